What follows belongs to an exercise in optimizing a design on an open flow for small area, a short achievable clock period and few clock cycles; a production flow would make more cautious choices.
Where RTL was checked, it was by simulation tests only, not by an equivalence proof against the original.
Runs are listed by start time; runs that overlapped did not see each other's results, and the first one shown may already differ from the original design.
The series may have gaps, and a smaller design here may also do less where the tests do not look.
Function not checked in runs 2, 4 to 7, 9, 13 to 17, 21 to 24 and 27: the RTL went through the layout flow alone.

==> flow/design.v <==
module Mips_Processor (
    input             clk,
    input             rst,
    output     [15:0] mem_addr,
    output            mem_wr,
    output     [15:0] mem_wdata,
    input      [15:0] mem_rdata,
    output reg        wb_we,
    output reg [3:0]  wb_rd,
    output reg [15:0] wb_data
);
    localparam OP_ADD  = 4'd0,  OP_ADDM = 4'd1,  OP_SUB = 4'd2,  OP_ADDI = 4'd3;
    localparam OP_MUL  = 4'd4,  OP_AND  = 4'd5,  OP_SHL = 4'd6,  OP_LW   = 4'd7;
    localparam OP_LWI  = 4'd8,  OP_SW   = 4'd9,  OP_SWI = 4'd10, OP_CLR  = 4'd11;
    localparam OP_LI   = 4'd12, OP_CMP  = 4'd13, OP_BNE = 4'd14, OP_J    = 4'd15;
    reg  [15:0] pc;
    reg         ifid_valid;
    reg  [15:0] ifid_instr, ifid_pcp2;
    reg         idex_valid;
    reg  [3:0]  idex_op, idex_r1, idex_r2;
    reg  [15:0] idex_v1, idex_v2, idex_imm;
    reg         exmem_valid;
    reg  [3:0]  exmem_op, exmem_rd;
    reg  [15:0] exmem_res, exmem_s;
    reg         exmem_phase;
    reg  [15:0] sr, hi, lo;
    reg  [15:0] rf [0:15];
    function writes_reg(input [3:0] op);
        writes_reg = (op == OP_ADD) || (op == OP_ADDM) || (op == OP_SUB) || (op == OP_ADDI) ||
                     (op == OP_AND) || (op == OP_SHL) || (op == OP_LW) || (op == OP_LWI) ||
                     (op == OP_CLR) || (op == OP_LI);
    endfunction
    function uses_ba(input [3:0] op);
        uses_ba = (op == OP_ADDM) || (op == OP_LW) || (op == OP_LWI) || (op == OP_SW) || (op == OP_SWI);
    endfunction
    function uses_mem(input [3:0] op);
        uses_mem = uses_ba(op);
    endfunction
    function is_load(input [3:0] op);
        is_load = (op == OP_ADDM) || (op == OP_LW) || (op == OP_LWI);
    endfunction
    function b_is_reg(input [3:0] op);
        b_is_reg = (op == OP_ADD) || (op == OP_SUB) || (op == OP_MUL) || (op == OP_AND) || (op == OP_CMP);
    endfunction
    function b_shifted(input [3:0] op);
        b_shifted = (op == OP_ADDM) || (op == OP_LW) || (op == OP_LI);
    endfunction
    function real_rd(input [3:0] r);
        real_rd = (r != 4'd0) && (r != 4'd9) && (r != 4'd12) && (r != 4'd13);
    endfunction
    wire mem_port   = exmem_valid && uses_mem(exmem_op);
    wire two_phase  = (exmem_op == OP_LWI) || (exmem_op == OP_SWI);
    wire stall_mem  = exmem_valid && two_phase && !exmem_phase;
    wire [15:0] data_addr = exmem_res;
    assign mem_addr  = mem_port ? data_addr : pc;
    assign mem_wr    = exmem_valid && ((exmem_op == OP_SW) || (exmem_op == OP_SWI && exmem_phase));
    assign mem_wdata = exmem_s;
    reg [15:0] mem_result;
    always @* begin
        case (exmem_op)
            OP_ADDM:       mem_result = exmem_s + mem_rdata;
            OP_LW, OP_LWI: mem_result = mem_rdata;
            default:       mem_result = exmem_res;
        endcase
    end
    wire mem_we       = exmem_valid && writes_reg(exmem_op) && !stall_mem;
    wire mem_fwd_ok   = exmem_valid && writes_reg(exmem_op) && !is_load(exmem_op) && real_rd(exmem_rd);
    wire wb_real      = wb_we && real_rd(wb_rd);
    function [15:0] fwd(input [3:0] r, input [15:0] v);
        if (mem_fwd_ok && exmem_rd == r)
            fwd = exmem_res;
        else if (wb_real && wb_rd == r)
            fwd = wb_data;
        else
            fwd = v;
    endfunction
    wire [15:0] f1 = fwd(idex_r1, idex_v1);
    wire [15:0] f2 = fwd(idex_r2, idex_v2);
    wire [15:0] ex_a = uses_ba(idex_op) ? f2 : f1;
    wire [15:0] ex_b = b_is_reg(idex_op) ? f2 : idex_imm;
    wire [16:0] ex_diff = {1'b0, ex_a} + {1'b0, ~ex_b} + 17'd1;
    wire        ex_eq   = (ex_a == ex_b);
    wire [31:0] ex_prod = ex_a * ex_b;
    wire [15:0] ex_shl  = (ex_b[15:4] != 12'd0) ? 16'd0 : (ex_a << ex_b[3:0]);
    reg [15:0] ex_res;
    always @* begin
        case (idex_op)
            OP_SUB:  ex_res = ex_diff[15:0];
            OP_AND:  ex_res = ex_a & ex_b;
            OP_SHL:  ex_res = ex_shl;
            OP_CLR:  ex_res = 16'd0;
            OP_LI:   ex_res = ex_b;
            default: ex_res = ex_a + ex_b;
        endcase
    end
    wire [15:0] ex_sr = {ex_eq, ex_diff[15], ex_diff[16],
                         (ex_a[15] != ex_b[15]) && (ex_diff[15] != ex_a[15]), 12'd0};
    wire [3:0]  id_op = ifid_instr[15:12];
    wire [3:0]  id_r1 = ifid_instr[11:8];
    wire [3:0]  id_r2 = uses_ba(id_op) ? 4'd10 : ifid_instr[7:4];
    wire [15:0] id_sx = {{8{ifid_instr[7]}}, ifid_instr[7:0]};
    wire [15:0] id_imm = b_shifted(id_op) ? {id_sx[14:0], 1'b0} : id_sx;
    function [15:0] rd_reg(input [3:0] r);
        if (r == 4'd0)
            rd_reg = 16'd0;
        else if (r == 4'd9)
            rd_reg = sr;
        else if (r == 4'd12)
            rd_reg = hi;
        else if (r == 4'd13)
            rd_reg = lo;
        else if (wb_real && wb_rd == r)
            rd_reg = wb_data;
        else
            rd_reg = rf[r];
    endfunction
    wire id_reads1 = ifid_valid && (id_op != OP_LI) && (id_op != OP_CLR) && (id_op != OP_BNE) &&
                     (id_op != OP_J) && (!uses_ba(id_op) || id_op == OP_ADDM || id_op == OP_SW || id_op == OP_SWI);
    wire id_reads2 = ifid_valid && (b_is_reg(id_op) || uses_ba(id_op));
    wire ex_load   = idex_valid && writes_reg(idex_op) && is_load(idex_op);
    wire load_use  = ex_load && ((id_reads1 && id_r1 == idex_r1) || (id_reads2 && id_r2 == idex_r1));
    function spec_hit(input [3:0] r);
        spec_hit = idex_valid && (((idex_op == OP_CMP) && r == 4'd9) ||
                                  ((idex_op == OP_MUL) && (r == 4'd12 || r == 4'd13)));
    endfunction
    wire spec_use  = (id_reads1 && spec_hit(id_r1)) || (id_reads2 && spec_hit(id_r2));
    wire stall_id  = load_use || spec_use;
    wire id_go     = ifid_valid && !stall_mem && !stall_id;
    wire ex_cmp    = idex_valid && (idex_op == OP_CMP);
    wire br_taken  = ifid_valid && (id_op == OP_BNE) && (ex_cmp ? !ex_eq : !sr[15]);
    wire redirect  = id_go && (br_taken || id_op == OP_J);
    wire [15:0] br_target = ifid_pcp2 + {id_sx[14:0], 1'b0};
    wire [15:0] j_target  = {ifid_pcp2[15:13], ifid_instr[11:0], 1'b0};
    wire fetch    = !mem_port;                  
    wire if_hold  = stall_mem || (ifid_valid && stall_id);
    wire [15:0] pcp2 = pc + 16'd2;
    integer i;
    always @(posedge clk) begin
        if (rst) begin
            pc <= 16'd0;
            ifid_valid <= 1'b0;
            idex_valid <= 1'b0;
            exmem_valid <= 1'b0;
            exmem_phase <= 1'b0;
            wb_we <= 1'b0;
            sr <= 16'd0;
            hi <= 16'd0;
            lo <= 16'd0;
            for (i = 0; i < 16; i = i + 1)
                rf[i] <= 16'd0;
        end else begin
            if (wb_real)
                rf[wb_rd] <= wb_data;
            wb_we   <= mem_we;
            wb_rd   <= exmem_rd;
            wb_data <= mem_result;
            if (stall_mem) begin
                exmem_phase <= 1'b1;
                exmem_res   <= mem_rdata;
                idex_v1     <= f1;
                idex_v2     <= f2;
            end else begin
                exmem_valid <= idex_valid && (idex_op != OP_BNE) && (idex_op != OP_J);
                exmem_op    <= idex_op;
                exmem_rd    <= idex_r1;
                exmem_res   <= ex_res;
                exmem_s     <= f1;
                exmem_phase <= 1'b0;
                if (idex_valid && idex_op == OP_CMP)
                    sr <= ex_sr;
                if (idex_valid && idex_op == OP_MUL) begin
                    hi <= ex_prod[31:16];
                    lo <= ex_prod[15:0];
                end
                idex_valid <= id_go;
                idex_op    <= id_op;
                idex_r1    <= id_r1;
                idex_r2    <= id_r2;
                idex_v1    <= rd_reg(id_r1);
                idex_v2    <= rd_reg(id_r2);
                idex_imm   <= id_imm;
            end
            if (redirect) begin
                pc <= (id_op == OP_J) ? j_target : br_target;
                ifid_valid <= 1'b0;
            end else if (!if_hold) begin
                if (fetch) begin
                    pc <= pcp2;
                    ifid_valid <= 1'b1;
                    ifid_instr <= mem_rdata;
                    ifid_pcp2  <= pcp2;
                end else begin
                    ifid_valid <= 1'b0;
                end
            end
        end
    end
endmodule
==> flow/run.sh <==
#!/bin/bash
# synth_recipe.tcl (not shown) runs the flow's synth.tcl, then flattens the netlist and writes it again
# the make line also repeats each setting of config.mk as NAME=value (left out here)
make -C /OpenROAD-flow-scripts/flow DESIGN_CONFIG=/design/flow/config.mk WORK_HOME=/design/flow/orfs CLKGATE_MAP_FILE= SYNTH_SCRIPT=/design/flow/synth_recipe.tcl finish
==> flow/config.mk <==
export PLATFORM = sky130hd
export DESIGN_NAME = Mips_Processor
export DESIGN_NICKNAME = Mips_Processor
export VERILOG_FILES = /design/flow/design.v
export SDC_FILE = /design/flow/constraint.sdc
export NUM_CORES = 4
export LEC_CHECK = 0
export CAP_MARGIN = 20
export CORE_MARGIN = 2
export CORE_UTILIZATION = 40
export PLACE_DENSITY = 0.6
export SLEW_MARGIN = 20
==> flow/constraint.sdc <==
create_clock -name core_clock -period 11.0 [get_ports {clk}]
set_input_delay 2.2000 -clock core_clock [delete_from_list [all_inputs] [get_ports {clk}]]
set_output_delay 2.2000 -clock core_clock [all_outputs]
set_load 0.01 [all_outputs]
==> results.rst, run 1 <==
.. list-table::
   :header-rows: 1

   * - Metric
     - Value
   * - Run status
     - complete, no violations
   * - Most used cell, CP
     - sky130_fd_sc_hd__fa_1
   * - Crit path capture type
     - register
   * - Time the worst path needs with I/O delays and setup
     - 10.22 ns
   * - Fill count
     - 8425
   * - Cell accounting for the most synthesized area
     - sky130_fd_sc_hd__edfxtp_1
   * - Final TNS setup
     - 0 ns
   * - Critical path launch point type
     - register
   * - Die Span X
     - 306 um
   * - Largest net degree at the start of global routing
     - 67
   * - Start of the worst register-to-register path
     - exmem_op[0]
   * - Clock latency on the worst-skew pair
     - 0.63 ns
   * - Final routed wirelength across all metal layers
     - 131000 um
   * - Remaining Overflow, GRT
     - 0
   * - Library cells used by synthesis
     - 88
   * - Post-DR wirelength/cell
     - 26.5 um
   * - Overall track demand over capacity in global routing
     - 27.7%
   * - Via count
     - 29.7k
   * - Clock Sinks
     - 462
   * - Detailed-route vias per instance
     - 6.03
   * - Largest stage delay, worst path
     - 0.59 ns
   * - Post-synthesis average cell area
     - 9.95 um2
   * - Maximum fanout along the worst path
     - 36
   * - Total of buffers placed on input and output ports
     - 71
   * - Fraction of the cycle the final worst path needs
     - 92.9%
   * - Y dimension of the die
     - 306 um
   * - Fraction of synthesized cell area taken by the top area cell type
     - 33.0%
   * - Clock tree skew after final layout
     - 0.0253 ns
   * - Number of max-slew violations in the final report
     - 0
   * - Via count of the first global-routing pass
     - 28.8k
   * - Critical Path RT
     - 11.45 ns
   * - # nets final
     - 4089
   * - Master of the slowest instance on the critical path
     - sky130_fd_sc_hd__o221ai_2
   * - Highest achievable clock rate
     - 97.8 MHz
   * - Clock root buffer
     - sky130_fd_sc_hd__clkbuf_16
   * - Area of the core region
     - 0.0901 mm2
   * - Number of levels the H-tree was split into
     - 2
   * - Instance count of the mapped netlist
     - 3664
   * - Number of design-rule violations left by the first detailed-router iteration
     - 3374
   * - Flop2flop setup slack
     - 0.78 ns
   * - Total setup violations reported at the end of the flow
     - 0
   * - Cell row count
     - 110
   * - TritonCTS clock tree
     - done
   * - Final-report hold violation count
     - 0
   * - Die outline area
     - 0.0936 mm2
   * - Most frequently used flop master after synthesis
     - sky130_fd_sc_hd__edfxtp_1
   * - Boundary Pins
     - 72
   * - Max-Slew Margin vs Limit
     - 23.8%
   * - Sum of net half-perimeters after detailed placement
     - 92300 um
   * - Starting density of the core
     - 40.4%
   * - Hold-fix buffers at CTS
     - 0
   * - Antenna Violating Nets Remaining
     - 0
   * - Type of the worst setup path
     - register to register
   * - Worst Hold Launch
     - lo[10]
   * - Total setup buffers inserted after CTS
     - 0
   * - Maxcap violations
     - 0
   * - Worst hold slack
     - 0.490 ns
   * - Yosys reg bits
     - 462
   * - Worst slew pin tran
     - 1.11 ns
   * - Part of the Yosys area used for sequential elements
     - 36.4%
   * - Top-count cell post-synth
     - sky130_fd_sc_hd__nand2_1
   * - Synth top cells by count
     - sky130_fd_sc_hd__nand2_1 (404), sky130_fd_sc_hd__edfxtp_1 (401), sky130_fd_sc_hd__nor2_1 (284)
   * - Layout area overhead
     - 10.8%
   * - Worst Setup SP
     - exmem_op[0]
   * - Arrival time reported for the critical path endpoint
     - 10.67 ns
   * - Setup repair after global routing missed its margin
     - false
   * - Antenna violations before repair
     - 4
   * - FFs w/ async S/R, synth
     - 0%
   * - Post-route DRC
     - 0
   * - Post-cts gate resize count
     - 0
   * - Placer Congestion
     - 0.959
   * - Clock slew seen by the registers of the worst setup and hold paths
     - 0.06 ns
   * - Count of synthesis-stage warnings from yosys
     - 1
   * - Detailed-routing iteration count for the pre-antenna-repair pass
     - 6
   * - Fraction of layout cells with a size suffix above 1
     - 9.96%
   * - Post-Syn Area
     - 0.0365 mm2
   * - Num CTS Buffers
     - 48
   * - Hold crit path type
     - register to register
   * - Top area cells in the synthesized netlist
     - sky130_fd_sc_hd__edfxtp_1 (33%), sky130_fd_sc_hd__fa_1 (11%), sky130_fd_sc_hd__ha_1 (5.7%)
   * - Maximum clock path buffer count
     - 3
   * - EDFF count, synth
     - 401
   * - First-pass GRT wire length
     - 193000 um
routing by layer:
layer | part of all wire [%] | wire length [um] | global-route usage (%)
met4 | 4.5 | 5850 | 10.4
met2 | 45 | 58300 | 43.4
met5 | 0.043 | 56 | 0
met1 | 41 | 54200 | 38.5
met3 | 9.4 | 12200 | 4.73
worst paths after layout:
check | endpoint | cells after the start
setup reg to reg | hi[15] | 30
setup / recovery | hi[15] | 30
hold reg to reg | lo[10] | 2
hold / removal | lo[10] | 2
sequential cells by signal (all words and copies together) (netlist names), 9 cells and up, named ones only:
signal,count
hi,16
rf,256
pc,16
ifid_pcp2,16
exmem_s,16
ifid_instr,16
idex_imm,9
exmem_res,16
wb_data,16
idex_v2,16
lo,16
idex_v1,16
critical path: cells and delay by family (launching register included):
kind | cells | cell delay (ns)
flops | 1 | 0.49
buf+inv | 7 | 1.42
mux | 1 | 0.42
compound gates | 9 | 3.01
simple gates | 5 | 1.12
fa+ha+maj | 8 | 3.57
area by class of cell:
cell class                 count  area, um2  share of cell area (%)
multi-input combinational   2722      21500                    53.3
sequential                   462      13300                    32.8
tap                         1176       1470                    3.64
timing repair buffer         170       1460                    3.60
clock buffer                  70       1370                    3.39
inverter                     302       1130                    2.81
clock inverter                18        174                   0.431
antenna                        2       5.00                  0.0124
through the flow:
stage / instances / util [%] / setup WS [ns] / cell area, um2
floorplan: 3727 / - / 2.24 / 36700
global placement: 4832 / 43.1 / 1.12 / 38800
detailed placement: 4832 / 43.1 / 0.924 / 38800
CTS: 4920 / 44.8 / 0.913 / 40400
global route: 4920 / 44.8 / 0.252 / 40400
finish: 4922 / 44.8 / 0.779 / 40400
cells by family after synthesis:
group	Yosys count	share of synthesized area, %
AND/OR/NAND/NOR	1244	16.4
AO/OA/AOI/OAI	729	13.6
buffers and inverters	543	5.66
flip-flops	462	36.4
adder cells (fa/ha/maj)	365	16.6
multiplexers	204	8.51
XOR/XNOR	116	2.82
other	1	0.0103
placed cells by master (no fill, tap or decap), drive strengths merged, types with 27 or more instances in the layout:
cell type / count
and2: 203
mux2i: 82
xor2: 30
clkbuf: 70
buf: 100
o21ai: 134
mux2: 42
nor2: 284
clkdlybuf4s50: 70
inv: 292
edfxtp: 401
xnor2: 85
ha: 167
mux4: 80
nand4: 32
dfxtp: 61
a21oi: 171
fa: 198
a21o: 27
conb: 64
a311oi: 27
nor2b: 53
nor3: 53
a31oi: 43
a211oi: 87
nand3: 92
nand2: 404
Testbench counts, summed over its fixed seeds: cycles 23,836.
Power of run 1 is not shown: the default activity estimate is doubtful for this run.
==> inputs of run 2 (changes only) <==
==> flow/design.v (replaced) <==
module Mips_Processor (
    input             clk,
    input             rst,
    output     [15:0] mem_addr,
    output            mem_wr,
    output     [15:0] mem_wdata,
    input      [15:0] mem_rdata,
    output reg        wb_we,
    output reg [3:0]  wb_rd,
    output reg [15:0] wb_data
);
    localparam OP_ADD  = 4'd0,  OP_ADDM = 4'd1,  OP_SUB = 4'd2,  OP_ADDI = 4'd3;
    localparam OP_MUL  = 4'd4,  OP_AND  = 4'd5,  OP_SHL = 4'd6,  OP_LW   = 4'd7;
    localparam OP_LWI  = 4'd8,  OP_SW   = 4'd9,  OP_SWI = 4'd10, OP_CLR  = 4'd11;
    localparam OP_LI   = 4'd12, OP_CMP  = 4'd13, OP_BNE = 4'd14, OP_J    = 4'd15;
    function writes_reg(input [3:0] op);
        writes_reg = (op == OP_ADD) || (op == OP_ADDM) || (op == OP_SUB) || (op == OP_ADDI) ||
                     (op == OP_AND) || (op == OP_SHL) || (op == OP_LW) || (op == OP_LWI) ||
                     (op == OP_CLR) || (op == OP_LI);
    endfunction
    function uses_ba(input [3:0] op);
        uses_ba = (op == OP_ADDM) || (op == OP_LW) || (op == OP_LWI) || (op == OP_SW) || (op == OP_SWI);
    endfunction
    function is_load(input [3:0] op);
        is_load = (op == OP_ADDM) || (op == OP_LW) || (op == OP_LWI);
    endfunction
    function b_is_reg(input [3:0] op);
        b_is_reg = (op == OP_ADD) || (op == OP_SUB) || (op == OP_MUL) || (op == OP_AND) || (op == OP_CMP);
    endfunction
    function real_rd(input [3:0] r);
        real_rd = (r != 4'd0) && (r != 4'd9) && (r != 4'd12) && (r != 4'd13);
    endfunction
    function is_hilo(input [3:0] r);
        is_hilo = (r == 4'd12) || (r == 4'd13);
    endfunction
    reg  [15:0] pc;
    reg         d_valid;
    reg  [15:0] d_ir;
    reg         e_valid;
    reg  [3:0]  e_op, e_rd;
    reg  [15:0] e_v1, e_v2, e_imm;
    reg         e_fm1, e_fw1, e_fm2, e_fw2;
    reg         e_fwd;           
    reg         m_valid, m_port, m_wr, m_phase, m_fwd;
    reg  [3:0]  m_op, m_rd;
    reg  [15:0] m_res, m_s;
    reg  [3:0]  sr;              
    reg  [15:0] hi, lo, mcand;
    reg  [2:0]  mcnt;
    reg  [15:0] rf [0:15];
    wire m_two  = (m_op == OP_LWI) || (m_op == OP_SWI);
    wire freeze = m_valid && m_two && !m_phase;    
    assign mem_addr  = m_port ? m_res : pc;
    assign mem_wr    = m_wr;
    assign mem_wdata = m_s;
    reg [15:0] m_result;
    always @* begin
        case (m_op)
            OP_ADDM:       m_result = m_s + mem_rdata;
            OP_LW, OP_LWI: m_result = mem_rdata;
            default:       m_result = m_res;
        endcase
    end
    wire [15:0] f1 = e_fm1 ? m_res : (e_fw1 ? wb_data : e_v1);
    wire [15:0] f2 = e_fm2 ? m_res : (e_fw2 ? wb_data : e_v2);
    wire        e_sub = (e_op == OP_SUB) || (e_op == OP_CMP);
    wire [15:0] e_b   = b_is_reg(e_op) ? f2 : e_imm;
    wire [16:0] e_sum = {1'b0, f1} + {1'b0, e_sub ? ~e_b : e_b} + {16'd0, e_sub};
    wire        e_eq  = (f1 == f2);
    wire [15:0] e_shl = (e_imm[7:4] != 4'd0) ? 16'd0 : (f1 << e_imm[3:0]);
    wire [3:0]  e_sr  = {e_eq, e_sum[15], e_sum[16], (f1[15] != f2[15]) && (e_sum[15] != f1[15])};
    reg [15:0] e_res;
    always @* begin
        case (e_op)
            OP_AND:         e_res = f1 & f2;
            OP_SHL:         e_res = e_shl;
            OP_CLR, OP_LI:  e_res = e_imm;
            OP_CMP:         e_res = {e_sr, 12'd0};
            default:        e_res = e_sum[15:0];
        endcase
    end
    wire e_cmp = e_valid && (e_op == OP_CMP);
    wire e_mul = e_valid && (e_op == OP_MUL);
    wire [3:0]  d_op  = d_ir[15:12];
    wire        d_ba  = uses_ba(d_op);
    wire [3:0]  d_r1  = d_ba ? 4'd10 : d_ir[11:8];
    wire [3:0]  d_r2  = d_ba ? d_ir[11:8] : d_ir[7:4];
    wire        d_rd1 = (d_op != OP_LI) && (d_op != OP_CLR) && (d_op != OP_BNE) && (d_op != OP_J);
    wire        d_rd2 = b_is_reg(d_op) || (d_op == OP_ADDM) || (d_op == OP_SW) || (d_op == OP_SWI);
    wire [15:0] d_sx  = {{8{d_ir[7]}}, d_ir[7:0]};
    wire [15:0] d_sx2 = {d_sx[14:0], 1'b0};
    reg  [15:0] d_imm;
    always @* begin
        case (d_op)
            OP_ADDM, OP_LW, OP_LI: d_imm = d_sx2;
            OP_CLR:                d_imm = 16'd0;
            default:               d_imm = d_sx;
        endcase
    end
    wire [3:0]  d_dest = (d_op == OP_CMP) ? 4'd9 : d_ir[11:8];
    wire        d_fwd  = (writes_reg(d_op) && !is_load(d_op) && real_rd(d_ir[11:8])) || (d_op == OP_CMP);
    function [15:0] rd_reg(input [3:0] r);
        if (r == 4'd0)
            rd_reg = 16'd0;
        else if (r == 4'd9)
            rd_reg = {sr, 12'd0};
        else if (r == 4'd12)
            rd_reg = hi;
        else if (r == 4'd13)
            rd_reg = lo;
        else if (wb_we && wb_rd == r)
            rd_reg = wb_data;
        else
            rd_reg = rf[r];
    endfunction
    wire e_load  = e_valid && is_load(e_op) && real_rd(e_rd);
    wire m_wreal = m_valid && writes_reg(m_op) && real_rd(m_rd);
    wire load_use = e_load && ((d_rd1 && d_r1 == e_rd) || (d_rd2 && d_r2 == e_rd));
    wire mul_busy = e_mul || (mcnt != 3'd0);
    wire hilo_use = mul_busy && ((d_rd1 && is_hilo(d_r1)) || (d_rd2 && is_hilo(d_r2)));
    wire stall_d  = load_use || hilo_use;
    wire d_adv    = d_valid && !freeze && !stall_d;
    wire br_taken = !(e_cmp ? e_eq : sr[3]);
    wire mispred  = d_valid && (d_op == OP_BNE) && !freeze && !br_taken;
    wire [15:0] pcp2   = pc + 16'd2;
    wire [3:0]  f_op   = mem_rdata[15:12];
    wire [15:0] f_sx2  = {{7{mem_rdata[7]}}, mem_rdata[7:0], 1'b0};
    wire        take   = !m_port && (!d_valid || d_adv) && !mispred;
    integer i;
    always @(posedge clk) begin
        if (rst) begin
            pc <= 16'd0;
            d_valid <= 1'b0;
            e_valid <= 1'b0;
            m_valid <= 1'b0;
            m_port <= 1'b0;
            m_wr <= 1'b0;
            m_phase <= 1'b0;
            wb_we <= 1'b0;
            sr <= 4'd0;
            hi <= 16'd0;
            lo <= 16'd0;
            mcnt <= 3'd0;
            for (i = 0; i < 16; i = i + 1)
                rf[i] <= 16'd0;
        end else begin
            if (wb_we && real_rd(wb_rd))
                rf[wb_rd] <= wb_data;
            wb_we   <= m_valid && writes_reg(m_op) && !freeze;
            wb_rd   <= m_rd;
            wb_data <= m_result;
            if (e_mul && !freeze) begin
                hi    <= 16'd0;
                lo    <= f2;
                mcand <= f1;
                mcnt  <= 3'd4;
            end else if (mcnt != 3'd0) begin
                {hi, lo} <= {({4'd0, hi} + mcand * lo[3:0]), lo[15:4]};
                mcnt <= mcnt - 3'd1;
            end
            if (freeze) begin
                m_phase <= 1'b1;
                m_res   <= mem_rdata;
                m_wr    <= (m_op == OP_SWI);
                e_v1    <= f1;
                e_v2    <= f2;
                e_fw1   <= 1'b0;
                e_fw2   <= 1'b0;
            end else begin
                m_valid <= e_valid;
                m_op    <= e_op;
                m_rd    <= e_rd;
                m_res   <= e_res;
                m_s     <= f2;
                m_fwd   <= e_valid && e_fwd;
                m_port  <= e_valid && uses_ba(e_op);
                m_wr    <= e_valid && (e_op == OP_SW);
                m_phase <= 1'b0;
                if (e_cmp)
                    sr <= e_sr;
                e_valid <= d_adv && (d_op != OP_BNE);
                e_op    <= d_op;
                e_rd    <= d_dest;
                e_fwd   <= d_fwd;
                e_v1    <= rd_reg(d_r1);
                e_v2    <= rd_reg(d_r2);
                e_imm   <= d_imm;
                e_fm1   <= e_valid && e_fwd && (e_rd == d_r1);
                e_fm2   <= e_valid && e_fwd && (e_rd == d_r2);
                e_fw1   <= m_wreal && (m_rd == d_r1);
                e_fw2   <= m_wreal && (m_rd == d_r2);
            end
            if (mispred) begin
                pc <= pc - d_sx2;
                d_valid <= 1'b0;
            end else if (take) begin
                if (f_op == OP_J) begin
                    pc <= {pcp2[15:13], mem_rdata[11:0], 1'b0};
                    d_valid <= 1'b0;
                end else begin
                    pc <= (f_op == OP_BNE) ? pcp2 + f_sx2 : pcp2;
                    d_valid <= 1'b1;
                    d_ir <= mem_rdata;
                end
            end else if (d_adv) begin
                d_valid <= 1'b0;
            end
        end
    end
endmodule
==> run 2 against run 1 <==
Against the previous run: highest routed layer is now met4; non-clock buffer count shrank 6; first-iteration DRC count grew 15%; via count fell by 7.0%; utilization is 0.41 points higher.
==> results.rst, run 2 <==
.. list-table::
   :header-rows: 1

   * - Metric
     - Value
   * - Run status
     - complete, no violations
   * - Max-Slew Margin vs Limit
     - 26.2% (+2.4 points)
   * - Highest achievable clock rate
     - 200 MHz (+100%)
   * - Setup repair after global routing missed its margin
     - false
   * - Critical-path cell list
     - mux2i_1 > o21ai_0 > buf_2 > ha_1 > nor4_1 > nand4_1 > nor2_1 > a21oi_1 > or3_1 > nand2_1 > a211oi_2 > buf_4
   * - Depth of the worst register-to-register path
     - 12 (-60%)
   * - Post-synthesis average cell area
     - 9.35 um2 (-6.1%)
   * - Number of design-rule violations left by the first detailed-router iteration
     - 3882 (+15%)
   * - Dominant delay contributor by cell family on the critical path
     - simple AND/OR/NAND/NOR gates
   * - Most frequently used flop master after synthesis
     - sky130_fd_sc_hd__edfxtp_1
   * - Ant diodes
     - 0 (-2)
   * - Flop2flop setup slack
     - 5.99 ns (+5.21 ns)
   * - Number of levels the H-tree was split into
     - 2 (unchanged)
   * - Clock tree skew after final layout
     - 0.0303 ns (+0.00496 ns)
   * - Num CTS Buffers
     - 55 (+15%)
   * - Sum of net half-perimeters after detailed placement
     - 80200 um (-13%)
   * - Starting density of the core
     - 40.4% (about the same)
   * - Total met2 wirelength after detailed routing
     - 50800 um (-13%)
   * - Worst slew pin tran
     - 1.11 ns (-0.00770 ns)
   * - Instance count of the mapped netlist
     - 3423 (-6.6%)
   * - Master of the slowest instance on the critical path
     - sky130_fd_sc_hd__edfxtp_1
   * - Via count
     - 27.6k (-7.0%)
   * - Worst Setup SP
     - wb_data[13]
   * - Critical path launch point type
     - register
   * - Yosys reg bits
     - 463 (+0.22%)
   * - Cell row count
     - 103 (-6.4%)
   * - Boundary Pins
     - 72 (unchanged)
   * - Most frequent cells in the layout
     - sky130_fd_sc_hd__nand2_1 (554), sky130_fd_sc_hd__edfxtp_1 (402), sky130_fd_sc_hd__nor2_1 (205)
   * - Area of combinational cells with multiple inputs
     - 0.0175 mm2 (-19%)
   * - Clock Sinks
     - 463 (+0.22%)
   * - Layout area overhead
     - 11.8%
   * - Number of instances on the worst hold path
     - 2 (unchanged)
   * - Final TNS setup
     - 0 ns (unchanged)
   * - Top area cells in the synthesized netlist
     - sky130_fd_sc_hd__edfxtp_1 (38%), sky130_fd_sc_hd__nand2_1 (6.5%), sky130_fd_sc_hd__ha_1 (4.1%)
   * - Fill count
     - 7675 (-8.9%)
   * - Capturing element of the worst setup path
     - d_ir[14]
   * - Sequential Area
     - 0.0133 mm2 (+0.19%)
   * - FFs w/ async S/R, synth
     - 0% (unchanged)
   * - Synth top cells by count
     - sky130_fd_sc_hd__nand2_1 (556), sky130_fd_sc_hd__edfxtp_1 (402), sky130_fd_sc_hd__nor2_1 (208)
   * - Total setup buffers inserted after CTS
     - 0 (unchanged)
   * - Detailed-routing iteration count for the pre-antenna-repair pass
     - 6 (unchanged)
   * - Time the worst path needs with I/O delays and setup
     - 5.01 ns (-5.21 ns)
   * - Antenna violations before repair
     - 5 (+1)
   * - Die outline area
     - 0.0823 mm2 (-12%)
   * - Fraction of layout cells with a size suffix above 1
     - 8.08% (-1.9 points)
   * - Part of the Yosys area used for sequential elements
     - 41.5% (+5.2 points)
   * - Routed metal-1 wire length
     - 49300 um (-9.1%)
   * - Clock root buffer
     - sky130_fd_sc_hd__clkbuf_16
   * - Sum of buffers and inverters on the critical path
     - 2 (-5)
   * - Placer Congestion
     - 0.971 (+1.3%)
   * - Maxcap violations
     - 0 (unchanged)
   * - Post-cts gate resize count
     - 0 (unchanged)
   * - Largest Register
     - rf
   * - Via count of the first global-routing pass
     - 26.0k (-9.8%)
   * - Clock latency on the worst-skew pair
     - 0.65 ns (+0.02 ns)
   * - Post-route DRC
     - 0 (unchanged)
   * - Flip-flop count of the largest register after layout
     - 256 (unchanged)
   * - Area of the core region
     - 0.0791 mm2 (-12%)
   * - Maximum fanout along the worst path
     - 17 (-53%)
   * - Post-Syn Area
     - 0.0320 mm2 (-12%)
   * - Start of the worst register-to-register path
     - wb_data[13]
   * - End of the worst register-to-register path
     - d_ir[14]
   * - Largest net degree at the start of global routing
     - 69 (+3.0%)
   * - Maximum clock path buffer count
     - 3 (unchanged)
   * - Arrival time reported for the critical path endpoint
     - 5.38 ns (-5.29 ns)
   * - Uppermost signal routing layer after detailed routing
     - met4
   * - Overall track demand over capacity in global routing
     - 27.8% (+0.098 points)
   * - Antenna Violating Nets Remaining
     - 0 (unchanged)
   * - Total of buffers placed on input and output ports
     - 71 (unchanged)
   * - TritonCTS clock tree
     - done
   * - Final-report hold violation count
     - 0 (unchanged)
   * - Remaining Overflow, GRT
     - 0 (unchanged)
   * - Detailed-route vias per instance
     - 6.08 (+0.78%)
   * - EDFF count, synth
     - 402 (+0.25%)
   * - Post-DR wirelength/cell
     - 25.7 um (-3.2%)
   * - Count of synthesis-stage warnings from yosys
     - 1 (unchanged)
   * - Critical Path RT
     - 11.37 ns (-0.08 ns)
   * - Clock slew seen by the registers of the worst setup and hold paths
     - 0.06 ns (about the same)
   * - DR WL met3
     - 11200 um (-8.8%)
   * - Total setup violations reported at the end of the flow
     - 0 (unchanged)
   * - Top-count cell post-synth
     - sky130_fd_sc_hd__nand2_1
   * - Fraction of the cycle the final worst path needs
     - 45.5% (-47 points)
   * - Fraction of synthesized cell area taken by the top area cell type
     - 37.7% (+4.7 points)
   * - Largest stage delay, worst path
     - 1.08 ns (+0.49 ns)
   * - Leading cell type in the layout, fill and taps excluded
     - sky130_fd_sc_hd__nand2_1
   * - Total number of cells along the worst setup path
     - 12 (-60%)
   * - Type of the worst setup path
     - register to register
   * - Hold-fix buffers at CTS
     - 0 (unchanged)
   * - First-pass GRT wire length
     - 171000 um (-11%)
   * - Crit path capture type
     - register
   * - Hold crit path type
     - register to register
   * - Die Span X
     - 287 um (-6.2%)
   * - Library cells used by synthesis
     - 101 (+15%)
   * - # nets final
     - 3620 (-11%)
   * - Number of max-slew violations in the final report
     - 0 (unchanged)
   * - Y dimension of the die
     - 287 um (-6.2%)
   * - Cell accounting for the most synthesized area
     - sky130_fd_sc_hd__edfxtp_1
   * - Final routed wirelength across all metal layers
     - 117000 um (-11%)
-- run 2: cell types whose count changed after synthesis, sizes merged, moves of 29 or more --
cell,before,now
clkbuf,195,160
mux2i,82,120
mux4,80,19
nand2,404,556
nor2,284,213
fa,198,47
and3,25,54
nor3,53,88
ha,167,106
inv,291,99
buf,46,98
-- run 2: logic make-up (layout without fill, tap and decap cells) --
| group | after synthesis | count (layout) | synth area share (%) |
|---|---|---|---|
| multiplexers | 169 | 169 | 6.15 |
| other | 1 | 64 | 0.0117 |
| adder cells (fa/ha/maj) | 154 | 154 | 7.12 |
| AO/OA/AOI/OAI | 791 | 791 | 16.6 |
| XOR/XNOR | 113 | 113 | 3.15 |
| buffers and inverters | 357 | 362 | 4.76 |
| AND/OR/NAND/NOR | 1375 | 1375 | 20.6 |
| flip-flops | 463 | 463 | 41.5 |
-- run 2: worst min-delay path by stage --
stage	start	to	slack, ns
after global placement	hi[3]	hi[3]	0.47
final	mcnt[1]	mcnt[1]	0.49
after detailed placement	mcnt[1]	mcnt[1]	0.49
after floorplan	d_ir[13]	e_op[1]	0.43
after CTS	mcnt[1]	mcnt[1]	0.50
after global routing	hi[3]	hi[3]	0.52
-- run 2: worst min-delay path: stages, from the launching register on --
cell and delay [ns]:
sky130_fd_sc_hd__dfxtp_1 0.32, sky130_fd_sc_hd__a21oi_1 0.06, sky130_fd_sc_hd__nor2_1 0.07
-- run 2: area by class of cell --
type / instances / area share (%)
clock buffers: 68 / 4.04
clock inverters: 31 / 1.22
inverters: 99 / 1.05
multi-input cells: 2666 / 48.9
flip-flops and latches: 463 / 37.2
well taps: 1050 / 3.67
repair buffers: 164 / 3.93
-- run 2: metal layers --
| layer | GRT usage, % | vias to the layer above |
|---|---|---|
| met5 | 0 | - |
| met4 | 11.8 | 0 |
| met3 | 4.62 | 250 |
| met2 | 42.1 | 1447 |
| met1 | 39.3 | 13364 |
| li1 | - | 12532 |
-- run 2: per-stage QoR --
stage	hold WS, ns	cell area, um2	cells	worst slack, ns	util (%)
after floorplan	0.428	32200	3486	4.52	-
after global placement	0.467	33900	4439	5.34	42.8
after detailed placement	0.491	33900	4441	5.40	42.8
after CTS	0.505	35800	4540	6.04	45.2
after global routing	0.518	35800	4541	5.68	45.2
final	0.493	35800	4541	5.99	45.2
Power of run 2 is not shown: the default activity estimate is doubtful for this run.
==> inputs of run 3 (changes only) <==
--- a/flow/design.v
+++ b/flow/design.v
@@ -120,12 +120,13 @@
     wire hilo_use = mul_busy && ((d_rd1 && is_hilo(d_r1)) || (d_rd2 && is_hilo(d_r2)));
     wire stall_d  = load_use || hilo_use;
     wire d_adv    = d_valid && !freeze && !stall_d;
-    wire br_taken = !(e_cmp ? e_eq : sr[3]);
-    wire mispred  = d_valid && (d_op == OP_BNE) && !freeze && !br_taken;
+    wire d_bne    = d_valid && (d_op == OP_BNE);
+    wire mis_e    = e_valid && (e_op == OP_BNE) && sr[3] && !freeze;
+    wire mis_d    = d_bne && !e_cmp && sr[3] && !freeze && !mis_e;
     wire [15:0] pcp2   = pc + 16'd2;
     wire [3:0]  f_op   = mem_rdata[15:12];
     wire [15:0] f_sx2  = {{7{mem_rdata[7]}}, mem_rdata[7:0], 1'b0};
-    wire        take   = !m_port && (!d_valid || d_adv) && !mispred;
+    wire        take   = !m_port && (!d_valid || d_adv) && !mis_d && !mis_e;
     integer i;
     always @(posedge clk) begin
         if (rst) begin
@@ -178,11 +179,11 @@
                 m_phase <= 1'b0;
                 if (e_cmp)
                     sr <= e_sr;
-                e_valid <= d_adv && (d_op != OP_BNE);
+                e_valid <= d_adv && !mis_e && (!d_bne || e_cmp);
                 e_op    <= d_op;
                 e_rd    <= d_dest;
                 e_fwd   <= d_fwd;
-                e_v1    <= rd_reg(d_r1);
+                e_v1    <= d_bne ? pc - d_sx2 : rd_reg(d_r1);    
                 e_v2    <= rd_reg(d_r2);
                 e_imm   <= d_imm;
                 e_fm1   <= e_valid && e_fwd && (e_rd == d_r1);
@@ -190,7 +191,10 @@
                 e_fw1   <= m_wreal && (m_rd == d_r1);
                 e_fw2   <= m_wreal && (m_rd == d_r2);
             end
-            if (mispred) begin
+            if (mis_e) begin
+                pc <= e_v1;
+                d_valid <= 1'b0;
+            end else if (mis_d) begin
                 pc <= pc - d_sx2;
                 d_valid <= 1'b0;
             end else if (take) begin
==> flow/flow/run.sh (new file) <==
#!/bin/bash
# Standard layout, with timing repair aimed at 8 ns of setup slack.
set -euo pipefail
bash standard.sh SETUP_SLACK_MARGIN=8 finish > flow_make.log 2>&1
==> flow/standard.sh (new file) <==
#!/bin/bash
# synth_recipe.tcl (not shown) runs the flow's synth.tcl, then flattens the netlist and writes it again
# the make line also repeats each setting of config.mk as NAME=value (left out here)
make -C /OpenROAD-flow-scripts/flow DESIGN_CONFIG=/design/flow/config.mk WORK_HOME=/design/flow/orfs CLKGATE_MAP_FILE= SYNTH_SCRIPT=/design/flow/synth_recipe.tcl "${@:-finish}"
removed: flow/run.sh
==> run 3 against run 2 <==
Against the previous run: critical path depth is 5 higher; clock-buffer cell count is 1 lower; highest routed layer is now met5; synthesized cell count is 3.2% lower; first-iteration DRC count is 32% higher; die area is 1.5% lower; utilization is 13 points higher; clock skew is 0.084 ns higher.
==> results.rst, run 3 <==
.. list-table::
   :header-rows: 1

   * - Metric
     - Value
   * - Starting density of the core
     - 40.5% (+0.094 points)
   * - Clock root buffer
     - sky130_fd_sc_hd__clkbuf_16
   * - Final routed wirelength across all metal layers
     - 151000 um (+29%)
   * - Top-count cell post-synth
     - sky130_fd_sc_hd__nand2_1
   * - Fraction of synthesized cell area taken by the top area cell type
     - 38.3% (+0.59 points)
   * - Post-Route Utilization
     - 58.3% (+13 points)
   * - Fraction of layout cells with a size suffix above 1
     - 33.1% (+25 points)
   * - Critical path launch point type
     - register
   * - Detailed-routing iteration count for the pre-antenna-repair pass
     - 7 (+1)
   * - Instance count of the mapped netlist
     - 3313 (-3.2%)
   * - Run status
     - complete, no violations
   * - Num CTS Buffers
     - 54 (-1.8%)
   * - Sum of net half-perimeters after detailed placement
     - 82800 um (+3.2%)
   * - Final-report hold violation count
     - 0 (unchanged)
   * - Arrival time reported for the critical path endpoint
     - 4.74 ns (-0.64 ns)
   * - First-pass GRT wire length
     - 207000 um (+21%)
   * - Maximum fanout along the worst path
     - 5 (-12)
   * - EDFF count, synth
     - 402 (unchanged)
   * - Boundary Pins
     - 72 (unchanged)
   * - Antenna Violating Nets Remaining
     - 0 (unchanged)
   * - Most frequent cells in the layout
     - sky130_fd_sc_hd__nand2_1 (465), sky130_fd_sc_hd__edfxtp_1 (402), sky130_fd_sc_hd__buf_4 (310)
   * - Placer Congestion
     - 1.00 (+3.0%)
   * - Overall track demand over capacity in global routing
     - 35.0% (+7.2 points)
   * - Post-synthesis average cell area
     - 9.51 um2 (+1.7%)
   * - Y dimension of the die
     - 285 um (-0.77%)
   * - Maxcap violations
     - 0 (unchanged)
   * - Synth top cells by count
     - sky130_fd_sc_hd__nand2_1 (504), sky130_fd_sc_hd__edfxtp_1 (402), sky130_fd_sc_hd__and2_1 (293)
   * - Part of the Yosys area used for sequential elements
     - 42.3% (+0.72 points)
   * - Post-DR wirelength/cell
     - 30.7 um (+20%)
   * - Clock latency on the worst-skew pair
     - 0.70 ns (+0.05 ns)
   * - Library cells used by synthesis
     - 98 (-3.0%)
   * - Number of max-slew violations in the final report
     - 0 (unchanged)
   * - Time the worst path needs with I/O delays and setup
     - 4.27 ns (-0.736 ns)
   * - DP Area
     - 0.0343 mm2 (+1.4%)
   * - Area of the core region
     - 0.0777 mm2 (-1.8%)
   * - Top area cells in the synthesized netlist
     - sky130_fd_sc_hd__edfxtp_1 (38%), sky130_fd_sc_hd__nand2_1 (6.0%), sky130_fd_sc_hd__and2_1 (5.8%)
   * - Type of the worst setup path
     - register to register
   * - Total setup violations reported at the end of the flow
     - 0 (unchanged)
   * - Cell accounting for the most synthesized area
     - sky130_fd_sc_hd__edfxtp_1
   * - Largest net degree at the start of global routing
     - 86 (+25%)
   * - Hold crit path type
     - register to register
   * - Number of design-rule violations left by the first detailed-router iteration
     - 5112 (+32%)
   * - Cell row count
     - 102 (-0.97%)
   * - Die outline area
     - 0.0810 mm2 (-1.5%)
   * - Post-route DRC
     - 0 (unchanged)
   * - Most frequently used flop master after synthesis
     - sky130_fd_sc_hd__edfxtp_1
   * - Area of all placed cells without fillers
     - 0.0453 mm2 (+27%)
   * - FFs w/ async S/R, synth
     - 0% (unchanged)
   * - Layout area overhead
     - 43.8%
   * - Remaining Overflow, GRT
     - 0 (unchanged)
   * - Via count
     - 31.7k (+15%)
   * - Clock tree skew after final layout
     - 0.114 ns (+0.0839 ns)
   * - Detailed-route vias per instance
     - 6.46 (+6.3%)
   * - # nets final
     - 3996 (+10%)
   * - Fraction of the cycle the final worst path needs
     - 38.8% (-6.7 points)
   * - Clock slew seen by the registers of the worst setup and hold paths
     - 0.06 ns (about the same)
   * - Die Span X
     - 285 um (-0.77%)
   * - Yosys reg bits
     - 464 (+0.22%)
   * - Max-Slew Margin vs Limit
     - 19.4% (-6.8 points)
   * - Number of levels the H-tree was split into
     - 2 (unchanged)
   * - Antenna violations before repair
     - 12 (+7)
   * - Area of combinational cells with multiple inputs
     - 0.0208 mm2 (+19%)
   * - Worst slew pin tran
     - 1.19 ns (+0.0855 ns)
   * - Crit path capture type
     - register
   * - Critical Path RT
     - 11.46 ns (+0.09 ns)
   * - Maximum clock path buffer count
     - 3 (unchanged)
   * - Count of synthesis-stage warnings from yosys
     - 1 (unchanged)
   * - Via count of the first global-routing pass
     - 28.9k (+11%)
   * - Sequential Area
     - 0.0133 mm2 (+0.32%)
   * - Setup repair after global routing missed its margin
     - true
   * - Leading cell type in the layout, fill and taps excluded
     - sky130_fd_sc_hd__nand2_1
   * - Post-Syn Area
     - 0.0315 mm2 (-1.5%)
   * - Highest achievable clock rate
     - 234 MHz (+17%)
   * - Flip-flop count of the largest register after layout
     - 256 (unchanged)
   * - Fill count
     - 6191 (-19%)
   * - Final TNS setup
     - 0 ns (unchanged)
   * - Largest Register
     - rf
   * - Clock Sinks
     - 464 (+0.22%)
   * - Total of buffers placed on input and output ports
     - 71 (unchanged)
   * - TritonCTS clock tree
     - done
## run 3: changes by cell type after synthesis, moves of 15 or more
cell                       delta
sky130_fd_sc_hd__and2_1     +118
sky130_fd_sc_hd__nand3_1     -75
sky130_fd_sc_hd__nor3_1      -53
sky130_fd_sc_hd__nand2_1     -52
sky130_fd_sc_hd__and3_1      -33
sky130_fd_sc_hd__a31oi_1     +30
sky130_fd_sc_hd__buf_2       -23
sky130_fd_sc_hd__a211oi_1    +21
sky130_fd_sc_hd__nor2_1      -21
sky130_fd_sc_hd__a221oi_1    +20
sky130_fd_sc_hd__o21ai_1     -18
sky130_fd_sc_hd__clkbuf_1    +17
sky130_fd_sc_hd__xnor2_1     +15
## run 3: area by class of cell
class                   instances  share of cell area (%)
multi-input cells            2584                    46.0
flip-flops and latches        464                    29.4
repair buffers                627                    16.6
clock buffers                  67                    3.16
well taps                    1040                    2.87
clock inverters                35                   0.986
inverters                      92                   0.828
repair inverters                2                  0.0718
diodes                          1                 0.00552
## run 3: per-stage QoR
stage	instances	hold WS, ns	worst slack (ns)
floorplan	3376	0.443	6.54
finish	4912	0.500	6.73
CTS	4811	0.505	6.65
detailed placement	4329	0.493	5.42
global placement	4328	0.472	5.47
global route	4911	0.546	6.57
## run 3: per-layer routing
metal	GRT usage, %	vias up	part of all wire (%)
met2	50.3	2640	41
met4	19.3	18	7.1
met5	0	-	0.19
li1	-	13111	-
met1	46.6	15253	37
met3	11.0	698	15
## run 3: final timing paths
kind	slack, ns	from	cells past startpoint	to
worst min register to register	0.50	mcnt[1]	2	mcnt[1]
worst max-delay path	6.73	lo[1]	17	hi[15]
worst min-delay path	0.50	mcnt[1]	2	mcnt[1]
worst max register to register	6.73	lo[1]	17	hi[15]
## run 3: cells by family (layout without fill, tap and decap cells)
family                   after synthesis  in the layout  share of synthesized area (%)
adder cells (fa/ha/maj)              153            153                           7.20
XOR/XNOR                             121            121                           3.36
other                                  1             65                         0.0119
flip-flops                           464            464                           42.3
AND/OR/NAND/NOR                     1232           1234                           19.1
buffers and inverters                334            823                           4.23
multiplexers                         134            134                           4.72
AO/OA/AOI/OAI                        874            878                           19.1
## run 3: critical path, stage by stage, from the launching register on
cell	delay, ns
sky130_fd_sc_hd__dfxtp_4	0.40
sky130_fd_sc_hd__buf_12	0.14
sky130_fd_sc_hd__nand2_4	0.04
sky130_fd_sc_hd__fa_1	0.51
sky130_fd_sc_hd__fa_1	0.45
sky130_fd_sc_hd__fa_1	0.54
sky130_fd_sc_hd__inv_2	0.05
sky130_fd_sc_hd__ha_4	0.21
sky130_fd_sc_hd__a21o_1	0.17
sky130_fd_sc_hd__a21o_1	0.18
sky130_fd_sc_hd__nand2_2	0.09
sky130_fd_sc_hd__a211oi_2	0.07
sky130_fd_sc_hd__o31a_1	0.30
sky130_fd_sc_hd__o41ai_4	0.37
sky130_fd_sc_hd__o21bai_2	0.13
sky130_fd_sc_hd__a41oi_2	0.15
sky130_fd_sc_hd__mux2i_1	0.19
sky130_fd_sc_hd__o211ai_1	0.09
## run 3: what timing repair did
| item | CTS | global route |
|---|---|---|
| gates cloned | 44 | 5 |
| hold buffers | 0 | 0 |
| pin swaps | 265 | 219 |
| buffers inserted | 336 | 95 |
| setup endpoints to repair | 578 | 290 |
| resized for setup | 916 | 247 |
Testbench counts for the RTL of run 3, summed over its fixed seeds: cycles 23,254.
Power of run 3 is not shown: the default activity estimate is doubtful for this run.
==> inputs of run 4 (changes only) <==
--- a/flow/design.v
+++ b/flow/design.v
@@ -37,50 +37,40 @@
     reg         d_valid;
     reg  [15:0] d_ir;
     reg         e_valid;
-    reg  [3:0]  e_op, e_rd;
+    reg  [3:0]  e_rd;
     reg  [15:0] e_v1, e_v2, e_imm;
     reg         e_fm1, e_fw1, e_fm2, e_fw2;
     reg         e_fwd;           
-    reg         m_valid, m_port, m_wr, m_phase, m_fwd;
-    reg  [3:0]  m_op, m_rd;
+    reg         e_ldr;           
+    reg         e_sub, e_breg, e_s_and, e_s_shl, e_s_imm, e_cmp, e_mul, e_bne;
+    reg         e_mem, e_sw, e_two, e_ld, e_addm, e_wr;
+    reg         m_valid, m_port, m_wr, m_phase, m_swi;
+    reg         m_two, m_ld, m_addm, m_wrr;
+    reg  [3:0]  m_rd;
     reg  [15:0] m_res, m_s;
     reg  [3:0]  sr;              
     reg  [15:0] hi, lo, mcand;
     reg  [2:0]  mcnt;
     reg  [15:0] rf [0:15];
-    wire m_two  = (m_op == OP_LWI) || (m_op == OP_SWI);
+    reg  [15:0] rv;              
     wire freeze = m_valid && m_two && !m_phase;    
     assign mem_addr  = m_port ? m_res : pc;
     assign mem_wr    = m_wr;
     assign mem_wdata = m_s;
-    reg [15:0] m_result;
-    always @* begin
-        case (m_op)
-            OP_ADDM:       m_result = m_s + mem_rdata;
-            OP_LW, OP_LWI: m_result = mem_rdata;
-            default:       m_result = m_res;
-        endcase
-    end
+    wire [15:0] m_result = m_ld ? mem_rdata : (m_addm ? m_s + mem_rdata : m_res);
     wire [15:0] f1 = e_fm1 ? m_res : (e_fw1 ? wb_data : e_v1);
     wire [15:0] f2 = e_fm2 ? m_res : (e_fw2 ? wb_data : e_v2);
-    wire        e_sub = (e_op == OP_SUB) || (e_op == OP_CMP);
-    wire [15:0] e_b   = b_is_reg(e_op) ? f2 : e_imm;
+    wire [15:0] e_b   = e_breg ? f2 : e_imm;
     wire [16:0] e_sum = {1'b0, f1} + {1'b0, e_sub ? ~e_b : e_b} + {16'd0, e_sub};
     wire        e_eq  = (f1 == f2);
     wire [15:0] e_shl = (e_imm[7:4] != 4'd0) ? 16'd0 : (f1 << e_imm[3:0]);
     wire [3:0]  e_sr  = {e_eq, e_sum[15], e_sum[16], (f1[15] != f2[15]) && (e_sum[15] != f1[15])};
-    reg [15:0] e_res;
-    always @* begin
-        case (e_op)
-            OP_AND:         e_res = f1 & f2;
-            OP_SHL:         e_res = e_shl;
-            OP_CLR, OP_LI:  e_res = e_imm;
-            OP_CMP:         e_res = {e_sr, 12'd0};
-            default:        e_res = e_sum[15:0];
-        endcase
-    end
-    wire e_cmp = e_valid && (e_op == OP_CMP);
-    wire e_mul = e_valid && (e_op == OP_MUL);
+    wire [15:0] e_res = e_s_and ? (f1 & f2) :
+                        e_s_shl ? e_shl :
+                        e_s_imm ? e_imm :
+                        e_cmp   ? {e_sr, 12'd0} : e_sum[15:0];
+    wire e_cmpv = e_valid && e_cmp;
+    wire e_mulv = e_valid && e_mul;
     wire [3:0]  d_op  = d_ir[15:12];
     wire        d_ba  = uses_ba(d_op);
     wire [3:0]  d_r1  = d_ba ? 4'd10 : d_ir[11:8];
@@ -111,24 +101,32 @@
         else if (wb_we && wb_rd == r)
             rd_reg = wb_data;
         else
-            rd_reg = rf[r];
-    endfunction
-    wire e_load  = e_valid && is_load(e_op) && real_rd(e_rd);
-    wire m_wreal = m_valid && writes_reg(m_op) && real_rd(m_rd);
-    wire load_use = e_load && ((d_rd1 && d_r1 == e_rd) || (d_rd2 && d_r2 == e_rd));
-    wire mul_busy = e_mul || (mcnt != 3'd0);
+            rd_reg = rv[r] ? rf[r] : 16'd0;
+    endfunction
+    wire [15:0] d_ra = rd_reg(d_ir[11:8]);
+    wire [15:0] d_rb = rd_reg(d_ir[7:4]);
+    wire [15:0] d_ba_v = rd_reg(4'd10);
+    wire m_wreal  = m_valid && m_wrr && real_rd(m_rd);
+    wire load_use = e_valid && e_ldr && ((d_rd1 && d_r1 == e_rd) || (d_rd2 && d_r2 == e_rd));
+    wire mul_busy = e_mulv || (mcnt != 3'd0);
     wire hilo_use = mul_busy && ((d_rd1 && is_hilo(d_r1)) || (d_rd2 && is_hilo(d_r2)));
     wire stall_d  = load_use || hilo_use;
     wire d_adv    = d_valid && !freeze && !stall_d;
     wire d_bne    = d_valid && (d_op == OP_BNE);
-    wire mis_e    = e_valid && (e_op == OP_BNE) && sr[3] && !freeze;
-    wire mis_d    = d_bne && !e_cmp && sr[3] && !freeze && !mis_e;
+    wire mis_e    = e_valid && e_bne && sr[3] && !freeze;
+    wire mis_d    = d_bne && !e_cmpv && sr[3] && !freeze && !mis_e;
     wire [15:0] pcp2   = pc + 16'd2;
     wire [3:0]  f_op   = mem_rdata[15:12];
-    wire [15:0] f_sx2  = {{7{mem_rdata[7]}}, mem_rdata[7:0], 1'b0};
+    wire [9:0]  f_lo   = {1'b0, pcp2[8:0]} + {1'b0, mem_rdata[7:0], 1'b0};
+    wire [6:0]  f_hi0  = pcp2[15:9];
+    wire [6:0]  f_hip  = pcp2[15:9] + 7'd1;
+    wire [6:0]  f_him  = pcp2[15:9] - 7'd1;
+    wire [6:0]  f_hi   = (f_lo[9] == mem_rdata[7]) ? f_hi0 : (f_lo[9] ? f_hip : f_him);
+    wire [15:0] f_btgt = {f_hi, f_lo[8:0]};
     wire        take   = !m_port && (!d_valid || d_adv) && !mis_d && !mis_e;
-    integer i;
     always @(posedge clk) begin
+        if (wb_we && real_rd(wb_rd))
+            rf[wb_rd] <= wb_data;
         if (rst) begin
             pc <= 16'd0;
             d_valid <= 1'b0;
@@ -142,15 +140,14 @@
             hi <= 16'd0;
             lo <= 16'd0;
             mcnt <= 3'd0;
-            for (i = 0; i < 16; i = i + 1)
-                rf[i] <= 16'd0;
+            rv <= 16'd0;
         end else begin
             if (wb_we && real_rd(wb_rd))
-                rf[wb_rd] <= wb_data;
-            wb_we   <= m_valid && writes_reg(m_op) && !freeze;
+                rv[wb_rd] <= 1'b1;
+            wb_we   <= m_valid && m_wrr && !freeze;
             wb_rd   <= m_rd;
             wb_data <= m_result;
-            if (e_mul && !freeze) begin
+            if (e_mulv && !freeze) begin
                 hi    <= 16'd0;
                 lo    <= f2;
                 mcand <= f1;
@@ -162,34 +159,51 @@
             if (freeze) begin
                 m_phase <= 1'b1;
                 m_res   <= mem_rdata;
-                m_wr    <= (m_op == OP_SWI);
+                m_wr    <= m_swi;
                 e_v1    <= f1;
                 e_v2    <= f2;
                 e_fw1   <= 1'b0;
                 e_fw2   <= 1'b0;
             end else begin
                 m_valid <= e_valid;
-                m_op    <= e_op;
                 m_rd    <= e_rd;
                 m_res   <= e_res;
                 m_s     <= f2;
-                m_fwd   <= e_valid && e_fwd;
-                m_port  <= e_valid && uses_ba(e_op);
-                m_wr    <= e_valid && (e_op == OP_SW);
+                m_port  <= e_valid && e_mem;
+                m_wr    <= e_valid && e_sw;
                 m_phase <= 1'b0;
-                if (e_cmp)
+                m_two   <= e_two;
+                m_swi   <= e_two && !e_wr;
+                m_ld    <= e_ld;
+                m_addm  <= e_addm;
+                m_wrr   <= e_wr;
+                if (e_cmpv)
                     sr <= e_sr;
-                e_valid <= d_adv && !mis_e && (!d_bne || e_cmp);
-                e_op    <= d_op;
+                e_valid <= d_adv && !mis_e && (!d_bne || e_cmpv);
                 e_rd    <= d_dest;
                 e_fwd   <= d_fwd;
-                e_v1    <= d_bne ? pc - d_sx2 : rd_reg(d_r1);    
-                e_v2    <= rd_reg(d_r2);
+                e_ldr   <= is_load(d_op) && real_rd(d_ir[11:8]);
+                e_v1    <= d_bne ? pc - d_sx2 : (d_ba ? d_ba_v : d_ra);    
+                e_v2    <= d_ba ? d_ra : d_rb;
                 e_imm   <= d_imm;
                 e_fm1   <= e_valid && e_fwd && (e_rd == d_r1);
                 e_fm2   <= e_valid && e_fwd && (e_rd == d_r2);
                 e_fw1   <= m_wreal && (m_rd == d_r1);
                 e_fw2   <= m_wreal && (m_rd == d_r2);
+                e_sub   <= (d_op == OP_SUB) || (d_op == OP_CMP);
+                e_breg  <= b_is_reg(d_op);
+                e_s_and <= (d_op == OP_AND);
+                e_s_shl <= (d_op == OP_SHL);
+                e_s_imm <= (d_op == OP_CLR) || (d_op == OP_LI);
+                e_cmp   <= (d_op == OP_CMP);
+                e_mul   <= (d_op == OP_MUL);
+                e_bne   <= (d_op == OP_BNE);
+                e_mem   <= d_ba;
+                e_sw    <= (d_op == OP_SW);
+                e_two   <= (d_op == OP_LWI) || (d_op == OP_SWI);
+                e_ld    <= (d_op == OP_LW) || (d_op == OP_LWI);
+                e_addm  <= (d_op == OP_ADDM);
+                e_wr    <= writes_reg(d_op);
             end
             if (mis_e) begin
                 pc <= e_v1;
@@ -202,7 +216,7 @@
                     pc <= {pcp2[15:13], mem_rdata[11:0], 1'b0};
                     d_valid <= 1'b0;
                 end else begin
-                    pc <= (f_op == OP_BNE) ? pcp2 + f_sx2 : pcp2;
+                    pc <= (f_op == OP_BNE) ? f_btgt : pcp2;
                     d_valid <= 1'b1;
                     d_ir <= mem_rdata;
                 end
==> flow/flow/run.sh (replaced) <==
#!/bin/bash
# Standard layout, with timing repair aimed at 7 ns of setup slack.
set -euo pipefail
bash standard.sh SETUP_SLACK_MARGIN=7 finish > flow_make.log 2>&1
==> run 4 against run 3 <==
Against the previous run: still clean; first-iteration DRC count fell by 34%; clock skew fell by 0.070 ns; cell area fell by 16%.
==> results.rst, run 4 <==
.. list-table::
   :header-rows: 1

   * - Metric
     - Value
   * - Run status
     - complete, no violations
   * - # nets final
     - 3163 (-21%)
   * - Area of the core region
     - 0.0793 mm2 (+2.0%)
   * - Largest net degree at the start of global routing
     - 62 (-28%)
   * - First-pass GRT wire length
     - 171000 um (-18%)
   * - Fraction of layout cells with a size suffix above 1
     - 22.3% (-11 points)
   * - DP Area
     - 0.0344 mm2 (+0.16%)
   * - Clock root buffer
     - sky130_fd_sc_hd__clkbuf_16
   * - Final routed wirelength across all metal layers
     - 118000 um (-22%)
   * - Number of levels the H-tree was split into
     - 2 (unchanged)
   * - Antenna Violating Nets Remaining
     - 0 (unchanged)
   * - Hold-fix buffers at CTS
     - 0 (unchanged)
   * - Y dimension of the die
     - 288 um (+1.0%)
   * - Die outline area
     - 0.0827 mm2 (+2.1%)
   * - Post-DR wirelength/cell
     - 28.9 um (-5.9%)
   * - Starting density of the core
     - 40.6% (+0.049 points)
   * - Boundary Pins
     - 72 (unchanged)
   * - Layout area overhead
     - 18.7%
   * - Final std cells w/o fill
     - 4090 (-17%)
   * - Yosys reg bits
     - 500 (+7.8%)
   * - Cell accounting for the most synthesized area
     - sky130_fd_sc_hd__edfxtp_1
   * - Number of design-rule violations left by the first detailed-router iteration
     - 3371 (-34%)
   * - Clock latency on the worst-skew pair
     - 0.67 ns (-0.03 ns)
   * - Crit path capture type
     - register
   * - Uppermost signal routing layer after detailed routing
     - met5
   * - Total setup violations reported at the end of the flow
     - 0 (unchanged)
   * - Number of cells in the design after placement
     - 3865 (-11%)
   * - Post-synthesis average cell area
     - 11.5 um2 (+21%)
   * - Placer Congestion
     - 0.975 (-2.5%)
   * - Detailed-routing iteration count for the pre-antenna-repair pass
     - 8 (+1)
   * - Cell row count
     - 103 (+0.98%)
   * - Time the worst path needs with I/O delays and setup
     - 4.42 ns (+0.153 ns)
   * - Routed metal-1 wire length
     - 46200 um (-17%)
   * - Type of the worst setup path
     - primary input to register
   * - Area of all placed cells without fillers
     - 0.0382 mm2 (-16%)
   * - Highest achievable clock rate
     - 226 MHz (-3.4%)
   * - Fraction of the cycle the final worst path needs
     - 40.2% (+1.4 points)
   * - Overall track demand over capacity in global routing
     - 28.2% (-6.8 points)
   * - Instance count of the mapped netlist
     - 2793 (-16%)
   * - Post-Syn Area
     - 0.0322 mm2 (+2.1%)
   * - Top-count cell post-synth
     - sky130_fd_sc_hd__edfxtp_1
   * - Remaining Overflow, GRT
     - 0 (unchanged)
   * - Most frequent cells in the layout
     - sky130_fd_sc_hd__edfxtp_1 (414), sky130_fd_sc_hd__nand2_1 (197), sky130_fd_sc_hd__nor2_1 (177)
   * - FFs w/ async S/R, synth
     - 0% (unchanged)
   * - Antenna violations before repair
     - 5 (-7)
   * - Worst slew pin tran
     - 1.11 ns (-0.0807 ns)
   * - Fraction of synthesized cell area taken by the top area cell type
     - 38.7% (+0.33 points)
   * - Sum of net half-perimeters after detailed placement
     - 79800 um (-3.6%)
   * - Synth top cells by count
     - sky130_fd_sc_hd__edfxtp_1 (414), sky130_fd_sc_hd__nand2_1 (200), sky130_fd_sc_hd__nor2_1 (182)
   * - Largest Register
     - rf
   * - Via count of the first global-routing pass
     - 24.9k (-14%)
   * - Arrival time reported for the critical path endpoint
     - 4.98 ns (+0.24 ns)
   * - Detailed-route vias per instance
     - 6.27 (-2.9%)
   * - Final-report hold violation count
     - 0 (unchanged)
   * - Critical Path RT
     - 11.55 ns (+0.09 ns)
   * - Clock Sinks
     - 500 (+7.8%)
   * - Most frequently used flop master after synthesis
     - sky130_fd_sc_hd__edfxtp_1
   * - Total met2 wirelength after detailed routing
     - 53800 um (-14%)
   * - Maxcap violations
     - 0 (unchanged)
   * - Final TNS setup
     - 0 ns (unchanged)
   * - Leading cell type in the layout, fill and taps excluded
     - sky130_fd_sc_hd__edfxtp_1
   * - DR WL met3
     - 10600 um (-51%)
   * - Num CTS Buffers
     - 58 (+7.4%)
   * - Top area cells in the synthesized netlist
     - sky130_fd_sc_hd__edfxtp_1 (39%), sky130_fd_sc_hd__mux4_2 (12%), sky130_fd_sc_hd__dfxtp_1 (5.4%)
   * - Clock slew seen by the registers of the worst setup and hold paths
     - 0.07 ns (about the same)
   * - Part of the Yosys area used for sequential elements
     - 44.0% (+1.7 points)
   * - Number of max-slew violations in the final report
     - 0 (unchanged)
   * - Maximum fanout along the worst path
     - 4 (-1)
   * - Die Span X
     - 288 um (+1.0%)
   * - Count of synthesis-stage warnings from yosys
     - 1 (unchanged)
   * - Library cells used by synthesis
     - 94 (-4.1%)
   * - Clock tree skew after final layout
     - 0.0443 ns (-0.0699 ns)
   * - Max-Slew Margin vs Limit
     - 25.1% (+5.7 points)
   * - Critical path launch point type
     - primary input
   * - Total of buffers placed on input and output ports
     - 71 (unchanged)
   * - Maximum clock path buffer count
     - 3 (unchanged)
   * - Flip-flop count of the largest register after layout
     - 256 (unchanged)
   * - Hold crit path type
     - register to register
   * - Post-route DRC
     - 0 (unchanged)
   * - TritonCTS clock tree
     - done
   * - Via count
     - 25.6k (-19%)
   * - Post-Route Utilization
     - 48.2% (-10 points)
   * - EDFF count, synth
     - 414 (+3.0%)
   * - Setup repair after global routing missed its margin
     - true
==> run 4: metal layers <==
metal,global-route usage [%],up-vias
li1,-,11021
met1,37.0,12878
met2,44.2,1363
met3,5.45,370
met4,14.9,8
met5,0,-
==> run 4: area by class of cell <==
| type | count | area, um2 |
|---|---|---|
| fillers | 7101 | 41100 |
| multi-input cells | 2050 | 17800 |
| flip-flops and latches | 500 | 14200 |
| repair buffers | 260 | 2450 |
| clock buffers | 70 | 1530 |
| well taps | 1050 | 1310 |
| clock inverters | 40 | 453 |
| inverters | 118 | 453 |
| diodes | 2 | 5.00 |
==> run 4: worst paths after layout <==
path	start	end	slack (ns)	cells after the start
hold / removal	e_addm	m_addm	0.42	0
setup / recovery	mem_rdata[0]	pc[14]	6.58	17
hold reg to reg	e_addm	m_addm	0.42	0
setup reg to reg	pc[5]	pc[14]	6.73	18
==> run 4: kinds of logic after synthesis <==
family                     count (synthesis)  synth area share [%]
AOI/OAI and AO/OA                        649                  12.8
xor gates and xnor gates                 111                  3.07
adders and majority gates                158                  7.26
buffers and inverters                    307                  3.82
DFF                                      500                  44.0
muxes                                    358                  18.1
other                                      1                0.0117
and+or+nand+nor                          709                  10.9
==> run 4: per-stage QoR <==
stage,hold WS [ns],worst slack (ns)
after global routing,0.434,6.35
after floorplan,0.400,6.27
after global placement,0.409,5.22
after detailed placement,0.407,5.18
final,0.423,6.58
after CTS,0.423,6.69
==> run 4: repair_timing <==
action,CTS,global route
setup buffers,91,20
resized for setup,222,100
cloned,1,0
pin swaps,46,45
endpoints found under the setup margin,116,92
==> run 4: critical path, cell delays in order <==
cell	delay, ns
sky130_fd_sc_hd__buf_12	0.08
sky130_fd_sc_hd__ha_4	0.13
sky130_fd_sc_hd__inv_2	0.03
sky130_fd_sc_hd__fa_2	0.33
sky130_fd_sc_hd__nand2b_4	0.16
sky130_fd_sc_hd__a21oi_4	0.17
sky130_fd_sc_hd__o21a_4	0.19
sky130_fd_sc_hd__inv_4	0.06
sky130_fd_sc_hd__ha_4	0.26
sky130_fd_sc_hd__nand3b_1	0.11
sky130_fd_sc_hd__o311ai_4	0.34
sky130_fd_sc_hd__a31oi_1	0.14
sky130_fd_sc_hd__nor2b_1	0.18
sky130_fd_sc_hd__a21oi_2	0.05
sky130_fd_sc_hd__xnor2_1	0.16
sky130_fd_sc_hd__a31oi_1	0.10
sky130_fd_sc_hd__a311oi_1	0.27
Power of run 4 is not shown: the default activity estimate is doubtful for this run.
==> inputs of run 5 (changes only) <==
==> flow/flow/run.sh (replaced) <==
#!/bin/bash
# Standard layout, with timing repair aimed at 7.5 ns of setup slack.
set -euo pipefail
bash standard.sh SETUP_SLACK_MARGIN=7.5 finish > flow_make.log 2>&1
==> run 5 against run 4 <==
Against the previous run: routed wire length is 7.3% higher; register-to-register slack better by 0.11 ns; clock-buffer cell count up 3; synthesized area is the same; fmax shrank 0.80%; synthesized cell count is the same; non-clock buffer count increased by 147; cell area grew 6.1%; still clean; sequential share of layout area down 2.1 points; first-iteration DRC count up 1.3%.
==> results.rst, run 5 <==
.. list-table::
   :header-rows: 1

   * - Metric
     - Value
   * - Layout area overhead
     - 26.0%
   * - Flip-flop count of the largest register after layout
     - 256 (unchanged)
   * - Num CTS Buffers
     - 59 (+1.7%)
   * - Maximum clock path buffer count
     - 3 (unchanged)
   * - Clock slew seen by the registers of the worst setup and hold paths
     - 0.06 ns (about the same)
   * - Number of design-rule violations left by the first detailed-router iteration
     - 3416 (+1.3%)
   * - Run status
     - complete, no violations
   * - Post-Syn Area
     - 0.0322 mm2 (unchanged)
   * - Antenna Violating Nets Remaining
     - 0 (unchanged)
   * - Instance count of the mapped netlist
     - 2793 (unchanged)
   * - Antenna violations before repair
     - 14 (+9)
   * - Final setup margin
     - 6.54 ns (-0.0356 ns)
   * - Synth top cells by count
     - sky130_fd_sc_hd__edfxtp_1 (414), sky130_fd_sc_hd__nand2_1 (200), sky130_fd_sc_hd__nor2_1 (182)
   * - Area of the core region
     - 0.0793 mm2 (unchanged)
   * - Top-count cell post-synth
     - sky130_fd_sc_hd__edfxtp_1
   * - Die Span X
     - 288 um (unchanged)
   * - First-pass GRT wire length
     - 180000 um (+5.4%)
   * - Setup repair after global routing missed its margin
     - true
   * - Overall track demand over capacity in global routing
     - 30.0% (+1.9 points)
   * - Worst Hold Launch
     - e_addm
   * - Fraction of layout cells with a size suffix above 1
     - 30.4% (+8.2 points)
   * - Cell accounting for the most synthesized area
     - sky130_fd_sc_hd__edfxtp_1
   * - Depth of the worst register-to-register path
     - 16 (-2)
   * - Arrival time reported for the critical path endpoint
     - 4.87 ns (-0.11 ns)
   * - FFs w/ async S/R, synth
     - 0% (unchanged)
   * - Flop2flop setup slack
     - 6.84 ns (+0.11 ns)
   * - Detailed-route vias per instance
     - 6.29 (+0.41%)
   * - Post-synthesis average cell area
     - 11.5 um2 (unchanged)
   * - Most frequent cells in the layout
     - sky130_fd_sc_hd__edfxtp_1 (414), sky130_fd_sc_hd__buf_4 (245), sky130_fd_sc_hd__nand2_1 (191)
   * - Sum of net half-perimeters after detailed placement
     - 79300 um (-0.55%)
   * - Routing usage on met1
     - 39.4% (+2.4 points)
   * - Largest Register
     - rf
   * - Via count of the first global-routing pass
     - 25.6k (+2.7%)
   * - Final routed wirelength across all metal layers
     - 127000 um (+7.3%)
   * - Largest net degree at the start of global routing
     - 81 (+31%)
   * - Yosys reg bits
     - 500 (unchanged)
   * - Fraction of synthesized cell area taken by the top area cell type
     - 38.7% (unchanged)
   * - Via count
     - 26.7k (+4.0%)
   * - Clock latency on the worst-skew pair
     - 0.68 ns (about the same)
   * - Top area cells in the synthesized netlist
     - sky130_fd_sc_hd__edfxtp_1 (39%), sky130_fd_sc_hd__mux4_2 (12%), sky130_fd_sc_hd__dfxtp_1 (5.4%)
   * - Y dimension of the die
     - 288 um (unchanged)
   * - Worst hold slack
     - 0.428 ns (+0.00463 ns)
   * - Critical Path RT
     - 11.41 ns (-0.14 ns)
   * - Total of buffers placed on input and output ports
     - 71 (unchanged)
   * - Time the worst path needs with I/O delays and setup
     - 4.46 ns (+0.0356 ns)
   * - Library cells used by synthesis
     - 94 (unchanged)
   * - Number of max-slew violations in the final report
     - 0 (unchanged)
   * - Boundary Pins
     - 72 (unchanged)
   * - Highest achievable clock rate
     - 224 MHz (-0.80%)
   * - TritonCTS clock tree
     - done
   * - EDFF count, synth
     - 414 (unchanged)
   * - Placer Congestion
     - 0.973 (-0.26%)
   * - # nets final
     - 3312 (+4.7%)
   * - Maxcap violations
     - 0 (unchanged)
   * - Start of the worst register-to-register path
     - pc[5]
   * - Max-Slew Margin vs Limit
     - 29.1% (+4.0 points)
   * - Remaining Overflow, GRT
     - 0 (unchanged)
   * - Most frequently used flop master after synthesis
     - sky130_fd_sc_hd__edfxtp_1
   * - Number of cells in the design after placement
     - 3871 (+0.16%)
   * - Critical path launch point type
     - primary input
   * - Fraction of the cycle the final worst path needs
     - 40.5% (+0.32 points)
   * - Final TNS setup
     - 0 ns (unchanged)
   * - Detailed-routing iteration count for the pre-antenna-repair pass
     - 6 (-2)
   * - Worst slew pin tran
     - 1.06 ns (-0.0486 ns)
   * - Leading cell type in the layout, fill and taps excluded
     - sky130_fd_sc_hd__edfxtp_1
   * - Global route hottest layer
     - met2
   * - Type of the worst setup path
     - primary input to register
   * - Part of the Yosys area used for sequential elements
     - 44.0% (unchanged)
   * - Final-report hold violation count
     - 0 (unchanged)
   * - Hold Crit Endpoint
     - m_addm
   * - Clock tree skew after final layout
     - 0.0666 ns (+0.0223 ns)
   * - Total setup violations reported at the end of the flow
     - 0 (unchanged)
   * - Die outline area
     - 0.0827 mm2 (unchanged)
   * - Clock root buffer
     - sky130_fd_sc_hd__clkbuf_16
   * - Count of synthesis-stage warnings from yosys
     - 1 (unchanged)
   * - Crit path capture type
     - register
   * - Clock Sinks
     - 500 (unchanged)
   * - Starting density of the core
     - 40.6% (unchanged)
   * - Cell row count
     - 103 (unchanged)
   * - Global Route met2 Usage
     - 45.4% (+1.1 points)
   * - End of the worst register-to-register path
     - pc[11]
   * - Met3 track demand over resource in global routing
     - 7.53% (+2.1 points)
   * - Final std cells w/o fill
     - 4237 (+3.6%)
   * - Number of levels the H-tree was split into
     - 2 (unchanged)
   * - Post-route DRC
     - 0 (unchanged)
   * - Number of instances on the worst hold path
     - 0 (unchanged)
   * - Post-DR wirelength/cell
     - 30.0 um (+3.6%)
   * - Hold crit path type
     - register to register
   * - Maximum fanout along the worst path
     - 3 (-1)
   * - Pre-CTS worst setup slack
     - 5.13 ns (-0.0551 ns)
run 5: cell count changes in the layout (fill, tap and decap cells not counted), moves of 15 or more:
cell	delta
sky130_fd_sc_hd__buf_4	+100
sky130_fd_sc_hd__buf_6	+51
sky130_fd_sc_hd__a21oi_2	+15
sky130_fd_sc_hd__o21ai_2	+16
sky130_fd_sc_hd__clkdlybuf4s50_1	-28
sky130_fd_sc_hd__a21oi_1	-17
sky130_fd_sc_hd__o21ai_0	-25
run 5: what timing repair did:
action	in CTS	in global routing
hold buffers	0	0
setup buffers	178	58
setup endpoints to repair	204	168
pin swaps	114	79
resized for setup	579	115
cloned	17	2
endpoints found under the hold margin	0	0
run 5: logic make-up after synthesis:
| family | Yosys count | synth area share [%] |
|---|---|---|
| AO/OA/AOI/OAI | 649 | 12.8 |
| XOR/XNOR | 111 | 3.07 |
| flip-flops | 500 | 44.0 |
| other | 1 | 0.0117 |
| multiplexers | 358 | 18.1 |
| AND/OR/NAND/NOR | 709 | 10.9 |
| adder cells (fa/ha/maj) | 158 | 7.26 |
| buffers and inverters | 307 | 3.82 |
run 5: stage by stage:
stage,util (%),instance area [um2]
global placement,43.6,34600
finish,51.1,40500
global route,51.1,40500
floorplan,-,32700
detailed placement,43.6,34600
CTS,49.9,39600
run 5: worst max-delay path, stage by stage:
cell	delay, ns
sky130_fd_sc_hd__buf_12	0.10
sky130_fd_sc_hd__buf_4	0.13
sky130_fd_sc_hd__buf_8	0.12
sky130_fd_sc_hd__ha_4	0.15
sky130_fd_sc_hd__inv_2	0.05
sky130_fd_sc_hd__fa_2	0.21
sky130_fd_sc_hd__nor2b_2	0.05
sky130_fd_sc_hd__o21ai_2	0.22
sky130_fd_sc_hd__a21boi_2	0.11
sky130_fd_sc_hd__o41a_1	0.35
sky130_fd_sc_hd__a41o_1	0.23
sky130_fd_sc_hd__o41ai_2	0.32
sky130_fd_sc_hd__o21ai_1	0.14
sky130_fd_sc_hd__xor2_1	0.17
sky130_fd_sc_hd__a221o_1	0.31
run 5: how the worst max path moves through the flow:
stage	from	end	slack, ns
after global routing	mem_rdata[0]	wb_data[14]	6.43
after floorplan	mem_rdata[0]	pc[14]	6.27
after CTS	mem_rdata[0]	pc[14]	6.70
after detailed placement	mem_rdata[1]	pc[14]	5.13
final	mem_rdata[0]	wb_data[14]	6.54
after global placement	mem_rdata[1]	pc[14]	5.19
run 5: final cells by class:
class	count	area (um2)
Fill cell	6883	38700
Multi-Input combinational cell	2051	18400
Sequential cell	500	14200
Timing Repair Buffer	407	4150
Clock buffer	73	1580
Tap cell	1050	1310
Inverter	118	487
Clock inverter	36	432
Antenna cell	2	5.00
run 5: per-layer routing:
metal | vias to the layer above | routed length, um
met1 | 13361 | 48600
met3 | 402 | 13800
met2 | 1569 | 55900
met5 | - | 111
met4 | 16 | 8600
li1 | 11323 | -
Power of run 5 is not shown: the default activity estimate is doubtful for this run.
==> inputs of run 6 (changes only) <==
--- a/flow/design.v
+++ b/flow/design.v
@@ -51,8 +51,8 @@
     reg  [3:0]  sr;              
     reg  [15:0] hi, lo, mcand;
     reg  [2:0]  mcnt;
-    reg  [15:0] rf [0:15];
-    reg  [15:0] rv;              
+    reg  [15:0] x1, x2, x3, x4, x5, x6, x7, x8, x10, x11, x14, x15;
+    reg         rst_q;           
     wire freeze = m_valid && m_two && !m_phase;    
     assign mem_addr  = m_port ? m_res : pc;
     assign mem_wr    = m_wr;
@@ -89,23 +89,30 @@
     end
     wire [3:0]  d_dest = (d_op == OP_CMP) ? 4'd9 : d_ir[11:8];
     wire        d_fwd  = (writes_reg(d_op) && !is_load(d_op) && real_rd(d_ir[11:8])) || (d_op == OP_CMP);
-    function [15:0] rd_reg(input [3:0] r);
-        if (r == 4'd0)
-            rd_reg = 16'd0;
-        else if (r == 4'd9)
-            rd_reg = {sr, 12'd0};
-        else if (r == 4'd12)
-            rd_reg = hi;
-        else if (r == 4'd13)
-            rd_reg = lo;
-        else if (wb_we && wb_rd == r)
-            rd_reg = wb_data;
-        else
-            rd_reg = rv[r] ? rf[r] : 16'd0;
-    endfunction
-    wire [15:0] d_ra = rd_reg(d_ir[11:8]);
-    wire [15:0] d_rb = rd_reg(d_ir[7:4]);
-    wire [15:0] d_ba_v = rd_reg(4'd10);
+    function [15:0] rf_rd(input [3:0] r);
+        case (r)
+            4'd1:    rf_rd = x1;
+            4'd2:    rf_rd = x2;
+            4'd3:    rf_rd = x3;
+            4'd4:    rf_rd = x4;
+            4'd5:    rf_rd = x5;
+            4'd6:    rf_rd = x6;
+            4'd7:    rf_rd = x7;
+            4'd8:    rf_rd = x8;
+            4'd9:    rf_rd = {sr, 12'd0};
+            4'd10:   rf_rd = x10;
+            4'd11:   rf_rd = x11;
+            4'd12:   rf_rd = hi;
+            4'd13:   rf_rd = lo;
+            4'd14:   rf_rd = x14;
+            4'd15:   rf_rd = x15;
+            default: rf_rd = 16'd0;
+        endcase
+    endfunction
+    wire        wb_real = wb_we && real_rd(wb_rd);
+    wire [15:0] d_ra    = (wb_real && wb_rd == d_ir[11:8]) ? wb_data : rf_rd(d_ir[11:8]);
+    wire [15:0] d_rb    = (wb_real && wb_rd == d_ir[7:4]) ? wb_data : rf_rd(d_ir[7:4]);
+    wire [15:0] d_ba_v  = (wb_we && wb_rd == 4'd10) ? wb_data : x10;
     wire m_wreal  = m_valid && m_wrr && real_rd(m_rd);
     wire load_use = e_valid && e_ldr && ((d_rd1 && d_r1 == e_rd) || (d_rd2 && d_r2 == e_rd));
     wire mul_busy = e_mulv || (mcnt != 3'd0);
@@ -121,12 +128,26 @@
     wire [6:0]  f_hi0  = pcp2[15:9];
     wire [6:0]  f_hip  = pcp2[15:9] + 7'd1;
     wire [6:0]  f_him  = pcp2[15:9] - 7'd1;
-    wire [6:0]  f_hi   = (f_lo[9] == mem_rdata[7]) ? f_hi0 : (f_lo[9] ? f_hip : f_him);
+    wire        f_s0   = (f_lo[9] == mem_rdata[7]);
+    wire        f_sp   = f_lo[9] && !mem_rdata[7];
+    wire        f_sm   = !f_lo[9] && mem_rdata[7];
+    wire [6:0]  f_hi   = ({7{f_s0}} & f_hi0) | ({7{f_sp}} & f_hip) | ({7{f_sm}} & f_him);
     wire [15:0] f_btgt = {f_hi, f_lo[8:0]};
     wire        take   = !m_port && (!d_valid || d_adv) && !mis_d && !mis_e;
     always @(posedge clk) begin
-        if (wb_we && real_rd(wb_rd))
-            rf[wb_rd] <= wb_data;
+        rst_q <= rst;
+        if (rst_q || (wb_we && wb_rd == 4'd1))  x1  <= rst_q ? 16'd0 : wb_data;
+        if (rst_q || (wb_we && wb_rd == 4'd2))  x2  <= rst_q ? 16'd0 : wb_data;
+        if (rst_q || (wb_we && wb_rd == 4'd3))  x3  <= rst_q ? 16'd0 : wb_data;
+        if (rst_q || (wb_we && wb_rd == 4'd4))  x4  <= rst_q ? 16'd0 : wb_data;
+        if (rst_q || (wb_we && wb_rd == 4'd5))  x5  <= rst_q ? 16'd0 : wb_data;
+        if (rst_q || (wb_we && wb_rd == 4'd6))  x6  <= rst_q ? 16'd0 : wb_data;
+        if (rst_q || (wb_we && wb_rd == 4'd7))  x7  <= rst_q ? 16'd0 : wb_data;
+        if (rst_q || (wb_we && wb_rd == 4'd8))  x8  <= rst_q ? 16'd0 : wb_data;
+        if (rst_q || (wb_we && wb_rd == 4'd10)) x10 <= rst_q ? 16'd0 : wb_data;
+        if (rst_q || (wb_we && wb_rd == 4'd11)) x11 <= rst_q ? 16'd0 : wb_data;
+        if (rst_q || (wb_we && wb_rd == 4'd14)) x14 <= rst_q ? 16'd0 : wb_data;
+        if (rst_q || (wb_we && wb_rd == 4'd15)) x15 <= rst_q ? 16'd0 : wb_data;
         if (rst) begin
             pc <= 16'd0;
             d_valid <= 1'b0;
@@ -140,10 +161,7 @@
             hi <= 16'd0;
             lo <= 16'd0;
             mcnt <= 3'd0;
-            rv <= 16'd0;
         end else begin
-            if (wb_we && real_rd(wb_rd))
-                rv[wb_rd] <= 1'b1;
             wb_we   <= m_valid && m_wrr && !freeze;
             wb_rd   <= m_rd;
             wb_data <= m_result;
==> flow/flow/run.sh (replaced) <==
#!/bin/bash
# Standard layout, with timing repair aimed at 7 ns of setup slack.
set -euo pipefail
bash standard.sh SETUP_SLACK_MARGIN=7 finish > flow_make.log 2>&1
==> run 6 against run 5 <==
Against the previous run: fmax down 7.7%; register-to-register slack better by 0.08 ns; die area down 14%; critical path type unchanged; global-route usage up 3.1 points.
==> results.rst, run 6 <==
.. list-table::
   :header-rows: 1

   * - Metric
     - Value
   * - Run status
     - complete, no violations
   * - Remaining Overflow, GRT
     - 0 (unchanged)
   * - Top-count cell post-synth
     - sky130_fd_sc_hd__edfxtp_1
   * - Total setup violations reported at the end of the flow
     - 0 (unchanged)
   * - Worst Setup SP
     - mem_rdata[0]
   * - Via count of the first global-routing pass
     - 24.2k (-5.3%)
   * - Clock tree skew after final layout
     - 0.0275 ns (-0.0391 ns)
   * - Post-Syn Area
     - 0.0275 mm2 (-14%)
   * - Y dimension of the die
     - 266 um (-7.4%)
   * - Maxcap violations
     - 0 (unchanged)
   * - Final routed wirelength across all metal layers
     - 121000 um (-4.8%)
   * - Start of the worst register-to-register path
     - mcand[4]
   * - Hold crit path type
     - register to register
   * - FFs w/ async S/R, synth
     - 0% (unchanged)
   * - Final setup margin
     - 6.17 ns (-0.374 ns)
   * - Count of synthesis-stage warnings from yosys
     - 1 (unchanged)
   * - Clock root buffer
     - sky130_fd_sc_hd__clkbuf_16
   * - Part of the Yosys area used for sequential elements
     - 42.7% (-1.3 points)
   * - Fraction of layout cells with a size suffix above 1
     - 18.0% (-12 points)
   * - Most used cell, CP
     - sky130_fd_sc_hd__a21o_1
   * - TritonCTS clock tree
     - done
   * - Antenna Violating Nets Remaining
     - 0 (unchanged)
   * - Top area cells in the synthesized netlist
     - sky130_fd_sc_hd__edfxtp_1 (38%), sky130_fd_sc_hd__ha_1 (4.8%), sky130_fd_sc_hd__dfxtp_1 (4.6%)
   * - Area of the core region
     - 0.0683 mm2 (-14%)
   * - Clock Sinks
     - 413 (-17%)
   * - Final TNS setup
     - 0 ns (unchanged)
   * - Cell row count
     - 96 (-6.8%)
   * - Leading cell type in the layout, fill and taps excluded
     - sky130_fd_sc_hd__edfxtp_1
   * - Setup repair after global routing missed its margin
     - true
   * - Pre-CTS worst setup slack
     - 4.79 ns (-0.337 ns)
   * - Antenna violations before repair
     - 4 (-10)
   * - Detailed-route vias per instance
     - 6.68 (+6.1%)
   * - Hold-fix buffers at CTS
     - 0 (unchanged)
   * - Max-Slew Margin vs Limit
     - 18.1% (-11 points)
   * - Maximum clock path buffer count
     - 3 (unchanged)
   * - Starting density of the core
     - 40.3% (-0.28 points)
   * - Layout area overhead
     - 20.6%
   * - Instance count of the mapped netlist
     - 2778 (-0.54%)
   * - First-pass GRT wire length
     - 171000 um (-5.1%)
   * - Die outline area
     - 0.0710 mm2 (-14%)
   * - Largest stage delay, worst path
     - 0.38 ns (+0.03 ns)
   * - Most frequently used flop master after synthesis
     - sky130_fd_sc_hd__edfxtp_1
   * - Boundary Pins
     - 72 (unchanged)
   * - End of the worst register-to-register path
     - hi[15]
   * - Number of levels the H-tree was split into
     - 2 (unchanged)
   * - Maximum fanout along the worst path
     - 3 (unchanged)
   * - Final-report hold violation count
     - 0 (unchanged)
   * - Synth top cells by count
     - sky130_fd_sc_hd__edfxtp_1 (350), sky130_fd_sc_hd__nand2_1 (265), sky130_fd_sc_hd__nor2_1 (172)
   * - Overall track demand over capacity in global routing
     - 33.1% (+3.1 points)
   * - Worst hold slack
     - 0.417 ns (-0.0105 ns)
   * - Fill count
     - 6182 (-10%)
   * - Die Span X
     - 266 um (-7.4%)
   * - Capturing element of the worst setup path
     - pc[12]
   * - Cell accounting for the most synthesized area
     - sky130_fd_sc_hd__edfxtp_1
   * - Number of design-rule violations left by the first detailed-router iteration
     - 4092 (+20%)
   * - Yosys reg bits
     - 413 (-17%)
   * - Highest achievable clock rate
     - 207 MHz (-7.7%)
   * - Arrival time reported for the critical path endpoint
     - 5.33 ns (+0.46 ns)
   * - Post-DR wirelength/cell
     - 31.4 um (+4.7%)
   * - Detailed-routing iteration count for the pre-antenna-repair pass
     - 9 (+3)
   * - Post-Route Utilization
     - 48.6% (-2.5 points)
   * - Number of max-slew violations in the final report
     - 0 (unchanged)
   * - Fraction of the cycle the final worst path needs
     - 43.9% (+3.4 points)
   * - Worst slew pin tran
     - 1.22 ns (+0.161 ns)
   * - Most frequent cells in the layout
     - sky130_fd_sc_hd__edfxtp_1 (350), sky130_fd_sc_hd__nand2_1 (264), sky130_fd_sc_hd__buf_4 (166)
   * - Post-synthesis average cell area
     - 9.92 um2 (-14%)
   * - Clock latency on the worst-skew pair
     - 0.63 ns (-0.05 ns)
   * - # nets final
     - 3098 (-6.5%)
   * - Post-route DRC
     - 0 (unchanged)
   * - Type of the worst setup path
     - primary input to register
   * - Sum of net half-perimeters after detailed placement
     - 82600 um (+4.2%)
   * - Via count
     - 25.7k (-3.5%)
   * - Master of the slowest instance on the critical path
     - sky130_fd_sc_hd__or3_4
   * - Placer Congestion
     - 0.981 (+0.83%)
   * - Num CTS Buffers
     - 48 (-19%)
   * - Crit path capture type
     - register
   * - Critical-path cell list
     - buf_12 > ha_4 > fa_2 > a21o_1 > a21oi_2 > o21ai_2 > a21o_1 > a21o_1 > a21o_1 > ha_4 > or3_4 > or3_1 > a221o_1 > o211ai_1 > a211oi_1 > a21oi_1 > a21oi_1
   * - Flop2flop setup slack
     - 6.92 ns (+0.08 ns)
   * - Largest net degree at the start of global routing
     - 70 (-14%)
   * - Clock slew seen by the registers of the worst setup and hold paths
     - 0.06 ns (about the same)
   * - Total of buffers placed on input and output ports
     - 71 (unchanged)
   * - Critical path launch point type
     - primary input
   * - Time the worst path needs with I/O delays and setup
     - 4.83 ns (+0.374 ns)
   * - Library cells used by synthesis
     - 92 (-2.1%)
   * - Depth of the worst register-to-register path
     - 16 (unchanged)
   * - Fraction of synthesized cell area taken by the top area cell type
     - 38.2% (-0.50 points)
   * - EDFF count, synth
     - 350 (-15%)
   * - Worst Hold Launch
     - e_ld
   * - Critical Path RT
     - 11.49 ns (+0.08 ns)
## run 6: metal layers
metal | wire (um) | global-route usage [%] | vias to the layer above
li1 | - | - | 10807
met1 | 46300 | 44.2 | 12510
met2 | 50400 | 48.1 | 1947
met3 | 16000 | 9.36 | 466
met4 | 8240 | 18.9 | 8
met5 | 54 | 0 | -
## run 6: worst max-delay path: cells and delay by family
kind,cells,cell delay [ns]
AOI/OAI and AO/OA,11,1.58
adders and majority gates,3,0.71
buffers and inverters,1,0.10
and+or+nand+nor,2,0.70
## run 6: final cells by class
| class | count | area (um2) | area share [%] |
|---|---|---|---|
| Multi-Input combinational cell | 2053 | 15700 | 47.2 |
| Sequential cell | 413 | 11800 | 35.5 |
| Timing Repair Buffer | 277 | 2410 | 7.26 |
| Clock buffer | 56 | 1260 | 3.80 |
| Tap cell | 882 | 1100 | 3.32 |
| Inverter | 135 | 510 | 1.54 |
| Clock inverter | 33 | 467 | 1.40 |
| Antenna cell | 3 | 7.51 | 0.0226 |
## run 6: timing repair
action / 4_1_cts / 5_1_grt
gates resized for setup: 163 / 109
setup buffers: 90 / 23
pin swaps: 41 / 52
endpoints found under the setup margin: 100 / 68
## run 6: worst min-delay path by stage
| stage | end | depth (start not counted) |
|---|---|---|
| after floorplan | m_addm | 0 |
| after global placement | m_ld | 0 |
| after detailed placement | m_ld | 0 |
| after CTS | m_ld | 0 |
| after global routing | m_ld | 0 |
| final | m_ld | 0 |
## run 6: per-stage QoR
step,cells,cell area (um2)
finish,3852,33200
global route,3849,33200
CTS,3825,32600
detailed placement,3646,29700
global placement,3643,29700
floorplan,2778,27800
## run 6: cell families after synthesis
| kind of cell | share of synthesized area, % |
|---|---|
| multiplexers | 5.47 |
| adder cells (fa/ha/maj) | 8.19 |
| AO/OA/AOI/OAI | 21.2 |
| XOR/XNOR | 3.55 |
| AND/OR/NAND/NOR | 14.4 |
| buffers and inverters | 4.43 |
| flip-flops | 42.7 |
Power of run 6 is not shown: the default activity estimate is doubtful for this run.
==> inputs of run 7 (changes only) <==
==> flow/flow/run.sh (replaced) <==
#!/bin/bash
# Standard layout, with timing repair aimed at 7.2 ns of setup slack.
set -euo pipefail
bash standard.sh SETUP_SLACK_MARGIN=7.2 finish > flow_make.log 2>&1
==> run 7 against run 6 <==
Against the previous run: fmax fell by 0.38%; via count grew 0.21%; routed wire length grew 1.7%; die area is the same; first-iteration DRC count fell by 6.8%; highest routed layer unchanged; non-clock buffer count grew 31; largest cell class unchanged; synthesized cell count stayed put.
==> results.rst, run 7 <==
.. list-table::
   :header-rows: 1

   * - Metric
     - Value
   * - Dominant combinational cell family by area after synthesis
     - compound AO/OA/AOI/OAI gates
   * - Clock latency on the worst-skew pair
     - 0.64 ns (about the same)
   * - Crit path capture type
     - register
   * - Clock Sinks
     - 413 (unchanged)
   * - Post-synthesis average cell area
     - 9.92 um2 (unchanged)
   * - Fraction of the cycle the final worst path needs
     - 44.1% (+0.17 points)
   * - Die outline area
     - 0.0710 mm2 (unchanged)
   * - Sum of buffers and inverters on the critical path
     - 1 (unchanged)
   * - Total of buffers placed on input and output ports
     - 71 (unchanged)
   * - Most frequently used flop master after synthesis
     - sky130_fd_sc_hd__edfxtp_1
   * - Maxcap violations
     - 0 (unchanged)
   * - Clock slew seen by the registers of the worst setup and hold paths
     - 0.07 ns (about the same)
   * - FFs w/ async S/R, synth
     - 0% (unchanged)
   * - Post-DR wirelength/cell
     - 31.7 um (+0.88%)
   * - Post-synthesis compound-gate area fraction
     - 21.2% (unchanged)
   * - Arrival time reported for the critical path endpoint
     - 5.37 ns (+0.04 ns)
   * - Clock tree skew after final layout
     - 0.0514 ns (+0.0239 ns)
   * - Maximum fanout along the worst path
     - 3 (unchanged)
   * - Area of the core region
     - 0.0683 mm2 (unchanged)
   * - Library cells used by synthesis
     - 92 (unchanged)
   * - Synthesized-area fraction occupied by xor and xnor cells
     - 3.55% (unchanged)
   * - Leading cell type in the layout, fill and taps excluded
     - sky130_fd_sc_hd__edfxtp_1
   * - Fraction of synthesized cell area taken by the top area cell type
     - 38.2% (unchanged)
   * - Master of the slowest instance on the critical path
     - sky130_fd_sc_hd__or3_4
   * - Most frequent cells in the layout
     - sky130_fd_sc_hd__edfxtp_1 (350), sky130_fd_sc_hd__nand2_1 (259), sky130_fd_sc_hd__buf_4 (197)
   * - Largest stage delay, worst path
     - 0.39 ns (about the same)
   * - Sum of net half-perimeters after detailed placement
     - 82900 um (+0.37%)
   * - Antenna violations before repair
     - 6 (+2)
   * - Clock root buffer
     - sky130_fd_sc_hd__clkbuf_16
   * - Starting density of the core
     - 40.3% (unchanged)
   * - Largest net degree at the start of global routing
     - 74 (+5.7%)
   * - Final routed wirelength across all metal layers
     - 123000 um (+1.7%)
   * - Number of max-slew violations in the final report
     - 0 (unchanged)
   * - Dominant delay contributor by cell family on the critical path
     - compound AO/OA/AOI/OAI gates
   * - Max-Slew Margin vs Limit
     - 13.7% (-4.4 points)
   * - Type of the worst setup path
     - primary input to register
   * - Critical Path RT
     - 11.52 ns (+0.03 ns)
   * - Detailed-routing iteration count for the pre-antenna-repair pass
     - 9 (unchanged)
   * - Top-count cell post-synth
     - sky130_fd_sc_hd__edfxtp_1
   * - Time the worst path needs with I/O delays and setup
     - 4.85 ns (+0.0182 ns)
   * - Critical-path cell list
     - buf_12 > ha_4 > fa_2 > a21o_1 > a21oi_2 > o21ai_2 > a21o_1 > a21o_1 > a21o_1 > ha_4 > or3_4 > or3_1 > a221o_1 > o211ai_1 > a211oi_2 > a21oi_1 > a21oi_1
   * - Cell row count
     - 96 (unchanged)
   * - Top area cells in the synthesized netlist
     - sky130_fd_sc_hd__edfxtp_1 (38%), sky130_fd_sc_hd__ha_1 (4.8%), sky130_fd_sc_hd__dfxtp_1 (4.6%)
   * - Simple-gate portion of the synthesized area
     - 14.4% (unchanged)
   * - First-pass GRT wire length
     - 174000 um (+2.1%)
   * - Via count of the first global-routing pass
     - 24.8k (+2.4%)
   * - # nets final
     - 3128 (+0.97%)
   * - Hold-fix buffers at CTS
     - 0 (unchanged)
   * - Post-route DRC
     - 0 (unchanged)
   * - Cell accounting for the most synthesized area
     - sky130_fd_sc_hd__edfxtp_1
   * - Via count
     - 25.8k (+0.21%)
   * - Boundary Pins
     - 72 (unchanged)
   * - Antenna Violating Nets Remaining
     - 0 (unchanged)
   * - EDFF count, synth
     - 350 (unchanged)
   * - Run status
     - complete, no violations
   * - Number of design-rule violations left by the first detailed-router iteration
     - 3814 (-6.8%)
   * - Synth top cells by count
     - sky130_fd_sc_hd__edfxtp_1 (350), sky130_fd_sc_hd__nand2_1 (265), sky130_fd_sc_hd__nor2_1 (172)
   * - Instance count of the mapped netlist
     - 2778 (unchanged)
   * - Y dimension of the die
     - 266 um (unchanged)
   * - Yosys reg bits
     - 413 (unchanged)
   * - Part of the Yosys area used for sequential elements
     - 42.7% (unchanged)
   * - Adder and majority cell fraction of the synthesized area
     - 8.19% (unchanged)
   * - Most used cell, CP
     - sky130_fd_sc_hd__a21o_1
   * - Setup repair after global routing missed its margin
     - true
   * - Num CTS Buffers
     - 47 (-2.1%)
   * - Total setup violations reported at the end of the flow
     - 0 (unchanged)
   * - Detailed-route vias per instance
     - 6.64 (-0.56%)
   * - Multiplexer area fraction after synthesis
     - 5.47% (unchanged)
   * - Final TNS setup
     - 0 ns (unchanged)
   * - Fill count
     - 6124 (-0.94%)
   * - Die Span X
     - 266 um (unchanged)
   * - Worst slew pin tran
     - 1.29 ns (+0.0695 ns)
   * - Number of levels the H-tree was split into
     - 2 (unchanged)
   * - Highest achievable clock rate
     - 206 MHz (-0.38%)
   * - Overall track demand over capacity in global routing
     - 33.8% (+0.68 points)
   * - Layout area overhead
     - 21.2%
   * - Critical path launch point type
     - primary input
   * - Placer Congestion
     - 0.998 (+1.8%)
   * - TritonCTS clock tree
     - done
   * - Hold crit path type
     - register to register
   * - Count of synthesis-stage warnings from yosys
     - 1 (unchanged)
   * - Final-report hold violation count
     - 0 (unchanged)
   * - Remaining Overflow, GRT
     - 0 (unchanged)
   * - Post-Syn Area
     - 0.0275 mm2 (unchanged)
   * - Maximum clock path buffer count
     - 3 (unchanged)
   * - Fraction of layout cells with a size suffix above 1
     - 19.4% (+1.4 points)
==> run 7: what timing repair did <==
action / 4_1_cts / 5_1_grt
pin swaps: 36 / 62
setup endpoints to repair: 135 / 85
gates resized for setup: 252 / 123
buffers inserted: 104 / 36
==> run 7: cells by family (layout without fill, tap and decap cells) <==
group / count (synthesis) / in the layout
compound gates: 840 / 840
simple gates: 806 / 806
flops: 413 / 413
buf+inv: 312 / 531
fa+ha+maj: 152 / 152
mux: 145 / 145
xor+xnor: 110 / 110
other cells: 0 / 3
==> run 7: cell type report <==
class,count,area (um2),share of cell area (%)
Tap cell,882,1100,3.30
Antenna cell,3,7.51,0.0225
Multi-Input combinational cell,2053,15700,46.9
Sequential cell,413,11800,35.3
Timing Repair Buffer,308,2730,8.16
Inverter,135,510,1.53
Clock inverter,24,258,0.772
Clock buffer,64,1320,3.95
==> run 7: worst paths after layout <==
kind / endpoint / from / cells past startpoint / slack (ns)
max: pc[12] / mem_rdata[0] / 17 / 6.15
min: m_ld / e_ld / 0 / 0.43
max reg2reg: hi[15] / mcand[9] / 16 / 6.87
min reg2reg: m_ld / e_ld / 0 / 0.43
==> run 7: metal layers <==
metal | wire [um] | up-vias | GRT usage, %
met3 | 16700 | 497 | 11.0
met4 | 8460 | 4 | 19.5
met2 | 51200 | 1923 | 49.5
met1 | 46600 | 12490 | 43.8
met5 | 18 | - | 0
li1 | - | 10878 | -
==> run 7: metrics by stage <==
step / instances / utilization (%) / cell area, um2 / hold WS (ns) / setup slack (ns)
floorplan: 2778 / - / 27900 / 0.400 / 5.71
global placement: 3648 / 43.6 / 29800 / 0.421 / 4.79
detailed placement: 3649 / 43.7 / 29800 / 0.422 / 4.79
CTS: 3841 / 47.8 / 32600 / 0.436 / 6.20
global route: 3881 / 48.9 / 33400 / 0.452 / 6.07
finish: 3882 / 48.9 / 33400 / 0.431 / 6.15
Power of run 7 is not shown: the default activity estimate is doubtful for this run.
==> inputs of run 8 (changes only) <==
==> flow/design.v: back to that of run 3 <==
==> flow/flow/run.sh (replaced) <==
#!/bin/bash
# Standard layout, with timing repair aimed at 7 ns of setup slack.
set -euo pipefail
bash standard.sh SETUP_SLACK_MARGIN=7 finish > flow_make.log 2>&1
==> run 8 against run 7 <==
Against the previous run: critical path depth unchanged; still clean; synthesized area grew 14%; cell area up 13%; cell count is 18% higher; routed wire length down 1.8%.
==> results.rst, run 8 <==
.. list-table::
   :header-rows: 1

   * - Metric
     - Value
   * - Number of max-slew violations in the final report
     - 0 (unchanged)
   * - Antenna violations before repair
     - 4 (-2)
   * - Fraction of synthesized cell area taken by the top area cell type
     - 38.3% (+0.17 points)
   * - Starting density of the core
     - 40.5% (+0.23 points)
   * - Post-DR wirelength/cell
     - 26.4 um (-17%)
   * - Hold crit path type
     - register to register
   * - TritonCTS clock tree
     - done
   * - Post-route DRC
     - 0 (unchanged)
   * - Remaining Overflow, GRT
     - 0 (unchanged)
   * - Flop2flop setup slack
     - 6.88 ns (about the same)
   * - Part of the Yosys area used for sequential elements
     - 42.3% (-0.47 points)
   * - Largest stage delay, worst path
     - 0.55 ns (+0.16 ns)
   * - Clock root buffer
     - sky130_fd_sc_hd__clkbuf_16
   * - Maximum fanout along the worst path
     - 6 (+3)
   * - Type of the worst setup path
     - register to register
   * - Cell accounting for the most synthesized area
     - sky130_fd_sc_hd__edfxtp_1
   * - Most frequent cells in the layout
     - sky130_fd_sc_hd__nand2_1 (497), sky130_fd_sc_hd__edfxtp_1 (402), sky130_fd_sc_hd__and2_1 (290)
   * - Highest achievable clock rate
     - 243 MHz (+18%)
   * - Final TNS setup
     - 0 ns (unchanged)
   * - Flip-flop count of the largest register after layout
     - 256
   * - Antenna Violating Nets Remaining
     - 0 (unchanged)
   * - Clock latency on the worst-skew pair
     - 0.66 ns (+0.02 ns)
   * - Y dimension of the die
     - 285 um (+6.8%)
   * - Layout area overhead
     - 19.4%
   * - Maxcap violations
     - 0 (unchanged)
   * - Clock tree skew after final layout
     - 0.0667 ns (+0.0153 ns)
   * - Dominant delay contributor by cell family on the critical path
     - adder cells
   * - EDFF count, synth
     - 402 (+15%)
   * - Critical-path cell list
     - buf_12 > nand2_4 > fa_1 > inv_1 > fa_1 > fa_1 > ha_4 > o21ai_2 > nand2b_1 > a21oi_2 > a211oi_2 > o31a_1 > o41ai_4 > o21bai_2 > a41oi_2 > mux2i_1 > o211ai_1
   * - Area of the core region
     - 0.0777 mm2 (+14%)
   * - Maximum clock path buffer count
     - 3 (unchanged)
   * - Total setup violations reported at the end of the flow
     - 0 (unchanged)
   * - Setup repair after global routing missed its margin
     - true
   * - Via count of the first global-routing pass
     - 26.0k (+4.8%)
   * - Capturing element of the worst setup path
     - hi[15]
   * - Number of design-rule violations left by the first detailed-router iteration
     - 3471 (-9.0%)
   * - Largest net degree at the start of global routing
     - 75 (+1.4%)
   * - Start of the worst register-to-register path
     - lo[1]
   * - Routing usage on met1
     - 41.3% (-2.5 points)
   * - Synth top cells by count
     - sky130_fd_sc_hd__nand2_1 (504), sky130_fd_sc_hd__edfxtp_1 (402), sky130_fd_sc_hd__and2_1 (293)
   * - Critical Path RT
     - 11.52 ns (about the same)
   * - Num CTS Buffers
     - 56 (+19%)
   * - Depth of the worst register-to-register path
     - 17 (+1)
   * - Global route hottest layer
     - met2
   * - Overall track demand over capacity in global routing
     - 28.8% (-5.0 points)
   * - Sum of buffers and inverters on the critical path
     - 2 (+1)
   * - Most frequently used flop master after synthesis
     - sky130_fd_sc_hd__edfxtp_1
   * - Most used cell, CP
     - sky130_fd_sc_hd__fa_1
   * - Cell row count
     - 102 (+6.3%)
   * - Max-Slew Margin vs Limit
     - 21.8% (+8.1 points)
   * - Number of levels the H-tree was split into
     - 2 (unchanged)
   * - # nets final
     - 3656 (+17%)
   * - Run status
     - complete, no violations
   * - End of the worst register-to-register path
     - hi[15]
   * - Leading cell type in the layout, fill and taps excluded
     - sky130_fd_sc_hd__nand2_1
   * - Largest Register
     - rf
   * - Met3 track demand over resource in global routing
     - 5.46% (-5.6 points)
   * - Die Span X
     - 285 um (+6.8%)
   * - Master of the slowest instance on the critical path
     - sky130_fd_sc_hd__fa_1
   * - Sum of net half-perimeters after detailed placement
     - 79500 um (-4.2%)
   * - FFs w/ async S/R, synth
     - 0% (unchanged)
   * - Instance count of the mapped netlist
     - 3313 (+19%)
   * - Die outline area
     - 0.0810 mm2 (+14%)
   * - Post-Syn Area
     - 0.0315 mm2 (+14%)
   * - Global Route met2 Usage
     - 42.9% (-6.5 points)
   * - Placer Congestion
     - 1.01 (+1.6%)
   * - Boundary Pins
     - 72 (unchanged)
   * - Clock slew seen by the registers of the worst setup and hold paths
     - 0.07 ns (about the same)
   * - Detailed-routing iteration count for the pre-antenna-repair pass
     - 6 (-3)
   * - Top-count cell post-synth
     - sky130_fd_sc_hd__nand2_1
   * - Final-report hold violation count
     - 0 (unchanged)
   * - Arrival time reported for the critical path endpoint
     - 4.64 ns (-0.73 ns)
   * - Fraction of the cycle the final worst path needs
     - 37.5% (-6.7 points)
   * - Worst Setup SP
     - lo[1]
   * - Clock Sinks
     - 464 (+12%)
   * - First-pass GRT wire length
     - 175000 um (+0.63%)
   * - Top area cells in the synthesized netlist
     - sky130_fd_sc_hd__edfxtp_1 (38%), sky130_fd_sc_hd__nand2_1 (6.0%), sky130_fd_sc_hd__and2_1 (5.8%)
   * - Critical path launch point type
     - register
   * - Post-synthesis average cell area
     - 9.51 um2 (-4.1%)
   * - Time the worst path needs with I/O delays and setup
     - 4.12 ns (-0.732 ns)
   * - Library cells used by synthesis
     - 98 (+6.5%)
   * - Total of buffers placed on input and output ports
     - 71 (unchanged)
   * - Crit path capture type
     - register
   * - Fraction of layout cells with a size suffix above 1
     - 15.6% (-3.8 points)
   * - Worst slew pin tran
     - 1.17 ns (-0.122 ns)
   * - Detailed-route vias per instance
     - 6.13 (-7.8%)
   * - Total number of cells along the worst setup path
     - 17 (unchanged)
   * - Count of synthesis-stage warnings from yosys
     - 1 (unchanged)
   * - Yosys reg bits
     - 464 (+12%)
   * - Via count
     - 28.0k (+8.6%)
   * - Final routed wirelength across all metal layers
     - 121000 um (-1.8%)
-- run 8: metal layers --
layer / vias up / wire length (um)
li1: 12423 / -
met3: 316 / 13400
met2: 1522 / 52200
met5: - / 0
met4: 0 / 5570
met1: 13754 / 49600
-- run 8: stage by stage --
step                cells  worst slack, ns  util (%)  hold WS, ns  cell area [um2]
global placement     4336             5.53      43.5        0.470            33800
floorplan            3376             6.53         -        0.443            32000
CTS                  4507             6.85      47.1        0.489            36600
detailed placement   4336             5.54      43.5        0.479            33800
finish               4571             6.88      48.4        0.492            37600
global route         4568             6.66      48.4        0.523            37600
-- run 8: worst min path at each step --
stage,start,to,slack (ns),cells past startpoint
5_1_grt,sr[2],sr[2],0.52,2
4_1_cts,sr[1],sr[1],0.49,2
3_3_place_gp,sr[1],sr[1],0.47,2
2_1_floorplan,d_ir[13],e_op[1],0.44,0
3_5_place_dp,sr[1],sr[1],0.48,2
6_report,sr[1],sr[1],0.49,2
-- run 8: cell type report --
| class | instances | area [um2] |
|---|---|---|
| fillers | 7168 | 40100 |
| diodes | 3 | 7.51 |
| flip-flops and latches | 464 | 13300 |
| clock inverters | 37 | 343 |
| multi-input cells | 2580 | 18200 |
| repair buffers | 291 | 2650 |
| clock buffers | 64 | 1430 |
| well taps | 1040 | 1300 |
| inverters | 92 | 350 |
-- run 8: cells by family after synthesis --
family | synth area share [%]
and+or+nand+nor | 19.1
AOI/OAI and AO/OA | 19.1
DFF | 42.3
buffers and inverters | 4.23
adders and majority gates | 7.20
muxes | 4.72
xor gates and xnor gates | 3.36
other | 0.0119
-- run 8: timing repair --
action / CTS / global route
hold endpoints to repair: 0 / 0
setup endpoints to repair: 206 / 84
resized for setup: 174 / 123
setup buffers: 68 / 61
pin swaps: 27 / 69
cloned: 2 / 0
hold buffers: 0 / 0
-- run 8: tightest hold or removal path, stage by stage (launching register included) --
cell and delay (ns):
sky130_fd_sc_hd__dfxtp_1 0.33, sky130_fd_sc_hd__nand2_1 0.06, sky130_fd_sc_hd__a21oi_1 0.06
Testbench counts for the RTL of run 8, summed over its fixed seeds: cycles 23,254.
Power of run 8 is not shown: the default activity estimate is doubtful for this run.
==> inputs of run 9 (changes only) <==
==> flow/design.v (replaced) <==
module Mips_Processor (
    input             clk,
    input             rst,
    output     [15:0] mem_addr,
    output            mem_wr,
    output     [15:0] mem_wdata,
    input      [15:0] mem_rdata,
    output reg        wb_we,
    output reg [3:0]  wb_rd,
    output reg [15:0] wb_data
);
    localparam OP_ADD  = 4'd0,  OP_ADDM = 4'd1,  OP_SUB = 4'd2,  OP_ADDI = 4'd3;
    localparam OP_MUL  = 4'd4,  OP_AND  = 4'd5,  OP_SHL = 4'd6,  OP_LW   = 4'd7;
    localparam OP_LWI  = 4'd8,  OP_SW   = 4'd9,  OP_SWI = 4'd10, OP_CLR  = 4'd11;
    localparam OP_LI   = 4'd12, OP_CMP  = 4'd13, OP_BNE = 4'd14, OP_J    = 4'd15;
    function writes_reg(input [3:0] op);
        writes_reg = (op == OP_ADD) || (op == OP_ADDM) || (op == OP_SUB) || (op == OP_ADDI) ||
                     (op == OP_AND) || (op == OP_SHL) || (op == OP_LW) || (op == OP_LWI) ||
                     (op == OP_CLR) || (op == OP_LI);
    endfunction
    function uses_ba(input [3:0] op);
        uses_ba = (op == OP_ADDM) || (op == OP_LW) || (op == OP_LWI) || (op == OP_SW) || (op == OP_SWI);
    endfunction
    function is_load(input [3:0] op);
        is_load = (op == OP_ADDM) || (op == OP_LW) || (op == OP_LWI);
    endfunction
    function b_is_reg(input [3:0] op);
        b_is_reg = (op == OP_ADD) || (op == OP_SUB) || (op == OP_MUL) || (op == OP_AND) || (op == OP_CMP);
    endfunction
    function real_rd(input [3:0] r);
        real_rd = (r != 4'd0) && (r != 4'd9) && (r != 4'd12) && (r != 4'd13);
    endfunction
    function is_hilo(input [3:0] r);
        is_hilo = (r == 4'd12) || (r == 4'd13);
    endfunction
    reg  [15:0] pc;
    reg         d_valid;
    reg  [15:0] d_ir;
    reg         d_ba, d_rd1, d_rd2, d_isbne, d_hl;
    reg         e_valid;
    reg  [3:0]  e_rd;
    reg  [15:0] e_v1, e_v2, e_imm;
    reg         e_fm1, e_fw1, e_fm2, e_fw2;
    reg         e_fwd;           
    reg         e_ldr;           
    reg         e_sub, e_breg, e_s_and, e_s_shl, e_s_imm, e_cmp, e_mul, e_bne;
    reg         e_mem, e_sw, e_two, e_ld, e_addm, e_wr;
    reg         m_valid, m_port, m_wr, m_ph1, m_swi;
    reg         m_two, m_ld, m_addm, m_wrr;
    reg  [3:0]  m_rd;
    reg  [15:0] m_res, m_s;
    reg  [3:0]  sr;              
    reg  [15:0] hi, lo, mcand;
    reg  [17:0] mcand3;          
    reg  [2:0]  mcnt;
    reg  [15:0] x1, x2, x3, x4, x5, x6, x7, x8, x10, x11, x14, x15;
    reg         rst_q;           
    wire freeze = m_ph1;        
    assign mem_addr  = m_port ? m_res : pc;
    assign mem_wr    = m_wr;
    assign mem_wdata = m_s;
    wire [15:0] m_sum    = m_s + mem_rdata;
    wire [15:0] m_result = m_ld ? mem_rdata : (m_addm ? m_sum : m_res);
    wire [15:0] f1 = e_fm1 ? m_res : (e_fw1 ? wb_data : e_v1);
    wire [15:0] f2 = e_fm2 ? m_res : (e_fw2 ? wb_data : e_v2);
    wire [15:0] e_b   = e_breg ? f2 : e_imm;
    wire [16:0] e_sum = {1'b0, f1} + {1'b0, e_sub ? ~e_b : e_b} + {16'd0, e_sub};
    wire        e_eq  = (f1 == f2);
    wire [15:0] e_shl = (e_imm[7:4] != 4'd0) ? 16'd0 : (f1 << e_imm[3:0]);
    wire [3:0]  e_sr  = {e_eq, e_sum[15], e_sum[16], (f1[15] != f2[15]) && (e_sum[15] != f1[15])};
    wire [15:0] e_res = e_s_and ? (f1 & f2) :
                        e_s_shl ? e_shl :
                        e_s_imm ? e_imm :
                        e_cmp   ? {e_sr, 12'd0} : e_sum[15:0];
    wire e_cmpv = e_valid && e_cmp;
    wire [17:0] mcand3_n = {2'b00, f1} + {1'b0, f1, 1'b0};
    wire e_mulv = e_valid && e_mul;
    wire [3:0]  d_op  = d_ir[15:12];
    wire [3:0]  d_r1  = d_ba ? 4'd10 : d_ir[11:8];
    wire [3:0]  d_r2  = d_ba ? d_ir[11:8] : d_ir[7:4];
    wire [15:0] d_sx  = {{8{d_ir[7]}}, d_ir[7:0]};
    wire [15:0] d_sx2 = {d_sx[14:0], 1'b0};
    reg  [15:0] d_imm;
    always @* begin
        case (d_op)
            OP_ADDM, OP_LW, OP_LI: d_imm = d_sx2;
            OP_CLR:                d_imm = 16'd0;
            default:               d_imm = d_sx;
        endcase
    end
    wire [3:0]  d_dest = (d_op == OP_CMP) ? 4'd9 : d_ir[11:8];
    wire        d_fwd  = (writes_reg(d_op) && !is_load(d_op) && real_rd(d_ir[11:8])) || (d_op == OP_CMP);
    function [15:0] rf_rd(input [3:0] r);
        case (r)
            4'd1:    rf_rd = x1;
            4'd2:    rf_rd = x2;
            4'd3:    rf_rd = x3;
            4'd4:    rf_rd = x4;
            4'd5:    rf_rd = x5;
            4'd6:    rf_rd = x6;
            4'd7:    rf_rd = x7;
            4'd8:    rf_rd = x8;
            4'd9:    rf_rd = {sr, 12'd0};
            4'd10:   rf_rd = x10;
            4'd11:   rf_rd = x11;
            4'd12:   rf_rd = hi;
            4'd13:   rf_rd = lo;
            4'd14:   rf_rd = x14;
            4'd15:   rf_rd = x15;
            default: rf_rd = 16'd0;
        endcase
    endfunction
    wire        wb_real = wb_we && real_rd(wb_rd);
    wire [15:0] d_ra    = (wb_real && wb_rd == d_ir[11:8]) ? wb_data : rf_rd(d_ir[11:8]);
    wire [15:0] d_rb    = (wb_real && wb_rd == d_ir[7:4]) ? wb_data : rf_rd(d_ir[7:4]);
    wire [15:0] d_ba_v  = (wb_we && wb_rd == 4'd10) ? wb_data : x10;
    wire m_wreal  = m_valid && m_wrr && real_rd(m_rd);
    wire load_use = e_valid && e_ldr && ((d_rd1 && d_r1 == e_rd) || (d_rd2 && d_r2 == e_rd));
    wire mul_busy = e_mulv || (mcnt != 3'd0);
    wire hilo_use = mul_busy && d_hl;
    wire stall_d  = load_use || hilo_use;
    wire d_adv    = d_valid && !freeze && !stall_d;
    wire d_bne    = d_valid && d_isbne;
    wire mis_e    = e_valid && e_bne && sr[3] && !freeze;
    wire mis_d    = d_bne && !e_cmpv && sr[3] && !freeze && !mis_e;
    wire [15:0] pcp2   = pc + 16'd2;
    wire [3:0]  f_op   = mem_rdata[15:12];
    wire [15:0] f_btgt = pcp2 + {{7{mem_rdata[7]}}, mem_rdata[7:0], 1'b0};
    wire        take   = !m_port && (!d_valid || d_adv) && !mis_d && !mis_e;
    wire        f_ba   = uses_ba(f_op);
    wire        f_rd1  = (f_op != OP_LI) && (f_op != OP_CLR) && (f_op != OP_BNE) && (f_op != OP_J);
    wire        f_rd2  = b_is_reg(f_op) || (f_op == OP_ADDM) || (f_op == OP_SW) || (f_op == OP_SWI);
    wire        f_hl   = (f_rd1 && !f_ba && is_hilo(mem_rdata[11:8])) ||
                         (f_rd2 && is_hilo(f_ba ? mem_rdata[11:8] : mem_rdata[7:4]));
    function [17:0] mpick(input [1:0] dgt);
        mpick = ({18{dgt == 2'd1}} & {2'b00, mcand}) |
                ({18{dgt == 2'd2}} & {1'b0, mcand, 1'b0}) |
                ({18{dgt == 2'd3}} & mcand3);
    endfunction
    wire [19:0] mul_p = {4'd0, hi} + {2'd0, mpick(lo[1:0])} + {mpick(lo[3:2]), 2'd0};
    always @(posedge clk) begin
        rst_q <= rst;
        if (rst_q || (wb_we && wb_rd == 4'd1))  x1  <= rst_q ? 16'd0 : wb_data;
        if (rst_q || (wb_we && wb_rd == 4'd2))  x2  <= rst_q ? 16'd0 : wb_data;
        if (rst_q || (wb_we && wb_rd == 4'd3))  x3  <= rst_q ? 16'd0 : wb_data;
        if (rst_q || (wb_we && wb_rd == 4'd4))  x4  <= rst_q ? 16'd0 : wb_data;
        if (rst_q || (wb_we && wb_rd == 4'd5))  x5  <= rst_q ? 16'd0 : wb_data;
        if (rst_q || (wb_we && wb_rd == 4'd6))  x6  <= rst_q ? 16'd0 : wb_data;
        if (rst_q || (wb_we && wb_rd == 4'd7))  x7  <= rst_q ? 16'd0 : wb_data;
        if (rst_q || (wb_we && wb_rd == 4'd8))  x8  <= rst_q ? 16'd0 : wb_data;
        if (rst_q || (wb_we && wb_rd == 4'd10)) x10 <= rst_q ? 16'd0 : wb_data;
        if (rst_q || (wb_we && wb_rd == 4'd11)) x11 <= rst_q ? 16'd0 : wb_data;
        if (rst_q || (wb_we && wb_rd == 4'd14)) x14 <= rst_q ? 16'd0 : wb_data;
        if (rst_q || (wb_we && wb_rd == 4'd15)) x15 <= rst_q ? 16'd0 : wb_data;
        if (rst) begin
            pc <= 16'd0;
            d_valid <= 1'b0;
            e_valid <= 1'b0;
            m_valid <= 1'b0;
            m_port <= 1'b0;
            m_wr <= 1'b0;
            m_ph1 <= 1'b0;
            wb_we <= 1'b0;
            sr <= 4'd0;
            hi <= 16'd0;
            lo <= 16'd0;
            mcnt <= 3'd0;
        end else begin
            wb_we   <= m_valid && m_wrr && !freeze;
            wb_rd   <= m_rd;
            wb_data <= m_result;
            if (e_mulv && !freeze) begin
                hi    <= 16'd0;
                lo    <= f2;
                mcand <= f1;
                mcand3 <= mcand3_n[17:0];
                mcnt  <= 3'd4;
            end else if (mcnt != 3'd0) begin
                {hi, lo} <= {mul_p, lo[15:4]};
                mcnt <= mcnt - 3'd1;
            end
            if (freeze) begin
                m_ph1   <= 1'b0;
                m_res   <= mem_rdata;
                m_wr    <= m_swi;
                e_v1    <= f1;
                e_v2    <= f2;
                e_fw1   <= 1'b0;
                e_fw2   <= 1'b0;
            end else begin
                m_valid <= e_valid;
                m_rd    <= e_rd;
                m_res   <= e_res;
                m_s     <= f2;
                m_port  <= e_valid && e_mem;
                m_wr    <= e_valid && e_sw;
                m_ph1   <= e_valid && e_two;
                m_two   <= e_two;
                m_swi   <= e_two && !e_wr;
                m_ld    <= e_ld;
                m_addm  <= e_addm;
                m_wrr   <= e_wr;
                if (e_cmpv)
                    sr <= e_sr;
                e_valid <= d_adv && !mis_e && (!d_bne || e_cmpv);
                e_rd    <= d_dest;
                e_fwd   <= d_fwd;
                e_ldr   <= is_load(d_op) && real_rd(d_ir[11:8]);
                e_v1    <= d_bne ? pc - d_sx2 : (d_ba ? d_ba_v : d_ra);    
                e_v2    <= d_ba ? d_ra : d_rb;
                e_imm   <= d_imm;
                e_fm1   <= e_valid && e_fwd && (e_rd == d_r1);
                e_fm2   <= e_valid && e_fwd && (e_rd == d_r2);
                e_fw1   <= m_wreal && (m_rd == d_r1);
                e_fw2   <= m_wreal && (m_rd == d_r2);
                e_sub   <= (d_op == OP_SUB) || (d_op == OP_CMP);
                e_breg  <= b_is_reg(d_op);
                e_s_and <= (d_op == OP_AND);
                e_s_shl <= (d_op == OP_SHL);
                e_s_imm <= (d_op == OP_CLR) || (d_op == OP_LI);
                e_cmp   <= (d_op == OP_CMP);
                e_mul   <= (d_op == OP_MUL);
                e_bne   <= (d_op == OP_BNE);
                e_mem   <= d_ba;
                e_sw    <= (d_op == OP_SW);
                e_two   <= (d_op == OP_LWI) || (d_op == OP_SWI);
                e_ld    <= (d_op == OP_LW) || (d_op == OP_LWI);
                e_addm  <= (d_op == OP_ADDM);
                e_wr    <= writes_reg(d_op);
            end
            if (mis_e) begin
                pc <= e_v1;
                d_valid <= 1'b0;
            end else if (mis_d) begin
                pc <= pc - d_sx2;
                d_valid <= 1'b0;
            end else if (take) begin
                if (f_op == OP_J) begin
                    pc <= {pcp2[15:13], mem_rdata[11:0], 1'b0};
                    d_valid <= 1'b0;
                end else begin
                    pc <= (f_op == OP_BNE) ? f_btgt : pcp2;
                    d_valid <= 1'b1;
                    d_ir <= mem_rdata;
                    d_ba <= f_ba;
                    d_rd1 <= f_rd1;
                    d_rd2 <= f_rd2;
                    d_isbne <= (f_op == OP_BNE);
                    d_hl <= f_hl;
                end
            end else if (d_adv) begin
                d_valid <= 1'b0;
            end
        end
    end
endmodule
==> flow/flow/run.sh (replaced) <==
#!/bin/bash
# Standard layout with extra make settings: a tighter timing-repair target,
# and the settings listed on the make line below.
set -euo pipefail
bash standard.sh 'SETUP_SLACK_MARGIN=7' 'SYNTH_WRAPPED_OPERATORS=1' 'BUFFER_PORTS_ARGS=-buffer_cell sky130_fd_sc_hd__buf_4' finish > flow_make.log 2>&1
==> run 9 against run 8 <==
Against the previous run: the run now fails in netlist read-in after synthesis (1_synth).
==> results.rst, run 9 <==
.. list-table::
   :header-rows: 1

   * - Metric
     - Value
   * - Run status
     - did not finish
   * - Failing step
     - netlist read-in after synthesis (1_synth)
   * - Error that stopped the run
     - Error: synth_odb.tcl, 4 SYNTH_WRAPPED_OPERATORS or SWAP_ARITH_OPERATORS require OPENROAD_HIERARCHICAL to be set.
   * - Count of synthesis-stage warnings from yosys
     - 21 (+20)
==> inputs of run 10 (changes only) <==
--- a/flow/design.v
+++ b/flow/design.v
@@ -33,6 +33,23 @@
     function is_hilo(input [3:0] r);
         is_hilo = (r == 4'd12) || (r == 4'd13);
     endfunction
+    function [20:0] ks20(input [19:0] a, input [19:0] b, input cin);
+        reg [19:0] g, p, gg, pp;
+        integer i, d;
+        begin
+            g = a & b;
+            p = a ^ b;
+            gg = g;
+            pp = p;
+            gg[0] = g[0] | (p[0] & cin);
+            for (d = 1; d < 20; d = d * 2)
+                for (i = 19; i >= d; i = i - 1) begin
+                    gg[i] = gg[i] | (pp[i] & gg[i - d]);
+                    pp[i] = pp[i] & pp[i - d];
+                end
+            ks20 = {gg[19], p ^ {gg[18:0], cin}};
+        end
+    endfunction
     reg  [15:0] pc;
     reg         d_valid;
     reg  [15:0] d_ir;
@@ -45,7 +62,7 @@
     reg         e_ldr;           
     reg         e_sub, e_breg, e_s_and, e_s_shl, e_s_imm, e_cmp, e_mul, e_bne;
     reg         e_mem, e_sw, e_two, e_ld, e_addm, e_wr;
-    reg         m_valid, m_port, m_wr, m_ph1, m_swi;
+    reg         m_valid, m_port, m_wr, m_phase, m_swi;
     reg         m_two, m_ld, m_addm, m_wrr;
     reg  [3:0]  m_rd;
     reg  [15:0] m_res, m_s;
@@ -55,16 +72,17 @@
     reg  [2:0]  mcnt;
     reg  [15:0] x1, x2, x3, x4, x5, x6, x7, x8, x10, x11, x14, x15;
     reg         rst_q;           
-    wire freeze = m_ph1;        
+    wire freeze = m_valid && m_two && !m_phase;    
     assign mem_addr  = m_port ? m_res : pc;
     assign mem_wr    = m_wr;
     assign mem_wdata = m_s;
-    wire [15:0] m_sum    = m_s + mem_rdata;
-    wire [15:0] m_result = m_ld ? mem_rdata : (m_addm ? m_sum : m_res);
+    wire [20:0] m_sum    = ks20({4'd0, m_s}, {4'd0, mem_rdata}, 1'b0);
+    wire [15:0] m_result = m_ld ? mem_rdata : (m_addm ? m_sum[15:0] : m_res);
     wire [15:0] f1 = e_fm1 ? m_res : (e_fw1 ? wb_data : e_v1);
     wire [15:0] f2 = e_fm2 ? m_res : (e_fw2 ? wb_data : e_v2);
     wire [15:0] e_b   = e_breg ? f2 : e_imm;
-    wire [16:0] e_sum = {1'b0, f1} + {1'b0, e_sub ? ~e_b : e_b} + {16'd0, e_sub};
+    wire [20:0] e_ks  = ks20({4'd0, f1}, {4'd0, e_sub ? ~e_b : e_b}, e_sub);
+    wire [16:0] e_sum = {e_ks[16], e_ks[15:0]};
     wire        e_eq  = (f1 == f2);
     wire [15:0] e_shl = (e_imm[7:4] != 4'd0) ? 16'd0 : (f1 << e_imm[3:0]);
     wire [3:0]  e_sr  = {e_eq, e_sum[15], e_sum[16], (f1[15] != f2[15]) && (e_sum[15] != f1[15])};
@@ -73,7 +91,7 @@
                         e_s_imm ? e_imm :
                         e_cmp   ? {e_sr, 12'd0} : e_sum[15:0];
     wire e_cmpv = e_valid && e_cmp;
-    wire [17:0] mcand3_n = {2'b00, f1} + {1'b0, f1, 1'b0};
+    wire [20:0] mcand3_n = ks20({4'd0, f1}, {3'd0, f1, 1'b0}, 1'b0);
     wire e_mulv = e_valid && e_mul;
     wire [3:0]  d_op  = d_ir[15:12];
     wire [3:0]  d_r1  = d_ba ? 4'd10 : d_ir[11:8];
@@ -125,7 +143,16 @@
     wire mis_d    = d_bne && !e_cmpv && sr[3] && !freeze && !mis_e;
     wire [15:0] pcp2   = pc + 16'd2;
     wire [3:0]  f_op   = mem_rdata[15:12];
-    wire [15:0] f_btgt = pcp2 + {{7{mem_rdata[7]}}, mem_rdata[7:0], 1'b0};
+    wire [20:0] f_ks   = ks20({12'd0, pcp2[8:1]}, {12'd0, mem_rdata[7:0]}, 1'b0);
+    wire [9:0]  f_lo   = {f_ks[8:0], pcp2[0]};
+    wire [6:0]  f_hi0  = pcp2[15:9];
+    wire [6:0]  f_hip  = pcp2[15:9] + 7'd1;
+    wire [6:0]  f_him  = pcp2[15:9] - 7'd1;
+    wire        f_s0   = (f_lo[9] == mem_rdata[7]);
+    wire        f_sp   = f_lo[9] && !mem_rdata[7];
+    wire        f_sm   = !f_lo[9] && mem_rdata[7];
+    wire [6:0]  f_hi   = ({7{f_s0}} & f_hi0) | ({7{f_sp}} & f_hip) | ({7{f_sm}} & f_him);
+    wire [15:0] f_btgt = {f_hi, f_lo[8:0]};
     wire        take   = !m_port && (!d_valid || d_adv) && !mis_d && !mis_e;
     wire        f_ba   = uses_ba(f_op);
     wire        f_rd1  = (f_op != OP_LI) && (f_op != OP_CLR) && (f_op != OP_BNE) && (f_op != OP_J);
@@ -137,7 +164,13 @@
                 ({18{dgt == 2'd2}} & {1'b0, mcand, 1'b0}) |
                 ({18{dgt == 2'd3}} & mcand3);
     endfunction
-    wire [19:0] mul_p = {4'd0, hi} + {2'd0, mpick(lo[1:0])} + {mpick(lo[3:2]), 2'd0};
+    wire [19:0] mul_x = {4'd0, hi};
+    wire [19:0] mul_y = {2'd0, mpick(lo[1:0])};
+    wire [19:0] mul_z = {mpick(lo[3:2]), 2'd0};
+    wire [19:0] mul_s = mul_x ^ mul_y ^ mul_z;
+    wire [19:0] mul_c = (mul_x & mul_y) | (mul_x & mul_z) | (mul_y & mul_z);
+    wire [20:0] mul_k = ks20(mul_s, {mul_c[18:0], 1'b0}, 1'b0);
+    wire [19:0] mul_p = mul_k[19:0];
     always @(posedge clk) begin
         rst_q <= rst;
         if (rst_q || (wb_we && wb_rd == 4'd1))  x1  <= rst_q ? 16'd0 : wb_data;
@@ -159,7 +192,7 @@
             m_valid <= 1'b0;
             m_port <= 1'b0;
             m_wr <= 1'b0;
-            m_ph1 <= 1'b0;
+            m_phase <= 1'b0;
             wb_we <= 1'b0;
             sr <= 4'd0;
             hi <= 16'd0;
@@ -180,7 +213,7 @@
                 mcnt <= mcnt - 3'd1;
             end
             if (freeze) begin
-                m_ph1   <= 1'b0;
+                m_phase <= 1'b1;
                 m_res   <= mem_rdata;
                 m_wr    <= m_swi;
                 e_v1    <= f1;
@@ -194,7 +227,7 @@
                 m_s     <= f2;
                 m_port  <= e_valid && e_mem;
                 m_wr    <= e_valid && e_sw;
-                m_ph1   <= e_valid && e_two;
+                m_phase <= 1'b0;
                 m_two   <= e_two;
                 m_swi   <= e_two && !e_wr;
                 m_ld    <= e_ld;
==> flow/flow/run.sh (replaced) <==
#!/bin/bash
# Standard layout with extra make settings: a tighter timing-repair target,
# and the settings listed on the make line below.
set -euo pipefail
bash standard.sh 'SETUP_SLACK_MARGIN=7' 'BUFFER_PORTS_ARGS=-buffer_cell sky130_fd_sc_hd__buf_4' finish > flow_make.log 2>&1
==> run 10 against run 9 <==
Against the previous run: the run now finishes clean.
==> results.rst, run 10 <==
.. list-table::
   :header-rows: 1

   * - Metric
     - Value
   * - Run status
     - complete, no violations
   * - FFs w/ async S/R, synth
     - 0%
   * - Largest Register
     - mcand3
   * - Count of synthesis-stage warnings from yosys
     - 1 (-95%)
   * - # nets final
     - 3062
   * - Part of the Yosys area used for sequential elements
     - 44.0%
   * - Simple-gate portion of the synthesized area
     - 13.4%
   * - Clock latency on the worst-skew pair
     - 0.63 ns
   * - Most used cell, CP
     - sky130_fd_sc_hd__a21o_1
   * - Pre-CTS worst setup slack
     - 5.46 ns
   * - Clock slew seen by the registers of the worst setup and hold paths
     - 0.06 ns
   * - Worst slew pin tran
     - 1.23 ns
   * - Post-synthesis average cell area
     - 10.0 um2
   * - Final routed wirelength across all metal layers
     - 118000 um
   * - Dominant delay contributor by cell family on the critical path
     - compound AO/OA/AOI/OAI gates
   * - Yosys reg bits
     - 435
   * - Maximum clock path buffer count
     - 3
   * - Final TNS setup
     - 0 ns
   * - Crit path capture type
     - register
   * - Synthesized-area fraction occupied by xor and xnor cells
     - 3.74%
   * - Number of max-slew violations in the final report
     - 0
   * - Synth top cells by count
     - sky130_fd_sc_hd__edfxtp_1 (372), sky130_fd_sc_hd__nand2_1 (262), sky130_fd_sc_hd__nor2_1 (198)
   * - Multiplexer area fraction after synthesis
     - 6.87%
   * - Worst Setup SP
     - mem_rdata[0]
   * - Antenna violations before repair
     - 6
   * - Largest stage delay, worst path
     - 0.37 ns
   * - Number of levels the H-tree was split into
     - 2
   * - EDFF count, synth
     - 372
   * - Depth of the worst register-to-register path
     - 8
   * - Top area cells in the synthesized netlist
     - sky130_fd_sc_hd__edfxtp_1 (40%), sky130_fd_sc_hd__ha_1 (5.1%), sky130_fd_sc_hd__dfxtp_1 (4.5%)
   * - Capturing element of the worst setup path
     - pc[9]
   * - Hold crit path type
     - register to register
   * - Number of design-rule violations left by the first detailed-router iteration
     - 3702
   * - Num CTS Buffers
     - 50
   * - Setup repair after global routing missed its margin
     - true
   * - Instance count of the mapped netlist
     - 2822
   * - Time the worst path needs with I/O delays and setup
     - 4.50 ns
   * - Overall track demand over capacity in global routing
     - 31.3%
   * - Worst hold slack
     - 0.425 ns
   * - Library cells used by synthesis
     - 99
   * - Most frequently used flop master after synthesis
     - sky130_fd_sc_hd__edfxtp_1
   * - Fraction of synthesized cell area taken by the top area cell type
     - 39.6%
   * - Via count of the first global-routing pass
     - 24.3k
   * - Post-Route Utilization
     - 46.8%
   * - Total number of cells along the worst setup path
     - 19
   * - Hold-fix buffers at CTS
     - 0
   * - Post-route DRC
     - 0
   * - Final setup margin
     - 6.50 ns
   * - Area of the core region
     - 0.0699 mm2
   * - Flop2flop setup slack
     - 7.04 ns
   * - Clock Sinks
     - 435
   * - Cell row count
     - 97
   * - First-pass GRT wire length
     - 168000 um
   * - Placer Congestion
     - 0.998
   * - Largest net degree at the start of global routing
     - 60
   * - Y dimension of the die
     - 270 um
   * - Arrival time reported for the critical path endpoint
     - 4.98 ns
   * - Starting density of the core
     - 40.4%
   * - Post-Syn Area
     - 0.0282 mm2
   * - Most frequent cells in the layout
     - sky130_fd_sc_hd__edfxtp_1 (372), sky130_fd_sc_hd__nand2_1 (259), sky130_fd_sc_hd__buf_4 (197)
   * - Detailed-routing iteration count for the pre-antenna-repair pass
     - 6
   * - Boundary Pins
     - 72
   * - Type of the worst setup path
     - primary input to register
   * - Post-synthesis compound-gate area fraction
     - 21.2%
   * - Via count
     - 25.6k
   * - Remaining Overflow, GRT
     - 0
   * - Maxcap violations
     - 0
   * - Max-Slew Margin vs Limit
     - 18.1%
   * - Post-DR wirelength/cell
     - 30.4 um
   * - Total setup violations reported at the end of the flow
     - 0
   * - Critical-path cell list
     - buf_12 > ha_4 > inv_2 > fa_2 > inv_2 > a21oi_2 > o21ai_2 > a21o_1 > a21o_1 > a21o_1 > nand2_2 > nand2b_4 > ha_4 > or3_4 > buf_4 > a211oi_2 > nor3_1 > a2111oi_1 > nor3_1
   * - Dominant combinational cell family by area after synthesis
     - compound AO/OA/AOI/OAI gates
   * - Total of buffers placed on input and output ports
     - 71
   * - Die Span X
     - 270 um
   * - Die outline area
     - 0.0727 mm2
   * - Layout area overhead
     - 15.9%
   * - Leading cell type in the layout, fill and taps excluded
     - sky130_fd_sc_hd__edfxtp_1
   * - Cell accounting for the most synthesized area
     - sky130_fd_sc_hd__edfxtp_1
   * - Top-count cell post-synth
     - sky130_fd_sc_hd__edfxtp_1
   * - Antenna Violating Nets Remaining
     - 0
   * - Detailed-route vias per instance
     - 6.59
   * - Final-report hold violation count
     - 0
   * - TritonCTS clock tree
     - done
   * - Master of the slowest instance on the critical path
     - sky130_fd_sc_hd__or3_4
   * - Number of instances on the worst hold path
     - 0
   * - Fraction of layout cells with a size suffix above 1
     - 17.0%
   * - Start of the worst register-to-register path
     - d_ir[7]
   * - Critical path launch point type
     - primary input
   * - Flip-flop count of the largest register after layout
     - 18
   * - Highest achievable clock rate
     - 222 MHz
   * - Sum of buffers and inverters on the critical path
     - 4
   * - Fraction of the cycle the final worst path needs
     - 40.9%
   * - Critical Path RT
     - 11.48 ns
   * - Maximum fanout along the worst path
     - 3
   * - Clock tree skew after final layout
     - 0.0387 ns
   * - End of the worst register-to-register path
     - e_v2[11]
   * - Adder and majority cell fraction of the synthesized area
     - 6.59%
   * - Sum of net half-perimeters after detailed placement
     - 82700 um
   * - Clock root buffer
     - sky130_fd_sc_hd__clkbuf_16
## run 10: worst min path at each step
stage / start / end / slack (ns)
floorplan: e_addm / m_addm / 0.40
global placement: e_addm / m_addm / 0.40
detailed placement: e_addm / m_addm / 0.41
CTS: e_addm / m_addm / 0.42
global route: e_addm / m_addm / 0.42
finish: e_addm / m_addm / 0.43
## run 10: metal layers
metal  GRT usage [%]  vias up  wire (um)
li1                -    10958          -
met1            42.3    12490      46600
met2            46.3     1779      50400
met3            8.64      385      15000
met4            15.1        0       6440
met5               0        -          0
## run 10: metrics by stage
stage,cells,area (um2)
after global placement,3737,30100
after global routing,3888,32700
after detailed placement,3739,30100
final,3889,32700
after CTS,3856,32200
after floorplan,2822,28400
## run 10: cell type report
class                      instances  area [um2]
antenna                            1        2.50
clock buffer                      67        1370
clock inverter                    25         289
fill                            6461       37200
inverter                         108         413
multi-input combinational       2104       15400
sequential                       435       12400
tap                              940        1180
timing repair buffer             209        1660
## run 10: cell families (layout without fill, tap and decap cells)
| kind of cell | count (synthesis) | count (layout) |
|---|---|---|
| simple gates | 796 | 796 |
| buf+inv | 283 | 409 |
| flops | 435 | 435 |
| xor+xnor | 119 | 119 |
| mux | 179 | 179 |
| fa+ha+maj | 137 | 137 |
| compound gates | 873 | 873 |
| other cells | 0 | 1 |
## run 10: timing repair
action | CTS | global route
setup endpoints to repair | 52 | 46
setup buffers | 25 | 32
gates resized for setup | 61 | 55
pin swaps | 28 | 28
Testbench counts for the RTL of run 10, summed over its fixed seeds: cycles 23,254.
Power of run 10 is not shown: the default activity estimate is doubtful for this run.
==> inputs of run 11 (changes only) <==
--- a/flow/design.v
+++ b/flow/design.v
@@ -50,7 +50,8 @@
             ks20 = {gg[19], p ^ {gg[18:0], cin}};
         end
     endfunction
-    reg  [15:0] pc;
+    reg  [15:0] pc, tgt;
+    reg         tsel;
     reg         d_valid;
     reg  [15:0] d_ir;
     reg         d_ba, d_rd1, d_rd2, d_isbne, d_hl;
@@ -62,7 +63,8 @@
     reg         e_ldr;           
     reg         e_sub, e_breg, e_s_and, e_s_shl, e_s_imm, e_cmp, e_mul, e_bne;
     reg         e_mem, e_sw, e_two, e_ld, e_addm, e_wr;
-    reg         m_valid, m_port, m_wr, m_phase, m_swi;
+    reg         m_valid, m_port, m_wr, m_ph1, m_swi;
+    reg         m_asel;          
     reg         m_two, m_ld, m_addm, m_wrr;
     reg  [3:0]  m_rd;
     reg  [15:0] m_res, m_s;
@@ -72,12 +74,13 @@
     reg  [2:0]  mcnt;
     reg  [15:0] x1, x2, x3, x4, x5, x6, x7, x8, x10, x11, x14, x15;
     reg         rst_q;           
-    wire freeze = m_valid && m_two && !m_phase;    
-    assign mem_addr  = m_port ? m_res : pc;
+    wire freeze = m_ph1;        
+    wire [15:0] fa   = tsel ? tgt : pc;
+    assign mem_addr  = m_asel ? m_res : fa;
     assign mem_wr    = m_wr;
     assign mem_wdata = m_s;
-    wire [20:0] m_sum    = ks20({4'd0, m_s}, {4'd0, mem_rdata}, 1'b0);
-    wire [15:0] m_result = m_ld ? mem_rdata : (m_addm ? m_sum[15:0] : m_res);
+    wire [20:0] m_sum    = ks20({4'd0, m_addm ? m_s : 16'd0}, {4'd0, mem_rdata}, 1'b0);
+    wire [15:0] m_result = (m_ld || m_addm) ? m_sum[15:0] : m_res;
     wire [15:0] f1 = e_fm1 ? m_res : (e_fw1 ? wb_data : e_v1);
     wire [15:0] f2 = e_fm2 ? m_res : (e_fw2 ? wb_data : e_v2);
     wire [15:0] e_b   = e_breg ? f2 : e_imm;
@@ -141,7 +144,7 @@
     wire d_bne    = d_valid && d_isbne;
     wire mis_e    = e_valid && e_bne && sr[3] && !freeze;
     wire mis_d    = d_bne && !e_cmpv && sr[3] && !freeze && !mis_e;
-    wire [15:0] pcp2   = pc + 16'd2;
+    wire [15:0] pcp2   = fa + 16'd2;
     wire [3:0]  f_op   = mem_rdata[15:12];
     wire [20:0] f_ks   = ks20({12'd0, pcp2[8:1]}, {12'd0, mem_rdata[7:0]}, 1'b0);
     wire [9:0]  f_lo   = {f_ks[8:0], pcp2[0]};
@@ -187,12 +190,14 @@
         if (rst_q || (wb_we && wb_rd == 4'd15)) x15 <= rst_q ? 16'd0 : wb_data;
         if (rst) begin
             pc <= 16'd0;
+            tsel <= 1'b0;
             d_valid <= 1'b0;
             e_valid <= 1'b0;
             m_valid <= 1'b0;
             m_port <= 1'b0;
+            m_asel <= 1'b0;
             m_wr <= 1'b0;
-            m_phase <= 1'b0;
+            m_ph1 <= 1'b0;
             wb_we <= 1'b0;
             sr <= 4'd0;
             hi <= 16'd0;
@@ -213,9 +218,10 @@
                 mcnt <= mcnt - 3'd1;
             end
             if (freeze) begin
-                m_phase <= 1'b1;
+                m_ph1   <= 1'b0;
                 m_res   <= mem_rdata;
                 m_wr    <= m_swi;
+                m_asel  <= 1'b1;
                 e_v1    <= f1;
                 e_v2    <= f2;
                 e_fw1   <= 1'b0;
@@ -226,8 +232,9 @@
                 m_res   <= e_res;
                 m_s     <= f2;
                 m_port  <= e_valid && e_mem;
+                m_asel  <= e_valid && e_mem;
                 m_wr    <= e_valid && e_sw;
-                m_phase <= 1'b0;
+                m_ph1   <= e_valid && e_two;
                 m_two   <= e_two;
                 m_swi   <= e_two && !e_wr;
                 m_ld    <= e_ld;
@@ -239,7 +246,7 @@
                 e_rd    <= d_dest;
                 e_fwd   <= d_fwd;
                 e_ldr   <= is_load(d_op) && real_rd(d_ir[11:8]);
-                e_v1    <= d_bne ? pc - d_sx2 : (d_ba ? d_ba_v : d_ra);    
+                e_v1    <= d_bne ? pc : (d_ba ? d_ba_v : d_ra);    
                 e_v2    <= d_ba ? d_ra : d_rb;
                 e_imm   <= d_imm;
                 e_fm1   <= e_valid && e_fwd && (e_rd == d_r1);
@@ -263,16 +270,21 @@
             end
             if (mis_e) begin
                 pc <= e_v1;
+                tsel <= 1'b0;
                 d_valid <= 1'b0;
             end else if (mis_d) begin
-                pc <= pc - d_sx2;
+                tsel <= 1'b0;
                 d_valid <= 1'b0;
             end else if (take) begin
                 if (f_op == OP_J) begin
                     pc <= {pcp2[15:13], mem_rdata[11:0], 1'b0};
+                    tsel <= 1'b0;
                     d_valid <= 1'b0;
                 end else begin
-                    pc <= (f_op == OP_BNE) ? f_btgt : pcp2;
+                    pc <= pcp2;
+                    tsel <= (f_op == OP_BNE);
+                    if (f_op == OP_BNE)
+                        tgt <= f_btgt;
                     d_valid <= 1'b1;
                     d_ir <= mem_rdata;
                     d_ba <= f_ba;
==> flow/flow/run.sh (replaced) <==
#!/bin/bash
# Standard layout with extra make settings: a tighter timing-repair target,
# and the settings listed on the make line below.
set -euo pipefail
bash standard.sh 'SETUP_SLACK_MARGIN=7.5' 'BUFFER_PORTS_ARGS=-buffer_cell sky130_fd_sc_hd__buf_4' finish > flow_make.log 2>&1
==> run 11 against run 10 <==
Against the previous run: flip-flop and latch count increased by 17; sequential share of layout area is 2.2 points lower; cell area rose by 10%; clock-buffer cell count decreased by 2; fmax rose by 8.6%; global-route usage up 0.40 points; routed wire length increased by 3.9%; critical path depth shrank 14; highest routed layer is now met5.
==> results.rst, run 11 <==
.. list-table::
   :header-rows: 1

   * - Metric
     - Value
   * - Run status
     - complete, no violations
   * - Via count of the first global-routing pass
     - 24.4k (+0.47%)
   * - Maximum fanout along the worst path
     - 6 (+3)
   * - TritonCTS clock tree
     - done
   * - Top area cells in the synthesized netlist
     - sky130_fd_sc_hd__edfxtp_1 (40%), sky130_fd_sc_hd__dfxtp_1 (4.5%), sky130_fd_sc_hd__ha_1 (4.4%)
   * - Post-Syn Area
     - 0.0287 mm2 (+1.8%)
   * - Fraction of the cycle the final worst path needs
     - 37.7% (-3.3 points)
   * - Detailed-route vias per instance
     - 6.45 (-2.1%)
   * - Clock slew seen by the registers of the worst setup and hold paths
     - 0.06 ns (about the same)
   * - Final-report hold violation count
     - 0 (unchanged)
   * - First-pass GRT wire length
     - 172000 um (+2.3%)
   * - Flop2flop setup slack
     - 7.22 ns (+0.18 ns)
   * - Detailed-routing iteration count for the pre-antenna-repair pass
     - 10 (+4)
   * - Maximum clock path buffer count
     - 3 (unchanged)
   * - Depth of the worst register-to-register path
     - 22 (+14)
   * - Highest achievable clock rate
     - 241 MHz (+8.6%)
   * - Most frequent cells in the layout
     - sky130_fd_sc_hd__edfxtp_1 (387), sky130_fd_sc_hd__buf_4 (281), sky130_fd_sc_hd__nand2_1 (257)
   * - Cell accounting for the most synthesized area
     - sky130_fd_sc_hd__edfxtp_1
   * - Number of instances on the worst hold path
     - 0 (unchanged)
   * - Total number of cells along the worst setup path
     - 5 (-14)
   * - Antenna violations before repair
     - 6 (unchanged)
   * - DR WL met3
     - 13200 um (-12%)
   * - Top-count cell post-synth
     - sky130_fd_sc_hd__edfxtp_1
   * - Instance count of the mapped netlist
     - 2797 (-0.89%)
   * - Maxcap violations
     - 0 (unchanged)
   * - Total of buffers placed on input and output ports
     - 71 (unchanged)
   * - FFs w/ async S/R, synth
     - 0% (unchanged)
   * - Post-route DRC
     - 0 (unchanged)
   * - Part of the Yosys area used for sequential elements
     - 45.0% (+0.94 points)
   * - Count of synthesis-stage warnings from yosys
     - 1 (unchanged)
   * - Number of cells in the design after placement
     - 3718 (-0.56%)
   * - Via count
     - 26.1k (+1.8%)
   * - Leading cell type in the layout, fill and taps excluded
     - sky130_fd_sc_hd__edfxtp_1
   * - Antenna Violating Nets Remaining
     - 0 (unchanged)
   * - Arrival time reported for the critical path endpoint
     - 1.94 ns (-3.04 ns)
   * - Number of max-slew violations in the final report
     - 0 (unchanged)
   * - Fraction of synthesized cell area taken by the top area cell type
     - 40.4% (+0.88 points)
   * - EDFF count, synth
     - 387 (+4.0%)
   * - Cell row count
     - 98 (+1.0%)
   * - Largest Register
     - mcand3
   * - Sum of net half-perimeters after detailed placement
     - 80500 um (-2.7%)
   * - Area of the core region
     - 0.0714 mm2 (+2.1%)
   * - Largest net degree at the start of global routing
     - 77 (+28%)
   * - Ant diodes
     - 0 (-1)
   * - Remaining Overflow, GRT
     - 0 (unchanged)
   * - Overall track demand over capacity in global routing
     - 31.7% (+0.40 points)
   * - Critical-path cell list
     - buf_12 > buf_12 > mux2_4 > mux2_4 > buf_6
   * - Dominant delay contributor by cell family on the critical path
     - multiplexers
   * - Worst slew pin tran
     - 1.14 ns (-0.0849 ns)
   * - Critical path launch point type
     - register
   * - Uppermost signal routing layer after detailed routing
     - met5
   * - Hold crit path type
     - register to register
   * - # nets final
     - 3190 (+4.2%)
   * - Max-Slew Margin vs Limit
     - 23.7% (+5.6 points)
   * - Setup repair after global routing missed its margin
     - true
   * - Routed metal-1 wire length
     - 48500 um (+4.0%)
   * - Die outline area
     - 0.0740 mm2 (+1.8%)
   * - Post-synthesis average cell area
     - 10.3 um2 (+2.7%)
   * - Yosys reg bits
     - 452 (+3.9%)
   * - Final std cells w/o fill
     - 4045 (+4.0%)
   * - Critical Path RT
     - 8.80 ns (-2.68 ns)
   * - Final routed wirelength across all metal layers
     - 123000 um (+3.9%)
   * - Starting density of the core
     - 40.3% (-0.12 points)
   * - Layout area overhead
     - 25.7%
   * - Sum of buffers and inverters on the critical path
     - 3 (-1)
   * - Largest stage delay, worst path
     - 0.36 ns (about the same)
   * - Post-DR wirelength/cell
     - 30.4 um (-0.14%)
   * - Boundary Pins
     - 72 (unchanged)
   * - Clock Sinks
     - 452 (+3.9%)
   * - Num CTS Buffers
     - 52 (+4.0%)
   * - Fraction of layout cells with a size suffix above 1
     - 26.8% (+9.8 points)
   * - Master of the slowest instance on the critical path
     - sky130_fd_sc_hd__dfxtp_4
   * - Die Span X
     - 272 um (+0.87%)
   * - Synth top cells by count
     - sky130_fd_sc_hd__edfxtp_1 (387), sky130_fd_sc_hd__nand2_1 (263), sky130_fd_sc_hd__nor2_1 (176)
   * - Number of design-rule violations left by the first detailed-router iteration
     - 3661 (-1.1%)
   * - Time the worst path needs with I/O delays and setup
     - 4.14 ns (-0.358 ns)
   * - Library cells used by synthesis
     - 105 (+6.1%)
   * - Clock root buffer
     - sky130_fd_sc_hd__clkbuf_16
   * - Y dimension of the die
     - 272 um (+0.87%)
   * - Most frequently used flop master after synthesis
     - sky130_fd_sc_hd__edfxtp_1
   * - Total met2 wirelength after detailed routing
     - 53300 um (+5.8%)
   * - Number of levels the H-tree was split into
     - 2 (unchanged)
   * - Clock tree skew after final layout
     - 0.0330 ns (-0.00570 ns)
   * - Flip-flop count of the largest register after layout
     - 18 (unchanged)
   * - Crit path capture type
     - output pin
   * - Type of the worst setup path
     - register to output pin
   * - Final TNS setup
     - 0 ns (unchanged)
   * - Total setup violations reported at the end of the flow
     - 0 (unchanged)
   * - Placer Congestion
     - 0.984 (-1.4%)
   * - Clock latency on the worst-skew pair
     - 0.64 ns (about the same)
## run 11: stage by stage
step,instance area (um2),hold WS (ns),utilization [%],setup slack [ns]
floorplan,29100,0.400,-,6.61
global placement,30700,0.405,43.0,6.24
detailed placement,30700,0.415,43.0,6.23
CTS,34600,0.423,48.5,6.84
global route,36100,0.430,50.6,6.83
finish,36100,0.426,50.6,6.86
## run 11: worst paths after layout
kind | startpoint | endpoint
setup / recovery | tsel | mem_addr[0]
hold / removal | e_addm | m_addm
setup reg to reg | tsel | tgt[7]
hold reg to reg | e_addm | m_addm
## run 11: cells by family after synthesis
family | after synthesis | synth area share, %
buffers and inverters | 284 | 4.03
and+or+nand+nor | 822 | 14.3
adders and majority gates | 122 | 5.80
xor gates and xnor gates | 106 | 3.39
muxes | 190 | 7.32
AOI/OAI and AO/OA | 821 | 20.2
DFF | 452 | 45.0
## run 11: per-layer routing
metal | GRT usage [%] | vias up
met3 | 7.09 | 405
met4 | 16.9 | 6
met2 | 48.0 | 1664
li1 | - | 11202
met5 | 0 | -
met1 | 42.3 | 12801
## run 11: worst register-to-register path: cells and delay by family, from the launching register on
kind            cells  cell delay (ns)
mux                 1             0.30
buf+inv            14             1.56
flops               1             0.36
fa+ha+maj           2             0.64
xor+xnor            2             0.29
compound gates      3             0.37
## run 11: layout make-up
cell class / count / area, um2
fill: 6317 / 35200
multi-input combinational: 2062 / 16400
sequential: 452 / 12900
timing repair buffer: 377 / 3410
clock buffer: 65 / 1430
tap: 950 / 1190
inverter: 106 / 458
clock inverter: 33 / 353
## run 11: timing repair
action / in CTS / in global routing
setup buffers: 153 / 72
endpoints found under the setup margin: 155 / 130
hold buffers: 0 / 0
gates cloned: 2 / 2
pin swaps: 75 / 100
gates resized for setup: 191 / 193
Testbench counts for the RTL of run 11, summed over its fixed seeds: cycles 23,254.
Power of run 11 is not shown: the default activity estimate is doubtful for this run.
==> inputs of run 12 (changes only) <==
==> flow/flow/run.sh (replaced) <==
#!/bin/bash
# Standard layout with extra make settings: a tighter timing-repair target,
# and the settings listed on the make line below.
set -euo pipefail
bash standard.sh 'SETUP_SLACK_MARGIN=7' 'BUFFER_PORTS_ARGS=-buffer_cell sky130_fd_sc_hd__buf_4' finish > flow_make.log 2>&1
==> run 12 against run 11 <==
Against the previous run: cell count down 3.7%; first-iteration DRC count down 1.5%; cell area down 7.3%; critical path depth down 1; fmax up 0.84%; worst setup slack better by 0.035 ns; flip-flop and latch count unchanged.
==> results.rst, run 12 <==
.. list-table::
   :header-rows: 1

   * - Metric
     - Value
   * - Run status
     - complete, no violations
   * - Final routed wirelength across all metal layers
     - 117000 um (-4.7%)
   * - Top area cells in the synthesized netlist
     - sky130_fd_sc_hd__edfxtp_1 (40%), sky130_fd_sc_hd__dfxtp_1 (4.5%), sky130_fd_sc_hd__ha_1 (4.4%)
   * - Crit path capture type
     - output pin
   * - Max-Slew Margin vs Limit
     - 14.8% (-8.9 points)
   * - FFs w/ async S/R, synth
     - 0% (unchanged)
   * - Clock latency on the worst-skew pair
     - 0.64 ns (about the same)
   * - Met3 track demand over resource in global routing
     - 6.10% (-0.99 points)
   * - Multiplexer area fraction after synthesis
     - 7.32% (unchanged)
   * - Part of the Yosys area used for sequential elements
     - 45.0% (unchanged)
   * - Synthesized-area fraction occupied by xor and xnor cells
     - 3.39% (unchanged)
   * - Critical Path RT
     - 8.80 ns (about the same)
   * - Final TNS setup
     - 0 ns (unchanged)
   * - Routing usage on met1
     - 41.5% (-0.88 points)
   * - Detailed-route vias per instance
     - 6.48 (+0.58%)
   * - Fraction of the cycle the final worst path needs
     - 37.4% (-0.32 points)
   * - Global Route met2 Usage
     - 46.7% (-1.3 points)
   * - Global route hottest layer
     - met2
   * - Leading cell type in the layout, fill and taps excluded
     - sky130_fd_sc_hd__edfxtp_1
   * - Maxcap violations
     - 0 (unchanged)
   * - Critical path launch point type
     - register
   * - Die outline area
     - 0.0740 mm2 (unchanged)
   * - Final-report hold violation count
     - 0 (unchanged)
   * - Layout area overhead
     - 16.6%
   * - Maximum fanout along the worst path
     - 7 (+1)
   * - Remaining Overflow, GRT
     - 0 (unchanged)
   * - Number of design-rule violations left by the first detailed-router iteration
     - 3607 (-1.5%)
   * - Via count
     - 25.3k (-3.1%)
   * - Sum of net half-perimeters after detailed placement
     - 81100 um (+0.84%)
   * - Clock root buffer
     - sky130_fd_sc_hd__clkbuf_16
   * - Library cells used by synthesis
     - 105 (unchanged)
   * - # nets final
     - 3041 (-4.7%)
   * - Total setup violations reported at the end of the flow
     - 0 (unchanged)
   * - Placer Congestion
     - 0.997 (+1.3%)
   * - Most used cell, CP
     - sky130_fd_sc_hd__mux2_4
   * - Antenna violations before repair
     - 2 (-4)
   * - Fraction of layout cells with a size suffix above 1
     - 18.0% (-8.9 points)
   * - Count of synthesis-stage warnings from yosys
     - 1 (unchanged)
   * - Highest achievable clock rate
     - 243 MHz (+0.84%)
   * - Num CTS Buffers
     - 51 (-1.9%)
   * - Master of the slowest instance on the critical path
     - sky130_fd_sc_hd__dfxtp_4
   * - EDFF count, synth
     - 387 (unchanged)
   * - Arrival time reported for the critical path endpoint
     - 1.91 ns (-0.03 ns)
   * - Y dimension of the die
     - 272 um (unchanged)
   * - Die Span X
     - 272 um (unchanged)
   * - Fraction of synthesized cell area taken by the top area cell type
     - 40.4% (unchanged)
   * - Critical-path cell list
     - buf_12 > mux2_4 > mux2_4 > buf_6
   * - Via count of the first global-routing pass
     - 24.1k (-1.5%)
   * - Maximum clock path buffer count
     - 3 (unchanged)
   * - Total of buffers placed on input and output ports
     - 71 (unchanged)
   * - Setup repair after global routing missed its margin
     - true
   * - Time the worst path needs with I/O delays and setup
     - 4.11 ns (-0.0347 ns)
   * - Post-synthesis average cell area
     - 10.3 um2 (unchanged)
   * - Post-DR wirelength/cell
     - 30.1 um (-1.1%)
   * - Largest Register
     - mcand3
   * - Hold crit path type
     - register to register
   * - Post-route DRC
     - 0 (unchanged)
   * - Cell row count
     - 98 (unchanged)
   * - Dominant combinational cell family by area after synthesis
     - compound AO/OA/AOI/OAI gates
   * - Synth top cells by count
     - sky130_fd_sc_hd__edfxtp_1 (387), sky130_fd_sc_hd__nand2_1 (263), sky130_fd_sc_hd__nor2_1 (176)
   * - Overall track demand over capacity in global routing
     - 30.7% (-1.0 points)
   * - Top-count cell post-synth
     - sky130_fd_sc_hd__edfxtp_1
   * - Largest stage delay, worst path
     - 0.40 ns (+0.04 ns)
   * - Antenna Violating Nets Remaining
     - 0 (unchanged)
   * - Most frequent cells in the layout
     - sky130_fd_sc_hd__edfxtp_1 (387), sky130_fd_sc_hd__nand2_1 (259), sky130_fd_sc_hd__buf_4 (208)
   * - Starting density of the core
     - 40.3% (unchanged)
   * - Clock slew seen by the registers of the worst setup and hold paths
     - 0.07 ns (about the same)
   * - Boundary Pins
     - 72 (unchanged)
   * - Area of the core region
     - 0.0714 mm2 (unchanged)
   * - Detailed-routing iteration count for the pre-antenna-repair pass
     - 7 (-3)
   * - Most frequently used flop master after synthesis
     - sky130_fd_sc_hd__edfxtp_1
   * - Number of levels the H-tree was split into
     - 2 (unchanged)
   * - First-pass GRT wire length
     - 167000 um (-2.7%)
   * - Flip-flop count of the largest register after layout
     - 18 (unchanged)
   * - Cell accounting for the most synthesized area
     - sky130_fd_sc_hd__edfxtp_1
   * - Clock tree skew after final layout
     - 0.0358 ns (+0.00283 ns)
   * - Type of the worst setup path
     - register to output pin
   * - Post-Syn Area
     - 0.0287 mm2 (unchanged)
   * - Adder and majority cell fraction of the synthesized area
     - 5.80% (unchanged)
   * - Simple-gate portion of the synthesized area
     - 14.3% (unchanged)
   * - Post-synthesis compound-gate area fraction
     - 20.2% (unchanged)
   * - Largest net degree at the start of global routing
     - 77 (unchanged)
   * - Yosys reg bits
     - 452 (unchanged)
   * - Instance count of the mapped netlist
     - 2797 (unchanged)
   * - Worst slew pin tran
     - 1.28 ns (+0.138 ns)
   * - Number of max-slew violations in the final report
     - 0 (unchanged)
   * - TritonCTS clock tree
     - done
   * - Clock Sinks
     - 452 (unchanged)
   * - Hold-fix buffers at CTS
     - 0 (unchanged)
run 12: cell counts after synthesis:
No cell type changed its count.
run 12: cell type report:
cell class / count / area, um2
Fill cell: 6601 / 37900
Sequential cell: 452 / 12900
Inverter: 106 / 433
Clock buffer: 60 / 1380
Multi-Input combinational cell: 2062 / 15300
Tap cell: 950 / 1190
Antenna cell: 2 / 5.00
Clock inverter: 36 / 348
Timing Repair Buffer: 229 / 1880
run 12: cell families after synthesis:
kind of cell,after synthesis
simple gates,822
compound gates,821
flops,452
buf+inv,284
mux,190
fa+ha+maj,122
xor+xnor,106
run 12: final timing paths:
path	startpoint	endpoint	slack [ns]	cells after the start
worst max-delay path	tsel	mem_addr[13]	6.89	4
worst max register to register	e_fw2	m_res[14]	7.14	15
worst min register to register	e_addm	m_addm	0.42	0
worst min-delay path	e_addm	m_addm	0.42	0
run 12: what timing repair did:
action,in CTS,in global routing
pin swaps,11,10
resized for setup,59,48
buffers inserted,35,39
setup endpoints to repair,65,60
gates cloned,2,1
run 12: through the flow:
| stage | util, % | setup WS, ns | instance area, um2 | hold slack [ns] | std cells |
|---|---|---|---|---|---|
| 3_5_place_dp | 43.0 | 6.23 | 30700 | 0.408 | 3722 |
| 3_3_place_gp | 42.9 | 6.22 | 30600 | 0.407 | 3721 |
| 2_1_floorplan | - | 6.61 | 29000 | 0.400 | 2797 |
| 5_1_grt | 46.9 | 6.84 | 33500 | 0.428 | 3895 |
| 4_1_cts | 46.2 | 6.88 | 33000 | 0.419 | 3855 |
| 6_report | 46.9 | 6.89 | 33500 | 0.416 | 3897 |
run 12: metal layers:
| metal | wire (um) | vias up |
|---|---|---|
| li1 | - | 10916 |
| met1 | 47300 | 12412 |
| met2 | 50700 | 1576 |
| met3 | 12100 | 366 |
| met4 | 7110 | 0 |
| met5 | 0 | - |
run 12: critical path: cells and delay by family (launching register included):
family | cells | cell delay [ns]
buffers and inverters | 2 | 0.27
DFF | 1 | 0.40
muxes | 2 | 0.60
Power of run 12 is not shown: the default activity estimate is doubtful for this run.
==> inputs of run 13 (changes only) <==
--- a/flow/design.v
+++ b/flow/design.v
@@ -64,7 +64,7 @@
     reg         e_sub, e_breg, e_s_and, e_s_shl, e_s_imm, e_cmp, e_mul, e_bne;
     reg         e_mem, e_sw, e_two, e_ld, e_addm, e_wr;
     reg         m_valid, m_port, m_wr, m_ph1, m_swi;
-    reg         m_asel;          
+    reg         m_asel, a_t, a_p;
     reg         m_two, m_ld, m_addm, m_wrr;
     reg  [3:0]  m_rd;
     reg  [15:0] m_res, m_s;
@@ -76,7 +76,7 @@
     reg         rst_q;           
     wire freeze = m_ph1;        
     wire [15:0] fa   = tsel ? tgt : pc;
-    assign mem_addr  = m_asel ? m_res : fa;
+    assign mem_addr  = ({16{m_asel}} & m_res) | ({16{a_t}} & tgt) | ({16{a_p}} & pc);
     assign mem_wr    = m_wr;
     assign mem_wdata = m_s;
     wire [20:0] m_sum    = ks20({4'd0, m_addm ? m_s : 16'd0}, {4'd0, mem_rdata}, 1'b0);
@@ -151,12 +151,13 @@
     wire [6:0]  f_hi0  = pcp2[15:9];
     wire [6:0]  f_hip  = pcp2[15:9] + 7'd1;
     wire [6:0]  f_him  = pcp2[15:9] - 7'd1;
-    wire        f_s0   = (f_lo[9] == mem_rdata[7]);
-    wire        f_sp   = f_lo[9] && !mem_rdata[7];
-    wire        f_sm   = !f_lo[9] && mem_rdata[7];
-    wire [6:0]  f_hi   = ({7{f_s0}} & f_hi0) | ({7{f_sp}} & f_hip) | ({7{f_sm}} & f_him);
+    wire [6:0]  f_hic  = mem_rdata[7] ? f_hi0 : f_hip;     
+    wire [6:0]  f_hin  = mem_rdata[7] ? f_him : f_hi0;     
+    wire [6:0]  f_hi   = ({7{f_lo[9]}} & f_hic) | ({7{!f_lo[9]}} & f_hin);
     wire [15:0] f_btgt = {f_hi, f_lo[8:0]};
     wire        take   = !m_port && (!d_valid || d_adv) && !mis_d && !mis_e;
+    wire        tsel_n = !mis_e && !mis_d && (take ? (f_op == OP_BNE) : tsel);
+    wire        masel_n = freeze || (e_valid && e_mem);
     wire        f_ba   = uses_ba(f_op);
     wire        f_rd1  = (f_op != OP_LI) && (f_op != OP_CLR) && (f_op != OP_BNE) && (f_op != OP_J);
     wire        f_rd2  = b_is_reg(f_op) || (f_op == OP_ADDM) || (f_op == OP_SW) || (f_op == OP_SWI);
@@ -196,6 +197,8 @@
             m_valid <= 1'b0;
             m_port <= 1'b0;
             m_asel <= 1'b0;
+            a_t <= 1'b0;
+            a_p <= 1'b1;
             m_wr <= 1'b0;
             m_ph1 <= 1'b0;
             wb_we <= 1'b0;
@@ -221,7 +224,6 @@
                 m_ph1   <= 1'b0;
                 m_res   <= mem_rdata;
                 m_wr    <= m_swi;
-                m_asel  <= 1'b1;
                 e_v1    <= f1;
                 e_v2    <= f2;
                 e_fw1   <= 1'b0;
@@ -232,7 +234,6 @@
                 m_res   <= e_res;
                 m_s     <= f2;
                 m_port  <= e_valid && e_mem;
-                m_asel  <= e_valid && e_mem;
                 m_wr    <= e_valid && e_sw;
                 m_ph1   <= e_valid && e_two;
                 m_two   <= e_two;
@@ -268,6 +269,9 @@
                 e_addm  <= (d_op == OP_ADDM);
                 e_wr    <= writes_reg(d_op);
             end
+            m_asel <= masel_n;
+            a_t    <= !masel_n && tsel_n;
+            a_p    <= !masel_n && !tsel_n;
             if (mis_e) begin
                 pc <= e_v1;
                 tsel <= 1'b0;
==> run 13 against run 12 <==
Against the previous run: cell area decreased by 2.1%; cell count decreased by 1.5%; register-to-register slack got worse by 0.12 ns; clock skew increased by 0.031 ns; first-iteration DRC count increased by 13%; routed wire length decreased by 1.8%; clock-buffer cell count increased by 8; flip-flop and latch count increased by 2; utilization increased by 0.71 points.
==> results.rst, run 13 <==
.. list-table::
   :header-rows: 1

   * - Metric
     - Value
   * - Antenna Violating Nets Remaining
     - 0 (unchanged)
   * - Top area cells in the synthesized netlist
     - sky130_fd_sc_hd__edfxtp_1 (42%), sky130_fd_sc_hd__dfxtp_1 (4.8%), sky130_fd_sc_hd__ha_1 (4.4%)
   * - Clock latency on the worst-skew pair
     - 0.66 ns (+0.02 ns)
   * - Starting density of the core
     - 40.6% (+0.32 points)
   * - Number of max-slew violations in the final report
     - 0 (unchanged)
   * - Critical path launch point type
     - primary input
   * - Maximum clock path buffer count
     - 3 (unchanged)
   * - Worst slew pin tran
     - 1.26 ns (-0.0206 ns)
   * - Maxcap violations
     - 0 (unchanged)
   * - Final-report hold violation count
     - 0 (unchanged)
   * - EDFF count, synth
     - 387 (unchanged)
   * - Instance count of the mapped netlist
     - 2734 (-2.3%)
   * - Fraction of layout cells with a size suffix above 1
     - 18.1% (+0.14 points)
   * - Cell accounting for the most synthesized area
     - sky130_fd_sc_hd__edfxtp_1
   * - Fraction of synthesized cell area taken by the top area cell type
     - 41.6% (+1.2 points)
   * - Antenna violations before repair
     - 4 (+2)
   * - Number of cells in the design after placement
     - 3644 (-2.1%)
   * - Total of buffers placed on input and output ports
     - 71 (unchanged)
   * - Fraction of the cycle the final worst path needs
     - 36.6% (-0.78 points)
   * - Detailed-routing iteration count for the pre-antenna-repair pass
     - 7 (unchanged)
   * - Maximum fanout along the worst path
     - 5 (-2)
   * - TritonCTS clock tree
     - done
   * - Via count
     - 25.3k (+0.091%)
   * - Worst Hold Launch
     - e_addm
   * - Clock Sinks
     - 454 (+0.44%)
   * - Clock root buffer
     - sky130_fd_sc_hd__clkbuf_16
   * - Area of the core region
     - 0.0688 mm2 (-3.6%)
   * - Post-Syn Area
     - 0.0279 mm2 (-2.8%)
   * - Hold Crit Endpoint
     - m_addm
   * - Number of instances on the worst hold path
     - 0 (unchanged)
   * - Via count of the first global-routing pass
     - 23.9k (-0.76%)
   * - Layout area overhead
     - 17.4%
   * - Yosys reg bits
     - 454 (+0.44%)
   * - Number of levels the H-tree was split into
     - 2 (unchanged)
   * - Total setup violations reported at the end of the flow
     - 0 (unchanged)
   * - Flop2flop setup slack
     - 7.02 ns (-0.12 ns)
   * - # nets final
     - 2998 (-1.4%)
   * - Final routed wirelength across all metal layers
     - 115000 um (-1.8%)
   * - Post-DR wirelength/cell
     - 30.0 um (-0.32%)
   * - Number of design-rule violations left by the first detailed-router iteration
     - 4080 (+13%)
   * - Time the worst path needs with I/O delays and setup
     - 4.02 ns (-0.0854 ns)
   * - Max-Slew Margin vs Limit
     - 15.9% (+1.1 points)
   * - Flip-flop count of the largest register after layout
     - 18 (unchanged)
   * - Crit path capture type
     - register
   * - Critical Path RT
     - 11.36 ns (+2.56 ns)
   * - Overall track demand over capacity in global routing
     - 31.3% (+0.61 points)
   * - Synth top cells by count
     - sky130_fd_sc_hd__edfxtp_1 (387), sky130_fd_sc_hd__nand2_1 (268), sky130_fd_sc_hd__nor2_1 (204)
   * - Placer Congestion
     - 0.991 (-0.63%)
   * - Leading cell type in the layout, fill and taps excluded
     - sky130_fd_sc_hd__edfxtp_1
   * - Largest net degree at the start of global routing
     - 73 (-5.2%)
   * - FFs w/ async S/R, synth
     - 0% (unchanged)
   * - Setup repair after global routing missed its margin
     - true
   * - Die Span X
     - 268 um (-1.4%)
   * - Highest achievable clock rate
     - 249 MHz (+2.1%)
   * - Hold crit path type
     - register to register
   * - Largest Register
     - mcand3
   * - Clock tree skew after final layout
     - 0.0673 ns (+0.0314 ns)
   * - Clock slew seen by the registers of the worst setup and hold paths
     - 0.06 ns (about the same)
   * - Worst hold slack
     - 0.423 ns (+0.00773 ns)
   * - Count of synthesis-stage warnings from yosys
     - 1 (unchanged)
   * - Post-synthesis average cell area
     - 10.2 um2 (-0.56%)
   * - Run status
     - complete, no violations
   * - Type of the worst setup path
     - primary input to register
   * - Start of the worst register-to-register path
     - wb_data[14]
   * - Post-route DRC
     - 0 (unchanged)
   * - Boundary Pins
     - 72 (unchanged)
   * - Most frequently used flop master after synthesis
     - sky130_fd_sc_hd__edfxtp_1
   * - Remaining Overflow, GRT
     - 0 (unchanged)
   * - Detailed-route vias per instance
     - 6.59 (+1.6%)
   * - Most frequent cells in the layout
     - sky130_fd_sc_hd__edfxtp_1 (387), sky130_fd_sc_hd__nand2_1 (264), sky130_fd_sc_hd__buf_4 (222)
   * - Final TNS setup
     - 0 ns (unchanged)
   * - Arrival time reported for the critical path endpoint
     - 4.38 ns (+2.47 ns)
   * - Final setup margin
     - 6.98 ns (+0.0854 ns)
   * - Depth of the worst register-to-register path
     - 13 (-2)
   * - Part of the Yosys area used for sequential elements
     - 46.4% (+1.4 points)
   * - End of the worst register-to-register path
     - m_res[12]
   * - Cell row count
     - 96 (-2.0%)
   * - Library cells used by synthesis
     - 97 (-7.6%)
   * - Die outline area
     - 0.0720 mm2 (-2.8%)
   * - Final std cells w/o fill
     - 3839 (-1.5%)
   * - Sum of net half-perimeters after detailed placement
     - 79900 um (-1.6%)
   * - First-pass GRT wire length
     - 164000 um (-2.0%)
   * - Num CTS Buffers
     - 52 (+2.0%)
   * - Top-count cell post-synth
     - sky130_fd_sc_hd__edfxtp_1
   * - Pre-CTS worst setup slack
     - 6.14 ns (-0.0862 ns)
   * - Y dimension of the die
     - 268 um (-1.4%)
[run 13: cell count changes in the layout (fill, tap and decap cells not counted), sizes merged, moves of 11 or more]
cell     change
o21ai       +13
mux2i       -11
o2bb2ai     +15
mux2        -11
a211oi      -24
a22o        -17
and3        -11
nor2b       -12
a222oi      +20
a21oi       +26
nor2        +29
[run 13: repair_timing]
action                     4_1_cts  5_1_grt
hold endpoints to repair         0        0
cloned                           0        2
setup buffers                   62       30
pin swaps                       15       31
resized for setup               34       68
hold buffers                     0        0
setup endpoints to repair       85       58
[run 13: stage by stage]
| step | area [um2] | utilization, % |
|---|---|---|
| floorplan | 28100 | - |
| global placement | 29700 | 43.2 |
| detailed placement | 29800 | 43.2 |
| CTS | 32200 | 46.8 |
| global route | 32800 | 47.6 |
| finish | 32800 | 47.7 |
[run 13: worst max-delay path, cell delays in order]
cell and delay, ns:
sky130_fd_sc_hd__buf_12 0.11, sky130_fd_sc_hd__ha_4 0.16, sky130_fd_sc_hd__fa_2 0.35, sky130_fd_sc_hd__a21o_1 0.19, sky130_fd_sc_hd__a21oi_2 0.16, sky130_fd_sc_hd__o21bai_1 0.10
sky130_fd_sc_hd__a2111o_1 0.45, sky130_fd_sc_hd__nand2_4 0.12, sky130_fd_sc_hd__nand2_1 0.11, sky130_fd_sc_hd__mux2i_1 0.19, sky130_fd_sc_hd__nand2_1 0.09, sky130_fd_sc_hd__xnor2_1 0.13
[run 13: layer usage]
layer / routed length (um) / share of wire (%) / global-route usage, %
met5: 23 / 0.020 / 0
met4: 6710 / 5.8 / 15.5
met3: 14600 / 13 / 7.85
met2: 49500 / 43 / 46.4
met1: 44300 / 38 / 42.5
[run 13: how the worst max path moves through the flow]
stage                             from         to  slack [ns]  depth (start not counted)
after floorplan           mem_rdata[0]    tgt[14]        6.56                         11
after global placement           e_fw2  m_res[12]        5.83                         14
after detailed placement  mem_rdata[0]    tgt[14]        6.14                         12
after CTS                        lo[3]     hi[14]        6.95                         14
after global routing      mem_rdata[0]    tgt[15]        6.86                         12
final                     mem_rdata[0]    tgt[14]        6.98                         12
[run 13: layout make-up]
class / count / area, um2
clock buffers: 68 / 1420
repair buffers: 237 / 1910
inverters: 103 / 408
well taps: 931 / 1160
diodes: 2 / 5.00
fillers: 6366 / 36000
clock inverters: 30 / 428
flip-flops and latches: 454 / 13000
multi-input cells: 2014 / 14500
[run 13: cell families after synthesis]
kind of cell / after synthesis / synth area share, %
AOI/OAI and AO/OA: 826 / 20.6
and+or+nand+nor: 799 / 13.4
DFF: 454 / 46.4
buffers and inverters: 266 / 3.94
muxes: 167 / 6.61
adders and majority gates: 119 / 5.83
xor gates and xnor gates: 103 / 3.23
Power of run 13 is not shown: the default activity estimate is doubtful for this run.
==> inputs of run 14 (changes only) <==
--- a/flow/config.mk
+++ b/flow/config.mk
@@ -7,6 +7,6 @@
 export LEC_CHECK = 0
 export CAP_MARGIN = 20
 export CORE_MARGIN = 2
-export CORE_UTILIZATION = 40
-export PLACE_DENSITY = 0.6
+export CORE_UTILIZATION = 55
+export PLACE_DENSITY = 0.7
 export SLEW_MARGIN = 20
==> run 14 against run 13 <==
Against the previous run: utilization rose by 17 points; critical path depth did not move; via count rose by 0.15%; flip-flop and latch count did not move; fmax fell by 1.7%; sequential share of layout area rose by 0.72 points; non-clock buffer count fell by 5; die area fell by 27%; clock skew fell by 0.050 ns; clock-buffer cell count did not move; critical endpoint unchanged.
==> results.rst, run 14 <==
.. list-table::
   :header-rows: 1

   * - Metric
     - Value
   * - DP Area
     - 0.0294 mm2 (-1.2%)
   * - Most frequently used flop master after synthesis
     - sky130_fd_sc_hd__edfxtp_1
   * - Dominant delay contributor by cell family on the critical path
     - compound AO/OA/AOI/OAI gates
   * - Number of design-rule violations left by the first detailed-router iteration
     - 4251 (+4.2%)
   * - Run status
     - complete, no violations
   * - Boundary Pins
     - 72 (unchanged)
   * - Worst slew pin tran
     - 1.31 ns (+0.0575 ns)
   * - Critical Path RT
     - 11.35 ns (about the same)
   * - Clock root buffer
     - sky130_fd_sc_hd__clkbuf_16
   * - Final routed wirelength across all metal layers
     - 112000 um (-3.0%)
   * - Count of synthesis-stage warnings from yosys
     - 1 (unchanged)
   * - Clock Sinks
     - 454 (unchanged)
   * - # nets final
     - 2992 (-0.20%)
   * - Post-Syn Area
     - 0.0279 mm2 (unchanged)
   * - Fraction of the cycle the final worst path needs
     - 37.2% (+0.62 points)
   * - First-pass GRT wire length
     - 159000 um (-2.9%)
   * - Die Span X
     - 229 um (-15%)
   * - Max-Slew Margin vs Limit
     - 12.1% (-3.8 points)
   * - Total setup violations reported at the end of the flow
     - 0 (unchanged)
   * - Starting density of the core
     - 55.7% (+15 points)
   * - Master of the slowest instance on the critical path
     - sky130_fd_sc_hd__a2111o_1
   * - Maximum fanout along the worst path
     - 4 (-1)
   * - Cell accounting for the most synthesized area
     - sky130_fd_sc_hd__edfxtp_1
   * - Via count of the first global-routing pass
     - 23.7k (-0.61%)
   * - Largest net degree at the start of global routing
     - 73 (unchanged)
   * - Synth top cells by count
     - sky130_fd_sc_hd__edfxtp_1 (387), sky130_fd_sc_hd__nand2_1 (268), sky130_fd_sc_hd__nor2_1 (204)
   * - EDFF count, synth
     - 387 (unchanged)
   * - Sum of buffers and inverters on the critical path
     - 1 (unchanged)
   * - Uppermost signal routing layer after detailed routing
     - met5
   * - Crit path capture type
     - register
   * - Sum of net half-perimeters after detailed placement
     - 78300 um (-2.0%)
   * - Clock latency on the worst-skew pair
     - 0.61 ns (-0.05 ns)
   * - Num CTS Buffers
     - 51 (-1.9%)
   * - Maximum clock path buffer count
     - 3 (unchanged)
   * - Maxcap violations
     - 0 (unchanged)
   * - Largest stage delay, worst path
     - 0.45 ns (about the same)
   * - Detailed-route vias per instance
     - 7.10 (+7.7%)
   * - Placer Congestion
     - 1.02 (+3.3%)
   * - Clock tree skew after final layout
     - 0.0178 ns (-0.0495 ns)
   * - Antenna Violating Nets Remaining
     - 0 (unchanged)
   * - Number of max-slew violations in the final report
     - 0 (unchanged)
   * - Post-Route Utilization
     - 64.2% (+17 points)
   * - Post-synthesis average cell area
     - 10.2 um2 (unchanged)
   * - Part of the Yosys area used for sequential elements
     - 46.4% (unchanged)
   * - Detailed-routing iteration count for the pre-antenna-repair pass
     - 9 (+2)
   * - Antenna violations before repair
     - 4 (unchanged)
   * - Time the worst path needs with I/O delays and setup
     - 4.09 ns (+0.0679 ns)
   * - Y dimension of the die
     - 229 um (-15%)
   * - Fraction of synthesized cell area taken by the top area cell type
     - 41.6% (unchanged)
   * - Total of buffers placed on input and output ports
     - 71 (unchanged)
   * - Flip-flop count of the largest register after layout
     - 18 (unchanged)
   * - Area of the core region
     - 0.0502 mm2 (-27%)
   * - Most frequent cells in the layout
     - sky130_fd_sc_hd__edfxtp_1 (387), sky130_fd_sc_hd__nand2_1 (266), sky130_fd_sc_hd__buf_4 (216)
   * - FFs w/ async S/R, synth
     - 0% (unchanged)
   * - Final-report hold violation count
     - 0 (unchanged)
   * - Overall track demand over capacity in global routing
     - 41.3% (+10 points)
   * - Largest Register
     - mcand3
   * - Flop2flop setup slack
     - 7.00 ns (-0.02 ns)
   * - Leading cell type in the layout, fill and taps excluded
     - sky130_fd_sc_hd__edfxtp_1
   * - Yosys reg bits
     - 454 (unchanged)
   * - Final std cells w/o fill
     - 3569 (-7.0%)
   * - Number of levels the H-tree was split into
     - 2 (unchanged)
   * - Setup repair after global routing missed its margin
     - true
   * - Critical path launch point type
     - primary input
   * - Instance count of the mapped netlist
     - 2734 (unchanged)
   * - Post-route DRC
     - 0 (unchanged)
   * - Top area cells in the synthesized netlist
     - sky130_fd_sc_hd__edfxtp_1 (42%), sky130_fd_sc_hd__dfxtp_1 (4.8%), sky130_fd_sc_hd__ha_1 (4.4%)
   * - TritonCTS clock tree
     - done
   * - Hold-fix buffers at CTS
     - 0 (unchanged)
   * - Top-count cell post-synth
     - sky130_fd_sc_hd__edfxtp_1
   * - Total met2 wirelength after detailed routing
     - 47800 um (-3.4%)
   * - Arrival time reported for the critical path endpoint
     - 4.44 ns (+0.06 ns)
   * - Final TNS setup
     - 0 ns (unchanged)
   * - Routed metal-1 wire length
     - 41300 um (-6.8%)
   * - Die outline area
     - 0.0526 mm2 (-27%)
   * - Highest achievable clock rate
     - 244 MHz (-1.7%)
   * - Via count
     - 25.3k (+0.15%)
   * - Type of the worst setup path
     - primary input to register
   * - Library cells used by synthesis
     - 97 (unchanged)
   * - Post-DR wirelength/cell
     - 31.3 um (+4.3%)
   * - Critical-path cell list
     - buf_12 > ha_4 > fa_2 > a21o_1 > a21oi_2 > o21bai_1 > a2111o_1 > nand2_4 > nand3_2 > o22ai_4 > nand2_1 > xnor2_1
   * - DR WL met3
     - 16200 um (+11%)
   * - Fraction of layout cells with a size suffix above 1
     - 17.3% (-0.80 points)
   * - Cell row count
     - 82 (-15%)
   * - Number of cells in the design after placement
     - 3385 (-7.1%)
   * - Hold crit path type
     - register to register
   * - Layout area overhead
     - 15.3%
   * - Clock slew seen by the registers of the worst setup and hold paths
     - 0.06 ns (about the same)
   * - Remaining Overflow, GRT
     - 0 (unchanged)
   * - Area of all placed cells without fillers
     - 0.0322 mm2 (-1.8%)
[run 14: cell count changes in the layout (fill, tap and decap cells not counted), sizes merged]
| cell | previous run | this run |
|---|---|---|
| clkinvlp | 10 | 4 |
| clkinv | 18 | 16 |
| buf | 235 | 232 |
| inv | 97 | 100 |
| diode | 2 | 1 |
| clkbuf | 70 | 68 |
[run 14: area by class of cell]
class	count	area (um2)
multi-input combinational	2014	14500
antenna	1	2.50
fill	4021	18000
timing repair buffer	232	1840
inverter	103	398
sequential	454	13000
tap	672	841
clock buffer	68	1370
clock inverter	25	328
[run 14: final timing paths]
kind,startpoint,end,cells after the start
setup / recovery,mem_rdata[0],tgt[14],12
hold / removal,e_addm,m_addm,0
setup reg to reg,d_ir[9],e_v1[13],10
hold reg to reg,e_addm,m_addm,0
[run 14: metrics by stage]
| stage | hold WS (ns) | setup WS (ns) |
|---|---|---|
| floorplan | 0.400 | 6.56 |
| global placement | 0.403 | 6.16 |
| detailed placement | 0.407 | 6.16 |
| CTS | 0.420 | 6.89 |
| global route | 0.423 | 6.86 |
| finish | 0.423 | 6.91 |
[run 14: repair_timing]
item / 4_1_cts / 5_1_grt
pin swaps: 13 / 31
gates resized for setup: 32 / 70
endpoints found under the setup margin: 45 / 49
gates cloned: 0 / 1
setup buffers: 43 / 44
[run 14: cell families after synthesis]
logic type / count (synthesis) / synth area share (%)
xor gates and xnor gates: 103 / 3.23
adders and majority gates: 119 / 5.83
DFF: 454 / 46.4
AOI/OAI and AO/OA: 826 / 20.6
and+or+nand+nor: 799 / 13.4
muxes: 167 / 6.61
buffers and inverters: 266 / 3.94
[run 14: routing by layer]
layer	track usage, %	up-vias
met5	0	-
met2	61.3	1936
met3	14.2	430
li1	-	10713
met1	54.4	12249
met4	19.5	2
Power of run 14 is not shown: the default activity estimate is doubtful for this run.
==> inputs of run 15 (changes only) <==
--- a/flow/config.mk
+++ b/flow/config.mk
@@ -7,6 +7,7 @@
 export LEC_CHECK = 0
 export CAP_MARGIN = 20
 export CORE_MARGIN = 2
-export CORE_UTILIZATION = 55
-export PLACE_DENSITY = 0.7
+export CORE_UTILIZATION = 40
+export CTS_BUF_LIST = sky130_fd_sc_hd__clkbuf_4
+export PLACE_DENSITY = 0.6
 export SLEW_MARGIN = 20
==> run 15 against run 14 <==
Against the previous run: critical path depth down 9; cell area up 1.3%; synthesized cell count stayed put; first-iteration DRC count decreased by 4.8%; utilization is 17 points lower; global-route usage shrank 9.8 points; critical path type is now register to output pin; highest routed layer unchanged.
==> results.rst, run 15 <==
.. list-table::
   :header-rows: 1

   * - Metric
     - Value
   * - EDFF count, synth
     - 387 (unchanged)
   * - Largest Register
     - mcand3
   * - Fraction of the cycle the final worst path needs
     - 39.3% (+2.1 points)
   * - Top-count cell post-synth
     - sky130_fd_sc_hd__edfxtp_1
   * - Starting density of the core
     - 40.6% (-15 points)
   * - Post-Syn Area
     - 0.0279 mm2 (unchanged)
   * - Area of the core region
     - 0.0688 mm2 (+37%)
   * - Dominant combinational cell family by area after synthesis
     - compound AO/OA/AOI/OAI gates
   * - Synthesized-area fraction occupied by xor and xnor cells
     - 3.23% (unchanged)
   * - Y dimension of the die
     - 268 um (+17%)
   * - Hold crit path type
     - register to register
   * - Detailed-routing iteration count for the pre-antenna-repair pass
     - 10 (+1)
   * - Clock root buffer
     - sky130_fd_sc_hd__clkbuf_4
   * - Clock slew seen by the registers of the worst setup and hold paths
     - 0.07 ns (about the same)
   * - Layout area overhead
     - 16.7%
   * - Maximum clock path buffer count
     - 3 (unchanged)
   * - Final-report hold violation count
     - 0 (unchanged)
   * - Total of buffers placed on input and output ports
     - 71 (unchanged)
   * - Final routed wirelength across all metal layers
     - 116000 um (+3.5%)
   * - Via count of the first global-routing pass
     - 24.6k (+3.9%)
   * - Adder and majority cell fraction of the synthesized area
     - 5.83% (unchanged)
   * - Crit path capture type
     - output pin
   * - Post-DR wirelength/cell
     - 29.0 um (-7.2%)
   * - Sum of net half-perimeters after detailed placement
     - 79900 um (+2.0%)
   * - Number of design-rule violations left by the first detailed-router iteration
     - 4045 (-4.8%)
   * - Antenna Violating Nets Remaining
     - 0 (unchanged)
   * - Top area cells in the synthesized netlist
     - sky130_fd_sc_hd__edfxtp_1 (42%), sky130_fd_sc_hd__dfxtp_1 (4.8%), sky130_fd_sc_hd__ha_1 (4.4%)
   * - Part of the Yosys area used for sequential elements
     - 46.4% (unchanged)
   * - Critical path launch point type
     - register
   * - Time the worst path needs with I/O delays and setup
     - 4.33 ns (+0.235 ns)
   * - Flop2flop setup slack
     - 7.05 ns (+0.05 ns)
   * - Most frequently used flop master after synthesis
     - sky130_fd_sc_hd__edfxtp_1
   * - Type of the worst setup path
     - register to output pin
   * - Final TNS setup
     - 0 ns (unchanged)
   * - Arrival time reported for the critical path endpoint
     - 2.13 ns (-2.31 ns)
   * - Number of instances on the worst hold path
     - 0 (unchanged)
   * - First-pass GRT wire length
     - 165000 um (+3.8%)
   * - Post-route DRC
     - 0 (unchanged)
   * - Highest achievable clock rate
     - 231 MHz (-5.4%)
   * - Run status
     - complete, no violations
   * - # nets final
     - 3076 (+2.8%)
   * - Overall track demand over capacity in global routing
     - 31.5% (-9.8 points)
   * - Count of synthesis-stage warnings from yosys
     - 1 (unchanged)
   * - Hold-fix buffers at CTS
     - 0 (unchanged)
   * - Fill count
     - 6420 (+60%)
   * - Cell row count
     - 96 (+17%)
   * - Worst Hold Launch
     - e_ld
   * - FFs w/ async S/R, synth
     - 0% (unchanged)
   * - Hold Crit Endpoint
     - m_ld
   * - Placer Congestion
     - 0.991 (-3.2%)
   * - Master of the slowest instance on the critical path
     - sky130_fd_sc_hd__a222oi_1
   * - Setup repair after global routing missed its margin
     - true
   * - Via count
     - 25.8k (+2.0%)
   * - Flip-flop count of the largest register after layout
     - 18 (unchanged)
   * - Maxcap violations
     - 0 (unchanged)
   * - Critical-path cell list
     - a222oi_1 > inv_1 > buf_6
   * - Maximum fanout along the worst path
     - 2 (-2)
   * - Remaining Overflow, GRT
     - 0 (unchanged)
   * - Die outline area
     - 0.0720 mm2 (+37%)
   * - Fraction of synthesized cell area taken by the top area cell type
     - 41.6% (unchanged)
   * - Instance count of the mapped netlist
     - 2734 (unchanged)
   * - Fraction of layout cells with a size suffix above 1
     - 20.9% (+3.6 points)
   * - Clock Sinks
     - 454 (unchanged)
   * - Max-Slew Margin vs Limit
     - 13.3% (+1.3 points)
   * - Most frequent cells in the layout
     - sky130_fd_sc_hd__edfxtp_1 (387), sky130_fd_sc_hd__nand2_1 (264), sky130_fd_sc_hd__buf_4 (234)
   * - Clock latency on the worst-skew pair
     - 0.94 ns (+0.33 ns)
   * - Synth top cells by count
     - sky130_fd_sc_hd__edfxtp_1 (387), sky130_fd_sc_hd__nand2_1 (268), sky130_fd_sc_hd__nor2_1 (204)
   * - Cell accounting for the most synthesized area
     - sky130_fd_sc_hd__edfxtp_1
   * - Post-synthesis average cell area
     - 10.2 um2 (unchanged)
   * - Yosys reg bits
     - 454 (unchanged)
   * - TritonCTS clock tree
     - done
   * - Largest stage delay, worst path
     - 0.49 ns (+0.04 ns)
   * - End of the worst register-to-register path
     - m_res[13]
   * - Depth of the worst register-to-register path
     - 16 (+6)
   * - Leading cell type in the layout, fill and taps excluded
     - sky130_fd_sc_hd__edfxtp_1
   * - Clock tree skew after final layout
     - 0.0855 ns (+0.0678 ns)
   * - Post-synthesis compound-gate area fraction
     - 20.6% (unchanged)
   * - Start of the worst register-to-register path
     - e_fw2
   * - Die Span X
     - 268 um (+17%)
   * - Simple-gate portion of the synthesized area
     - 13.4% (unchanged)
   * - Library cells used by synthesis
     - 97 (unchanged)
   * - Boundary Pins
     - 72 (unchanged)
   * - Critical Path RT
     - 8.80 ns (-2.55 ns)
   * - Num CTS Buffers
     - 120 (+140%)
   * - Largest net degree at the start of global routing
     - 73 (unchanged)
   * - Sum of buffers and inverters on the critical path
     - 2 (+1)
   * - Worst slew pin tran
     - 1.30 ns (-0.0193 ns)
   * - Number of levels the H-tree was split into
     - 3 (+1)
   * - Detailed-route vias per instance
     - 6.49 (-8.5%)
   * - Dominant delay contributor by cell family on the critical path
     - compound AO/OA/AOI/OAI gates
   * - Total setup violations reported at the end of the flow
     - 0 (unchanged)
   * - Number of max-slew violations in the final report
     - 0 (unchanged)
   * - Multiplexer area fraction after synthesis
     - 6.61% (unchanged)
   * - Antenna violations before repair
     - 6 (+2)
[run 15: cell counts after synthesis]
No cell type changed its count.
[run 15: worst max-delay path by stage]
stage            startpoint      endpoint  slack, ns  cells past startpoint
3_3_place_gp          e_fw2     m_res[12]       5.83                     14
5_1_grt           m_res[13]  mem_addr[13]       6.61                      3
4_1_cts           m_res[12]  mem_addr[12]       6.64                      3
2_1_floorplan  mem_rdata[0]       tgt[14]       6.56                     11
6_report          m_res[13]  mem_addr[13]       6.67                      3
3_5_place_dp   mem_rdata[0]       tgt[14]       6.14                     12
[run 15: worst register-to-register path, delay by kind of cell (launching register included)]
| family | cells | cell delay [ns] |
|---|---|---|
| flops | 1 | 0.41 |
| simple gates | 2 | 0.55 |
| buf+inv | 2 | 0.30 |
| compound gates | 8 | 1.64 |
| mux | 2 | 0.31 |
| fa+ha+maj | 1 | 0.42 |
| xor+xnor | 1 | 0.18 |
[run 15: repair_timing]
action | 4_1_cts | 5_1_grt
resized for setup | 28 | 71
endpoints found under the setup margin | 98 | 74
gates cloned | 0 | 1
buffers inserted | 65 | 37
pin swaps | 9 | 30
[run 15: metrics by stage]
step	util (%)	instance area (um2)	setup slack, ns	cells	hold WS, ns
global placement	43.2	29700	5.83	3641	0.409
global route	47.4	32600	6.61	3974	0.434
detailed placement	43.2	29800	6.14	3644	0.415
floorplan	-	28100	6.56	2734	0.400
finish	47.4	32600	6.67	3979	0.426
CTS	46.4	32000	6.64	3933	0.430
[run 15: cells by family (layout without fill, tap and decap cells)]
group           count (synthesis)  in the layout
fa+ha+maj                     119            119
flops                         454            454
buf+inv                       266            574
compound gates                826            826
other cells                     0              6
simple gates                  799            799
mux                           167            167
xor+xnor                      103            103
[run 15: per-layer routing]
metal	wire [um]	share of wire, %	track usage [%]
met3	14900	13	8.75
met5	48	0.042	0
met4	6990	6.1	18.2
met1	44600	39	42.0
met2	49100	42	45.9
[run 15: final cells by class]
class | instances | area, um2 | share of cell area (%)
inverters | 103 | 405 | 1.24
well taps | 931 | 1160 | 3.57
clock inverters | 52 | 314 | 0.963
repair buffers | 247 | 1960 | 6.00
multi-input cells | 2014 | 14500 | 44.4
clock buffers | 172 | 1290 | 3.96
flip-flops and latches | 454 | 13000 | 39.8
diodes | 6 | 15.0 | 0.0460
Power of run 15 is not shown: the default activity estimate is doubtful for this run.
==> inputs of run 16 (changes only) <==
--- a/flow/design.v
+++ b/flow/design.v
@@ -59,6 +59,7 @@
     reg  [3:0]  e_rd;
     reg  [15:0] e_v1, e_v2, e_imm;
     reg         e_fm1, e_fw1, e_fm2, e_fw2;
+    reg         e_fv1, e_fv2;    
     reg         e_fwd;           
     reg         e_ldr;           
     reg         e_sub, e_breg, e_s_and, e_s_shl, e_s_imm, e_cmp, e_mul, e_bne;
@@ -81,8 +82,8 @@
     assign mem_wdata = m_s;
     wire [20:0] m_sum    = ks20({4'd0, m_addm ? m_s : 16'd0}, {4'd0, mem_rdata}, 1'b0);
     wire [15:0] m_result = (m_ld || m_addm) ? m_sum[15:0] : m_res;
-    wire [15:0] f1 = e_fm1 ? m_res : (e_fw1 ? wb_data : e_v1);
-    wire [15:0] f2 = e_fm2 ? m_res : (e_fw2 ? wb_data : e_v2);
+    wire [15:0] f1 = ({16{e_fm1}} & m_res) | ({16{e_fw1}} & wb_data) | ({16{e_fv1}} & e_v1);
+    wire [15:0] f2 = ({16{e_fm2}} & m_res) | ({16{e_fw2}} & wb_data) | ({16{e_fv2}} & e_v2);
     wire [15:0] e_b   = e_breg ? f2 : e_imm;
     wire [20:0] e_ks  = ks20({4'd0, f1}, {4'd0, e_sub ? ~e_b : e_b}, e_sub);
     wire [16:0] e_sum = {e_ks[16], e_ks[15:0]};
@@ -140,6 +141,10 @@
     wire mul_busy = e_mulv || (mcnt != 3'd0);
     wire hilo_use = mul_busy && d_hl;
     wire stall_d  = load_use || hilo_use;
+    wire fm1_n = e_valid && e_fwd && (e_rd == d_r1);
+    wire fm2_n = e_valid && e_fwd && (e_rd == d_r2);
+    wire fw1_n = m_wreal && (m_rd == d_r1);
+    wire fw2_n = m_wreal && (m_rd == d_r2);
     wire d_adv    = d_valid && !freeze && !stall_d;
     wire d_bne    = d_valid && d_isbne;
     wire mis_e    = e_valid && e_bne && sr[3] && !freeze;
@@ -226,8 +231,12 @@
                 m_wr    <= m_swi;
                 e_v1    <= f1;
                 e_v2    <= f2;
+                e_fm1   <= 1'b0;
+                e_fm2   <= 1'b0;
                 e_fw1   <= 1'b0;
                 e_fw2   <= 1'b0;
+                e_fv1   <= 1'b1;
+                e_fv2   <= 1'b1;
             end else begin
                 m_valid <= e_valid;
                 m_rd    <= e_rd;
@@ -250,10 +259,12 @@
                 e_v1    <= d_bne ? pc : (d_ba ? d_ba_v : d_ra);    
                 e_v2    <= d_ba ? d_ra : d_rb;
                 e_imm   <= d_imm;
-                e_fm1   <= e_valid && e_fwd && (e_rd == d_r1);
-                e_fm2   <= e_valid && e_fwd && (e_rd == d_r2);
-                e_fw1   <= m_wreal && (m_rd == d_r1);
-                e_fw2   <= m_wreal && (m_rd == d_r2);
+                e_fm1   <= fm1_n;
+                e_fm2   <= fm2_n;
+                e_fw1   <= !fm1_n && fw1_n;
+                e_fw2   <= !fm2_n && fw2_n;
+                e_fv1   <= !fm1_n && !fw1_n;
+                e_fv2   <= !fm2_n && !fw2_n;
                 e_sub   <= (d_op == OP_SUB) || (d_op == OP_CMP);
                 e_breg  <= b_is_reg(d_op);
                 e_s_and <= (d_op == OP_AND);
--- a/flow/config.mk
+++ b/flow/config.mk
@@ -8,6 +8,5 @@
 export CAP_MARGIN = 20
 export CORE_MARGIN = 2
 export CORE_UTILIZATION = 40
-export CTS_BUF_LIST = sky130_fd_sc_hd__clkbuf_4
 export PLACE_DENSITY = 0.6
 export SLEW_MARGIN = 20
==> run 16 against run 15 <==
Against the previous run: sequential share of layout area shrank 0.28 points; via count shrank 2.5%; hold slack lost 0.0029 ns; clock skew shrank 0.042 ns; die area grew 1.1%; critical endpoint is now mem_addr[1].
==> results.rst, run 16 <==
.. list-table::
   :header-rows: 1

   * - Metric
     - Value
   * - Run status
     - complete, no violations
   * - TritonCTS clock tree
     - done
   * - Final TNS setup
     - 0 ns (unchanged)
   * - Top area cells in the synthesized netlist
     - sky130_fd_sc_hd__edfxtp_1 (41%), sky130_fd_sc_hd__dfxtp_1 (4.7%), sky130_fd_sc_hd__ha_1 (4.4%)
   * - FFs w/ async S/R, synth
     - 0% (unchanged)
   * - Hold-fix buffers at CTS
     - 0 (unchanged)
   * - Master of the slowest instance on the critical path
     - sky130_fd_sc_hd__a222oi_1
   * - Starting density of the core
     - 40.3% (-0.24 points)
   * - Placer Congestion
     - 0.990 (-0.10%)
   * - Fraction of synthesized cell area taken by the top area cell type
     - 41.3% (-0.26 points)
   * - Layout area overhead
     - 16.8% (about the same)
   * - Final routed wirelength across all metal layers
     - 117000 um (+1.5%)
   * - Largest net degree at the start of global routing
     - 55 (-25%)
   * - Setup repair after global routing missed its margin
     - true
   * - Clock latency on the worst-skew pair
     - 0.64 ns (-0.30 ns)
   * - Clock slew seen by the registers of the worst setup and hold paths
     - 0.06 ns (about the same)
   * - Top-count cell post-synth
     - sky130_fd_sc_hd__edfxtp_1
   * - Count of synthesis-stage warnings from yosys
     - 1 (unchanged)
   * - Critical-path cell list
     - a222oi_1 > inv_1 > buf_4
   * - Crit path capture type
     - output pin
   * - Detailed-routing iteration count for the pre-antenna-repair pass
     - 7 (-3)
   * - Via count
     - 25.2k (-2.5%)
   * - Arrival time reported for the critical path endpoint
     - 1.91 ns (-0.22 ns)
   * - Maxcap violations
     - 0 (unchanged)
   * - # nets final
     - 3015 (-2.0%)
   * - Worst slew pin tran
     - 1.29 ns (-0.00209 ns)
   * - Critical Path RT
     - 8.80 ns (about the same)
   * - Final setup margin
     - 6.89 ns (+0.215 ns)
   * - Total setup violations reported at the end of the flow
     - 0 (unchanged)
   * - Fraction of layout cells with a size suffix above 1
     - 17.3% (-3.6 points)
   * - Library cells used by synthesis
     - 95 (-2.1%)
   * - Most frequently used flop master after synthesis
     - sky130_fd_sc_hd__edfxtp_1
   * - Highest achievable clock rate
     - 243 MHz (+5.2%)
   * - Detailed-route vias per instance
     - 6.52 (+0.37%)
   * - Cell accounting for the most synthesized area
     - sky130_fd_sc_hd__edfxtp_1
   * - First-pass GRT wire length
     - 167000 um (+1.1%)
   * - Number of design-rule violations left by the first detailed-router iteration
     - 3882 (-4.0%)
   * - Clock Sinks
     - 456 (+0.44%)
   * - Antenna Violating Nets Remaining
     - 0 (unchanged)
   * - Post-DR wirelength/cell
     - 30.3 um (+4.5%)
   * - Critical path launch point type
     - register
   * - Final std cells w/o fill
     - 3865 (-2.9%)
   * - Type of the worst setup path
     - register to output pin
   * - Die outline area
     - 0.0728 mm2 (+1.1%)
   * - Synth top cells by count
     - sky130_fd_sc_hd__edfxtp_1 (389), sky130_fd_sc_hd__nand2_1 (269), sky130_fd_sc_hd__o21ai_0 (148)
   * - Final-report hold violation count
     - 0 (unchanged)
   * - Overall track demand over capacity in global routing
     - 31.0% (-0.54 points)
   * - Antenna violations before repair
     - 2 (-4)
   * - Number of cells in the design after placement
     - 3662 (+0.49%)
   * - Clock tree skew after final layout
     - 0.0438 ns (-0.0417 ns)
   * - Cell row count
     - 97 (+1.0%)
   * - Via count of the first global-routing pass
     - 24.0k (-2.7%)
   * - Max-Slew Margin vs Limit
     - 13.4% (+0.094 points)
   * - Post-Syn Area
     - 0.0283 mm2 (+1.1%)
   * - Largest Register
     - mcand3
   * - Part of the Yosys area used for sequential elements
     - 46.1% (-0.31 points)
   * - Post-synthesis average cell area
     - 10.2 um2 (+0.29%)
   * - Leading cell type in the layout, fill and taps excluded
     - sky130_fd_sc_hd__edfxtp_1
   * - Post-route DRC
     - 0 (unchanged)
   * - Die Span X
     - 270 um (+0.56%)
   * - Fraction of the cycle the final worst path needs
     - 37.4% (-2.0 points)
   * - Hold crit path type
     - register to register
   * - Sum of net half-perimeters after detailed placement
     - 81600 um (+2.1%)
   * - Number of levels the H-tree was split into
     - 2 (-1)
   * - Area of the core region
     - 0.0700 mm2 (+1.7%)
   * - Flip-flop count of the largest register after layout
     - 18 (unchanged)
   * - Clock root buffer
     - sky130_fd_sc_hd__clkbuf_16
   * - Instance count of the mapped netlist
     - 2757 (+0.84%)
   * - Pre-CTS worst setup slack
     - 5.85 ns (-0.296 ns)
   * - Num CTS Buffers
     - 54 (-55%)
   * - Largest stage delay, worst path
     - 0.57 ns (+0.08 ns)
   * - Remaining Overflow, GRT
     - 0 (unchanged)
   * - Maximum fanout along the worst path
     - 2 (unchanged)
   * - Y dimension of the die
     - 270 um (+0.56%)
   * - Total of buffers placed on input and output ports
     - 71 (unchanged)
   * - Most frequent cells in the layout
     - sky130_fd_sc_hd__edfxtp_1 (389), sky130_fd_sc_hd__nand2_1 (267), sky130_fd_sc_hd__buf_4 (237)
   * - EDFF count, synth
     - 389 (+0.52%)
   * - Time the worst path needs with I/O delays and setup
     - 4.11 ns (-0.215 ns)
   * - Yosys reg bits
     - 456 (+0.44%)
   * - Number of max-slew violations in the final report
     - 0 (unchanged)
   * - Boundary Pins
     - 72 (unchanged)
   * - Maximum clock path buffer count
     - 3 (unchanged)
## run 16: repair_timing
item | in CTS | in global routing
resized for setup | 27 | 47
pin swaps | 38 | 23
setup buffers | 84 | 15
gates cloned | 1 | 1
endpoints found under the setup margin | 132 | 139
## run 16: cell type report
cell class | instances | area, um2
fillers | 6424 | 37000
multi-input cells | 1999 | 14500
flip-flops and latches | 456 | 13000
repair buffers | 251 | 1980
clock buffers | 72 | 1540
well taps | 940 | 1180
inverters | 115 | 440
clock inverters | 29 | 314
repair inverters | 2 | 12.5
diodes | 1 | 2.50
## run 16: worst paths after layout
check                end  slack [ns]  startpoint  cells after the start
max          mem_addr[1]        6.89    m_res[1]                      3
max reg2reg    m_res[15]        6.99       e_fv2                     15
min reg2reg       m_addm        0.42      e_addm                      0
min               m_addm        0.42      e_addm                      0
## run 16: cell families after synthesis
kind of cell / after synthesis / share of synthesized area [%]
compound gates: 843 / 21.2
xor+xnor: 102 / 3.19
flops: 456 / 46.1
fa+ha+maj: 119 / 5.77
buf+inv: 302 / 4.33
mux: 130 / 4.97
simple gates: 805 / 14.4
## run 16: critical path, delay by kind of cell (launching register included)
kind	cells	cell delay (ns)
buffers and inverters	2	0.25
flip-flops	1	0.46
AO/OA/AOI/OAI	1	0.57
## run 16: routing by layer
metal | wire length [um] | vias up | global-route usage (%) | share of wire (%)
met2 | 53500 | 1588 | 49.8 | 46
met4 | 6220 | 0 | 14.9 | 5.3
li1 | - | 10894 | - | -
met1 | 44900 | 12377 | 39.9 | 38
met5 | 0 | - | 0 | 0
met3 | 12600 | 330 | 6.45 | 11
## run 16: through the flow
step / hold WS [ns] / util (%) / cell area [um2]
after floorplan: 0.400 / - / 28400
after global placement: 0.412 / 42.9 / 30000
after detailed placement: 0.414 / 42.9 / 30000
after CTS: 0.426 / 46.7 / 32700
after global routing: 0.442 / 47.1 / 33000
final: 0.423 / 47.1 / 33000
Power of run 16 is not shown: the default activity estimate is doubtful for this run.
==> inputs of run 17 (changes only) <==
--- a/flow/design.v
+++ b/flow/design.v
@@ -133,9 +133,8 @@
         endcase
     endfunction
     wire        wb_real = wb_we && real_rd(wb_rd);
-    wire [15:0] d_ra    = (wb_real && wb_rd == d_ir[11:8]) ? wb_data : rf_rd(d_ir[11:8]);
-    wire [15:0] d_rb    = (wb_real && wb_rd == d_ir[7:4]) ? wb_data : rf_rd(d_ir[7:4]);
-    wire [15:0] d_ba_v  = (wb_we && wb_rd == 4'd10) ? wb_data : x10;
+    wire [15:0] d_ra    = (wb_real && wb_rd == d_r1) ? wb_data : rf_rd(d_r1);
+    wire [15:0] d_rb    = (wb_real && wb_rd == d_r2) ? wb_data : rf_rd(d_r2);
     wire m_wreal  = m_valid && m_wrr && real_rd(m_rd);
     wire load_use = e_valid && e_ldr && ((d_rd1 && d_r1 == e_rd) || (d_rd2 && d_r2 == e_rd));
     wire mul_busy = e_mulv || (mcnt != 3'd0);
@@ -194,6 +193,29 @@
         if (rst_q || (wb_we && wb_rd == 4'd11)) x11 <= rst_q ? 16'd0 : wb_data;
         if (rst_q || (wb_we && wb_rd == 4'd14)) x14 <= rst_q ? 16'd0 : wb_data;
         if (rst_q || (wb_we && wb_rd == 4'd15)) x15 <= rst_q ? 16'd0 : wb_data;
+        if (rst)
+            mcnt <= 3'd0;
+        else if (e_mulv && !freeze)
+            mcnt <= 3'd4;
+        else if (mcnt != 3'd0)
+            mcnt <= mcnt - 3'd1;
+        if (rst_q) begin
+            hi <= 16'd0;
+            lo <= 16'd0;
+        end else if (e_mulv && !freeze) begin
+            hi <= 16'd0;
+            lo <= f2;
+        end else if (mcnt != 3'd0) begin
+            {hi, lo} <= {mul_p, lo[15:4]};
+        end
+        if (e_mulv && !freeze) begin
+            mcand  <= f1;
+            mcand3 <= mcand3_n[17:0];
+        end
+        if (rst_q)
+            sr <= 4'd0;
+        else if (e_cmpv && !freeze)
+            sr <= e_sr;
         if (rst) begin
             pc <= 16'd0;
             tsel <= 1'b0;
@@ -207,24 +229,10 @@
             m_wr <= 1'b0;
             m_ph1 <= 1'b0;
             wb_we <= 1'b0;
-            sr <= 4'd0;
-            hi <= 16'd0;
-            lo <= 16'd0;
-            mcnt <= 3'd0;
         end else begin
             wb_we   <= m_valid && m_wrr && !freeze;
             wb_rd   <= m_rd;
             wb_data <= m_result;
-            if (e_mulv && !freeze) begin
-                hi    <= 16'd0;
-                lo    <= f2;
-                mcand <= f1;
-                mcand3 <= mcand3_n[17:0];
-                mcnt  <= 3'd4;
-            end else if (mcnt != 3'd0) begin
-                {hi, lo} <= {mul_p, lo[15:4]};
-                mcnt <= mcnt - 3'd1;
-            end
             if (freeze) begin
                 m_ph1   <= 1'b0;
                 m_res   <= mem_rdata;
@@ -250,14 +258,12 @@
                 m_ld    <= e_ld;
                 m_addm  <= e_addm;
                 m_wrr   <= e_wr;
-                if (e_cmpv)
-                    sr <= e_sr;
                 e_valid <= d_adv && !mis_e && (!d_bne || e_cmpv);
                 e_rd    <= d_dest;
                 e_fwd   <= d_fwd;
                 e_ldr   <= is_load(d_op) && real_rd(d_ir[11:8]);
-                e_v1    <= d_bne ? pc : (d_ba ? d_ba_v : d_ra);    
-                e_v2    <= d_ba ? d_ra : d_rb;
+                e_v1    <= d_bne ? pc : d_ra;    
+                e_v2    <= d_rb;
                 e_imm   <= d_imm;
                 e_fm1   <= fm1_n;
                 e_fm2   <= fm2_n;
--- a/flow/config.mk
+++ b/flow/config.mk
@@ -5,6 +5,7 @@
 export SDC_FILE = /design/flow/constraint.sdc
 export NUM_CORES = 4
 export LEC_CHECK = 0
+export ABC_AREA = 1
 export CAP_MARGIN = 20
 export CORE_MARGIN = 2
 export CORE_UTILIZATION = 40
==> run 17 against run 16 <==
Against the previous run: routed wire length fell by 13%; first-iteration DRC count shrank 9.2%; still clean; critical path type is now register to register; utilization is 1.4 points lower.
==> results.rst, run 17 <==
.. list-table::
   :header-rows: 1

   * - Metric
     - Value
   * - Sum of net half-perimeters after detailed placement
     - 74900 um (-8.2%)
   * - Antenna violations before repair
     - 3 (+1)
   * - Yosys reg bits
     - 456 (unchanged)
   * - Fill count
     - 6555 (+2.0%)
   * - Die Span X
     - 264 um (-2.1%)
   * - Fraction of the cycle the final worst path needs
     - 36.5% (-0.83 points)
   * - Arrival time reported for the critical path endpoint
     - 4.41 ns (+2.50 ns)
   * - # nets final
     - 3316 (+10%)
   * - Boundary Pins
     - 72 (unchanged)
   * - Critical path launch point type
     - register
   * - First-pass GRT wire length
     - 148000 um (-12%)
   * - Time the worst path needs with I/O delays and setup
     - 4.02 ns (-0.0915 ns)
   * - Library cells used by synthesis
     - 61 (-36%)
   * - Clock latency on the worst-skew pair
     - 0.66 ns (+0.02 ns)
   * - Post-route DRC
     - 0 (unchanged)
   * - Top-count cell post-synth
     - sky130_fd_sc_hd__nand2_1
   * - Final TNS setup
     - 0 ns (unchanged)
   * - Clock root buffer
     - sky130_fd_sc_hd__clkbuf_16
   * - Die outline area
     - 0.0697 mm2 (-4.2%)
   * - Clock slew seen by the registers of the worst setup and hold paths
     - 0.06 ns (about the same)
   * - Total of buffers placed on input and output ports
     - 71 (unchanged)
   * - Post-Syn Area
     - 0.0270 mm2 (-4.3%)
   * - Post-DR wirelength/cell
     - 25.0 um (-18%)
   * - Maximum clock path buffer count
     - 3 (unchanged)
   * - Antenna Violating Nets Remaining
     - 0 (unchanged)
   * - Cell row count
     - 95 (-2.1%)
   * - Part of the Yosys area used for sequential elements
     - 48.2% (+2.1 points)
   * - Number of cells in the design after placement
     - 3974 (+8.5%)
   * - Post-Route Utilization
     - 45.8% (-1.4 points)
   * - Y dimension of the die
     - 264 um (-2.1%)
   * - Crit path capture type
     - register
   * - Number of design-rule violations left by the first detailed-router iteration
     - 3526 (-9.2%)
   * - Maximum fanout along the worst path
     - 16 (+14)
   * - Number of levels the H-tree was split into
     - 2 (unchanged)
   * - Leading cell type in the layout, fill and taps excluded
     - sky130_fd_sc_hd__nand2_1
   * - Critical Path RT
     - 11.39 ns (+2.59 ns)
   * - EDFF count, synth
     - 389 (unchanged)
   * - Final-report hold violation count
     - 0 (unchanged)
   * - Synth top cells by count
     - sky130_fd_sc_hd__nand2_1 (617), sky130_fd_sc_hd__inv_1 (448), sky130_fd_sc_hd__edfxtp_1 (389)
   * - TritonCTS clock tree
     - done
   * - Fraction of layout cells with a size suffix above 1
     - 10.3% (-7.0 points)
   * - Worst slew pin tran
     - 1.08 ns (-0.216 ns)
   * - Highest achievable clock rate
     - 249 MHz (+2.3%)
   * - Placer Congestion
     - 0.980 (-0.95%)
   * - Maxcap violations
     - 0 (unchanged)
   * - Remaining Overflow, GRT
     - 0 (unchanged)
   * - Fraction of synthesized cell area taken by the top area cell type
     - 43.2% (+1.9 points)
   * - Via count
     - 24.3k (-3.7%)
   * - Setup repair after global routing missed its margin
     - true
   * - Number of max-slew violations in the final report
     - 0 (unchanged)
   * - Instance count of the mapped netlist
     - 3107 (+13%)
   * - Final std cells w/o fill
     - 4099 (+6.1%)
   * - Starting density of the core
     - 40.3% (about the same)
   * - Max-Slew Margin vs Limit
     - 27.9% (+14 points)
   * - Post-synthesis average cell area
     - 8.70 um2 (-15%)
   * - Total setup violations reported at the end of the flow
     - 0 (unchanged)
   * - Most frequent cells in the layout
     - sky130_fd_sc_hd__nand2_1 (612), sky130_fd_sc_hd__inv_1 (442), sky130_fd_sc_hd__edfxtp_1 (389)
   * - Area of the core region
     - 0.0670 mm2 (-4.3%)
   * - Largest Register
     - mcand3
   * - Via count of the first global-routing pass
     - 22.3k (-7.0%)
   * - Hold crit path type
     - register to register
   * - Clock Sinks
     - 456 (unchanged)
   * - Type of the worst setup path
     - register to register
   * - Count of synthesis-stage warnings from yosys
     - 1 (unchanged)
   * - Most frequently used flop master after synthesis
     - sky130_fd_sc_hd__edfxtp_1
   * - Top area cells in the synthesized netlist
     - sky130_fd_sc_hd__edfxtp_1 (43%), sky130_fd_sc_hd__nand2_1 (8.6%), sky130_fd_sc_hd__inv_1 (6.2%)
   * - Clock tree skew after final layout
     - 0.0735 ns (+0.0297 ns)
   * - Detailed-route vias per instance
     - 5.92 (-9.2%)
   * - Layout area overhead
     - 13.4%
   * - Overall track demand over capacity in global routing
     - 28.7% (-2.3 points)
   * - Run status
     - complete, no violations
   * - Hold-fix buffers at CTS
     - 0 (unchanged)
   * - Flip-flop count of the largest register after layout
     - 18 (unchanged)
   * - Cell accounting for the most synthesized area
     - sky130_fd_sc_hd__edfxtp_1
   * - Final routed wirelength across all metal layers
     - 103000 um (-13%)
   * - Largest net degree at the start of global routing
     - 71 (+29%)
   * - Detailed-routing iteration count for the pre-antenna-repair pass
     - 8 (+1)
   * - Num CTS Buffers
     - 52 (-3.7%)
   * - FFs w/ async S/R, synth
     - 0% (unchanged)
-- run 17: changes by cell type after synthesis, sizes merged, moves of 50 or more --
cell,change
nand2,+362
o22ai,+120
xnor2,-54
a22o,-51
mux2i,-69
a222oi,-63
o21ai,+110
a22oi,-138
nor2b,-52
inv,+340
nor2,+100
mux2,-50
-- run 17: kinds of logic (layout without fill, tap and decap cells) --
group | after synthesis | after routing | share of synthesized area, %
multiplexers | 8 | 8 | 0.305
other | 0 | 4 | 0
adder cells (fa/ha/maj) | 118 | 118 | 5.99
AO/OA/AOI/OAI | 771 | 771 | 17.4
buffers and inverters | 569 | 684 | 8.16
flip-flops | 456 | 456 | 48.2
XOR/XNOR | 96 | 96 | 3.21
AND/OR/NAND/NOR | 1089 | 1089 | 16.8
-- run 17: critical path: stages (launching register included) --
cell and delay, ns:
sky130_fd_sc_hd__edfxtp_1 0.73, sky130_fd_sc_hd__o21ai_1 0.35, sky130_fd_sc_hd__inv_1 0.21, sky130_fd_sc_hd__nor2_1 0.17, sky130_fd_sc_hd__nand2_1 0.71, sky130_fd_sc_hd__o22ai_1 0.18, sky130_fd_sc_hd__nor4_1 0.80, sky130_fd_sc_hd__nand3_1 0.37
sky130_fd_sc_hd__nand2_1 0.15, sky130_fd_sc_hd__a21oi_1 0.07
-- run 17: path summary, 6_finish.rpt --
path	from	endpoint	slack, ns	depth (start not counted)
max	d_ba	e_v2[5]	6.98	9
min	e_addm	m_addm	0.43	0
max reg2reg	d_ba	e_v2[5]	6.98	9
min reg2reg	e_addm	m_addm	0.43	0
-- run 17: repair_timing --
item,in CTS,in global routing
buffers inserted,2,22
pin swaps,0,10
gates resized for setup,12,51
endpoints found under the hold margin,0,0
endpoints found under the setup margin,22,37
cloned,0,1
-- run 17: metal layers --
metal | vias up | routed length, um | GRT usage [%] | part of all wire, %
met1 | 11570 | 42500 | 40.5 | 41
met4 | 6 | 5030 | 13.1 | 4.9
met5 | - | 91 | 0.693 | 0.089
li1 | 10975 | - | - | -
met3 | 261 | 12300 | 7.07 | 12
met2 | 1455 | 42600 | 41.2 | 42
-- run 17: area by class of cell --
cell class / instances / area (um2) / share of cell area, %
clock buffers: 72 / 1420 / 4.62
repair buffers: 127 / 953 / 3.11
clock inverters: 24 / 260 / 0.848
well taps: 873 / 1090 / 3.56
inverters: 460 / 1750 / 5.71
repair inverters: 1 / 5.00 / 0.0163
multi-input cells: 2082 / 12200 / 39.6
flip-flops and latches: 456 / 13000 / 42.5
diodes: 4 / 10.0 / 0.0326
-- run 17: per-stage QoR --
step	hold slack, ns	area (um2)	setup slack [ns]
2_1_floorplan	0.400	27100	6.82
3_3_place_gp	0.405	28500	6.40
3_5_place_dp	0.413	28500	6.38
4_1_cts	0.431	30200	7.01
5_1_grt	0.434	30700	6.76
6_report	0.428	30700	6.98
Power of run 17 is not shown: the default activity estimate is doubtful for this run.
==> inputs of run 18 (changes only) <==
--- a/flow/design.v
+++ b/flow/design.v
@@ -193,29 +193,6 @@
         if (rst_q || (wb_we && wb_rd == 4'd11)) x11 <= rst_q ? 16'd0 : wb_data;
         if (rst_q || (wb_we && wb_rd == 4'd14)) x14 <= rst_q ? 16'd0 : wb_data;
         if (rst_q || (wb_we && wb_rd == 4'd15)) x15 <= rst_q ? 16'd0 : wb_data;
-        if (rst)
-            mcnt <= 3'd0;
-        else if (e_mulv && !freeze)
-            mcnt <= 3'd4;
-        else if (mcnt != 3'd0)
-            mcnt <= mcnt - 3'd1;
-        if (rst_q) begin
-            hi <= 16'd0;
-            lo <= 16'd0;
-        end else if (e_mulv && !freeze) begin
-            hi <= 16'd0;
-            lo <= f2;
-        end else if (mcnt != 3'd0) begin
-            {hi, lo} <= {mul_p, lo[15:4]};
-        end
-        if (e_mulv && !freeze) begin
-            mcand  <= f1;
-            mcand3 <= mcand3_n[17:0];
-        end
-        if (rst_q)
-            sr <= 4'd0;
-        else if (e_cmpv && !freeze)
-            sr <= e_sr;
         if (rst) begin
             pc <= 16'd0;
             tsel <= 1'b0;
@@ -229,10 +206,24 @@
             m_wr <= 1'b0;
             m_ph1 <= 1'b0;
             wb_we <= 1'b0;
+            sr <= 4'd0;
+            hi <= 16'd0;
+            lo <= 16'd0;
+            mcnt <= 3'd0;
         end else begin
             wb_we   <= m_valid && m_wrr && !freeze;
             wb_rd   <= m_rd;
             wb_data <= m_result;
+            if (e_mulv && !freeze) begin
+                hi    <= 16'd0;
+                lo    <= f2;
+                mcand <= f1;
+                mcand3 <= mcand3_n[17:0];
+                mcnt  <= 3'd4;
+            end else if (mcnt != 3'd0) begin
+                {hi, lo} <= {mul_p, lo[15:4]};
+                mcnt <= mcnt - 3'd1;
+            end
             if (freeze) begin
                 m_ph1   <= 1'b0;
                 m_res   <= mem_rdata;
@@ -258,6 +249,8 @@
                 m_ld    <= e_ld;
                 m_addm  <= e_addm;
                 m_wrr   <= e_wr;
+                if (e_cmpv)
+                    sr <= e_sr;
                 e_valid <= d_adv && !mis_e && (!d_bne || e_cmpv);
                 e_rd    <= d_dest;
                 e_fwd   <= d_fwd;
==> run 18 against run 17 <==
Against the previous run: critical path type unchanged; sequential share of layout area barely moved; synthesized cell count rose by 0.74%; critical path depth did not move; die area barely moved; fmax rose by 0.73%; still clean; non-clock buffer count rose by 2; hold slack improved by 0.0016 ns; largest cell class unchanged; global-route usage rose by 0.061 points.
==> results.rst, run 18 <==
.. list-table::
   :header-rows: 1

   * - Metric
     - Value
   * - Antenna Violating Nets Remaining
     - 0 (unchanged)
   * - Worst slew pin tran
     - 1.10 ns (+0.0243 ns)
   * - Post-synthesis average cell area
     - 8.64 um2 (-0.70%)
   * - Largest Register
     - mcand3
   * - Fraction of the cycle the final worst path needs
     - 36.3% (-0.26 points)
   * - Maximum clock path buffer count
     - 3 (unchanged)
   * - Synth top cells by count
     - sky130_fd_sc_hd__nand2_1 (648), sky130_fd_sc_hd__inv_1 (422), sky130_fd_sc_hd__edfxtp_1 (389)
   * - Post-route DRC
     - 0 (unchanged)
   * - Clock tree skew after final layout
     - 0.0420 ns (-0.0315 ns)
   * - Pre-CTS worst setup slack
     - 6.41 ns (+0.0290 ns)
   * - Clock latency on the worst-skew pair
     - 0.64 ns (-0.02 ns)
   * - Die outline area
     - 0.0697 mm2 (about the same)
   * - Y dimension of the die
     - 264 um (about the same)
   * - Clock slew seen by the registers of the worst setup and hold paths
     - 0.06 ns (about the same)
   * - Fraction of layout cells with a size suffix above 1
     - 9.86% (-0.44 points)
   * - Fill count
     - 6586 (+0.47%)
   * - Post-Syn Area
     - 0.0270 mm2 (about the same)
   * - First-pass GRT wire length
     - 148000 um (+0.54%)
   * - Clock Sinks
     - 456 (unchanged)
   * - Crit path capture type
     - register
   * - Via count of the first global-routing pass
     - 22.4k (+0.50%)
   * - Final TNS setup
     - 0 ns (unchanged)
   * - Arrival time reported for the critical path endpoint
     - 4.35 ns (-0.06 ns)
   * - TritonCTS clock tree
     - done
   * - Number of design-rule violations left by the first detailed-router iteration
     - 3478 (-1.4%)
   * - Number of max-slew violations in the final report
     - 0 (unchanged)
   * - Top area cells in the synthesized netlist
     - sky130_fd_sc_hd__edfxtp_1 (43%), sky130_fd_sc_hd__nand2_1 (9.0%), sky130_fd_sc_hd__inv_1 (5.9%)
   * - Critical Path RT
     - 11.36 ns (-0.03 ns)
   * - Clock root buffer
     - sky130_fd_sc_hd__clkbuf_16
   * - Cell row count
     - 95 (unchanged)
   * - Highest achievable clock rate
     - 251 MHz (+0.73%)
   * - Post-Route Utilization
     - 45.8% (about the same)
   * - Maxcap violations
     - 0 (unchanged)
   * - Final-report hold violation count
     - 0 (unchanged)
   * - Start of the worst register-to-register path
     - d_ba
   * - Depth of the worst register-to-register path
     - 9 (unchanged)
   * - FFs w/ async S/R, synth
     - 0% (unchanged)
   * - Boundary Pins
     - 72 (unchanged)
   * - Flip-flop count of the largest register after layout
     - 18 (unchanged)
   * - Count of synthesis-stage warnings from yosys
     - 1 (unchanged)
   * - Part of the Yosys area used for sequential elements
     - 48.2% (about the same)
   * - Layout area overhead
     - 13.4% (about the same)
   * - Placer Congestion
     - 0.996 (+1.6%)
   * - Sum of net half-perimeters after detailed placement
     - 74900 um (about the same)
   * - Hold crit path type
     - register to register
   * - Die Span X
     - 264 um (about the same)
   * - DP Area
     - 0.0285 mm2 (about the same)
   * - Library cells used by synthesis
     - 65 (+6.6%)
   * - Number of instances on the worst hold path
     - 0 (unchanged)
   * - EDFF count, synth
     - 389 (unchanged)
   * - Detailed-routing iteration count for the pre-antenna-repair pass
     - 7 (-1)
   * - Num CTS Buffers
     - 52 (unchanged)
   * - Detailed-route vias per instance
     - 5.92 (about the same)
   * - # nets final
     - 3336 (+0.60%)
   * - Starting density of the core
     - 40.3% (about the same)
   * - Top-count cell post-synth
     - sky130_fd_sc_hd__nand2_1
   * - Worst Setup SP
     - d_ba
   * - Leading cell type in the layout, fill and taps excluded
     - sky130_fd_sc_hd__nand2_1
   * - Run status
     - complete, no violations
   * - Area of all placed cells without fillers
     - 0.0307 mm2 (about the same)
   * - Worst Hold Launch
     - e_ld
   * - Total of buffers placed on input and output ports
     - 71 (unchanged)
   * - Ant diodes
     - 0 (-4)
   * - Post-DR wirelength/cell
     - 25.0 um (-0.24%)
   * - Yosys reg bits
     - 456 (unchanged)
   * - Largest net degree at the start of global routing
     - 74 (+4.2%)
   * - Fraction of synthesized cell area taken by the top area cell type
     - 43.2% (about the same)
   * - Cell accounting for the most synthesized area
     - sky130_fd_sc_hd__edfxtp_1
   * - Area of the core region
     - 0.0670 mm2 (unchanged)
   * - Final setup margin
     - 7.01 ns (+0.0291 ns)
   * - Maximum fanout along the worst path
     - 16 (unchanged)
   * - Setup repair after global routing missed its margin
     - true
   * - Remaining Overflow, GRT
     - 0 (unchanged)
   * - Max-Slew Margin vs Limit
     - 24.6% (-3.3 points)
   * - Hold-fix buffers at CTS
     - 0 (unchanged)
   * - Overall track demand over capacity in global routing
     - 28.7% (+0.061 points)
   * - Total setup violations reported at the end of the flow
     - 0 (unchanged)
   * - Number of levels the H-tree was split into
     - 2 (unchanged)
   * - Final routed wirelength across all metal layers
     - 103000 um (+0.20%)
   * - Via count
     - 24.4k (+0.49%)
   * - Time the worst path needs with I/O delays and setup
     - 3.99 ns (-0.0291 ns)
   * - Most frequent cells in the layout
     - sky130_fd_sc_hd__nand2_1 (640), sky130_fd_sc_hd__inv_1 (415), sky130_fd_sc_hd__edfxtp_1 (389)
   * - Critical path launch point type
     - register
   * - Type of the worst setup path
     - register to register
   * - Instance count of the mapped netlist
     - 3130 (+0.74%)
   * - Antenna violations before repair
     - 1 (-2)
   * - Most frequently used flop master after synthesis
     - sky130_fd_sc_hd__edfxtp_1
-- run 18: worst paths after layout --
kind | slack (ns) | endpoint
worst min-delay path | 0.43 | m_ld
worst max register to register | 7.01 | e_v1[6]
worst min register to register | 0.43 | m_ld
worst max-delay path | 7.01 | e_v1[6]
-- run 18: through the flow --
stage / hold slack, ns / cells
after global routing: 0.441 / 4117
after detailed placement: 0.416 / 3991
after global placement: 0.404 / 3991
after CTS: 0.431 / 4093
after floorplan: 0.400 / 3130
final: 0.429 / 4117
-- run 18: cell families (layout without fill, tap and decap cells) --
group                      count (synthesis)  count (layout)  share of synthesized area, %
and+or+nand+nor                         1138            1139                          17.5
AOI/OAI and AO/OA                        764             764                          17.1
buffers and inverters                    553             666                          7.86
DFF                                      456             456                          48.2
adders and majority gates                118             118                          5.99
xor gates and xnor gates                  94              94                          3.17
muxes                                      7               7                         0.296
-- run 18: layout make-up --
| type | instances | area, um2 | share of cell area [%] |
|---|---|---|---|
| Inverter | 438 | 1660 | 5.40 |
| Timing Repair inverter | 1 | 5.00 | 0.0163 |
| Clock buffer | 74 | 1420 | 4.64 |
| Timing Repair Buffer | 129 | 978 | 3.19 |
| Clock inverter | 24 | 285 | 0.930 |
| Tap cell | 873 | 1090 | 3.56 |
| Multi-Input combinational cell | 2122 | 12200 | 39.8 |
| Sequential cell | 456 | 13000 | 42.5 |
-- run 18: layer usage --
layer  global-route usage [%]  wire length, um  vias up
li1                         -                -    11028
met1                     42.0            43300    11640
met2                     41.5            42500     1493
met3                     5.98            12500      225
met4                     11.1             4460        0
met5                        0                0        -
-- run 18: timing repair --
action | 4_1_cts | 5_1_grt
pin swaps | 0 | 4
setup endpoints to repair | 26 | 59
cloned | 0 | 2
resized for setup | 12 | 39
setup buffers | 4 | 22
-- run 18: critical path: stages, from the launching register on --
cell and delay [ns]:
sky130_fd_sc_hd__edfxtp_1 0.70, sky130_fd_sc_hd__inv_2 0.10, sky130_fd_sc_hd__nand2_2 0.19, sky130_fd_sc_hd__nor2_1 0.17, sky130_fd_sc_hd__nand3_1 0.66, sky130_fd_sc_hd__o22ai_1 0.20, sky130_fd_sc_hd__nor4_1 0.84, sky130_fd_sc_hd__nand3_1 0.31
sky130_fd_sc_hd__a21oi_1 0.40, sky130_fd_sc_hd__o22ai_1 0.11
Testbench counts for the RTL of run 18, summed over its fixed seeds: cycles 23,254.
Power of run 18 is not shown: the default activity estimate is doubtful for this run.
==> inputs of run 19 (changes only) <==
--- a/flow/design.v
+++ b/flow/design.v
@@ -55,6 +55,7 @@
     reg         d_valid;
     reg  [15:0] d_ir;
     reg         d_ba, d_rd1, d_rd2, d_isbne, d_hl;
+    reg  [3:0]  d_r1, d_r2;
     reg         e_valid;
     reg  [3:0]  e_rd;
     reg  [15:0] e_v1, e_v2, e_imm;
@@ -98,8 +99,6 @@
     wire [20:0] mcand3_n = ks20({4'd0, f1}, {3'd0, f1, 1'b0}, 1'b0);
     wire e_mulv = e_valid && e_mul;
     wire [3:0]  d_op  = d_ir[15:12];
-    wire [3:0]  d_r1  = d_ba ? 4'd10 : d_ir[11:8];
-    wire [3:0]  d_r2  = d_ba ? d_ir[11:8] : d_ir[7:4];
     wire [15:0] d_sx  = {{8{d_ir[7]}}, d_ir[7:0]};
     wire [15:0] d_sx2 = {d_sx[14:0], 1'b0};
     reg  [15:0] d_imm;
@@ -193,6 +192,29 @@
         if (rst_q || (wb_we && wb_rd == 4'd11)) x11 <= rst_q ? 16'd0 : wb_data;
         if (rst_q || (wb_we && wb_rd == 4'd14)) x14 <= rst_q ? 16'd0 : wb_data;
         if (rst_q || (wb_we && wb_rd == 4'd15)) x15 <= rst_q ? 16'd0 : wb_data;
+        if (rst)
+            mcnt <= 3'd0;
+        else if (e_mulv && !freeze)
+            mcnt <= 3'd4;
+        else if (mcnt != 3'd0)
+            mcnt <= mcnt - 3'd1;
+        if (rst_q) begin
+            hi <= 16'd0;
+            lo <= 16'd0;
+        end else if (e_mulv && !freeze) begin
+            hi <= 16'd0;
+            lo <= f2;
+        end else if (mcnt != 3'd0) begin
+            {hi, lo} <= {mul_p, lo[15:4]};
+        end
+        if (e_mulv && !freeze) begin
+            mcand  <= f1;
+            mcand3 <= mcand3_n[17:0];
+        end
+        if (rst_q)
+            sr <= 4'd0;
+        else if (e_cmpv && !freeze)
+            sr <= e_sr;
         if (rst) begin
             pc <= 16'd0;
             tsel <= 1'b0;
@@ -206,24 +228,10 @@
             m_wr <= 1'b0;
             m_ph1 <= 1'b0;
             wb_we <= 1'b0;
-            sr <= 4'd0;
-            hi <= 16'd0;
-            lo <= 16'd0;
-            mcnt <= 3'd0;
         end else begin
             wb_we   <= m_valid && m_wrr && !freeze;
             wb_rd   <= m_rd;
             wb_data <= m_result;
-            if (e_mulv && !freeze) begin
-                hi    <= 16'd0;
-                lo    <= f2;
-                mcand <= f1;
-                mcand3 <= mcand3_n[17:0];
-                mcnt  <= 3'd4;
-            end else if (mcnt != 3'd0) begin
-                {hi, lo} <= {mul_p, lo[15:4]};
-                mcnt <= mcnt - 3'd1;
-            end
             if (freeze) begin
                 m_ph1   <= 1'b0;
                 m_res   <= mem_rdata;
@@ -249,8 +257,6 @@
                 m_ld    <= e_ld;
                 m_addm  <= e_addm;
                 m_wrr   <= e_wr;
-                if (e_cmpv)
-                    sr <= e_sr;
                 e_valid <= d_adv && !mis_e && (!d_bne || e_cmpv);
                 e_rd    <= d_dest;
                 e_fwd   <= d_fwd;
@@ -302,6 +308,8 @@
                     d_valid <= 1'b1;
                     d_ir <= mem_rdata;
                     d_ba <= f_ba;
+                    d_r1 <= f_ba ? 4'd10 : mem_rdata[11:8];
+                    d_r2 <= f_ba ? mem_rdata[11:8] : mem_rdata[7:4];
                     d_rd1 <= f_rd1;
                     d_rd2 <= f_rd2;
                     d_isbne <= (f_op == OP_BNE);
==> run 19 against run 18 <==
Against the previous run: register-to-register slack better by 0.17 ns; worst setup slack better by 0.15 ns; clock skew up 0.0029 ns; global-route usage down 1.5 points; cell count down 0.29%; critical path type is now register to output pin; critical endpoint is now mem_addr[15].
==> results.rst, run 19 <==
.. list-table::
   :header-rows: 1

   * - Metric
     - Value
   * - Arrival time reported for the critical path endpoint
     - 1.64 ns (-2.71 ns)
   * - Y dimension of the die
     - 265 um (+0.56%)
   * - Post-Syn Area
     - 0.0274 mm2 (+1.1%)
   * - Cell accounting for the most synthesized area
     - sky130_fd_sc_hd__edfxtp_1
   * - Top area cells in the synthesized netlist
     - sky130_fd_sc_hd__edfxtp_1 (44%), sky130_fd_sc_hd__nand2_1 (9.0%), sky130_fd_sc_hd__inv_1 (5.9%)
   * - Depth of the worst register-to-register path
     - 19 (+10)
   * - Master of the slowest instance on the critical path
     - sky130_fd_sc_hd__edfxtp_1
   * - Maxcap violations
     - 0 (unchanged)
   * - First-pass GRT wire length
     - 143000 um (-3.6%)
   * - Most frequent cells in the layout
     - sky130_fd_sc_hd__nand2_1 (653), sky130_fd_sc_hd__inv_1 (422), sky130_fd_sc_hd__edfxtp_1 (397)
   * - Fill count
     - 6541 (-0.68%)
   * - Flop2flop setup slack
     - 7.18 ns (+0.17 ns)
   * - Global route hottest layer
     - met2
   * - Maximum fanout along the worst path
     - 4 (-12)
   * - FFs w/ async S/R, synth
     - 0% (unchanged)
   * - Yosys reg bits
     - 464 (+1.8%)
   * - Cell row count
     - 95 (unchanged)
   * - Setup repair after global routing missed its margin
     - true
   * - Global Route met2 Usage
     - 41.7% (+0.22 points)
   * - Final TNS setup
     - 0 ns (unchanged)
   * - Final-report hold violation count
     - 0 (unchanged)
   * - Overall track demand over capacity in global routing
     - 27.2% (-1.5 points)
   * - Number of design-rule violations left by the first detailed-router iteration
     - 3019 (-13%)
   * - Starting density of the core
     - 40.6% (+0.24 points)
   * - Worst Hold Launch
     - e_addm
   * - Clock tree skew after final layout
     - 0.0450 ns (+0.00294 ns)
   * - Hold-fix buffers at CTS
     - 0 (unchanged)
   * - Leading cell type in the layout, fill and taps excluded
     - sky130_fd_sc_hd__nand2_1
   * - Fraction of the cycle the final worst path needs
     - 34.9% (-1.4 points)
   * - Final routed wirelength across all metal layers
     - 97900 um (-4.6%)
   * - Time the worst path needs with I/O delays and setup
     - 3.84 ns (-0.149 ns)
   * - Number of levels the H-tree was split into
     - 2 (unchanged)
   * - Detailed-routing iteration count for the pre-antenna-repair pass
     - 6 (-1)
   * - Post-route DRC
     - 0 (unchanged)
   * - Met3 track demand over resource in global routing
     - 5.17% (-0.82 points)
   * - Synth top cells by count
     - sky130_fd_sc_hd__nand2_1 (656), sky130_fd_sc_hd__inv_1 (427), sky130_fd_sc_hd__edfxtp_1 (397)
   * - Clock Sinks
     - 464 (+1.8%)
   * - Via count of the first global-routing pass
     - 22.2k (-0.84%)
   * - Routing usage on met1
     - 38.3% (-3.7 points)
   * - EDFF count, synth
     - 397 (+2.1%)
   * - Number of instances on the worst hold path
     - 0 (unchanged)
   * - Hold Crit Endpoint
     - m_addm
   * - Post-synthesis average cell area
     - 8.77 um2 (+1.5%)
   * - Clock slew seen by the registers of the worst setup and hold paths
     - 0.06 ns (about the same)
   * - Ant diodes
     - 0 (unchanged)
   * - Run status
     - complete, no violations
   * - Highest achievable clock rate
     - 260 MHz (+3.9%)
   * - Count of synthesis-stage warnings from yosys
     - 1 (unchanged)
   * - Die outline area
     - 0.0705 mm2 (+1.1%)
   * - Largest stage delay, worst path
     - 0.57 ns (-0.27 ns)
   * - Critical-path cell list
     - nand2_1 > nand3_1 > buf_4
   * - Number of max-slew violations in the final report
     - 0 (unchanged)
   * - Critical Path RT
     - 8.80 ns (-2.56 ns)
   * - Largest net degree at the start of global routing
     - 83 (+12%)
   * - Part of the Yosys area used for sequential elements
     - 48.5% (+0.34 points)
   * - Instance count of the mapped netlist
     - 3120 (-0.32%)
   * - Clock latency on the worst-skew pair
     - 0.64 ns (about the same)
   * - Remaining Overflow, GRT
     - 0 (unchanged)
   * - Hold crit path type
     - register to register
   * - End of the worst register-to-register path
     - m_res[10]
   * - Boundary Pins
     - 72 (unchanged)
   * - Layout area overhead
     - 13.2%
   * - Start of the worst register-to-register path
     - wb_data[1]
   * - Antenna violations before repair
     - 2 (+1)
   * - Library cells used by synthesis
     - 68 (+4.6%)
   * - Type of the worst setup path
     - register to output pin
   * - Die Span X
     - 265 um (+0.56%)
   * - Antenna Violating Nets Remaining
     - 0 (unchanged)
   * - Fraction of layout cells with a size suffix above 1
     - 10.2% (+0.35 points)
   * - Worst slew pin tran
     - 1.07 ns (-0.0365 ns)
   * - Flip-flop count of the largest register after layout
     - 18 (unchanged)
   * - Total of buffers placed on input and output ports
     - 71 (unchanged)
   * - Maximum clock path buffer count
     - 3 (unchanged)
   * - Sum of net half-perimeters after detailed placement
     - 72000 um (-3.8%)
   * - Area of the core region
     - 0.0674 mm2 (+0.53%)
   * - Detailed-route vias per instance
     - 5.84 (-1.5%)
   * - Clock root buffer
     - sky130_fd_sc_hd__clkbuf_16
   * - Largest Register
     - mcand3
   * - Total setup violations reported at the end of the flow
     - 0 (unchanged)
   * - # nets final
     - 3326 (-0.30%)
   * - Num CTS Buffers
     - 52 (unchanged)
   * - Most frequently used flop master after synthesis
     - sky130_fd_sc_hd__edfxtp_1
   * - Max-Slew Margin vs Limit
     - 28.7% (+4.0 points)
   * - Post-DR wirelength/cell
     - 23.9 um (-4.4%)
   * - Fraction of synthesized cell area taken by the top area cell type
     - 43.6% (+0.39 points)
   * - Top-count cell post-synth
     - sky130_fd_sc_hd__nand2_1
   * - TritonCTS clock tree
     - done
   * - Placer Congestion
     - 0.976 (-2.0%)
   * - Via count
     - 24.0k (-1.8%)
   * - Crit path capture type
     - output pin
   * - Critical path launch point type
     - register
## run 19: changes by cell type in the layout (fill, tap and decap cells not counted), moves of 11 or more
cell,change
sky130_fd_sc_hd__a21oi_1,-52
sky130_fd_sc_hd__o211ai_1,+11
sky130_fd_sc_hd__nand3_1,+52
sky130_fd_sc_hd__a31oi_1,+21
sky130_fd_sc_hd__o21ai_0,-40
sky130_fd_sc_hd__nor2_1,-25
sky130_fd_sc_hd__a2111oi_0,+11
sky130_fd_sc_hd__nand2_1,+13
## run 19: layout make-up
type | count | area (um2) | area share (%)
inverters | 444 | 1690 | 5.44
clock buffers | 65 | 1380 | 4.46
repair inverters | 1 | 5.00 | 0.0162
flip-flops and latches | 464 | 13300 | 42.8
clock inverters | 31 | 397 | 1.28
repair buffers | 135 | 1020 | 3.30
well taps | 873 | 1090 | 3.53
multi-input cells | 2092 | 12100 | 39.2
## run 19: layer usage
layer	routed length, um	up-vias
li1	-	11005
met1	40600	11406
met2	42800	1323
met3	10800	215
met4	3690	4
met5	101	-
## run 19: cells by family (layout without fill, tap and decap cells)
| kind of cell | Yosys count | count (layout) | synth area share (%) |
|---|---|---|---|
| AOI/OAI and AO/OA | 710 | 710 | 16.2 |
| muxes | 7 | 7 | 0.325 |
| xor gates and xnor gates | 95 | 95 | 3.17 |
| buffers and inverters | 564 | 676 | 7.96 |
| and+or+nand+nor | 1162 | 1162 | 17.9 |
| DFF | 464 | 464 | 48.5 |
| adders and majority gates | 118 | 118 | 5.92 |
## run 19: critical path: cells and delay by family (launching register included)
kind | cells | cell delay (ns)
simple gates | 2 | 0.26
buf+inv | 1 | 0.17
flops | 1 | 0.57
## run 19: what timing repair did
action                                  4_1_cts  5_1_grt
hold endpoints to repair                      0        0
cloned                                        0        1
setup buffers                                 1       26
pin swaps                                     0       10
endpoints found under the setup margin        5       49
resized for setup                             9       26
## run 19: worst max-delay path by stage
stage	end	slack, ns	from
6_report	mem_addr[15]	7.16	m_res[15]
3_5_place_dp	tgt[15]	6.41	mem_rdata[0]
4_1_cts	mem_addr[12]	7.00	m_asel
2_1_floorplan	tgt[15]	6.81	mem_rdata[0]
5_1_grt	hi[12]	6.97	lo[2]
3_3_place_gp	tgt[15]	6.42	mem_rdata[0]
## run 19: metrics by stage
step	setup WS, ns	cells	instance area, um2	hold slack, ns	util [%]
finish	7.16	4105	31000	0.421	46.0
global placement	6.42	3981	28900	0.401	42.8
detailed placement	6.41	3981	28900	0.406	42.8
CTS	7.00	4078	30700	0.422	45.5
floorplan	6.81	3120	27400	0.400	-
global route	6.97	4105	31000	0.425	46.0
Testbench counts for the RTL of run 19, summed over its fixed seeds: cycles 23,254.
Power of run 19 is not shown: the default activity estimate is doubtful for this run.
==> inputs of run 20 (changes only) <==
--- a/flow/config.mk
+++ b/flow/config.mk
@@ -9,5 +9,6 @@
 export CAP_MARGIN = 20
 export CORE_MARGIN = 2
 export CORE_UTILIZATION = 40
+export CTS_BUF_LIST = sky130_fd_sc_hd__clkbuf_8
 export PLACE_DENSITY = 0.6
 export SLEW_MARGIN = 20
==> run 20 against run 19 <==
Against the previous run: still clean on timing, DRC and antenna; cell area hardly changed; cell count grew 1.5%; clock skew increased by 0.018 ns; register-to-register slack worse by 0.04 ns; clock-buffer cell count grew 26; synthesized area unchanged; fmax fell by 1.9%; highest routed layer unchanged.
==> results.rst, run 20 <==
.. list-table::
   :header-rows: 1

   * - Metric
     - Value
   * - Run status
     - complete, no violations
   * - Clock root buffer
     - sky130_fd_sc_hd__clkbuf_8
   * - TritonCTS clock tree
     - done
   * - Sum of net half-perimeters after detailed placement
     - 72000 um (unchanged)
   * - Post-Syn Area
     - 0.0274 mm2 (unchanged)
   * - Worst slew pin tran
     - 1.09 ns (+0.0284 ns)
   * - Total setup violations reported at the end of the flow
     - 0 (unchanged)
   * - Synth top cells by count
     - sky130_fd_sc_hd__nand2_1 (656), sky130_fd_sc_hd__inv_1 (427), sky130_fd_sc_hd__edfxtp_1 (397)
   * - Post-synthesis average cell area
     - 8.77 um2 (unchanged)
   * - Post-DR wirelength/cell
     - 23.7 um (-0.78%)
   * - Die outline area
     - 0.0705 mm2 (unchanged)
   * - Detailed-route vias per instance
     - 5.83 (about the same)
   * - Cell accounting for the most synthesized area
     - sky130_fd_sc_hd__edfxtp_1
   * - Synthesized-area fraction occupied by xor and xnor cells
     - 3.17% (unchanged)
   * - # nets final
     - 3361 (+1.1%)
   * - Adder and majority cell fraction of the synthesized area
     - 5.92% (unchanged)
   * - Routed metal-1 wire length
     - 40500 um (about the same)
   * - DR WL met3
     - 11300 um (+4.3%)
   * - Master of the slowest instance on the critical path
     - sky130_fd_sc_hd__edfxtp_1
   * - Type of the worst setup path
     - register to output pin
   * - EDFF count, synth
     - 397 (unchanged)
   * - Remaining Overflow, GRT
     - 0 (unchanged)
   * - Clock tree skew after final layout
     - 0.0629 ns (+0.0180 ns)
   * - Flip-flop count of the largest register after layout
     - 18 (unchanged)
   * - Yosys reg bits
     - 464 (unchanged)
   * - Max-Slew Margin vs Limit
     - 27.1% (-1.6 points)
   * - Most frequently used flop master after synthesis
     - sky130_fd_sc_hd__edfxtp_1
   * - Dominant combinational cell family by area after synthesis
     - simple AND/OR/NAND/NOR gates
   * - Crit path capture type
     - output pin
   * - Overall track demand over capacity in global routing
     - 27.6% (+0.32 points)
   * - Boundary Pins
     - 72 (unchanged)
   * - Setup repair after global routing missed its margin
     - true
   * - Clock Sinks
     - 464 (unchanged)
   * - Placer Congestion
     - 0.976 (unchanged)
   * - Final routed wirelength across all metal layers
     - 98600 um (+0.69%)
   * - Largest net degree at the start of global routing
     - 83 (unchanged)
   * - Cell row count
     - 95 (unchanged)
   * - Hold crit path type
     - register to register
   * - Starting density of the core
     - 40.6% (unchanged)
   * - Largest Register
     - mcand3
   * - Total met2 wirelength after detailed routing
     - 42800 um (about the same)
   * - Part of the Yosys area used for sequential elements
     - 48.5% (unchanged)
   * - Simple-gate portion of the synthesized area
     - 17.9% (unchanged)
   * - Library cells used by synthesis
     - 68 (unchanged)
   * - Antenna Violating Nets Remaining
     - 0 (unchanged)
   * - Fraction of the cycle the final worst path needs
     - 35.6% (+0.67 points)
   * - Fraction of synthesized cell area taken by the top area cell type
     - 43.6% (unchanged)
   * - Post-synthesis compound-gate area fraction
     - 16.2% (unchanged)
   * - Layout area overhead
     - 13.2% (about the same)
   * - Total of buffers placed on input and output ports
     - 71 (unchanged)
   * - Maximum clock path buffer count
     - 3 (unchanged)
   * - Top area cells in the synthesized netlist
     - sky130_fd_sc_hd__edfxtp_1 (44%), sky130_fd_sc_hd__nand2_1 (9.0%), sky130_fd_sc_hd__inv_1 (5.9%)
   * - First-pass GRT wire length
     - 144000 um (+0.88%)
   * - Multiplexer area fraction after synthesis
     - 0.325% (unchanged)
   * - Leading cell type in the layout, fill and taps excluded
     - sky130_fd_sc_hd__nand2_1
   * - Critical-path cell list
     - nand2_1 > nand3_1 > buf_4
   * - Highest achievable clock rate
     - 255 MHz (-1.9%)
   * - Critical Path RT
     - 8.80 ns (about the same)
   * - Number of design-rule violations left by the first detailed-router iteration
     - 2998 (-0.70%)
   * - Number of max-slew violations in the final report
     - 0 (unchanged)
   * - Top-count cell post-synth
     - sky130_fd_sc_hd__nand2_1
   * - Clock slew seen by the registers of the worst setup and hold paths
     - 0.07 ns (about the same)
   * - Via count of the first global-routing pass
     - 22.5k (+1.3%)
   * - Arrival time reported for the critical path endpoint
     - 1.71 ns (+0.07 ns)
   * - Fraction of layout cells with a size suffix above 1
     - 11.0% (+0.79 points)
   * - Area of the core region
     - 0.0674 mm2 (unchanged)
   * - Number of levels the H-tree was split into
     - 3 (+1)
   * - Uppermost signal routing layer after detailed routing
     - met5
   * - Die Span X
     - 265 um (unchanged)
   * - Maxcap violations
     - 0 (unchanged)
   * - Most frequent cells in the layout
     - sky130_fd_sc_hd__nand2_1 (653), sky130_fd_sc_hd__inv_1 (447), sky130_fd_sc_hd__edfxtp_1 (397)
   * - Time the worst path needs with I/O delays and setup
     - 3.91 ns (+0.0733 ns)
   * - Count of synthesis-stage warnings from yosys
     - 1 (unchanged)
   * - Final TNS setup
     - 0 ns (unchanged)
   * - Post-route DRC
     - 0 (unchanged)
   * - FFs w/ async S/R, synth
     - 0% (unchanged)
   * - Y dimension of the die
     - 265 um (unchanged)
   * - Antenna violations before repair
     - 3 (+1)
   * - Via count
     - 24.3k (+1.4%)
   * - Detailed-routing iteration count for the pre-antenna-repair pass
     - 6 (unchanged)
   * - Instance count of the mapped netlist
     - 3120 (unchanged)
   * - Largest stage delay, worst path
     - 0.58 ns (about the same)
   * - Critical path launch point type
     - register
   * - Clock latency on the worst-skew pair
     - 0.71 ns (+0.07 ns)
   * - Num CTS Buffers
     - 82 (+58%)
   * - Final-report hold violation count
     - 0 (unchanged)
   * - Maximum fanout along the worst path
     - 4 (unchanged)
-- run 20: cell counts after synthesis --
No cell type changed its count.
-- run 20: what timing repair did --
action                                  4_1_cts  5_1_grt
hold buffers                                  0        0
resized for setup                            12       20
buffers inserted                              0       32
pin swaps                                     0        5
cloned                                        0        1
endpoints found under the setup margin       20       15
hold endpoints to repair                      0        0
-- run 20: metrics by stage --
stage / hold slack (ns) / cells / worst slack (ns) / util (%) / instance area (um2)
after floorplan: 0.400 / 3120 / 6.81 / - / 27400
after global placement: 0.401 / 3981 / 6.42 / 42.8 / 28900
after detailed placement: 0.406 / 3981 / 6.41 / 42.8 / 28900
final: 0.417 / 4166 / 7.09 / 45.9 / 31000
after CTS: 0.420 / 4132 / 7.01 / 45.4 / 30600
after global routing: 0.425 / 4166 / 6.97 / 45.9 / 31000
-- run 20: cells by family after synthesis --
group                      count (synthesis)
and+or+nand+nor                         1162
AOI/OAI and AO/OA                        710
buffers and inverters                    564
DFF                                      464
adders and majority gates                118
xor gates and xnor gates                  95
muxes                                      7
-- run 20: critical path: cells and delay by family, from the launching register on --
family | cells | cell delay, ns
buffers and inverters | 1 | 0.17
DFF | 1 | 0.58
and+or+nand+nor | 2 | 0.25
-- run 20: path summary, 6_finish.rpt --
check                           cells after the start       from           end  slack (ns)
worst max-delay path                                3  m_res[15]  mem_addr[15]        7.09
worst min-delay path                                0     e_addm        m_addm        0.42
worst max register to register                     19      e_fv2     m_res[12]        7.14
worst min register to register                      0     e_addm        m_addm        0.42
-- run 20: area by class of cell --
cell class / count / area [um2]
Clock inverter: 60 / 470
Timing Repair inverter: 1 / 5.00
Clock buffer: 91 / 1250
Inverter: 444 / 1690
Sequential cell: 464 / 13300
Multi-Input combinational cell: 2092 / 12100
Timing Repair Buffer: 140 / 1060
Tap cell: 873 / 1090
Fill cell: 6567 / 36400
Antenna cell: 1 / 2.50
-- run 20: metal layers --
metal | global-route usage, % | vias up
li1 | - | 11100
met1 | 38.4 | 11571
met2 | 41.8 | 1358
met3 | 6.42 | 259
met4 | 10.0 | 4
met5 | 0 | -
Power of run 20 is not shown: the default activity estimate is doubtful for this run.
==> inputs of run 21 (changes only) <==
--- a/flow/design.v
+++ b/flow/design.v
@@ -158,7 +158,8 @@
     wire [6:0]  f_hin  = mem_rdata[7] ? f_him : f_hi0;     
     wire [6:0]  f_hi   = ({7{f_lo[9]}} & f_hic) | ({7{!f_lo[9]}} & f_hin);
     wire [15:0] f_btgt = {f_hi, f_lo[8:0]};
-    wire        take   = !m_port && (!d_valid || d_adv) && !mis_d && !mis_e;
+    wire        d_free = !d_valid || d_adv;      
+    wire        take   = !m_port && d_free && !mis_d && !mis_e;
     wire        tsel_n = !mis_e && !mis_d && (take ? (f_op == OP_BNE) : tsel);
     wire        masel_n = freeze || (e_valid && e_mem);
     wire        f_ba   = uses_ba(f_op);
@@ -192,6 +193,16 @@
         if (rst_q || (wb_we && wb_rd == 4'd11)) x11 <= rst_q ? 16'd0 : wb_data;
         if (rst_q || (wb_we && wb_rd == 4'd14)) x14 <= rst_q ? 16'd0 : wb_data;
         if (rst_q || (wb_we && wb_rd == 4'd15)) x15 <= rst_q ? 16'd0 : wb_data;
+        if (d_free) begin
+            d_ir <= mem_rdata;
+            d_ba <= f_ba;
+            d_r1 <= f_ba ? 4'd10 : mem_rdata[11:8];
+            d_r2 <= f_ba ? mem_rdata[11:8] : mem_rdata[7:4];
+            d_rd1 <= f_rd1;
+            d_rd2 <= f_rd2;
+            d_isbne <= (f_op == OP_BNE);
+            d_hl <= f_hl;
+        end
         if (rst)
             mcnt <= 3'd0;
         else if (e_mulv && !freeze)
@@ -306,14 +317,6 @@
                     if (f_op == OP_BNE)
                         tgt <= f_btgt;
                     d_valid <= 1'b1;
-                    d_ir <= mem_rdata;
-                    d_ba <= f_ba;
-                    d_r1 <= f_ba ? 4'd10 : mem_rdata[11:8];
-                    d_r2 <= f_ba ? mem_rdata[11:8] : mem_rdata[7:4];
-                    d_rd1 <= f_rd1;
-                    d_rd2 <= f_rd2;
-                    d_isbne <= (f_op == OP_BNE);
-                    d_hl <= f_hl;
                 end
             end else if (d_adv) begin
                 d_valid <= 1'b0;
--- a/flow/config.mk
+++ b/flow/config.mk
@@ -9,6 +9,5 @@
 export CAP_MARGIN = 20
 export CORE_MARGIN = 2
 export CORE_UTILIZATION = 40
-export CTS_BUF_LIST = sky130_fd_sc_hd__clkbuf_8
 export PLACE_DENSITY = 0.6
 export SLEW_MARGIN = 20
==> run 21 against run 20 <==
Against the previous run: clock skew decreased by 0.037 ns; sequential share of layout area decreased by 0.22 points; first-iteration DRC count increased by 18%; non-clock buffer count rose by 11; highest routed layer is now met4; synthesized area fell by 0.17%; cell count down 1.6%; routed wire length grew 0.87%; die area fell by 0.17%; cell area rose by 0.55%; critical path depth is 6 higher; flip-flop and latch count unchanged; utilization up 0.25 points.
==> results.rst, run 21 <==
.. list-table::
   :header-rows: 1

   * - Metric
     - Value
   * - Fraction of synthesized cell area taken by the top area cell type
     - 43.7% (+0.076 points)
   * - First-pass GRT wire length
     - 143000 um (-0.97%)
   * - Die Span X
     - 265 um (about the same)
   * - Master of the slowest instance on the critical path
     - sky130_fd_sc_hd__clkinv_1
   * - Sum of buffers and inverters on the critical path
     - 2 (+1)
   * - Fraction of layout cells with a size suffix above 1
     - 11.0% (-0.030 points)
   * - Leading cell type in the layout, fill and taps excluded
     - sky130_fd_sc_hd__nand2_1
   * - Post-synthesis average cell area
     - 8.81 um2 (+0.50%)
   * - Number of levels the H-tree was split into
     - 2 (-1)
   * - Start of the worst register-to-register path
     - wb_rd[3]
   * - Fraction of the cycle the final worst path needs
     - 35.9% (+0.36 points)
   * - Most used cell, CP
     - sky130_fd_sc_hd__nor2_1
   * - Cell accounting for the most synthesized area
     - sky130_fd_sc_hd__edfxtp_1
   * - Uppermost signal routing layer after detailed routing
     - met4
   * - Count of synthesis-stage warnings from yosys
     - 1 (unchanged)
   * - Number of design-rule violations left by the first detailed-router iteration
     - 3527 (+18%)
   * - Sum of net half-perimeters after detailed placement
     - 73200 um (+1.7%)
   * - DR WL met3
     - 11800 um (+4.7%)
   * - Ant diodes
     - 0 (-1)
   * - Run status
     - complete, no violations
   * - Clock root buffer
     - sky130_fd_sc_hd__clkbuf_16
   * - Final routed wirelength across all metal layers
     - 99500 um (+0.87%)
   * - Num CTS Buffers
     - 52 (-37%)
   * - Total setup violations reported at the end of the flow
     - 0 (unchanged)
   * - EDFF count, synth
     - 397 (unchanged)
   * - Remaining Overflow, GRT
     - 0 (unchanged)
   * - Final TNS setup
     - 0 ns (unchanged)
   * - Post-route DRC
     - 0 (unchanged)
   * - Maxcap violations
     - 0 (unchanged)
   * - Hold crit path type
     - register to register
   * - Clock Sinks
     - 464 (unchanged)
   * - Antenna violations before repair
     - 0 (-3)
   * - Most frequently used flop master after synthesis
     - sky130_fd_sc_hd__edfxtp_1
   * - Final-report hold violation count
     - 0 (unchanged)
   * - Setup repair after global routing missed its margin
     - false
   * - Post-Syn Area
     - 0.0273 mm2 (-0.17%)
   * - Crit path capture type
     - register
   * - Clock slew seen by the registers of the worst setup and hold paths
     - 0.07 ns (about the same)
   * - Worst slew pin tran
     - 1.19 ns (+0.0975 ns)
   * - Type of the worst setup path
     - register to register
   * - Time the worst path needs with I/O delays and setup
     - 3.95 ns (+0.0393 ns)
   * - Starting density of the core
     - 40.5% (-0.071 points)
   * - Via count of the first global-routing pass
     - 22.1k (-2.0%)
   * - Placer Congestion
     - 0.968 (-0.80%)
   * - Critical path launch point type
     - register
   * - Critical Path RT
     - 11.35 ns (+2.55 ns)
   * - Overall track demand over capacity in global routing
     - 27.4% (-0.12 points)
   * - Total met2 wirelength after detailed routing
     - 41900 um (-2.0%)
   * - TritonCTS clock tree
     - done
   * - Instance count of the mapped netlist
     - 3099 (-0.67%)
   * - Number of max-slew violations in the final report
     - 0 (unchanged)
   * - # nets final
     - 3320 (-1.2%)
   * - Flip-flop count of the largest register after layout
     - 18 (unchanged)
   * - Layout area overhead
     - 14.0%
   * - Max-Slew Margin vs Limit
     - 18.5% (-8.6 points)
   * - Antenna Violating Nets Remaining
     - 0 (unchanged)
   * - Maximum clock path buffer count
     - 3 (unchanged)
   * - FFs w/ async S/R, synth
     - 0% (unchanged)
   * - Die outline area
     - 0.0704 mm2 (-0.17%)
   * - Hold-fix buffers at CTS
     - 0 (unchanged)
   * - Area of the core region
     - 0.0674 mm2 (unchanged)
   * - Yosys reg bits
     - 464 (unchanged)
   * - Via count
     - 24.1k (-0.87%)
   * - Clock tree skew after final layout
     - 0.0257 ns (-0.0372 ns)
   * - Largest Register
     - mcand3
   * - Detailed-route vias per instance
     - 5.87 (+0.70%)
   * - Y dimension of the die
     - 265 um (about the same)
   * - Detailed-routing iteration count for the pre-antenna-repair pass
     - 8 (+2)
   * - Cell row count
     - 95 (unchanged)
   * - Boundary Pins
     - 72 (unchanged)
   * - Post-DR wirelength/cell
     - 24.3 um (+2.5%)
   * - Largest stage delay, worst path
     - 0.74 ns (+0.16 ns)
   * - Dominant delay contributor by cell family on the critical path
     - compound AO/OA/AOI/OAI gates
   * - Part of the Yosys area used for sequential elements
     - 48.6% (+0.084 points)
   * - Maximum fanout along the worst path
     - 23 (+19)
   * - Worst Setup SP
     - wb_rd[3]
   * - Highest achievable clock rate
     - 253 MHz (-0.99%)
   * - Most frequent cells in the layout
     - sky130_fd_sc_hd__nand2_1 (641), sky130_fd_sc_hd__inv_1 (414), sky130_fd_sc_hd__edfxtp_1 (397)
   * - Library cells used by synthesis
     - 73 (+7.4%)
   * - Critical-path cell list
     - inv_1 > nor2_1 > nor2_1 > a221oi_1 > nand2_1 > clkinv_1 > a31oi_1 > o221ai_1 > o21ai_0
   * - Routed metal-1 wire length
     - 42100 um (+3.8%)
   * - Total of buffers placed on input and output ports
     - 71 (unchanged)
   * - Top area cells in the synthesized netlist
     - sky130_fd_sc_hd__edfxtp_1 (44%), sky130_fd_sc_hd__nand2_1 (8.9%), sky130_fd_sc_hd__inv_1 (5.8%)
   * - Synth top cells by count
     - sky130_fd_sc_hd__nand2_1 (647), sky130_fd_sc_hd__inv_1 (421), sky130_fd_sc_hd__edfxtp_1 (397)
   * - Clock latency on the worst-skew pair
     - 0.63 ns (-0.08 ns)
   * - Largest net degree at the start of global routing
     - 79 (-4.8%)
   * - Worst Hold Launch
     - e_addm
   * - Arrival time reported for the critical path endpoint
     - 4.30 ns (+2.59 ns)
   * - Top-count cell post-synth
     - sky130_fd_sc_hd__nand2_1
[run 21: cell count changes in the layout (fill, tap and decap cells not counted), moves of 17 or more]
cell / previous run / this run
sky130_fd_sc_hd__o21ai_0: 182 / 221
sky130_fd_sc_hd__o21ai_1: 38 / 21
sky130_fd_sc_hd__clkbuf_8: 91 / 3
sky130_fd_sc_hd__inv_1: 447 / 414
sky130_fd_sc_hd__nand3_1: 170 / 119
sky130_fd_sc_hd__clkbuf_16: 0 / 54
sky130_fd_sc_hd__a221oi_1: 70 / 52
[run 21: worst paths after layout]
path | endpoint | slack, ns | depth (start not counted)
worst max-delay path | e_v1[1] | 7.05 | 9
worst min-delay path | m_addm | 0.43 | 0
worst max register to register | e_v1[1] | 7.05 | 9
worst min register to register | m_addm | 0.43 | 0
[run 21: cell type report]
cell class                 instances  area (um2)
clock buffer                      66        1430
clock inverter                    32         408
fill                            6457       36300
inverter                         437        1670
multi-input combinational       2077       12100
sequential                       464       13300
tap                              873        1090
timing repair buffer             151        1160
timing repair inverter             1        5.00
[run 21: metal layers]
layer  up-vias  GRT usage (%)
met4         0           9.54
met2      1387           40.1
met5         -              0
met1     11544           40.3
met3       209           5.39
li1      10940              -
[run 21: timing repair]
item                                    4_1_cts  5_1_grt
cloned                                        0        1
endpoints found under the setup margin       14       41
gates resized for setup                       8       31
pin swaps                                     0        3
setup buffers                                 0       30
[run 21: logic make-up after synthesis]
| family | count (synthesis) | share of synthesized area, % |
|---|---|---|
| compound gates | 726 | 16.3 |
| xor+xnor | 103 | 3.55 |
| fa+ha+maj | 118 | 5.93 |
| buf+inv | 558 | 7.92 |
| flops | 464 | 48.6 |
| mux | 10 | 0.385 |
| simple gates | 1120 | 17.3 |
[run 21: worst register-to-register path, cell delays in order (launching register included)]
cell	delay [ns]
sky130_fd_sc_hd__edfxtp_1	0.54
sky130_fd_sc_hd__inv_1	0.17
sky130_fd_sc_hd__nor2_1	0.07
sky130_fd_sc_hd__nor2_1	0.10
sky130_fd_sc_hd__a221oi_1	0.11
sky130_fd_sc_hd__nand2_1	0.58
sky130_fd_sc_hd__clkinv_1	0.75
sky130_fd_sc_hd__a31oi_1	0.60
sky130_fd_sc_hd__o221ai_1	0.36
sky130_fd_sc_hd__o21ai_0	0.41
[run 21: through the flow]
stage	util [%]	instances	hold WS, ns	worst slack (ns)	cell area (um2)
floorplan	-	3099	0.400	6.85	27400
global placement	42.9	3971	0.402	6.49	28900
detailed placement	42.9	3971	0.416	6.46	28900
CTS	45.6	4069	0.431	7.02	30800
global route	46.2	4101	0.445	6.98	31100
finish	46.2	4101	0.427	7.05	31100
Power of run 21 is not shown: the default activity estimate is doubtful for this run.
==> inputs of run 22 (changes only) <==
--- a/flow/design.v
+++ b/flow/design.v
@@ -58,9 +58,10 @@
     reg  [3:0]  d_r1, d_r2;
     reg         e_valid;
     reg  [3:0]  e_rd;
-    reg  [15:0] e_v1, e_v2, e_imm;
+    reg  [15:0] e_v1, e_v2, e_imm;    
     reg         e_fm1, e_fw1, e_fm2, e_fw2;
     reg         e_fv1, e_fv2;    
+    reg         e_bm, e_bw, e_bv, e_bi;
     reg         e_fwd;           
     reg         e_ldr;           
     reg         e_sub, e_breg, e_s_and, e_s_shl, e_s_imm, e_cmp, e_mul, e_bne;
@@ -84,9 +85,12 @@
     wire [20:0] m_sum    = ks20({4'd0, m_addm ? m_s : 16'd0}, {4'd0, mem_rdata}, 1'b0);
     wire [15:0] m_result = (m_ld || m_addm) ? m_sum[15:0] : m_res;
     wire [15:0] f1 = ({16{e_fm1}} & m_res) | ({16{e_fw1}} & wb_data) | ({16{e_fv1}} & e_v1);
-    wire [15:0] f2 = ({16{e_fm2}} & m_res) | ({16{e_fw2}} & wb_data) | ({16{e_fv2}} & e_v2);
-    wire [15:0] e_b   = e_breg ? f2 : e_imm;
-    wire [20:0] e_ks  = ks20({4'd0, f1}, {4'd0, e_sub ? ~e_b : e_b}, e_sub);
+    wire [15:0] e_s16 = {16{e_sub}};
+    wire [15:0] f2x = ({16{e_fm2}} & (m_res ^ e_s16)) | ({16{e_fw2}} & (wb_data ^ e_s16)) | ({16{e_fv2}} & e_v2);
+    wire [15:0] f2  = f2x ^ e_s16;
+    wire [15:0] e_b = ({16{e_bm}} & (m_res ^ e_s16)) | ({16{e_bw}} & (wb_data ^ e_s16)) |
+                      ({16{e_bv}} & e_v2) | ({16{e_bi}} & e_imm);
+    wire [20:0] e_ks  = ks20({4'd0, f1}, {4'd0, e_b}, e_sub);
     wire [16:0] e_sum = {e_ks[16], e_ks[15:0]};
     wire        e_eq  = (f1 == f2);
     wire [15:0] e_shl = (e_imm[7:4] != 4'd0) ? 16'd0 : (f1 << e_imm[3:0]);
@@ -110,6 +114,8 @@
         endcase
     end
     wire [3:0]  d_dest = (d_op == OP_CMP) ? 4'd9 : d_ir[11:8];
+    wire        d_sub  = (d_op == OP_SUB) || (d_op == OP_CMP);
+    wire        d_breg = b_is_reg(d_op);
     wire        d_fwd  = (writes_reg(d_op) && !is_load(d_op) && real_rd(d_ir[11:8])) || (d_op == OP_CMP);
     function [15:0] rf_rd(input [3:0] r);
         case (r)
@@ -248,7 +254,11 @@
                 m_res   <= mem_rdata;
                 m_wr    <= m_swi;
                 e_v1    <= f1;
-                e_v2    <= f2;
+                e_v2    <= f2x;
+                e_bm    <= 1'b0;
+                e_bw    <= 1'b0;
+                e_bv    <= e_breg;
+                e_bi    <= !e_breg;
                 e_fm1   <= 1'b0;
                 e_fm2   <= 1'b0;
                 e_fw1   <= 1'b0;
@@ -273,7 +283,11 @@
                 e_fwd   <= d_fwd;
                 e_ldr   <= is_load(d_op) && real_rd(d_ir[11:8]);
                 e_v1    <= d_bne ? pc : d_ra;    
-                e_v2    <= d_rb;
+                e_v2    <= d_sub ? ~d_rb : d_rb;
+                e_bm    <= d_breg && fm2_n;
+                e_bw    <= d_breg && !fm2_n && fw2_n;
+                e_bv    <= d_breg && !fm2_n && !fw2_n;
+                e_bi    <= !d_breg;
                 e_imm   <= d_imm;
                 e_fm1   <= fm1_n;
                 e_fm2   <= fm2_n;
@@ -281,8 +295,8 @@
                 e_fw2   <= !fm2_n && fw2_n;
                 e_fv1   <= !fm1_n && !fw1_n;
                 e_fv2   <= !fm2_n && !fw2_n;
-                e_sub   <= (d_op == OP_SUB) || (d_op == OP_CMP);
-                e_breg  <= b_is_reg(d_op);
+                e_sub   <= d_sub;
+                e_breg  <= d_breg;
                 e_s_and <= (d_op == OP_AND);
                 e_s_shl <= (d_op == OP_SHL);
                 e_s_imm <= (d_op == OP_CLR) || (d_op == OP_LI);
==> run 22 against run 21 <==
Against the previous run: still clean; synthesized area is 5.0% higher; sequential share of layout area shrank 1.1 points; global-route usage up 0.63 points; routed wire length grew 6.5%; utilization decreased by 0.96 points; cell area grew 3.5%; fmax is 0.39% higher; synthesized cell count increased by 11%; hold slack worse by 0.0062 ns; clock-buffer cell count up 1; via count is 6.7% higher; critical path type is now register to output pin; critical endpoint is now mem_addr[13]; largest cell class unchanged.
==> results.rst, run 22 <==
.. list-table::
   :header-rows: 1

   * - Metric
     - Value
   * - Maximum fanout along the worst path
     - 4 (-83%)
   * - Maxcap violations
     - 0 (unchanged)
   * - Synth top cells by count
     - sky130_fd_sc_hd__nand2_1 (850), sky130_fd_sc_hd__inv_1 (471), sky130_fd_sc_hd__edfxtp_1 (401)
   * - Hold-fix buffers at CTS
     - 0 (unchanged)
   * - Global Route met2 Usage
     - 41.8% (+1.6 points)
   * - Clock root buffer
     - sky130_fd_sc_hd__clkbuf_16
   * - Type of the worst setup path
     - register to output pin
   * - Via count
     - 25.7k (+6.7%)
   * - Starting density of the core
     - 40.2% (-0.28 points)
   * - Final routed wirelength across all metal layers
     - 106000 um (+6.5%)
   * - Post-synthesis average cell area
     - 8.33 um2 (-5.5%)
   * - Crit path capture type
     - output pin
   * - Remaining Overflow, GRT
     - 0 (unchanged)
   * - Total setup violations reported at the end of the flow
     - 0 (unchanged)
   * - Area of the core region
     - 0.0712 mm2 (+5.7%)
   * - Highest achievable clock rate
     - 254 MHz (+0.39%)
   * - Setup repair after global routing missed its margin
     - true
   * - Most frequently used flop master after synthesis
     - sky130_fd_sc_hd__edfxtp_1
   * - Final-report hold violation count
     - 0 (unchanged)
   * - Total of buffers placed on input and output ports
     - 71 (unchanged)
   * - Leading cell type in the layout, fill and taps excluded
     - sky130_fd_sc_hd__nand2_1
   * - Global route hottest layer
     - met2
   * - Number of max-slew violations in the final report
     - 0 (unchanged)
   * - Post-DR wirelength/cell
     - 23.6 um (-2.6%)
   * - Maximum clock path buffer count
     - 3 (unchanged)
   * - Arrival time reported for the critical path endpoint
     - 1.74 ns (-2.56 ns)
   * - Flip-flop count of the largest register after layout
     - 18 (unchanged)
   * - Yosys reg bits
     - 468 (+0.86%)
   * - TritonCTS clock tree
     - done
   * - Boundary Pins
     - 72 (unchanged)
   * - Die outline area
     - 0.0738 mm2 (+4.9%)
   * - Worst slew pin tran
     - 1.19 ns (-0.00268 ns)
   * - Run status
     - complete, no violations
   * - Y dimension of the die
     - 272 um (+2.4%)
   * - Routing usage on met1
     - 39.3% (-1.0 points)
   * - # nets final
     - 3626 (+9.2%)
   * - Antenna Violating Nets Remaining
     - 0 (unchanged)
   * - Max-Slew Margin vs Limit
     - 20.0% (+1.5 points)
   * - EDFF count, synth
     - 401 (+1.0%)
   * - Die Span X
     - 272 um (+2.4%)
   * - Fraction of the cycle the final worst path needs
     - 35.8% (-0.14 points)
   * - Clock Sinks
     - 468 (+0.86%)
   * - Clock tree skew after final layout
     - 0.0527 ns (+0.0269 ns)
   * - Count of synthesis-stage warnings from yosys
     - 1 (unchanged)
   * - Cell accounting for the most synthesized area
     - sky130_fd_sc_hd__edfxtp_1
   * - Detailed-routing iteration count for the pre-antenna-repair pass
     - 8 (unchanged)
   * - Most frequent cells in the layout
     - sky130_fd_sc_hd__nand2_1 (848), sky130_fd_sc_hd__inv_1 (468), sky130_fd_sc_hd__edfxtp_1 (401)
   * - Post-route DRC
     - 0 (unchanged)
   * - Final TNS setup
     - 0 ns (unchanged)
   * - Layout area overhead
     - 12.4%
   * - Ant diodes
     - 0 (unchanged)
   * - Top area cells in the synthesized netlist
     - sky130_fd_sc_hd__edfxtp_1 (42%), sky130_fd_sc_hd__nand2_1 (11%), sky130_fd_sc_hd__inv_1 (6.2%)
   * - Time the worst path needs with I/O delays and setup
     - 3.94 ns (-0.0153 ns)
   * - Overall track demand over capacity in global routing
     - 28.1% (+0.63 points)
   * - Fraction of layout cells with a size suffix above 1
     - 8.18% (-2.8 points)
   * - First-pass GRT wire length
     - 155000 um (+8.1%)
   * - Library cells used by synthesis
     - 56 (-23%)
   * - Hold crit path type
     - register to register
   * - Placer Congestion
     - 0.971 (+0.31%)
   * - Largest Register
     - mcand3
   * - Critical path launch point type
     - register
   * - Clock slew seen by the registers of the worst setup and hold paths
     - 0.06 ns (about the same)
   * - Num CTS Buffers
     - 53 (+1.9%)
   * - Clock latency on the worst-skew pair
     - 0.66 ns (+0.03 ns)
   * - Post-Syn Area
     - 0.0287 mm2 (+5.0%)
   * - Number of levels the H-tree was split into
     - 2 (unchanged)
   * - Detailed-route vias per instance
     - 5.73 (-2.4%)
   * - Cell row count
     - 98 (+3.2%)
   * - Part of the Yosys area used for sequential elements
     - 46.7% (-1.9 points)
   * - Critical Path RT
     - 8.80 ns (-2.55 ns)
   * - FFs w/ async S/R, synth
     - 0% (unchanged)
   * - Instance count of the mapped netlist
     - 3443 (+11%)
   * - Largest net degree at the start of global routing
     - 75 (-5.1%)
   * - Sum of net half-perimeters after detailed placement
     - 78700 um (+7.5%)
   * - Antenna violations before repair
     - 7 (+7)
   * - Fraction of synthesized cell area taken by the top area cell type
     - 42.0% (-1.7 points)
   * - Number of design-rule violations left by the first detailed-router iteration
     - 3229 (-8.4%)
   * - Via count of the first global-routing pass
     - 23.9k (+8.5%)
   * - Top-count cell post-synth
     - sky130_fd_sc_hd__nand2_1
   * - Met3 track demand over resource in global routing
     - 6.46% (+1.1 points)
-- run 22: stage by stage --
step                setup slack, ns  hold slack [ns]  cell area (um2)  instances  util [%]
detailed placement             6.59            0.413            30200       4368      42.4
floorplan                      7.01            0.400            28700       3443         -
CTS                            7.03            0.422            32000       4470      44.9
finish                         7.06            0.421            32200       4483      45.2
global route                   6.91            0.428            32200       4483      45.2
global placement               6.62            0.403            30200       4368      42.4
-- run 22: area by class of cell --
class	instances	area, um2
Fill cell	7004	39000
Sequential cell	468	13400
Multi-Input combinational cell	2359	13100
Inverter	482	1810
Clock buffer	67	1390
Tap cell	950	1190
Timing Repair Buffer	125	961
Clock inverter	32	378
-- run 22: routing by layer --
metal	vias to the layer above	wire length, um
li1	11861	-
met1	12262	44300
met2	1370	45600
met3	204	11700
met4	2	4390
met5	-	12
-- run 22: worst paths after layout --
path | endpoint | from | slack (ns) | cells past startpoint
max | mem_addr[13] | m_res[13] | 7.06 | 3
min reg2reg | m_ld | e_ld | 0.42 | 0
max reg2reg | e_v2[0] | d_r2[2] | 7.14 | 12
min | m_ld | e_ld | 0.42 | 0
-- run 22: cells by family (layout without fill, tap and decap cells) --
family	after synthesis	in the layout	synth area share (%)
AND/OR/NAND/NOR	1397	1397	20.2
AO/OA/AOI/OAI	704	704	14.7
buffers and inverters	616	706	8.24
flip-flops	468	468	46.7
XOR/XNOR	134	134	4.25
adder cells (fa/ha/maj)	119	119	5.72
multiplexers	5	5	0.175
-- run 22: worst max-delay path, cell delays in order (launching register included) --
cell,delay (ns)
sky130_fd_sc_hd__edfxtp_1,0.62
sky130_fd_sc_hd__nand2_1,0.14
sky130_fd_sc_hd__nand3_1,0.14
sky130_fd_sc_hd__buf_4,0.18
-- run 22: timing repair --
item / 4_1_cts / 5_1_grt
setup endpoints to repair: 15 / 40
buffers inserted: 3 / 12
resized for setup: 4 / 15
pin swaps: 0 / 1
cloned: 0 / 0
Power of run 22 is not shown: the default activity estimate is doubtful for this run.
==> inputs of run 23 (changes only) <==
--- a/flow/design.v
+++ b/flow/design.v
@@ -56,6 +56,7 @@
     reg  [15:0] d_ir;
     reg         d_ba, d_rd1, d_rd2, d_isbne, d_hl;
     reg  [3:0]  d_r1, d_r2;
+    reg         d_byp1, d_byp2;  
     reg         e_valid;
     reg  [3:0]  e_rd;
     reg  [15:0] e_v1, e_v2, e_imm;    
@@ -68,7 +69,7 @@
     reg         e_mem, e_sw, e_two, e_ld, e_addm, e_wr;
     reg         m_valid, m_port, m_wr, m_ph1, m_swi;
     reg         m_asel, a_t, a_p;
-    reg         m_two, m_ld, m_addm, m_wrr;
+    reg         m_ld, m_addm, m_wrr;
     reg  [3:0]  m_rd;
     reg  [15:0] m_res, m_s;
     reg  [3:0]  sr;              
@@ -137,9 +138,8 @@
             default: rf_rd = 16'd0;
         endcase
     endfunction
-    wire        wb_real = wb_we && real_rd(wb_rd);
-    wire [15:0] d_ra    = (wb_real && wb_rd == d_r1) ? wb_data : rf_rd(d_r1);
-    wire [15:0] d_rb    = (wb_real && wb_rd == d_r2) ? wb_data : rf_rd(d_r2);
+    wire [15:0] d_ra    = d_byp1 ? wb_data : rf_rd(d_r1);
+    wire [15:0] d_rb    = d_byp2 ? wb_data : rf_rd(d_r2);
     wire m_wreal  = m_valid && m_wrr && real_rd(m_rd);
     wire load_use = e_valid && e_ldr && ((d_rd1 && d_r1 == e_rd) || (d_rd2 && d_r2 == e_rd));
     wire mul_busy = e_mulv || (mcnt != 3'd0);
@@ -169,6 +169,11 @@
     wire        tsel_n = !mis_e && !mis_d && (take ? (f_op == OP_BNE) : tsel);
     wire        masel_n = freeze || (e_valid && e_mem);
     wire        f_ba   = uses_ba(f_op);
+    wire [3:0]  f_r1   = f_ba ? 4'd10 : mem_rdata[11:8];
+    wire [3:0]  f_r2   = f_ba ? mem_rdata[11:8] : mem_rdata[7:4];
+    wire        w_next = m_valid && m_wrr && !freeze && real_rd(m_rd);
+    wire [3:0]  nd_r1  = d_free ? f_r1 : d_r1;
+    wire [3:0]  nd_r2  = d_free ? f_r2 : d_r2;
     wire        f_rd1  = (f_op != OP_LI) && (f_op != OP_CLR) && (f_op != OP_BNE) && (f_op != OP_J);
     wire        f_rd2  = b_is_reg(f_op) || (f_op == OP_ADDM) || (f_op == OP_SW) || (f_op == OP_SWI);
     wire        f_hl   = (f_rd1 && !f_ba && is_hilo(mem_rdata[11:8])) ||
@@ -199,11 +204,13 @@
         if (rst_q || (wb_we && wb_rd == 4'd11)) x11 <= rst_q ? 16'd0 : wb_data;
         if (rst_q || (wb_we && wb_rd == 4'd14)) x14 <= rst_q ? 16'd0 : wb_data;
         if (rst_q || (wb_we && wb_rd == 4'd15)) x15 <= rst_q ? 16'd0 : wb_data;
+        d_byp1 <= w_next && (m_rd == nd_r1);
+        d_byp2 <= w_next && (m_rd == nd_r2);
         if (d_free) begin
             d_ir <= mem_rdata;
             d_ba <= f_ba;
-            d_r1 <= f_ba ? 4'd10 : mem_rdata[11:8];
-            d_r2 <= f_ba ? mem_rdata[11:8] : mem_rdata[7:4];
+            d_r1 <= f_r1;
+            d_r2 <= f_r2;
             d_rd1 <= f_rd1;
             d_rd2 <= f_rd2;
             d_isbne <= (f_op == OP_BNE);
@@ -273,7 +280,6 @@
                 m_port  <= e_valid && e_mem;
                 m_wr    <= e_valid && e_sw;
                 m_ph1   <= e_valid && e_two;
-                m_two   <= e_two;
                 m_swi   <= e_two && !e_wr;
                 m_ld    <= e_ld;
                 m_addm  <= e_addm;
==> run 23 against run 22 <==
Against the previous run: highest routed layer unchanged; clock-buffer cell count fell by 4; fmax rose by 0.53%; largest cell class unchanged; still clean on timing, DRC and antenna; via count rose by 3.4%; global-route usage rose by 0.52 points; utilization fell by 0.13 points; sequential share of layout area fell by 0.15 points; hold slack got worse by 0.0013 ns; first-iteration DRC count rose by 6.3%; worst setup slack improved by 0.021 ns; flip-flop and latch count rose by 2.
==> results.rst, run 23 <==
.. list-table::
   :header-rows: 1

   * - Metric
     - Value
   * - Pre-CTS worst setup slack
     - 6.66 ns (+0.0649 ns)
   * - Clock slew seen by the registers of the worst setup and hold paths
     - 0.07 ns (about the same)
   * - Top area cells in the synthesized netlist
     - sky130_fd_sc_hd__edfxtp_1 (41%), sky130_fd_sc_hd__nand2_1 (12%), sky130_fd_sc_hd__inv_1 (6.4%)
   * - Critical Path RT
     - 8.80 ns (about the same)
   * - Clock tree skew after final layout
     - 0.0202 ns (-0.0325 ns)
   * - Largest stage delay, worst path
     - 0.85 ns (+0.23 ns)
   * - Clock latency on the worst-skew pair
     - 0.62 ns (-0.04 ns)
   * - TritonCTS clock tree
     - done
   * - Sum of net half-perimeters after detailed placement
     - 80900 um (+2.8%)
   * - Fraction of layout cells with a size suffix above 1
     - 6.94% (-1.2 points)
   * - Highest achievable clock rate
     - 255 MHz (+0.53%)
   * - Maximum clock path buffer count
     - 3 (unchanged)
   * - Total number of cells along the worst setup path
     - 1 (-2)
   * - Post-Route Utilization
     - 45.1% (-0.13 points)
   * - Synthesized-area fraction occupied by xor and xnor cells
     - 3.97% (-0.29 points)
   * - Number of design-rule violations left by the first detailed-router iteration
     - 3431 (+6.3%)
   * - Hold-fix buffers at CTS
     - 0 (unchanged)
   * - Synth top cells by count
     - sky130_fd_sc_hd__nand2_1 (935), sky130_fd_sc_hd__inv_1 (490), sky130_fd_sc_hd__edfxtp_1 (393)
   * - Cell row count
     - 98 (unchanged)
   * - Critical-path cell list
     - buf_4
   * - Fraction of synthesized cell area taken by the top area cell type
     - 40.8% (-1.2 points)
   * - Hold crit path type
     - register to register
   * - Type of the worst setup path
     - register to output pin
   * - Time the worst path needs with I/O delays and setup
     - 3.92 ns (-0.0206 ns)
   * - Detailed-routing iteration count for the pre-antenna-repair pass
     - 8 (unchanged)
   * - Flip-flop count of the largest register after layout
     - 18 (unchanged)
   * - Largest Register
     - mcand3
   * - Worst slew pin tran
     - 1.04 ns (-0.150 ns)
   * - Fraction of the cycle the final worst path needs
     - 35.6% (-0.19 points)
   * - Depth of the worst register-to-register path
     - 12 (unchanged)
   * - Placer Congestion
     - 1.00 (+3.4%)
   * - Setup repair after global routing missed its margin
     - true
   * - Most frequently used flop master after synthesis
     - sky130_fd_sc_hd__edfxtp_1
   * - Area of combinational cells with multiple inputs
     - 0.0132 mm2 (+0.64%)
   * - Post-synthesis average cell area
     - 8.13 um2 (-2.4%)
   * - Total of buffers placed on input and output ports
     - 71 (unchanged)
   * - Post-Syn Area
     - 0.0289 mm2 (+0.83%)
   * - Sequential Area
     - 0.0133 mm2 (-0.30%)
   * - Maximum fanout along the worst path
     - 6 (+2)
   * - Final routed wirelength across all metal layers
     - 109000 um (+2.7%)
   * - Fill count
     - 7130 (+1.8%)
   * - Instance count of the mapped netlist
     - 3555 (+3.3%)
   * - Final TNS setup
     - 0 ns (unchanged)
   * - Final-report hold violation count
     - 0 (unchanged)
   * - Total setup violations reported at the end of the flow
     - 0 (unchanged)
   * - FFs w/ async S/R, synth
     - 0% (unchanged)
   * - Part of the Yosys area used for sequential elements
     - 46.2% (-0.52 points)
   * - Top-count cell post-synth
     - sky130_fd_sc_hd__nand2_1
   * - Largest net degree at the start of global routing
     - 58 (-23%)
   * - Multiplexer area fraction after synthesis
     - 0.277% (+0.10 points)
   * - Sum of buffers and inverters on the critical path
     - 1 (unchanged)
   * - Post-synthesis compound-gate area fraction
     - 13.8% (-0.92 points)
   * - Antenna Violating Nets Remaining
     - 0 (unchanged)
   * - Simple-gate portion of the synthesized area
     - 21.6% (+1.4 points)
   * - Die outline area
     - 0.0744 mm2 (+0.82%)
   * - Antenna violations before repair
     - 5 (-2)
   * - Y dimension of the die
     - 273 um (+0.41%)
   * - Post-route DRC
     - 0 (unchanged)
   * - Via count
     - 26.6k (+3.4%)
   * - Clock root buffer
     - sky130_fd_sc_hd__clkbuf_16
   * - EDFF count, synth
     - 393 (-2.0%)
   * - Critical path launch point type
     - register
   * - Crit path capture type
     - output pin
   * - Starting density of the core
     - 40.4% (+0.19 points)
   * - Run status
     - complete, no violations
   * - Dominant combinational cell family by area after synthesis
     - simple AND/OR/NAND/NOR gates
   * - Maxcap violations
     - 0 (unchanged)
   * - Adder and majority cell fraction of the synthesized area
     - 5.67% (-0.047 points)
   * - Boundary Pins
     - 72 (unchanged)
   * - Cell accounting for the most synthesized area
     - sky130_fd_sc_hd__edfxtp_1
   * - Dominant delay contributor by cell family on the critical path
     - flip-flops
   * - Master of the slowest instance on the critical path
     - sky130_fd_sc_hd__edfxtp_1
   * - Number of levels the H-tree was split into
     - 2 (unchanged)
   * - Arrival time reported for the critical path endpoint
     - 1.72 ns (-0.02 ns)
   * - First-pass GRT wire length
     - 158000 um (+2.5%)
   * - Post-DR wirelength/cell
     - 23.8 um (+0.54%)
   * - Yosys reg bits
     - 470 (+0.43%)
   * - Final setup margin
     - 7.08 ns (+0.0206 ns)
   * - Worst hold slack
     - 0.419 ns (-0.00133 ns)
   * - Area of the core region
     - 0.0715 mm2 (+0.34%)
   * - Detailed-route vias per instance
     - 5.80 (+1.2%)
   * - Most frequent cells in the layout
     - sky130_fd_sc_hd__nand2_1 (934), sky130_fd_sc_hd__inv_1 (486), sky130_fd_sc_hd__edfxtp_1 (393)
   * - Leading cell type in the layout, fill and taps excluded
     - sky130_fd_sc_hd__nand2_1
   * - Via count of the first global-routing pass
     - 24.4k (+1.9%)
   * - Max-Slew Margin vs Limit
     - 30.5% (+10 points)
   * - Number of instances on the worst hold path
     - 0 (unchanged)
   * - Remaining Overflow, GRT
     - 0 (unchanged)
   * - Overall track demand over capacity in global routing
     - 28.6% (+0.52 points)
   * - Library cells used by synthesis
     - 56 (unchanged)
   * - Num CTS Buffers
     - 51 (-3.8%)
   * - Count of synthesis-stage warnings from yosys
     - 1 (unchanged)
   * - Clock Sinks
     - 470 (+0.43%)
   * - Flop2flop setup slack
     - 7.13 ns (about the same)
   * - # nets final
     - 3724 (+2.7%)
   * - Number of max-slew violations in the final report
     - 0 (unchanged)
   * - Die Span X
     - 273 um (+0.41%)
   * - Layout area overhead
     - 11.6%
run 23: cell count changes in the layout (fill, tap and decap cells not counted), sizes merged, moves of 13 or more:
cell / delta
nand2: +80
nand3: +30
o21ai: +23
a221oi: -22
o211ai: -15
inv: +13
run 23: worst paths after layout:
path | from | endpoint
hold / removal | e_ld | m_ld
setup / recovery | wb_data[11] | wb_data[11]
hold reg to reg | e_ld | m_ld
setup reg to reg | wb_data[2] | mcand3[15]
run 23: final cells by class:
type | count | area share, %
Clock inverter | 33 | 1.00
Timing Repair Buffer | 124 | 2.99
Sequential cell | 470 | 41.4
Tap cell | 950 | 3.69
Multi-Input combinational cell | 2446 | 40.9
Antenna cell | 1 | 0.00776
Clock buffer | 63 | 4.26
Inverter | 494 | 5.77
run 23: repair_timing:
item	in CTS	in global routing
setup endpoints to repair	6	16
buffers inserted	0	13
resized for setup	2	11
gates cloned	0	0
run 23: routing by layer:
layer	vias to the layer above	track usage, %	routed length, um
li1	12083	-	-
met1	12650	40.3	44700
met2	1582	42.7	46600
met3	256	6.10	12600
met4	6	11.4	4840
met5	-	0	43
run 23: kinds of logic after synthesis:
family	after synthesis
and+or+nand+nor	1507
AOI/OAI and AO/OA	685
buffers and inverters	639
DFF	470
xor gates and xnor gates	127
adders and majority gates	119
muxes	8
run 23: stage by stage:
| stage | cell area, um2 | std cells |
|---|---|---|
| 6_report | 32200 | 4581 |
| 5_1_grt | 32200 | 4580 |
| 4_1_cts | 32100 | 4567 |
| 3_5_place_dp | 30400 | 4471 |
| 3_3_place_gp | 30400 | 4470 |
| 2_1_floorplan | 28900 | 3555 |
run 23: worst reg2reg max path, cell delays in order (launching register included):
cell	delay [ns]
sky130_fd_sc_hd__edfxtp_1	0.73
sky130_fd_sc_hd__nand2_1	0.11
sky130_fd_sc_hd__nand3_1	0.48
sky130_fd_sc_hd__inv_1	0.27
sky130_fd_sc_hd__fa_1	0.47
sky130_fd_sc_hd__nand3b_1	0.17
sky130_fd_sc_hd__nand2_1	0.10
sky130_fd_sc_hd__a21oi_1	0.11
sky130_fd_sc_hd__o21ai_0	0.27
sky130_fd_sc_hd__a21boi_0	0.20
sky130_fd_sc_hd__o21ai_0	0.34
sky130_fd_sc_hd__a21boi_0	0.21
sky130_fd_sc_hd__xnor2_1	0.16
Power of run 23 is not shown: the default activity estimate is doubtful for this run.
==> inputs of run 24 (changes only) <==
--- a/flow/design.v
+++ b/flow/design.v
@@ -59,10 +59,9 @@
     reg         d_byp1, d_byp2;  
     reg         e_valid;
     reg  [3:0]  e_rd;
-    reg  [15:0] e_v1, e_v2, e_imm;    
+    reg  [15:0] e_v1, e_v2, e_imm;
     reg         e_fm1, e_fw1, e_fm2, e_fw2;
     reg         e_fv1, e_fv2;    
-    reg         e_bm, e_bw, e_bv, e_bi;
     reg         e_fwd;           
     reg         e_ldr;           
     reg         e_sub, e_breg, e_s_and, e_s_shl, e_s_imm, e_cmp, e_mul, e_bne;
@@ -86,12 +85,9 @@
     wire [20:0] m_sum    = ks20({4'd0, m_addm ? m_s : 16'd0}, {4'd0, mem_rdata}, 1'b0);
     wire [15:0] m_result = (m_ld || m_addm) ? m_sum[15:0] : m_res;
     wire [15:0] f1 = ({16{e_fm1}} & m_res) | ({16{e_fw1}} & wb_data) | ({16{e_fv1}} & e_v1);
-    wire [15:0] e_s16 = {16{e_sub}};
-    wire [15:0] f2x = ({16{e_fm2}} & (m_res ^ e_s16)) | ({16{e_fw2}} & (wb_data ^ e_s16)) | ({16{e_fv2}} & e_v2);
-    wire [15:0] f2  = f2x ^ e_s16;
-    wire [15:0] e_b = ({16{e_bm}} & (m_res ^ e_s16)) | ({16{e_bw}} & (wb_data ^ e_s16)) |
-                      ({16{e_bv}} & e_v2) | ({16{e_bi}} & e_imm);
-    wire [20:0] e_ks  = ks20({4'd0, f1}, {4'd0, e_b}, e_sub);
+    wire [15:0] f2 = ({16{e_fm2}} & m_res) | ({16{e_fw2}} & wb_data) | ({16{e_fv2}} & e_v2);
+    wire [15:0] e_b   = e_breg ? f2 : e_imm;
+    wire [20:0] e_ks  = ks20({4'd0, f1}, {4'd0, e_sub ? ~e_b : e_b}, e_sub);
     wire [16:0] e_sum = {e_ks[16], e_ks[15:0]};
     wire        e_eq  = (f1 == f2);
     wire [15:0] e_shl = (e_imm[7:4] != 4'd0) ? 16'd0 : (f1 << e_imm[3:0]);
@@ -115,8 +111,6 @@
         endcase
     end
     wire [3:0]  d_dest = (d_op == OP_CMP) ? 4'd9 : d_ir[11:8];
-    wire        d_sub  = (d_op == OP_SUB) || (d_op == OP_CMP);
-    wire        d_breg = b_is_reg(d_op);
     wire        d_fwd  = (writes_reg(d_op) && !is_load(d_op) && real_rd(d_ir[11:8])) || (d_op == OP_CMP);
     function [15:0] rf_rd(input [3:0] r);
         case (r)
@@ -164,13 +158,13 @@
     wire [6:0]  f_hin  = mem_rdata[7] ? f_him : f_hi0;     
     wire [6:0]  f_hi   = ({7{f_lo[9]}} & f_hic) | ({7{!f_lo[9]}} & f_hin);
     wire [15:0] f_btgt = {f_hi, f_lo[8:0]};
-    wire        d_free = !d_valid || d_adv;      
-    wire        take   = !m_port && d_free && !mis_d && !mis_e;
+    wire        take   = !m_port && (!d_valid || d_adv) && !mis_d && !mis_e;
     wire        tsel_n = !mis_e && !mis_d && (take ? (f_op == OP_BNE) : tsel);
     wire        masel_n = freeze || (e_valid && e_mem);
     wire        f_ba   = uses_ba(f_op);
     wire [3:0]  f_r1   = f_ba ? 4'd10 : mem_rdata[11:8];
     wire [3:0]  f_r2   = f_ba ? mem_rdata[11:8] : mem_rdata[7:4];
+    wire        d_free = !d_valid || d_adv;
     wire        w_next = m_valid && m_wrr && !freeze && real_rd(m_rd);
     wire [3:0]  nd_r1  = d_free ? f_r1 : d_r1;
     wire [3:0]  nd_r2  = d_free ? f_r2 : d_r2;
@@ -206,16 +200,6 @@
         if (rst_q || (wb_we && wb_rd == 4'd15)) x15 <= rst_q ? 16'd0 : wb_data;
         d_byp1 <= w_next && (m_rd == nd_r1);
         d_byp2 <= w_next && (m_rd == nd_r2);
-        if (d_free) begin
-            d_ir <= mem_rdata;
-            d_ba <= f_ba;
-            d_r1 <= f_r1;
-            d_r2 <= f_r2;
-            d_rd1 <= f_rd1;
-            d_rd2 <= f_rd2;
-            d_isbne <= (f_op == OP_BNE);
-            d_hl <= f_hl;
-        end
         if (rst)
             mcnt <= 3'd0;
         else if (e_mulv && !freeze)
@@ -261,11 +245,7 @@
                 m_res   <= mem_rdata;
                 m_wr    <= m_swi;
                 e_v1    <= f1;
-                e_v2    <= f2x;
-                e_bm    <= 1'b0;
-                e_bw    <= 1'b0;
-                e_bv    <= e_breg;
-                e_bi    <= !e_breg;
+                e_v2    <= f2;
                 e_fm1   <= 1'b0;
                 e_fm2   <= 1'b0;
                 e_fw1   <= 1'b0;
@@ -289,11 +269,7 @@
                 e_fwd   <= d_fwd;
                 e_ldr   <= is_load(d_op) && real_rd(d_ir[11:8]);
                 e_v1    <= d_bne ? pc : d_ra;    
-                e_v2    <= d_sub ? ~d_rb : d_rb;
-                e_bm    <= d_breg && fm2_n;
-                e_bw    <= d_breg && !fm2_n && fw2_n;
-                e_bv    <= d_breg && !fm2_n && !fw2_n;
-                e_bi    <= !d_breg;
+                e_v2    <= d_rb;
                 e_imm   <= d_imm;
                 e_fm1   <= fm1_n;
                 e_fm2   <= fm2_n;
@@ -301,8 +277,8 @@
                 e_fw2   <= !fm2_n && fw2_n;
                 e_fv1   <= !fm1_n && !fw1_n;
                 e_fv2   <= !fm2_n && !fw2_n;
-                e_sub   <= d_sub;
-                e_breg  <= d_breg;
+                e_sub   <= (d_op == OP_SUB) || (d_op == OP_CMP);
+                e_breg  <= b_is_reg(d_op);
                 e_s_and <= (d_op == OP_AND);
                 e_s_shl <= (d_op == OP_SHL);
                 e_s_imm <= (d_op == OP_CLR) || (d_op == OP_LI);
@@ -337,6 +313,14 @@
                     if (f_op == OP_BNE)
                         tgt <= f_btgt;
                     d_valid <= 1'b1;
+                    d_ir <= mem_rdata;
+                    d_ba <= f_ba;
+                    d_r1 <= f_r1;
+                    d_r2 <= f_r2;
+                    d_rd1 <= f_rd1;
+                    d_rd2 <= f_rd2;
+                    d_isbne <= (f_op == OP_BNE);
+                    d_hl <= f_hl;
                 end
             end else if (d_adv) begin
                 d_valid <= 1'b0;
==> run 24 against run 23 <==
Against the previous run: flip-flop and latch count shrank 4; die area shrank 5.0%; fmax grew 1.4%; global-route usage shrank 0.87 points; cell area shrank 3.2%; synthesized cell count shrank 12%; hold slack is essentially flat; sequential share of layout area grew 1.2 points; cell count shrank 9.5%; routed wire length shrank 7.3%; utilization grew 0.65 points; critical endpoint is now wb_data[13]; largest cell class unchanged.
==> results.rst, run 24 <==
.. list-table::
   :header-rows: 1

   * - Metric
     - Value
   * - Run status
     - complete, no violations
   * - Time the worst path needs with I/O delays and setup
     - 3.86 ns (-0.0538 ns)
   * - Clock Sinks
     - 466 (-0.85%)
   * - Boundary Pins
     - 72 (unchanged)
   * - Hold Crit Endpoint
     - m_addm
   * - Flop2flop setup slack
     - 7.15 ns (+0.02 ns)
   * - Post-DR wirelength/cell
     - 24.3 um (+2.4%)
   * - Part of the Yosys area used for sequential elements
     - 48.5% (+2.3 points)
   * - Ant diodes
     - 0 (-1)
   * - Synth top cells by count
     - sky130_fd_sc_hd__nand2_1 (615), sky130_fd_sc_hd__inv_1 (456), sky130_fd_sc_hd__edfxtp_1 (397)
   * - End of the worst register-to-register path
     - m_res[9]
   * - Post-route DRC
     - 0 (unchanged)
   * - Largest Register
     - mcand3
   * - Arrival time reported for the critical path endpoint
     - 4.22 ns (+2.50 ns)
   * - Sum of net half-perimeters after detailed placement
     - 74100 um (-8.4%)
   * - Critical path launch point type
     - primary input
   * - Post-synthesis average cell area
     - 8.73 um2 (+7.3%)
   * - Worst slew pin tran
     - 1.25 ns (+0.215 ns)
   * - Number of levels the H-tree was split into
     - 2 (unchanged)
   * - Hold-fix buffers at CTS
     - 0 (unchanged)
   * - Library cells used by synthesis
     - 65 (+16%)
   * - Type of the worst setup path
     - primary input to register
   * - Simple-gate portion of the synthesized area
     - 16.6% (-5.1 points)
   * - Critical Path RT
     - 11.35 ns (+2.55 ns)
   * - Placer Congestion
     - 0.996 (-0.82%)
   * - Fraction of the cycle the final worst path needs
     - 35.1% (-0.49 points)
   * - Y dimension of the die
     - 266 um (-2.5%)
   * - Clock slew seen by the registers of the worst setup and hold paths
     - 0.06 ns (about the same)
   * - Post-Syn Area
     - 0.0274 mm2 (-5.0%)
   * - Overall track demand over capacity in global routing
     - 27.7% (-0.87 points)
   * - Most frequent cells in the layout
     - sky130_fd_sc_hd__nand2_1 (610), sky130_fd_sc_hd__inv_1 (451), sky130_fd_sc_hd__edfxtp_1 (397)
   * - Num CTS Buffers
     - 52 (+2.0%)
   * - Maximum fanout along the worst path
     - 5 (-1)
   * - Fraction of layout cells with a size suffix above 1
     - 10.2% (+3.3 points)
   * - Final-report hold violation count
     - 0 (unchanged)
   * - Detailed-routing iteration count for the pre-antenna-repair pass
     - 6 (-2)
   * - Number of instances on the worst hold path
     - 0 (unchanged)
   * - Area of the core region
     - 0.0682 mm2 (-4.6%)
   * - Leading cell type in the layout, fill and taps excluded
     - sky130_fd_sc_hd__nand2_1
   * - Detailed-route vias per instance
     - 5.87 (+1.1%)
   * - Final setup margin
     - 7.14 ns (+0.0538 ns)
   * - # nets final
     - 3356 (-9.9%)
   * - Post-Route Utilization
     - 45.8% (+0.65 points)
   * - Synthesized-area fraction occupied by xor and xnor cells
     - 3.02% (-0.94 points)
   * - Layout area overhead
     - 13.7%
   * - TritonCTS clock tree
     - done
   * - Antenna Violating Nets Remaining
     - 0 (unchanged)
   * - Fraction of synthesized cell area taken by the top area cell type
     - 43.4% (+2.6 points)
   * - FFs w/ async S/R, synth
     - 0% (unchanged)
   * - Largest net degree at the start of global routing
     - 69 (+19%)
   * - Die Span X
     - 266 um (-2.5%)
   * - Multiplexer area fraction after synthesis
     - 0.228% (-0.049 points)
   * - Most frequently used flop master after synthesis
     - sky130_fd_sc_hd__edfxtp_1
   * - Hold crit path type
     - register to register
   * - Die outline area
     - 0.0707 mm2 (-5.0%)
   * - Antenna violations before repair
     - 0 (-5)
   * - Dominant combinational cell family by area after synthesis
     - compound AO/OA/AOI/OAI gates
   * - Maxcap violations
     - 0 (unchanged)
   * - Cell row count
     - 96 (-2.0%)
   * - Clock tree skew after final layout
     - 0.0265 ns (+0.00630 ns)
   * - Remaining Overflow, GRT
     - 0 (unchanged)
   * - Start of the worst register-to-register path
     - e_fw1
   * - EDFF count, synth
     - 397 (+1.0%)
   * - Max-Slew Margin vs Limit
     - 14.2% (-16 points)
   * - Via count
     - 24.3k (-8.5%)
   * - Post-synthesis compound-gate area fraction
     - 17.6% (+3.7 points)
   * - Via count of the first global-routing pass
     - 22.4k (-8.3%)
   * - Depth of the worst register-to-register path
     - 18 (+6)
   * - Total of buffers placed on input and output ports
     - 71 (unchanged)
   * - Total setup violations reported at the end of the flow
     - 0 (unchanged)
   * - Top-count cell post-synth
     - sky130_fd_sc_hd__nand2_1
   * - Adder and majority cell fraction of the synthesized area
     - 5.90% (+0.23 points)
   * - Number of max-slew violations in the final report
     - 0 (unchanged)
   * - Count of synthesis-stage warnings from yosys
     - 1 (unchanged)
   * - Instance count of the mapped netlist
     - 3145 (-12%)
   * - Cell accounting for the most synthesized area
     - sky130_fd_sc_hd__edfxtp_1
   * - Highest achievable clock rate
     - 259 MHz (+1.4%)
   * - Clock root buffer
     - sky130_fd_sc_hd__clkbuf_16
   * - Pre-CTS worst setup slack
     - 6.39 ns (-0.270 ns)
   * - Number of design-rule violations left by the first detailed-router iteration
     - 3255 (-5.1%)
   * - Top area cells in the synthesized netlist
     - sky130_fd_sc_hd__edfxtp_1 (43%), sky130_fd_sc_hd__nand2_1 (8.4%), sky130_fd_sc_hd__inv_1 (6.2%)
   * - Clock latency on the worst-skew pair
     - 0.63 ns (about the same)
   * - Yosys reg bits
     - 466 (-0.85%)
   * - Final routed wirelength across all metal layers
     - 101000 um (-7.3%)
   * - Flip-flop count of the largest register after layout
     - 18 (unchanged)
   * - First-pass GRT wire length
     - 146000 um (-8.2%)
   * - Maximum clock path buffer count
     - 3 (unchanged)
   * - Worst Hold Launch
     - e_addm
   * - Setup repair after global routing missed its margin
     - false
   * - Starting density of the core
     - 40.2% (-0.20 points)
   * - Crit path capture type
     - register
   * - Final TNS setup
     - 0 ns (unchanged)
## run 24: cell count changes after synthesis, moves of 18 or more
cell	previous run	this run
sky130_fd_sc_hd__o22ai_1	150	125
sky130_fd_sc_hd__nand3_1	207	150
sky130_fd_sc_hd__inv_1	490	456
sky130_fd_sc_hd__a221oi_1	16	53
sky130_fd_sc_hd__o221ai_1	8	32
sky130_fd_sc_hd__clkbuf_1	114	89
sky130_fd_sc_hd__a211oi_1	25	7
sky130_fd_sc_hd__o21ai_1	6	25
sky130_fd_sc_hd__xor2_1	100	66
sky130_fd_sc_hd__nor3_1	40	16
sky130_fd_sc_hd__nand2_1	935	615
## run 24: cell type report
| class | count | area [um2] |
|---|---|---|
| Fill cell | 6656 | 37000 |
| Sequential cell | 466 | 13300 |
| Multi-Input combinational cell | 2087 | 12100 |
| Inverter | 470 | 1780 |
| Clock buffer | 71 | 1470 |
| Timing Repair Buffer | 142 | 1150 |
| Tap cell | 882 | 1100 |
| Clock inverter | 26 | 325 |
| Timing Repair inverter | 1 | 5.00 |
## run 24: logic make-up (layout without fill, tap and decap cells)
kind of cell	Yosys count	after routing
multiplexers	6	6
buffers and inverters	592	710
adder cells (fa/ha/maj)	118	118
AND/OR/NAND/NOR	1081	1081
flip-flops	466	466
AO/OA/AOI/OAI	789	789
XOR/XNOR	93	93
## run 24: worst max path at each step
stage	start	end	slack [ns]	cells after the start
6_report	mem_rdata[2]	wb_data[13]	7.14	12
3_5_place_dp	mem_rdata[0]	tgt[15]	6.39	17
4_1_cts	lo[1]	hi[12]	6.98	17
2_1_floorplan	mem_rdata[0]	tgt[14]	6.82	13
3_3_place_gp	mem_rdata[0]	tgt[15]	6.38	17
5_1_grt	lo[2]	hi[12]	6.98	19
## run 24: timing repair
| action | in CTS | in global routing |
|---|---|---|
| pin swaps | 0 | 3 |
| resized for setup | 3 | 32 |
| cloned | 0 | 1 |
| endpoints found under the setup margin | 5 | 40 |
| buffers inserted | 0 | 27 |
## run 24: worst max-delay path, cell delays in order
cell and delay, ns:
sky130_fd_sc_hd__buf_4 0.14, sky130_fd_sc_hd__ha_1 0.35, sky130_fd_sc_hd__a21oi_1 0.14, sky130_fd_sc_hd__nand2_1 0.11, sky130_fd_sc_hd__a21oi_1 0.26, sky130_fd_sc_hd__o21ai_1 0.15
sky130_fd_sc_hd__a21boi_1 0.27, sky130_fd_sc_hd__o21ai_1 0.15, sky130_fd_sc_hd__nand3_1 0.13, sky130_fd_sc_hd__nand2_1 0.08, sky130_fd_sc_hd__xnor2_1 0.14, sky130_fd_sc_hd__o21ai_0 0.10
## run 24: through the flow
step	std cells	cell area [um2]	hold slack (ns)
3_3_place_gp	4019	29000	0.405
3_5_place_dp	4019	29000	0.406
4_1_cts	4116	30800	0.420
6_report	4145	31200	0.419
5_1_grt	4145	31200	0.432
2_1_floorplan	3145	27500	0.400
## run 24: metal layers
metal	GRT usage [%]	wire length (um)	up-vias
li1	-	-	11124
met1	38.3	41900	11610
met5	0	0	-
met2	42.5	44400	1346
met3	6.47	10700	238
met4	9.90	3820	0
Power of run 24 is not shown: the default activity estimate is doubtful for this run.
==> inputs of run 25 (changes only) <==
==> flow/design.v: back to that of run 19 <==
--- a/flow/config.mk
+++ b/flow/config.mk
@@ -9,5 +9,7 @@
 export CAP_MARGIN = 20
 export CORE_MARGIN = 2
 export CORE_UTILIZATION = 40
+export CTS_CLUSTER_DIAMETER = 80
+export CTS_CLUSTER_SIZE = 30
 export PLACE_DENSITY = 0.6
 export SLEW_MARGIN = 20
==> run 25 against run 24 <==
Against the previous run: cell area down 2.7%; still clean; critical endpoint is now mem_addr[0]; utilization down 0.70 points; flip-flop and latch count down 2; register-to-register slack about the same; highest routed layer is now met5; hold slack better by 0.012 ns; fmax down 2.6%.
==> results.rst, run 25 <==
.. list-table::
   :header-rows: 1

   * - Metric
     - Value
   * - Y dimension of the die
     - 265 um (-0.17%)
   * - Post-Syn Area
     - 0.0274 mm2 (-0.33%)
   * - Cell accounting for the most synthesized area
     - sky130_fd_sc_hd__edfxtp_1
   * - Remaining Overflow, GRT
     - 0 (unchanged)
   * - Top area cells in the synthesized netlist
     - sky130_fd_sc_hd__edfxtp_1 (44%), sky130_fd_sc_hd__nand2_1 (9.0%), sky130_fd_sc_hd__inv_1 (5.9%)
   * - Worst Hold Launch
     - e_ld
   * - FFs w/ async S/R, synth
     - 0% (unchanged)
   * - TritonCTS clock tree
     - done
   * - Number of max-slew violations in the final report
     - 0 (unchanged)
   * - Post-synthesis average cell area
     - 8.77 um2 (+0.47%)
   * - Num CTS Buffers
     - 28 (-46%)
   * - Clock Sinks
     - 464 (-0.43%)
   * - Most frequently used flop master after synthesis
     - sky130_fd_sc_hd__edfxtp_1
   * - Time the worst path needs with I/O delays and setup
     - 3.97 ns (+0.102 ns)
   * - Post-route DRC
     - 0 (unchanged)
   * - Number of design-rule violations left by the first detailed-router iteration
     - 2935 (-9.8%)
   * - Critical path launch point type
     - register
   * - Max-Slew Margin vs Limit
     - 28.2% (+14 points)
   * - Leading cell type in the layout, fill and taps excluded
     - sky130_fd_sc_hd__nand2_1
   * - Worst Setup SP
     - m_res[0]
   * - Fraction of layout cells with a size suffix above 1
     - 9.67% (-0.57 points)
   * - Clock latency on the worst-skew pair
     - 0.68 ns (+0.05 ns)
   * - Arrival time reported for the critical path endpoint
     - 1.77 ns (-2.45 ns)
   * - Detailed-route vias per instance
     - 5.83 (-0.60%)
   * - Global Route met2 Usage
     - 41.6% (-0.97 points)
   * - Clock slew seen by the registers of the worst setup and hold paths
     - 0.10 ns (+0.04 ns)
   * - Sum of net half-perimeters after detailed placement
     - 72000 um (-2.8%)
   * - Global route hottest layer
     - met2
   * - Starting density of the core
     - 40.6% (+0.36 points)
   * - Final TNS setup
     - 0 ns (unchanged)
   * - Antenna Violating Nets Remaining
     - 0 (unchanged)
   * - Fill count
     - 6579 (-1.2%)
   * - Critical Path RT
     - 8.80 ns (-2.55 ns)
   * - Clock tree skew after final layout
     - 0.0940 ns (+0.0675 ns)
   * - Maximum fanout along the worst path
     - 4 (-1)
   * - Total of buffers placed on input and output ports
     - 71 (unchanged)
   * - Final routed wirelength across all metal layers
     - 97400 um (-3.5%)
   * - Start of the worst register-to-register path
     - e_fm1
   * - Worst hold slack
     - 0.431 ns (+0.0125 ns)
   * - Fraction of the cycle the final worst path needs
     - 36.1% (+0.93 points)
   * - Via count of the first global-routing pass
     - 21.9k (-1.9%)
   * - Library cells used by synthesis
     - 68 (+4.6%)
   * - Setup repair after global routing missed its margin
     - true
   * - Most frequent cells in the layout
     - sky130_fd_sc_hd__nand2_1 (653), sky130_fd_sc_hd__inv_1 (422), sky130_fd_sc_hd__edfxtp_1 (397)
   * - Fraction of synthesized cell area taken by the top area cell type
     - 43.6% (+0.15 points)
   * - Cell row count
     - 95 (-1.0%)
   * - Post-DR wirelength/cell
     - 23.9 um (-1.7%)
   * - Placer Congestion
     - 0.976 (-2.0%)
   * - Run status
     - complete, no violations
   * - Number of levels the H-tree was split into
     - 1 (-1)
   * - Detailed-routing iteration count for the pre-antenna-repair pass
     - 5 (-1)
   * - Top-count cell post-synth
     - sky130_fd_sc_hd__nand2_1
   * - EDFF count, synth
     - 397 (unchanged)
   * - Count of synthesis-stage warnings from yosys
     - 1 (unchanged)
   * - Met3 track demand over resource in global routing
     - 5.36% (-1.1 points)
   * - Clock root buffer
     - sky130_fd_sc_hd__clkbuf_16
   * - Worst slew pin tran
     - 1.07 ns (-0.182 ns)
   * - Type of the worst setup path
     - register to output pin
   * - First-pass GRT wire length
     - 142000 um (-2.2%)
   * - Hold crit path type
     - register to register
   * - Largest net degree at the start of global routing
     - 83 (+20%)
   * - Routing usage on met1
     - 38.2% (-0.087 points)
   * - Largest Register
     - mcand3
   * - Final-report hold violation count
     - 0 (unchanged)
   * - Flip-flop count of the largest register after layout
     - 18 (unchanged)
   * - Boundary Pins
     - 72 (unchanged)
   * - Area of the core region
     - 0.0674 mm2 (-1.2%)
   * - Overall track demand over capacity in global routing
     - 27.0% (-0.70 points)
   * - Synth top cells by count
     - sky130_fd_sc_hd__nand2_1 (656), sky130_fd_sc_hd__inv_1 (427), sky130_fd_sc_hd__edfxtp_1 (397)
   * - Highest achievable clock rate
     - 252 MHz (-2.6%)
   * - Yosys reg bits
     - 464 (-0.43%)
   * - Die outline area
     - 0.0705 mm2 (-0.33%)
   * - Layout area overhead
     - 11.0%
   * - Antenna violations before repair
     - 4 (+4)
   * - # nets final
     - 3311 (-1.3%)
   * - Part of the Yosys area used for sequential elements
     - 48.5% (about the same)
   * - Die Span X
     - 265 um (-0.17%)
   * - Ant diodes
     - 0 (unchanged)
   * - Via count
     - 23.7k (-2.4%)
   * - Maxcap violations
     - 0 (unchanged)
   * - Maximum clock path buffer count
     - 3 (unchanged)
   * - Crit path capture type
     - output pin
   * - Instance count of the mapped netlist
     - 3120 (-0.79%)
   * - Total setup violations reported at the end of the flow
     - 0 (unchanged)
## run 25: per-stage QoR
step / setup slack (ns) / utilization [%] / cells / cell area (um2)
after floorplan: 6.81 / - / 3120 / 27400
after global routing: 6.98 / 45.0 / 4070 / 30400
after detailed placement: 6.41 / 42.8 / 3981 / 28900
after global placement: 6.42 / 42.8 / 3981 / 28900
after CTS: 7.00 / 44.5 / 4034 / 30000
final: 7.03 / 45.0 / 4070 / 30400
## run 25: final timing paths
kind / to / slack (ns) / depth (start not counted)
min reg2reg: m_ld / 0.43 / 0
max: mem_addr[0] / 7.03 / 4
max reg2reg: m_res[12] / 7.14 / 18
min: m_ld / 0.43 / 0
## run 25: cells by family (layout without fill, tap and decap cells)
family / after synthesis / after routing / synth area share [%]
flip-flops: 464 / 464 / 48.5
AO/OA/AOI/OAI: 710 / 710 / 16.2
adder cells (fa/ha/maj): 118 / 118 / 5.92
XOR/XNOR: 95 / 95 / 3.17
AND/OR/NAND/NOR: 1162 / 1162 / 17.9
multiplexers: 7 / 7 / 0.325
buffers and inverters: 564 / 641 / 7.96
## run 25: critical path: stages (launching register included)
cell and delay (ns):
sky130_fd_sc_hd__edfxtp_1 0.55, sky130_fd_sc_hd__buf_4 0.21, sky130_fd_sc_hd__nand2_1 0.05, sky130_fd_sc_hd__nand3_1 0.12
sky130_fd_sc_hd__buf_4 0.17
## run 25: final cells by class
cell class	instances	area, um2	share of cell area [%]
clock inverters	24	392	1.29
repair buffers	144	1100	3.63
inverters	444	1690	5.55
well taps	873	1090	3.60
clock buffers	28	701	2.31
flip-flops and latches	464	13300	43.7
repair inverters	1	5.00	0.0165
multi-input cells	2092	12100	39.9
## run 25: what timing repair did
action                                  in CTS  in global routing
hold buffers                                 0                  0
buffers inserted                             1                 35
gates cloned                                 0                  1
resized for setup                           12                 21
pin swaps                                    0                  8
endpoints found under the setup margin      16                 26
## run 25: routing by layer
layer / vias to the layer above / wire length [um]
met3: 198 / 10900
li1: 10948 / -
met1: 11320 / 40300
met5: - / 34
met2: 1263 / 42700
met4: 6 / 3420
Testbench counts for the RTL of run 25, summed over its fixed seeds: cycles 23,254.
Power of run 25 is not shown: the default activity estimate is doubtful for this run.
==> inputs of run 26 (changes only) <==
--- a/flow/config.mk
+++ b/flow/config.mk
@@ -9,7 +9,7 @@
 export CAP_MARGIN = 20
 export CORE_MARGIN = 2
 export CORE_UTILIZATION = 40
-export CTS_CLUSTER_DIAMETER = 80
-export CTS_CLUSTER_SIZE = 30
+export CTS_CLUSTER_DIAMETER = 70
+export CTS_CLUSTER_SIZE = 24
 export PLACE_DENSITY = 0.6
 export SLEW_MARGIN = 20
==> run 26 against run 25 <==
Against the previous run: synthesized cell count stayed put; critical path depth down 1; cell area increased by 0.19%; clock skew shrank 0.045 ns; register-to-register slack got worse by 0.03 ns; routed wire length increased by 0.40%; largest cell class unchanged; global-route usage grew 0.20 points; worst setup slack better by 0.019 ns; die area did not move.
==> results.rst, run 26 <==
.. list-table::
   :header-rows: 1

   * - Metric
     - Value
   * - Number of max-slew violations in the final report
     - 0 (unchanged)
   * - Total of buffers placed on input and output ports
     - 71 (unchanged)
   * - FFs w/ async S/R, synth
     - 0% (unchanged)
   * - # nets final
     - 3311 (unchanged)
   * - Die Span X
     - 265 um (unchanged)
   * - Clock root buffer
     - sky130_fd_sc_hd__clkbuf_16
   * - Hold crit path type
     - register to register
   * - Num CTS Buffers
     - 35 (+25%)
   * - Detailed-routing iteration count for the pre-antenna-repair pass
     - 8 (+3)
   * - Synth top cells by count
     - sky130_fd_sc_hd__nand2_1 (656), sky130_fd_sc_hd__inv_1 (427), sky130_fd_sc_hd__edfxtp_1 (397)
   * - Most frequent cells in the layout
     - sky130_fd_sc_hd__nand2_1 (652), sky130_fd_sc_hd__inv_1 (422), sky130_fd_sc_hd__edfxtp_1 (397)
   * - Time the worst path needs with I/O delays and setup
     - 3.95 ns (-0.0190 ns)
   * - Hold Crit Endpoint
     - m_addm
   * - Cell accounting for the most synthesized area
     - sky130_fd_sc_hd__edfxtp_1
   * - Post-route DRC
     - 0 (unchanged)
   * - Worst hold slack
     - 0.408 ns (-0.0231 ns)
   * - Count of synthesis-stage warnings from yosys
     - 1 (unchanged)
   * - Crit path capture type
     - output pin
   * - Arrival time reported for the critical path endpoint
     - 1.75 ns (-0.02 ns)
   * - Most frequently used flop master after synthesis
     - sky130_fd_sc_hd__edfxtp_1
   * - Antenna violations before repair
     - 3 (-1)
   * - Leading cell type in the layout, fill and taps excluded
     - sky130_fd_sc_hd__nand2_1
   * - Yosys reg bits
     - 464 (unchanged)
   * - Library cells used by synthesis
     - 68 (unchanged)
   * - Post-DR wirelength/cell
     - 24.0 um (+0.28%)
   * - Depth of the worst register-to-register path
     - 18 (unchanged)
   * - Largest Register
     - mcand3
   * - EDFF count, synth
     - 397 (unchanged)
   * - Critical Path RT
     - 8.80 ns (about the same)
   * - Start of the worst register-to-register path
     - e_fm1
   * - Detailed-route vias per instance
     - 5.85 (+0.35%)
   * - Cell row count
     - 95 (unchanged)
   * - Worst slew pin tran
     - 1.07 ns (-0.00481 ns)
   * - Critical path launch point type
     - register
   * - Maximum fanout along the worst path
     - 16 (+12)
   * - Area of the core region
     - 0.0674 mm2 (unchanged)
   * - Clock Sinks
     - 464 (unchanged)
   * - Fraction of synthesized cell area taken by the top area cell type
     - 43.6% (unchanged)
   * - Part of the Yosys area used for sequential elements
     - 48.5% (unchanged)
   * - Via count of the first global-routing pass
     - 22.1k (+0.67%)
   * - Final TNS setup
     - 0 ns (unchanged)
   * - Setup repair after global routing missed its margin
     - false
   * - Hold-fix buffers at CTS
     - 0 (unchanged)
   * - Die outline area
     - 0.0705 mm2 (unchanged)
   * - Highest achievable clock rate
     - 253 MHz (+0.48%)
   * - Layout area overhead
     - 11.2%
   * - Flip-flop count of the largest register after layout
     - 18 (unchanged)
   * - Boundary Pins
     - 72 (unchanged)
   * - Antenna Violating Nets Remaining
     - 0 (unchanged)
   * - Largest net degree at the start of global routing
     - 83 (unchanged)
   * - Top-count cell post-synth
     - sky130_fd_sc_hd__nand2_1
   * - Maxcap violations
     - 0 (unchanged)
   * - Final-report hold violation count
     - 0 (unchanged)
   * - Post-synthesis average cell area
     - 8.77 um2 (unchanged)
   * - Flop2flop setup slack
     - 7.11 ns (-0.03 ns)
   * - Starting density of the core
     - 40.6% (unchanged)
   * - Clock slew seen by the registers of the worst setup and hold paths
     - 0.08 ns (-0.02 ns)
   * - Clock latency on the worst-skew pair
     - 0.61 ns (-0.07 ns)
   * - Y dimension of the die
     - 265 um (unchanged)
   * - Instance count of the mapped netlist
     - 3120 (unchanged)
   * - First-pass GRT wire length
     - 143000 um (+0.40%)
   * - Number of design-rule violations left by the first detailed-router iteration
     - 3181 (+8.4%)
   * - Remaining Overflow, GRT
     - 0 (unchanged)
   * - Overall track demand over capacity in global routing
     - 27.2% (+0.20 points)
   * - End of the worst register-to-register path
     - m_res[12]
   * - Worst Hold Launch
     - e_addm
   * - Type of the worst setup path
     - register to output pin
   * - Top area cells in the synthesized netlist
     - sky130_fd_sc_hd__edfxtp_1 (44%), sky130_fd_sc_hd__nand2_1 (9.0%), sky130_fd_sc_hd__inv_1 (5.9%)
   * - Run status
     - complete, no violations
   * - Total setup violations reported at the end of the flow
     - 0 (unchanged)
   * - Fraction of the cycle the final worst path needs
     - 35.9% (-0.17 points)
   * - Final routed wirelength across all metal layers
     - 97800 um (+0.40%)
   * - Via count
     - 23.8k (+0.47%)
   * - Max-Slew Margin vs Limit
     - 27.0% (-1.2 points)
   * - Placer Congestion
     - 0.976 (unchanged)
   * - TritonCTS clock tree
     - done
   * - Clock tree skew after final layout
     - 0.0489 ns (-0.0451 ns)
   * - Number of levels the H-tree was split into
     - 2 (+1)
   * - Post-Syn Area
     - 0.0274 mm2 (unchanged)
   * - Sum of net half-perimeters after detailed placement
     - 72000 um (unchanged)
   * - Number of instances on the worst hold path
     - 0 (unchanged)
   * - Maximum clock path buffer count
     - 3 (unchanged)
   * - Fraction of layout cells with a size suffix above 1
     - 9.78% (+0.11 points)
## run 26: layout make-up
| type | count | area (um2) |
|---|---|---|
| Fill cell | 6565 | 37000 |
| Inverter | 444 | 1690 |
| Clock inverter | 26 | 308 |
| Timing Repair Buffer | 137 | 1040 |
| Sequential cell | 464 | 13300 |
| Antenna cell | 1 | 2.50 |
| Tap cell | 873 | 1090 |
| Timing Repair inverter | 1 | 5.00 |
| Multi-Input combinational cell | 2092 | 12100 |
| Clock buffer | 37 | 883 |
## run 26: routing by layer
| metal | track usage [%] | up-vias | wire (um) |
|---|---|---|---|
| met5 | 0 | - | 20 |
| met4 | 9.80 | 4 | 3770 |
| met3 | 5.03 | 223 | 10800 |
| met2 | 41.5 | 1330 | 42600 |
| met1 | 38.6 | 11330 | 40600 |
| li1 | - | 10960 | - |
## run 26: logic make-up (layout without fill, tap and decap cells)
group / after synthesis / in the layout / share of synthesized area, %
other: 0 / 1 / 0
adder cells (fa/ha/maj): 118 / 118 / 5.92
flip-flops: 464 / 464 / 48.5
XOR/XNOR: 95 / 95 / 3.17
AO/OA/AOI/OAI: 710 / 710 / 16.2
multiplexers: 7 / 7 / 0.325
buffers and inverters: 564 / 645 / 7.96
AND/OR/NAND/NOR: 1162 / 1162 / 17.9
## run 26: how the worst max path moves through the flow
stage,start,endpoint,slack (ns),cells after the start
CTS,e_fm1,m_res[10],7.01,19
floorplan,mem_rdata[0],tgt[15],6.81,16
global route,mem_rdata[0],tgt[15],6.97,17
detailed placement,mem_rdata[0],tgt[15],6.41,17
global placement,mem_rdata[0],tgt[15],6.42,17
finish,a_t,mem_addr[15],7.05,3
## run 26: what timing repair did
item | CTS | global route
buffers inserted | 4 | 25
cloned | 0 | 1
resized for setup | 9 | 29
endpoints found under the setup margin | 6 | 74
pin swaps | 0 | 12
## run 26: metrics by stage
step	cells	area (um2)	utilization, %	worst slack [ns]
floorplan	3120	27400	-	6.81
global placement	3981	28900	42.8	6.42
detailed placement	3981	28900	42.8	6.41
CTS	4048	30100	44.7	7.01
global route	4074	30400	45.1	6.97
finish	4075	30400	45.1	7.05
## run 26: critical path, cell delays in order, from the launching register on
cell and delay [ns]:
sky130_fd_sc_hd__dfxtp_1 0.73, sky130_fd_sc_hd__nand2_1 0.11, sky130_fd_sc_hd__nand3_1 0.16, sky130_fd_sc_hd__buf_4 0.14
Power of run 26 is not shown: the default activity estimate is doubtful for this run.
==> inputs of run 27 (changes only) <==
==> flow/design.v: back to that of run 24 <==
--- a/flow/config.mk
+++ b/flow/config.mk
@@ -9,7 +9,7 @@
 export CAP_MARGIN = 20
 export CORE_MARGIN = 2
 export CORE_UTILIZATION = 40
-export CTS_CLUSTER_DIAMETER = 70
-export CTS_CLUSTER_SIZE = 24
+export CTS_CLUSTER_DIAMETER = 80
+export CTS_CLUSTER_SIZE = 30
 export PLACE_DENSITY = 0.6
 export SLEW_MARGIN = 20
==> run 27 against run 26 <==
Against the previous run: register-to-register slack improved by 0.05 ns; flip-flop and latch count increased by 2; utilization down 0.47 points; first-iteration DRC count decreased by 2.2%; non-clock buffer count rose by 3; synthesized area increased by 0.33%; critical path type is now primary input to register; cell area rose by 0.17%; critical path depth grew 9.
==> results.rst, run 27 <==
.. list-table::
   :header-rows: 1

   * - Metric
     - Value
   * - Antenna Violating Nets Remaining
     - 0 (unchanged)
   * - Most frequent cells in the layout
     - sky130_fd_sc_hd__nand2_1 (610), sky130_fd_sc_hd__inv_1 (451), sky130_fd_sc_hd__edfxtp_1 (397)
   * - Start of the worst register-to-register path
     - wb_data[0]
   * - Num CTS Buffers
     - 28 (-20%)
   * - Critical Path RT
     - 11.36 ns (+2.56 ns)
   * - Final TNS setup
     - 0 ns (unchanged)
   * - Ant diodes
     - 0 (-1)
   * - Flip-flop count of the largest register after layout
     - 18 (unchanged)
   * - Post-DR wirelength/cell
     - 24.4 um (+1.5%)
   * - Detailed-route vias per instance
     - 5.85 (about the same)
   * - Starting density of the core
     - 40.2% (-0.36 points)
   * - Leading cell type in the layout, fill and taps excluded
     - sky130_fd_sc_hd__nand2_1
   * - Largest Register
     - mcand3
   * - Number of levels the H-tree was split into
     - 1 (-1)
   * - First-pass GRT wire length
     - 144000 um (+0.55%)
   * - End of the worst register-to-register path
     - m_res[13]
   * - Library cells used by synthesis
     - 65 (-4.4%)
   * - Clock slew seen by the registers of the worst setup and hold paths
     - 0.09 ns (about the same)
   * - Clock latency on the worst-skew pair
     - 0.63 ns (+0.02 ns)
   * - Area of the core region
     - 0.0682 mm2 (+1.2%)
   * - Flop2flop setup slack
     - 7.16 ns (+0.05 ns)
   * - Worst slew pin tran
     - 1.16 ns (+0.0951 ns)
   * - Hold Crit Endpoint
     - m_addm
   * - Setup repair after global routing missed its margin
     - false
   * - Fraction of synthesized cell area taken by the top area cell type
     - 43.4% (-0.15 points)
   * - EDFF count, synth
     - 397 (unchanged)
   * - Die Span X
     - 266 um (+0.17%)
   * - Time the worst path needs with I/O delays and setup
     - 3.85 ns (-0.0947 ns)
   * - Via count of the first global-routing pass
     - 22.1k (-0.15%)
   * - Most frequently used flop master after synthesis
     - sky130_fd_sc_hd__edfxtp_1
   * - Fill count
     - 6716 (+2.3%)
   * - Maximum fanout along the worst path
     - 5 (-11)
   * - Post-route DRC
     - 0 (unchanged)
   * - Instance count of the mapped netlist
     - 3145 (+0.80%)
   * - Post-synthesis average cell area
     - 8.73 um2 (-0.46%)
   * - Top area cells in the synthesized netlist
     - sky130_fd_sc_hd__edfxtp_1 (43%), sky130_fd_sc_hd__nand2_1 (8.4%), sky130_fd_sc_hd__inv_1 (6.2%)
   * - Worst Hold Launch
     - e_addm
   * - Cell row count
     - 96 (+1.1%)
   * - Depth of the worst register-to-register path
     - 21 (+3)
   * - Die outline area
     - 0.0707 mm2 (+0.33%)
   * - # nets final
     - 3330 (+0.57%)
   * - Total setup violations reported at the end of the flow
     - 0 (unchanged)
   * - Hold crit path type
     - register to register
   * - Placer Congestion
     - 0.996 (+2.1%)
   * - Run status
     - complete, no violations
   * - TritonCTS clock tree
     - done
   * - Dominant combinational cell family by area after synthesis
     - compound AO/OA/AOI/OAI gates
   * - Post-Syn Area
     - 0.0274 mm2 (+0.33%)
   * - Simple-gate portion of the synthesized area
     - 16.6% (-1.4 points)
   * - Layout area overhead
     - 11.0%
   * - Highest achievable clock rate
     - 260 MHz (+2.5%)
   * - Arrival time reported for the critical path endpoint
     - 4.22 ns (+2.47 ns)
   * - Maxcap violations
     - 0 (unchanged)
   * - Boundary Pins
     - 72 (unchanged)
   * - Critical path launch point type
     - primary input
   * - Fraction of layout cells with a size suffix above 1
     - 9.39% (-0.39 points)
   * - Top-count cell post-synth
     - sky130_fd_sc_hd__nand2_1
   * - Clock tree skew after final layout
     - 0.0226 ns (-0.0263 ns)
   * - Count of synthesis-stage warnings from yosys
     - 1 (unchanged)
   * - Type of the worst setup path
     - primary input to register
   * - Final-report hold violation count
     - 0 (unchanged)
   * - Number of design-rule violations left by the first detailed-router iteration
     - 3110 (-2.2%)
   * - Total of buffers placed on input and output ports
     - 71 (unchanged)
   * - Y dimension of the die
     - 266 um (+0.17%)
   * - Largest net degree at the start of global routing
     - 69 (-17%)
   * - Cell accounting for the most synthesized area
     - sky130_fd_sc_hd__edfxtp_1
   * - Detailed-routing iteration count for the pre-antenna-repair pass
     - 5 (-3)
   * - Yosys reg bits
     - 466 (+0.43%)
   * - Number of max-slew violations in the final report
     - 0 (unchanged)
   * - Clock root buffer
     - sky130_fd_sc_hd__clkbuf_16
   * - Synthesized-area fraction occupied by xor and xnor cells
     - 3.02% (-0.14 points)
   * - Sum of net half-perimeters after detailed placement
     - 74100 um (+2.9%)
   * - Final routed wirelength across all metal layers
     - 99800 um (+2.1%)
   * - Maximum clock path buffer count
     - 3 (unchanged)
   * - Adder and majority cell fraction of the synthesized area
     - 5.90% (-0.020 points)
   * - Remaining Overflow, GRT
     - 0 (unchanged)
   * - Number of instances on the worst hold path
     - 0 (unchanged)
   * - Crit path capture type
     - register
   * - Antenna violations before repair
     - 1 (-2)
   * - Synth top cells by count
     - sky130_fd_sc_hd__nand2_1 (615), sky130_fd_sc_hd__inv_1 (456), sky130_fd_sc_hd__edfxtp_1 (397)
   * - Hold-fix buffers at CTS
     - 0 (unchanged)
   * - Max-Slew Margin vs Limit
     - 20.5% (-6.5 points)
   * - Via count
     - 24.0k (+0.47%)
   * - Part of the Yosys area used for sequential elements
     - 48.5% (about the same)
   * - Multiplexer area fraction after synthesis
     - 0.228% (-0.097 points)
   * - Fraction of the cycle the final worst path needs
     - 35.0% (-0.86 points)
   * - FFs w/ async S/R, synth
     - 0% (unchanged)
   * - Clock Sinks
     - 466 (+0.43%)
   * - Overall track demand over capacity in global routing
     - 27.4% (+0.16 points)
   * - Post-synthesis compound-gate area fraction
     - 17.6% (+1.4 points)
-- run 27: cell types whose count changed after synthesis, moves of 13 or more --
cell                        delta
sky130_fd_sc_hd__a21oi_1      +33
sky130_fd_sc_hd__a221oi_1     -17
sky130_fd_sc_hd__inv_1        +29
sky130_fd_sc_hd__nand2_1      -41
sky130_fd_sc_hd__nand3_1      -28
sky130_fd_sc_hd__nand4_1      -13
sky130_fd_sc_hd__nor2_1       -13
sky130_fd_sc_hd__o2111ai_1    +14
sky130_fd_sc_hd__o21ai_0      +56
sky130_fd_sc_hd__o221ai_1     +13
-- run 27: stage by stage --
stage / cells / util, % / setup slack, ns / hold WS (ns) / instance area (um2)
after floorplan: 3145 / - / 6.82 / 0.400 / 27500
after global placement: 4019 / 42.5 / 6.38 / 0.405 / 29000
after detailed placement: 4019 / 42.5 / 6.39 / 0.406 / 29000
after CTS: 4071 / 44.0 / 6.95 / 0.428 / 30000
after global routing: 4098 / 44.7 / 6.99 / 0.442 / 30500
final: 4098 / 44.7 / 7.15 / 0.427 / 30500
-- run 27: cells by family (layout without fill, tap and decap cells) --
family,count (synthesis),count (layout)
AOI/OAI and AO/OA,789,789
xor gates and xnor gates,93,93
adders and majority gates,118,118
DFF,466,466
muxes,6,6
buffers and inverters,592,663
and+or+nand+nor,1081,1081
-- run 27: metal layers --
layer / vias up / share of wire [%] / GRT usage (%)
met2: 1274 / 44 / 42.0
li1: 11040 / - / -
met5: - / 0 / 0
met1: 11419 / 41 / 37.5
met3: 226 / 11 / 6.79
met4: 0 / 4.0 / 9.78
-- run 27: how the worst max path moves through the flow --
| stage | to | from | depth (start not counted) |
|---|---|---|---|
| 2_1_floorplan | tgt[14] | mem_rdata[0] | 13 |
| 3_3_place_gp | tgt[15] | mem_rdata[0] | 17 |
| 3_5_place_dp | tgt[15] | mem_rdata[0] | 17 |
| 4_1_cts | hi[12] | lo[1] | 17 |
| 5_1_grt | hi[11] | lo[3] | 22 |
| 6_report | wb_data[13] | mem_rdata[2] | 12 |
-- run 27: cell type report --
| type | count | area (um2) | share of cell area (%) |
|---|---|---|---|
| clock inverters | 22 | 319 | 1.05 |
| repair inverters | 1 | 5.00 | 0.0164 |
| clock buffers | 30 | 729 | 2.39 |
| repair buffers | 140 | 1150 | 3.76 |
| well taps | 882 | 1100 | 3.62 |
| multi-input cells | 2087 | 12100 | 39.6 |
| inverters | 470 | 1780 | 5.84 |
| flip-flops and latches | 466 | 13300 | 43.7 |
-- run 27: what timing repair did --
action	in CTS	in global routing
setup endpoints to repair	6	42
buffers inserted	0	25
resized for setup	3	34
pin swaps	0	3
cloned	0	1
-- run 27: worst max-delay path, stage by stage --
cell	delay (ns)
sky130_fd_sc_hd__buf_4	0.14
sky130_fd_sc_hd__ha_1	0.35
sky130_fd_sc_hd__a21oi_1	0.14
sky130_fd_sc_hd__nand2_1	0.11
sky130_fd_sc_hd__a21oi_1	0.25
sky130_fd_sc_hd__o21ai_1	0.15
sky130_fd_sc_hd__a21boi_1	0.27
sky130_fd_sc_hd__o21ai_1	0.15
sky130_fd_sc_hd__nand3_1	0.13
sky130_fd_sc_hd__nand2_1	0.08
sky130_fd_sc_hd__xnor2_1	0.14
sky130_fd_sc_hd__o21ai_0	0.10
Power of run 27 is not shown: the default activity estimate is doubtful for this run.
==> inputs of run 28 (changes only) <==
==> flow/design.v: back to that of run 19 <==
==> flow/flow/run.sh (replaced) <==
#!/bin/bash
# Standard layout with extra make settings: a tighter timing-repair target,
# and the settings listed on the make line below.
set -euo pipefail
bash standard.sh 'SETUP_SLACK_MARGIN=7.15' 'BUFFER_PORTS_ARGS=-buffer_cell sky130_fd_sc_hd__buf_4' finish > flow_make.log 2>&1
==> run 28 against run 27 <==
Against the previous run: still clean on timing, DRC and antenna; global-route usage decreased by 0.49 points; first-iteration DRC count increased by 10%; die area decreased by 0.33%; worst setup slack improved by 0.013 ns; register-to-register slack improved by 0.09 ns; cell count about the same; clock skew increased by 0.074 ns; critical path type is now register to output pin.
==> results.rst, run 28 <==
.. list-table::
   :header-rows: 1

   * - Metric
     - Value
   * - Run status
     - complete, no violations
   * - Y dimension of the die
     - 265 um (-0.17%)
   * - End of the worst register-to-register path
     - tgt[0]
   * - Clock tree skew after final layout
     - 0.0969 ns (+0.0743 ns)
   * - Largest net degree at the start of global routing
     - 82 (+19%)
   * - Fraction of synthesized cell area taken by the top area cell type
     - 43.6% (+0.15 points)
   * - Number of design-rule violations left by the first detailed-router iteration
     - 3432 (+10%)
   * - Fraction of the cycle the final worst path needs
     - 34.9% (-0.12 points)
   * - Clock slew seen by the registers of the worst setup and hold paths
     - 0.11 ns (+0.02 ns)
   * - Final-report hold violation count
     - 0 (unchanged)
   * - Yosys reg bits
     - 464 (-0.43%)
   * - Routing usage on met1
     - 38.9% (+1.4 points)
   * - Num CTS Buffers
     - 28 (unchanged)
   * - Maximum clock path buffer count
     - 3 (unchanged)
   * - Layout area overhead
     - 12.5%
   * - Die Span X
     - 265 um (-0.17%)
   * - Part of the Yosys area used for sequential elements
     - 48.5% (about the same)
   * - Dominant delay contributor by cell family on the critical path
     - flip-flops
   * - Setup repair after global routing missed its margin
     - true
   * - Depth of the worst register-to-register path
     - 8 (-62%)
   * - Sum of net half-perimeters after detailed placement
     - 72100 um (-2.7%)
   * - Remaining Overflow, GRT
     - 0 (unchanged)
   * - Clock Sinks
     - 464 (-0.43%)
   * - Final routed wirelength across all metal layers
     - 97100 um (-2.7%)
   * - Overall track demand over capacity in global routing
     - 26.9% (-0.49 points)
   * - Number of max-slew violations in the final report
     - 0 (unchanged)
   * - Maxcap violations
     - 0 (unchanged)
   * - Leading cell type in the layout, fill and taps excluded
     - sky130_fd_sc_hd__nand2_1
   * - TritonCTS clock tree
     - done
   * - Number of levels the H-tree was split into
     - 1 (unchanged)
   * - Total setup violations reported at the end of the flow
     - 0 (unchanged)
   * - Antenna violations before repair
     - 4 (+3)
   * - Die outline area
     - 0.0705 mm2 (-0.33%)
   * - Top-count cell post-synth
     - sky130_fd_sc_hd__nand2_1
   * - Max-Slew Margin vs Limit
     - 25.1% (+4.6 points)
   * - Master of the slowest instance on the critical path
     - sky130_fd_sc_hd__edfxtp_1
   * - Boundary Pins
     - 72 (unchanged)
   * - Arrival time reported for the critical path endpoint
     - 1.64 ns (-2.58 ns)
   * - Total of buffers placed on input and output ports
     - 71 (unchanged)
   * - Critical path launch point type
     - register
   * - Via count of the first global-routing pass
     - 21.9k (-0.87%)
   * - Cell row count
     - 95 (-1.0%)
   * - Number of instances on the worst hold path
     - 0 (unchanged)
   * - Most frequently used flop master after synthesis
     - sky130_fd_sc_hd__edfxtp_1
   * - Synth top cells by count
     - sky130_fd_sc_hd__nand2_1 (656), sky130_fd_sc_hd__inv_1 (427), sky130_fd_sc_hd__edfxtp_1 (397)
   * - Hold crit path type
     - register to register
   * - Final std cells w/o fill
     - 4094 (-0.098%)
   * - Detailed-route vias per instance
     - 5.89 (+0.81%)
   * - Worst slew pin tran
     - 1.12 ns (-0.0393 ns)
   * - EDFF count, synth
     - 397 (unchanged)
   * - First-pass GRT wire length
     - 142000 um (-1.0%)
   * - Clock root buffer
     - sky130_fd_sc_hd__clkbuf_16
   * - Area of the core region
     - 0.0674 mm2 (-1.2%)
   * - Placer Congestion
     - 0.973 (-2.4%)
   * - Starting density of the core
     - 40.6% (+0.36 points)
   * - Worst Hold Launch
     - e_ld
   * - Fraction of layout cells with a size suffix above 1
     - 11.2% (+1.8 points)
   * - Worst Setup SP
     - m_res[14]
   * - Instance count of the mapped netlist
     - 3120 (-0.79%)
   * - Post-DR wirelength/cell
     - 23.7 um (-2.6%)
   * - Final TNS setup
     - 0 ns (unchanged)
   * - Post-synthesis average cell area
     - 8.77 um2 (+0.47%)
   * - Flip-flop count of the largest register after layout
     - 18 (unchanged)
   * - Met3 track demand over resource in global routing
     - 4.02% (-2.8 points)
   * - FFs w/ async S/R, synth
     - 0% (unchanged)
   * - Antenna Violating Nets Remaining
     - 0 (unchanged)
   * - Area of all placed cells without fillers
     - 0.0308 mm2 (+0.97%)
   * - Maximum fanout along the worst path
     - 2 (-3)
   * - Largest Register
     - mcand3
   * - Sum of buffers and inverters on the critical path
     - 1 (unchanged)
   * - Number of cells in the design after placement
     - 3980 (-0.97%)
   * - Critical Path RT
     - 8.80 ns (-2.56 ns)
   * - Type of the worst setup path
     - register to output pin
   * - Start of the worst register-to-register path
     - m_ph1
   * - Hold-fix buffers at CTS
     - 0 (unchanged)
   * - Clock latency on the worst-skew pair
     - 0.69 ns (+0.06 ns)
   * - Cell accounting for the most synthesized area
     - sky130_fd_sc_hd__edfxtp_1
   * - Fill count
     - 6557 (-2.4%)
   * - Post-Syn Area
     - 0.0274 mm2 (-0.33%)
   * - Via count
     - 24.1k (+0.71%)
   * - Library cells used by synthesis
     - 68 (+4.6%)
   * - Crit path capture type
     - output pin
   * - Critical-path cell list
     - nand2_1 > nand3_1 > buf_4
   * - Count of synthesis-stage warnings from yosys
     - 1 (unchanged)
   * - DP Area
     - 0.0289 mm2 (-0.30%)
   * - Hold Crit Endpoint
     - m_ld
   * - Post-route DRC
     - 0 (unchanged)
   * - Global route hottest layer
     - met2
   * - # nets final
     - 3334 (+0.12%)
   * - Highest achievable clock rate
     - 260 MHz (+0.33%)
   * - Time the worst path needs with I/O delays and setup
     - 3.84 ns (-0.0129 ns)
   * - Flop2flop setup slack
     - 7.25 ns (+0.09 ns)
   * - Detailed-routing iteration count for the pre-antenna-repair pass
     - 7 (+2)
   * - Global Route met2 Usage
     - 41.2% (-0.79 points)
   * - Most frequent cells in the layout
     - sky130_fd_sc_hd__nand2_1 (648), sky130_fd_sc_hd__inv_1 (420), sky130_fd_sc_hd__edfxtp_1 (397)
   * - Largest stage delay, worst path
     - 0.53 ns (+0.18 ns)
   * - Top area cells in the synthesized netlist
     - sky130_fd_sc_hd__edfxtp_1 (44%), sky130_fd_sc_hd__nand2_1 (9.0%), sky130_fd_sc_hd__inv_1 (5.9%)
-- run 28: cell types whose count changed in the layout (fill, tap and decap cells not counted), sizes merged, moves of 11 or more --
| cell | before | now |
|---|---|---|
| nand2 | 623 | 663 |
| nand3 | 151 | 181 |
| nor2 | 228 | 239 |
| inv | 468 | 446 |
| a21oi | 164 | 133 |
| buf | 140 | 166 |
| o2111ai | 16 | 2 |
| o221ai | 32 | 19 |
| o21ai | 282 | 228 |
| a221oi | 53 | 71 |
-- run 28: worst max-delay path by stage --
| stage | to | slack (ns) | cells past startpoint |
|---|---|---|---|
| 3_5_place_dp | tgt[15] | 6.39 | 17 |
| 6_report | mem_addr[14] | 7.16 | 3 |
| 2_1_floorplan | tgt[15] | 6.81 | 16 |
| 5_1_grt | tgt[0] | 7.03 | 8 |
| 3_3_place_gp | tgt[15] | 6.40 | 17 |
| 4_1_cts | hi[12] | 7.13 | 17 |
-- run 28: cell families after synthesis --
family                     count (synthesis)  synth area share, %
xor gates and xnor gates                  95                 3.17
muxes                                      7                0.325
DFF                                      464                 48.5
and+or+nand+nor                         1162                 17.9
AOI/OAI and AO/OA                        710                 16.2
buffers and inverters                    564                 7.96
adders and majority gates                118                 5.92
-- run 28: per-stage QoR --
stage | util [%] | worst slack [ns] | hold WS [ns]
global route | 45.6 | 7.03 | 0.450
floorplan | - | 6.81 | 0.400
global placement | 42.9 | 6.40 | 0.402
detailed placement | 42.9 | 6.39 | 0.406
CTS | 44.9 | 7.13 | 0.430
finish | 45.6 | 7.16 | 0.429
-- run 28: layout make-up --
| class | instances | area [um2] | share of cell area (%) |
|---|---|---|---|
| clock inverter | 23 | 373 | 1.21 |
| tap | 873 | 1090 | 3.55 |
| timing repair inverter | 2 | 10.0 | 0.0325 |
| timing repair buffer | 166 | 1320 | 4.27 |
| inverter | 444 | 1690 | 5.49 |
| sequential | 464 | 13300 | 43.2 |
| antenna | 1 | 2.50 | 0.00813 |
| clock buffer | 29 | 704 | 2.29 |
| multi-input combinational | 2092 | 12300 | 40.0 |
-- run 28: metal layers --
metal,wire length [um],vias to the layer above
li1,-,11020
met1,40800,11554
met2,43000,1366
met3,9940,186
met4,3360,4
met5,33,-
-- run 28: worst register-to-register path, cell delays in order, from the launching register on --
cell,delay (ns)
sky130_fd_sc_hd__dfxtp_1,0.33
sky130_fd_sc_hd__buf_4,0.41
sky130_fd_sc_hd__nor2_1,0.21
sky130_fd_sc_hd__nand3_1,0.11
sky130_fd_sc_hd__buf_4,0.30
sky130_fd_sc_hd__clkinv_1,0.60
sky130_fd_sc_hd__nor3_1,0.43
sky130_fd_sc_hd__nand2_1,0.19
sky130_fd_sc_hd__nor2_2,0.77
-- run 28: timing repair --
item / CTS / global route
resized for setup: 18 / 50
pin swaps: 3 / 18
cloned: 1 / 1
setup buffers: 26 / 32
setup endpoints to repair: 30 / 76
Testbench counts for the RTL of run 28, summed over its fixed seeds: cycles 23,254.
Power of run 28 is not shown: the default activity estimate is doubtful for this run.
==> inputs of run 29 (changes only) <==
--- a/flow/config.mk
+++ b/flow/config.mk
@@ -9,7 +9,7 @@
 export CAP_MARGIN = 20
 export CORE_MARGIN = 2
 export CORE_UTILIZATION = 40
-export CTS_CLUSTER_DIAMETER = 80
-export CTS_CLUSTER_SIZE = 30
+export CTS_CLUSTER_DIAMETER = 70
+export CTS_CLUSTER_SIZE = 24
 export PLACE_DENSITY = 0.6
 export SLEW_MARGIN = 20
==> run 29 against run 28 <==
Against the previous run: sequential share of layout area decreased by 0.18 points; still clean; critical path depth unchanged; fmax is 0.15% higher.
==> results.rst, run 29 <==
.. list-table::
   :header-rows: 1

   * - Metric
     - Value
   * - Run status
     - complete, no violations
   * - Post-DR wirelength/cell
     - 23.7 um (about the same)
   * - Detailed-routing iteration count for the pre-antenna-repair pass
     - 6 (-1)
   * - First-pass GRT wire length
     - 142000 um (-0.17%)
   * - Max-Slew Margin vs Limit
     - 26.2% (+1.0 points)
   * - Fraction of synthesized cell area taken by the top area cell type
     - 43.6% (unchanged)
   * - Clock latency on the worst-skew pair
     - 0.60 ns (-0.09 ns)
   * - Num CTS Buffers
     - 34 (+21%)
   * - Largest stage delay, worst path
     - 0.58 ns (+0.05 ns)
   * - Type of the worst setup path
     - register to output pin
   * - Fill count
     - 6544 (-0.20%)
   * - Global route hottest layer
     - met2
   * - Area of combinational cells with multiple inputs
     - 0.0123 mm2 (+0.35%)
   * - Boundary Pins
     - 72 (unchanged)
   * - Master of the slowest instance on the critical path
     - sky130_fd_sc_hd__edfxtp_1
   * - Instance count of the mapped netlist
     - 3120 (unchanged)
   * - Antenna Violating Nets Remaining
     - 0 (unchanged)
   * - Count of synthesis-stage warnings from yosys
     - 1 (unchanged)
   * - Fraction of the cycle the final worst path needs
     - 34.9% (-0.054 points)
   * - Ant diodes
     - 0 (-1)
   * - Leading cell type in the layout, fill and taps excluded
     - sky130_fd_sc_hd__nand2_1
   * - Clock root buffer
     - sky130_fd_sc_hd__clkbuf_16
   * - Final routed wirelength across all metal layers
     - 97300 um (+0.16%)
   * - Hold crit path type
     - register to register
   * - Placer Congestion
     - 0.973 (unchanged)
   * - Top area cells in the synthesized netlist
     - sky130_fd_sc_hd__edfxtp_1 (44%), sky130_fd_sc_hd__nand2_1 (9.0%), sky130_fd_sc_hd__inv_1 (5.9%)
   * - Crit path capture type
     - output pin
   * - Largest Register
     - mcand3
   * - Post-synthesis average cell area
     - 8.77 um2 (unchanged)
   * - Via count
     - 24.0k (-0.70%)
   * - Layout area overhead
     - 12.9%
   * - Largest net degree at the start of global routing
     - 82 (unchanged)
   * - Final-report hold violation count
     - 0 (unchanged)
   * - Total of buffers placed on input and output ports
     - 71 (unchanged)
   * - Clock Sinks
     - 464 (unchanged)
   * - TritonCTS clock tree
     - done
   * - Part of the Yosys area used for sequential elements
     - 48.5% (unchanged)
   * - Critical Path RT
     - 8.80 ns (about the same)
   * - Post-route DRC
     - 0 (unchanged)
   * - Setup repair after global routing missed its margin
     - true
   * - Number of levels the H-tree was split into
     - 2 (+1)
   * - Final TNS setup
     - 0 ns (unchanged)
   * - Y dimension of the die
     - 265 um (unchanged)
   * - Yosys reg bits
     - 464 (unchanged)
   * - Most frequent cells in the layout
     - sky130_fd_sc_hd__nand2_1 (646), sky130_fd_sc_hd__inv_1 (420), sky130_fd_sc_hd__edfxtp_1 (397)
   * - Dominant delay contributor by cell family on the critical path
     - flip-flops
   * - Sum of buffers and inverters on the critical path
     - 1 (unchanged)
   * - Detailed-route vias per instance
     - 5.85 (-0.77%)
   * - Synth top cells by count
     - sky130_fd_sc_hd__nand2_1 (656), sky130_fd_sc_hd__inv_1 (427), sky130_fd_sc_hd__edfxtp_1 (397)
   * - Total setup violations reported at the end of the flow
     - 0 (unchanged)
   * - Die Span X
     - 265 um (unchanged)
   * - Via count of the first global-routing pass
     - 21.8k (-0.16%)
   * - Most frequently used flop master after synthesis
     - sky130_fd_sc_hd__edfxtp_1
   * - Cell accounting for the most synthesized area
     - sky130_fd_sc_hd__edfxtp_1
   * - # nets final
     - 3334 (unchanged)
   * - Time the worst path needs with I/O delays and setup
     - 3.83 ns (-0.00589 ns)
   * - Die outline area
     - 0.0705 mm2 (unchanged)
   * - Global Route met2 Usage
     - 41.5% (+0.24 points)
   * - Flip-flop count of the largest register after layout
     - 18 (unchanged)
   * - Clock slew seen by the registers of the worst setup and hold paths
     - 0.09 ns (-0.02 ns)
   * - Remaining Overflow, GRT
     - 0 (unchanged)
   * - Arrival time reported for the critical path endpoint
     - 1.63 ns (about the same)
   * - Cell row count
     - 95 (unchanged)
   * - Post-Syn Area
     - 0.0274 mm2 (unchanged)
   * - Worst slew pin tran
     - 1.11 ns (-0.0156 ns)
   * - EDFF count, synth
     - 397 (unchanged)
   * - Highest achievable clock rate
     - 261 MHz (+0.15%)
   * - Number of design-rule violations left by the first detailed-router iteration
     - 3090 (-10%)
   * - Met3 track demand over resource in global routing
     - 4.45% (+0.44 points)
   * - Maximum clock path buffer count
     - 3 (unchanged)
   * - FFs w/ async S/R, synth
     - 0% (unchanged)
   * - Clock tree skew after final layout
     - 0.0434 ns (-0.0535 ns)
   * - Overall track demand over capacity in global routing
     - 26.9% (+0.063 points)
   * - Routing usage on met1
     - 38.6% (-0.34 points)
   * - Critical-path cell list
     - nand2_1 > nand3_1 > buf_4
   * - Maxcap violations
     - 0 (unchanged)
   * - Sum of net half-perimeters after detailed placement
     - 72100 um (unchanged)
   * - Starting density of the core
     - 40.6% (unchanged)
   * - Sequential Area
     - 0.0133 mm2 (about the same)
   * - Number of max-slew violations in the final report
     - 0 (unchanged)
   * - Fraction of layout cells with a size suffix above 1
     - 11.4% (+0.20 points)
   * - Area of the core region
     - 0.0674 mm2 (unchanged)
   * - Library cells used by synthesis
     - 68 (unchanged)
   * - Maximum fanout along the worst path
     - 4 (+2)
   * - Critical path launch point type
     - register
   * - Top-count cell post-synth
     - sky130_fd_sc_hd__nand2_1
   * - Antenna violations before repair
     - 3 (-1)
## run 29: cell counts after synthesis
Identical to the previous run, type by type.
## run 29: final cells by class
class	count	area share [%]
multi-input combinational	2092	40.0
timing repair buffer	160	4.13
tap	873	3.54
inverter	444	5.47
clock inverter	22	0.900
timing repair inverter	2	0.0324
clock buffer	40	2.97
sequential	464	43.0
## run 29: logic make-up (layout without fill, tap and decap cells)
group / count (synthesis) / in the layout / share of synthesized area [%]
xor+xnor: 95 / 95 / 3.17
simple gates: 1162 / 1162 / 17.9
buf+inv: 564 / 668 / 7.96
flops: 464 / 464 / 48.5
fa+ha+maj: 118 / 118 / 5.92
mux: 7 / 7 / 0.325
compound gates: 710 / 710 / 16.2
## run 29: layer usage
| metal | part of all wire [%] | up-vias |
|---|---|---|
| li1 | - | 11013 |
| met5 | 0 | - |
| met3 | 10 | 164 |
| met2 | 44 | 1300 |
| met4 | 3.2 | 0 |
| met1 | 42 | 11484 |
## run 29: final timing paths
path | slack (ns) | depth (start not counted) | start | to
worst max-delay path | 7.17 | 3 | m_res[14] | mem_addr[14]
worst max register to register | 7.28 | 19 | e_fm2 | m_res[15]
worst min register to register | 0.42 | 0 | e_ld | m_ld
worst min-delay path | 0.42 | 0 | e_ld | m_ld
## run 29: worst reg2reg max path, delay by kind of cell, from the launching register on
| kind | cells | cell delay, ns |
|---|---|---|
| xor+xnor | 1 | 0.11 |
| compound gates | 5 | 1.06 |
| flops | 1 | 0.53 |
| fa+ha+maj | 1 | 0.38 |
| buf+inv | 2 | 0.28 |
| simple gates | 10 | 1.10 |
## run 29: stage by stage
| stage | util [%] | hold slack [ns] | std cells | instance area (um2) | setup WS [ns] |
|---|---|---|---|---|---|
| 6_report | 45.8 | 0.425 | 4097 | 30900 | 7.17 |
| 4_1_cts | 45.0 | 0.427 | 4058 | 30300 | 7.04 |
| 5_1_grt | 45.8 | 0.447 | 4097 | 30900 | 7.01 |
| 2_1_floorplan | - | 0.400 | 3120 | 27500 | 6.81 |
| 3_3_place_gp | 42.9 | 0.402 | 3980 | 28900 | 6.40 |
| 3_5_place_dp | 42.9 | 0.406 | 3980 | 28900 | 6.39 |
## run 29: what timing repair did
| action | 4_1_cts | 5_1_grt |
|---|---|---|
| hold buffers | 0 | 0 |
| gates cloned | 0 | 2 |
| resized for setup | 18 | 58 |
| setup endpoints to repair | 31 | 71 |
| pin swaps | 2 | 23 |
| buffers inserted | 16 | 35 |
Power of run 29 is not shown: the default activity estimate is doubtful for this run.

-- what the ideal ports hide --
How much do the figures lean on ideal ports? The routed layouts below were timed once more, with nothing changed but the port constraints.
Step 1 assumes that a clkbuf_16 drives the clock port and a buf_2 every other input.
Step 2 adds t to the input delays and takes it off the output delays; t is the mean of the earliest and latest rising clock arrival at the registers after step 1. Input paths then give back, and output paths get back, about the clock's delay inside the block.
a / b / c = ideal / step 1 / step 2; a / b = the first two.
run	shift t [ns]	slack for setup (ns)	worst setup path after step 2	worst register clock-pin slew, ns	pins driven straight from the clock port
run 1	0.680	0.779 / 0.779 / 0.779	register to register	0.07 / 0.07	1
run 2	0.698	5.993 / 5.993 / 5.340	input to register	0.07 / 0.07	1
run 3	0.711	6.728 / 6.728 / 6.229	input to register	0.07 / 0.07	1
run 4	0.712	6.576 / 6.578 / 5.867	input to register	0.07 / 0.07	1
run 5	0.717	6.540 / 6.556 / 5.839	input to register	0.07 / 0.07	1
run 6	0.680	6.166 / 6.186 / 5.505	input to register	0.07 / 0.07	1
run 7	0.679	6.148 / 6.170 / 5.491	input to register	0.07 / 0.07	1
run 8	0.683	6.880 / 6.880 / 6.406	input to register	0.07 / 0.07	1
run 10	0.676	6.499 / 6.514 / 5.838	input to register	0.06 / 0.06	1
run 11	0.686	6.856 / 6.789 / 6.265	input to register	0.07 / 0.07	1
run 12	0.691	6.891 / 6.826 / 6.343	input to register	0.07 / 0.07	1
run 13	0.698	6.976 / 6.935 / 6.298	input to register	0.07 / 0.07	1
run 14	0.661	6.908 / 6.871 / 6.259	input to register	0.07 / 0.07	1
run 15	0.963	6.673 / 6.611 / 6.117	input to register	0.08 / 0.08	1
run 16	0.681	6.889 / 6.824 / 6.270	input to register	0.07 / 0.07	1
run 17	0.686	6.980 / 6.980 / 6.498	input to register	0.07 / 0.07	1
run 18	0.674	7.009 / 7.009 / 6.464	input to register	0.07 / 0.07	1
run 19	0.683	7.159 / 7.096 / 6.513	input to register	0.07 / 0.07	1
run 20	0.748	7.085 / 7.019 / 6.419	input to register	0.07 / 0.07	1
run 21	0.678	7.046 / 7.005 / 6.532	input to register	0.07 / 0.07	1
run 22	0.700	7.061 / 6.997 / 6.523	input to register	0.07 / 0.07	1
run 23	0.675	7.082 / 7.016 / 6.611	input to register	0.07 / 0.07	1
run 24	0.679	7.136 / 7.116 / 6.496	input to register	0.07 / 0.07	1
run 25	0.696	7.034 / 6.968 / 6.489	input to register	0.11 / 0.11	1
run 26	0.652	7.053 / 6.988 / 6.527	input to register	0.10 / 0.10	1
run 27	0.680	7.148 / 7.122 / 6.507	input to register	0.11 / 0.11	1
run 28	0.709	7.160 / 7.093 / 6.592	input to register	0.12 / 0.12	1
run 29	0.645	7.166 / 7.101 / 6.558	input to register	0.10 / 0.10	1
After both steps setup and hold are still met in every run listed. For run 4, which loses most, drivers alone change the setup slack by +0.002 ns; drivers and shift together by -0.709 ns.
